Source: an optimization exercise on an open RTL-to-GDS flow (aim: small area, a short achievable clock period and few clock cycles per item). Production flows keep margins and buffers that such runs may drop.
At most, simulation tests tie the RTL to the original design; equivalence was not proved.
Order is by start time. A run may have started before the one above it ended, and the first run may already hold edits.
Some runs may be left out. An edit can pass the tests and still lose a function that they never use.
No functional check of the RTL was part of runs 2 to 12, 14 to 22, 26, 28 to 31, 36 to 39, 41, 43 to 51, 58 and 59.

===== run.sh =====
#!/bin/bash
# synth_recipe.tcl (not shown) runs the flow's synth.tcl, then flattens the netlist and writes it again
# the make line also repeats each setting of config.mk as NAME=value (left out here)
make -C /OpenROAD-flow-scripts/flow DESIGN_CONFIG=/design/flow/config.mk WORK_HOME=/design/flow/orfs CLKGATE_MAP_FILE= SYNTH_SCRIPT=/design/flow/synth_recipe.tcl finish

===== config.mk =====
export PLATFORM = sky130hd
export DESIGN_NAME = expression_solver
export DESIGN_NICKNAME = expression_solver
export VERILOG_FILES = /design/flow/design.v
export SDC_FILE = /design/flow/constraint.sdc
export NUM_CORES = 4
export LEC_CHECK = 0
export CAP_MARGIN = 20
export CORE_MARGIN = 2
export CORE_UTILIZATION = 40
export SLEW_MARGIN = 20

===== constraint.sdc =====
create_clock -name core_clock -period 11.0 [get_ports {clk}]
set_input_delay 2.2000 -clock core_clock [delete_from_list [all_inputs] [get_ports {clk}]]
set_output_delay 2.2000 -clock core_clock [all_outputs]
set_load 0.01 [all_outputs]

===== design.v =====
module alu (
    input h,
    input [15:0] a,
    input [15:0] b,
    output overflow,
    output [15:0] result
);
    assign {overflow, result} = h ? a * b : a + b;
endmodule
module mux 
(
    input [1:0] select,
    input [15:0] a,
    input [15:0] b,
    input [15:0] c,
    input [15:0] d,
    output [15:0] out
);
    assign out = select == 2'b00 ? a : select == 2'b01 ? b : select == 2'b10 ? c : d;
endmodule
module register
(
    input clk,
    input rst,
    input l,
    input [15:0] in,
    output reg [15:0] out
);
    always @(posedge clk)
    begin
        if (l) out <= in;
    end
endmodule
module control (
    input clk,
    input rst,
    input start,
    output reg LX,
    output reg LS,
    output reg LH,
    output reg OP,
    output reg [1:0] M0,
    output reg [1:0] M1,
    output reg [1:0] M2,
    output reg completed
);
    parameter [3:0] A = 4'b0000, B = 4'b0001, C = 4'b0010, D = 4'b0011, E = 4'b0100, F = 4'b0101, G = 4'b0110, H = 4'b0111, I = 4'b1000;
    reg [3:0] state;
    always @(posedge clk or posedge rst) 
    begin
        if (rst) 
        begin
            state <= A;
            completed <= 1'b0;
        end
        else begin
            case (state)
                A : begin
                    LX <= 1'b0;
                    M0 <= 2'b00;
                    M1 <= 2'b00;
                    M2 <= 2'b00;
                    OP <= 1'b0;
                    LS <= 1'b0;
                    LH <= 1'b0;
                    completed <= 1'b0;
                    if (start == 1'b1) state <= B;
                end
                B : begin
                    LX <= 1'b1; 
                    M0 <= 2'b00; 
                    M1 <= 2'b01;
                    M2 <= 2'b00; 
                    OP <= 1'b1; 
                    LS <= 1'b0; 
                    LH <= 1'b0;
                    completed <= 1'b0;
                    state <= C;
                end
                C : begin
                    LX <= 1'b0;
                    M0 <= 2'b00; 
                    M1 <= 2'b01;
                    M2 <= 2'b00; 
                    OP <= 1'b1; 
                    LS <= 1'b1; 
                    LH <= 1'b0; 
                    completed <= 1'b0;
                    state <= D;
                end
                D : begin
                    LX <= 1'b0; 
                    M0 <= 2'b01; 
                    M1 <= 2'b00;
                    M2 <= 2'b10; 
                    OP <= 1'b1; 
                    LS <= 1'b0; 
                    LH <= 1'b1;
                    completed <= 1'b0;
                    state <= E;
                end
                E : begin
                    LX <= 1'b0;
                    M0 <= 2'b10;
                    M1 <= 2'b00;
                    M2 <= 2'b00; 
                    OP <= 1'b1;
                    LS <= 1'b1;
                    LH <= 1'b0;
                    completed <= 1'b0;
                    state <= F;
                end
                F : begin
                    LX <= 1'b0;
                    M0 <= 2'b10;
                    M1 <= 2'b11;
                    M2 <= 2'b10; 
                    OP <= 1'b0;
                    LS <= 1'b0;
                    LH <= 1'b1;
                    completed <= 1'b0;
                    state <= G;
                end
                G : begin
                    LX <= 1'b0;
                    M0 <= 2'b11;
                    M1 <= 2'b00;
                    M2 <= 2'b11; 
                    OP <= 1'b0;
                    LS <= 1'b1;
                    LH <= 1'b0;
                    completed <= 1'b0;
                    state <= H;
                end
                H : begin
                    LX <= 1'b0;
                    M0 <= 2'b00;
                    M1 <= 2'b00;
                    M2 <= 2'b00; 
                    OP <= 1'b0;
                    LS <= 1'b0;
                    LH <= 1'b0;
                    completed <= 1'b1;
                    state <= I;
                end
            endcase
        end
    end
endmodule
module operative 
(
    input clk,
    input [7:0] input_X,
    input [15:0] A,
    input [15:0] B,
    input [15:0] C,
    input LX,
    input LS,
    input LH,
    input H,
    input [1:0] M0,
    input [1:0] M1,
    input [1:0] M2,
    output zero,
    output overflow,
    output [15:0] result
);
    parameter z = 16'b0;
    wire [15:0] X, Reg_X, Reg_S, Reg_H, M0_out, M1_out, M2_out, ula_out;
    assign X = input_X;
    mux mux_0 (M0, z, A, B, C, M0_out);
    mux mux_1 (M1, M0_out, Reg_X, Reg_S, Reg_H, M1_out);
    mux mux_2 (M2, Reg_X, M0_out, Reg_S, Reg_H, M2_out);
    register reg_x (clk, rst, LX, X, Reg_X);
    register reg_s (clk, rst, LS, ula_out, Reg_S);
    register reg_h (clk, rst, LH, ula_out, Reg_H);
    alu alu_0 (H, M2_out, M1_out, overflow, ula_out);
    assign result = Reg_S;
    assign zero = result ? 1'b0 : 1'b1;
endmodule
module expression_solver
(
    input clk,
    input rst,
    input start,
    input [7:0] X,
    input [15:0] A,
    input [15:0] B,
    input [15:0] C,
    output [15:0] result,
    output zero,
    output overflow,
    output completed
);
    wire LX, LS, LH, H;
    wire [1:0] M0, M1, M2;
    control control_block (clk, rst, start, LX, LS, LH, H, M0, M1, M2, completed);
    operative operative_block (clk, X, A, B, C, LX, LS, LH, H, M0, M1, M2, zero, overflow, result);
endmodule

==> flow_metrics.tcl, run 1 <==
set metrics [dict create \
    outcome "complete, no violations" \
    grt_pass1_vias 6828 \
    core-area_mm2 0.0203 \
    setup-tns-final_ns 0 \
    drt_wl_total_um 22500 \
    grt_start_max_net_pins 37 \
    crit_path_frequent_cell "sky130_fd_sc_hd__xnor2_1" \
    cts_hold_repair.buffers 0 \
    floorplan.rows 52 \
    crit_arrival_ns 8.46 \
    numPortBuffers 77 \
    drt_pass1_iterations 7 \
    clk_pin_slew_worst_paths_ns 0.07 \
    tritoncts.num_buffers 5 \
    num_antenna_cells 0 \
    timing.final.setup_violations 0 \
    hold_viol_final 0 \
    max_cap_violations 0 \
    initial_core_utilization_pct 40.8 \
    routed_via_density 5.03 \
    detailroute.via_count 6488 \
    synth.yosys.seq_area_share_pct 19.7 \
    number_of_remaining_drc_errors 0 \
    mostFrequentLayoutCell "sky130_fd_sc_hd__inv_1" \
    asyncSetResetFlopFracSynth_pct 9.09 \
    tritoncts_num_sinks 55 \
    clkLatencyLatePin_ns 0.30 \
    topRoutingLayerUsed "met4" \
    worstSetupEndpointType "primary output" \
    layout-drive-gt1-share_pct 14.1 \
    fmax_mhz 93.8 \
    die_w_um 148 \
    yosys-top-cells-area "sky130_fd_sc_hd__fa_1 (23%), sky130_fd_sc_hd__edfxtp_1 (18%), sky130_fd_sc_hd__ha_1 (10%)" \
    post-route-min-period_ns 10.66 \
    overflow 0 \
    cts_buffer_depth 2 \
    finalWeightedCongestion 0.907 \
    global_route_wire_length_before_repair_um 36400 \
    synth.lib_cells_used.distinct 62 \
    synth.largest_area_cell "sky130_fd_sc_hd__fa_1" \
    synthDominantCellAreaShare_pct 23.0 \
    yosysWarningCount 3 \
    post_synth_instance_area_mm2 0.00827 \
    crit_path_kind "primary input to primary output" \
    cpPeakStageDelay_ns 0.54 \
    worst-slew-pin-transition_ns 0.900 \
    synth_seq_cells 55 \
    critical_path.cell_chain "clkdlybuf4s50_1, mux2_4, a22o_1, mux4_2, and2_1, fa_1, inv_1, fa_1, inv_1, fa_1, inv_1, fa_1, fa_1, fa_1, xnor2_1, xnor2_1, xnor2_1, xnor2_1, xnor2_1, xnor2_1, xnor3_1, xnor2_1, a211oi_2, clkbuf_2" \
    dieArea_mm2 0.0219 \
    detail_route.iter0.violations 388 \
    critPathBufInv 5 \
    worstSetupStartpointType "primary input" \
    finish.net_count 1238 \
    antenna_violating_nets_post_route 0 \
    synth_flop_cell "sky130_fd_sc_hd__edfxtp_1" \
    timing.reg2reg.setup_slack_ns 3.83 \
    detailed_place_hpwl_um 19000 \
    cpLargestDelayFamily "adder cells" \
    post_layout_utilization_of_the_core_pct 49.3 \
    fillerInstances 1984 \
    final-max-slew-violation-count 0 \
    h-tree-depth 2 \
    hold_path.class "register to register" \
    syn_avg_cell_area_um2 9.30 \
    globalRouteTotalUtil_pct 21.4 \
    tritoncts "done" \
    io_pins 78 \
    post-cts-setup-buffers 0 \
    critPathSlowestCell "sky130_fd_sc_hd__mux4_2" \
    path_max_fanout 4 \
    area.growth.synth_to_final_pct 21.0 \
    syn_inst 890 \
    floorplan.die.height_um 148 \
    routedWlPerCell_um 17.4 \
    final.period_utilization_pct 96.9 \
    initial_antenna_violation_count 0 \
    clock-skew-final_ns 0.00677 \
    met2_wirelength_um 10500 \
    clk_root_buffer_cell "sky130_fd_sc_hd__clkbuf_16" \
    final_cell_mix "sky130_fd_sc_hd__inv_1 (159), sky130_fd_sc_hd__nand2_1 (108), sky130_fd_sc_hd__fa_1 (95)" \
    met3_length_um 1060 \
    wl_met1_um 10500 \
    rsz0062_at_grt "no" \
    worst_endpoint_required_time_ns 8.80 \
    synth-edff-count 50 \
    slew_headroom_pct 40.0 \
]
tightest hold or removal path, delay by kind of cell, from the launching register on:
| family | cells | cell delay (ns) |
|---|---|---|
| AND/OR/NAND/NOR | 1 | 0.05 |
| flip-flops | 1 | 0.36 |
| AO/OA/AOI/OAI | 1 | 0.06 |
layer usage:
| metal | up-vias | global-route usage [%] |
|---|---|---|
| li1 | 3139 | - |
| met1 | 3171 | 30.1 |
| met2 | 154 | 35.3 |
| met3 | 24 | 3.27 |
| met4 | 0 | 4.24 |
| met5 | - | 0 |
cells in the mapped netlist (4+ instances only):
| master | instances |
|---|---|
| sky130_fd_sc_hd__mux2_2 | 21 |
| sky130_fd_sc_hd__nor4_1 | 6 |
| sky130_fd_sc_hd__a22oi_1 | 8 |
| sky130_fd_sc_hd__inv_1 | 159 |
| sky130_fd_sc_hd__edfxtp_1 | 50 |
| sky130_fd_sc_hd__nor2_1 | 72 |
| sky130_fd_sc_hd__and2_1 | 21 |
| sky130_fd_sc_hd__o2bb2ai_1 | 6 |
| sky130_fd_sc_hd__nor2b_1 | 16 |
| sky130_fd_sc_hd__a21o_1 | 13 |
| sky130_fd_sc_hd__a221oi_1 | 5 |
| sky130_fd_sc_hd__mux4_2 | 10 |
| sky130_fd_sc_hd__or3_1 | 4 |
| sky130_fd_sc_hd__nor3_1 | 7 |
| sky130_fd_sc_hd__dfrtp_1 | 5 |
| sky130_fd_sc_hd__buf_2 | 11 |
| sky130_fd_sc_hd__o21ai_0 | 27 |
| sky130_fd_sc_hd__a21oi_1 | 26 |
| sky130_fd_sc_hd__xnor2_1 | 31 |
| sky130_fd_sc_hd__o21a_1 | 5 |
| sky130_fd_sc_hd__nand2b_1 | 8 |
| sky130_fd_sc_hd__fa_1 | 95 |
| sky130_fd_sc_hd__clkbuf_1 | 19 |
| sky130_fd_sc_hd__xor2_1 | 16 |
| sky130_fd_sc_hd__mux2i_1 | 13 |
| sky130_fd_sc_hd__nand2_1 | 108 |
| sky130_fd_sc_hd__ha_1 | 66 |
metrics by stage:
| step | hold slack [ns] | area [um^2] | setup slack (ns) | instances |
|---|---|---|---|---|
| 6_report | 0.501 | 10000 | 0.342 | 1289 |
| 3_3_place_gp | 0.470 | 9830 | -0.135 | 1281 |
| 5_1_grt | 0.552 | 10000 | 0.00386 | 1289 |
| 4_1_cts | 0.510 | 10000 | 0.0889 | 1289 |
| 3_5_place_dp | 0.489 | 9830 | -0.171 | 1281 |
| 2_1_floorplan | 0.516 | 8270 | 0.836 | 890 |
what timing repair did:
item,CTS,global route
cloned,0,0
endpoints found under the setup margin,1,1
hold endpoints to repair,0,0
gates resized for setup,1,5
pin swaps,0,2
cells by family (layout without fill, tap and decap cells):
family                   Yosys count  in the layout  synth area share [%]
XOR/XNOR                          50             50                  5.79
adder cells (fa/ha/maj)          161            161                  33.0
AO/OA/AOI/OAI                    125            125                  10.8
flip-flops                        55             55                  19.7
AND/OR/NAND/NOR                  253            253                  13.7
multiplexers                      47             47                  7.61
buffers and inverters            199            328                  9.42
registers in the layout, indices dropped and copies added, names as in the netlist:
| name | flops |
|---|---|
| operative_block.reg_h.out | 16 |
| operative_block.reg_s.out | 16 |
| operative_block.reg_x.out | 8 |
| control_block.state | 4 |
| control_block.M0 | 2 |
| control_block.M1 | 2 |
| control_block.M2 | 2 |
| control_block.LH | 1 |
| control_block.LS | 1 |
| control_block.LX | 1 |
| control_block.OP | 1 |
| control_block.completed | 1 |
path summary, 6_finish.rpt:
check	start	endpoint	cells after the start
max in group asynchronous	rst	control_block.state[2]	2
hold reg to reg	control_block.completed	control_block.completed	2
hold / removal	control_block.completed	control_block.completed	2
setup / recovery	B[6]	overflow	24
setup reg to reg	control_block.M0[1]	operative_block.reg_s.out[15]	25
min in group asynchronous	rst	control_block.state[0]	2
cell type report:
type	instances	area [um^2]	area share (%)
Multi-Input combinational cell	636	5880	58.7
Sequential cell	55	1630	16.2
Timing Repair Buffer	158	1390	13.8
Inverter	162	608	6.07
Tap cell	270	338	3.37
Clock buffer	5	125	1.25
Clock inverter	3	50.0	0.500
Testbench counts, summed over its fixed seeds: cycles 10,800, items 1,200.
Power of run 1 is left out: the tool's default activity adds up to more than one toggle a clock period on the data nets, which glitch-free logic cannot reach.
==> inputs of run 2 (changes only) <==
==> design.v (replaced) <==
module alu (
    input [7:0] x,
    input [15:0] a,
    input [15:0] b,
    input [15:0] c,
    output [15:0] result
);
    wire [15:0] x16 = {8'd0, x};
    wire [15:0] t = a * x16 + b;
    assign result = t * x16 + c;
endmodule
module mux
(
    input select,
    input [15:0] a,
    input [15:0] b,
    output [15:0] out
);
    assign out = select ? b : a;
endmodule
module register
(
    input clk,
    input hold,
    input [15:0] in,
    output reg [15:0] out
);
    always @(posedge clk)
    begin
        if (!hold) out <= in;
    end
endmodule
module control (
    input clk,
    input rst,
    input start,
    output reg done
);
    always @(posedge clk or posedge rst)
    begin
        if (rst) done <= 1'b0;
        else if (start) done <= 1'b1;
    end
endmodule
module expression_solver
(
    input clk,
    input rst,
    input start,
    input [7:0] X,
    input [15:0] A,
    input [15:0] B,
    input [15:0] C,
    output [15:0] result,
    output zero,
    output overflow,
    output completed
);
    wire done;
    wire [15:0] value;
    wire [15:0] held;
    control control_block (clk, rst, start, done);
    alu alu_0 (X, A, B, C, value);
    register reg_s (clk, done, value, held);
    assign completed = done | (start & ~rst);
    mux mux_0 (done, value, held, result);
    assign zero = ~|result;
    assign overflow = 1'b0;
endmodule
==> flow_metrics.tcl, run 2 <==
set metrics [dict create \
    crit_path_kind "primary input to primary output" \
    mostFrequentLayoutCell "sky130_fd_sc_hd__inv_1" \
    synthTopCellsByCount "sky130_fd_sc_hd__inv_1 (192), sky130_fd_sc_hd__fa_1 (148), sky130_fd_sc_hd__nand2_1 (138)" \
    synth_seq_cells 17 \
    rsz0062_at_grt "yes" \
    post_synth_instance_area_mm2 0.00686 \
    numPortBuffers 76 \
    worst_endpoint_required_time_ns 8.80 \
    h-tree-depth 1 \
    topRoutingLayerUsed "met4" \
    final_cell_mix "sky130_fd_sc_hd__inv_1 (172), sky130_fd_sc_hd__buf_4 (149), sky130_fd_sc_hd__fa_1 (138)" \
    met2_wirelength_um 8660 \
    detail_route.iter0.violations 199 \
    largest_register_ffs 16 \
    synth.lib_cells_used.distinct 50 \
    wl_met1_um 7770 \
    syn_inst 788 \
    worstSetupStartpointType "primary input" \
    crit_path_frequent_cell "sky130_fd_sc_hd__fa_1" \
    fmax_mhz 79.8 \
    clkLatencyLatePin_ns 0.25 \
    io_pins 78 \
    timing.rr.start "control_block.done" \
    synth.yosys.seq_area_share_pct 5.03 \
    placed_cell_area_mm2 0.00887 \
    crit_arrival_ns 10.33 \
    drt_pass1_iterations 4 \
    check-failures "negative setup slack" \
    hold_viol_final 0 \
    detailed_place_hpwl_um 13900 \
    global_route_wire_length_before_repair_um 28900 \
    antenna_violating_nets_post_route 0 \
    layout-drive-gt1-share_pct 30.1 \
    yosysWarningCount 2 \
    tritoncts.num_buffers 3 \
    timing.final.setup_violations 11 \
    met3_length_um 579 \
    number_of_remaining_drc_errors 0 \
    asyncSetResetFlopFracSynth_pct 5.88 \
    synth.largest_area_cell "sky130_fd_sc_hd__fa_1" \
    finalWeightedCongestion 0.884 \
    core-area_mm2 0.0167 \
    synth-edff-count 0 \
    die_w_um 135 \
    synth_flop_cell "sky130_fd_sc_hd__dfxtp_1" \
    post-route-worst-setup-slack_ns -1.53 \
    register_with_the_highest_flop_count "reg_s.out" \
    outcome "complete, but fails checks" \
    drt_wl_total_um 17100 \
    fin_area_mm2 0.00978 \
    final-max-slew-violation-count 0 \
    hp-start "reg_s.out[2]" \
    initial_core_utilization_pct 41.1 \
    yosys-top-cells-area "sky130_fd_sc_hd__fa_1 (43%), sky130_fd_sc_hd__inv_1 (11%), sky130_fd_sc_hd__ha_1 (9.1%)" \
    cts_buffer_depth 2 \
    length_in_cells_of_the_worst_reg_to_reg_path 3 \
    yosys.cell_count.top_type "sky130_fd_sc_hd__inv_1" \
    clk_root_buffer_cell "sky130_fd_sc_hd__clkbuf_16" \
    grt_start_max_net_pins 24 \
    overflow 0 \
    clk_pin_slew_worst_paths_ns 0.05 \
    synthDominantCellAreaShare_pct 43.2 \
    routed_via_density 4.63 \
    hold-path-cell-count 1 \
    max_cap_violations 0 \
    globalRouteTotalUtil_pct 19.6 \
    critical_path.reg2reg.endpoint "reg_s.out[15]" \
    area.growth.synth_to_final_pct 42.5 \
    cpPeakStageDelay_ns 0.52 \
    hold_path.class "register to register" \
    dieArea_mm2 0.0182 \
    path_max_fanout 5 \
    grt_use_met1_pct 28.1 \
    met3_usage_pct 1.16 \
    worstSetupEndpointType "primary output" \
    grt-busiest-layer "met2" \
    finish.net_count 1270 \
    syn_avg_cell_area_um2 8.71 \
    reg.largest.list "reg_s.out (16), control_block.done (1)" \
    routedWlPerCell_um 13.9 \
    num_antenna_cells 0 \
    tritoncts "done" \
    clock-skew-final_ns 0.00737 \
    detailroute.via_count 5702 \
    critPathSlowestCell "sky130_fd_sc_hd__fa_1" \
    floorplan.die.height_um 135 \
    setup-tns-final_ns -8.16 \
    initial_antenna_violation_count 0 \
    timing.reg2reg.setup_slack_ns 9.57 \
    worst_hold_endpoint "reg_s.out[2]" \
    tritoncts_num_sinks 17 \
    final.period_utilization_pct 114 \
    cts_hold_repair.buffers 0 \
    gr-usage-met2_pct 34.2 \
    grt_pass1_vias 6067 \
    post-route-min-period_ns 12.53 \
    floorplan.rows 47 \
]
==> run 2: area by class of cell <==
type | count | area (um^2)
fillers | 1513 | 6920
multi-input cells | 553 | 6240
repair buffers | 246 | 2120
inverters | 192 | 721
flip-flops and latches | 17 | 345
well taps | 220 | 275
clock buffers | 4 | 78.8
==> run 2: metrics by stage <==
| stage | setup slack (ns) | utilization (%) | hold slack (ns) | std cells |
|---|---|---|---|---|
| after global placement | -2.32 | 53.1 | 0.475 | 1182 |
| after detailed placement | -2.40 | 53.1 | 0.479 | 1182 |
| final | -1.53 | 58.6 | 0.489 | 1232 |
| after global routing | -1.86 | 58.6 | 0.507 | 1232 |
| after floorplan | -1.12 | - | 0.467 | 788 |
| after CTS | -1.50 | 57.7 | 0.490 | 1222 |
==> run 2: repair_timing <==
item,4_1_cts,5_1_grt
cloned,1,0
buffers inserted,35,10
gates resized for setup,202,22
hold endpoints to repair,0,0
endpoints found under the setup margin,13,12
pin swaps,83,37
==> run 2: worst max path at each step <==
| stage | startpoint | end |
|---|---|---|
| 6_report | X[0] | zero |
| 5_1_grt | B[9] | zero |
| 4_1_cts | X[0] | zero |
| 3_5_place_dp | X[1] | zero |
| 3_3_place_gp | X[1] | zero |
| 2_1_floorplan | X[3] | zero |
==> run 2: cells by family (layout without fill, tap and decap cells) <==
| family | Yosys count | count (layout) | share of synthesized area [%] |
|---|---|---|---|
| AOI/OAI and AO/OA | 54 | 54 | 5.32 |
| xor gates and xnor gates | 43 | 43 | 6.31 |
| adders and majority gates | 198 | 198 | 52.3 |
| buffers and inverters | 218 | 442 | 12.1 |
| DFF | 17 | 17 | 5.03 |
| muxes | 8 | 8 | 1.35 |
| other | 1 | 1 | 0.0546 |
| and+or+nand+nor | 249 | 249 | 17.6 |
==> run 2: critical path, delay by kind of cell <==
family,cells,cell delay (ns)
compound gates,3,0.66
xor+xnor,3,0.57
fa+ha+maj,10,4.34
buf+inv,10,0.80
mux,1,0.30
simple gates,6,1.47
Power of run 2 is left out for the same reason.
==> inputs of run 3 (changes only) <==
==> design.v (replaced) <==
module alu (
    input [15:0] m,
    input [7:0] x,
    input [15:0] k,
    output [15:0] y
);
    assign y = m * {8'd0, x} + k;
endmodule
module mux
(
    input select,
    input [15:0] a,
    input [15:0] b,
    output [15:0] out
);
    assign out = select ? b : a;
endmodule
module register
(
    input clk,
    input hold,
    input [15:0] in,
    output reg [15:0] out
);
    always @(posedge clk)
    begin
        if (!hold) out <= in;
    end
endmodule
module control (
    input clk,
    input rst,
    input start,
    output reg busy,
    output reg done
);
    always @(posedge clk or posedge rst)
    begin
        if (rst) begin
            busy <= 1'b0;
            done <= 1'b0;
        end else begin
            if (start) busy <= 1'b1;
            done <= busy;
        end
    end
endmodule
module operative
(
    input clk,
    input busy,
    input done,
    input [7:0] X,
    input [15:0] A,
    input [15:0] B,
    input [15:0] C,
    output [15:0] T,
    output [15:0] mac_out
);
    wire [15:0] m, k;
    mux mux_m (busy, A, T, m);
    mux mux_k (busy, B, C, k);
    alu alu_0 (m, X, k, mac_out);
    register reg_t (clk, done, mac_out, T);
endmodule
module expression_solver
(
    input clk,
    input rst,
    input start,
    input [7:0] X,
    input [15:0] A,
    input [15:0] B,
    input [15:0] C,
    output [15:0] result,
    output zero,
    output overflow,
    output completed
);
    wire busy, done;
    wire [15:0] T, mac_out;
    control control_block (clk, rst, start, busy, done);
    operative operative_block (clk, busy, done, X, A, B, C, T, mac_out);
    assign completed = busy;
    mux mux_r (done, mac_out, T, result);
    assign zero = ~|result;
    assign overflow = 1'b0;
endmodule
==> flow_metrics.tcl, run 3 <==
set metrics [dict create \
    outcome "complete, no violations" \
    critPathSlowestCell "sky130_fd_sc_hd__clkdlybuf4s50_1" \
    crit_arrival_ns 8.17 \
    largest_register_ffs 16 \
    clock-skew-final_ns 0.00238 \
    core-area_mm2 0.0103 \
    detailed_place_hpwl_um 8810 \
    yosys-top-cells-area "sky130_fd_sc_hd__fa_1 (35%), sky130_fd_sc_hd__inv_1 (8.7%), sky130_fd_sc_hd__dfxtp_1 (7.5%)" \
    timing.reg2reg.setup_slack_ns 5.14 \
    synth_compound_area_share_pct 6.03 \
    final.period_utilization_pct 94.3 \
    path_max_fanout 8 \
    antenna_violating_nets_post_route 0 \
    syn_inst 466 \
    post-route-min-period_ns 10.37 \
    pre_cts_slack_ns 0.643 \
    die_w_um 107 \
    timing.final.setup_violations 0 \
    floorplan.die.height_um 107 \
    drt_pass1_iterations 4 \
    gr-usage-met2_pct 35.0 \
    endpoint "zero" \
    crit_path_kind "primary input to primary output" \
    synthDominantCellAreaShare_pct 34.8 \
    grt_use_met1_pct 24.2 \
    synth.largest_area_cell "sky130_fd_sc_hd__fa_1" \
    crit_path_frequent_cell "sky130_fd_sc_hd__fa_1" \
    numPortBuffers 76 \
    timing.rr.start "control_block.busy" \
    final_cell_mix "sky130_fd_sc_hd__inv_1 (99), sky130_fd_sc_hd__clkdlybuf4s50_1 (76), sky130_fd_sc_hd__fa_1 (74)" \
    floorplan.rows 37 \
    tritoncts "done" \
    reg.largest.list "operative_block.reg_t.out (16), control_block.busy (1), control_block.done (1)" \
    clk_root_buffer_cell "sky130_fd_sc_hd__clkbuf_8" \
    synth-simple-area-share_pct 18.2 \
    worstSetupPathDepth 20 \
    post_synth_instance_area_mm2 0.00425 \
    initial_core_utilization_pct 41.2 \
    register_with_the_highest_flop_count "operative_block.reg_t.out" \
    asyncSetResetFlopFracSynth_pct 11.1 \
    yosysWarningCount 2 \
    routed_via_density 4.86 \
    drt_wl_total_um 10100 \
    mostFrequentLayoutCell "sky130_fd_sc_hd__inv_1" \
    rsz0062_at_grt "no" \
    area.growth.synth_to_final_pct 22.0 \
    worst_endpoint_required_time_ns 8.80 \
    synth_adder_area_share_pct 42.2 \
    critPathBufInv 5 \
    initial_antenna_violation_count 0 \
    io_pins 78 \
    length_in_cells_of_the_worst_reg_to_reg_path 16 \
    finish.net_count 694 \
    number_of_remaining_drc_errors 0 \
    grt_pass1_vias 3508 \
    synthTopCellsByCount "sky130_fd_sc_hd__inv_1 (99), sky130_fd_sc_hd__fa_1 (74), sky130_fd_sc_hd__nand2_1 (46)" \
    post-route-worst-setup-slack_ns 0.631 \
    dieArea_mm2 0.0115 \
    clk_pin_slew_worst_paths_ns 0.07 \
    critical_path.reg2reg.endpoint "operative_block.reg_t.out[14]" \
    global_route_wire_length_before_repair_um 17200 \
    yosys.cell_count.top_type "sky130_fd_sc_hd__inv_1" \
    routedWlPerCell_um 15.0 \
    worstSetupStartpointType "primary input" \
    met3_usage_pct 2.07 \
    synth-edff-count 0 \
    syn_avg_cell_area_um2 9.12 \
    post_layout_utilization_of_the_core_pct 50.2 \
    globalRouteTotalUtil_pct 19.0 \
    fmax_mhz 96.4 \
    layout-drive-gt1-share_pct 6.92 \
]
## run 3: changes by cell type after synthesis, moves of 8 or more
cell,previous run,this run
sky130_fd_sc_hd__mux2i_1,1,17
sky130_fd_sc_hd__and2_1,75,40
sky130_fd_sc_hd__inv_1,192,99
sky130_fd_sc_hd__clkbuf_1,24,7
sky130_fd_sc_hd__ha_1,50,25
sky130_fd_sc_hd__fa_1,148,74
sky130_fd_sc_hd__nor2b_1,3,18
sky130_fd_sc_hd__o21ai_1,8,0
sky130_fd_sc_hd__mux2_2,5,19
sky130_fd_sc_hd__xnor2_1,30,11
sky130_fd_sc_hd__nand2_1,138,46
## run 3: worst min-delay path by stage
stage,slack (ns),endpoint,cells after the start,startpoint
after global placement,0.50,operative_block.reg_t.out[15],2,operative_block.reg_t.out[15]
final,0.51,operative_block.reg_t.out[15],2,operative_block.reg_t.out[15]
after global routing,0.55,operative_block.reg_t.out[15],2,operative_block.reg_t.out[15]
after detailed placement,0.51,operative_block.reg_t.out[15],2,operative_block.reg_t.out[15]
after floorplan,0.45,control_block.done,0,control_block.busy
after CTS,0.52,operative_block.reg_t.out[15],2,operative_block.reg_t.out[15]
## run 3: cells by family (layout without fill, tap and decap cells)
logic type	Yosys count	after routing
buffers and inverters	113	182
flip-flops	18	18
multiplexers	37	37
AO/OA/AOI/OAI	37	37
other	1	1
adder cells (fa/ha/maj)	99	99
AND/OR/NAND/NOR	139	139
XOR/XNOR	22	22
## run 3: area by class of cell
class / instances / area, um^2
Fill cell: 1005 / 5140
Multi-Input combinational cell: 335 / 3440
Timing Repair Buffer: 79 / 783
Sequential cell: 18 / 372
Inverter: 99 / 372
Tap cell: 136 / 170
Clock buffer: 4 / 55.1
## run 3: through the flow
step	instances	hold WS (ns)	area, um^2
finish	671	0.513	5190
global route	671	0.549	5190
CTS	671	0.518	5190
detailed placement	667	0.508	5130
global placement	667	0.503	5130
floorplan	466	0.454	4250
## run 3: layer usage
metal  part of all wire, %  routed length (um)
met1                    42                4250
met2                    52                5210
met3                   4.0                 407
met4                   2.1                 215
met5                     0                   0
Power of run 3 is left out for the same reason.
==> run 4: too many edits to list; what changed since run 3 <==
design.v: 88 -> 442 lines; modules unchanged: 5
  alu: edited, 8 -> 362 lines, not shown
==> flow_metrics.tcl, run 4 <==
set metrics [dict create \
    outcome "complete, no violations" \
    post-cts-setup-buffers 0 \
    synthTopCellsByCount "sky130_fd_sc_hd__inv_1 (77), sky130_fd_sc_hd__fa_1 (71), sky130_fd_sc_hd__nand2_1 (67)" \
    cpPeakStageDelay_ns 0.58 \
    worstSetupPathDepth 19 \
    routedWlPerCell_um 16.2 \
    worst-slew-pin-transition_ns 0.944 \
    length_in_cells_of_the_worst_reg_to_reg_path 17 \
    antenna_violating_nets_post_route 0 \
    number_of_remaining_drc_errors 0 \
    core-area_mm2 0.00982 \
    worstSetupEndpointType "primary output" \
    worstSetupStartpointType "primary input" \
    critical_path.cell_chain "clkdlybuf4s50_1, mux2_2, and2_1, fa_1, fa_1, fa_1, inv_1, fa_1, inv_1, ha_1, a21o_1, or3_1, o21a_1, xnor2_1, o21ai_1, nor4_1, or4b_1, nor4_2, clkdlybuf4s50_1" \
    global_route_wire_length_before_repair_um 18100 \
    pre_cts_slack_ns 0.465 \
    max_cap_violations 0 \
    mostFrequentLayoutCell "sky130_fd_sc_hd__inv_1" \
    reg.largest.list "operative_block.reg_t.out (16), control_block.busy (1), control_block.done (1)" \
    dieArea_mm2 0.0110 \
    floorplan.rows 36 \
    clock-skew-final_ns 0.00164 \
    grt_pass1_vias 3619 \
    hold-path-cell-count 2 \
    detailed_place_hpwl_um 9400 \
    tritoncts.num_buffers 3 \
    worst_endpoint_required_time_ns 8.80 \
    floorplan.die.height_um 105 \
    clkLatencyLatePin_ns 0.26 \
    yosysWarningCount 2 \
    routed_via_density 4.97 \
    synth.largest_area_cell "sky130_fd_sc_hd__fa_1" \
    path_max_fanout 8 \
    initial_core_utilization_pct 41.5 \
    critPathSlowestCell "sky130_fd_sc_hd__clkdlybuf4s50_1" \
    yosys.cell_count.top_type "sky130_fd_sc_hd__inv_1" \
    cpLargestDelayFamily "adder cells" \
    grt_start_max_net_pins 32 \
    largest_register_ffs 16 \
    globalRouteTotalUtil_pct 20.8 \
    clk_pin_slew_worst_paths_ns 0.07 \
    drt_wl_total_um 10800 \
    detail_route.iter0.violations 153 \
    final-max-slew-violation-count 0 \
    tritoncts "done" \
    die_w_um 105 \
    yosys-top-cells-area "sky130_fd_sc_hd__fa_1 (35%), sky130_fd_sc_hd__dfxtp_1 (7.9%), sky130_fd_sc_hd__inv_1 (7.1%)" \
    drt_pass1_iterations 4 \
    placed_cell_area_mm2 0.00499 \
    overflow 0 \
    stdcell_count 663 \
    num_antenna_cells 0 \
    crit_path_kind "primary input to primary output" \
    tritoncts_num_sinks 18 \
    crit_path_frequent_cell "sky130_fd_sc_hd__fa_1" \
    crit_arrival_ns 8.37 \
    cts_resized 0 \
    synth_seq_cells 18 \
    syn_inst 456 \
    clk_root_buffer_cell "sky130_fd_sc_hd__clkbuf_8" \
    final_cell_mix "sky130_fd_sc_hd__inv_1 (77), sky130_fd_sc_hd__clkdlybuf4s50_1 (76), sky130_fd_sc_hd__fa_1 (71)" \
    post-route-worst-setup-slack_ns 0.429 \
    cts_hold_repair.buffers 0 \
    hold_viol_final 0 \
    critPathBufInv 4 \
    cts_buffer_depth 2 \
    syn_avg_cell_area_um2 8.93 \
    io_pins 78 \
    timing.final.setup_violations 0 \
    synth.yosys.seq_area_share_pct 9.10 \
    register_with_the_highest_flop_count "operative_block.reg_t.out" \
    setup-tns-final_ns 0 \
    synth-edff-count 0 \
    post_synth_instance_area_mm2 0.00407 \
    initial_antenna_violation_count 0 \
    area.growth.synth_to_final_pct 24.1 \
    asyncSetResetFlopFracSynth_pct 11.1 \
    rsz0062_at_grt "no" \
    synthDominantCellAreaShare_pct 34.9 \
    detailroute.via_count 3296 \
    slew_headroom_pct 37.1 \
    final.period_utilization_pct 96.1 \
    fmax_mhz 94.6 \
    hold_path.class "register to register" \
    synth_flop_cell "sky130_fd_sc_hd__dfxtp_1" \
    finalWeightedCongestion 0.861 \
    h-tree-depth 1 \
    finish.net_count 683 \
    fin_area_mm2 0.00505 \
    layout-drive-gt1-share_pct 8.11 \
    synth.lib_cells_used.distinct 46 \
    numPortBuffers 76 \
    numPlacedInstances 659 \
    post-route-min-period_ns 10.57 \
]
run 4: cells by family after synthesis:
| group | Yosys count | share of synthesized area, % |
|---|---|---|
| buffers and inverters | 92 | 8.85 |
| XOR/XNOR | 26 | 5.93 |
| AND/OR/NAND/NOR | 141 | 17.3 |
| AO/OA/AOI/OAI | 51 | 7.90 |
| adder cells (fa/ha/maj) | 93 | 41.7 |
| other | 1 | 0.0921 |
| multiplexers | 34 | 9.16 |
| flip-flops | 18 | 9.10 |
run 4: worst paths after layout:
| kind | start | end | slack, ns |
|---|---|---|---|
| hold reg to reg | operative_block.reg_t.out[8] | operative_block.reg_t.out[8] | 0.49 |
| max in group asynchronous | rst | control_block.busy | 8.79 |
| hold / removal | operative_block.reg_t.out[8] | operative_block.reg_t.out[8] | 0.49 |
| setup / recovery | A[7] | zero | 0.43 |
| setup reg to reg | control_block.busy | operative_block.reg_t.out[15] | 5.04 |
| min in group asynchronous | rst | control_block.busy | 2.09 |
run 4: final cells by class:
class	count	area [um^2]
timing repair buffer	85	828
multi-input combinational	346	3340
inverter	77	289
fill	1002	4770
tap	133	166
clock buffer	4	55.1
sequential	18	372
run 4: through the flow:
| stage | util (%) | hold slack (ns) |
|---|---|---|
| floorplan | - | 0.430 |
| global placement | 50.9 | 0.478 |
| detailed placement | 50.9 | 0.489 |
| CTS | 51.4 | 0.499 |
| global route | 51.4 | 0.553 |
| finish | 51.4 | 0.493 |
run 4: per-layer routing:
| metal | global-route usage, % | part of all wire (%) | up-vias | wire length, um |
|---|---|---|---|---|
| met1 | 26.4 | 43 | 1635 | 4610 |
| met3 | 2.37 | 3.8 | 16 | 413 |
| met2 | 37.4 | 51 | 76 | 5550 |
| met5 | 0 | 0 | - | 0 |
| met4 | 5.33 | 1.9 | 0 | 207 |
| li1 | - | - | 1569 | - |
run 4: worst min-delay path, delay by kind of cell (launching register included):
kind               cells  cell delay [ns]
DFF                    1             0.31
AOI/OAI and AO/OA      1             0.08
and+or+nand+nor        1             0.05
Power of run 4 is left out for the same reason.
==> inputs of run 5 (changes only) <==
==> design.v (replaced) <==
module alu (
    input [15:0] m,
    input [7:0] x,
    input [15:0] k,
    output [15:0] y,
    output z
);
    wire pp_0_0 = x[0] & m[0];
    wire pp_0_1 = x[0] & m[1];
    wire pp_0_2 = x[0] & m[2];
    wire pp_0_3 = x[0] & m[3];
    wire pp_0_4 = x[0] & m[4];
    wire pp_0_5 = x[0] & m[5];
    wire pp_0_6 = x[0] & m[6];
    wire pp_0_7 = x[0] & m[7];
    wire pp_0_8 = x[0] & m[8];
    wire pp_0_9 = x[0] & m[9];
    wire pp_0_10 = x[0] & m[10];
    wire pp_0_11 = x[0] & m[11];
    wire pp_0_12 = x[0] & m[12];
    wire pp_0_13 = x[0] & m[13];
    wire pp_0_14 = x[0] & m[14];
    wire pp_0_15 = x[0] & m[15];
    wire pp_1_0 = x[1] & m[0];
    wire pp_1_1 = x[1] & m[1];
    wire pp_1_2 = x[1] & m[2];
    wire pp_1_3 = x[1] & m[3];
    wire pp_1_4 = x[1] & m[4];
    wire pp_1_5 = x[1] & m[5];
    wire pp_1_6 = x[1] & m[6];
    wire pp_1_7 = x[1] & m[7];
    wire pp_1_8 = x[1] & m[8];
    wire pp_1_9 = x[1] & m[9];
    wire pp_1_10 = x[1] & m[10];
    wire pp_1_11 = x[1] & m[11];
    wire pp_1_12 = x[1] & m[12];
    wire pp_1_13 = x[1] & m[13];
    wire pp_1_14 = x[1] & m[14];
    wire pp_2_0 = x[2] & m[0];
    wire pp_2_1 = x[2] & m[1];
    wire pp_2_2 = x[2] & m[2];
    wire pp_2_3 = x[2] & m[3];
    wire pp_2_4 = x[2] & m[4];
    wire pp_2_5 = x[2] & m[5];
    wire pp_2_6 = x[2] & m[6];
    wire pp_2_7 = x[2] & m[7];
    wire pp_2_8 = x[2] & m[8];
    wire pp_2_9 = x[2] & m[9];
    wire pp_2_10 = x[2] & m[10];
    wire pp_2_11 = x[2] & m[11];
    wire pp_2_12 = x[2] & m[12];
    wire pp_2_13 = x[2] & m[13];
    wire pp_3_0 = x[3] & m[0];
    wire pp_3_1 = x[3] & m[1];
    wire pp_3_2 = x[3] & m[2];
    wire pp_3_3 = x[3] & m[3];
    wire pp_3_4 = x[3] & m[4];
    wire pp_3_5 = x[3] & m[5];
    wire pp_3_6 = x[3] & m[6];
    wire pp_3_7 = x[3] & m[7];
    wire pp_3_8 = x[3] & m[8];
    wire pp_3_9 = x[3] & m[9];
    wire pp_3_10 = x[3] & m[10];
    wire pp_3_11 = x[3] & m[11];
    wire pp_3_12 = x[3] & m[12];
    wire pp_4_0 = x[4] & m[0];
    wire pp_4_1 = x[4] & m[1];
    wire pp_4_2 = x[4] & m[2];
    wire pp_4_3 = x[4] & m[3];
    wire pp_4_4 = x[4] & m[4];
    wire pp_4_5 = x[4] & m[5];
    wire pp_4_6 = x[4] & m[6];
    wire pp_4_7 = x[4] & m[7];
    wire pp_4_8 = x[4] & m[8];
    wire pp_4_9 = x[4] & m[9];
    wire pp_4_10 = x[4] & m[10];
    wire pp_4_11 = x[4] & m[11];
    wire pp_5_0 = x[5] & m[0];
    wire pp_5_1 = x[5] & m[1];
    wire pp_5_2 = x[5] & m[2];
    wire pp_5_3 = x[5] & m[3];
    wire pp_5_4 = x[5] & m[4];
    wire pp_5_5 = x[5] & m[5];
    wire pp_5_6 = x[5] & m[6];
    wire pp_5_7 = x[5] & m[7];
    wire pp_5_8 = x[5] & m[8];
    wire pp_5_9 = x[5] & m[9];
    wire pp_5_10 = x[5] & m[10];
    wire pp_6_0 = x[6] & m[0];
    wire pp_6_1 = x[6] & m[1];
    wire pp_6_2 = x[6] & m[2];
    wire pp_6_3 = x[6] & m[3];
    wire pp_6_4 = x[6] & m[4];
    wire pp_6_5 = x[6] & m[5];
    wire pp_6_6 = x[6] & m[6];
    wire pp_6_7 = x[6] & m[7];
    wire pp_6_8 = x[6] & m[8];
    wire pp_6_9 = x[6] & m[9];
    wire pp_7_0 = x[7] & m[0];
    wire pp_7_1 = x[7] & m[1];
    wire pp_7_2 = x[7] & m[2];
    wire pp_7_3 = x[7] & m[3];
    wire pp_7_4 = x[7] & m[4];
    wire pp_7_5 = x[7] & m[5];
    wire pp_7_6 = x[7] & m[6];
    wire pp_7_7 = x[7] & m[7];
    wire pp_7_8 = x[7] & m[8];
    wire s1, c2;
    ha ha_s1 (pp_0_5, pp_1_4, s1, c2);
    wire s3, c4;
    fa fa_s3 (pp_0_6, pp_1_5, pp_2_4, s3, c4);
    wire s5, c6;
    ha ha_s5 (pp_3_3, pp_4_2, s5, c6);
    wire s7, c8;
    fa fa_s7 (pp_0_7, pp_1_6, pp_2_5, s7, c8);
    wire s9, c10;
    fa fa_s9 (pp_3_4, pp_4_3, pp_5_2, s9, c10);
    wire s11, c12;
    ha ha_s11 (pp_6_1, pp_7_0, s11, c12);
    wire s13, c14;
    fa fa_s13 (pp_0_8, pp_1_7, pp_2_6, s13, c14);
    wire s15, c16;
    fa fa_s15 (pp_3_5, pp_4_4, pp_5_3, s15, c16);
    wire s17, c18;
    fa fa_s17 (pp_6_2, pp_7_1, k[8], s17, c18);
    wire s19, c20;
    fa fa_s19 (pp_0_9, pp_1_8, pp_2_7, s19, c20);
    wire s21, c22;
    fa fa_s21 (pp_3_6, pp_4_5, pp_5_4, s21, c22);
    wire s23, c24;
    fa fa_s23 (pp_6_3, pp_7_2, k[9], s23, c24);
    wire s25, c26;
    fa fa_s25 (pp_0_10, pp_1_9, pp_2_8, s25, c26);
    wire s27, c28;
    fa fa_s27 (pp_3_7, pp_4_6, pp_5_5, s27, c28);
    wire s29, c30;
    fa fa_s29 (pp_6_4, pp_7_3, k[10], s29, c30);
    wire s31, c32;
    fa fa_s31 (pp_0_11, pp_1_10, pp_2_9, s31, c32);
    wire s33, c34;
    fa fa_s33 (pp_3_8, pp_4_7, pp_5_6, s33, c34);
    wire s35, c36;
    fa fa_s35 (pp_6_5, pp_7_4, k[11], s35, c36);
    wire s37, c38;
    fa fa_s37 (pp_0_12, pp_1_11, pp_2_10, s37, c38);
    wire s39, c40;
    fa fa_s39 (pp_3_9, pp_4_8, pp_5_7, s39, c40);
    wire s41, c42;
    fa fa_s41 (pp_6_6, pp_7_5, k[12], s41, c42);
    wire s43, c44;
    fa fa_s43 (pp_0_13, pp_1_12, pp_2_11, s43, c44);
    wire s45, c46;
    fa fa_s45 (pp_3_10, pp_4_9, pp_5_8, s45, c46);
    wire s47, c48;
    fa fa_s47 (pp_6_7, pp_7_6, k[13], s47, c48);
    wire s49, c50;
    fa fa_s49 (pp_0_14, pp_1_13, pp_2_12, s49, c50);
    wire s51, c52;
    fa fa_s51 (pp_3_11, pp_4_10, pp_5_9, s51, c52);
    wire s53, c54;
    fa fa_s53 (pp_6_8, pp_7_7, k[14], s53, c54);
    wire s55, c56;
    fa fa_s55 (pp_0_15, pp_1_14, pp_2_13, s55, c56);
    wire s57, c58;
    fa fa_s57 (pp_3_12, pp_4_11, pp_5_10, s57, c58);
    wire s59, c60;
    fa fa_s59 (pp_6_9, pp_7_8, k[15], s59, c60);
    wire s61, c62;
    ha ha_s61 (pp_0_3, pp_1_2, s61, c62);
    wire s63, c64;
    fa fa_s63 (pp_0_4, pp_1_3, pp_2_2, s63, c64);
    wire s65, c66;
    ha ha_s65 (pp_3_1, pp_4_0, s65, c66);
    wire s67, c68;
    fa fa_s67 (pp_2_3, pp_3_2, pp_4_1, s67, c68);
    wire s69, c70;
    fa fa_s69 (pp_5_0, k[5], s1, s69, c70);
    wire s71, c72;
    fa fa_s71 (pp_5_1, pp_6_0, k[6], s71, c72);
    wire s73, c74;
    fa fa_s73 (s3, s5, c2, s73, c74);
    wire s75, c76;
    fa fa_s75 (k[7], s7, s9, s75, c76);
    wire s77, c78;
    fa fa_s77 (s11, c4, c6, s77, c78);
    wire s79, c80;
    fa fa_s79 (s13, s15, s17, s79, c80);
    wire s81, c82;
    fa fa_s81 (c8, c10, c12, s81, c82);
    wire s83, c84;
    fa fa_s83 (s19, s21, s23, s83, c84);
    wire s85, c86;
    fa fa_s85 (c14, c16, c18, s85, c86);
    wire s87, c88;
    fa fa_s87 (s25, s27, s29, s87, c88);
    wire s89, c90;
    fa fa_s89 (c20, c22, c24, s89, c90);
    wire s91, c92;
    fa fa_s91 (s31, s33, s35, s91, c92);
    wire s93, c94;
    fa fa_s93 (c26, c28, c30, s93, c94);
    wire s95, c96;
    fa fa_s95 (s37, s39, s41, s95, c96);
    wire s97, c98;
    fa fa_s97 (c32, c34, c36, s97, c98);
    wire s99, c100;
    fa fa_s99 (s43, s45, s47, s99, c100);
    wire s101, c102;
    fa fa_s101 (c38, c40, c42, s101, c102);
    wire s103, c104;
    fa fa_s103 (s49, s51, s53, s103, c104);
    wire s105, c106;
    fa fa_s105 (c44, c46, c48, s105, c106);
    wire s107, c108;
    fa fa_s107 (s55, s57, s59, s107, c108);
    wire s109, c110;
    fa fa_s109 (c50, c52, c54, s109, c110);
    wire s111, c112;
    ha ha_s111 (pp_0_2, pp_1_1, s111, c112);
    wire s113, c114;
    fa fa_s113 (pp_2_1, pp_3_0, k[3], s113, c114);
    wire s115, c116;
    fa fa_s115 (k[4], s63, s65, s115, c116);
    wire s117, c118;
    fa fa_s117 (s67, s69, c64, s117, c118);
    wire s119, c120;
    fa fa_s119 (s71, s73, c68, s119, c120);
    wire s121, c122;
    fa fa_s121 (s75, s77, c72, s121, c122);
    wire s123, c124;
    fa fa_s123 (s79, s81, c76, s123, c124);
    wire s125, c126;
    fa fa_s125 (s83, s85, c80, s125, c126);
    wire s127, c128;
    fa fa_s127 (s87, s89, c84, s127, c128);
    wire s129, c130;
    fa fa_s129 (s91, s93, c88, s129, c130);
    wire s131, c132;
    fa fa_s131 (s95, s97, c92, s131, c132);
    wire s133, c134;
    fa fa_s133 (s99, s101, c96, s133, c134);
    wire s135, c136;
    fa fa_s135 (s103, s105, c100, s135, c136);
    wire s137, c138;
    fa fa_s137 (s107, s109, c104, s137, c138);
    wire s139, c140;
    ha ha_s139 (pp_0_1, pp_1_0, s139, c140);
    wire s141, c142;
    fa fa_s141 (pp_2_0, k[2], s111, s141, c142);
    wire s143, c144;
    fa fa_s143 (s61, s113, c112, s143, c144);
    wire s145, c146;
    fa fa_s145 (c62, s115, c114, s145, c146);
    wire s147, c148;
    fa fa_s147 (c66, s117, c116, s147, c148);
    wire s149, c150;
    fa fa_s149 (c70, s119, c118, s149, c150);
    wire s151, c152;
    fa fa_s151 (c74, s121, c120, s151, c152);
    wire s153, c154;
    fa fa_s153 (c78, s123, c122, s153, c154);
    wire s155, c156;
    fa fa_s155 (c82, s125, c124, s155, c156);
    wire s157, c158;
    fa fa_s157 (c86, s127, c126, s157, c158);
    wire s159, c160;
    fa fa_s159 (c90, s129, c128, s159, c160);
    wire s161, c162;
    fa fa_s161 (c94, s131, c130, s161, c162);
    wire s163, c164;
    fa fa_s163 (c98, s133, c132, s163, c164);
    wire s165, c166;
    fa fa_s165 (c102, s135, c134, s165, c166);
    wire s167, c168;
    fa fa_s167 (c106, s137, c136, s167, c168);
    wire [15:0] r0 = {s167, s165, s163, s161, s159, s157, s155, s153, s151, s149, s147, s145, s143, s141, k[1], pp_0_0};
    wire [15:0] r1 = {c166, c164, c162, c160, c158, c156, c154, c152, c150, c148, c146, c144, c142, c140, s139, k[0]};
    assign y = r0 + r1;
    wire [15:0] p = r0 ^ r1;
    wire [15:0] o = r0 | r1;
    assign z = ~|(p ^ {o[14:0], 1'b0});
endmodule
module fa (input a, input b, input c, output s, output co);
    assign s = a ^ b ^ c;
    assign co = (a & b) | (a & c) | (b & c);
endmodule
module ha (input a, input b, output s, output co);
    assign s = a ^ b;
    assign co = a & b;
endmodule
module expression_solver
(
    input clk,
    input rst,
    input start,
    input [7:0] X,
    input [15:0] A,
    input [15:0] B,
    input [15:0] C,
    output [15:0] result,
    output zero,
    output overflow,
    output completed
);
    reg busy;        
    reg done;        
    reg [15:0] T;
    reg Z;           
    wire [15:0] mac_out;
    wire mac_zero;
    always @(posedge clk or posedge rst)
    begin
        if (rst) begin
            busy <= 1'b0;
            done <= 1'b0;
        end else begin
            if (start) busy <= 1'b1;
            done <= busy;
        end
    end
    alu alu_0 (busy ? T : A, X, busy ? C : B, mac_out, mac_zero);
    assign result = done ? T : mac_out;
    assign zero = done ? Z : mac_zero;
    always @(posedge clk)
    begin
        T <= result;
        Z <= zero;
    end
    assign completed = busy;
    assign overflow = 1'b0;
endmodule
--- a/config.mk
+++ b/config.mk
@@ -9,3 +9,5 @@
 export CORE_MARGIN = 2
 export CORE_UTILIZATION = 40
 export SLEW_MARGIN = 20
+export SYNTH_HIERARCHICAL = 1
+export SYNTH_MINIMUM_KEEP_SIZE = 0
==> flow_metrics.tcl, run 5 <==
set metrics [dict create \
    tritoncts_num_sinks 19 \
    area.growth.synth_to_final_pct 19.2 \
    clkLatencyLatePin_ns 0.25 \
    clk_root_buffer_cell "sky130_fd_sc_hd__clkbuf_16" \
    num_antenna_cells 0 \
    initial_antenna_violation_count 0 \
    placed_cell_area_mm2 0.00544 \
    dieArea_mm2 0.0125 \
    max_cap_violations 0 \
    post-cts-setup-buffers 0 \
    routedWlPerCell_um 17.1 \
    hold-path-cell-count 0 \
    synth-simple-area-share_pct 15.9 \
    routed_via_density 4.97 \
    pre_cts_slack_ns 1.15 \
    floorplan.rows 39 \
    n_all_inverters 34 \
    taps 143 \
    die_w_um 112 \
    detail_route.iter0.violations 123 \
    largest_family_of_logic_cells_by_synthesized_area "adder cells" \
    synthDominantCellAreaShare_pct 33.7 \
    bufAreaShareNonClock_pct 13.9 \
    finish.net_count 660 \
    hold_path.class "register to register" \
    number_of_remaining_drc_errors 0 \
    globalRouteTotalUtil_pct 18.3 \
    worst_endpoint_required_time_ns 8.80 \
    detailroute.via_count 3122 \
    detailed_place_hpwl_um 8750 \
    tritoncts "done" \
    post_synth_instance_area_mm2 0.00463 \
    met2_wirelength_um 5010 \
    non_clock_buffer_count_in_the_final_layout 77 \
    h-tree-depth 1 \
    worst-slew-pin-transition_ns 0.906 \
    crit_arrival_ns 7.67 \
    multi_input_gate_area_mm2 0.00397 \
    syn_avg_cell_area_um2 11.1 \
    length_in_cells_of_the_worst_reg_to_reg_path 16 \
    clk_pin_slew_worst_paths_ns 0.05 \
    seq_cells 19 \
    synth.largest_area_cell "sky130_fd_sc_hd__fa_1" \
    overflow 0 \
    register_with_the_highest_flop_count "T" \
    cts_resized 0 \
    clock-skew-final_ns 0.00173 \
    synth.yosys.seq_area_share_pct 8.43 \
    numPortBuffers 76 \
    synthTopCellsByCount "sky130_fd_sc_hd__and2_1 (101), sky130_fd_sc_hd__fa_1 (78), sky130_fd_sc_hd__mux2_4 (39)" \
    met3_length_um 410 \
    hold_ws_ns 0.422 \
    worstSetupEndpointType "primary output" \
    core-area_mm2 0.0114 \
    area_dominant_class "multi-input gates" \
    topRoutingLayerUsed "met4" \
    outcome "complete, no violations" \
    timing.final.setup_violations 0 \
    asyncSetResetFlopFracSynth_pct 10.5 \
    final.clkbuf_count 3 \
    grt_pass1_vias 3586 \
    seqAreaFraction_pct 7.09 \
    final.period_utilization_pct 89.8 \
    post-route-min-period_ns 9.87 \
    crit_path_kind "primary input to primary output" \
    final-clk-cell-share_pct 1.45 \
    drt_wl_total_um 10800 \
    synth-edff-count 0 \
    final_cell_mix "sky130_fd_sc_hd__and2_1 (101), sky130_fd_sc_hd__fa_1 (78), sky130_fd_sc_hd__clkdlybuf4s50_1 (76)" \
    synth.lib_cells_used.distinct 41 \
    largest_register_ffs 16 \
]
[run 5: cell types whose count changed in the layout (fill, tap and decap cells not counted), moves of 8 or more]
cell	before	now
sky130_fd_sc_hd__and2_1	33	101
sky130_fd_sc_hd__buf_4	9	1
sky130_fd_sc_hd__ha_1	22	37
sky130_fd_sc_hd__inv_1	77	34
sky130_fd_sc_hd__mux2_2	25	10
sky130_fd_sc_hd__mux2_4	0	39
sky130_fd_sc_hd__mux2i_1	8	0
sky130_fd_sc_hd__nand2_1	67	5
sky130_fd_sc_hd__nor2b_1	12	2
sky130_fd_sc_hd__o21ai_0	12	4
[run 5: critical path, cell delays in order]
cell                              delay (ns)
sky130_fd_sc_hd__clkdlybuf4s50_1        0.75
sky130_fd_sc_hd__and2_1                 0.31
sky130_fd_sc_hd__ha_1                   0.31
sky130_fd_sc_hd__fa_1                   0.46
sky130_fd_sc_hd__fa_1                   0.50
sky130_fd_sc_hd__fa_1                   0.55
sky130_fd_sc_hd__inv_1                  0.05
sky130_fd_sc_hd__ha_1                   0.37
sky130_fd_sc_hd__and3_1                 0.24
sky130_fd_sc_hd__a221oi_2               0.38
sky130_fd_sc_hd__o31ai_2                0.12
sky130_fd_sc_hd__a311o_1                0.38
sky130_fd_sc_hd__a21oi_2                0.15
sky130_fd_sc_hd__xnor2_1                0.16
sky130_fd_sc_hd__mux2_2                 0.20
sky130_fd_sc_hd__clkdlybuf4s50_1        0.54
[run 5: path summary, 6_finish.rpt]
kind | slack (ns) | startpoint | endpoint
worst max register to register | 5.49 | busy | T[14]
max in group asynchronous | 8.79 | rst | busy
worst max-delay path | 1.13 | X[0] | result[14]
worst min register to register | 0.42 | busy | done
worst min-delay path | 0.42 | busy | done
min in group asynchronous | 2.09 | rst | done
[run 5: logic make-up after synthesis]
kind of cell    count (synthesis)
xor+xnor                       30
mux                            49
simple gates                  121
flops                          19
compound gates                 35
fa+ha+maj                     115
other cells                     1
buf+inv                        49
[run 5: routing by layer]
metal  GRT usage (%)  up-vias
met2            30.7       73
met3            2.18       10
met4            2.22        0
li1                -     1469
met5               0        -
met1            26.4     1570
Power of run 5 is left out for the same reason.
==> inputs of run 6 (changes only) <==
--- a/config.mk
+++ b/config.mk
@@ -9,5 +9,3 @@
 export CORE_MARGIN = 2
 export CORE_UTILIZATION = 40
 export SLEW_MARGIN = 20
-export SYNTH_HIERARCHICAL = 1
-export SYNTH_MINIMUM_KEEP_SIZE = 0
==> flow_metrics.tcl, run 6 <==
set metrics [dict create \
    outcome "complete, no violations" \
    num_antenna_cells 0 \
    tritoncts "done" \
    register_with_the_highest_flop_count "T" \
    hold_path.class "register to register" \
    overflow 0 \
    placed_cell_area_mm2 0.00533 \
    worst-slew-pin-transition_ns 0.939 \
    fmax_mhz 99.7 \
    synth.yosys.seq_area_share_pct 8.73 \
    met2_wirelength_um 5820 \
    worst_setup_path_startpoint "X[0]" \
    timing.rr.start "busy" \
    gr-usage-met2_pct 37.1 \
    post_synth_instance_area_mm2 0.00447 \
    routedWlPerCell_um 16.0 \
    final.period_utilization_pct 91.2 \
    timing.final.setup_violations 0 \
    clk_root_buffer_cell "sky130_fd_sc_hd__clkbuf_8" \
    die_w_um 110 \
    critical_path.cell_chain "clkdlybuf4s50_1, nand2_1, fa_1, inv_1, fa_1, fa_1, fa_1, ha_1, nor3_1, o211ai_1, a41oi_1, nor2_1, a31o_2, xnor2_1, o21ai_0, clkdlybuf4s50_1" \
    topRoutingLayerUsed "met4" \
    dieArea_mm2 0.0120 \
    post-route-min-period_ns 10.03 \
    grt_use_met1_pct 26.3 \
    core-area_mm2 0.0109 \
    worst_endpoint_required_time_ns 8.80 \
    clock-skew-final_ns 0.00453 \
    clk_pin_slew_worst_paths_ns 0.07 \
    initial_antenna_violation_count 0 \
    crit_path_kind "primary input to primary output" \
    h-tree-depth 1 \
    crit_arrival_ns 7.83 \
    crit_path_frequent_cell "sky130_fd_sc_hd__fa_1" \
    post-cts-setup-buffers 0 \
    detailroute.via_count 3458 \
    max_cap_violations 0 \
    setup-tns-final_ns 0 \
    hold_viol_final 0 \
    yosysWarningCount 1 \
    asyncSetResetFlopFracSynth_pct 10.5 \
    numPortBuffers 76 \
    synth_flop_cell "sky130_fd_sc_hd__dfxtp_1" \
    synth.largest_area_cell "sky130_fd_sc_hd__fa_1" \
    final_cell_mix "sky130_fd_sc_hd__inv_1 (88), sky130_fd_sc_hd__clkdlybuf4s50_1 (76), sky130_fd_sc_hd__fa_1 (71)" \
    floorplan.rows 38 \
    routed_via_density 4.94 \
    hold_ws_ns 0.477 \
    cpPeakStageDelay_ns 0.90 \
    synthDominantCellAreaShare_pct 31.8 \
    finish.net_count 728 \
    grt_pass1_vias 3714 \
    synth.lib_cells_used.distinct 43 \
    detail_route.iter0.violations 120 \
    globalRouteTotalUtil_pct 19.9 \
    grt-busiest-layer "met2" \
    met3_usage_pct 0.889 \
    worstSetupEndpointType "primary output" \
    hp-start "Z" \
    largest_register_ffs 16 \
    area.growth.synth_to_final_pct 20.3 \
    synth-edff-count 0 \
    cts_resized 0 \
    cpLargestDelayFamily "adder cells" \
    timing.reg2reg.setup_slack_ns 5.32 \
    syn_avg_cell_area_um2 9.00 \
    critPathSlowestCell "sky130_fd_sc_hd__clkdlybuf4s50_1" \
    clkLatencyLatePin_ns 0.26 \
    drt_wl_total_um 11200 \
    detailed_place_hpwl_um 9300 \
    met3_length_um 357 \
]
## run 6: cell types whose count changed in the layout (fill, tap and decap cells not counted), moves of 7 or more
cell / previous run / this run
sky130_fd_sc_hd__nand2_1: 5 / 61
sky130_fd_sc_hd__fa_1: 78 / 71
sky130_fd_sc_hd__mux2_4: 39 / 5
sky130_fd_sc_hd__o21ai_0: 4 / 18
sky130_fd_sc_hd__mux2i_1: 0 / 12
sky130_fd_sc_hd__inv_1: 34 / 88
sky130_fd_sc_hd__mux2_2: 10 / 17
sky130_fd_sc_hd__nor2b_1: 2 / 15
sky130_fd_sc_hd__xnor2_1: 20 / 28
sky130_fd_sc_hd__and2_1: 101 / 35
## run 6: final cells by class
| class | count | area (um^2) | share of cell area, % |
|---|---|---|---|
| clock buffers | 4 | 45.0 | 0.838 |
| inverters | 88 | 330 | 6.14 |
| multi-input cells | 371 | 3660 | 68.1 |
| flip-flops and latches | 19 | 392 | 7.28 |
| well taps | 140 | 175 | 3.26 |
| repair buffers | 78 | 776 | 14.4 |
## run 6: metrics by stage
| step | worst slack, ns | utilization (%) |
|---|---|---|
| 3_5_place_dp | 1.01 | 49.0 |
| 5_1_grt | 0.668 | 49.4 |
| 3_3_place_gp | 1.14 | 49.0 |
| 6_report | 0.971 | 49.4 |
| 4_1_cts | 0.987 | 49.4 |
| 2_1_floorplan | 2.46 | - |
## run 6: worst paths after layout
path                              end  cells past startpoint
max                        result[13]                     16
max reg2reg                     T[13]                     15
min in group asynchronous        busy                      2
min reg2reg                         Z                      2
max in group asynchronous        busy                      2
min                                 Z                      2
## run 6: kinds of logic (layout without fill, tap and decap cells)
group                      Yosys count  count (layout)  synth area share [%]
AOI/OAI and AO/OA                   46              46                  6.35
xor gates and xnor gates            43              43                  9.09
adders and majority gates          108             108                  42.1
buffers and inverters              107             170                  9.43
DFF                                 19              19                  8.73
muxes                               34              34                  8.65
other                                1               1                0.0839
and+or+nand+nor                    139             139                  15.5
Power of run 6 is left out for the same reason.
==> inputs of run 7 (changes only) <==
--- a/config.mk
+++ b/config.mk
@@ -8,4 +8,5 @@
 export CAP_MARGIN = 20
 export CORE_MARGIN = 2
 export CORE_UTILIZATION = 40
+export SETUP_SLACK_MARGIN = 1
 export SLEW_MARGIN = 20
==> flow_metrics.tcl, run 7 <==
set metrics [dict create \
    cpLargestDelayFamily "adder cells" \
    drt_pass1_iterations 4 \
    yosys.cell_count.top_type "sky130_fd_sc_hd__inv_1" \
    antenna_violating_nets_post_route 0 \
    finish.net_count 728 \
    floorplan.rows 38 \
    clock-skew-final_ns 0.00407 \
    synth-simple-area-share_pct 15.5 \
    worstSetupPathDepth 16 \
    detailed_place_hpwl_um 9300 \
    numPlacedInstances 696 \
    crit_path_kind "primary input to primary output" \
    slew_headroom_pct 37.2 \
    largest_register_ffs 16 \
    hold-path-cell-count 2 \
    synth_seq_cells 19 \
    number_of_remaining_drc_errors 0 \
    overflow 0 \
    final_cell_mix "sky130_fd_sc_hd__inv_1 (88), sky130_fd_sc_hd__clkdlybuf4s50_1 (72), sky130_fd_sc_hd__fa_1 (71)" \
    grt_start_max_net_pins 37 \
    core-area_mm2 0.0109 \
    tritoncts_num_sinks 19 \
    synthDominantCellAreaShare_pct 31.8 \
    worstSetupEndpointType "primary output" \
    synth.largest_area_cell "sky130_fd_sc_hd__fa_1" \
    tritoncts.num_buffers 3 \
    num_antenna_cells 0 \
    routedWlPerCell_um 16.0 \
    crit_path_frequent_cell "sky130_fd_sc_hd__fa_1" \
    clk_root_buffer_cell "sky130_fd_sc_hd__clkbuf_8" \
    placed_cell_area_mm2 0.00533 \
    asyncSetResetFlopFracSynth_pct 10.5 \
    routed_via_density 4.92 \
    timing.rr.start "busy" \
    fmax_mhz 102 \
    dieArea_mm2 0.0120 \
    length_in_cells_of_the_worst_reg_to_reg_path 16 \
    critPathSlowestCell "sky130_fd_sc_hd__clkdlybuf4s50_1" \
    hold_viol_final 0 \
    area.growth.synth_to_final_pct 20.5 \
    max_cap_violations 0 \
    yosysWarningCount 1 \
    worstSetupStartpointType "primary input" \
    timing.final.setup_violations 0 \
    drt_wl_total_um 11200 \
    cts_buffer_depth 2 \
    rsz0062_at_grt "yes" \
    post-route-min-period_ns 9.77 \
    critical_path.cell_chain "clkdlybuf4s50_1, nand2_1, fa_1, inv_1, fa_1, fa_1, fa_1, ha_1, nor3_1, o211ai_1, a41oi_2, nor2_1, a31o_2, xnor2_1, o21ai_0, clkdlybuf4s50_1" \
    die_w_um 110 \
    grt_pass1_vias 3714 \
    largest_family_of_logic_cells_by_synthesized_area "adder cells" \
    critPathBufInv 3 \
    synth_compound_area_share_pct 6.35 \
    clk_pin_slew_worst_paths_ns 0.07 \
    synth_flop_cell "sky130_fd_sc_hd__dfxtp_1" \
    initial_core_utilization_pct 41.1 \
    path_max_fanout 14 \
    tritoncts "done" \
    hp-start "Z" \
    syn_inst 497 \
    floorplan.die.height_um 110 \
    worst_hold_endpoint "Z" \
    synth.lib_cells_used.distinct 43 \
    finalWeightedCongestion 0.908 \
    hold_ws_ns 0.479 \
    detailroute.via_count 3445 \
    synth.yosys.seq_area_share_pct 8.73 \
    detail_route.iter0.violations 124 \
    initial_antenna_violation_count 0 \
    post_synthesis_share_of_cell_area_spent_on_xor_and_xnor_gates_pct 9.09 \
    clkLatencyLatePin_ns 0.26 \
    fin_area_mm2 0.00539 \
    io_pins 78 \
    hold_path.class "register to register" \
    layout-drive-gt1-share_pct 6.61 \
    worst-slew-pin-transition_ns 0.942 \
    synth-edff-count 0 \
    outcome "complete, no violations" \
    register_with_the_highest_flop_count "T" \
    post-cts-setup-buffers 0 \
    worst_endpoint_required_time_ns 8.80 \
    yosys-top-cells-area "sky130_fd_sc_hd__fa_1 (32%), sky130_fd_sc_hd__ha_1 (10%), sky130_fd_sc_hd__dfxtp_1 (7.6%)" \
    stdcell_count 700 \
    h-tree-depth 1 \
    crit_arrival_ns 7.57 \
    post_synth_instance_area_mm2 0.00447 \
    setup-tns-final_ns 0 \
    synth_mux_area_share_pct 8.65 \
    timing.reg2reg.setup_slack_ns 5.38 \
    critical_path.reg2reg.endpoint "T[14]" \
    final-max-slew-violation-count 0 \
    globalRouteTotalUtil_pct 19.9 \
    numPortBuffers 76 \
    final.period_utilization_pct 88.8 \
    syn_avg_cell_area_um2 9.00 \
    mostFrequentLayoutCell "sky130_fd_sc_hd__inv_1" \
    global_route_wire_length_before_repair_um 18400 \
    cpPeakStageDelay_ns 0.85 \
    synthTopCellsByCount "sky130_fd_sc_hd__inv_1 (88), sky130_fd_sc_hd__fa_1 (71), sky130_fd_sc_hd__nand2_1 (61)" \
    synth_adder_area_share_pct 42.1 \
]
[run 7: cell counts after synthesis]
No cell type changed its count.
[run 7: kinds of logic (layout without fill, tap and decap cells)]
family | after synthesis | after routing
simple gates | 139 | 139
fa+ha+maj | 108 | 108
buf+inv | 107 | 170
compound gates | 46 | 46
xor+xnor | 43 | 43
mux | 34 | 34
flops | 19 | 19
other cells | 1 | 1
[run 7: per-layer routing]
metal	track usage, %	share of wire [%]
met5	0	0
met4	1.81	0.53
met3	0.889	2.1
met2	37.1	53
met1	26.3	45
[run 7: final cells by class]
| class | instances | area, um^2 |
|---|---|---|
| Sequential cell | 19 | 392 |
| Fill cell | 1057 | 5500 |
| Clock buffer | 4 | 45.0 |
| Timing Repair Buffer | 78 | 778 |
| Tap cell | 140 | 175 |
| Inverter | 88 | 330 |
| Multi-Input combinational cell | 371 | 3670 |
[run 7: through the flow]
step	setup WS, ns	utilization [%]
6_report	1.23	49.5
5_1_grt	0.993	49.5
3_3_place_gp	1.14	49.0
2_1_floorplan	2.46	-
4_1_cts	1.14	49.4
3_5_place_dp	1.01	49.0
[run 7: worst max path at each step]
stage	startpoint	end	slack, ns
global placement	X[1]	result[13]	1.14
global route	A[6]	result[13]	0.99
floorplan	A[8]	result[13]	2.46
finish	X[2]	result[13]	1.23
detailed placement	X[0]	result[13]	1.01
CTS	X[3]	result[13]	1.14
[run 7: what timing repair did]
item,in CTS,in global routing
setup endpoints to repair,1,2
resized for setup,2,3
hold buffers,0,0
[run 7: worst reg2reg max path: cells and delay by family, from the launching register on]
kind,cells,cell delay (ns)
fa+ha+maj,5,2.35
simple gates,1,0.22
flops,1,0.99
mux,1,0.54
xor+xnor,1,0.22
compound gates,5,0.97
buf+inv,3,0.19
Power of run 7 is left out for the same reason.
==> inputs of run 8 (changes only) <==
--- a/config.mk
+++ b/config.mk
@@ -8,5 +8,5 @@
 export CAP_MARGIN = 20
 export CORE_MARGIN = 2
 export CORE_UTILIZATION = 40
-export SETUP_SLACK_MARGIN = 1
+export SETUP_SLACK_MARGIN = 2
 export SLEW_MARGIN = 20
==> flow_metrics.tcl, run 8 <==
set metrics [dict create \
    outcome "complete, no violations" \
    syn_inst 497 \
    synth_flop_cell "sky130_fd_sc_hd__dfxtp_1" \
    layout-drive-gt1-share_pct 21.1 \
    hp-start "T[11]" \
    initial_antenna_violation_count 0 \
    final.period_utilization_pct 81.1 \
    worst_endpoint_required_time_ns 8.80 \
    dieArea_mm2 0.0120 \
    drt_wl_total_um 12100 \
    max_cap_violations 0 \
    io_pins 78 \
    clk_root_buffer_cell "sky130_fd_sc_hd__clkbuf_8" \
    rsz0062_at_grt "no" \
    placed_cell_area_mm2 0.00533 \
    overflow 0 \
    tritoncts.num_buffers 3 \
    synthDominantCellAreaShare_pct 31.8 \
    floorplan.die.height_um 110 \
    drt_pass1_iterations 4 \
    clkLatencyLatePin_ns 0.25 \
    crit_arrival_ns 6.72 \
    hold_path.class "register to register" \
    largest_family_of_logic_cells_by_synthesized_area "adder cells" \
    final_cell_mix "sky130_fd_sc_hd__inv_1 (85), sky130_fd_sc_hd__fa_1 (60), sky130_fd_sc_hd__nand2_1 (56)" \
    worstSetupEndpointType "primary output" \
    floorplan.rows 38 \
    worst_hold_endpoint "T[11]" \
    synth.lib_cells_used.distinct 43 \
    globalRouteTotalUtil_pct 20.5 \
    setup-tns-final_ns 0 \
    synthTopCellsByCount "sky130_fd_sc_hd__inv_1 (88), sky130_fd_sc_hd__fa_1 (71), sky130_fd_sc_hd__nand2_1 (61)" \
    detailroute.via_count 3635 \
    numPlacedInstances 696 \
    stdcell_count 728 \
    clock-skew-final_ns 0.00378 \
    detailed_place_hpwl_um 9300 \
    fmax_mhz 112 \
    numPortBuffers 76 \
    timing.reg2reg.setup_slack_ns 5.67 \
    hold_viol_final 0 \
    cts_buffer_depth 2 \
    number_of_remaining_drc_errors 0 \
    synth_seq_cells 19 \
    asyncSetResetFlopFracSynth_pct 10.5 \
    clk_pin_slew_worst_paths_ns 0.07 \
    routed_via_density 4.99 \
    area.growth.synth_to_final_pct 31.8 \
    pre_cts_slack_ns 1.01 \
    global_route_wire_length_before_repair_um 19000 \
    yosysWarningCount 1 \
    syn_avg_cell_area_um2 9.00 \
    yosys-top-cells-area "sky130_fd_sc_hd__fa_1 (32%), sky130_fd_sc_hd__ha_1 (10%), sky130_fd_sc_hd__dfxtp_1 (7.6%)" \
    synth_adder_area_share_pct 42.1 \
    register_with_the_highest_flop_count "T" \
    synth_compound_area_share_pct 6.35 \
    post_synth_instance_area_mm2 0.00447 \
    worstSetupStartpointType "primary input" \
    timing.final.setup_violations 0 \
    post-route-worst-setup-slack_ns 2.08 \
    synth.yosys.seq_area_share_pct 8.73 \
    antenna_violating_nets_post_route 0 \
    grt_start_max_net_pins 37 \
    tritoncts_num_sinks 19 \
    crit_path_kind "primary input to primary output" \
    fin_area_mm2 0.00589 \
    die_w_um 110 \
    synth-edff-count 0 \
    hold_ws_ns 0.484 \
    core-area_mm2 0.0109 \
    finalWeightedCongestion 0.908 \
    routedWlPerCell_um 16.6 \
    num_antenna_cells 0 \
    worst_setup_path_startpoint "A[7]" \
    final-max-slew-violation-count 0 \
    path_max_fanout 5 \
    synth.largest_area_cell "sky130_fd_sc_hd__fa_1" \
    post-route-min-period_ns 8.92 \
    hold-path-cell-count 2 \
    mostFrequentLayoutCell "sky130_fd_sc_hd__inv_1" \
    h-tree-depth 1 \
    worst-slew-pin-transition_ns 0.999 \
    post_synthesis_share_of_cell_area_spent_on_xor_and_xnor_gates_pct 9.09 \
    critical_path.reg2reg.endpoint "T[15]" \
    yosys.cell_count.top_type "sky130_fd_sc_hd__inv_1" \
    timing.rr.start "busy" \
    tritoncts "done" \
    finish.net_count 756 \
    post_layout_utilization_of_the_core_pct 54.1 \
    largest_register_ffs 16 \
    detail_route.iter0.violations 98 \
    length_in_cells_of_the_worst_reg_to_reg_path 17 \
    synth-simple-area-share_pct 15.5 \
    synth_mux_area_share_pct 8.65 \
    slew_headroom_pct 33.4 \
    grt_pass1_vias 3839 \
    initial_core_utilization_pct 41.1 \
]
[run 8: cell counts after synthesis]
No cell type changed its count.
[run 8: logic make-up (layout without fill, tap and decap cells)]
kind of cell,count (synthesis),in the layout
other,1,1
buffers and inverters,107,198
muxes,34,34
and+or+nand+nor,139,139
xor gates and xnor gates,43,43
adders and majority gates,108,108
AOI/OAI and AO/OA,46,46
DFF,19,19
[run 8: critical path: stages]
cell and delay, ns:
sky130_fd_sc_hd__clkdlybuf4s50_1 0.43, sky130_fd_sc_hd__mux2_4 0.32, sky130_fd_sc_hd__and2_1 0.19, sky130_fd_sc_hd__fa_1 0.54, sky130_fd_sc_hd__fa_1 0.43, sky130_fd_sc_hd__fa_1 0.48
sky130_fd_sc_hd__fa_2 0.60, sky130_fd_sc_hd__ha_4 0.23, sky130_fd_sc_hd__a21oi_4 0.13, sky130_fd_sc_hd__nand2_1 0.08, sky130_fd_sc_hd__a41oi_2 0.22, sky130_fd_sc_hd__nor2_1 0.11
sky130_fd_sc_hd__a31o_2 0.28, sky130_fd_sc_hd__xnor2_2 0.14, sky130_fd_sc_hd__o21ai_1 0.16, sky130_fd_sc_hd__clkbuf_2 0.17
[run 8: worst max-delay path by stage]
stage,to,slack [ns]
6_report,result[13],2.08
5_1_grt,result[15],1.94
4_1_cts,result[13],1.92
3_5_place_dp,result[13],1.01
3_3_place_gp,result[13],1.14
2_1_floorplan,result[13],2.46
[run 8: area by class of cell]
cell class	count	area (um^2)
clock buffer	4	45.0
sequential	19	392
multi-input combinational	371	3970
inverter	88	330
tap	140	175
timing repair buffer	106	980
fill	1014	5000
[run 8: timing repair]
action,in CTS,in global routing
setup buffers,10,18
hold buffers,0,0
pin swaps,16,53
setup endpoints to repair,11,10
gates resized for setup,61,55
gates cloned,0,0
[run 8: per-layer routing]
layer / part of all wire [%] / global-route usage (%)
met1: 42 / 26.6
met2: 53 / 38.0
met3: 4.0 / 1.60
met4: 0.72 / 3.07
met5: 0 / 0
Power of run 8 is left out for the same reason.
==> inputs of run 9 (changes only) <==
==> flow/run.sh (new file) <==
#!/bin/bash
# The standard layout, with the port buffers made from the smallest buffer
# (buf_1) instead of the delay buffer buffer_ports picks by default; the
# resizer still upsizes them where timing, slew or load ask for it.
set -euo pipefail
export BUFFER_PORTS_ARGS="-buffer_cell sky130_fd_sc_hd__buf_1"
bash standard.sh > standard_finish.log 2>&1
==> standard.sh (new file) <==
#!/bin/bash
# synth_recipe.tcl (not shown) runs the flow's synth.tcl, then flattens the netlist and writes it again
# the make line also repeats each setting of config.mk as NAME=value (left out here)
make -C /OpenROAD-flow-scripts/flow DESIGN_CONFIG=/design/flow/config.mk WORK_HOME=/design/flow/orfs CLKGATE_MAP_FILE= SYNTH_SCRIPT=/design/flow/synth_recipe.tcl "${@:-finish}"
--- a/config.mk
+++ b/config.mk
@@ -8,5 +8,4 @@
 export CAP_MARGIN = 20
 export CORE_MARGIN = 2
 export CORE_UTILIZATION = 40
-export SETUP_SLACK_MARGIN = 2
 export SLEW_MARGIN = 20
removed: run.sh
==> flow_metrics.tcl, run 9 <==
set metrics [dict create \
    outcome "complete, no violations" \
    largest_register_ffs 16 \
    die_w_um 110 \
    post-cts-setup-buffers 0 \
    finish.net_count 728 \
    synth_flop_cell "sky130_fd_sc_hd__dfxtp_1" \
    worst-slew-pin-transition_ns 0.876 \
    synth-edff-count 0 \
    syn_inst 497 \
    detailed_place_hpwl_um 9110 \
    pre_cts_slack_ns 1.74 \
    yosysWarningCount 1 \
    grt_start_max_net_pins 32 \
    overflow 0 \
    fmax_mhz 107 \
    area.growth.synth_to_final_pct 9.65 \
    worst_setup_path_startpoint "X[0]" \
    tritoncts_num_sinks 19 \
    global_route_wire_length_before_repair_um 17800 \
    max_cap_violations 0 \
    cts_buffer_depth 2 \
    crit_path_kind "primary input to primary output" \
    io_pins 78 \
    initial_core_utilization_pct 41.1 \
    synth_seq_cells 19 \
    register_with_the_highest_flop_count "T" \
    clk_root_buffer_cell "sky130_fd_sc_hd__clkbuf_8" \
    h-tree-depth 1 \
    numPortBuffers 76 \
    slew_headroom_pct 39.9 \
    drt_wl_total_um 10800 \
    rsz0062_at_grt "no" \
    asyncSetResetFlopFracSynth_pct 10.5 \
    yosys.cell_count.top_type "sky130_fd_sc_hd__inv_1" \
    post_layout_utilization_of_the_core_pct 45.0 \
    worst_endpoint_required_time_ns 8.80 \
    post-route-min-period_ns 9.32 \
    finalWeightedCongestion 0.952 \
    final_cell_mix "sky130_fd_sc_hd__inv_1 (88), sky130_fd_sc_hd__buf_1 (76), sky130_fd_sc_hd__fa_1 (71)" \
    drt_pass1_iterations 4 \
    globalRouteTotalUtil_pct 19.3 \
    placed_cell_area_mm2 0.00486 \
    layout-drive-gt1-share_pct 6.61 \
    routedWlPerCell_um 15.5 \
    tritoncts "done" \
    number_of_remaining_drc_errors 0 \
    length_in_cells_of_the_worst_reg_to_reg_path 15 \
    cts_hold_repair.buffers 0 \
    final-max-slew-violation-count 0 \
    endpoint "result[13]" \
    grt_pass1_vias 3621 \
    synthTopCellsByCount "sky130_fd_sc_hd__inv_1 (88), sky130_fd_sc_hd__fa_1 (71), sky130_fd_sc_hd__nand2_1 (61)" \
    fillerInstances 1092 \
    synthDominantCellAreaShare_pct 31.8 \
    hold_viol_final 0 \
    routed_via_density 4.94 \
    post_synth_instance_area_mm2 0.00447 \
    mostFrequentLayoutCell "sky130_fd_sc_hd__inv_1" \
    dieArea_mm2 0.0120 \
    initial_antenna_violation_count 0 \
    num_antenna_cells 0 \
    clk_pin_slew_worst_paths_ns 0.08 \
    clock-skew-final_ns 0.00554 \
    fin_area_mm2 0.00490 \
    floorplan.die.height_um 110 \
    hold_ws_ns 0.476 \
    antenna_violating_nets_post_route 0 \
    floorplan.rows 38 \
    hold_path.class "register to register" \
    critical_path.reg2reg.endpoint "T[13]" \
    numPlacedInstances 696 \
    syn_avg_cell_area_um2 9.00 \
    worstSetupEndpointType "primary output" \
    detail_route.iter0.violations 137 \
    synth.largest_area_cell "sky130_fd_sc_hd__fa_1" \
    worstSetupStartpointType "primary input" \
    timing.final.setup_violations 0 \
    core-area_mm2 0.0109 \
    crit_arrival_ns 7.12 \
    final.period_utilization_pct 84.7 \
    cts_resized 0 \
    clkLatencyLatePin_ns 0.26 \
    post-route-worst-setup-slack_ns 1.68 \
    timing.rr.start "busy" \
    timing.reg2reg.setup_slack_ns 5.12 \
    detailroute.via_count 3457 \
    synth.lib_cells_used.distinct 43 \
    stdcell_count 700 \
    yosys-top-cells-area "sky130_fd_sc_hd__fa_1 (32%), sky130_fd_sc_hd__ha_1 (10%), sky130_fd_sc_hd__dfxtp_1 (7.6%)" \
    path_max_fanout 16 \
    tritoncts.num_buffers 3 \
    synth.yosys.seq_area_share_pct 8.73 \
    setup-tns-final_ns 0 \
]
==> run 9: cell counts after synthesis <==
Identical to the previous run, type by type.
==> run 9: worst min-delay path by stage <==
stage / from / end / cells after the start
2_1_floorplan: busy / done / 0
3_3_place_gp: Z / Z / 2
3_5_place_dp: Z / Z / 2
4_1_cts: Z / Z / 2
5_1_grt: Z / Z / 2
6_report: Z / Z / 2
==> run 9: worst max-delay path, cell delays in order <==
cell	delay, ns
sky130_fd_sc_hd__buf_1	0.61
sky130_fd_sc_hd__nand2_1	0.18
sky130_fd_sc_hd__fa_1	0.57
sky130_fd_sc_hd__inv_1	0.05
sky130_fd_sc_hd__fa_1	0.56
sky130_fd_sc_hd__fa_1	0.44
sky130_fd_sc_hd__fa_1	0.49
sky130_fd_sc_hd__ha_1	0.26
sky130_fd_sc_hd__nor3_1	0.28
sky130_fd_sc_hd__o211ai_1	0.21
sky130_fd_sc_hd__a41oi_1	0.36
sky130_fd_sc_hd__nor2_1	0.11
sky130_fd_sc_hd__a31o_2	0.26
sky130_fd_sc_hd__xnor2_1	0.13
sky130_fd_sc_hd__o21ai_0	0.22
sky130_fd_sc_hd__buf_1	0.19
==> run 9: layout make-up <==
cell class                      count  area [um^2]  area share (%)
Inverter                           88          330            6.74
Timing Repair Buffer               78          300            6.12
Sequential cell                    19          392            7.99
Clock buffer                        3         41.3           0.842
Multi-Input combinational cell    371         3660            74.6
Tap cell                          140          175            3.57
Clock inverter                      1         5.00           0.102
==> run 9: cell families (layout without fill, tap and decap cells) <==
group,count (synthesis),in the layout,synth area share (%)
other cells,1,1,0.0839
fa+ha+maj,108,108,42.1
mux,34,34,8.65
xor+xnor,43,43,9.09
simple gates,139,139,15.5
flops,19,19,8.73
buf+inv,107,170,9.43
compound gates,46,46,6.35
==> run 9: metal layers <==
| layer | GRT usage, % | routed length (um) |
|---|---|---|
| met3 | 1.19 | 411 |
| met4 | 3.44 | 145 |
| met2 | 35.1 | 5510 |
| met1 | 25.5 | 4770 |
| met5 | 0 | 0 |
Power of run 9 is left out for the same reason.
## Run 10: large edit since run 9, in outline
design.v: 331 -> 318 lines; modules unchanged: 1
  expression_solver: edited, 41 -> 314 lines, shown in part
  removed: alu, ha
==> module expression_solver, changes in run 10, first 44 of 297 lines <==
@@ -16,8 +16,6 @@
     reg done;        
     reg [15:0] T;
     reg Z;           
-    wire [15:0] mac_out;
-    wire mac_zero;
     always @(posedge clk or posedge rst)
     begin
         if (rst) begin
@@ -28,9 +26,284 @@
             done <= busy;
         end
     end
-    alu alu_0 (busy ? T : A, X, busy ? C : B, mac_out, mac_zero);
-    assign result = done ? T : mac_out;
-    assign zero = done ? Z : mac_zero;
+    wire [15:0] m = busy ? T : A;
+    wire [15:0] kn = ~(busy ? C : B);
+    wire pp_0_0 = ~(X[0] & m[0]);
+    wire pp_0_1 = ~(X[0] & m[1]);
+    wire pp_0_2 = ~(X[0] & m[2]);
+    wire pp_0_3 = ~(X[0] & m[3]);
+    wire pp_0_4 = ~(X[0] & m[4]);
+    wire pp_0_5 = ~(X[0] & m[5]);
+    wire pp_0_6 = ~(X[0] & m[6]);
+    wire pp_0_7 = ~(X[0] & m[7]);
+    wire pp_0_8 = ~(X[0] & m[8]);
+    wire pp_0_9 = ~(X[0] & m[9]);
+    wire pp_0_10 = ~(X[0] & m[10]);
+    wire pp_0_11 = ~(X[0] & m[11]);
+    wire pp_0_12 = ~(X[0] & m[12]);
+    wire pp_0_13 = ~(X[0] & m[13]);
+    wire pp_0_14 = ~(X[0] & m[14]);
+    wire pp_0_15 = ~(X[0] & m[15]);
+    wire pp_1_0 = ~(X[1] & m[0]);
+    wire pp_1_1 = ~(X[1] & m[1]);
+    wire pp_1_2 = ~(X[1] & m[2]);
+    wire pp_1_3 = ~(X[1] & m[3]);
+    wire pp_1_4 = ~(X[1] & m[4]);
+    wire pp_1_5 = ~(X[1] & m[5]);
+    wire pp_1_6 = ~(X[1] & m[6]);
+    wire pp_1_7 = ~(X[1] & m[7]);
+    wire pp_1_8 = ~(X[1] & m[8]);
+    wire pp_1_9 = ~(X[1] & m[9]);
--- a/config.mk
+++ b/config.mk
@@ -9,3 +9,5 @@
 export CORE_MARGIN = 2
 export CORE_UTILIZATION = 40
 export SLEW_MARGIN = 20
+export SYNTH_HIERARCHICAL = 1
+export SYNTH_MINIMUM_KEEP_SIZE = 0
==> flow_metrics.tcl, run 10 <==
set metrics [dict create \
    routed_via_density 5.08 \
    tritoncts.num_buffers 3 \
    slew_headroom_pct 36.1 \
    initial_core_utilization_pct 41.2 \
    synth_seq_cells 19 \
    detailroute.via_count 3369 \
    drt_wl_total_um 10500 \
    critical_path.reg2reg.endpoint "T[12]" \
    global_route_wire_length_before_repair_um 17500 \
    detailed_place_hpwl_um 8840 \
    overflow 0 \
    mostFrequentLayoutCell "sky130_fd_sc_hd__nand2_1" \
    tritoncts_num_sinks 19 \
    post-cts-setup-buffers 0 \
    post_synth_instance_area_mm2 0.00423 \
    clk_root_buffer_cell "sky130_fd_sc_hd__clkbuf_8" \
    critPathBufInv 3 \
    post-route-min-period_ns 9.50 \
    synth_mux_area_share_pct 8.78 \
    worst_setup_path_startpoint "X[0]" \
    timing.final.setup_violations 0 \
    finish.net_count 695 \
    placed_cell_area_mm2 0.00463 \
    outcome "complete, no violations" \
    critical_path.cell_chain "buf_1, nand2_1, fa_1, fa_1, fa_1, fa_1, inv_1, ha_1, o21ai_0, nand2b_1, a31oi_1, o21ai_0, nor4_1, a211oi_1, buf_1" \
    synth-simple-area-share_pct 15.0 \
    hold_viol_final 0 \
    asyncSetResetFlopFracSynth_pct 10.5 \
    h-tree-depth 1 \
    length_in_cells_of_the_worst_reg_to_reg_path 15 \
    cts_buffer_depth 2 \
    detail_route.iter0.violations 126 \
    final-max-slew-violation-count 0 \
    final_cell_mix "sky130_fd_sc_hd__nand2_1 (102), sky130_fd_sc_hd__buf_1 (76), sky130_fd_sc_hd__fa_1 (71)" \
    worstSetupPathDepth 15 \
    finalWeightedCongestion 0.883 \
    hold_ws_ns 0.501 \
    clk_pin_slew_worst_paths_ns 0.09 \
    register_with_the_highest_flop_count "T" \
    post_layout_utilization_of_the_core_pct 45.5 \
    fin_area_mm2 0.00467 \
    met3_length_um 424 \
    grt_pass1_vias 3557 \
    syn_avg_cell_area_um2 9.16 \
    crit_path_kind "primary input to primary output" \
    crit_arrival_ns 7.30 \
    cts_hold_repair.buffers 0 \
    floorplan.rows 37 \
    wl_met1_um 4580 \
    drt_pass1_iterations 4 \
    synth.largest_area_cell "sky130_fd_sc_hd__fa_1" \
    antenna_violating_nets_post_route 0 \
    synth-edff-count 0 \
    fmax_mhz 105 \
    layout-drive-gt1-share_pct 6.07 \
    floorplan.die.height_um 107 \
    timing.reg2reg.setup_slack_ns 5.23 \
    post_synthesis_share_of_cell_area_spent_on_xor_and_xnor_gates_pct 8.60 \
    io_pins 78 \
    synthDominantCellAreaShare_pct 33.6 \
    cpPeakStageDelay_ns 0.69 \
    num_antenna_cells 0 \
    largest_family_of_logic_cells_by_synthesized_area "adder cells" \
    synth.yosys.seq_area_share_pct 9.22 \
    timing.rr.start "busy" \
    dieArea_mm2 0.0114 \
    globalRouteTotalUtil_pct 19.3 \
    rsz0062_at_grt "no" \
    worst-slew-pin-transition_ns 0.959 \
    clkLatencyLatePin_ns 0.26 \
    met2_wirelength_um 5400 \
    setup-tns-final_ns 0 \
    area.growth.synth_to_final_pct 10.4 \
    yosys.cell_count.top_type "sky130_fd_sc_hd__nand2_1" \
    worstSetupEndpointType "primary output" \
    endpoint "result[12]" \
    yosysWarningCount 7 \
    hp-start "T[0]" \
    cts_resized 0 \
    core-area_mm2 0.0103 \
    hold_path.class "register to register" \
    grt_start_max_net_pins 34 \
    die_w_um 107 \
    routedWlPerCell_um 15.9 \
    synth.lib_cells_used.distinct 44 \
    largest_register_ffs 16 \
    syn_inst 462 \
    synth_compound_area_share_pct 7.48 \
    number_of_remaining_drc_errors 0 \
    yosys-top-cells-area "sky130_fd_sc_hd__fa_1 (34%), sky130_fd_sc_hd__ha_1 (11%), sky130_fd_sc_hd__nand2_1 (9.0%)" \
    max_cap_violations 0 \
    final.period_utilization_pct 86.4 \
    critPathSlowestCell "sky130_fd_sc_hd__buf_1" \
    path_max_fanout 18 \
    initial_antenna_violation_count 0 \
    fillerInstances 1053 \
    synthTopCellsByCount "sky130_fd_sc_hd__nand2_1 (102), sky130_fd_sc_hd__fa_1 (71), sky130_fd_sc_hd__inv_1 (49)" \
    numPortBuffers 76 \
    synth_adder_area_share_pct 44.5 \
    cpLargestDelayFamily "adder cells" \
    synth_flop_cell "sky130_fd_sc_hd__dfxtp_1" \
    worst_endpoint_required_time_ns 8.80 \
    worstSetupStartpointType "primary input" \
    crit_path_frequent_cell "sky130_fd_sc_hd__fa_1" \
    tritoncts "done" \
    topRoutingLayerUsed "met4" \
    clock-skew-final_ns 0.0139 \
]
run 10: Yosys stat by module (local to each module, per instance):
module / times used / flip-flops and latches
fa: 70 / 0
expression_solver: 1 / 19
run 10: through the flow:
| step | instances | setup WS [ns] |
|---|---|---|
| after CTS | 663 | 1.55 |
| after floorplan | 462 | 2.37 |
| after detailed placement | 659 | 1.57 |
| after global placement | 659 | 1.66 |
| final | 663 | 1.50 |
| after global routing | 663 | 1.21 |
run 10: layout make-up:
cell class | instances | area (um^2) | area share [%]
multi-input cells | 376 | 3570 | 76.5
well taps | 136 | 170 | 3.64
flip-flops and latches | 19 | 392 | 8.38
clock buffers | 4 | 45.0 | 0.964
repair buffers | 79 | 308 | 6.59
inverters | 49 | 184 | 3.94
run 10: layer usage:
metal	vias up	GRT usage, %
met2	90	34.7
met1	1670	26.5
met4	0	2.60
met3	7	0.912
li1	1602	-
met5	-	0
run 10: worst min-delay path by stage:
stage / slack (ns) / depth (start not counted) / end
2_1_floorplan: 0.45 / 0 / done
3_3_place_gp: 0.48 / 1 / T[0]
3_5_place_dp: 0.48 / 1 / T[0]
4_1_cts: 0.50 / 1 / T[0]
5_1_grt: 0.53 / 1 / T[0]
6_report: 0.50 / 1 / T[0]
run 10: cells by family after synthesis:
family                   Yosys count
other                              1
adder cells (fa/ha/maj)          108
AO/OA/AOI/OAI                     52
flip-flops                        19
buffers and inverters             67
XOR/XNOR                          39
AND/OR/NAND/NOR                  143
multiplexers                      33
Power of run 10 is left out for the same reason.
==> inputs of run 11 (changes only) <==
==> design.v: back to that of run 4 <==
--- a/config.mk
+++ b/config.mk
@@ -9,5 +9,3 @@
 export CORE_MARGIN = 2
 export CORE_UTILIZATION = 40
 export SLEW_MARGIN = 20
-export SYNTH_HIERARCHICAL = 1
-export SYNTH_MINIMUM_KEEP_SIZE = 0
==> flow_metrics.tcl, run 11 <==
set metrics [dict create \
    largest_register_ffs 16 \
    yosys.cell_count.top_type "sky130_fd_sc_hd__inv_1" \
    globalRouteTotalUtil_pct 20.1 \
    floorplan.die.height_um 105 \
    critical_path.cell_chain "buf_1, mux2i_1, nor2b_1, fa_1, fa_1, fa_1, inv_1, fa_1, inv_1, ha_1, a21o_1, or3_1, o21a_1, a31oi_1, xor2_1, o21ai_1, or4b_1, nor4_2, buf_1" \
    outcome "complete, no violations" \
    h-tree-depth 1 \
    timing.final.setup_violations 0 \
    clock-skew-final_ns 0.00308 \
    layout.area.seq_um2 372 \
    synth-edff-count 0 \
    critical_path.reg2reg.endpoint "operative_block.reg_t.out[15]" \
    core-area_mm2 0.00982 \
    die_w_um 105 \
    finalWeightedCongestion 0.905 \
    critPathSlowestCell "sky130_fd_sc_hd__or4b_1" \
    asyncSetResetFlopFracSynth_pct 11.1 \
    layout-drive-gt1-share_pct 7.59 \
    synth.largest_area_cell "sky130_fd_sc_hd__fa_1" \
    cts_resized 0 \
    routed_via_density 5.04 \
    cpLargestDelayFamily "adder cells" \
    final_cell_mix "sky130_fd_sc_hd__inv_1 (77), sky130_fd_sc_hd__buf_1 (76), sky130_fd_sc_hd__fa_1 (71)" \
    synth.yosys.seq_area_share_pct 9.10 \
    grt_pass1_vias 3550 \
    timing.rr.start "control_block.busy" \
    syn_inst 456 \
    fin_area_mm2 0.00455 \
    critPathBufInv 4 \
    crit_path_frequent_cell "sky130_fd_sc_hd__fa_1" \
    synthTopCellsByCount "sky130_fd_sc_hd__inv_1 (77), sky130_fd_sc_hd__fa_1 (71), sky130_fd_sc_hd__nand2_1 (67)" \
    post-cts-setup-buffers 0 \
    length_in_cells_of_the_worst_reg_to_reg_path 16 \
    grt_start_max_net_pins 32 \
    cts_hold_repair.buffers 0 \
    io_pins 78 \
    finish.net_count 680 \
    detail_route.iter0.violations 122 \
    hold_viol_final 0 \
    clk_root_buffer_cell "sky130_fd_sc_hd__clkbuf_8" \
    multi_input_gate_area_mm2 0.00334 \
    path_max_fanout 8 \
    initial_antenna_violation_count 0 \
    hold_path.class "register to register" \
    cts_buffer_depth 2 \
    routedWlPerCell_um 16.0 \
    num_antenna_cells 0 \
    worstSetupPathDepth 19 \
    crit_arrival_ns 7.68 \
    setup-tns-final_ns 0 \
    synthDominantCellAreaShare_pct 34.9 \
    detailroute.via_count 3328 \
    clk_pin_slew_worst_paths_ns 0.07 \
    mostFrequentLayoutCell "sky130_fd_sc_hd__inv_1" \
    clkLatencyLatePin_ns 0.25 \
    final.period_utilization_pct 89.8 \
    dieArea_mm2 0.0110 \
    rsz0062_at_grt "no" \
    register_with_the_highest_flop_count "operative_block.reg_t.out" \
    yosysWarningCount 2 \
    worst_setup_path_startpoint "A[2]" \
    worstSetupStartpointType "primary input" \
    floorplan.rows 36 \
    hp-start "operative_block.reg_t.out[8]" \
    worstSetupEndpointType "primary output" \
    slew_headroom_pct 54.5 \
    post_synth_instance_area_mm2 0.00407 \
    worst_endpoint_required_time_ns 8.80 \
    fillerInstances 1016 \
    endpoint "zero" \
    initial_core_utilization_pct 41.5 \
]
==> run 11: cell types whose count changed after synthesis, moves of 15 or more <==
cell / previous run / this run
sky130_fd_sc_hd__nand2_1: 102 / 67
sky130_fd_sc_hd__inv_1: 49 / 77
sky130_fd_sc_hd__ha_1: 37 / 22
sky130_fd_sc_hd__and2_1: 14 / 33
==> run 11: kinds of logic (layout without fill, tap and decap cells) <==
group,count (synthesis),in the layout,share of synthesized area (%)
xor+xnor,26,26,5.93
other cells,1,1,0.0921
compound gates,51,51,7.90
mux,34,34,9.16
fa+ha+maj,93,93,41.7
buf+inv,92,163,8.85
flops,18,18,9.10
simple gates,141,141,17.3
==> run 11: cell type report <==
| cell class | count | area share (%) |
|---|---|---|
| clock buffer | 4 | 1.21 |
| inverter | 77 | 6.35 |
| multi-input combinational | 346 | 73.4 |
| timing repair buffer | 82 | 7.26 |
| sequential | 18 | 8.16 |
| tap | 133 | 3.66 |
==> run 11: through the flow <==
step / util [%] / std cells / hold WS, ns
after detailed placement: 45.8 / 656 / 0.482
after floorplan: - / 456 / 0.430
after global routing: 46.4 / 660 / 0.523
final: 46.4 / 660 / 0.492
after global placement: 45.8 / 656 / 0.482
after CTS: 46.4 / 660 / 0.492
==> run 11: metal layers <==
metal  GRT usage, %  up-vias  wire length (um)
met5              0        -                 0
met4           3.43        0               134
met3           1.50       10               567
met2           35.5      109              5300
met1           27.5     1640              4560
li1               -     1569                 -
==> run 11: worst min-delay path by stage <==
| stage | endpoint | slack (ns) | depth (start not counted) |
|---|---|---|---|
| finish | operative_block.reg_t.out[8] | 0.49 | 2 |
| CTS | operative_block.reg_t.out[8] | 0.49 | 2 |
| floorplan | control_block.done | 0.43 | 0 |
| global route | operative_block.reg_t.out[8] | 0.52 | 2 |
| detailed placement | operative_block.reg_t.out[8] | 0.48 | 2 |
| global placement | operative_block.reg_t.out[8] | 0.48 | 2 |
Power of run 11 is left out for the same reason.
==> run 12: too many edits to list; what changed since run 11 <==
design.v: 442 -> 307 lines; modules unchanged: 0
  fa: new, 4 lines
  expression_solver: edited, 23 -> 303 lines, shown in part
  removed: alu, mux, register, control, operative
==> module fa as of run 12 <==
module fa (input a, input b, input c, output s, output co);
    assign s = a ^ b ^ c;
    assign co = (a & b) | (a & c) | (b & c);
endmodule
==> module expression_solver, changes in run 12, first 41 of 299 lines <==
@@ -12,12 +12,292 @@
     output overflow,
     output completed
 );
-    wire busy, done;
-    wire [15:0] T, mac_out;
-    control control_block (clk, rst, start, busy, done);
-    operative operative_block (clk, busy, done, X, A, B, C, T, mac_out);
+    reg busy;          
+    reg done;          
+    reg [15:0] T;
+    always @(posedge clk or posedge rst)
+    begin
+        if (rst) begin
+            busy <= 1'b0;
+            done <= 1'b0;
+        end else begin
+            if (start) busy <= 1'b1;
+            done <= busy;
+        end
+    end
+    wire [15:0] m = busy ? T : A;
+    wire [7:0] x = X;
+    wire [15:0] kn = ~(busy ? C : B);
+    wire pp_0_0 = ~(x[0] & m[0]);
+    wire pp_0_1 = ~(x[0] & m[1]);
+    wire pp_0_2 = ~(x[0] & m[2]);
+    wire pp_0_3 = ~(x[0] & m[3]);
+    wire pp_0_4 = ~(x[0] & m[4]);
+    wire pp_0_5 = ~(x[0] & m[5]);
+    wire pp_0_6 = ~(x[0] & m[6]);
+    wire pp_0_7 = ~(x[0] & m[7]);
+    wire pp_0_8 = ~(x[0] & m[8]);
+    wire pp_0_9 = ~(x[0] & m[9]);
+    wire pp_0_10 = ~(x[0] & m[10]);
+    wire pp_0_11 = ~(x[0] & m[11]);
+    wire pp_0_12 = ~(x[0] & m[12]);
+    wire pp_0_13 = ~(x[0] & m[13]);
+    wire pp_0_14 = ~(x[0] & m[14]);
+    wire pp_0_15 = ~(x[0] & m[15]);
+    wire pp_1_0 = ~(x[1] & m[0]);
--- a/config.mk
+++ b/config.mk
@@ -9,3 +9,5 @@
 export CORE_MARGIN = 2
 export CORE_UTILIZATION = 40
 export SLEW_MARGIN = 20
+export SYNTH_HIERARCHICAL = 1
+export SYNTH_MINIMUM_KEEP_SIZE = 0
==> flow_metrics.tcl, run 12 <==
set metrics [dict create \
    synthDominantCellAreaShare_pct 36.9 \
    synthTopCellsByCount "sky130_fd_sc_hd__nand2_1 (115), sky130_fd_sc_hd__fa_1 (71), sky130_fd_sc_hd__inv_1 (46)" \
    globalRouteTotalUtil_pct 19.5 \
    synth_flop_cell "sky130_fd_sc_hd__dfxtp_1" \
    h-tree-depth 1 \
    synth.lib_cells_used.distinct 51 \
    grt_start_max_net_pins 31 \
    timing.rr.start "busy" \
    number_of_remaining_drc_errors 0 \
    detail_route.iter0.violations 106 \
    post_synthesis_share_of_cell_area_spent_on_xor_and_xnor_gates_pct 5.01 \
    overflow 0 \
    drt_pass1_iterations 4 \
    post-route-min-period_ns 9.61 \
    global_route_wire_length_before_repair_um 16200 \
    slew_headroom_pct 35.6 \
    yosysWarningCount 7 \
    tritoncts_num_sinks 18 \
    synth.yosys.seq_area_share_pct 9.63 \
    num_antenna_cells 0 \
    worstSetupStartpointType "primary input" \
    hold-path-cell-count 2 \
    hold_ws_ns 0.534 \
    routedWlPerCell_um 15.2 \
    syn_inst 425 \
    layout-drive-gt1-share_pct 7.36 \
    cts_resized 0 \
    synth_seq_cells 18 \
    cts_buffer_depth 2 \
    clk_pin_slew_worst_paths_ns 0.06 \
    worst_endpoint_required_time_ns 8.80 \
    synth_mux_area_share_pct 9.24 \
    reg.largest.list "T (16), busy (1), done (1)" \
    hp-start "T[4]" \
    finalWeightedCongestion 0.857 \
    largest_family_of_logic_cells_by_synthesized_area "adder cells" \
    max_cap_violations 0 \
    detailed_place_hpwl_um 7970 \
    hold_path.class "register to register" \
    length_in_cells_of_the_worst_reg_to_reg_path 16 \
    register_with_the_highest_flop_count "T" \
    dieArea_mm2 0.0104 \
    routed_via_density 5.13 \
    initial_core_utilization_pct 41.4 \
    final-max-slew-violation-count 0 \
    post-cts-setup-buffers 0 \
    detailroute.via_count 3170 \
    clk_root_buffer_cell "sky130_fd_sc_hd__clkbuf_8" \
    final_cell_mix "sky130_fd_sc_hd__nand2_1 (115), sky130_fd_sc_hd__buf_1 (76), sky130_fd_sc_hd__fa_1 (71)" \
    worst_setup_path_startpoint "X[0]" \
    outcome "complete, no violations" \
    synth-edff-count 0 \
    asyncSetResetFlopFracSynth_pct 11.1 \
    hold_viol_final 0 \
    yosys.cell_count.top_type "sky130_fd_sc_hd__nand2_1" \
    endpoint "zero" \
    yosys-top-cells-area "sky130_fd_sc_hd__fa_1 (37%), sky130_fd_sc_hd__nand2_1 (11%), sky130_fd_sc_hd__dfxtp_1 (8.3%)" \
    mostFrequentLayoutCell "sky130_fd_sc_hd__nand2_1" \
    worstSetupEndpointType "primary output" \
    die_w_um 102 \
    drt_wl_total_um 9410 \
    syn_avg_cell_area_um2 9.05 \
    path_max_fanout 18 \
    worst_hold_endpoint "T[4]" \
    cts_hold_repair.buffers 0 \
    clkLatencyLatePin_ns 0.25 \
    setup-tns-final_ns 0 \
    synth_compound_area_share_pct 9.85 \
    largest_register_ffs 16 \
    grt_pass1_vias 3382 \
    fmax_mhz 104 \
    final.period_utilization_pct 87.4 \
    floorplan.die.height_um 102 \
    area.growth.synth_to_final_pct 11.1 \
    clock-skew-final_ns 0.00178 \
    antenna_violating_nets_post_route 0 \
    synth.largest_area_cell "sky130_fd_sc_hd__fa_1" \
    rsz0062_at_grt "no" \
    crit_arrival_ns 7.41 \
    synth_adder_area_share_pct 43.8 \
    io_pins 78 \
    initial_antenna_violation_count 0 \
    finish.net_count 641 \
    floorplan.rows 35 \
    timing.final.setup_violations 0 \
    tritoncts.num_buffers 3 \
    worst-slew-pin-transition_ns 0.966 \
    crit_path_kind "primary input to primary output" \
    tritoncts "done" \
    critical_path.reg2reg.endpoint "T[15]" \
    core-area_mm2 0.00928 \
    numPortBuffers 76 \
    synth-simple-area-share_pct 15.8 \
    post_synth_instance_area_mm2 0.00385 \
    timing.reg2reg.setup_slack_ns 5.62 \
]
## run 12: cell count changes after synthesis, sizes merged, moves of 3 or more
cell and delta:
nand2 +48, inv -31, and2 -29, nor2b -12, xor2 -9, mux2 -6, xnor2 +6, mux2i +5
nor2 -4, nand2b -3
## run 12: worst max-delay path, stage by stage
cell	delay, ns
sky130_fd_sc_hd__buf_1	0.70
sky130_fd_sc_hd__nand2_1	0.20
sky130_fd_sc_hd__fa_1	0.48
sky130_fd_sc_hd__fa_1	0.41
sky130_fd_sc_hd__fa_1	0.50
sky130_fd_sc_hd__fa_1	0.49
sky130_fd_sc_hd__inv_1	0.04
sky130_fd_sc_hd__ha_1	0.35
sky130_fd_sc_hd__and3_1	0.21
sky130_fd_sc_hd__o221ai_2	0.06
sky130_fd_sc_hd__a41oi_1	0.14
sky130_fd_sc_hd__or3_1	0.32
sky130_fd_sc_hd__a31o_1	0.25
sky130_fd_sc_hd__or4_4	0.52
sky130_fd_sc_hd__nor4_2	0.15
sky130_fd_sc_hd__o2111a_1	0.22
sky130_fd_sc_hd__buf_1	0.16
## run 12: final cells by class
| cell class | instances | area (um^2) |
|---|---|---|
| clock buffer | 4 | 55.1 |
| sequential | 18 | 372 |
| multi-input combinational | 344 | 3220 |
| tap | 129 | 161 |
| fill | 949 | 5010 |
| inverter | 46 | 173 |
| timing repair buffer | 77 | 293 |
## run 12: routing by layer
metal / wire (um) / GRT usage (%) / vias to the layer above
li1: - / - / 1500
met1: 3970 / 25.5 / 1580
met2: 4970 / 35.9 / 82
met3: 349 / 1.64 / 8
met4: 123 / 3.08 / 0
met5: 0 / 0 / -
## run 12: per-module statistics from Yosys, one instance, submodules excluded
module,cell area (um^2),cells inside
expression_solver,2430,354
fa,20.0,1
## run 12: per-stage QoR
stage,std cells,utilization (%),instance area [um^2],setup slack [ns]
finish,618,46.1,4280,1.39
global route,618,46.1,4280,1.13
CTS,618,46.1,4280,1.40
detailed placement,614,45.5,4220,1.39
global placement,614,45.5,4220,1.49
floorplan,425,-,3850,1.97
Power of run 12 is left out for the same reason.
==> inputs of run 13 (changes only) <==
==> design.v (replaced) <==
module fa (input a, input b, input c, output s, output co);
    assign s = a ^ b ^ c;
    assign co = (a & b) | (a & c) | (b & c);
endmodule
module expression_solver
(
    input clk,
    input rst,
    input start,
    input [7:0] X,
    input [15:0] A,
    input [15:0] B,
    input [15:0] C,
    output [15:0] result,
    output zero,
    output overflow,
    output completed
);
    reg busy;        
    reg done;        
    reg [15:0] T;
    always @(posedge clk or posedge rst)
    begin
        if (rst) begin
            busy <= 1'b0;
            done <= 1'b0;
        end else begin
            if (start) busy <= 1'b1;
            done <= busy;
        end
    end
    wire [15:0] m = busy ? T : A;
    wire [15:0] kn = ~(busy ? C : B);
    wire pp_0_0 = ~(X[0] & m[0]);
    wire pp_0_1 = ~(X[0] & m[1]);
    wire pp_0_2 = ~(X[0] & m[2]);
    wire pp_0_3 = ~(X[0] & m[3]);
    wire pp_0_4 = ~(X[0] & m[4]);
    wire pp_0_5 = ~(X[0] & m[5]);
    wire pp_0_6 = ~(X[0] & m[6]);
    wire pp_0_7 = ~(X[0] & m[7]);
    wire pp_0_8 = ~(X[0] & m[8]);
    wire pp_0_9 = ~(X[0] & m[9]);
    wire pp_0_10 = ~(X[0] & m[10]);
    wire pp_0_11 = ~(X[0] & m[11]);
    wire pp_0_12 = ~(X[0] & m[12]);
    wire pp_0_13 = ~(X[0] & m[13]);
    wire pp_0_14 = ~(X[0] & m[14]);
    wire pp_0_15 = ~(X[0] & m[15]);
    wire pp_1_0 = ~(X[1] & m[0]);
    wire pp_1_1 = ~(X[1] & m[1]);
    wire pp_1_2 = ~(X[1] & m[2]);
    wire pp_1_3 = ~(X[1] & m[3]);
    wire pp_1_4 = ~(X[1] & m[4]);
    wire pp_1_5 = ~(X[1] & m[5]);
    wire pp_1_6 = ~(X[1] & m[6]);
    wire pp_1_7 = ~(X[1] & m[7]);
    wire pp_1_8 = ~(X[1] & m[8]);
    wire pp_1_9 = ~(X[1] & m[9]);
    wire pp_1_10 = ~(X[1] & m[10]);
    wire pp_1_11 = ~(X[1] & m[11]);
    wire pp_1_12 = ~(X[1] & m[12]);
    wire pp_1_13 = ~(X[1] & m[13]);
    wire pp_1_14 = ~(X[1] & m[14]);
    wire pp_2_0 = ~(X[2] & m[0]);
    wire pp_2_1 = ~(X[2] & m[1]);
    wire pp_2_2 = ~(X[2] & m[2]);
    wire pp_2_3 = ~(X[2] & m[3]);
    wire pp_2_4 = ~(X[2] & m[4]);
    wire pp_2_5 = ~(X[2] & m[5]);
    wire pp_2_6 = ~(X[2] & m[6]);
    wire pp_2_7 = ~(X[2] & m[7]);
    wire pp_2_8 = ~(X[2] & m[8]);
    wire pp_2_9 = ~(X[2] & m[9]);
    wire pp_2_10 = ~(X[2] & m[10]);
    wire pp_2_11 = ~(X[2] & m[11]);
    wire pp_2_12 = ~(X[2] & m[12]);
    wire pp_2_13 = ~(X[2] & m[13]);
    wire pp_3_0 = ~(X[3] & m[0]);
    wire pp_3_1 = ~(X[3] & m[1]);
    wire pp_3_2 = ~(X[3] & m[2]);
    wire pp_3_3 = ~(X[3] & m[3]);
    wire pp_3_4 = ~(X[3] & m[4]);
    wire pp_3_5 = ~(X[3] & m[5]);
    wire pp_3_6 = ~(X[3] & m[6]);
    wire pp_3_7 = ~(X[3] & m[7]);
    wire pp_3_8 = ~(X[3] & m[8]);
    wire pp_3_9 = ~(X[3] & m[9]);
    wire pp_3_10 = ~(X[3] & m[10]);
    wire pp_3_11 = ~(X[3] & m[11]);
    wire pp_3_12 = ~(X[3] & m[12]);
    wire pp_4_0 = ~(X[4] & m[0]);
    wire pp_4_1 = ~(X[4] & m[1]);
    wire pp_4_2 = ~(X[4] & m[2]);
    wire pp_4_3 = ~(X[4] & m[3]);
    wire pp_4_4 = ~(X[4] & m[4]);
    wire pp_4_5 = ~(X[4] & m[5]);
    wire pp_4_6 = ~(X[4] & m[6]);
    wire pp_4_7 = ~(X[4] & m[7]);
    wire pp_4_8 = ~(X[4] & m[8]);
    wire pp_4_9 = ~(X[4] & m[9]);
    wire pp_4_10 = ~(X[4] & m[10]);
    wire pp_4_11 = ~(X[4] & m[11]);
    wire pp_5_0 = ~(X[5] & m[0]);
    wire pp_5_1 = ~(X[5] & m[1]);
    wire pp_5_2 = ~(X[5] & m[2]);
    wire pp_5_3 = ~(X[5] & m[3]);
    wire pp_5_4 = ~(X[5] & m[4]);
    wire pp_5_5 = ~(X[5] & m[5]);
    wire pp_5_6 = ~(X[5] & m[6]);
    wire pp_5_7 = ~(X[5] & m[7]);
    wire pp_5_8 = ~(X[5] & m[8]);
    wire pp_5_9 = ~(X[5] & m[9]);
    wire pp_5_10 = ~(X[5] & m[10]);
    wire pp_6_0 = ~(X[6] & m[0]);
    wire pp_6_1 = ~(X[6] & m[1]);
    wire pp_6_2 = ~(X[6] & m[2]);
    wire pp_6_3 = ~(X[6] & m[3]);
    wire pp_6_4 = ~(X[6] & m[4]);
    wire pp_6_5 = ~(X[6] & m[5]);
    wire pp_6_6 = ~(X[6] & m[6]);
    wire pp_6_7 = ~(X[6] & m[7]);
    wire pp_6_8 = ~(X[6] & m[8]);
    wire pp_6_9 = ~(X[6] & m[9]);
    wire pp_7_0 = ~(X[7] & m[0]);
    wire pp_7_1 = ~(X[7] & m[1]);
    wire pp_7_2 = ~(X[7] & m[2]);
    wire pp_7_3 = ~(X[7] & m[3]);
    wire pp_7_4 = ~(X[7] & m[4]);
    wire pp_7_5 = ~(X[7] & m[5]);
    wire pp_7_6 = ~(X[7] & m[6]);
    wire pp_7_7 = ~(X[7] & m[7]);
    wire pp_7_8 = ~(X[7] & m[8]);
    wire s1, c2;
    assign s1 = ~(pp_0_5 ^ pp_1_4);
    assign c2 = pp_0_5 | pp_1_4;
    wire s3, c4;
    fa fa_s3 (pp_0_6, pp_1_5, pp_2_4, s3, c4);
    wire s5, c6;
    assign s5 = ~(pp_3_3 ^ pp_4_2);
    assign c6 = pp_3_3 | pp_4_2;
    wire s7, c8;
    fa fa_s7 (pp_0_7, pp_1_6, pp_2_5, s7, c8);
    wire s9, c10;
    fa fa_s9 (pp_3_4, pp_4_3, pp_5_2, s9, c10);
    wire s11, c12;
    assign s11 = ~(pp_6_1 ^ pp_7_0);
    assign c12 = pp_6_1 | pp_7_0;
    wire s13, c14;
    fa fa_s13 (pp_0_8, pp_1_7, pp_2_6, s13, c14);
    wire s15, c16;
    fa fa_s15 (pp_3_5, pp_4_4, pp_5_3, s15, c16);
    wire s17, c18;
    fa fa_s17 (pp_6_2, pp_7_1, kn[8], s17, c18);
    wire s19, c20;
    fa fa_s19 (pp_0_9, pp_1_8, pp_2_7, s19, c20);
    wire s21, c22;
    fa fa_s21 (pp_3_6, pp_4_5, pp_5_4, s21, c22);
    wire s23, c24;
    fa fa_s23 (pp_6_3, pp_7_2, kn[9], s23, c24);
    wire s25, c26;
    fa fa_s25 (pp_0_10, pp_1_9, pp_2_8, s25, c26);
    wire s27, c28;
    fa fa_s27 (pp_3_7, pp_4_6, pp_5_5, s27, c28);
    wire s29, c30;
    fa fa_s29 (pp_6_4, pp_7_3, kn[10], s29, c30);
    wire s31, c32;
    fa fa_s31 (pp_0_11, pp_1_10, pp_2_9, s31, c32);
    wire s33, c34;
    fa fa_s33 (pp_3_8, pp_4_7, pp_5_6, s33, c34);
    wire s35, c36;
    fa fa_s35 (pp_6_5, pp_7_4, kn[11], s35, c36);
    wire s37, c38;
    fa fa_s37 (pp_0_12, pp_1_11, pp_2_10, s37, c38);
    wire s39, c40;
    fa fa_s39 (pp_3_9, pp_4_8, pp_5_7, s39, c40);
    wire s41, c42;
    fa fa_s41 (pp_6_6, pp_7_5, kn[12], s41, c42);
    wire s43, c44;
    fa fa_s43 (pp_0_13, pp_1_12, pp_2_11, s43, c44);
    wire s45, c46;
    fa fa_s45 (pp_3_10, pp_4_9, pp_5_8, s45, c46);
    wire s47, c48;
    fa fa_s47 (pp_6_7, pp_7_6, kn[13], s47, c48);
    wire s49, c50;
    fa fa_s49 (pp_0_14, pp_1_13, pp_2_12, s49, c50);
    wire s51, c52;
    fa fa_s51 (pp_3_11, pp_4_10, pp_5_9, s51, c52);
    wire s53, c54;
    fa fa_s53 (pp_6_8, pp_7_7, kn[14], s53, c54);
    wire s55 = pp_0_15 ^ pp_1_14 ^ pp_2_13;
    wire s57 = pp_3_12 ^ pp_4_11 ^ pp_5_10;
    wire s59 = pp_6_9 ^ pp_7_8 ^ kn[15];
    wire s61, c62;
    assign s61 = ~(pp_0_3 ^ pp_1_2);
    assign c62 = pp_0_3 | pp_1_2;
    wire s63, c64;
    fa fa_s63 (pp_0_4, pp_1_3, pp_2_2, s63, c64);
    wire s65, c66;
    assign s65 = ~(pp_3_1 ^ pp_4_0);
    assign c66 = pp_3_1 | pp_4_0;
    wire s67, c68;
    fa fa_s67 (pp_2_3, pp_3_2, pp_4_1, s67, c68);
    wire s69, c70;
    fa fa_s69 (pp_5_0, kn[5], s1, s69, c70);
    wire s71, c72;
    fa fa_s71 (pp_5_1, pp_6_0, kn[6], s71, c72);
    wire s73, c74;
    fa fa_s73 (s3, s5, c2, s73, c74);
    wire s75, c76;
    fa fa_s75 (kn[7], s7, s9, s75, c76);
    wire s77, c78;
    fa fa_s77 (s11, c4, c6, s77, c78);
    wire s79, c80;
    fa fa_s79 (s13, s15, s17, s79, c80);
    wire s81, c82;
    fa fa_s81 (c8, c10, c12, s81, c82);
    wire s83, c84;
    fa fa_s83 (s19, s21, s23, s83, c84);
    wire s85, c86;
    fa fa_s85 (c14, c16, c18, s85, c86);
    wire s87, c88;
    fa fa_s87 (s25, s27, s29, s87, c88);
    wire s89, c90;
    fa fa_s89 (c20, c22, c24, s89, c90);
    wire s91, c92;
    fa fa_s91 (s31, s33, s35, s91, c92);
    wire s93, c94;
    fa fa_s93 (c26, c28, c30, s93, c94);
    wire s95, c96;
    fa fa_s95 (s37, s39, s41, s95, c96);
    wire s97, c98;
    fa fa_s97 (c32, c34, c36, s97, c98);
    wire s99, c100;
    fa fa_s99 (s43, s45, s47, s99, c100);
    wire s101, c102;
    fa fa_s101 (c38, c40, c42, s101, c102);
    wire s103, c104;
    fa fa_s103 (s49, s51, s53, s103, c104);
    wire s105, c106;
    fa fa_s105 (c44, c46, c48, s105, c106);
    wire s107 = s55 ^ s57 ^ s59;
    wire s109 = c50 ^ c52 ^ c54;
    wire s111, c112;
    assign s111 = ~(pp_0_2 ^ pp_1_1);
    assign c112 = pp_0_2 | pp_1_1;
    wire s113, c114;
    fa fa_s113 (pp_2_1, pp_3_0, kn[3], s113, c114);
    wire s115, c116;
    fa fa_s115 (kn[4], s63, s65, s115, c116);
    wire s117, c118;
    fa fa_s117 (s67, s69, c64, s117, c118);
    wire s119, c120;
    fa fa_s119 (s71, s73, c68, s119, c120);
    wire s121, c122;
    fa fa_s121 (s75, s77, c72, s121, c122);
    wire s123, c124;
    fa fa_s123 (s79, s81, c76, s123, c124);
    wire s125, c126;
    fa fa_s125 (s83, s85, c80, s125, c126);
    wire s127, c128;
    fa fa_s127 (s87, s89, c84, s127, c128);
    wire s129, c130;
    fa fa_s129 (s91, s93, c88, s129, c130);
    wire s131, c132;
    fa fa_s131 (s95, s97, c92, s131, c132);
    wire s133, c134;
    fa fa_s133 (s99, s101, c96, s133, c134);
    wire s135, c136;
    fa fa_s135 (s103, s105, c100, s135, c136);
    wire s137 = s107 ^ s109 ^ c104;
    wire s139, c140;
    assign s139 = ~(pp_0_1 ^ pp_1_0);
    assign c140 = pp_0_1 | pp_1_0;
    wire s141, c142;
    fa fa_s141 (pp_2_0, kn[2], s111, s141, c142);
    wire s143, c144;
    fa fa_s143 (s61, s113, c112, s143, c144);
    wire s145, c146;
    fa fa_s145 (c62, s115, c114, s145, c146);
    wire s147, c148;
    fa fa_s147 (c66, s117, c116, s147, c148);
    wire s149, c150;
    fa fa_s149 (c70, s119, c118, s149, c150);
    wire s151, c152;
    fa fa_s151 (c74, s121, c120, s151, c152);
    wire s153, c154;
    fa fa_s153 (c78, s123, c122, s153, c154);
    wire s155, c156;
    fa fa_s155 (c82, s125, c124, s155, c156);
    wire s157, c158;
    fa fa_s157 (c86, s127, c126, s157, c158);
    wire s159, c160;
    fa fa_s159 (c90, s129, c128, s159, c160);
    wire s161, c162;
    fa fa_s161 (c94, s131, c130, s161, c162);
    wire s163, c164;
    fa fa_s163 (c98, s133, c132, s163, c164);
    wire s165, c166;
    fa fa_s165 (c102, s135, c134, s165, c166);
    wire s167 = c106 ^ s137 ^ c136;
    wire [15:0] r0 = {~s167, ~s165, ~s163, ~s161, ~s159, ~s157, ~s155, ~s153, ~s151, ~s149, ~s147, ~s145, ~s143, ~s141, ~kn[1], ~pp_0_0};
    wire [15:0] r1 = {~c166, ~c164, ~c162, ~c160, ~c158, ~c156, ~c154, ~c152, ~c150, ~c148, ~c146, ~c144, ~c142, ~c140, ~s139, ~kn[0]};
    wire [15:0] y = r0 + r1;
    assign result = done ? T : y;
    assign zero = ~|result;
    always @(posedge clk)
    begin
        T <= result;
    end
    assign completed = busy;
    assign overflow = 1'b0;
endmodule
==> flow_metrics.tcl, run 13 <==
set metrics [dict create \
    drt_wl_total_um 10200 \
    yosysWarningCount 7 \
    detail_route.iter0.violations 142 \
    crit_arrival_ns 7.52 \
    antenna_violating_nets_post_route 0 \
    cts_resized 0 \
    cts_buffer_depth 2 \
    num_antenna_cells 0 \
    globalRouteTotalUtil_pct 20.2 \
    asyncSetResetFlopFracSynth_pct 11.1 \
    tritoncts "done" \
    final-max-slew-violation-count 0 \
    post-cts-setup-buffers 0 \
    grt_start_max_net_pins 39 \
    fmax_mhz 103 \
    h-tree-depth 1 \
    floorplan.rows 36 \
    overflow 0 \
    largest_register_ffs 16 \
    mostFrequentLayoutCell "sky130_fd_sc_hd__nand2_1" \
    core-area_mm2 0.00964 \
    syn_inst 423 \
    number_of_remaining_drc_errors 0 \
    synthDominantCellAreaShare_pct 36.4 \
    synth_flop_cell "sky130_fd_sc_hd__dfxtp_1" \
    initial_core_utilization_pct 40.6 \
    outcome "complete, no violations" \
    cts_hold_repair.buffers 0 \
    fillerInstances 977 \
    synth-edff-count 0 \
    clkLatencyLatePin_ns 0.25 \
    worst-slew-pin-transition_ns 0.982 \
    length_in_cells_of_the_worst_reg_to_reg_path 16 \
    yosys.cell_count.top_type "sky130_fd_sc_hd__nand2_1" \
    floorplan.die.height_um 103 \
    hold_viol_final 0 \
    worst_endpoint_required_time_ns 8.80 \
    io_pins 78 \
    timing.final.setup_violations 0 \
    detailed_place_hpwl_um 8100 \
    finalWeightedCongestion 0.888 \
    clk_pin_slew_worst_paths_ns 0.07 \
    routed_via_density 5.14 \
    area.growth.synth_to_final_pct 11.2 \
    synth.yosys.seq_area_share_pct 9.47 \
    synth.lib_cells_used.distinct 44 \
    synth.largest_area_cell "sky130_fd_sc_hd__fa_1" \
    grt_pass1_vias 3334 \
    detailroute.via_count 3190 \
    post-route-min-period_ns 9.72 \
    final.period_utilization_pct 88.4 \
    syn_avg_cell_area_um2 9.24 \
    setup-tns-final_ns 0 \
    crit_path_kind "primary input to primary output" \
    post_synth_instance_area_mm2 0.00391 \
    die_w_um 103 \
    max_cap_violations 0 \
    routedWlPerCell_um 16.4 \
    yosys-top-cells-area "sky130_fd_sc_hd__fa_1 (36%), sky130_fd_sc_hd__nand2_1 (9.3%), sky130_fd_sc_hd__dfxtp_1 (8.2%)" \
    post_layout_utilization_of_the_core_pct 45.1 \
    finish.net_count 641 \
    initial_antenna_violation_count 0 \
    rsz0062_at_grt "no" \
    slew_headroom_pct 34.5 \
    synth_seq_cells 18 \
    clock-skew-final_ns 0.00824 \
    dieArea_mm2 0.0106 \
    register_with_the_highest_flop_count "T" \
    synthTopCellsByCount "sky130_fd_sc_hd__nand2_1 (97), sky130_fd_sc_hd__fa_1 (71), sky130_fd_sc_hd__inv_1 (41)" \
    worstSetupEndpointType "primary output" \
    hold_path.class "register to register" \
    tritoncts.num_buffers 3 \
    tritoncts_num_sinks 18 \
    drt_pass1_iterations 4 \
    global_route_wire_length_before_repair_um 16500 \
    layout-drive-gt1-share_pct 6.76 \
    reg.largest.list "T (16), busy (1), done (1)" \
    clk_root_buffer_cell "sky130_fd_sc_hd__clkbuf_8" \
    worstSetupStartpointType "primary input" \
    hold-path-cell-count 2 \
    final_cell_mix "sky130_fd_sc_hd__nand2_1 (97), sky130_fd_sc_hd__buf_1 (76), sky130_fd_sc_hd__fa_1 (71)" \
    numPortBuffers 76 \
    path_max_fanout 16 \
]
[run 13: final timing paths]
path,startpoint,to,slack (ns)
min reg2reg,T[2],T[2],0.51
max,X[0],zero,1.28
min,T[2],T[2],0.51
min in group asynchronous,rst,done,1.77
max reg2reg,busy,T[14],5.18
max in group asynchronous,rst,busy,9.11
[run 13: metrics by stage]
step                      std cells  cell area (um^2)  hold WS [ns]  worst slack, ns
after floorplan                 423              3910         0.454             2.20
after global placement          617              4290         0.478             1.50
after detailed placement        617              4290         0.495             1.32
after CTS                       621              4350         0.510             1.31
after global routing            621              4350         0.525            0.899
final                           621              4350         0.506             1.28
[run 13: logic make-up after synthesis]
group / share of synthesized area (%)
simple gates: 15.0
fa+ha+maj: 43.4
compound gates: 9.89
buf+inv: 5.95
mux: 10.2
xor+xnor: 5.95
flops: 9.47
other cells: 0.0959
[run 13: layout make-up]
class                      instances  area [um^2]  area share (%)
tap                              133          166            3.83
timing repair buffer              77          293            6.74
inverter                          41          154            3.54
multi-input combinational        348         3310            76.1
clock buffer                       4         55.1            1.27
sequential                        18          372            8.55
[run 13: metal layers]
layer	up-vias	GRT usage [%]	wire length (um)
met5	-	0	0
met4	0	3.14	117
met3	10	2.10	484
met2	113	37.7	5290
met1	1566	25.7	4310
li1	1501	-	-
[run 13: worst max-delay path: stages]
cell	delay, ns
sky130_fd_sc_hd__buf_1	0.62
sky130_fd_sc_hd__nand2_1	0.19
sky130_fd_sc_hd__fa_1	0.55
sky130_fd_sc_hd__fa_1	0.52
sky130_fd_sc_hd__fa_1	0.53
sky130_fd_sc_hd__fa_1	0.52
sky130_fd_sc_hd__inv_1	0.04
sky130_fd_sc_hd__ha_1	0.35
sky130_fd_sc_hd__a211oi_1	0.37
sky130_fd_sc_hd__o31ai_1	0.12
sky130_fd_sc_hd__a211oi_1	0.36
sky130_fd_sc_hd__xnor2_1	0.17
sky130_fd_sc_hd__o21ai_0	0.18
sky130_fd_sc_hd__nor3_1	0.26
sky130_fd_sc_hd__nand3_1	0.14
sky130_fd_sc_hd__a2111oi_4	0.23
sky130_fd_sc_hd__buf_1	0.18
Testbench counts for the RTL of run 13, summed over its fixed seeds: cycles 2,400, items 1,200.
Power of run 13 is left out for the same reason.
==> inputs of run 14 (changes only) <==
==> design.v: back to that of run 12 <==
--- a/config.mk
+++ b/config.mk
@@ -8,6 +8,7 @@
 export CAP_MARGIN = 20
 export CORE_MARGIN = 2
 export CORE_UTILIZATION = 40
+export SETUP_SLACK_MARGIN = 1
 export SLEW_MARGIN = 20
 export SYNTH_HIERARCHICAL = 1
 export SYNTH_MINIMUM_KEEP_SIZE = 0
==> flow_metrics.tcl, run 14 <==
set metrics [dict create \
    multi_input_gate_area_mm2 0.00322 \
    final.period_utilization_pct 87.4 \
    routed_via_density 5.13 \
    rsz0062_at_grt "no" \
    initial_antenna_violation_count 0 \
    synth_seq_cells 18 \
    cts_hold_repair.buffers 0 \
    overflow 0 \
    layout.area.seq_um2 372 \
    antenna_violating_nets_post_route 0 \
    clock-skew-final_ns 0.00178 \
    initial_core_utilization_pct 41.4 \
    synth_flop_cell "sky130_fd_sc_hd__dfxtp_1" \
    drt_pass1_iterations 4 \
    num_antenna_cells 0 \
    drt_wl_total_um 9410 \
    routedWlPerCell_um 15.2 \
    synth.lib_cells_used.distinct 51 \
    placed_cell_area_mm2 0.00422 \
    worst-slew-pin-transition_ns 0.966 \
    crit_path_frequent_cell "sky130_fd_sc_hd__fa_1" \
    h-tree-depth 1 \
    critical_path.cell_chain "buf_1, nand2_1, fa_1, fa_1, fa_1, fa_1, inv_1, ha_1, and3_1, o221ai_2, a41oi_1, or3_1, a31o_1, or4_4, nor4_2, o2111a_1, buf_1" \
    worstSetupStartpointType "primary input" \
    final_cell_mix "sky130_fd_sc_hd__nand2_1 (115), sky130_fd_sc_hd__buf_1 (76), sky130_fd_sc_hd__fa_1 (71)" \
    yosysWarningCount 7 \
    slew_headroom_pct 35.6 \
    dieArea_mm2 0.0104 \
    worst_endpoint_required_time_ns 8.80 \
    detailroute.via_count 3170 \
    detailed_place_hpwl_um 7970 \
    path_max_fanout 18 \
    floorplan.die.height_um 102 \
    clk_pin_slew_worst_paths_ns 0.06 \
    die_w_um 102 \
    global_route_wire_length_before_repair_um 16200 \
    finish.net_count 641 \
    fin_area_mm2 0.00428 \
    timing.final.setup_violations 0 \
    crit_path_kind "primary input to primary output" \
    tritoncts.num_buffers 3 \
    post_synth_instance_area_mm2 0.00385 \
    asyncSetResetFlopFracSynth_pct 11.1 \
    numPortBuffers 76 \
    cts_resized 0 \
    post-route-min-period_ns 9.61 \
    fmax_mhz 104 \
    io_pins 78 \
    syn_inst 425 \
    hold_viol_final 0 \
    detail_route.iter0.violations 106 \
    syn_avg_cell_area_um2 9.05 \
    synthTopCellsByCount "sky130_fd_sc_hd__nand2_1 (115), sky130_fd_sc_hd__fa_1 (71), sky130_fd_sc_hd__inv_1 (46)" \
    layout-drive-gt1-share_pct 7.36 \
    post-cts-setup-buffers 0 \
    floorplan.rows 35 \
    yosys.cell_count.top_type "sky130_fd_sc_hd__nand2_1" \
    clk_root_buffer_cell "sky130_fd_sc_hd__clkbuf_8" \
    synth.yosys.seq_area_share_pct 9.63 \
    tritoncts_num_sinks 18 \
    cts_buffer_depth 2 \
    area.growth.synth_to_final_pct 11.1 \
    grt_pass1_vias 3382 \
    number_of_remaining_drc_errors 0 \
    post_layout_utilization_of_the_core_pct 46.1 \
    crit_arrival_ns 7.41 \
    final-max-slew-violation-count 0 \
    synthDominantCellAreaShare_pct 36.9 \
    fillerInstances 949 \
    globalRouteTotalUtil_pct 19.5 \
    worstSetupEndpointType "primary output" \
    cpLargestDelayFamily "adder cells" \
    synth.largest_area_cell "sky130_fd_sc_hd__fa_1" \
    largest_register_ffs 16 \
    critPathSlowestCell "sky130_fd_sc_hd__buf_1" \
    mostFrequentLayoutCell "sky130_fd_sc_hd__nand2_1" \
    setup-tns-final_ns 0 \
    clkLatencyLatePin_ns 0.25 \
    reg.largest.list "T (16), busy (1), done (1)" \
    grt_start_max_net_pins 31 \
    yosys-top-cells-area "sky130_fd_sc_hd__fa_1 (37%), sky130_fd_sc_hd__nand2_1 (11%), sky130_fd_sc_hd__dfxtp_1 (8.3%)" \
    cpPeakStageDelay_ns 0.70 \
    finalWeightedCongestion 0.857 \
    core-area_mm2 0.00928 \
    max_cap_violations 0 \
    critPathBufInv 3 \
    hold_path.class "register to register" \
    tritoncts "done" \
    register_with_the_highest_flop_count "T" \
    synth-edff-count 0 \
    outcome "complete, no violations" \
]
## run 14: changes by cell type after synthesis, sizes merged, moves of 5 or more
cell   change
a21oi      -8
and2      -11
xor2       -5
nand2     +16
inv        +5
## run 14: per-stage QoR
step                      hold slack, ns  setup WS (ns)  cells
final                              0.534           1.39    618
after global routing               0.569           1.13    618
after CTS                          0.534           1.40    618
after detailed placement           0.514           1.39    614
after global placement             0.496           1.49    614
after floorplan                    0.433           1.97    425
## run 14: path summary, 6_finish.rpt
kind | startpoint | to | slack (ns) | cells after the start
worst min-delay path | T[4] | T[4] | 0.53 | 2
worst max register to register | busy | T[15] | 5.62 | 16
worst min register to register | T[4] | T[4] | 0.53 | 2
min in group asynchronous | rst | done | 1.76 | 2
worst max-delay path | X[0] | zero | 1.39 | 17
max in group asynchronous | rst | busy | 9.12 | 2
## run 14: routing by layer
metal  routed length, um  vias up  track usage [%]
met2                4970       82             35.9
li1                    -     1500                -
met3                 349        8             1.64
met1                3970     1580             25.5
met5                   0        -                0
met4                 123        0             3.08
## run 14: area by class of cell
class | instances | area share (%)
Sequential cell | 18 | 8.69
Timing Repair Buffer | 77 | 6.85
Clock buffer | 4 | 1.29
Tap cell | 129 | 3.78
Multi-Input combinational cell | 344 | 75.4
Inverter | 46 | 4.04
## run 14: cell families (layout without fill, tap and decap cells)
| group | count (synthesis) | in the layout | share of synthesized area (%) |
|---|---|---|---|
| AO/OA/AOI/OAI | 54 | 54 | 9.85 |
| buffers and inverters | 63 | 127 | 6.63 |
| XOR/XNOR | 22 | 22 | 5.01 |
| multiplexers | 33 | 33 | 9.24 |
| other | 1 | 1 | 0.0975 |
| AND/OR/NAND/NOR | 142 | 142 | 15.8 |
| adder cells (fa/ha/maj) | 92 | 92 | 43.8 |
| flip-flops | 18 | 18 | 9.63 |
## run 14: per-module statistics from Yosys (local to each module, per instance)
module | cells inside | area (um^2) | flops+latches
expression_solver | 354 | 2430 | 18
fa | 1 | 20.0 | 0
Power of run 14 is left out for the same reason.
==> inputs of run 15 (changes only) <==
--- a/config.mk
+++ b/config.mk
@@ -8,7 +8,7 @@
 export CAP_MARGIN = 20
 export CORE_MARGIN = 2
 export CORE_UTILIZATION = 40
-export SETUP_SLACK_MARGIN = 1
+export SETUP_SLACK_MARGIN = 2
 export SLEW_MARGIN = 20
 export SYNTH_HIERARCHICAL = 1
 export SYNTH_MINIMUM_KEEP_SIZE = 0
==> flow_metrics.tcl, run 15 <==
set metrics [dict create \
    final.period_utilization_pct 81.7 \
    largest_family_of_logic_cells_by_synthesized_area "adder cells" \
    antenna_violating_nets_post_route 0 \
    outcome "complete, no violations" \
    cts_hold_repair.buffers 0 \
    synth_flop_cell "sky130_fd_sc_hd__dfxtp_1" \
    grt_pass1_vias 3258 \
    finish.net_count 648 \
    layout-drive-gt1-share_pct 12.3 \
    critical_path.reg2reg.endpoint "T[15]" \
    io_pins 78 \
    met3_usage_pct 1.50 \
    routed_via_density 5.11 \
    num_antenna_cells 0 \
    timing.reg2reg.setup_slack_ns 5.69 \
    hold_path.class "register to register" \
    synth.largest_area_cell "sky130_fd_sc_hd__fa_1" \
    routedWlPerCell_um 14.7 \
    hp-start "T[11]" \
    globalRouteTotalUtil_pct 18.8 \
    overflow 0 \
    dieArea_mm2 0.0104 \
    core-area_mm2 0.00928 \
    post_synth_instance_area_mm2 0.00385 \
    synth.yosys.seq_area_share_pct 9.63 \
    number_of_remaining_drc_errors 0 \
    met3_length_um 301 \
    max_cap_violations 0 \
    reg.largest.list "T (16), busy (1), done (1)" \
    timing.final.setup_violations 0 \
    tritoncts.num_buffers 3 \
    length_in_cells_of_the_worst_reg_to_reg_path 17 \
    worstSetupStartpointType "primary input" \
    topRoutingLayerUsed "met4" \
    met2_wirelength_um 4950 \
    crit_arrival_ns 6.79 \
    stdcell_count 625 \
    crit_path_kind "primary input to primary output" \
    wl_met1_um 3920 \
    yosysWarningCount 7 \
    synth_mux_area_share_pct 9.24 \
    numPortBuffers 76 \
    cts_resized 27 \
    setup-tns-final_ns 0 \
    clkLatencyLatePin_ns 0.25 \
    syn_inst 425 \
    slew_headroom_pct 42.9 \
    pre_cts_slack_ns 1.39 \
    synth_adder_area_share_pct 43.8 \
    synth_compound_area_share_pct 9.85 \
    synthTopCellsByCount "sky130_fd_sc_hd__nand2_1 (115), sky130_fd_sc_hd__fa_1 (71), sky130_fd_sc_hd__inv_1 (46)" \
    post_synthesis_share_of_cell_area_spent_on_xor_and_xnor_gates_pct 5.01 \
    die_w_um 102 \
    grt_use_met1_pct 25.4 \
    grt-busiest-layer "met2" \
    synth-edff-count 0 \
    global_route_wire_length_before_repair_um 15600 \
    worst-slew-pin-transition_ns 0.857 \
    register_with_the_highest_flop_count "T" \
    detail_route.iter0.violations 88 \
    grt_start_max_net_pins 31 \
    detailroute.via_count 3191 \
    fmax_mhz 111 \
    floorplan.rows 35 \
    timing.rr.start "busy" \
    syn_avg_cell_area_um2 9.05 \
    drt_wl_total_um 9210 \
    post-cts-setup-buffers 4 \
    floorplan.die.height_um 102 \
    post-route-worst-setup-slack_ns 2.01 \
    worstSetupEndpointType "primary output" \
    hold-path-cell-count 2 \
    clk_root_buffer_cell "sky130_fd_sc_hd__clkbuf_8" \
    rsz0062_at_grt "yes" \
    detailed_place_hpwl_um 7740 \
    yosys.cell_count.top_type "sky130_fd_sc_hd__nand2_1" \
    hold_viol_final 0 \
    numPlacedInstances 614 \
    gr-usage-met2_pct 33.9 \
    clk_pin_slew_worst_paths_ns 0.06 \
    yosys-top-cells-area "sky130_fd_sc_hd__fa_1 (37%), sky130_fd_sc_hd__nand2_1 (11%), sky130_fd_sc_hd__dfxtp_1 (8.3%)" \
    h-tree-depth 1 \
    asyncSetResetFlopFracSynth_pct 11.1 \
    cts_buffer_depth 2 \
    hold_ws_ns 0.531 \
    post-route-min-period_ns 8.99 \
    clock-skew-final_ns 0.00321 \
    initial_core_utilization_pct 41.4 \
    worst_endpoint_required_time_ns 8.80 \
    synthDominantCellAreaShare_pct 36.9 \
    initial_antenna_violation_count 0 \
    synth.lib_cells_used.distinct 51 \
    final_cell_mix "sky130_fd_sc_hd__nand2_1 (115), sky130_fd_sc_hd__fa_1 (70), sky130_fd_sc_hd__buf_1 (67)" \
    path_max_fanout 6 \
    worst_hold_endpoint "T[11]" \
    tritoncts "done" \
    final-max-slew-violation-count 0 \
    largest_register_ffs 16 \
    mostFrequentLayoutCell "sky130_fd_sc_hd__nand2_1" \
    area.growth.synth_to_final_pct 15.6 \
    drt_pass1_iterations 4 \
    synth-simple-area-share_pct 15.8 \
    synth_seq_cells 18 \
    tritoncts_num_sinks 18 \
    finalWeightedCongestion 0.851 \
]
run 15: cell counts after synthesis:
Identical to the previous run, type by type.
run 15: how the worst max path moves through the flow:
| stage | from | to | slack [ns] | depth (start not counted) |
|---|---|---|---|---|
| floorplan | X[0] | zero | 2.06 | 17 |
| global route | A[8] | zero | 1.83 | 19 |
| detailed placement | X[0] | zero | 1.39 | 19 |
| finish | A[8] | zero | 2.01 | 19 |
| global placement | X[0] | zero | 1.49 | 17 |
| CTS | A[8] | zero | 2.00 | 18 |
run 15: worst max-delay path: stages:
cell,delay (ns)
sky130_fd_sc_hd__buf_1,0.11
sky130_fd_sc_hd__mux2_4,0.29
sky130_fd_sc_hd__buf_4,0.17
sky130_fd_sc_hd__nand2_1,0.08
sky130_fd_sc_hd__fa_1,0.43
sky130_fd_sc_hd__fa_1,0.52
sky130_fd_sc_hd__fa_1,0.43
sky130_fd_sc_hd__fa_1,0.50
sky130_fd_sc_hd__inv_1,0.04
sky130_fd_sc_hd__ha_1,0.32
sky130_fd_sc_hd__a21oi_1,0.17
sky130_fd_sc_hd__o21ai_0,0.16
sky130_fd_sc_hd__a31oi_1,0.26
sky130_fd_sc_hd__o21bai_1,0.11
sky130_fd_sc_hd__xnor2_1,0.21
sky130_fd_sc_hd__o21ai_2,0.13
sky130_fd_sc_hd__nor4_4,0.29
sky130_fd_sc_hd__o2111a_1,0.22
sky130_fd_sc_hd__clkbuf_2,0.14
run 15: cell type report:
cell class,count,area [um^2]
fill,938,4840
multi-input combinational,344,3330
sequential,18,372
timing repair buffer,84,362
inverter,46,173
tap,129,161
clock buffer,4,55.1
run 15: metrics by stage:
step / instance area, um^2 / util [%]
after floorplan: 3850 / -
after global placement: 4220 / 45.5
after detailed placement: 4220 / 45.5
after CTS: 4380 / 47.2
after global routing: 4450 / 47.9
final: 4450 / 47.9
run 15: modules after synthesis (local to each module, per instance):
module | cells inside | cell area (um^2)
expression_solver | 354 | 2430
fa | 1 | 20.0
Power of run 15 is left out for the same reason.
==> inputs of run 16 (changes only) <==
--- a/config.mk
+++ b/config.mk
@@ -8,7 +8,7 @@
 export CAP_MARGIN = 20
 export CORE_MARGIN = 2
 export CORE_UTILIZATION = 40
-export SETUP_SLACK_MARGIN = 2
+export SETUP_SLACK_MARGIN = 3
 export SLEW_MARGIN = 20
 export SYNTH_HIERARCHICAL = 1
 export SYNTH_MINIMUM_KEEP_SIZE = 0
==> flow_metrics.tcl, run 16 <==
set metrics [dict create \
    floorplan.die.height_um 102 \
    core-area_mm2 0.00928 \
    setup-tns-final_ns 0 \
    syn_avg_cell_area_um2 9.05 \
    clock-skew-final_ns 0.00143 \
    dieArea_mm2 0.0104 \
    detailed_place_hpwl_um 7690 \
    timing.final.setup_violations 0 \
    grt_start_max_net_pins 38 \
    largest_register_ffs 16 \
    yosysWarningCount 7 \
    hold_path.class "register to register" \
    crit_path_kind "primary input to primary output" \
    drt_wl_total_um 9490 \
    numPortBuffers 76 \
    worst_endpoint_required_time_ns 8.80 \
    tritoncts_num_sinks 18 \
    tritoncts "done" \
    finalWeightedCongestion 0.803 \
    cts_hold_repair.buffers 0 \
    clk_root_buffer_cell "sky130_fd_sc_hd__clkbuf_8" \
    synthDominantCellAreaShare_pct 36.9 \
    antenna_violating_nets_post_route 0 \
    final_cell_mix "sky130_fd_sc_hd__nand2_1 (108), sky130_fd_sc_hd__fa_1 (68), sky130_fd_sc_hd__buf_1 (61)" \
    globalRouteTotalUtil_pct 19.0 \
    reg.largest.list "T (16), busy (1), done (1)" \
    clkLatencyLatePin_ns 0.25 \
    synth.yosys.seq_area_share_pct 9.63 \
    register_with_the_highest_flop_count "T" \
    grt_pass1_vias 3328 \
    post-route-min-period_ns 8.85 \
    overflow 0 \
    worst-slew-pin-transition_ns 0.994 \
    area.growth.synth_to_final_pct 21.7 \
    number_of_remaining_drc_errors 0 \
    slew_headroom_pct 33.7 \
    floorplan.rows 35 \
    detailroute.via_count 3261 \
    worstSetupStartpointType "primary input" \
    cpPeakStageDelay_ns 0.54 \
    fillerInstances 930 \
    layout-drive-gt1-share_pct 19.6 \
    critPathBufInv 5 \
    routedWlPerCell_um 15.0 \
    asyncSetResetFlopFracSynth_pct 11.1 \
    num_antenna_cells 0 \
    path_max_fanout 6 \
    cpLargestDelayFamily "adder cells" \
    initial_core_utilization_pct 41.4 \
    detail_route.iter0.violations 129 \
    critical_path.cell_chain "buf_1, mux2_4, nand2_1, fa_1, inv_1, ha_1, inv_1, fa_1, fa_1, inv_1, ha_4, and3_1, o221ai_2, a41oi_2, or3_1, a31o_1, or4_4, nor4_2, o2111a_1, buf_2" \
    multi_input_gate_area_mm2 0.00348 \
    drt_pass1_iterations 4 \
    critPathSlowestCell "sky130_fd_sc_hd__fa_1" \
    rsz0062_at_grt "yes" \
    yosys.cell_count.top_type "sky130_fd_sc_hd__nand2_1" \
    h-tree-depth 1 \
    mostFrequentLayoutCell "sky130_fd_sc_hd__nand2_1" \
    io_pins 78 \
    final-max-slew-violation-count 0 \
    yosys-top-cells-area "sky130_fd_sc_hd__fa_1 (37%), sky130_fd_sc_hd__nand2_1 (11%), sky130_fd_sc_hd__dfxtp_1 (8.3%)" \
    clk_pin_slew_worst_paths_ns 0.07 \
    syn_inst 425 \
    synth.largest_area_cell "sky130_fd_sc_hd__fa_1" \
    worstSetupEndpointType "primary output" \
    hold_viol_final 0 \
    synth.lib_cells_used.distinct 51 \
    synth_flop_cell "sky130_fd_sc_hd__dfxtp_1" \
    fmax_mhz 113 \
    cts_buffer_depth 2 \
    initial_antenna_violation_count 0 \
    tritoncts.num_buffers 3 \
    outcome "complete, no violations" \
    global_route_wire_length_before_repair_um 15700 \
    synthTopCellsByCount "sky130_fd_sc_hd__nand2_1 (115), sky130_fd_sc_hd__fa_1 (71), sky130_fd_sc_hd__inv_1 (46)" \
    max_cap_violations 0 \
    post_synth_instance_area_mm2 0.00385 \
    crit_arrival_ns 6.65 \
    synth_seq_cells 18 \
    finish.net_count 656 \
    final.period_utilization_pct 80.4 \
    layout.area.seq_um2 372 \
    synth-edff-count 0 \
    routed_via_density 5.15 \
    die_w_um 102 \
]
==> run 16: modules after synthesis (local to each module, per instance) <==
module             area, um^2  times used  cells
fa                       20.0          71      1
expression_solver        2430           1    354
==> run 16: layout make-up <==
cell class,count,share of cell area [%]
clock buffers,4,1.18
inverters,46,3.69
multi-input cells,344,74.4
flip-flops and latches,18,7.93
well taps,129,3.45
repair buffers,92,9.35
==> run 16: worst paths after layout <==
check                       from    end  slack (ns)  cells past startpoint
min reg2reg                T[11]  T[11]        0.51                      2
min in group asynchronous    rst   busy        1.76                      2
min                        T[11]  T[11]        0.51                      2
max reg2reg                 busy  T[12]        5.96                     16
max in group asynchronous    rst   busy        9.12                      2
max                         A[3]   zero        2.15                     20
==> run 16: what timing repair did <==
| action | CTS | global route |
|---|---|---|
| setup endpoints to repair | 12 | 11 |
| pin swaps | 12 | 7 |
| buffers inserted | 15 | 1 |
| gates resized for setup | 46 | 15 |
==> run 16: metal layers <==
metal | track usage [%] | routed length, um | vias to the layer above
li1 | - | - | 1537
met1 | 25.5 | 4110 | 1643
met2 | 34.5 | 4980 | 73
met3 | 1.16 | 279 | 8
met4 | 3.28 | 113 | 0
met5 | 0 | 0 | -
==> run 16: logic make-up (layout without fill, tap and decap cells) <==
family	count (synthesis)	in the layout	share of synthesized area [%]
simple gates	142	142	15.8
fa+ha+maj	92	92	43.8
buf+inv	63	142	6.63
compound gates	54	54	9.85
mux	33	33	9.24
xor+xnor	22	22	5.01
flops	18	18	9.63
other cells	1	1	0.0975
==> run 16: metrics by stage <==
step	instance area [um^2]	instances	setup slack, ns	hold WS [ns]	util [%]
floorplan	3960	425	2.41	0.433	-
global route	4680	633	2.00	0.559	50.4
finish	4680	633	2.15	0.515	50.4
detailed placement	4300	613	1.57	0.494	46.3
global placement	4300	613	1.62	0.500	46.3
CTS	4600	632	2.13	0.523	49.5
Power of run 16 is left out for the same reason.
==> inputs of run 17 (changes only) <==
--- a/config.mk
+++ b/config.mk
@@ -8,7 +8,7 @@
 export CAP_MARGIN = 20
 export CORE_MARGIN = 2
 export CORE_UTILIZATION = 40
-export SETUP_SLACK_MARGIN = 3
+export SETUP_SLACK_MARGIN = 4
 export SLEW_MARGIN = 20
 export SYNTH_HIERARCHICAL = 1
 export SYNTH_MINIMUM_KEEP_SIZE = 0
==> flow_metrics.tcl, run 17 <==
set metrics [dict create \
    numPortBuffers 76 \
    floorplan.rows 35 \
    crit_path_kind "primary input to primary output" \
    number_of_remaining_drc_errors 0 \
    critPathSlowestCell "sky130_fd_sc_hd__or4_4" \
    clk_pin_slew_worst_paths_ns 0.07 \
    globalRouteTotalUtil_pct 20.3 \
    floorplan.die.height_um 102 \
    cpPeakStageDelay_ns 0.56 \
    synth_flop_cell "sky130_fd_sc_hd__dfxtp_1" \
    worst_endpoint_required_time_ns 8.80 \
    synth-edff-count 0 \
    hold_viol_final 0 \
    detail_route.iter0.violations 93 \
    tritoncts.num_buffers 3 \
    synth.largest_area_cell "sky130_fd_sc_hd__fa_1" \
    synthDominantCellAreaShare_pct 36.9 \
    post-route-worst-setup-slack_ns 2.14 \
    core-area_mm2 0.00928 \
    cts_hold_repair.buffers 0 \
    crit_arrival_ns 6.66 \
    reg.largest.list "T (16), busy (1), done (1)" \
    post_synth_instance_area_mm2 0.00385 \
    detailed_place_hpwl_um 7960 \
    final-max-slew-violation-count 0 \
    finalWeightedCongestion 0.796 \
    clkLatencyLatePin_ns 0.25 \
    pre_cts_slack_ns 1.77 \
    grt_start_max_net_pins 35 \
    asyncSetResetFlopFracSynth_pct 11.1 \
    initial_antenna_violation_count 0 \
    slew_headroom_pct 38.7 \
    crit_path_frequent_cell "sky130_fd_sc_hd__fa_1" \
    path_max_fanout 6 \
    timing.final.setup_violations 0 \
    stdcell_count 653 \
    final.period_utilization_pct 80.6 \
    register_with_the_highest_flop_count "T" \
    initial_core_utilization_pct 41.4 \
    synthTopCellsByCount "sky130_fd_sc_hd__nand2_1 (115), sky130_fd_sc_hd__fa_1 (71), sky130_fd_sc_hd__inv_1 (46)" \
    detailroute.via_count 3300 \
    drt_wl_total_um 10200 \
    grt_use_met1_pct 26.2 \
    synth.lib_cells_used.distinct 51 \
    synth.yosys.seq_area_share_pct 9.63 \
    outcome "complete, no violations" \
    tritoncts_num_sinks 18 \
    routedWlPerCell_um 15.7 \
    fmax_mhz 113 \
    overflow 0 \
    critical_path.cell_chain "buf_1, mux2_4, nand2_4, fa_1, inv_1, ha_1, inv_1, fa_1, fa_1, inv_2, ha_4, and3_4, o221ai_2, a41oi_2, or3_1, a31o_1, or4_4, nor4_4, o2111a_1, buf_2" \
    dieArea_mm2 0.0104 \
    synth_seq_cells 18 \
    area.growth.synth_to_final_pct 32.3 \
    gr-usage-met2_pct 37.5 \
    syn_inst 425 \
    grt-busiest-layer "met2" \
    hold_path.class "register to register" \
    global_route_wire_length_before_repair_um 16500 \
    yosys.cell_count.top_type "sky130_fd_sc_hd__nand2_1" \
    fillerInstances 873 \
    clock-skew-final_ns 0.00233 \
    grt_pass1_vias 3397 \
    worst-slew-pin-transition_ns 0.919 \
    worstSetupEndpointType "primary output" \
    yosys-top-cells-area "sky130_fd_sc_hd__fa_1 (37%), sky130_fd_sc_hd__nand2_1 (11%), sky130_fd_sc_hd__dfxtp_1 (8.3%)" \
    finish.net_count 676 \
    clk_root_buffer_cell "sky130_fd_sc_hd__clkbuf_8" \
    post-route-min-period_ns 8.86 \
    h-tree-depth 1 \
    yosysWarningCount 7 \
    io_pins 78 \
    numPlacedInstances 615 \
    max_cap_violations 0 \
    num_antenna_cells 0 \
    setup-tns-final_ns 0 \
    routed_via_density 5.05 \
    drt_pass1_iterations 4 \
    syn_avg_cell_area_um2 9.05 \
    met3_usage_pct 1.09 \
    antenna_violating_nets_post_route 0 \
    final_cell_mix "sky130_fd_sc_hd__nand2_1 (96), sky130_fd_sc_hd__fa_1 (61), sky130_fd_sc_hd__buf_1 (57)" \
    worstSetupStartpointType "primary input" \
    largest_register_ffs 16 \
    tritoncts "done" \
    mostFrequentLayoutCell "sky130_fd_sc_hd__nand2_1" \
    die_w_um 102 \
    rsz0062_at_grt "yes" \
    cts_buffer_depth 2 \
    layout-drive-gt1-share_pct 31.5 \
]
==> run 17: cell counts after synthesis <==
No cell type changed its count.
==> run 17: Yosys stat by module (local to each module, per instance) <==
module,area [um^2],copies in the design
expression_solver,2430,1
fa,20.0,71
==> run 17: final cells by class <==
cell class	count	area [um^2]	area share [%]
timing repair buffer	112	632	12.4
tap	129	161	3.17
multi-input combinational	344	3700	72.6
clock buffer	4	55.1	1.08
inverter	46	175	3.44
sequential	18	372	7.30
==> run 17: logic make-up after synthesis <==
family,share of synthesized area [%]
AO/OA/AOI/OAI,9.85
buffers and inverters,6.63
flip-flops,9.63
multiplexers,9.24
other,0.0975
AND/OR/NAND/NOR,15.8
adder cells (fa/ha/maj),43.8
XOR/XNOR,5.01
==> run 17: repair_timing <==
item,4_1_cts,5_1_grt
setup buffers,23,11
pin swaps,25,32
resized for setup,62,42
setup endpoints to repair,15,14
==> run 17: path summary, 6_finish.rpt <==
| check | cells after the start | slack, ns | to | start |
|---|---|---|---|---|
| worst max register to register | 17 | 6.16 | T[15] | busy |
| worst min-delay path | 0 | 0.42 | done | busy |
| min in group asynchronous | 2 | 1.76 | busy | rst |
| max in group asynchronous | 2 | 9.12 | busy | rst |
| worst min register to register | 0 | 0.42 | done | busy |
| worst max-delay path | 20 | 2.14 | zero | A[4] |
==> run 17: metrics by stage <==
stage	cell area [um^2]	hold WS (ns)	utilization, %
after CTS	4860	0.418	52.3
after global placement	4390	0.394	47.3
after global routing	5090	0.426	54.8
after floorplan	4060	0.433	-
final	5090	0.417	54.8
after detailed placement	4390	0.403	47.3
==> run 17: worst max-delay path: cells and delay by family <==
family                   cells  cell delay (ns)
AO/OA/AOI/OAI                4             0.64
adder cells (fa/ha/maj)      5             1.97
buffers and inverters        5             0.37
multiplexers                 1             0.23
AND/OR/NAND/NOR              5             1.26
==> run 17: routing by layer <==
metal	up-vias	part of all wire (%)
met5	-	0
li1	1571	-
met3	23	3.4
met4	0	3.4
met2	94	53
met1	1612	40
Power of run 17 is left out for the same reason.
==> inputs of run 18 (changes only) <==
--- a/config.mk
+++ b/config.mk
@@ -7,8 +7,8 @@
 export LEC_CHECK = 0
 export CAP_MARGIN = 20
 export CORE_MARGIN = 2
-export CORE_UTILIZATION = 40
-export SETUP_SLACK_MARGIN = 4
+export CORE_UTILIZATION = 60
+export SETUP_SLACK_MARGIN = 2
 export SLEW_MARGIN = 20
 export SYNTH_HIERARCHICAL = 1
 export SYNTH_MINIMUM_KEEP_SIZE = 0
==> flow_metrics.tcl, run 18 <==
set metrics [dict create \
    outcome "complete, no violations" \
    seq_cells 18 \
    critPathSlowestCell "sky130_fd_sc_hd__or4_4" \
    worstSetupStartpointType "primary input" \
    hold_path.class "register to register" \
    syn_inst 425 \
    placed_cell_area_mm2 0.00415 \
    critPathBufInv 4 \
    fmax_mhz 110 \
    final_cell_mix "sky130_fd_sc_hd__nand2_1 (111), sky130_fd_sc_hd__fa_1 (69), sky130_fd_sc_hd__buf_1 (67)" \
    synth_flop_cell "sky130_fd_sc_hd__dfxtp_1" \
    timing.reg2reg.setup_slack_ns 5.29 \
    bufAreaShareNonClock_pct 8.48 \
    io_pins 78 \
    reg.largest.list "T (16), busy (1), done (1)" \
    synth.largest_area_cell "sky130_fd_sc_hd__fa_1" \
    post-route-min-period_ns 9.06 \
    number_of_remaining_drc_errors 0 \
    global_route_wire_length_before_repair_um 15700 \
    detailroute.via_count 3183 \
    area.growth.synth_to_final_pct 14.6 \
    timing.rr.start "busy" \
    final-max-slew-violation-count 0 \
    non_clock_buffer_count_in_the_final_layout 85 \
    post_synth_instance_area_mm2 0.00385 \
    crit_path_frequent_cell "sky130_fd_sc_hd__fa_1" \
    drt_pass1_iterations 5 \
    largest_register_ffs 16 \
    globalRouteTotalUtil_pct 27.5 \
    detailed_place_hpwl_um 7570 \
    hold_ws_ns 0.518 \
    area_dominant_class "multi-input gates" \
    final-clk-cell-share_pct 1.02 \
    syn_avg_cell_area_um2 9.05 \
    crit_arrival_ns 6.86 \
    synthTopCellsByCount "sky130_fd_sc_hd__nand2_1 (115), sky130_fd_sc_hd__fa_1 (71), sky130_fd_sc_hd__inv_1 (46)" \
    hp-start "T[11]" \
    topRoutingLayerUsed "met4" \
    register_with_the_highest_flop_count "T" \
    grt_pass1_vias 3332 \
    die_w_um 84.1 \
    final.clkbuf_count 4 \
    cpLargestDelayFamily "adder cells" \
    floorplan.die.height_um 84.1 \
    clk_pin_slew_worst_paths_ns 0.06 \
    seqAreaFraction_pct 8.40 \
    taps 77 \
    post_layout_utilization_of_the_core_pct 70.3 \
    yosys.cell_count.top_type "sky130_fd_sc_hd__nand2_1" \
    path_max_fanout 8 \
    worst-slew-pin-transition_ns 0.963 \
    setup-tns-final_ns 0 \
    crit_path_kind "primary input to primary output" \
    cts_buffer_depth 2 \
    wl_met1_um 3850 \
    layout.area.seq_um2 370 \
    antenna_violating_nets_post_route 0 \
    yosysWarningCount 7 \
    multi_input_gate_area_mm2 0.00335 \
    finalWeightedCongestion 0.842 \
    multiInputCombCellCount 344 \
    tritoncts "done" \
    worst_endpoint_required_time_ns 8.80 \
    detail_route.iter0.violations 151 \
    yosys-top-cells-area "sky130_fd_sc_hd__fa_1 (37%), sky130_fd_sc_hd__nand2_1 (11%), sky130_fd_sc_hd__dfxtp_1 (8.3%)" \
    length_in_cells_of_the_worst_reg_to_reg_path 17 \
    fillerInstances 525 \
    core-area_mm2 0.00628 \
    fin_area_mm2 0.00441 \
    synth-edff-count 0 \
    asyncSetResetFlopFracSynth_pct 11.1 \
]
[run 18: changes by cell type in the layout (fill, tap and decap cells not counted), moves of 10 or more]
cell and change:
sky130_fd_sc_hd__o21ai_0 +10, sky130_fd_sc_hd__nand2_2 -12, sky130_fd_sc_hd__buf_4 -21, sky130_fd_sc_hd__nand2_1 +15, sky130_fd_sc_hd__buf_1 +10, sky130_fd_sc_hd__o21ai_2 -10
[run 18: how the worst max path moves through the flow]
stage               startpoint  endpoint  slack (ns)  depth (start not counted)
global route              A[6]      zero        1.79                         17
detailed placement        X[0]      zero        1.46                         19
CTS                       A[4]      zero        2.00                         18
finish                    A[6]      zero        1.94                         17
global placement          X[0]      zero        1.55                         17
floorplan                 X[0]      zero        2.06                         17
[run 18: tightest hold or removal path, stage by stage, from the launching register on]
cell	delay, ns
sky130_fd_sc_hd__dfxtp_1	0.33
sky130_fd_sc_hd__mux2i_1	0.09
sky130_fd_sc_hd__inv_1	0.07
[run 18: stage by stage]
stage / worst slack (ns) / cells
after floorplan: 2.06 / 425
after global placement: 1.55 / 562
after detailed placement: 1.46 / 562
after CTS: 2.00 / 570
after global routing: 1.79 / 574
final: 1.94 / 574
[run 18: kinds of logic (layout without fill, tap and decap cells)]
kind of cell	count (synthesis)	count (layout)	synth area share, %
buffers and inverters	63	135	6.63
AO/OA/AOI/OAI	54	54	9.85
other	1	1	0.0975
flip-flops	18	18	9.63
AND/OR/NAND/NOR	142	142	15.8
XOR/XNOR	22	22	5.01
multiplexers	33	33	9.24
adder cells (fa/ha/maj)	92	92	43.8
[run 18: repair_timing]
| action | in CTS | in global routing |
|---|---|---|
| gates resized for setup | 24 | 19 |
| pin swaps | 0 | 12 |
| endpoints found under the hold margin | 0 | 0 |
| setup endpoints to repair | 3 | 2 |
| setup buffers | 4 | 4 |
[run 18: modules after synthesis (local to each module, per instance)]
module	cells inside	cell area, um^2
fa	1	20.0
expression_solver	354	2430
[run 18: routing by layer]
metal / vias up / global-route usage (%)
li1: 1521 / -
met1: 1555 / 37.6
met2: 97 / 47.3
met3: 10 / 2.27
met4: 0 / 7.04
met5: - / 0
Power of run 18 is left out for the same reason.
==> inputs of run 19 (changes only) <==
--- a/config.mk
+++ b/config.mk
@@ -7,8 +7,8 @@
 export LEC_CHECK = 0
 export CAP_MARGIN = 20
 export CORE_MARGIN = 2
-export CORE_UTILIZATION = 60
-export SETUP_SLACK_MARGIN = 2
+export CORE_UTILIZATION = 40
+export SETUP_SLACK_MARGIN = 2.5
 export SLEW_MARGIN = 20
 export SYNTH_HIERARCHICAL = 1
 export SYNTH_MINIMUM_KEEP_SIZE = 0
==> flow_metrics.tcl, run 19 <==
set metrics [dict create \
    yosys-top-cells-area "sky130_fd_sc_hd__fa_1 (37%), sky130_fd_sc_hd__nand2_1 (11%), sky130_fd_sc_hd__dfxtp_1 (8.3%)" \
    post_synthesis_share_of_cell_area_spent_on_xor_and_xnor_gates_pct 5.01 \
    critPathBufInv 5 \
    cpPeakStageDelay_ns 0.54 \
    max_cap_violations 0 \
    tritoncts.num_buffers 3 \
    synth.largest_area_cell "sky130_fd_sc_hd__fa_1" \
    io_pins 78 \
    synth_flop_cell "sky130_fd_sc_hd__dfxtp_1" \
    post_synth_instance_area_mm2 0.00385 \
    synthTopCellsByCount "sky130_fd_sc_hd__nand2_1 (115), sky130_fd_sc_hd__fa_1 (71), sky130_fd_sc_hd__inv_1 (46)" \
    syn_inst 425 \
    global_route_wire_length_before_repair_um 15600 \
    stdcell_count 628 \
    layout-drive-gt1-share_pct 15.0 \
    worstSetupStartpointType "primary input" \
    largest_family_of_logic_cells_by_synthesized_area "adder cells" \
    die_w_um 102 \
    crit_path_kind "primary input to primary output" \
    setup-tns-final_ns 0 \
    core-area_mm2 0.00928 \
    pre_cts_slack_ns 1.54 \
    post-route-worst-setup-slack_ns 2.08 \
    hold_ws_ns 0.518 \
    detailroute.via_count 3279 \
    final_cell_mix "sky130_fd_sc_hd__nand2_1 (112), sky130_fd_sc_hd__fa_1 (68), sky130_fd_sc_hd__buf_1 (63)" \
    yosys.cell_count.top_type "sky130_fd_sc_hd__nand2_1" \
    cpLargestDelayFamily "adder cells" \
    register_with_the_highest_flop_count "T" \
    globalRouteTotalUtil_pct 19.2 \
    cts_buffer_depth 2 \
    fmax_mhz 112 \
    reg.largest.list "T (16), busy (1), done (1)" \
    rsz0062_at_grt "yes" \
    antenna_violating_nets_post_route 0 \
    overflow 0 \
    hold_path.class "register to register" \
    final-max-slew-violation-count 0 \
    timing.reg2reg.setup_slack_ns 5.81 \
    drt_pass1_iterations 4 \
    clkLatencyLatePin_ns 0.26 \
    synth-edff-count 0 \
    synth-simple-area-share_pct 15.8 \
    detail_route.iter0.violations 119 \
    yosysWarningCount 7 \
    fin_area_mm2 0.00449 \
    detailed_place_hpwl_um 7790 \
    crit_arrival_ns 6.72 \
    synth_compound_area_share_pct 9.85 \
    critPathSlowestCell "sky130_fd_sc_hd__fa_1" \
    post_layout_utilization_of_the_core_pct 48.4 \
    floorplan.die.height_um 102 \
    tritoncts "done" \
    worst_endpoint_required_time_ns 8.80 \
    area.growth.synth_to_final_pct 16.7 \
    number_of_remaining_drc_errors 0 \
    clk_pin_slew_worst_paths_ns 0.07 \
    syn_avg_cell_area_um2 9.05 \
    placed_cell_area_mm2 0.00425 \
    post-route-min-period_ns 8.92 \
    largest_register_ffs 16 \
    grt_pass1_vias 3262 \
    synth_mux_area_share_pct 9.24 \
    numPlacedInstances 613 \
    finalWeightedCongestion 0.846 \
    worst-slew-pin-transition_ns 1.05 \
    outcome "complete, no violations" \
    num_antenna_cells 0 \
    path_max_fanout 6 \
    synth_adder_area_share_pct 43.8 \
    asyncSetResetFlopFracSynth_pct 11.1 \
]
[run 19: final timing paths]
kind | startpoint | endpoint | depth (start not counted)
setup / recovery | A[4] | zero | 20
hold / removal | T[11] | T[11] | 2
setup reg to reg | busy | T[15] | 15
hold reg to reg | T[11] | T[11] | 2
max in group asynchronous | rst | busy | 2
min in group asynchronous | rst | busy | 2
[run 19: cell type report]
cell class	instances	area (um^2)
fillers	938	4790
multi-input cells	344	3350
repair buffers	87	392
flip-flops and latches	18	372
inverters	46	173
well taps	129	161
clock buffers	4	45.0
[run 19: worst register-to-register path: stages, from the launching register on]
cell                      delay [ns]
sky130_fd_sc_hd__dfrtp_2        1.07
sky130_fd_sc_hd__mux2_4         0.39
sky130_fd_sc_hd__nand2_1        0.10
sky130_fd_sc_hd__fa_1           0.46
sky130_fd_sc_hd__fa_1           0.57
sky130_fd_sc_hd__fa_1           0.43
sky130_fd_sc_hd__fa_1           0.51
sky130_fd_sc_hd__inv_1          0.05
sky130_fd_sc_hd__ha_1           0.31
sky130_fd_sc_hd__and3_1         0.19
sky130_fd_sc_hd__and2_1         0.19
sky130_fd_sc_hd__a21oi_2        0.21
sky130_fd_sc_hd__o21ai_2        0.08
sky130_fd_sc_hd__a31oi_1        0.21
sky130_fd_sc_hd__xnor2_1        0.17
sky130_fd_sc_hd__o21ai_1        0.11
[run 19: modules after synthesis (local to each module, per instance)]
| module | times used | area (um^2) | cells | flip-flops and latches |
|---|---|---|---|---|
| fa | 71 | 20.0 | 1 | 0 |
| expression_solver | 1 | 2430 | 354 | 18 |
[run 19: timing repair]
item	4_1_cts	5_1_grt
hold endpoints to repair	0	0
setup buffers	4	7
pin swaps	0	8
endpoints found under the setup margin	9	5
resized for setup	28	21
[run 19: routing by layer]
metal / track usage [%] / vias up / wire (um)
met5: 0 / - / 0
met4: 2.87 / 0 / 100
met3: 2.05 / 12 / 459
met2: 34.6 / 99 / 5040
met1: 25.4 / 1644 / 3970
li1: - / 1524 / -
Power of run 19 is left out for the same reason.
==> inputs of run 20 (changes only) <==
--- a/design.v
+++ b/design.v
@@ -30,8 +30,8 @@
         end
     end
     wire [15:0] m = busy ? T : A;
-    wire [7:0] x = X;
-    wire [15:0] kn = ~(busy ? C : B);
+    wire [7:0] x = done ? 8'd1 : X;
+    wire [15:0] kn = ~(done ? 16'd0 : busy ? C : B);
     wire pp_0_0 = ~(x[0] & m[0]);
     wire pp_0_1 = ~(x[0] & m[1]);
     wire pp_0_2 = ~(x[0] & m[2]);
@@ -296,11 +296,11 @@
     wire [15:0] r0 = {~c160, ~c158, ~c156, ~c154, ~c152, ~c150, ~c148, ~c146, ~c144, ~c142, ~c140, ~c138, ~c136, ~c134, ~s133, ~pp_0_0};
     wire [15:0] r1 = {~s161, ~s159, ~s157, ~s155, ~s153, ~s151, ~s149, ~s147, ~s145, ~s143, ~s141, ~h139, ~h137, ~h135, 1'b0, ~kn[0]};
     wire [15:0] y = r0 + r1;
-    assign result = done ? T : y;
-    assign zero = ~|result;
+    assign result = y;
+    assign zero = ~|y;
     always @(posedge clk)
     begin
-        T <= result;
+        T <= y;
     end
     assign completed = busy;
     assign overflow = 1'b0;
--- a/config.mk
+++ b/config.mk
@@ -8,7 +8,7 @@
 export CAP_MARGIN = 20
 export CORE_MARGIN = 2
 export CORE_UTILIZATION = 40
-export SETUP_SLACK_MARGIN = 2.5
+export SETUP_SLACK_MARGIN = 2
 export SLEW_MARGIN = 20
 export SYNTH_HIERARCHICAL = 1
 export SYNTH_MINIMUM_KEEP_SIZE = 0
==> flow_metrics.tcl, run 20 <==
set metrics [dict create \
    initial_antenna_violation_count 0 \
    slew_headroom_pct 27.4 \
    io_pins 78 \
    synth_seq_cells 18 \
    asyncSetResetFlopFracSynth_pct 11.1 \
    floorplan.rows 35 \
    cts_buffer_depth 2 \
    post-route-worst-setup-slack_ns 2.12 \
    synth.lib_cells_used.distinct 50 \
    cpPeakStageDelay_ns 0.51 \
    core-area_mm2 0.00928 \
    final.period_utilization_pct 80.7 \
    drt_pass1_iterations 4 \
    grt_pass1_vias 3195 \
    worst-slew-pin-transition_ns 1.09 \
    clk_pin_slew_worst_paths_ns 0.07 \
    number_of_remaining_drc_errors 0 \
    tritoncts_num_sinks 18 \
    initial_core_utilization_pct 41.3 \
    multi_input_gate_area_mm2 0.00347 \
    path_max_fanout 8 \
    syn_avg_cell_area_um2 9.28 \
    register_with_the_highest_flop_count "T" \
    yosys.cell_count.top_type "sky130_fd_sc_hd__nand2_1" \
    synth.largest_area_cell "sky130_fd_sc_hd__fa_1" \
    clk_root_buffer_cell "sky130_fd_sc_hd__clkbuf_8" \
    reg.largest.list "T (16), busy (1), done (1)" \
    fillerInstances 917 \
    detailed_place_hpwl_um 7730 \
    critical_path.cell_chain "clkbuf_2, nor2b_4, nand2_2, fa_1, inv_1, ha_1, inv_2, fa_1, fa_1, inv_1, ha_2, or2_2, a21oi_2, a31oi_2, a221o_1, a311oi_2, xnor2_2, nor4_2, buf_2" \
    syn_inst 413 \
    cts_hold_repair.buffers 0 \
    post_layout_utilization_of_the_core_pct 51.1 \
    finalWeightedCongestion 0.863 \
    layout-drive-gt1-share_pct 20.7 \
    post-cts-setup-buffers 8 \
    numPortBuffers 76 \
    layout.area.seq_um2 372 \
    clock-skew-final_ns 0.00152 \
    crit_path_frequent_cell "sky130_fd_sc_hd__fa_1" \
    final_cell_mix "sky130_fd_sc_hd__nand2_1 (103), sky130_fd_sc_hd__buf_1 (73), sky130_fd_sc_hd__fa_1 (67)" \
    tritoncts.num_buffers 3 \
    tritoncts "done" \
    clkLatencyLatePin_ns 0.25 \
    dieArea_mm2 0.0104 \
    die_w_um 102 \
    fmax_mhz 113 \
    synthDominantCellAreaShare_pct 37.1 \
    timing.final.setup_violations 0 \
    area.growth.synth_to_final_pct 23.6 \
    cpLargestDelayFamily "adder cells" \
    cts_resized 20 \
    detail_route.iter0.violations 125 \
    synth_flop_cell "sky130_fd_sc_hd__dfxtp_1" \
    hold_path.class "register to register" \
    largest_register_ffs 16 \
    critPathSlowestCell "sky130_fd_sc_hd__fa_1" \
    post_synth_instance_area_mm2 0.00383 \
    post-route-min-period_ns 8.88 \
    worstSetupStartpointType "primary input" \
    mostFrequentLayoutCell "sky130_fd_sc_hd__nand2_1" \
    setup-tns-final_ns 0 \
    critPathBufInv 5 \
    detailroute.via_count 3176 \
    pre_cts_slack_ns 1.33 \
    routed_via_density 4.98 \
    yosysWarningCount 7 \
    drt_wl_total_um 10100 \
    crit_arrival_ns 6.68 \
    synthTopCellsByCount "sky130_fd_sc_hd__nand2_1 (106), sky130_fd_sc_hd__fa_1 (71), sky130_fd_sc_hd__inv_1 (41)" \
    grt_start_max_net_pins 36 \
    antenna_violating_nets_post_route 0 \
    final-max-slew-violation-count 0 \
    outcome "complete, no violations" \
    finish.net_count 660 \
    yosys-top-cells-area "sky130_fd_sc_hd__fa_1 (37%), sky130_fd_sc_hd__nand2_1 (10%), sky130_fd_sc_hd__dfxtp_1 (8.4%)" \
    worstSetupEndpointType "primary output" \
    overflow 0 \
    rsz0062_at_grt "no" \
    global_route_wire_length_before_repair_um 15500 \
    routedWlPerCell_um 15.9 \
    synth-edff-count 0 \
    h-tree-depth 1 \
    synth.yosys.seq_area_share_pct 9.66 \
    worst_endpoint_required_time_ns 8.80 \
    max_cap_violations 0 \
    crit_path_kind "primary input to primary output" \
    hold_viol_final 0 \
    floorplan.die.height_um 102 \
    globalRouteTotalUtil_pct 19.1 \
]
-- run 20: cell types whose count changed after synthesis, moves of 4 or more --
cell and change:
sky130_fd_sc_hd__inv_1 -5, sky130_fd_sc_hd__mux2_2 -7, sky130_fd_sc_hd__nand2_1 -9, sky130_fd_sc_hd__nor2_1 +6, sky130_fd_sc_hd__nor2b_1 +5, sky130_fd_sc_hd__o21ai_0 -12, sky130_fd_sc_hd__or2_2 +13, sky130_fd_sc_hd__xnor2_1 -4
-- run 20: path summary, 6_finish.rpt --
kind / slack (ns) / depth (start not counted) / start / end
hold / removal: 0.89 / 3 / T[0] / T[0]
setup / recovery: 2.12 / 19 / X[5] / zero
setup reg to reg: 5.55 / 17 / busy / T[14]
hold reg to reg: 0.89 / 3 / T[0] / T[0]
max in group asynchronous: 9.12 / 2 / rst / busy
min in group asynchronous: 1.76 / 2 / rst / done
-- run 20: final cells by class --
class                      instances  area share, %
multi-input combinational        338           73.2
timing repair buffer             107           11.3
sequential                        18           7.84
tap                              129           3.41
inverter                          41           3.25
clock buffer                       4          0.950
antenna                            1         0.0528
-- run 20: cells by family after synthesis --
| group | after synthesis | synth area share [%] |
|---|---|---|
| AO/OA/AOI/OAI | 27 | 5.45 |
| XOR/XNOR | 24 | 6.56 |
| adder cells (fa/ha/maj) | 92 | 43.9 |
| buffers and inverters | 58 | 6.14 |
| flip-flops | 18 | 9.66 |
| multiplexers | 32 | 9.07 |
| other | 1 | 0.0978 |
| AND/OR/NAND/NOR | 161 | 19.1 |
-- run 20: per-stage QoR --
| stage | instances | area (um^2) | hold slack (ns) |
|---|---|---|---|
| floorplan | 413 | 3830 | 0.454 |
| global placement | 602 | 4210 | 0.920 |
| detailed placement | 602 | 4210 | 0.927 |
| CTS | 614 | 4380 | 0.943 |
| global route | 637 | 4740 | 0.945 |
| finish | 638 | 4740 | 0.888 |
-- run 20: per-layer routing --
metal  track usage (%)  routed length, um
met5                 0                  0
met4              2.77                114
met3              2.74                471
met2              34.5               5300
met1              25.0               4250
Power of run 20 is not shown: the default activity estimate is doubtful for this run.
## Run 21: large edit since run 20, in outline
design.v: 307 -> 374 lines; modules unchanged: 0
  expression_solver: edited, 303 -> 374 lines, not shown
  removed: fa
--- a/config.mk
+++ b/config.mk
@@ -10,5 +10,3 @@
 export CORE_UTILIZATION = 40
 export SETUP_SLACK_MARGIN = 2
 export SLEW_MARGIN = 20
-export SYNTH_HIERARCHICAL = 1
-export SYNTH_MINIMUM_KEEP_SIZE = 0
==> flow_metrics.tcl, run 21 <==
set metrics [dict create \
    outcome "complete, no violations" \
    critPathSlowestCell "sky130_fd_sc_hd__fa_1" \
    clkLatencyLatePin_ns 0.25 \
    detailroute.via_count 3545 \
    area.growth.synth_to_final_pct 26.1 \
    cts_buffer_depth 2 \
    worstSetupStartpointType "primary input" \
    post_synth_instance_area_mm2 0.00419 \
    synth.yosys.seq_area_share_pct 8.84 \
    synthTopCellsByCount "sky130_fd_sc_hd__inv_1 (77), sky130_fd_sc_hd__fa_1 (71), sky130_fd_sc_hd__nand2_1 (52)" \
    worst-slew-pin-transition_ns 0.702 \
    synth-edff-count 0 \
    synth_flop_cell "sky130_fd_sc_hd__dfxtp_1" \
    worst_endpoint_required_time_ns 8.80 \
    syn_inst 467 \
    routedWlPerCell_um 16.1 \
    drt_pass1_iterations 4 \
    synth.largest_area_cell "sky130_fd_sc_hd__fa_1" \
    dieArea_mm2 0.0113 \
    initial_core_utilization_pct 41.0 \
    rsz0062_at_grt "yes" \
    fmax_mhz 111 \
    finish.net_count 713 \
    hold_viol_final 0 \
    worstSetupEndpointType "primary output" \
    yosys.cell_count.top_type "sky130_fd_sc_hd__inv_1" \
    core-area_mm2 0.0102 \
    timing.rr.start "busy" \
    clk_pin_slew_worst_paths_ns 0.07 \
    floorplan.rows 37 \
    max_cap_violations 0 \
    synthDominantCellAreaShare_pct 33.9 \
    synth.lib_cells_used.distinct 53 \
    synth_seq_cells 18 \
    numPortBuffers 76 \
    h-tree-depth 1 \
    hp-start "T[4]" \
    crit_arrival_ns 6.82 \
    antenna_violating_nets_post_route 0 \
    detailed_place_hpwl_um 8710 \
    crit_path_frequent_cell "sky130_fd_sc_hd__fa_1" \
    overflow 0 \
    tritoncts.num_buffers 3 \
    path_max_fanout 7 \
    tritoncts "done" \
    final.period_utilization_pct 82.0 \
    asyncSetResetFlopFracSynth_pct 11.1 \
    yosys-top-cells-area "sky130_fd_sc_hd__fa_1 (34%), sky130_fd_sc_hd__dfxtp_1 (7.6%), sky130_fd_sc_hd__inv_1 (6.9%)" \
    mostFrequentLayoutCell "sky130_fd_sc_hd__inv_1" \
    layout-drive-gt1-share_pct 22.1 \
    tritoncts_num_sinks 18 \
    clock-skew-final_ns 0.00500 \
    number_of_remaining_drc_errors 0 \
    detail_route.iter0.violations 113 \
    slew_headroom_pct 53.2 \
    cpLargestDelayFamily "adder cells" \
    grt_pass1_vias 3826 \
    reg.largest.list "T (16), busy (1), done (1)" \
    floorplan.die.height_um 106 \
    initial_antenna_violation_count 0 \
    grt_start_max_net_pins 38 \
    final-max-slew-violation-count 0 \
    hold_path.class "register to register" \
    register_with_the_highest_flop_count "T" \
    yosysWarningCount 1 \
    setup-tns-final_ns 0 \
    critPathBufInv 5 \
    critical_path.cell_chain "buf_2, mux2i_4, buf_12, nor2b_2, fa_1, fa_1, inv_1, fa_1, inv_1, fa_1, ha_4, o21ai_4, a21oi_4, nand2_2, a21boi_2, o31ai_2, a211o_2, or4_4, nor4_4, buf_2" \
    cpPeakStageDelay_ns 0.54 \
    routed_via_density 5.09 \
    global_route_wire_length_before_repair_um 18800 \
    syn_avg_cell_area_um2 8.97 \
    die_w_um 106 \
    clk_root_buffer_cell "sky130_fd_sc_hd__clkbuf_8" \
    timing.final.setup_violations 0 \
    worst_setup_path_startpoint "A[9]" \
    post-route-min-period_ns 9.02 \
    finalWeightedCongestion 0.838 \
    post_layout_utilization_of_the_core_pct 51.6 \
    largest_register_ffs 16 \
    io_pins 78 \
    drt_wl_total_um 11300 \
    num_antenna_cells 0 \
    globalRouteTotalUtil_pct 20.9 \
    crit_path_kind "primary input to primary output" \
    final_cell_mix "sky130_fd_sc_hd__inv_1 (75), sky130_fd_sc_hd__fa_1 (70), sky130_fd_sc_hd__buf_1 (68)" \
]
## run 21: final cells by class
class	count	area (um^2)
multi-input combinational	356	3830
sequential	18	374
clock buffer	4	55.1
timing repair buffer	106	566
fill	985	4950
inverter	77	289
tap	136	170
## run 21: metal layers
metal | track usage [%] | wire length, um | part of all wire [%] | vias to the layer above
li1 | - | - | - | 1677
met1 | 26.7 | 4730 | 42 | 1758
met2 | 39.1 | 5980 | 53 | 96
met3 | 1.53 | 419 | 3.7 | 14
met4 | 3.01 | 129 | 1.1 | 0
met5 | 0 | 0 | 0 | -
## run 21: cells by family (layout without fill, tap and decap cells)
group	count (synthesis)	in the layout	share of synthesized area, %
buffers and inverters	93	187	9.32
adder cells (fa/ha/maj)	92	92	40.2
AO/OA/AOI/OAI	59	59	9.17
XOR/XNOR	22	22	4.93
multiplexers	33	33	8.51
flip-flops	18	18	8.84
other	1	1	0.0895
AND/OR/NAND/NOR	149	149	19.0
## run 21: through the flow
step / std cells / worst slack (ns) / hold WS [ns] / area [um^2]
after floorplan: 467 / 2.01 / 0.430 / 4220
after global placement: 664 / 1.41 / 0.489 / 4580
after detailed placement: 664 / 1.29 / 0.492 / 4580
after CTS: 692 / 1.95 / 0.501 / 5200
after global routing: 697 / 1.83 / 0.553 / 5280
final: 697 / 1.98 / 0.511 / 5280
## run 21: final timing paths
kind / endpoint / slack (ns) / cells after the start
setup reg to reg: T[15] / 5.68 / 15
min in group asynchronous: done / 1.77 / 2
hold / removal: T[4] / 0.51 / 2
setup / recovery: zero / 1.98 / 20
max in group asynchronous: busy / 9.10 / 2
hold reg to reg: T[4] / 0.51 / 2
## run 21: timing repair
item,4_1_cts,5_1_grt
buffers inserted,24,5
setup endpoints to repair,4,2
hold buffers,0,0
pin swaps,29,16
gates resized for setup,77,11
Power of run 21 is left out: the tool's default activity adds up to more than one toggle a clock period on the data nets, which glitch-free logic cannot reach.
==> inputs of run 22 (changes only) <==
==> design.v: back to that of run 20 <==
--- a/config.mk
+++ b/config.mk
@@ -8,5 +8,7 @@
 export CAP_MARGIN = 20
 export CORE_MARGIN = 2
 export CORE_UTILIZATION = 40
-export SETUP_SLACK_MARGIN = 2
+export SETUP_SLACK_MARGIN = 2.5
 export SLEW_MARGIN = 20
+export SYNTH_HIERARCHICAL = 1
+export SYNTH_MINIMUM_KEEP_SIZE = 0
==> flow_metrics.tcl, run 22 <==
set metrics [dict create \
    cts_hold_repair.buffers 0 \
    number_of_remaining_drc_errors 0 \
    die_w_um 102 \
    syn_avg_cell_area_um2 9.28 \
    hold_viol_final 0 \
    endpoint "zero" \
    floorplan.die.height_um 102 \
    clk_pin_slew_worst_paths_ns 0.07 \
    core-area_mm2 0.00928 \
    globalRouteTotalUtil_pct 20.4 \
    yosys-top-cells-area "sky130_fd_sc_hd__fa_1 (37%), sky130_fd_sc_hd__nand2_1 (10%), sky130_fd_sc_hd__dfxtp_1 (8.4%)" \
    detail_route.iter0.violations 111 \
    cpLargestDelayFamily "adder cells" \
    synth_flop_cell "sky130_fd_sc_hd__dfxtp_1" \
    post_synth_instance_area_mm2 0.00383 \
    clock-skew-final_ns 0.00187 \
    drt_wl_total_um 10500 \
    drt_pass1_iterations 4 \
    tritoncts "done" \
    synthTopCellsByCount "sky130_fd_sc_hd__nand2_1 (106), sky130_fd_sc_hd__fa_1 (71), sky130_fd_sc_hd__inv_1 (41)" \
    clk_root_buffer_cell "sky130_fd_sc_hd__clkbuf_8" \
    path_max_fanout 11 \
    finalWeightedCongestion 0.815 \
    final.period_utilization_pct 80.7 \
    yosys.cell_count.top_type "sky130_fd_sc_hd__nand2_1" \
    hold_ws_ns 0.896 \
    tritoncts_num_sinks 18 \
    register_with_the_highest_flop_count "T" \
    initial_antenna_violation_count 0 \
    detailroute.via_count 3276 \
    fin_area_mm2 0.00499 \
    mostFrequentLayoutCell "sky130_fd_sc_hd__nand2_1" \
    floorplan.rows 35 \
    reg.largest.list "T (16), busy (1), done (1)" \
    placed_cell_area_mm2 0.00428 \
    final-max-slew-violation-count 0 \
    synthDominantCellAreaShare_pct 37.1 \
    area.growth.synth_to_final_pct 30.3 \
    critical_path.reg2reg.endpoint "T[15]" \
    worstSetupStartpointType "primary input" \
    worst-slew-pin-transition_ns 0.987 \
    grt_pass1_vias 3442 \
    io_pins 78 \
    finish.net_count 673 \
    setup-tns-final_ns 0 \
    timing.reg2reg.setup_slack_ns 5.59 \
    final_cell_mix "sky130_fd_sc_hd__nand2_1 (102), sky130_fd_sc_hd__buf_1 (70), sky130_fd_sc_hd__fa_1 (55)" \
    synth.lib_cells_used.distinct 50 \
    crit_arrival_ns 6.68 \
    hold_path.class "register to register" \
    critPathSlowestCell "sky130_fd_sc_hd__fa_1" \
    fmax_mhz 113 \
    layout-drive-gt1-share_pct 27.6 \
    tritoncts.num_buffers 3 \
    critical_path.cell_chain "buf_1, and2b_4, nand2_1, fa_1, inv_1, ha_1, inv_1, fa_1, fa_1, inv_1, ha_2, or3_1, a2111o_1, and3_4, nor3_2, xor2_1, o2111ai_2, nor4_2, buf_2" \
    max_cap_violations 0 \
    critPathBufInv 5 \
    synth-edff-count 0 \
    h-tree-depth 1 \
    synth.yosys.seq_area_share_pct 9.66 \
    cpPeakStageDelay_ns 0.51 \
    routed_via_density 5.04 \
    routedWlPerCell_um 16.1 \
    grt_start_max_net_pins 36 \
    crit_path_kind "primary input to primary output" \
    worstSetupEndpointType "primary output" \
    outcome "complete, no violations" \
    numPortBuffers 76 \
    num_antenna_cells 0 \
    yosysWarningCount 7 \
    post-route-min-period_ns 8.88 \
    asyncSetResetFlopFracSynth_pct 11.1 \
    largest_register_ffs 16 \
    worst_setup_path_startpoint "X[4]" \
    worstSetupPathDepth 19 \
    detailed_place_hpwl_um 7730 \
    initial_core_utilization_pct 41.3 \
    antenna_violating_nets_post_route 0 \
    dieArea_mm2 0.0104 \
    cts_buffer_depth 2 \
    worst_endpoint_required_time_ns 8.80 \
    timing.final.setup_violations 0 \
    syn_inst 413 \
    rsz0062_at_grt "yes" \
    slew_headroom_pct 34.2 \
    global_route_wire_length_before_repair_um 16300 \
    synth_seq_cells 18 \
    timing.rr.start "busy" \
    clkLatencyLatePin_ns 0.26 \
    length_in_cells_of_the_worst_reg_to_reg_path 18 \
    synth.largest_area_cell "sky130_fd_sc_hd__fa_1" \
    post_layout_utilization_of_the_core_pct 53.8 \
    overflow 0 \
]
## run 22: cell types whose count changed after synthesis, sizes merged, moves of 8 or more
cell	before	now
a21oi	16	8
and2	20	3
inv	77	41
nand2	52	106
nand2b	11	1
nor2b	39	5
o21ai	13	3
or2	2	16
## run 22: per-layer routing
metal | global-route usage (%) | share of wire, % | vias up
met1 | 25.9 | 39 | 1601
met2 | 37.6 | 52 | 129
met5 | 0 | 0 | -
li1 | - | - | 1530
met3 | 3.15 | 7.0 | 16
met4 | 3.18 | 1.3 | 0
## run 22: kinds of logic (layout without fill, tap and decap cells)
logic type / after synthesis / in the layout / share of synthesized area (%)
adders and majority gates: 92 / 92 / 43.9
DFF: 18 / 18 / 9.66
other: 1 / 1 / 0.0978
AOI/OAI and AO/OA: 27 / 27 / 5.45
and+or+nand+nor: 161 / 162 / 19.1
muxes: 32 / 32 / 9.07
xor gates and xnor gates: 24 / 24 / 6.56
buffers and inverters: 58 / 165 / 6.14
## run 22: metrics by stage
step                cells  worst slack [ns]
finish                650              2.12
global route          650              1.96
CTS                   633              2.20
detailed placement    601              1.69
global placement      601              1.77
floorplan             413              2.40
## run 22: area by class of cell
class | instances | area, um^2
clock buffer | 4 | 55.1
sequential | 18 | 373
inverter | 41 | 154
multi-input combinational | 338 | 3570
timing repair buffer | 120 | 678
fill | 886 | 4290
tap | 129 | 161
## run 22: worst min path at each step
stage,from,to,depth (start not counted)
after floorplan,busy,done,0
after global placement,T[0],T[0],3
after detailed placement,T[0],T[0],3
after CTS,T[0],T[0],3
after global routing,T[0],T[0],3
final,T[0],T[0],3
## run 22: timing repair
item	in CTS	in global routing
endpoints found under the setup margin	7	5
gates resized for setup	71	14
buffers inserted	27	17
pin swaps	17	4
cloned	1	0
## run 22: worst min-delay path: stages, from the launching register on
cell and delay [ns]:
sky130_fd_sc_hd__dfxtp_1 0.32, sky130_fd_sc_hd__mux2_4 0.20, sky130_fd_sc_hd__and2_1 0.14, sky130_fd_sc_hd__ha_1 0.19
Power of run 22 is not shown: the default activity estimate is doubtful for this run.
==> inputs of run 23 (changes only) <==
--- a/design.v
+++ b/design.v
@@ -30,8 +30,8 @@
         end
     end
     wire [15:0] m = busy ? T : A;
-    wire [7:0] x = done ? 8'd1 : X;
-    wire [15:0] kn = ~(done ? 16'd0 : busy ? C : B);
+    wire [7:0] x = X;
+    wire [15:0] kn = ~(busy ? C : B);
     wire pp_0_0 = ~(x[0] & m[0]);
     wire pp_0_1 = ~(x[0] & m[1]);
     wire pp_0_2 = ~(x[0] & m[2]);
@@ -293,14 +293,15 @@
     wire s159, c160;
     fa fa_s159 (s102, c129, s130, s159, c160);
     wire s161 = s105 ^ c131 ^ s132;
-    wire [15:0] r0 = {~c160, ~c158, ~c156, ~c154, ~c152, ~c150, ~c148, ~c146, ~c144, ~c142, ~c140, ~c138, ~c136, ~c134, ~s133, ~pp_0_0};
-    wire [15:0] r1 = {~s161, ~s159, ~s157, ~s155, ~s153, ~s151, ~s149, ~s147, ~s145, ~s143, ~s141, ~h139, ~h137, ~h135, 1'b0, ~kn[0]};
-    wire [15:0] y = r0 + r1;
-    assign result = y;
-    assign zero = ~|y;
+    wire [15:0] n0 = {c160, c158, c156, c154, c152, c150, c148, c146, c144, c142, c140, c138, c136, c134, s133, pp_0_0};
+    wire [15:0] n1 = {s161, s159, s157, s155, s153, s151, s149, s147, s145, s143, s141, h139, h137, h135, 1'b1, kn[0]};
+    wire [15:0] yn = n0 + n1 + 16'd1;
+    wire [15:0] y = ~yn;
+    assign result = done ? T : y;
+    assign zero = ~|result;
     always @(posedge clk)
     begin
-        T <= y;
+        T <= result;
     end
     assign completed = busy;
     assign overflow = 1'b0;
==> flow_metrics.tcl, run 23 <==
set metrics [dict create \
    timing.final.setup_violations 0 \
    max_cap_violations 0 \
    slew_headroom_pct 41.9 \
    tritoncts_num_sinks 18 \
    mostFrequentLayoutCell "sky130_fd_sc_hd__nand2_1" \
    routedWlPerCell_um 15.6 \
    core-area_mm2 0.00928 \
    tritoncts "done" \
    floorplan.die.height_um 102 \
    finalWeightedCongestion 0.852 \
    outcome "complete, no violations" \
    area.growth.synth_to_final_pct 18.2 \
    placed_cell_area_mm2 0.00424 \
    crit_path_frequent_cell "sky130_fd_sc_hd__fa_1" \
    drt_wl_total_um 9590 \
    globalRouteTotalUtil_pct 19.3 \
    fmax_mhz 114 \
    finish.net_count 638 \
    reg.largest.list "T (16), busy (1), done (1)" \
    yosys.cell_count.top_type "sky130_fd_sc_hd__nand2_1" \
    cts_buffer_depth 2 \
    detail_route.iter0.violations 147 \
    crit_path_kind "primary input to primary output" \
    synth-edff-count 0 \
    post_synth_instance_area_mm2 0.00384 \
    worstSetupEndpointType "primary output" \
    hold_viol_final 0 \
    worstSetupStartpointType "primary input" \
    detailroute.via_count 3157 \
    tritoncts.num_buffers 3 \
    post-route-worst-setup-slack_ns 2.20 \
    detailed_place_hpwl_um 7950 \
    synth.largest_area_cell "sky130_fd_sc_hd__fa_1" \
    asyncSetResetFlopFracSynth_pct 11.1 \
    number_of_remaining_drc_errors 0 \
    initial_antenna_violation_count 0 \
    synth.lib_cells_used.distinct 55 \
    dieArea_mm2 0.0104 \
    clk_root_buffer_cell "sky130_fd_sc_hd__clkbuf_8" \
    synth_seq_cells 18 \
    setup-tns-final_ns 0 \
    pre_cts_slack_ns 1.66 \
    endpoint "zero" \
    critical_path.reg2reg.endpoint "T[14]" \
    critPathBufInv 4 \
    post-route-min-period_ns 8.80 \
    synth.yosys.seq_area_share_pct 9.64 \
    numPortBuffers 76 \
    floorplan.rows 35 \
    worst-slew-pin-transition_ns 0.872 \
    syn_avg_cell_area_um2 9.30 \
    critPathSlowestCell "sky130_fd_sc_hd__fa_1" \
    global_route_wire_length_before_repair_um 15800 \
    initial_core_utilization_pct 41.4 \
    largest_register_ffs 16 \
    h-tree-depth 1 \
    synthDominantCellAreaShare_pct 37.0 \
    clk_pin_slew_worst_paths_ns 0.07 \
    register_with_the_highest_flop_count "T" \
    syn_inst 413 \
    clock-skew-final_ns 0.00281 \
    timing.rr.start "busy" \
    io_pins 78 \
    num_antenna_cells 0 \
    crit_arrival_ns 6.60 \
    rsz0062_at_grt "yes" \
    worst_setup_path_startpoint "X[1]" \
    overflow 0 \
    cpLargestDelayFamily "adder cells" \
    synth_flop_cell "sky130_fd_sc_hd__dfxtp_1" \
    length_in_cells_of_the_worst_reg_to_reg_path 15 \
    antenna_violating_nets_post_route 0 \
    clkLatencyLatePin_ns 0.26 \
    timing.reg2reg.setup_slack_ns 6.03 \
    worst_endpoint_required_time_ns 8.80 \
    grt_pass1_vias 3268 \
    final_cell_mix "sky130_fd_sc_hd__nand2_1 (109), sky130_fd_sc_hd__fa_1 (67), sky130_fd_sc_hd__buf_1 (65)" \
    final-max-slew-violation-count 0 \
    path_max_fanout 15 \
    layout-drive-gt1-share_pct 15.8 \
    routed_via_density 5.13 \
    yosysWarningCount 7 \
    die_w_um 102 \
    hold_ws_ns 0.524 \
    yosys-top-cells-area "sky130_fd_sc_hd__fa_1 (37%), sky130_fd_sc_hd__nand2_1 (11%), sky130_fd_sc_hd__dfxtp_1 (8.3%)" \
    fin_area_mm2 0.00454 \
    drt_pass1_iterations 4 \
    cpPeakStageDelay_ns 0.51 \
    final.period_utilization_pct 80.0 \
    critical_path.cell_chain "buf_2, nand2_1, fa_1, inv_1, ha_1, inv_1, fa_1, fa_1, ha_4, or2_2, o31a_1, o2111ai_4, a211oi_2, nor2_2, a221o_1, nand4bb_1, a2111oi_4, buf_2" \
    grt_start_max_net_pins 28 \
    worstSetupPathDepth 18 \
    hold_path.class "register to register" \
    synthTopCellsByCount "sky130_fd_sc_hd__nand2_1 (111), sky130_fd_sc_hd__fa_1 (71), sky130_fd_sc_hd__inv_1 (32)" \
]
[run 23: cell count changes after synthesis, sizes merged, moves of 4 or more]
cell | previous run | this run
inv | 41 | 32
mux2i | 16 | 12
or3 | 4 | 0
mux2 | 16 | 22
o21ai | 3 | 8
nand2 | 106 | 112
or2 | 16 | 3
[run 23: through the flow]
| stage | instances | util (%) |
|---|---|---|
| after floorplan | 413 | - |
| after global placement | 601 | 45.7 |
| after detailed placement | 601 | 45.7 |
| after CTS | 610 | 47.6 |
| after global routing | 615 | 48.9 |
| final | 615 | 48.9 |
[run 23: area by class of cell]
cell class                 instances  area [um^2]
clock buffer                       4         55.1
fill                             941         4740
inverter                          32          120
multi-input combinational        345         3440
sequential                        18          372
tap                              129          161
timing repair buffer              87          387
[run 23: what timing repair did]
| action | in CTS | in global routing |
|---|---|---|
| hold endpoints to repair | 0 | 0 |
| setup endpoints to repair | 9 | 5 |
| gates resized for setup | 28 | 21 |
| buffers inserted | 5 | 5 |
| hold buffers | 0 | 0 |
| pin swaps | 8 | 13 |
[run 23: logic make-up after synthesis]
kind of cell,after synthesis,synth area share (%)
and+or+nand+nor,149,16.8
adders and majority gates,92,43.9
buffers and inverters,50,5.25
AOI/OAI and AO/OA,48,9.97
muxes,34,9.58
xor gates and xnor gates,21,4.79
DFF,18,9.64
other,1,0.0977
[run 23: per-module statistics from Yosys (local to each module, per instance)]
module	cell area (um^2)	flip-flops and latches	copies in the design
expression_solver	2420	18	1
fa	20.0	0	71
[run 23: worst min-delay path by stage]
stage,startpoint,endpoint,slack (ns),depth (start not counted)
2_1_floorplan,busy,done,0.45,0
3_3_place_gp,T[0],T[0],0.49,1
3_5_place_dp,T[8],T[8],0.51,1
4_1_cts,T[0],T[0],0.53,1
5_1_grt,T[1],T[1],0.55,1
6_report,T[8],T[8],0.52,1
[run 23: per-layer routing]
layer | track usage [%] | routed length (um) | part of all wire, %
met1 | 24.9 | 4130 | 43
met4 | 4.00 | 144 | 1.5
met3 | 1.85 | 278 | 2.9
met5 | 0 | 0 | 0
met2 | 35.2 | 5040 | 53
Testbench counts for the RTL of run 23, summed over its fixed seeds: cycles 2,400, items 1,200.
Power of run 23 is left out: the tool's default activity adds up to more than one toggle a clock period on the data nets, which glitch-free logic cannot reach.
==> inputs of run 24 (changes only) <==
--- a/config.mk
+++ b/config.mk
@@ -7,8 +7,8 @@
 export LEC_CHECK = 0
 export CAP_MARGIN = 20
 export CORE_MARGIN = 2
-export CORE_UTILIZATION = 40
-export SETUP_SLACK_MARGIN = 2.5
+export CORE_UTILIZATION = 55
+export SETUP_SLACK_MARGIN = 2
 export SLEW_MARGIN = 20
 export SYNTH_HIERARCHICAL = 1
 export SYNTH_MINIMUM_KEEP_SIZE = 0
==> flow_metrics.tcl, run 24 <==
set metrics [dict create \
    outcome "complete, no violations" \
    cts_resized 11 \
    length_in_cells_of_the_worst_reg_to_reg_path 15 \
    crit_path_frequent_cell "sky130_fd_sc_hd__fa_1" \
    clkLatencyLatePin_ns 0.25 \
    synth_flop_cell "sky130_fd_sc_hd__dfxtp_1" \
    worstSetupPathDepth 18 \
    initial_core_utilization_pct 56.8 \
    register_with_the_highest_flop_count "T" \
    global_route_wire_length_before_repair_um 15100 \
    path_max_fanout 5 \
    worstSetupEndpointType "primary output" \
    globalRouteTotalUtil_pct 25.5 \
    final-max-slew-violation-count 0 \
    cts_hold_repair.buffers 0 \
    tritoncts "done" \
    syn_avg_cell_area_um2 9.30 \
    tritoncts_num_sinks 18 \
    mostFrequentLayoutCell "sky130_fd_sc_hd__nand2_1" \
    detailed_place_hpwl_um 7790 \
    slew_headroom_pct 34.0 \
    clk_root_buffer_cell "sky130_fd_sc_hd__clkbuf_8" \
    overflow 0 \
    multi_input_gate_area_mm2 0.00345 \
    layout.area.seq_um2 372 \
    hold_path.class "register to register" \
    synth.yosys.seq_area_share_pct 9.64 \
    crit_arrival_ns 6.70 \
    worst-slew-pin-transition_ns 0.990 \
    h-tree-depth 1 \
    post-cts-setup-buffers 0 \
    num_antenna_cells 0 \
    synthDominantCellAreaShare_pct 37.0 \
    yosysWarningCount 7 \
    hold-path-cell-count 1 \
    largest_register_ffs 16 \
    antenna_violating_nets_post_route 0 \
    post-route-min-period_ns 8.90 \
    finish.net_count 633 \
    floorplan.rows 30 \
    hold_viol_final 0 \
    detail_route.iter0.violations 193 \
    cts_buffer_depth 2 \
    synth.largest_area_cell "sky130_fd_sc_hd__fa_1" \
    layout-drive-gt1-share_pct 14.8 \
    rsz0062_at_grt "yes" \
    critPathBufInv 3 \
    reg.largest.list "T (16), busy (1), done (1)" \
    critPathSlowestCell "sky130_fd_sc_hd__fa_1" \
    syn_inst 413 \
    critical_path.cell_chain "buf_1, mux2_4, buf_12, nand2_1, fa_1, fa_2, fa_1, fa_1, ha_4, o21a_1, o21ai_2, o21bai_1, a31oi_2, o21ai_1, xnor2_1, mux2_4, a2111oi_4, buf_2" \
    tritoncts.num_buffers 3 \
    yosys.cell_count.top_type "sky130_fd_sc_hd__nand2_1" \
    cpPeakStageDelay_ns 0.57 \
    synth-edff-count 0 \
    asyncSetResetFlopFracSynth_pct 11.1 \
    number_of_remaining_drc_errors 0 \
    clock-skew-final_ns 0.00240 \
    dieArea_mm2 0.00767 \
    final.period_utilization_pct 80.9 \
    fillerInstances 586 \
    met3_usage_pct 2.54 \
    post_synth_instance_area_mm2 0.00384 \
    fmax_mhz 112 \
    detailroute.via_count 3218 \
    yosys-top-cells-area "sky130_fd_sc_hd__fa_1 (37%), sky130_fd_sc_hd__nand2_1 (11%), sky130_fd_sc_hd__dfxtp_1 (8.3%)" \
    finalWeightedCongestion 0.857 \
    die_w_um 87.6 \
    grt_use_met1_pct 35.3 \
    numPortBuffers 76 \
    max_cap_violations 0 \
    clk_pin_slew_worst_paths_ns 0.07 \
    area.growth.synth_to_final_pct 15.6 \
    final_cell_mix "sky130_fd_sc_hd__nand2_1 (108), sky130_fd_sc_hd__buf_1 (69), sky130_fd_sc_hd__fa_1 (66)" \
    setup-tns-final_ns 0 \
    cpLargestDelayFamily "adder cells" \
    grt_pass1_vias 3144 \
    routed_via_density 5.74 \
    initial_antenna_violation_count 0 \
    crit_path_kind "primary input to primary output" \
    timing.final.setup_violations 0 \
    routedWlPerCell_um 17.2 \
    drt_pass1_iterations 4 \
    floorplan.die.height_um 87.6 \
    worstSetupStartpointType "primary input" \
    drt_wl_total_um 9630 \
    synthTopCellsByCount "sky130_fd_sc_hd__nand2_1 (111), sky130_fd_sc_hd__fa_1 (71), sky130_fd_sc_hd__inv_1 (32)" \
    io_pins 78 \
    synth_seq_cells 18 \
    grt-busiest-layer "met2" \
    grt_start_max_net_pins 38 \
    worst_endpoint_required_time_ns 8.80 \
    core-area_mm2 0.00676 \
    gr-usage-met2_pct 43.9 \
    synth.lib_cells_used.distinct 55 \
]
-- run 24: cell types whose count changed in the layout (fill, tap and decap cells not counted), moves of 2 or more --
cell / delta
sky130_fd_sc_hd__buf_1: +4
sky130_fd_sc_hd__clkbuf_2: -2
sky130_fd_sc_hd__buf_4: -8
sky130_fd_sc_hd__ha_4: -2
sky130_fd_sc_hd__nand2_2: +2
-- run 24: cells by family after synthesis --
group           share of synthesized area (%)
mux                                      9.58
xor+xnor                                 4.79
compound gates                           9.97
buf+inv                                  5.25
simple gates                             16.8
fa+ha+maj                                43.9
other cells                            0.0977
flops                                    9.64
-- run 24: per-stage QoR --
| stage | setup WS, ns | instance area [um^2] | std cells | hold slack (ns) | util, % |
|---|---|---|---|---|---|
| 6_report | 2.10 | 4440 | 561 | 0.522 | 65.7 |
| 5_1_grt | 1.96 | 4440 | 561 | 0.552 | 65.7 |
| 4_1_cts | 2.00 | 4220 | 556 | 0.520 | 62.4 |
| 3_5_place_dp | 1.72 | 4150 | 552 | 0.501 | 61.5 |
| 3_3_place_gp | 1.81 | 4150 | 552 | 0.495 | 61.5 |
| 2_1_floorplan | 2.06 | 3840 | 413 | 0.454 | - |
-- run 24: per-layer routing --
layer / vias up / wire [um]
met5: - / 0
met4: 0 / 155
met3: 16 / 491
met2: 119 / 4980
met1: 1589 / 4010
li1: 1494 / -
-- run 24: area by class of cell --
type,instances,area share [%]
repair buffers,82,8.00
flip-flops and latches,18,8.37
clock buffers,4,1.01
inverters,32,2.71
multi-input cells,345,77.6
well taps,80,2.25
-- run 24: final timing paths --
check	slack (ns)	start	to
hold / removal	0.52	T[1]	T[1]
min in group asynchronous	1.75	rst	busy
hold reg to reg	0.52	T[1]	T[1]
setup reg to reg	5.75	busy	T[14]
setup / recovery	2.10	A[3]	zero
max in group asynchronous	9.13	rst	busy
-- run 24: per-module statistics from Yosys (local to each module, per instance) --
| module | times used | flip-flops and latches |
|---|---|---|
| expression_solver | 1 | 18 |
| fa | 71 | 0 |
Power of run 24 is left out for the same reason.
==> inputs of run 25 (changes only) <==
--- a/config.mk
+++ b/config.mk
@@ -7,7 +7,10 @@
 export LEC_CHECK = 0
 export CAP_MARGIN = 20
 export CORE_MARGIN = 2
-export CORE_UTILIZATION = 55
+export CORE_UTILIZATION = 40
+export CTS_BUF_LIST = sky130_fd_sc_hd__clkbuf_8
+export CTS_CLUSTER_DIAMETER = 200
+export CTS_CLUSTER_SIZE = 50
 export SETUP_SLACK_MARGIN = 2
 export SLEW_MARGIN = 20
 export SYNTH_HIERARCHICAL = 1
==> flow_metrics.tcl, run 25 <==
set metrics [dict create \
    timing.final.setup_violations 0 \
    grt_use_met1_pct 25.4 \
    largest_register_ffs 16 \
    max_cap_violations 0 \
    layout-drive-gt1-share_pct 11.5 \
    worst_endpoint_required_time_ns 8.80 \
    yosysWarningCount 7 \
    setup-tns-final_ns 0 \
    synthTopCellsByCount "sky130_fd_sc_hd__nand2_1 (111), sky130_fd_sc_hd__fa_1 (71), sky130_fd_sc_hd__inv_1 (32)" \
    post-route-min-period_ns 8.79 \
    worstSetupEndpointType "primary output" \
    crit_path_frequent_cell "sky130_fd_sc_hd__fa_1" \
    clk_pin_slew_worst_paths_ns 0.07 \
    crit_arrival_ns 6.59 \
    initial_antenna_violation_count 0 \
    met2_wirelength_um 4980 \
    number_of_remaining_drc_errors 0 \
    synth.largest_area_cell "sky130_fd_sc_hd__fa_1" \
    drt_pass1_iterations 4 \
    final_cell_mix "sky130_fd_sc_hd__nand2_1 (111), sky130_fd_sc_hd__fa_1 (71), sky130_fd_sc_hd__buf_1 (68)" \
    slew_headroom_pct 35.1 \
    numPortBuffers 76 \
    critical_path.cell_chain "buf_1, mux2_4, nand2_1, fa_1, inv_1, ha_1, inv_1, fa_1, fa_1, ha_4, or2_2, o31a_1, o2111ai_4, a211oi_2, nor2_1, a221o_1, nand4bb_1, a2111oi_2, buf_2" \
    final.period_utilization_pct 79.9 \
    area.growth.synth_to_final_pct 14.3 \
    post_synth_instance_area_mm2 0.00384 \
    dieArea_mm2 0.0104 \
    h-tree-depth 1 \
    num_antenna_cells 0 \
    synth_mux_area_share_pct 9.58 \
    cts_buffer_depth 2 \
    largest_family_of_logic_cells_by_synthesized_area "adder cells" \
    grt_pass1_vias 3204 \
    clk_root_buffer_cell "sky130_fd_sc_hd__clkbuf_8" \
    path_max_fanout 8 \
    met3_usage_pct 1.30 \
    detail_route.iter0.violations 136 \
    mostFrequentLayoutCell "sky130_fd_sc_hd__nand2_1" \
    fmax_mhz 114 \
    tritoncts.num_buffers 3 \
    grt_start_max_net_pins 38 \
    crit_path_kind "primary input to primary output" \
    overflow 0 \
    worstSetupStartpointType "primary input" \
    register_with_the_highest_flop_count "T" \
    synth_flop_cell "sky130_fd_sc_hd__dfxtp_1" \
    synth_adder_area_share_pct 43.9 \
    critPathSlowestCell "sky130_fd_sc_hd__fa_1" \
    syn_avg_cell_area_um2 9.30 \
    routed_via_density 5.21 \
    detailed_place_hpwl_um 7900 \
    tritoncts_num_sinks 18 \
    clkLatencyLatePin_ns 0.26 \
    synth.lib_cells_used.distinct 55 \
    asyncSetResetFlopFracSynth_pct 11.1 \
    synth-edff-count 0 \
    finish.net_count 630 \
    global_route_wire_length_before_repair_um 15500 \
    cpLargestDelayFamily "adder cells" \
    gr-usage-met2_pct 34.1 \
    clock-skew-final_ns 0.00182 \
    finalWeightedCongestion 0.882 \
    yosys.cell_count.top_type "sky130_fd_sc_hd__nand2_1" \
    fillerInstances 984 \
    grt-busiest-layer "met2" \
    synthDominantCellAreaShare_pct 37.0 \
    synth_compound_area_share_pct 9.97 \
    post_synthesis_share_of_cell_area_spent_on_xor_and_xnor_gates_pct 4.79 \
    critPathBufInv 4 \
    tritoncts "done" \
    wl_met1_um 4030 \
    floorplan.rows 35 \
    initial_core_utilization_pct 41.4 \
    hold_path.class "register to register" \
    routedWlPerCell_um 15.5 \
    cpPeakStageDelay_ns 0.54 \
    final-max-slew-violation-count 0 \
    met3_length_um 361 \
    detailroute.via_count 3161 \
    antenna_violating_nets_post_route 0 \
    multi_input_gate_area_mm2 0.00335 \
    layout.area.seq_um2 372 \
    drt_wl_total_um 9430 \
    globalRouteTotalUtil_pct 18.8 \
    worst-slew-pin-transition_ns 0.973 \
    core-area_mm2 0.00928 \
    rsz0062_at_grt "yes" \
    reg.largest.list "T (16), busy (1), done (1)" \
    io_pins 78 \
    synth-simple-area-share_pct 16.8 \
    syn_inst 413 \
    hold_viol_final 0 \
    topRoutingLayerUsed "met4" \
    floorplan.die.height_um 102 \
    outcome "complete, no violations" \
    synth_seq_cells 18 \
    yosys-top-cells-area "sky130_fd_sc_hd__fa_1 (37%), sky130_fd_sc_hd__nand2_1 (11%), sky130_fd_sc_hd__dfxtp_1 (8.3%)" \
    synth.yosys.seq_area_share_pct 9.64 \
    die_w_um 102 \
]
[run 25: changes by cell type in the layout (fill, tap and decap cells not counted), sizes merged]
cell,previous run,this run
clkbuf,4,6
buf,82,77
[run 25: what timing repair did]
action	in CTS	in global routing
setup endpoints to repair	5	1
buffers inserted	0	3
hold buffers	0	0
resized for setup	17	18
pin swaps	0	3
[run 25: worst paths after layout]
| kind | startpoint | end | slack, ns | cells past startpoint |
|---|---|---|---|---|
| setup / recovery | A[3] | zero | 2.21 | 19 |
| hold / removal | T[1] | T[1] | 0.53 | 1 |
| setup reg to reg | busy | T[15] | 5.77 | 17 |
| hold reg to reg | T[1] | T[1] | 0.53 | 1 |
| max in group asynchronous | rst | busy | 9.12 | 2 |
| min in group asynchronous | rst | done | 1.76 | 2 |
[run 25: layout make-up]
class	instances	share of cell area (%)
clock buffer	4	1.25
inverter	32	2.74
multi-input combinational	345	76.4
sequential	18	8.47
tap	129	3.68
timing repair buffer	79	7.41
[run 25: logic make-up after synthesis]
kind of cell / after synthesis
AND/OR/NAND/NOR: 149
adder cells (fa/ha/maj): 92
buffers and inverters: 50
AO/OA/AOI/OAI: 48
multiplexers: 34
XOR/XNOR: 21
flip-flops: 18
other: 1
[run 25: stage by stage]
step / util [%] / hold slack (ns) / setup slack [ns] / instance area, um^2 / instances
5_1_grt: 47.3 / 0.561 / 1.99 / 4390 / 607
3_3_place_gp: 45.3 / 0.494 / 1.63 / 4210 / 600
3_5_place_dp: 45.3 / 0.506 / 1.42 / 4210 / 600
6_report: 47.3 / 0.531 / 2.21 / 4390 / 607
2_1_floorplan: - / 0.454 / 2.06 / 3840 / 413
4_1_cts: 46.2 / 0.527 / 2.01 / 4290 / 604
[run 25: per-module statistics from Yosys, one instance, submodules excluded]
module	area, um^2	flip-flops and latches
fa	20.0	0
expression_solver	2420	18
Power of run 25 is left out for the same reason.
==> inputs of run 26 (changes only) <==
--- a/design.v
+++ b/design.v
@@ -197,16 +197,16 @@
     fa fa_s62 (pp_3_1, pp_4_0, kn[4], s62, c63);
     wire s64, c65;
     fa fa_s64 (pp_3_2, pp_4_1, pp_5_0, s64, c65);
-    wire h66 = ~(kn[5] ^ s1);
-    wire c67 = kn[5] | s1;
+    wire h66, c67;
+    fa fa_h66 (kn[5], s1, 1'b1, h66, c67);
     wire s68, c69;
     fa fa_s68 (pp_6_0, kn[6], c2, s68, c69);
-    wire h70 = ~(s3 ^ s5);
-    wire c71 = s3 | s5;
+    wire h70, c71;
+    fa fa_h70 (s3, s5, 1'b1, h70, c71);
     wire s72, c73;
     fa fa_s72 (c4, c6, s7, s72, c73);
-    wire h74 = ~(s9 ^ s11);
-    wire c75 = s9 | s11;
+    wire h74, c75;
+    fa fa_h74 (s9, s11, 1'b1, h74, c75);
     wire s76, c77;
     fa fa_s76 (c10, c8, s13, s76, c77);
     wire s78, c79;
@@ -246,11 +246,11 @@
     wire s112, c113;
     fa fa_s112 (c61, s64, c63, s112, c113);
     wire s114, c115;
-    fa fa_s114 (c65, c67, h70, s114, c115);
+    fa fa_s114 (c65, c67, s68, s114, c115);
     wire s116, c117;
-    fa fa_s116 (c69, c71, h74, s116, c117);
+    fa fa_s116 (c69, c71, s72, s116, c117);
     wire s118, c119;
-    fa fa_s118 (c73, c75, s76, s118, c119);
+    fa fa_s118 (c73, s76, c75, s118, c119);
     wire s120, c121;
     fa fa_s120 (c77, s80, c79, s120, c121);
     wire s122, c123;
@@ -266,18 +266,18 @@
     wire s132 = c101 ^ s104 ^ c103;
     wire s133, c134;
     fa fa_s133 (pp_0_1, pp_1_0, kn[1], s133, c134);
-    wire h135 = ~(kn[2] ^ s106);
-    wire c136 = kn[2] | s106;
-    wire h137 = ~(c107 ^ s108);
-    wire c138 = c107 | s108;
-    wire h139 = ~(c109 ^ s110);
-    wire c140 = c109 | s110;
+    wire h135, c136;
+    fa fa_h135 (kn[2], s106, 1'b1, h135, c136);
+    wire h137, c138;
+    fa fa_h137 (c107, s108, 1'b1, h137, c138);
+    wire h139, c140;
+    fa fa_h139 (c109, s110, 1'b1, h139, c140);
     wire s141, c142;
     fa fa_s141 (h66, c111, s112, s141, c142);
     wire s143, c144;
-    fa fa_s143 (s68, c113, s114, s143, c144);
+    fa fa_s143 (c113, h70, s114, s143, c144);
     wire s145, c146;
-    fa fa_s145 (s72, c115, s116, s145, c146);
+    fa fa_s145 (h74, c115, s116, s145, c146);
     wire s147, c148;
     fa fa_s147 (s78, c117, s118, s147, c148);
     wire s149, c150;
--- a/config.mk
+++ b/config.mk
@@ -8,9 +8,6 @@
 export CAP_MARGIN = 20
 export CORE_MARGIN = 2
 export CORE_UTILIZATION = 40
-export CTS_BUF_LIST = sky130_fd_sc_hd__clkbuf_8
-export CTS_CLUSTER_DIAMETER = 200
-export CTS_CLUSTER_SIZE = 50
 export SETUP_SLACK_MARGIN = 2
 export SLEW_MARGIN = 20
 export SYNTH_HIERARCHICAL = 1
==> flow_metrics.tcl, run 26 <==
set metrics [dict create \
    floorplan.die.height_um 101 \
    synth-edff-count 0 \
    drt_pass1_iterations 4 \
    hold-path-cell-count 1 \
    length_in_cells_of_the_worst_reg_to_reg_path 14 \
    worst_setup_path_startpoint "A[3]" \
    io_pins 78 \
    final_cell_mix "sky130_fd_sc_hd__nand2_1 (108), sky130_fd_sc_hd__fa_1 (72), sky130_fd_sc_hd__buf_1 (68)" \
    critical_path.cell_chain "buf_1, mux2_4, buf_6, buf_6, nand2_4, fa_2, fa_2, fa_1, fa_1, ha_4, o21a_1, o21ai_2, o21bai_1, a31oi_2, buf_4, xnor2_4, a211oi_2, nand4bb_4, a2111oi_4, buf_2" \
    asyncSetResetFlopFracSynth_pct 11.1 \
    path_max_fanout 4 \
    cts_resized 33 \
    timing.reg2reg.setup_slack_ns 5.95 \
    antenna_violating_nets_post_route 0 \
    core-area_mm2 0.00920 \
    grt_start_max_net_pins 23 \
    cpPeakStageDelay_ns 0.57 \
    synth.yosys.seq_area_share_pct 9.82 \
    num_antenna_cells 0 \
    synth-simple-area-share_pct 16.3 \
    endpoint "zero" \
    finalWeightedCongestion 0.845 \
    fmax_mhz 112 \
    synth_adder_area_share_pct 45.9 \
    synth_seq_cells 18 \
    detailed_place_hpwl_um 7890 \
    largest_register_ffs 16 \
    crit_arrival_ns 6.72 \
    floorplan.rows 35 \
    crit_path_kind "primary input to primary output" \
    area.growth.synth_to_final_pct 19.6 \
    initial_core_utilization_pct 41.0 \
    setup-tns-final_ns 0 \
    synthTopCellsByCount "sky130_fd_sc_hd__nand2_1 (111), sky130_fd_sc_hd__fa_1 (77), sky130_fd_sc_hd__mux2_2 (20)" \
    globalRouteTotalUtil_pct 19.3 \
    number_of_remaining_drc_errors 0 \
    yosys.cell_count.top_type "sky130_fd_sc_hd__nand2_1" \
    finish.net_count 618 \
    post-cts-setup-buffers 9 \
    worst-slew-pin-transition_ns 0.670 \
    numPortBuffers 76 \
    register_with_the_highest_flop_count "T" \
    h-tree-depth 1 \
    grt_pass1_vias 3306 \
    mostFrequentLayoutCell "sky130_fd_sc_hd__nand2_1" \
    largest_family_of_logic_cells_by_synthesized_area "adder cells" \
    cts_buffer_depth 2 \
    global_route_wire_length_before_repair_um 15600 \
    rsz0062_at_grt "yes" \
    post_synthesis_share_of_cell_area_spent_on_xor_and_xnor_gates_pct 5.11 \
    reg.largest.list "T (16), busy (1), done (1)" \
    overflow 0 \
    detailroute.via_count 3087 \
    hold_viol_final 0 \
    detail_route.iter0.violations 94 \
    worstSetupEndpointType "primary output" \
    final.period_utilization_pct 81.1 \
    critPathSlowestCell "sky130_fd_sc_hd__fa_1" \
    hp-start "T[0]" \
    synth_mux_area_share_pct 10.1 \
    post_synth_instance_area_mm2 0.00377 \
    clk_pin_slew_worst_paths_ns 0.06 \
    drt_wl_total_um 9410 \
    worst_endpoint_required_time_ns 8.80 \
    outcome "complete, no violations" \
    yosysWarningCount 7 \
    dieArea_mm2 0.0102 \
    worstSetupStartpointType "primary input" \
    syn_inst 386 \
    synth_compound_area_share_pct 9.19 \
    routedWlPerCell_um 16.3 \
]
==> run 26: changes by cell type in the layout (fill, tap and decap cells not counted), moves of 4 or more <==
cell	previous run	this run
sky130_fd_sc_hd__buf_4	4	12
sky130_fd_sc_hd__conb_1	1	7
sky130_fd_sc_hd__fa_2	0	5
sky130_fd_sc_hd__ha_1	18	10
sky130_fd_sc_hd__inv_1	32	9
sky130_fd_sc_hd__mux2_2	13	17
sky130_fd_sc_hd__mux2_4	9	4
==> run 26: stage by stage <==
step / utilization [%] / std cells / setup slack, ns / hold slack (ns) / area, um^2
after global routing: 49.0 / 577 / 1.86 / 0.559 / 4510
after CTS: 47.4 / 575 / 2.01 / 0.528 / 4360
after floorplan: - / 391 / 2.02 / 0.430 / 3800
after global placement: 45.0 / 562 / 1.52 / 0.493 / 4140
after detailed placement: 45.0 / 562 / 1.39 / 0.508 / 4140
final: 49.0 / 577 / 2.08 / 0.529 / 4510
==> run 26: cell families after synthesis <==
family	count (synthesis)
buffers and inverters	26
DFF	18
other	2
muxes	35
xor gates and xnor gates	22
AOI/OAI and AO/OA	48
adders and majority gates	92
and+or+nand+nor	143
==> run 26: modules after synthesis, one instance, submodules excluded <==
module,area [um^2],times used,cells
fa,20.0,77,1
expression_solver,2230,1,309
==> run 26: cell type report <==
class / count / area [um^2] / share of cell area [%]
inverter: 9 / 33.8 / 0.749
timing repair buffer: 88 / 404 / 8.96
sequential: 18 / 372 / 8.24
multi-input combinational: 347 / 3510 / 77.8
tap: 111 / 139 / 3.08
clock buffer: 4 / 55.1 / 1.22
==> run 26: layer usage <==
layer / part of all wire (%) / up-vias / global-route usage, %
met2: 55 / 75 / 36.7
met3: 3.6 / 4 / 1.66
met4: 0.74 / 0 / 2.39
met5: 0 / - / 0
li1: - / 1437 / -
met1: 41 / 1571 / 24.4
==> run 26: critical path, delay by kind of cell <==
family	cells	cell delay (ns)
buffers and inverters	5	0.67
AO/OA/AOI/OAI	6	1.17
XOR/XNOR	1	0.08
AND/OR/NAND/NOR	2	0.20
multiplexers	1	0.30
adder cells (fa/ha/maj)	5	2.08
Power of run 26 is left out for the same reason.
==> inputs of run 27 (changes only) <==
--- a/design.v
+++ b/design.v
@@ -197,16 +197,16 @@
     fa fa_s62 (pp_3_1, pp_4_0, kn[4], s62, c63);
     wire s64, c65;
     fa fa_s64 (pp_3_2, pp_4_1, pp_5_0, s64, c65);
-    wire h66, c67;
-    fa fa_h66 (kn[5], s1, 1'b1, h66, c67);
+    wire h66 = ~(kn[5] ^ s1);
+    wire c67 = kn[5] | s1;
     wire s68, c69;
     fa fa_s68 (pp_6_0, kn[6], c2, s68, c69);
-    wire h70, c71;
-    fa fa_h70 (s3, s5, 1'b1, h70, c71);
+    wire h70 = ~(s3 ^ s5);
+    wire c71 = s3 | s5;
     wire s72, c73;
     fa fa_s72 (c4, c6, s7, s72, c73);
-    wire h74, c75;
-    fa fa_h74 (s9, s11, 1'b1, h74, c75);
+    wire h74 = ~(s9 ^ s11);
+    wire c75 = s9 | s11;
     wire s76, c77;
     fa fa_s76 (c10, c8, s13, s76, c77);
     wire s78, c79;
@@ -246,11 +246,11 @@
     wire s112, c113;
     fa fa_s112 (c61, s64, c63, s112, c113);
     wire s114, c115;
-    fa fa_s114 (c65, c67, s68, s114, c115);
+    fa fa_s114 (c65, c67, h70, s114, c115);
     wire s116, c117;
-    fa fa_s116 (c69, c71, s72, s116, c117);
+    fa fa_s116 (c69, c71, h74, s116, c117);
     wire s118, c119;
-    fa fa_s118 (c73, s76, c75, s118, c119);
+    fa fa_s118 (c73, c75, s76, s118, c119);
     wire s120, c121;
     fa fa_s120 (c77, s80, c79, s120, c121);
     wire s122, c123;
@@ -266,18 +266,18 @@
     wire s132 = c101 ^ s104 ^ c103;
     wire s133, c134;
     fa fa_s133 (pp_0_1, pp_1_0, kn[1], s133, c134);
-    wire h135, c136;
-    fa fa_h135 (kn[2], s106, 1'b1, h135, c136);
-    wire h137, c138;
-    fa fa_h137 (c107, s108, 1'b1, h137, c138);
-    wire h139, c140;
-    fa fa_h139 (c109, s110, 1'b1, h139, c140);
+    wire h135 = ~(kn[2] ^ s106);
+    wire c136 = kn[2] | s106;
+    wire h137 = ~(c107 ^ s108);
+    wire c138 = c107 | s108;
+    wire h139 = ~(c109 ^ s110);
+    wire c140 = c109 | s110;
     wire s141, c142;
     fa fa_s141 (h66, c111, s112, s141, c142);
     wire s143, c144;
-    fa fa_s143 (c113, h70, s114, s143, c144);
+    fa fa_s143 (s68, c113, s114, s143, c144);
     wire s145, c146;
-    fa fa_s145 (h74, c115, s116, s145, c146);
+    fa fa_s145 (s72, c115, s116, s145, c146);
     wire s147, c148;
     fa fa_s147 (s78, c117, s118, s147, c148);
     wire s149, c150;
==> flow_metrics.tcl, run 27 <==
set metrics [dict create \
    post-route-min-period_ns 8.79 \
    number_of_remaining_drc_errors 0 \
    worstSetupEndpointType "primary output" \
    critPathBufInv 4 \
    clkLatencyLatePin_ns 0.26 \
    cpPeakStageDelay_ns 0.54 \
    setup-tns-final_ns 0 \
    initial_core_utilization_pct 41.4 \
    largest_register_ffs 16 \
    rsz0062_at_grt "yes" \
    asyncSetResetFlopFracSynth_pct 11.1 \
    post_layout_utilization_of_the_core_pct 47.3 \
    global_route_wire_length_before_repair_um 15500 \
    synth.lib_cells_used.distinct 55 \
    slew_headroom_pct 35.1 \
    outcome "complete, no violations" \
    hold_ws_ns 0.531 \
    timing.reg2reg.setup_slack_ns 5.77 \
    io_pins 78 \
    fmax_mhz 114 \
    routedWlPerCell_um 15.5 \
    numPlacedInstances 600 \
    cpLargestDelayFamily "adder cells" \
    core-area_mm2 0.00928 \
    die_w_um 102 \
    crit_arrival_ns 6.59 \
    max_cap_violations 0 \
    placed_cell_area_mm2 0.00421 \
    worst-slew-pin-transition_ns 0.973 \
    num_antenna_cells 0 \
    floorplan.rows 35 \
    numPortBuffers 76 \
    timing.final.setup_violations 0 \
    crit_path_kind "primary input to primary output" \
    layout-drive-gt1-share_pct 11.5 \
    yosys.cell_count.top_type "sky130_fd_sc_hd__nand2_1" \
    synth.yosys.seq_area_share_pct 9.64 \
    final-max-slew-violation-count 0 \
    pre_cts_slack_ns 1.42 \
    antenna_violating_nets_post_route 0 \
    overflow 0 \
    finish.net_count 630 \
    register_with_the_highest_flop_count "T" \
    synth_seq_cells 18 \
    crit_path_frequent_cell "sky130_fd_sc_hd__fa_1" \
    critical_path.cell_chain "buf_1, mux2_4, nand2_1, fa_1, inv_1, ha_1, inv_1, fa_1, fa_1, ha_4, or2_2, o31a_1, o2111ai_4, a211oi_2, nor2_1, a221o_1, nand4bb_1, a2111oi_2, buf_2" \
    finalWeightedCongestion 0.882 \
    clock-skew-final_ns 0.00182 \
    hold_viol_final 0 \
    syn_avg_cell_area_um2 9.30 \
    tritoncts "done" \
    cts_buffer_depth 2 \
    clk_pin_slew_worst_paths_ns 0.07 \
    post-route-worst-setup-slack_ns 2.21 \
    synthTopCellsByCount "sky130_fd_sc_hd__nand2_1 (111), sky130_fd_sc_hd__fa_1 (71), sky130_fd_sc_hd__inv_1 (32)" \
    synth.largest_area_cell "sky130_fd_sc_hd__fa_1" \
    drt_wl_total_um 9430 \
    globalRouteTotalUtil_pct 18.8 \
    mostFrequentLayoutCell "sky130_fd_sc_hd__nand2_1" \
    reg.largest.list "T (16), busy (1), done (1)" \
    clk_root_buffer_cell "sky130_fd_sc_hd__clkbuf_8" \
    synth-edff-count 0 \
    worst_endpoint_required_time_ns 8.80 \
    yosysWarningCount 7 \
    area.growth.synth_to_final_pct 14.3 \
    worstSetupStartpointType "primary input" \
    detail_route.iter0.violations 136 \
    yosys-top-cells-area "sky130_fd_sc_hd__fa_1 (37%), sky130_fd_sc_hd__nand2_1 (11%), sky130_fd_sc_hd__dfxtp_1 (8.3%)" \
    post_synth_instance_area_mm2 0.00384 \
    detailroute.via_count 3161 \
    routed_via_density 5.21 \
    initial_antenna_violation_count 0 \
    floorplan.die.height_um 102 \
    detailed_place_hpwl_um 7900 \
    final_cell_mix "sky130_fd_sc_hd__nand2_1 (111), sky130_fd_sc_hd__fa_1 (71), sky130_fd_sc_hd__buf_1 (68)" \
    hold_path.class "register to register" \
    path_max_fanout 8 \
    grt_start_max_net_pins 38 \
    tritoncts.num_buffers 3 \
    syn_inst 413 \
    fin_area_mm2 0.00439 \
    drt_pass1_iterations 4 \
    critPathSlowestCell "sky130_fd_sc_hd__fa_1" \
    synthDominantCellAreaShare_pct 37.0 \
    tritoncts_num_sinks 18 \
    dieArea_mm2 0.0104 \
    stdcell_count 607 \
    h-tree-depth 1 \
    synth_flop_cell "sky130_fd_sc_hd__dfxtp_1" \
    grt_pass1_vias 3204 \
    final.period_utilization_pct 79.9 \
]
run 27: cell types whose count changed in the layout (fill, tap and decap cells not counted), sizes merged, moves of 6 or more:
cell | previous run | this run
ha | 15 | 21
fa | 77 | 71
conb | 7 | 1
buf | 88 | 77
inv | 9 | 32
run 27: modules after synthesis (local to each module, per instance):
module / times used / cell area [um^2]
expression_solver: 1 / 2420
fa: 71 / 20.0
run 27: what timing repair did:
action / 4_1_cts / 5_1_grt
setup endpoints to repair: 5 / 1
buffers inserted: 0 / 3
pin swaps: 0 / 3
gates resized for setup: 17 / 18
hold buffers: 0 / 0
run 27: path summary, 6_finish.rpt:
| path | start | end | depth (start not counted) |
|---|---|---|---|
| worst max-delay path | A[3] | zero | 19 |
| worst min-delay path | T[1] | T[1] | 1 |
| worst max register to register | busy | T[15] | 17 |
| worst min register to register | T[1] | T[1] | 1 |
| max in group asynchronous | rst | busy | 2 |
| min in group asynchronous | rst | done | 2 |
run 27: per-layer routing:
| layer | global-route usage [%] | up-vias | wire length (um) |
|---|---|---|---|
| li1 | - | 1488 | - |
| met1 | 25.4 | 1589 | 4030 |
| met2 | 34.1 | 79 | 4980 |
| met3 | 1.30 | 5 | 361 |
| met4 | 2.36 | 0 | 54 |
| met5 | 0 | - | 0 |
run 27: area by class of cell:
type                            instances  area (um^2)
Fill cell                             984         4900
Sequential cell                        18          372
Multi-Input combinational cell        345         3350
Tap cell                              129          161
Clock buffer                            4         55.1
Timing Repair Buffer                   79          325
Inverter                               32          120
run 27: cell families (layout without fill, tap and decap cells):
| group | after synthesis | in the layout | share of synthesized area [%] |
|---|---|---|---|
| mux | 34 | 34 | 9.58 |
| buf+inv | 50 | 115 | 5.25 |
| compound gates | 48 | 48 | 9.97 |
| simple gates | 149 | 149 | 16.8 |
| xor+xnor | 21 | 21 | 4.79 |
| fa+ha+maj | 92 | 92 | 43.9 |
| other cells | 1 | 1 | 0.0977 |
| flops | 18 | 18 | 9.64 |
Testbench counts for the RTL of run 27, summed over its fixed seeds: cycles 2,400, items 1,200.
Power of run 27 is left out for the same reason.
==> inputs of run 28 (changes only) <==
--- a/design.v
+++ b/design.v
@@ -19,6 +19,7 @@
     reg busy;          
     reg done;          
     reg [15:0] T;
+    reg Z;             
     always @(posedge clk or posedge rst)
     begin
         if (rst) begin
@@ -297,11 +298,15 @@
     wire [15:0] n1 = {s161, s159, s157, s155, s153, s151, s149, s147, s145, s143, s141, h139, h137, h135, 1'b1, kn[0]};
     wire [15:0] yn = n0 + n1 + 16'd1;
     wire [15:0] y = ~yn;
+    wire [15:0] p = n0 ^ n1;
+    wire [15:0] o = ~(n0 & n1);
+    wire yz = ~|(p ^ {o[14:0], 1'b0});
     assign result = done ? T : y;
-    assign zero = ~|result;
+    assign zero = done ? Z : yz;
     always @(posedge clk)
     begin
         T <= result;
+        Z <= zero;
     end
     assign completed = busy;
     assign overflow = 1'b0;
==> flow_metrics.tcl, run 28 <==
set metrics [dict create \
    syn_avg_cell_area_um2 9.76 \
    clkLatencyLatePin_ns 0.27 \
    fmax_mhz 114 \
    hold_ws_ns 0.500 \
    numPortBuffers 76 \
    core-area_mm2 0.00968 \
    outcome "complete, no violations" \
    synth_adder_area_share_pct 49.7 \
    worstSetupEndpointType "primary output" \
    slew_headroom_pct 44.9 \
    synth.largest_area_cell "sky130_fd_sc_hd__fa_1" \
    clock-skew-final_ns 0.00477 \
    h-tree-depth 1 \
    fillerInstances 971 \
    antenna_violating_nets_post_route 0 \
    grt_start_max_net_pins 30 \
    tritoncts_num_sinks 19 \
    synth_seq_cells 19 \
    routed_via_density 5.08 \
    crit_path_kind "primary input to primary output" \
    post-route-min-period_ns 8.75 \
    path_max_fanout 12 \
    pre_cts_slack_ns 2.00 \
    fin_area_mm2 0.00440 \
    syn_inst 406 \
    max_cap_violations 0 \
    synthTopCellsByCount "sky130_fd_sc_hd__nand2_1 (115), sky130_fd_sc_hd__fa_1 (84), sky130_fd_sc_hd__inv_1 (32)" \
    synth.yosys.seq_area_share_pct 9.85 \
    cts_hold_repair.buffers 0 \
    placed_cell_area_mm2 0.00434 \
    synthDominantCellAreaShare_pct 42.4 \
    crit_arrival_ns 6.55 \
    floorplan.die.height_um 104 \
    synth_compound_area_share_pct 4.99 \
    asyncSetResetFlopFracSynth_pct 10.5 \
    post_synthesis_share_of_cell_area_spent_on_xor_and_xnor_gates_pct 6.54 \
    largest_register_ffs 16 \
    drt_pass1_iterations 4 \
    initial_core_utilization_pct 40.9 \
    worstSetupStartpointType "primary input" \
    layout-drive-gt1-share_pct 7.87 \
    post-route-worst-setup-slack_ns 2.25 \
    synth_mux_area_share_pct 9.63 \
    synth-edff-count 0 \
    number_of_remaining_drc_errors 0 \
    final.period_utilization_pct 79.5 \
    yosys.cell_count.top_type "sky130_fd_sc_hd__nand2_1" \
    synth-simple-area-share_pct 14.2 \
    die_w_um 104 \
    setup-tns-final_ns 0 \
    synth.lib_cells_used.distinct 41 \
    hold_path.class "register to register" \
    clk_pin_slew_worst_paths_ns 0.08 \
    mostFrequentLayoutCell "sky130_fd_sc_hd__nand2_1" \
    routedWlPerCell_um 15.3 \
    largest_family_of_logic_cells_by_synthesized_area "adder cells" \
    stdcell_count 603 \
    hold_viol_final 0 \
    grt_pass1_vias 3333 \
    cts_buffer_depth 2 \
    io_pins 78 \
    floorplan.rows 36 \
    overflow 0 \
    final_cell_mix "sky130_fd_sc_hd__nand2_1 (115), sky130_fd_sc_hd__fa_1 (84), sky130_fd_sc_hd__buf_1 (72)" \
    num_antenna_cells 0 \
    post-cts-setup-buffers 0 \
    detailroute.via_count 3065 \
    cts_resized 1 \
    finish.net_count 637 \
    final-max-slew-violation-count 0 \
    finalWeightedCongestion 0.815 \
    globalRouteTotalUtil_pct 18.1 \
    register_with_the_highest_flop_count "T" \
    post_synth_instance_area_mm2 0.00396 \
    drt_wl_total_um 9230 \
    detail_route.iter0.violations 96 \
    numPlacedInstances 599 \
    detailed_place_hpwl_um 8040 \
    yosysWarningCount 7 \
    tritoncts.num_buffers 3 \
    tritoncts "done" \
    timing.final.setup_violations 0 \
    synth_flop_cell "sky130_fd_sc_hd__dfxtp_1" \
    area.growth.synth_to_final_pct 11.0 \
    post_layout_utilization_of_the_core_pct 45.4 \
    dieArea_mm2 0.0107 \
    initial_antenna_violation_count 0 \
    rsz0062_at_grt "no" \
    worst_endpoint_required_time_ns 8.80 \
    yosys-top-cells-area "sky130_fd_sc_hd__fa_1 (42%), sky130_fd_sc_hd__nand2_1 (11%), sky130_fd_sc_hd__dfxtp_1 (8.6%)" \
    clk_root_buffer_cell "sky130_fd_sc_hd__clkbuf_8" \
    worst-slew-pin-transition_ns 0.826 \
    global_route_wire_length_before_repair_um 15900 \
]
## run 28: cell types whose count changed after synthesis, sizes merged, moves of 5 or more
cell and change:
a21o -6, fa +13, xor2 +6, nor2 -5, o21ai +6, nand2 +5
## run 28: critical path, stage by stage
cell	delay [ns]
sky130_fd_sc_hd__buf_1	0.49
sky130_fd_sc_hd__nand2_1	0.16
sky130_fd_sc_hd__fa_1	0.52
sky130_fd_sc_hd__fa_1	0.47
sky130_fd_sc_hd__fa_1	0.51
sky130_fd_sc_hd__fa_1	0.46
sky130_fd_sc_hd__ha_1	0.22
sky130_fd_sc_hd__fa_1	0.35
sky130_fd_sc_hd__a31o_2	0.22
sky130_fd_sc_hd__a31o_2	0.24
sky130_fd_sc_hd__a31oi_1	0.21
sky130_fd_sc_hd__xor2_1	0.09
sky130_fd_sc_hd__mux2_2	0.28
sky130_fd_sc_hd__buf_1	0.13
## run 28: layout make-up
cell class	instances	area, um^2	area share [%]
Sequential cell	19	392	8.90
Clock buffer	3	41.3	0.939
Inverter	32	120	2.73
Clock inverter	1	7.51	0.171
Timing Repair Buffer	77	298	6.77
Multi-Input combinational cell	338	3370	76.7
Tap cell	133	166	3.78
## run 28: layer usage
metal,global-route usage [%],wire (um),vias up,part of all wire [%]
met5,0,0,-,0
met4,4.63,181,0,2.0
met3,1.70,361,14,3.9
met2,32.1,4730,93,51
met1,24.0,3960,1531,43
li1,-,-,1427,-
## run 28: path summary, 6_finish.rpt
| check | from | to | slack [ns] | depth (start not counted) |
|---|---|---|---|---|
| max reg2reg | busy | T[13] | 5.78 | 14 |
| max | X[4] | result[13] | 2.25 | 14 |
| max in group asynchronous | rst | busy | 9.14 | 2 |
| min in group asynchronous | rst | busy | 1.74 | 2 |
| min | T[3] | T[3] | 0.50 | 2 |
| min reg2reg | T[3] | T[3] | 0.50 | 2 |
## run 28: per-module statistics from Yosys (local to each module, per instance)
module	copies in the design	area (um^2)	flops+latches
expression_solver	1	2540	19
fa	71	20.0	0
Power of run 28 is left out for the same reason.
==> inputs of run 29 (changes only) <==
--- a/design.v
+++ b/design.v
@@ -19,7 +19,6 @@
     reg busy;          
     reg done;          
     reg [15:0] T;
-    reg Z;             
     always @(posedge clk or posedge rst)
     begin
         if (rst) begin
@@ -31,8 +30,8 @@
         end
     end
     wire [15:0] m = busy ? T : A;
-    wire [7:0] x = X;
-    wire [15:0] kn = ~(busy ? C : B);
+    wire [7:0] x = done ? 8'd1 : X;
+    wire [15:0] kn = ~(done ? 16'd0 : busy ? C : B);
     wire pp_0_0 = ~(x[0] & m[0]);
     wire pp_0_1 = ~(x[0] & m[1]);
     wire pp_0_2 = ~(x[0] & m[2]);
@@ -298,15 +297,11 @@
     wire [15:0] n1 = {s161, s159, s157, s155, s153, s151, s149, s147, s145, s143, s141, h139, h137, h135, 1'b1, kn[0]};
     wire [15:0] yn = n0 + n1 + 16'd1;
     wire [15:0] y = ~yn;
-    wire [15:0] p = n0 ^ n1;
-    wire [15:0] o = ~(n0 & n1);
-    wire yz = ~|(p ^ {o[14:0], 1'b0});
-    assign result = done ? T : y;
-    assign zero = done ? Z : yz;
+    assign result = y;
+    assign zero = ~|y;
     always @(posedge clk)
     begin
-        T <= result;
-        Z <= zero;
+        T <= y;
     end
     assign completed = busy;
     assign overflow = 1'b0;
==> flow_metrics.tcl, run 29 <==
set metrics [dict create \
    outcome "complete, no violations" \
    asyncSetResetFlopFracSynth_pct 11.1 \
    detail_route.iter0.violations 193 \
    finish.net_count 641 \
    yosysWarningCount 7 \
    post-route-min-period_ns 9.18 \
    routedWlPerCell_um 17.3 \
    yosys.cell_count.top_type "sky130_fd_sc_hd__nand2_1" \
    mostFrequentLayoutCell "sky130_fd_sc_hd__nand2_1" \
    layout-drive-gt1-share_pct 19.0 \
    area.growth.synth_to_final_pct 22.2 \
    worst-slew-pin-transition_ns 0.949 \
    final.period_utilization_pct 83.4 \
    clkLatencyLatePin_ns 0.26 \
    clock-skew-final_ns 0.000990 \
    post-route-worst-setup-slack_ns 1.82 \
    post_synth_instance_area_mm2 0.00370 \
    max_cap_violations 0 \
    cpPeakStageDelay_ns 0.58 \
    syn_inst 396 \
    crit_path_kind "primary input to primary output" \
    register_with_the_highest_flop_count "T" \
    hold_path.class "register to register" \
    core-area_mm2 0.00911 \
    drt_pass1_iterations 5 \
    rsz0062_at_grt "yes" \
    worstSetupEndpointType "primary output" \
    io_pins 78 \
    initial_core_utilization_pct 40.6 \
    h-tree-depth 1 \
    timing.reg2reg.setup_slack_ns 5.62 \
    global_route_wire_length_before_repair_um 16700 \
    floorplan.die.height_um 100 \
    yosys-top-cells-area "sky130_fd_sc_hd__fa_1 (38%), sky130_fd_sc_hd__nand2_1 (11%), sky130_fd_sc_hd__dfxtp_1 (8.7%)" \
    synthTopCellsByCount "sky130_fd_sc_hd__nand2_1 (106), sky130_fd_sc_hd__fa_1 (71), sky130_fd_sc_hd__inv_1 (25)" \
    cpLargestDelayFamily "simple AND/OR/NAND/NOR gates" \
    initial_antenna_violation_count 0 \
    grt_start_max_net_pins 25 \
    tritoncts_num_sinks 18 \
    cts_hold_repair.buffers 0 \
    routed_via_density 5.43 \
    tritoncts.num_buffers 3 \
    detailroute.via_count 3255 \
    hold_viol_final 0 \
    syn_avg_cell_area_um2 9.35 \
    grt_pass1_vias 3295 \
    pre_cts_slack_ns 1.35 \
    clk_root_buffer_cell "sky130_fd_sc_hd__clkbuf_8" \
    synth.largest_area_cell "sky130_fd_sc_hd__fa_1" \
    finalWeightedCongestion 0.883 \
    num_antenna_cells 0 \
    crit_path_frequent_cell "sky130_fd_sc_hd__fa_1" \
    cts_buffer_depth 2 \
    synth.yosys.seq_area_share_pct 10.0 \
    clk_pin_slew_worst_paths_ns 0.07 \
    worstSetupStartpointType "primary input" \
    synthDominantCellAreaShare_pct 38.4 \
    detailed_place_hpwl_um 7920 \
    synth_seq_cells 18 \
    numPlacedInstances 573 \
    critical_path.cell_chain "buf_1, nor2b_2, buf_6, buf_6, nand2_1, fa_1, fa_1, fa_1, ha_2, a21boi_2, o21a_1, or4_1, or4_4, or4_4, nor4_4, buf_2" \
    fillerInstances 874 \
    number_of_remaining_drc_errors 0 \
    final_cell_mix "sky130_fd_sc_hd__nand2_1 (105), sky130_fd_sc_hd__buf_1 (75), sky130_fd_sc_hd__fa_1 (71)" \
    synth.lib_cells_used.distinct 43 \
    path_max_fanout 9 \
    fmax_mhz 109 \
    timing.final.setup_violations 0 \
    synth_flop_cell "sky130_fd_sc_hd__dfxtp_1" \
    globalRouteTotalUtil_pct 21.4 \
    crit_arrival_ns 6.98 \
    reg.largest.list "T (16), busy (1), done (1)" \
    worst_endpoint_required_time_ns 8.80 \
    synth-edff-count 0 \
    critPathSlowestCell "sky130_fd_sc_hd__fa_1" \
    dieArea_mm2 0.0100 \
    tritoncts "done" \
    overflow 0 \
    critPathBufInv 4 \
    largest_register_ffs 16 \
    numPortBuffers 76 \
    drt_wl_total_um 10400 \
    die_w_um 100 \
    slew_headroom_pct 36.7 \
    floorplan.rows 35 \
    final-max-slew-violation-count 0 \
    stdcell_count 600 \
    antenna_violating_nets_post_route 0 \
    setup-tns-final_ns 0 \
]
[run 29: cell count changes after synthesis, sizes merged, moves of 4 or more]
cell and change:
fa -13, inv -7, mux2 -5, a31oi -5, nor3 +4, nor2b +6
o21ai -11, nor2 +9, a21oi +6, o21a +4, nand2 -11, or2 +14
[run 29: cell type report]
type                    count  area [um^2]  share of cell area (%)
multi-input cells         337         3330                    73.5
repair buffers            105          539                    11.9
flip-flops and latches     18          372                    8.21
well taps                 111          139                    3.07
inverters                  25         93.8                    2.07
clock buffers               4         55.1                    1.22
[run 29: per-stage QoR]
step                      utilization (%)  hold WS (ns)  cell area, um^2
after CTS                            48.3         0.947             4400
after global routing                 49.7         0.975             4530
after detailed placement             45.2         0.921             4120
after floorplan                         -         0.433             3720
after global placement               45.2         0.892             4120
final                                49.7         0.944             4530
[run 29: Yosys stat by module, one instance, submodules excluded]
module | cells inside | flops+latches
expression_solver | 325 | 18
fa | 1 | 0
[run 29: path summary, 6_finish.rpt]
kind,start,end,cells after the start
setup / recovery,X[3],zero,16
hold / removal,T[0],T[0],3
setup reg to reg,busy,T[15],14
hold reg to reg,T[0],T[0],3
max in group asynchronous,rst,busy,2
min in group asynchronous,rst,busy,2
[run 29: per-layer routing]
metal / global-route usage, % / routed length [um] / vias up
met1: 29.1 / 4300 / 1626
li1: - / - / 1454
met4: 3.48 / 187 / 0
met5: 0 / 0 / -
met2: 36.4 / 5080 / 148
met3: 3.69 / 798 / 27
[run 29: cells by family (layout without fill, tap and decap cells)]
kind of cell,after synthesis,after routing,share of synthesized area [%]
simple gates,158,158,19.1
fa+ha+maj,92,92,45.5
buf+inv,41,134,4.29
mux,32,32,9.19
compound gates,27,27,5.41
xor+xnor,27,27,6.39
flops,18,18,10.0
other cells,1,1,0.101
[run 29: repair_timing]
action,in CTS,in global routing
gates resized for setup,17,20
pin swaps,0,9
buffers inserted,19,4
endpoints found under the setup margin,4,3
Power of run 29 is not shown: the default activity estimate is doubtful for this run.
==> inputs of run 30 (changes only) <==
--- a/design.v
+++ b/design.v
@@ -19,6 +19,7 @@
     reg busy;          
     reg done;          
     reg [15:0] T;
+    reg Z;             
     always @(posedge clk or posedge rst)
     begin
         if (rst) begin
@@ -30,8 +31,8 @@
         end
     end
     wire [15:0] m = busy ? T : A;
-    wire [7:0] x = done ? 8'd1 : X;
-    wire [15:0] kn = ~(done ? 16'd0 : busy ? C : B);
+    wire [7:0] x = X;
+    wire [15:0] kn = ~(busy ? C : B);
     wire pp_0_0 = ~(x[0] & m[0]);
     wire pp_0_1 = ~(x[0] & m[1]);
     wire pp_0_2 = ~(x[0] & m[2]);
@@ -297,11 +298,15 @@
     wire [15:0] n1 = {s161, s159, s157, s155, s153, s151, s149, s147, s145, s143, s141, h139, h137, h135, 1'b1, kn[0]};
     wire [15:0] yn = n0 + n1 + 16'd1;
     wire [15:0] y = ~yn;
-    assign result = y;
-    assign zero = ~|y;
+    wire [15:0] p = n0 ^ n1;
+    wire [15:0] o = ~(n0 & n1);
+    wire yz = ~|(p ^ {o[14:0], 1'b0});
+    assign result = done ? T : y;
+    assign zero = done ? Z : yz;
     always @(posedge clk)
     begin
-        T <= y;
+        T <= result;
+        Z <= zero;
     end
     assign completed = busy;
     assign overflow = 1'b0;
--- a/config.mk
+++ b/config.mk
@@ -8,7 +8,7 @@
 export CAP_MARGIN = 20
 export CORE_MARGIN = 2
 export CORE_UTILIZATION = 40
-export SETUP_SLACK_MARGIN = 2
+export SETUP_SLACK_MARGIN = 2.5
 export SLEW_MARGIN = 20
 export SYNTH_HIERARCHICAL = 1
 export SYNTH_MINIMUM_KEEP_SIZE = 0
==> flow_metrics.tcl, run 30 <==
set metrics [dict create \
    register_with_the_highest_flop_count "T" \
    multi_input_gate_area_mm2 0.00356 \
    hold_path.class "register to register" \
    timing.reg2reg.setup_slack_ns 5.93 \
    crit_arrival_ns 6.24 \
    detailed_place_hpwl_um 8150 \
    hp-start "T[12]" \
    io_pins 78 \
    mostFrequentLayoutCell "sky130_fd_sc_hd__nand2_1" \
    global_route_wire_length_before_repair_um 16100 \
    area_dominant_class "multi-input gates" \
    detailroute.via_count 3084 \
    final.period_utilization_pct 76.7 \
    drt_wl_total_um 9600 \
    met3_usage_pct 1.45 \
    bufAreaShareNonClock_pct 8.32 \
    num_antenna_cells 0 \
    slew_headroom_pct 39.7 \
    synth.largest_area_cell "sky130_fd_sc_hd__fa_1" \
    h-tree-depth 1 \
    numPortBuffers 76 \
    globalRouteTotalUtil_pct 18.3 \
    layout.area.seq_um2 392 \
    grt_use_met1_pct 24.0 \
    synth_seq_cells 19 \
    clock-skew-final_ns 0.00203 \
    crit_path_kind "primary input to primary output" \
    routedWlPerCell_um 15.7 \
    drt_pass1_iterations 4 \
    gr-usage-met2_pct 33.7 \
    setup-tns-final_ns 0 \
    grt_start_max_net_pins 30 \
    layout-drive-gt1-share_pct 18.3 \
    yosysWarningCount 7 \
    floorplan.die.height_um 104 \
    wl_met1_um 4110 \
    grt-busiest-layer "met2" \
    cts_hold_repair.buffers 0 \
    final-clk-cell-share_pct 1.04 \
    clk_pin_slew_worst_paths_ns 0.08 \
    floorplan.rows 36 \
    critical_path.reg2reg.endpoint "Z" \
    yosys.cell_count.top_type "sky130_fd_sc_hd__nand2_1" \
    tritoncts_num_sinks 19 \
    share_of_cell_area_taken_by_multi_input_logic_gates_pct 76.1 \
    met3_length_um 271 \
    timing.final.setup_violations 0 \
    rsz0062_at_grt "yes" \
    final-max-slew-violation-count 0 \
    synth.yosys.seq_area_share_pct 9.85 \
    overflow 0 \
    clkLatencyLatePin_ns 0.27 \
    initial_antenna_violation_count 0 \
    worst_endpoint_required_time_ns 8.80 \
    length_in_cells_of_the_worst_reg_to_reg_path 13 \
    synth_flop_cell "sky130_fd_sc_hd__dfxtp_1" \
    synth-edff-count 0 \
    multiInputCombCellCount 338 \
    fillerInstances 949 \
    taps 133 \
    fmax_mhz 119 \
    finish.net_count 647 \
    n_all_inverters 32 \
    final_cell_mix "sky130_fd_sc_hd__nand2_1 (108), sky130_fd_sc_hd__fa_1 (72), sky130_fd_sc_hd__buf_1 (63)" \
    detail_route.iter0.violations 123 \
    post-route-min-period_ns 8.44 \
    topRoutingLayerUsed "met4" \
    timing.rr.start "busy" \
    non_clock_buffer_count_in_the_final_layout 87 \
    post-cts-setup-buffers 3 \
    path_max_fanout 6 \
    routed_via_density 5.03 \
    synthTopCellsByCount "sky130_fd_sc_hd__nand2_1 (115), sky130_fd_sc_hd__fa_1 (84), sky130_fd_sc_hd__inv_1 (32)" \
    syn_avg_cell_area_um2 9.76 \
    grt_pass1_vias 3381 \
    cts_resized 20 \
    final.clkbuf_count 3 \
    die_w_um 104 \
    worst_hold_endpoint "T[12]" \
    post_synth_instance_area_mm2 0.00396 \
    worst-slew-pin-transition_ns 0.905 \
    max_cap_violations 0 \
    tritoncts "done" \
    core-area_mm2 0.00968 \
    worstSetupEndpointType "primary output" \
    initial_core_utilization_pct 40.9 \
    outcome "complete, no violations" \
    cts_buffer_depth 2 \
    finalWeightedCongestion 0.836 \
    worstSetupStartpointType "primary input" \
    syn_inst 406 \
    antenna_violating_nets_post_route 0 \
    seq_cells 19 \
    met2_wirelength_um 5120 \
    largest_register_ffs 16 \
    seqAreaFraction_pct 8.38 \
    asyncSetResetFlopFracSynth_pct 10.5 \
    tritoncts.num_buffers 3 \
    yosys-top-cells-area "sky130_fd_sc_hd__fa_1 (42%), sky130_fd_sc_hd__nand2_1 (11%), sky130_fd_sc_hd__dfxtp_1 (8.6%)" \
    synth.lib_cells_used.distinct 41 \
    number_of_remaining_drc_errors 0 \
    hold-path-cell-count 2 \
]
[run 30: cell types whose count changed after synthesis, sizes merged, moves of 5 or more]
cell and delta:
or2 -14, fa +13, nand2 +11, o21ai +11
nor2 -9, inv +7, a21oi -6, nor2b -6
a31oi +5, mux2 +5
[run 30: Yosys stat by module, one instance, submodules excluded]
module	copies in the design	cells
fa	71	1
expression_solver	1	335
[run 30: critical path, cell delays in order]
cell and delay [ns]:
sky130_fd_sc_hd__buf_1 0.07, sky130_fd_sc_hd__mux2_4 0.32, sky130_fd_sc_hd__nand2_2 0.08, sky130_fd_sc_hd__fa_1 0.44, sky130_fd_sc_hd__fa_2 0.60, sky130_fd_sc_hd__fa_1 0.45, sky130_fd_sc_hd__fa_2 0.41, sky130_fd_sc_hd__ha_2 0.19
sky130_fd_sc_hd__fa_1 0.37, sky130_fd_sc_hd__a31o_2 0.23, sky130_fd_sc_hd__a31o_4 0.23, sky130_fd_sc_hd__a31oi_4 0.14, sky130_fd_sc_hd__xor2_1 0.09, sky130_fd_sc_hd__mux2_2 0.28, sky130_fd_sc_hd__buf_2 0.14
[run 30: stage by stage]
step	area (um^2)	cells	hold WS (ns)	util, %	setup WS (ns)
floorplan	3960	406	0.454	-	2.57
global placement	4340	599	0.471	44.9	2.08
detailed placement	4340	599	0.480	44.9	2.00
CTS	4450	606	0.502	46.0	2.49
global route	4670	613	0.503	48.3	2.42
finish	4670	613	0.481	48.3	2.56
[run 30: how the worst max path moves through the flow]
| stage | from | endpoint | slack, ns | cells past startpoint |
|---|---|---|---|---|
| after detailed placement | X[0] | result[13] | 2.00 | 14 |
| after global placement | X[0] | result[13] | 2.08 | 14 |
| after global routing | A[6] | result[13] | 2.42 | 15 |
| final | A[7] | result[13] | 2.56 | 15 |
| after floorplan | X[0] | result[13] | 2.57 | 14 |
| after CTS | A[8] | result[13] | 2.49 | 15 |
[run 30: cell families after synthesis]
kind of cell	synth area share, %
simple gates	14.2
mux	9.63
fa+ha+maj	49.7
compound gates	4.99
buf+inv	5.02
xor+xnor	6.54
other cells	0.0946
flops	9.85
Power of run 30 is left out: the tool's default activity adds up to more than one toggle a clock period on the data nets, which glitch-free logic cannot reach.
==> inputs of run 31 (changes only) <==
--- a/config.mk
+++ b/config.mk
@@ -8,7 +8,7 @@
 export CAP_MARGIN = 20
 export CORE_MARGIN = 2
 export CORE_UTILIZATION = 40
-export SETUP_SLACK_MARGIN = 2.5
+export SETUP_SLACK_MARGIN = 1.5
 export SLEW_MARGIN = 20
 export SYNTH_HIERARCHICAL = 1
 export SYNTH_MINIMUM_KEEP_SIZE = 0
==> flow_metrics.tcl, run 31 <==
set metrics [dict create \
    setup-tns-final_ns 0 \
    pre_cts_slack_ns 2.00 \
    grt_use_met1_pct 24.0 \
    yosysWarningCount 7 \
    routed_via_density 5.08 \
    fmax_mhz 111 \
    bufAreaShareNonClock_pct 6.66 \
    slew_headroom_pct 39.1 \
    yosys-top-cells-area "sky130_fd_sc_hd__fa_1 (42%), sky130_fd_sc_hd__nand2_1 (11%), sky130_fd_sc_hd__dfxtp_1 (8.6%)" \
    timing.reg2reg.setup_slack_ns 5.77 \
    hold-path-cell-count 2 \
    initial_antenna_violation_count 0 \
    cpLargestDelayFamily "adder cells" \
    final_cell_mix "sky130_fd_sc_hd__nand2_1 (115), sky130_fd_sc_hd__fa_1 (84), sky130_fd_sc_hd__buf_1 (76)" \
    detailed_place_hpwl_um 8040 \
    layout.area.seq_um2 392 \
    largest_register_ffs 16 \
    synth.lib_cells_used.distinct 41 \
    final-max-slew-violation-count 0 \
    critical_path.reg2reg.endpoint "T[13]" \
    hp-start "T[3]" \
    crit_arrival_ns 6.82 \
    path_max_fanout 18 \
    layout-drive-gt1-share_pct 7.02 \
    syn_inst 406 \
    globalRouteTotalUtil_pct 18.1 \
    multi_input_gate_area_mm2 0.00337 \
    clock-skew-final_ns 0.00427 \
    finalWeightedCongestion 0.815 \
    die_w_um 104 \
    floorplan.die.height_um 104 \
    numPortBuffers 76 \
    global_route_wire_length_before_repair_um 15900 \
    detailroute.via_count 3065 \
    n_all_inverters 32 \
    timing.rr.start "busy" \
    numPlacedInstances 599 \
    num_antenna_cells 0 \
    drt_pass1_iterations 4 \
    initial_core_utilization_pct 40.9 \
    number_of_remaining_drc_errors 0 \
    max_cap_violations 0 \
    core-area_mm2 0.00968 \
    synth.largest_area_cell "sky130_fd_sc_hd__fa_1" \
    cts_hold_repair.buffers 0 \
    timing.final.setup_violations 0 \
    post-cts-setup-buffers 0 \
    clk_pin_slew_worst_paths_ns 0.08 \
    tritoncts.num_buffers 3 \
    non_clock_buffer_count_in_the_final_layout 77 \
    hold_viol_final 0 \
    finish.net_count 637 \
    length_in_cells_of_the_worst_reg_to_reg_path 14 \
    cts_buffer_depth 2 \
    area_dominant_class "multi-input gates" \
    crit_path_kind "primary input to primary output" \
    critical_path.cell_chain "buf_1, nand2_1, fa_1, fa_1, fa_1, fa_1, ha_1, fa_1, a31o_2, a31o_2, a31oi_1, xor2_1, mux2_2, buf_1" \
    cts_resized 0 \
    grt_pass1_vias 3335 \
    worst_endpoint_required_time_ns 8.80 \
    worstSetupEndpointType "primary output" \
    post-route-worst-setup-slack_ns 1.98 \
    antenna_violating_nets_post_route 0 \
    worst_hold_endpoint "T[3]" \
    synth_seq_cells 19 \
    worstSetupStartpointType "primary input" \
    synth_flop_cell "sky130_fd_sc_hd__dfxtp_1" \
    tritoncts "done" \
    worst-slew-pin-transition_ns 0.914 \
    post-route-min-period_ns 9.02 \
    synth-edff-count 0 \
    register_with_the_highest_flop_count "T" \
    hold_ws_ns 0.500 \
    syn_avg_cell_area_um2 9.76 \
    critPathBufInv 2 \
    multiInputCombCellCount 338 \
    cpPeakStageDelay_ns 0.66 \
    h-tree-depth 1 \
    seq_cells 19 \
    fillerInstances 973 \
    overflow 0 \
    tritoncts_num_sinks 19 \
    final.clkbuf_count 3 \
    io_pins 78 \
    clkLatencyLatePin_ns 0.27 \
    seqAreaFraction_pct 8.91 \
    yosys.cell_count.top_type "sky130_fd_sc_hd__nand2_1" \
    critPathSlowestCell "sky130_fd_sc_hd__buf_1" \
    final.period_utilization_pct 82.0 \
    gr-usage-met2_pct 32.1 \
    crit_path_frequent_cell "sky130_fd_sc_hd__fa_1" \
    drt_wl_total_um 9230 \
    met3_length_um 343 \
    stdcell_count 603 \
    grt_start_max_net_pins 30 \
    synthTopCellsByCount "sky130_fd_sc_hd__nand2_1 (115), sky130_fd_sc_hd__fa_1 (84), sky130_fd_sc_hd__inv_1 (32)" \
    outcome "complete, no violations" \
    grt-busiest-layer "met2" \
    routedWlPerCell_um 15.3 \
    floorplan.rows 36 \
    wl_met1_um 3960 \
    asyncSetResetFlopFracSynth_pct 10.5 \
]
-- run 31: cell counts after synthesis --
Identical to the previous run, type by type.
-- run 31: cells by family (layout without fill, tap and decap cells) --
family | Yosys count | after routing | share of synthesized area (%)
mux | 34 | 34 | 9.63
flops | 19 | 19 | 9.85
compound gates | 32 | 32 | 4.99
xor+xnor | 28 | 28 | 6.54
other cells | 1 | 1 | 0.0946
buf+inv | 49 | 113 | 5.02
simple gates | 136 | 136 | 14.2
fa+ha+maj | 107 | 107 | 49.7
-- run 31: Yosys stat by module, one instance, submodules excluded --
module,copies in the design,cells inside,flops+latches
fa,71,1,0
expression_solver,1,335,19
-- run 31: worst max path at each step --
stage               startpoint          to  slack (ns)  depth (start not counted)
floorplan                 X[0]  result[13]        2.47                         14
global placement          X[0]  result[13]        2.08                         14
detailed placement        X[0]  result[13]        2.00                         14
CTS                       X[0]  result[13]        1.98                         14
global route              X[0]  result[13]        1.68                         18
finish                    X[0]  result[13]        1.98                         14
-- run 31: stage by stage --
stage	area [um^2]	utilization (%)
after global routing	4390	45.4
after detailed placement	4340	44.9
after floorplan	3960	-
after global placement	4340	44.9
final	4390	45.4
after CTS	4390	45.4
-- run 31: worst register-to-register path, cell delays in order (launching register included) --
cell                      delay (ns)
sky130_fd_sc_hd__dfrtp_2        0.63
sky130_fd_sc_hd__buf_4          0.40
sky130_fd_sc_hd__mux2_2         0.47
sky130_fd_sc_hd__nand2_1        0.13
sky130_fd_sc_hd__fa_1           0.42
sky130_fd_sc_hd__fa_1           0.47
sky130_fd_sc_hd__fa_1           0.53
sky130_fd_sc_hd__fa_1           0.46
sky130_fd_sc_hd__ha_1           0.22
sky130_fd_sc_hd__fa_1           0.35
sky130_fd_sc_hd__a31o_2         0.22
sky130_fd_sc_hd__a31o_2         0.24
sky130_fd_sc_hd__a31oi_1        0.21
sky130_fd_sc_hd__xor2_1         0.09
sky130_fd_sc_hd__mux2_2         0.28
Power of run 31 is left out for the same reason.
==> inputs of run 32 (changes only) <==
--- a/design.v
+++ b/design.v
@@ -198,16 +198,16 @@
     fa fa_s62 (pp_3_1, pp_4_0, kn[4], s62, c63);
     wire s64, c65;
     fa fa_s64 (pp_3_2, pp_4_1, pp_5_0, s64, c65);
-    wire h66 = ~(kn[5] ^ s1);
-    wire c67 = kn[5] | s1;
+    wire h66, c67;
+    fa fa_h66 (kn[5], s1, 1'b1, h66, c67);
     wire s68, c69;
     fa fa_s68 (pp_6_0, kn[6], c2, s68, c69);
-    wire h70 = ~(s3 ^ s5);
-    wire c71 = s3 | s5;
+    wire h70, c71;
+    fa fa_h70 (s3, s5, 1'b1, h70, c71);
     wire s72, c73;
     fa fa_s72 (c4, c6, s7, s72, c73);
-    wire h74 = ~(s9 ^ s11);
-    wire c75 = s9 | s11;
+    wire h74, c75;
+    fa fa_h74 (s9, s11, 1'b1, h74, c75);
     wire s76, c77;
     fa fa_s76 (c10, c8, s13, s76, c77);
     wire s78, c79;
@@ -247,11 +247,11 @@
     wire s112, c113;
     fa fa_s112 (c61, s64, c63, s112, c113);
     wire s114, c115;
-    fa fa_s114 (c65, c67, h70, s114, c115);
+    fa fa_s114 (c65, c67, s68, s114, c115);
     wire s116, c117;
-    fa fa_s116 (c69, c71, h74, s116, c117);
+    fa fa_s116 (c69, c71, s72, s116, c117);
     wire s118, c119;
-    fa fa_s118 (c73, c75, s76, s118, c119);
+    fa fa_s118 (c73, s76, c75, s118, c119);
     wire s120, c121;
     fa fa_s120 (c77, s80, c79, s120, c121);
     wire s122, c123;
@@ -267,18 +267,18 @@
     wire s132 = c101 ^ s104 ^ c103;
     wire s133, c134;
     fa fa_s133 (pp_0_1, pp_1_0, kn[1], s133, c134);
-    wire h135 = ~(kn[2] ^ s106);
-    wire c136 = kn[2] | s106;
-    wire h137 = ~(c107 ^ s108);
-    wire c138 = c107 | s108;
-    wire h139 = ~(c109 ^ s110);
-    wire c140 = c109 | s110;
+    wire h135, c136;
+    fa fa_h135 (kn[2], s106, 1'b1, h135, c136);
+    wire h137, c138;
+    fa fa_h137 (c107, s108, 1'b1, h137, c138);
+    wire h139, c140;
+    fa fa_h139 (c109, s110, 1'b1, h139, c140);
     wire s141, c142;
     fa fa_s141 (h66, c111, s112, s141, c142);
     wire s143, c144;
-    fa fa_s143 (s68, c113, s114, s143, c144);
+    fa fa_s143 (c113, h70, s114, s143, c144);
     wire s145, c146;
-    fa fa_s145 (s72, c115, s116, s145, c146);
+    fa fa_s145 (h74, c115, s116, s145, c146);
     wire s147, c148;
     fa fa_s147 (s78, c117, s118, s147, c148);
     wire s149, c150;
==> flow/run.sh (replaced) <==
#!/bin/bash
# The standard layout, with two changes:
# - the port buffers are made from the smallest buffer (buf_1) instead of the
#   delay buffer buffer_ports picks by default; the resizer still upsizes
#   them where timing, slew or load ask for it;
# - clock tree synthesis does not add dummy loads.
set -euo pipefail
export BUFFER_PORTS_ARGS="-buffer_cell sky130_fd_sc_hd__buf_1"
export CTS_ARGS="-sink_clustering_enable -repair_clock_nets -dont_use_dummy_load"
bash standard.sh > standard_finish.log 2>&1
--- a/config.mk
+++ b/config.mk
@@ -8,7 +8,7 @@
 export CAP_MARGIN = 20
 export CORE_MARGIN = 2
 export CORE_UTILIZATION = 40
-export SETUP_SLACK_MARGIN = 1.5
+export SETUP_SLACK_MARGIN = 2
 export SLEW_MARGIN = 20
 export SYNTH_HIERARCHICAL = 1
 export SYNTH_MINIMUM_KEEP_SIZE = 0
==> flow_metrics.tcl, run 32 <==
set metrics [dict create \
    cts_buffer_depth 2 \
    number_of_remaining_drc_errors 0 \
    synth-edff-count 0 \
    finalWeightedCongestion 0.835 \
    yosys.cell_count.top_type "sky130_fd_sc_hd__nand2_1" \
    detailroute.via_count 2940 \
    dieArea_mm2 0.0106 \
    cts_hold_repair.buffers 0 \
    antenna_violating_nets_post_route 0 \
    post-route-worst-setup-slack_ns 2.21 \
    timing.rr.start "busy" \
    yosysWarningCount 7 \
    slew_headroom_pct 44.3 \
    initial_core_utilization_pct 40.7 \
    cpPeakStageDelay_ns 0.63 \
    synthTopCellsByCount "sky130_fd_sc_hd__nand2_1 (113), sky130_fd_sc_hd__fa_1 (90), sky130_fd_sc_hd__dfxtp_1 (17), sky130_fd_sc_hd__ha_1 (17), sky130_fd_sc_hd__mux2_2 (16)" \
    global_route_wire_length_before_repair_um 15300 \
    final_cell_mix "sky130_fd_sc_hd__nand2_1 (113), sky130_fd_sc_hd__fa_1 (90), sky130_fd_sc_hd__buf_1 (69)" \
    synth_flop_cell "sky130_fd_sc_hd__dfxtp_1" \
    worstSetupEndpointType "primary output" \
    drt_pass1_iterations 4 \
    post_synth_instance_area_mm2 0.00392 \
    finish.net_count 615 \
    globalRouteTotalUtil_pct 18.7 \
    final-max-slew-violation-count 0 \
    yosys-top-cells-area "sky130_fd_sc_hd__fa_1 (46%), sky130_fd_sc_hd__nand2_1 (11%), sky130_fd_sc_hd__dfxtp_1 (8.7%)" \
    worst_endpoint_required_time_ns 8.80 \
    worstSetupStartpointType "primary input" \
    h-tree-depth 1 \
    worst-slew-pin-transition_ns 0.836 \
    synth.largest_area_cell "sky130_fd_sc_hd__fa_1" \
    io_pins 78 \
    synthDominantCellAreaShare_pct 46.0 \
    num_antenna_cells 0 \
    outcome "complete, no violations" \
    fillerInstances 958 \
    core-area_mm2 0.00964 \
    path_max_fanout 8 \
    hp-start "T[5]" \
    routedWlPerCell_um 15.6 \
    grt_pass1_vias 3154 \
    tritoncts_num_sinks 19 \
    layout-drive-gt1-share_pct 8.72 \
    routed_via_density 5.07 \
    critPathSlowestCell "sky130_fd_sc_hd__or4b_2" \
    clk_pin_slew_worst_paths_ns 0.07 \
    detailed_place_hpwl_um 7910 \
    worst_setup_path_startpoint "A[6]" \
    asyncSetResetFlopFracSynth_pct 10.5 \
    syn_inst 379 \
    post-route-min-period_ns 8.79 \
    post_layout_utilization_of_the_core_pct 45.4 \
    pre_cts_slack_ns 1.90 \
    synth_seq_cells 19 \
    clock-skew-final_ns 0.00924 \
    drt_wl_total_um 9030 \
    clkLatencyLatePin_ns 0.26 \
    numPortBuffers 76 \
    floorplan.rows 36 \
    hold_path.class "register to register" \
    setup-tns-final_ns 0 \
    crit_arrival_ns 6.59 \
    critical_path.cell_chain "buf_1, mux2_2, nand2_1, fa_1, fa_1, fa_1, fa_1, ha_1, fa_1, nand4_1, or4b_2, nor4_1, a22o_1, buf_1" \
    grt_start_max_net_pins 38 \
    tritoncts.num_buffers 3 \
    clk_root_buffer_cell "sky130_fd_sc_hd__clkbuf_8" \
    floorplan.die.height_um 103 \
    hold_viol_final 0 \
    timing.final.setup_violations 0 \
    initial_antenna_violation_count 0 \
    rsz0062_at_grt "no" \
    synth.yosys.seq_area_share_pct 9.96 \
    overflow 0 \
    largest_register_ffs 16 \
    syn_avg_cell_area_um2 10.3 \
    detail_route.iter0.violations 147 \
    die_w_um 103 \
    mostFrequentLayoutCell "sky130_fd_sc_hd__nand2_1" \
    fmax_mhz 114 \
    crit_path_frequent_cell "sky130_fd_sc_hd__fa_1" \
    final.period_utilization_pct 79.9 \
    max_cap_violations 0 \
    synth.lib_cells_used.distinct 40 \
    placed_cell_area_mm2 0.00432 \
    register_with_the_highest_flop_count "T" \
    crit_path_kind "primary input to primary output" \
    tritoncts "done" \
    area.growth.synth_to_final_pct 11.6 \
    fin_area_mm2 0.00437 \
]
## run 32: area by class of cell
type / instances / area (um^2) / share of cell area [%]
clock buffers: 3 / 41.3 / 0.944
inverters: 7 / 26.3 / 0.601
multi-input cells: 341 / 3440 / 78.7
flip-flops and latches: 19 / 392 / 8.96
well taps: 133 / 166 / 3.81
repair buffers: 77 / 304 / 6.95
## run 32: kinds of logic after synthesis
group | after synthesis | share of synthesized area, %
buffers and inverters | 24 | 2.65
XOR/XNOR | 27 | 6.93
adder cells (fa/ha/maj) | 107 | 51.4
AO/OA/AOI/OAI | 34 | 5.17
flip-flops | 19 | 9.96
AND/OR/NAND/NOR | 131 | 13.7
other | 2 | 0.192
multiplexers | 35 | 9.96
## run 32: path summary, 6_finish.rpt
path	end	depth (start not counted)	slack [ns]
worst max-delay path	zero	14	2.21
worst min-delay path	T[5]	2	0.50
worst max register to register	Z	13	5.79
worst min register to register	T[5]	2	0.50
max in group asynchronous	busy	2	9.14
min in group asynchronous	done	2	1.74
## run 32: worst max-delay path: cells and delay by family
kind / cells / cell delay, ns
buf+inv: 2 / 0.23
fa+ha+maj: 6 / 2.56
mux: 1 / 0.35
compound gates: 1 / 0.20
simple gates: 4 / 1.03
## run 32: per-layer routing
metal	global-route usage, %	share of wire (%)	up-vias
li1	-	-	1364
met1	24.9	42	1484
met2	34.4	53	81
met3	1.42	3.8	11
met4	2.43	0.87	0
met5	0	0	-
## run 32: timing repair
action | CTS | global route
setup endpoints to repair | 2 | 5
buffers inserted | 0 | 0
gates resized for setup | 3 | 5
## run 32: Yosys stat by module (local to each module, per instance)
module	cells	flops+latches	times used	area [um^2]
expression_solver	302	19	1	2380
fa	1	0	77	20.0
## run 32: metrics by stage
stage                     hold slack (ns)  instances
after floorplan                     0.454        384
after global placement              0.475        577
after detailed placement            0.488        577
after CTS                           0.507        580
after global routing                0.523        580
final                               0.498        580
Testbench counts for the RTL of run 32, summed over its fixed seeds: cycles 2,400, items 1,200.
Power of run 32 is left out for the same reason.
==> inputs of run 33 (changes only) <==
==> flow/run.sh (replaced) <==
#!/bin/bash
# The standard layout, with the port buffers made from the smallest buffer
# (buf_1) instead of the delay buffer buffer_ports picks by default; the
# resizer still upsizes them where timing, slew or load ask for it.
set -euo pipefail
export BUFFER_PORTS_ARGS="-buffer_cell sky130_fd_sc_hd__buf_1"
bash standard.sh > standard_finish.log 2>&1
==> flow_metrics.tcl, run 33 <==
set metrics [dict create \
    outcome "complete, no violations" \
    grt_use_met1_pct 24.9 \
    multi_input_gate_area_mm2 0.00344 \
    synth_flop_cell "sky130_fd_sc_hd__dfxtp_1" \
    routedWlPerCell_um 15.5 \
    yosys.cell_count.top_type "sky130_fd_sc_hd__nand2_1" \
    worstSetupEndpointType "primary output" \
    mostFrequentLayoutCell "sky130_fd_sc_hd__nand2_1" \
    critPathSlowestCell "sky130_fd_sc_hd__or4b_2" \
    clock-skew-final_ns 0.00256 \
    initial_antenna_violation_count 0 \
    finalWeightedCongestion 0.835 \
    yosysWarningCount 7 \
    critical_path.cell_chain "buf_1, mux2_2, nand2_1, fa_1, fa_1, fa_1, fa_1, ha_1, fa_1, nand4_1, or4b_2, nor4_1, a22o_1, buf_1" \
    topRoutingLayerUsed "met4" \
    max_cap_violations 0 \
    grt-busiest-layer "met2" \
    crit_arrival_ns 6.58 \
    post-cts-setup-buffers 0 \
    tritoncts.num_buffers 3 \
    routed_via_density 5.08 \
    synthDominantCellAreaShare_pct 46.0 \
    worst_endpoint_required_time_ns 8.80 \
    crit_path_frequent_cell "sky130_fd_sc_hd__fa_1" \
    clkLatencyLatePin_ns 0.26 \
    final-max-slew-violation-count 0 \
    met3_usage_pct 1.42 \
    clk_root_buffer_cell "sky130_fd_sc_hd__clkbuf_8" \
    area.growth.synth_to_final_pct 11.7 \
    global_route_wire_length_before_repair_um 15300 \
    synth.lib_cells_used.distinct 40 \
    cts_hold_repair.buffers 0 \
    hold-path-cell-count 2 \
    io_pins 78 \
    path_max_fanout 8 \
    register_with_the_highest_flop_count "T" \
    initial_core_utilization_pct 40.7 \
    syn_inst 379 \
    gr-usage-met2_pct 34.4 \
    largest_register_ffs 16 \
    crit_path_kind "primary input to primary output" \
    tritoncts "done" \
    drt_wl_total_um 9030 \
    setup-tns-final_ns 0 \
    wl_met1_um 3760 \
    length_in_cells_of_the_worst_reg_to_reg_path 13 \
    syn_avg_cell_area_um2 10.3 \
    numPortBuffers 76 \
    overflow 0 \
    cts_resized 3 \
    finish.net_count 615 \
    worst-slew-pin-transition_ns 0.832 \
    final_cell_mix "sky130_fd_sc_hd__nand2_1 (113), sky130_fd_sc_hd__fa_1 (90), sky130_fd_sc_hd__buf_1 (69)" \
    slew_headroom_pct 44.6 \
    antenna_violating_nets_post_route 0 \
    synthTopCellsByCount "sky130_fd_sc_hd__nand2_1 (113), sky130_fd_sc_hd__fa_1 (90), sky130_fd_sc_hd__dfxtp_1 (17), sky130_fd_sc_hd__ha_1 (17), sky130_fd_sc_hd__mux2_2 (16)" \
    synth-edff-count 0 \
    globalRouteTotalUtil_pct 18.7 \
    grt_pass1_vias 3154 \
    met3_length_um 387 \
    synth.largest_area_cell "sky130_fd_sc_hd__fa_1" \
    hold_path.class "register to register" \
    fmax_mhz 114 \
    number_of_remaining_drc_errors 0 \
    layout.area.seq_um2 392 \
    hold_viol_final 0 \
    cpPeakStageDelay_ns 0.63 \
    floorplan.die.height_um 103 \
    detailroute.via_count 2954 \
    fillerInstances 958 \
    detail_route.iter0.violations 119 \
    asyncSetResetFlopFracSynth_pct 10.5 \
    clk_pin_slew_worst_paths_ns 0.08 \
    post-route-min-period_ns 8.78 \
    tritoncts_num_sinks 19 \
    synth.yosys.seq_area_share_pct 9.96 \
    layout-drive-gt1-share_pct 8.93 \
    timing.final.setup_violations 0 \
    core-area_mm2 0.00964 \
    final.period_utilization_pct 79.9 \
    grt_start_max_net_pins 38 \
    h-tree-depth 1 \
    worstSetupStartpointType "primary input" \
    met2_wirelength_um 4810 \
    yosys-top-cells-area "sky130_fd_sc_hd__fa_1 (46%), sky130_fd_sc_hd__nand2_1 (11%), sky130_fd_sc_hd__dfxtp_1 (8.7%)" \
    num_antenna_cells 0 \
    floorplan.rows 36 \
    synth_seq_cells 19 \
    rsz0062_at_grt "no" \
    die_w_um 103 \
    detailed_place_hpwl_um 7910 \
    post_synth_instance_area_mm2 0.00392 \
    dieArea_mm2 0.0106 \
    drt_pass1_iterations 4 \
    cts_buffer_depth 2 \
]
==> run 33: cell counts after synthesis <==
No cell type changed its count.
==> run 33: cells by family (layout without fill, tap and decap cells) <==
| kind of cell | Yosys count | count (layout) | share of synthesized area, % |
|---|---|---|---|
| compound gates | 34 | 34 | 5.17 |
| xor+xnor | 27 | 27 | 6.93 |
| fa+ha+maj | 107 | 107 | 51.4 |
| buf+inv | 24 | 88 | 2.65 |
| flops | 19 | 19 | 9.96 |
| mux | 35 | 35 | 9.96 |
| other cells | 2 | 7 | 0.192 |
| simple gates | 131 | 131 | 13.7 |
==> run 33: per-stage QoR <==
step	setup slack, ns	utilization (%)	std cells	hold slack, ns	area, um^2
2_1_floorplan	2.34	-	384	0.454	3940
3_3_place_gp	1.97	44.8	577	0.475	4320
3_5_place_dp	1.90	44.8	577	0.488	4320
4_1_cts	2.02	45.3	581	0.509	4370
5_1_grt	2.02	45.4	581	0.525	4380
6_report	2.22	45.4	581	0.500	4380
==> run 33: cell type report <==
cell class | count | area share (%)
clock inverter | 1 | 0.114
inverter | 7 | 0.600
clock buffer | 3 | 0.943
tap | 133 | 3.80
multi-input combinational | 341 | 78.7
timing repair buffer | 77 | 6.94
sequential | 19 | 8.95
==> run 33: modules after synthesis, one instance, submodules excluded <==
module / area, um^2 / cells / copies in the design / flip-flops and latches
fa: 20.0 / 1 / 77 / 0
expression_solver: 2380 / 302 / 1 / 19
==> run 33: critical path: cells and delay by family <==
family	cells	cell delay, ns
and+or+nand+nor	4	1.03
buffers and inverters	2	0.23
adders and majority gates	6	2.56
muxes	1	0.35
AOI/OAI and AO/OA	1	0.19
==> run 33: path summary, 6_finish.rpt <==
path | startpoint | endpoint | slack (ns)
worst max register to register | busy | Z | 5.79
max in group asynchronous | rst | busy | 9.14
worst min register to register | T[5] | T[5] | 0.50
worst min-delay path | T[5] | T[5] | 0.50
min in group asynchronous | rst | done | 1.74
worst max-delay path | A[6] | zero | 2.22
Power of run 33 is left out for the same reason.
==> inputs of run 34 (changes only) <==
--- a/config.mk
+++ b/config.mk
@@ -8,6 +8,7 @@
 export CAP_MARGIN = 20
 export CORE_MARGIN = 2
 export CORE_UTILIZATION = 40
+export PLACE_DENSITY = 0.8
 export SETUP_SLACK_MARGIN = 2
 export SLEW_MARGIN = 20
 export SYNTH_HIERARCHICAL = 1
==> flow_metrics.tcl, run 34 <==
set metrics [dict create \
    routedWlPerCell_um 16.3 \
    final-max-slew-violation-count 0 \
    hold_viol_final 0 \
    max_cap_violations 0 \
    drt_pass1_iterations 5 \
    largest_register_ffs 16 \
    worst-slew-pin-transition_ns 0.966 \
    final_cell_mix "sky130_fd_sc_hd__nand2_1 (113), sky130_fd_sc_hd__fa_1 (90), sky130_fd_sc_hd__buf_1 (69)" \
    worst_endpoint_required_time_ns 8.80 \
    outcome "complete, no violations" \
    detail_route.iter0.violations 110 \
    final.period_utilization_pct 80.6 \
    synth-edff-count 0 \
    detailed_place_hpwl_um 8140 \
    h-tree-depth 1 \
    synth.lib_cells_used.distinct 40 \
    clk_root_buffer_cell "sky130_fd_sc_hd__clkbuf_8" \
    detailroute.via_count 3016 \
    dieArea_mm2 0.0106 \
    grt_start_max_net_pins 39 \
    length_in_cells_of_the_worst_reg_to_reg_path 12 \
    endpoint "zero" \
    worst_setup_path_startpoint "A[6]" \
    synth_flop_cell "sky130_fd_sc_hd__dfxtp_1" \
    crit_arrival_ns 6.67 \
    setup-tns-final_ns 0 \
    cts_buffer_depth 2 \
    hold_path.class "register to register" \
    cpLargestDelayFamily "adder cells" \
    register_with_the_highest_flop_count "T" \
    timing.rr.start "busy" \
    floorplan.rows 36 \
    yosys-top-cells-area "sky130_fd_sc_hd__fa_1 (46%), sky130_fd_sc_hd__nand2_1 (11%), sky130_fd_sc_hd__dfxtp_1 (8.7%)" \
    hold-path-cell-count 2 \
    post-route-min-period_ns 8.87 \
    clkLatencyLatePin_ns 0.26 \
    grt-busiest-layer "met2" \
    rsz0062_at_grt "no" \
    globalRouteTotalUtil_pct 19.1 \
    synth.yosys.seq_area_share_pct 9.96 \
    worst_hold_endpoint "T[6]" \
    synthTopCellsByCount "sky130_fd_sc_hd__nand2_1 (113), sky130_fd_sc_hd__fa_1 (90), sky130_fd_sc_hd__dfxtp_1 (17), sky130_fd_sc_hd__ha_1 (17), sky130_fd_sc_hd__mux2_2 (16)" \
    tritoncts_num_sinks 19 \
    mostFrequentLayoutCell "sky130_fd_sc_hd__nand2_1" \
    finish.net_count 614 \
    num_antenna_cells 0 \
    slew_headroom_pct 35.6 \
    critPathBufInv 2 \
    critical_path.reg2reg.endpoint "Z" \
    met3_usage_pct 1.49 \
    syn_avg_cell_area_um2 10.3 \
    syn_inst 379 \
    io_pins 78 \
    yosysWarningCount 7 \
    tritoncts "done" \
    worstSetupStartpointType "primary input" \
    fmax_mhz 113 \
    initial_core_utilization_pct 40.7 \
    worstSetupEndpointType "primary output" \
    grt_pass1_vias 3319 \
    cpPeakStageDelay_ns 0.66 \
    core-area_mm2 0.00964 \
    finalWeightedCongestion 0.879 \
    number_of_remaining_drc_errors 0 \
    drt_wl_total_um 9460 \
    hp-start "T[6]" \
    path_max_fanout 8 \
    yosys.cell_count.top_type "sky130_fd_sc_hd__nand2_1" \
    post_synth_instance_area_mm2 0.00392 \
    layout-drive-gt1-share_pct 8.72 \
    grt_use_met1_pct 23.8 \
]
run 34: metrics by stage:
stage | setup slack (ns) | util [%] | cell area (um^2) | std cells
floorplan | 2.34 | - | 3940 | 384
CTS | 2.08 | 45.3 | 4360 | 580
detailed placement | 1.83 | 44.7 | 4310 | 576
global route | 2.03 | 45.4 | 4380 | 580
finish | 2.13 | 45.4 | 4380 | 580
global placement | 1.97 | 44.7 | 4310 | 576
run 34: cell families (layout without fill, tap and decap cells):
group,count (synthesis),after routing,share of synthesized area (%)
compound gates,34,34,5.17
xor+xnor,27,27,6.93
fa+ha+maj,107,107,51.4
buf+inv,24,87,2.65
flops,19,19,9.96
mux,35,35,9.96
other cells,2,7,0.192
simple gates,131,131,13.7
run 34: per-layer routing:
layer	vias to the layer above	part of all wire (%)
met3	16	4.5
li1	1365	-
met5	-	0
met4	0	2.0
met1	1525	40
met2	110	53
run 34: layout make-up:
cell class                 instances  area [um^2]
clock buffer                       4         45.0
fill                             940         5260
inverter                           7         26.3
multi-input combinational        341         3450
sequential                        19          392
tap                              133          166
timing repair buffer              76          297
run 34: worst reg2reg max path, stage by stage, from the launching register on:
cell and delay [ns]:
sky130_fd_sc_hd__dfrtp_2 1.00, sky130_fd_sc_hd__mux2_2 0.54, sky130_fd_sc_hd__nand2_1 0.13, sky130_fd_sc_hd__fa_1 0.45, sky130_fd_sc_hd__fa_1 0.48, sky130_fd_sc_hd__fa_1 0.53, sky130_fd_sc_hd__fa_1 0.48, sky130_fd_sc_hd__ha_1 0.22
sky130_fd_sc_hd__fa_1 0.48, sky130_fd_sc_hd__nand4_1 0.09, sky130_fd_sc_hd__or4b_2 0.66, sky130_fd_sc_hd__nor4_2 0.18, sky130_fd_sc_hd__a22o_1 0.19
run 34: timing repair:
action,4_1_cts,5_1_grt
resized for setup,5,4
buffers inserted,0,0
pin swaps,0,0
endpoints found under the setup margin,3,1
hold endpoints to repair,0,0
run 34: modules after synthesis (local to each module, per instance):
module | flip-flops and latches | times used | cells inside | cell area [um^2]
expression_solver | 19 | 1 | 302 | 2380
fa | 0 | 77 | 1 | 20.0
Power of run 34 is left out for the same reason.
==> inputs of run 35 (changes only) <==
--- a/config.mk
+++ b/config.mk
@@ -7,7 +7,7 @@
 export LEC_CHECK = 0
 export CAP_MARGIN = 20
 export CORE_MARGIN = 2
-export CORE_UTILIZATION = 40
+export CORE_UTILIZATION = 60
 export PLACE_DENSITY = 0.8
 export SETUP_SLACK_MARGIN = 2
 export SLEW_MARGIN = 20
==> flow_metrics.tcl, run 35 <==
set metrics [dict create \
    outcome "complete, no violations" \
    io_pins 78 \
    syn_avg_cell_area_um2 10.3 \
    worst-slew-pin-transition_ns 0.942 \
    die_w_um 84.8 \
    yosys.cell_count.top_type "sky130_fd_sc_hd__nand2_1" \
    core-area_mm2 0.00635 \
    met2_wirelength_um 4800 \
    drt_pass1_iterations 4 \
    grt-busiest-layer "met2" \
    number_of_remaining_drc_errors 0 \
    grt_pass1_vias 3262 \
    path_max_fanout 8 \
    area.growth.synth_to_final_pct 9.80 \
    final_cell_mix "sky130_fd_sc_hd__nand2_1 (113), sky130_fd_sc_hd__fa_1 (90), sky130_fd_sc_hd__buf_1 (69)" \
    h-tree-depth 1 \
    detailed_place_hpwl_um 7730 \
    fillerInstances 528 \
    final.clkbuf_count 3 \
    worstSetupStartpointType "primary input" \
    register_with_the_highest_flop_count "T" \
    setup-tns-final_ns 0 \
    yosysWarningCount 7 \
    initial_core_utilization_pct 61.7 \
    seq_cells 19 \
    tritoncts_num_sinks 19 \
    clk_pin_slew_worst_paths_ns 0.08 \
    clk_root_buffer_cell "sky130_fd_sc_hd__clkbuf_8" \
    synth.lib_cells_used.distinct 40 \
    rsz0062_at_grt "no" \
    worstSetupEndpointType "primary output" \
    final-clk-cell-share_pct 1.13 \
    clock-skew-final_ns 0.00576 \
    n_all_inverters 7 \
    share_of_cell_area_taken_by_multi_input_logic_gates_pct 80.0 \
    gr-usage-met2_pct 48.2 \
    largest_register_ffs 16 \
    mostFrequentLayoutCell "sky130_fd_sc_hd__nand2_1" \
    synth.yosys.seq_area_share_pct 9.96 \
    area_dominant_class "multi-input gates" \
    bufAreaShareNonClock_pct 6.89 \
    numPortBuffers 76 \
    stdcell_count 524 \
    pre_cts_slack_ns 1.86 \
    final.period_utilization_pct 80.3 \
    yosys-top-cells-area "sky130_fd_sc_hd__fa_1 (46%), sky130_fd_sc_hd__nand2_1 (11%), sky130_fd_sc_hd__dfxtp_1 (8.7%)" \
    synth.largest_area_cell "sky130_fd_sc_hd__fa_1" \
    post-route-min-period_ns 8.84 \
    drt_wl_total_um 8940 \
    cts_buffer_depth 2 \
    seqAreaFraction_pct 9.10 \
    numPlacedInstances 520 \
    routed_via_density 5.69 \
    num_antenna_cells 0 \
    hold_viol_final 0 \
    syn_inst 379 \
    post_synth_instance_area_mm2 0.00392 \
    clkLatencyLatePin_ns 0.27 \
    fin_area_mm2 0.00430 \
    floorplan.die.height_um 84.8 \
    global_route_wire_length_before_repair_um 15300 \
    crit_path_kind "primary input to primary output" \
    overflow 0 \
    hold_ws_ns 0.502 \
    synthTopCellsByCount "sky130_fd_sc_hd__nand2_1 (113), sky130_fd_sc_hd__fa_1 (90), sky130_fd_sc_hd__dfxtp_1 (17), sky130_fd_sc_hd__ha_1 (17), sky130_fd_sc_hd__mux2_2 (16)" \
    slew_headroom_pct 37.2 \
    met3_usage_pct 2.72 \
    placed_cell_area_mm2 0.00424 \
    taps 77 \
    post-route-worst-setup-slack_ns 2.16 \
    multi_input_gate_area_mm2 0.00344 \
    hold_path.class "register to register" \
    wl_met1_um 3530 \
    initial_antenna_violation_count 0 \
    tritoncts "done" \
    synth_flop_cell "sky130_fd_sc_hd__dfxtp_1" \
    antenna_violating_nets_post_route 0 \
    dieArea_mm2 0.00719 \
    routedWlPerCell_um 17.1 \
    floorplan.rows 29 \
    layout.area.seq_um2 392 \
    crit_arrival_ns 6.64 \
    finalWeightedCongestion 0.856 \
    post_layout_utilization_of_the_core_pct 67.8 \
    grt_use_met1_pct 34.4 \
    globalRouteTotalUtil_pct 26.9 \
    worst_endpoint_required_time_ns 8.80 \
    met3_length_um 333 \
    max_cap_violations 0 \
    detail_route.iter0.violations 127 \
    synth-edff-count 0 \
    grt_start_max_net_pins 39 \
    fmax_mhz 113 \
    topRoutingLayerUsed "met4" \
    finish.net_count 614 \
    final-max-slew-violation-count 0 \
    detailroute.via_count 2983 \
    layout-drive-gt1-share_pct 8.72 \
    multiInputCombCellCount 341 \
    non_clock_buffer_count_in_the_final_layout 76 \
    cts_hold_repair.buffers 0 \
    synth_seq_cells 19 \
]
[run 35: cell types whose count changed in the layout (fill, tap and decap cells not counted)]
cell                         delta
sky130_fd_sc_hd__buf_2          -1
sky130_fd_sc_hd__clkbuf_1       -1
sky130_fd_sc_hd__clkbuf_2       +1
sky130_fd_sc_hd__clkinvlp_4     +1
sky130_fd_sc_hd__nor4_1         +1
sky130_fd_sc_hd__nor4_2         -1
[run 35: modules after synthesis (local to each module, per instance)]
module | copies in the design | flops+latches
expression_solver | 1 | 19
fa | 77 | 0
[run 35: kinds of logic after synthesis]
family	Yosys count	synth area share, %
AND/OR/NAND/NOR	131	13.7
adder cells (fa/ha/maj)	107	51.4
multiplexers	35	9.96
AO/OA/AOI/OAI	34	5.17
XOR/XNOR	27	6.93
buffers and inverters	24	2.65
flip-flops	19	9.96
other	2	0.192
[run 35: timing repair]
action                                 in CTS  in global routing
buffers inserted                            0                  0
setup endpoints to repair                   2                  1
resized for setup                           4                  4
endpoints found under the hold margin       0                  0
[run 35: worst paths after layout]
path                       cells past startpoint  endpoint  slack (ns)  startpoint
max                                           14      zero        2.16        A[7]
min                                            2      T[2]        0.50        T[2]
max reg2reg                                   12         Z        5.55        busy
min reg2reg                                    2      T[2]        0.50        T[2]
max in group asynchronous                      2      busy        9.15         rst
min in group asynchronous                      2      busy        1.73         rst
[run 35: critical path, stage by stage]
cell and delay [ns]:
sky130_fd_sc_hd__buf_1 0.07, sky130_fd_sc_hd__mux2_2 0.34, sky130_fd_sc_hd__nand2_1 0.12, sky130_fd_sc_hd__fa_1 0.45, sky130_fd_sc_hd__fa_1 0.45, sky130_fd_sc_hd__fa_1 0.52, sky130_fd_sc_hd__fa_1 0.49, sky130_fd_sc_hd__ha_1 0.23
sky130_fd_sc_hd__fa_1 0.48, sky130_fd_sc_hd__nand4_1 0.09, sky130_fd_sc_hd__or4b_2 0.63, sky130_fd_sc_hd__nor4_1 0.21, sky130_fd_sc_hd__a22o_1 0.19, sky130_fd_sc_hd__buf_1 0.15
Power of run 35 is left out for the same reason.
==> inputs of run 36 (changes only) <==
--- a/design.v
+++ b/design.v
@@ -2,6 +2,10 @@
     assign s = a ^ b ^ c;
     assign co = (a & b) | (a & c) | (b & c);
 endmodule
+module ha (input a, input b, output s, output c);
+    assign s = a ^ b;
+    assign c = a & b;
+endmodule
 module expression_solver
 (
     input clk,
@@ -296,11 +300,35 @@
     wire s161 = s105 ^ c131 ^ s132;
     wire [15:0] n0 = {c160, c158, c156, c154, c152, c150, c148, c146, c144, c142, c140, c138, c136, c134, s133, pp_0_0};
     wire [15:0] n1 = {s161, s159, s157, s155, s153, s151, s149, s147, s145, s143, s141, h139, h137, h135, 1'b1, kn[0]};
-    wire [15:0] yn = n0 + n1 + 16'd1;
-    wire [15:0] y = ~yn;
-    wire [15:0] p = n0 ^ n1;
-    wire [15:0] o = ~(n0 & n1);
-    wire yz = ~|(p ^ {o[14:0], 1'b0});
+    wire [15:0] p, g;
+    ha ha_0 (n0[0], n1[0], p[0], g[0]);
+    ha ha_1 (n0[1], n1[1], p[1], g[1]);
+    ha ha_2 (n0[2], n1[2], p[2], g[2]);
+    ha ha_3 (n0[3], n1[3], p[3], g[3]);
+    ha ha_4 (n0[4], n1[4], p[4], g[4]);
+    ha ha_5 (n0[5], n1[5], p[5], g[5]);
+    ha ha_6 (n0[6], n1[6], p[6], g[6]);
+    ha ha_7 (n0[7], n1[7], p[7], g[7]);
+    ha ha_8 (n0[8], n1[8], p[8], g[8]);
+    ha ha_9 (n0[9], n1[9], p[9], g[9]);
+    ha ha_10 (n0[10], n1[10], p[10], g[10]);
+    ha ha_11 (n0[11], n1[11], p[11], g[11]);
+    ha ha_12 (n0[12], n1[12], p[12], g[12]);
+    ha ha_13 (n0[13], n1[13], p[13], g[13]);
+    ha ha_14 (n0[14], n1[14], p[14], g[14]);
+    ha ha_15 (n0[15], n1[15], p[15], g[15]);
+    wire [15:0] G0 = {g[15:1], g[0] | p[0]};
+    wire [15:0] P0 = {p[15:1], 1'b0};
+    wire [15:0] G1 = {G0[15:1] | (P0[15:1] & G0[14:0]), G0[0:0]};
+    wire [15:0] P1 = {P0[15:1] & P0[14:0], P0[0:0]};
+    wire [15:0] G2 = {G1[15:2] | (P1[15:2] & G1[13:0]), G1[1:0]};
+    wire [15:0] P2 = {P1[15:2] & P1[13:0], P1[1:0]};
+    wire [15:0] G3 = {G2[15:4] | (P2[15:4] & G2[11:0]), G2[3:0]};
+    wire [15:0] P3 = {P2[15:4] & P2[11:0], P2[3:0]};
+    wire [15:0] G4 = {G3[15:8] | (P3[15:8] & G3[7:0]), G3[7:0]};
+    wire [15:0] P4 = {P3[15:8] & P3[7:0], P3[7:0]};
+    wire [15:0] y = p ^ ~{G4[14:0], 1'b1};
+    wire yz = ~p[0] & (&(p[15:1] ^ g[14:0]));
     assign result = done ? T : y;
     assign zero = done ? Z : yz;
     always @(posedge clk)
--- a/config.mk
+++ b/config.mk
@@ -7,8 +7,7 @@
 export LEC_CHECK = 0
 export CAP_MARGIN = 20
 export CORE_MARGIN = 2
-export CORE_UTILIZATION = 60
-export PLACE_DENSITY = 0.8
+export CORE_UTILIZATION = 40
 export SETUP_SLACK_MARGIN = 2
 export SLEW_MARGIN = 20
 export SYNTH_HIERARCHICAL = 1
==> flow_metrics.tcl, run 36 <==
set metrics [dict create \
    clk_root_buffer_cell "sky130_fd_sc_hd__clkbuf_8" \
    overflow 0 \
    synth_flop_cell "sky130_fd_sc_hd__dfxtp_1" \
    gr-usage-met2_pct 33.3 \
    synth_seq_cells 19 \
    io_pins 78 \
    floorplan.die.height_um 103 \
    tritoncts_num_sinks 19 \
    met3_usage_pct 1.76 \
    num_antenna_cells 0 \
    fmax_mhz 114 \
    finish.net_count 641 \
    fillerInstances 994 \
    synth-edff-count 0 \
    routedWlPerCell_um 15.6 \
    core-area_mm2 0.00964 \
    path_max_fanout 8 \
    hold_path.class "register to register" \
    area.growth.synth_to_final_pct 11.5 \
    crit_path_kind "primary input to primary output" \
    clk_pin_slew_worst_paths_ns 0.08 \
    final_cell_mix "sky130_fd_sc_hd__nand2_1 (126), sky130_fd_sc_hd__fa_1 (77), sky130_fd_sc_hd__buf_1 (69)" \
    globalRouteTotalUtil_pct 19.3 \
    timing.rr.start "busy" \
    h-tree-depth 1 \
    synth.lib_cells_used.distinct 44 \
    die_w_um 103 \
    worst-slew-pin-transition_ns 0.956 \
    layout.area.seq_um2 392 \
    cpLargestDelayFamily "adder cells" \
    crit_arrival_ns 6.57 \
    finalWeightedCongestion 0.851 \
    numPlacedInstances 603 \
    post-route-min-period_ns 8.77 \
    length_in_cells_of_the_worst_reg_to_reg_path 13 \
    timing.reg2reg.setup_slack_ns 5.85 \
    tritoncts.num_buffers 3 \
    drt_pass1_iterations 4 \
    slew_headroom_pct 36.3 \
    dieArea_mm2 0.0106 \
    syn_inst 405 \
    critical_path.reg2reg.endpoint "T[15]" \
    yosys-top-cells-area "sky130_fd_sc_hd__fa_1 (39%), sky130_fd_sc_hd__nand2_1 (12%), sky130_fd_sc_hd__ha_1 (9.6%)" \
    floorplan.rows 36 \
    syn_avg_cell_area_um2 9.70 \
    tritoncts "done" \
    yosysWarningCount 7 \
    register_with_the_highest_flop_count "T" \
    post-cts-setup-buffers 0 \
    drt_wl_total_um 9460 \
    yosys.cell_count.top_type "sky130_fd_sc_hd__nand2_1" \
    largest_register_ffs 16 \
    final.period_utilization_pct 79.7 \
    cts_hold_repair.buffers 0 \
    clock-skew-final_ns 0.00575 \
    outcome "complete, no violations" \
    routed_via_density 5.20 \
    antenna_violating_nets_post_route 0 \
    grt-busiest-layer "met2" \
    worstSetupEndpointType "primary output" \
    rsz0062_at_grt "no" \
    clkLatencyLatePin_ns 0.27 \
    stdcell_count 607 \
    hold-path-cell-count 2 \
    hp-start "T[10]" \
    worst_hold_endpoint "T[10]" \
    grt_start_max_net_pins 36 \
    worst_endpoint_required_time_ns 8.80 \
    critPathBufInv 2 \
    grt_use_met1_pct 25.5 \
    crit_path_frequent_cell "sky130_fd_sc_hd__fa_1" \
    synthDominantCellAreaShare_pct 39.2 \
    layout-drive-gt1-share_pct 8.23 \
    max_cap_violations 0 \
    setup-tns-final_ns 0 \
    asyncSetResetFlopFracSynth_pct 10.5 \
    numPortBuffers 76 \
    global_route_wire_length_before_repair_um 15800 \
    initial_core_utilization_pct 40.8 \
    detail_route.iter0.violations 102 \
    cts_buffer_depth 2 \
    detailed_place_hpwl_um 8270 \
    synthTopCellsByCount "sky130_fd_sc_hd__nand2_1 (126), sky130_fd_sc_hd__fa_1 (77), sky130_fd_sc_hd__ha_1 (30)" \
    hold_viol_final 0 \
    number_of_remaining_drc_errors 0 \
    mostFrequentLayoutCell "sky130_fd_sc_hd__nand2_1" \
    synth.yosys.seq_area_share_pct 9.94 \
    critPathSlowestCell "sky130_fd_sc_hd__fa_1" \
    cpPeakStageDelay_ns 0.49 \
    timing.final.setup_violations 0 \
    post_synth_instance_area_mm2 0.00393 \
    detailroute.via_count 3154 \
    cts_resized 4 \
    initial_antenna_violation_count 0 \
    multi_input_gate_area_mm2 0.00346 \
    synth.largest_area_cell "sky130_fd_sc_hd__fa_1" \
    critical_path.cell_chain "buf_1, mux2_2, nand2_1, fa_1, fa_1, fa_1, fa_1, ha_2, ha_1, nor2_1, o21ai_1, a311oi_2, a21oi_2, or4_1, nand3_1, buf_1" \
    worstSetupStartpointType "primary input" \
    grt_pass1_vias 3276 \
    final-max-slew-violation-count 0 \
]
==> run 36: kinds of logic after synthesis <==
family / Yosys count / synth area share (%)
AND/OR/NAND/NOR: 160 / 16.8
AO/OA/AOI/OAI: 37 / 6.69
adder cells (fa/ha/maj): 107 / 48.8
flip-flops: 19 / 9.94
other: 2 / 0.191
buffers and inverters: 21 / 2.77
XOR/XNOR: 25 / 5.57
multiplexers: 34 / 9.30
==> run 36: through the flow <==
step / area [um^2] / utilization (%) / hold slack [ns] / setup slack (ns)
final: 4380 / 45.4 / 0.499 / 2.23
after floorplan: 3950 / - / 0.430 / 2.33
after global routing: 4380 / 45.4 / 0.528 / 2.02
after detailed placement: 4310 / 44.8 / 0.478 / 1.82
after CTS: 4370 / 45.3 / 0.500 / 2.04
after global placement: 4310 / 44.8 / 0.475 / 1.90
==> run 36: worst max path at each step <==
stage	startpoint	to	slack, ns	cells after the start
floorplan	X[0]	result[15]	2.33	15
global placement	X[0]	result[15]	1.90	15
detailed placement	X[0]	result[15]	1.82	15
CTS	X[4]	result[15]	2.04	15
global route	A[4]	result[15]	2.02	16
finish	A[4]	result[15]	2.23	16
==> run 36: Yosys stat by module, one instance, submodules excluded <==
| module | flops+latches | copies in the design | cells inside | area [um^2] |
|---|---|---|---|---|
| expression_solver | 19 | 1 | 312 | 2190 |
| fa | 0 | 77 | 1 | 20.0 |
| ha | 0 | 16 | 1 | 12.5 |
==> run 36: metal layers <==
| layer | vias up | wire length (um) |
|---|---|---|
| met1 | 1576 | 4110 |
| met2 | 81 | 4720 |
| met3 | 20 | 340 |
| met4 | 0 | 284 |
| li1 | 1477 | - |
| met5 | - | 0 |
==> run 36: layout make-up <==
| cell class | count | share of cell area, % |
|---|---|---|
| multi-input combinational | 371 | 79.0 |
| sequential | 19 | 8.94 |
| timing repair buffer | 77 | 6.88 |
| tap | 133 | 3.80 |
| clock buffer | 3 | 0.943 |
| inverter | 3 | 0.257 |
| clock inverter | 1 | 0.171 |
Power of run 36 is left out for the same reason.
==> inputs of run 37 (changes only) <==
--- a/design.v
+++ b/design.v
@@ -23,7 +23,6 @@
     reg busy;          
     reg done;          
     reg [15:0] T;
-    reg Z;             
     always @(posedge clk or posedge rst)
     begin
         if (rst) begin
@@ -328,13 +327,11 @@
     wire [15:0] G4 = {G3[15:8] | (P3[15:8] & G3[7:0]), G3[7:0]};
     wire [15:0] P4 = {P3[15:8] & P3[7:0], P3[7:0]};
     wire [15:0] y = p ^ ~{G4[14:0], 1'b1};
-    wire yz = ~p[0] & (&(p[15:1] ^ g[14:0]));
     assign result = done ? T : y;
-    assign zero = done ? Z : yz;
+    assign zero = ~|result;
     always @(posedge clk)
     begin
         T <= result;
-        Z <= zero;
     end
     assign completed = busy;
     assign overflow = 1'b0;
==> flow_metrics.tcl, run 37 <==
set metrics [dict create \
    cpPeakStageDelay_ns 0.54 \
    clk_pin_slew_worst_paths_ns 0.08 \
    yosysWarningCount 7 \
    tritoncts "done" \
    hold_viol_final 0 \
    final.period_utilization_pct 81.4 \
    reg.largest.list "T (16), busy (1), done (1)" \
    path_max_fanout 4 \
    core-area_mm2 0.00928 \
    drt_wl_total_um 9940 \
    h-tree-depth 1 \
    floorplan.die.height_um 102 \
    worst-slew-pin-transition_ns 0.894 \
    detailroute.via_count 3242 \
    stdcell_count 606 \
    final-max-slew-violation-count 0 \
    synth.lib_cells_used.distinct 53 \
    routedWlPerCell_um 16.4 \
    max_cap_violations 0 \
    grt_start_max_net_pins 30 \
    critPathSlowestCell "sky130_fd_sc_hd__fa_1" \
    io_pins 78 \
    number_of_remaining_drc_errors 0 \
    detailed_place_hpwl_um 8130 \
    overflow 0 \
    finish.net_count 631 \
    crit_arrival_ns 6.75 \
    cts_hold_repair.buffers 0 \
    post_layout_utilization_of_the_core_pct 48.5 \
    placed_cell_area_mm2 0.00423 \
    outcome "complete, no violations" \
    initial_core_utilization_pct 41.6 \
    worst_setup_path_startpoint "A[4]" \
    num_antenna_cells 0 \
    globalRouteTotalUtil_pct 19.7 \
    synth.largest_area_cell "sky130_fd_sc_hd__fa_1" \
    crit_path_frequent_cell "sky130_fd_sc_hd__fa_1" \
    final_cell_mix "sky130_fd_sc_hd__nand2_1 (103), sky130_fd_sc_hd__fa_1 (74), sky130_fd_sc_hd__buf_1 (68)" \
    critical_path.cell_chain "buf_1, mux2_4, nand2_4, fa_1, fa_2, fa_1, fa_1, ha_4, and2_4, a221o_1, o21a_1, o31ai_2, o2111ai_2, a2111oi_2, o2111ai_1, nor4_2, buf_2" \
    initial_antenna_violation_count 0 \
    asyncSetResetFlopFracSynth_pct 11.1 \
    numPortBuffers 76 \
    tritoncts_num_sinks 18 \
    fin_area_mm2 0.00451 \
    timing.rr.start "busy" \
    setup-tns-final_ns 0 \
    global_route_wire_length_before_repair_um 16100 \
    hold_ws_ns 0.533 \
    worstSetupStartpointType "primary input" \
    grt_pass1_vias 3293 \
    post-route-worst-setup-slack_ns 2.05 \
    fmax_mhz 112 \
    synth_seq_cells 18 \
    detail_route.iter0.violations 151 \
    area.growth.synth_to_final_pct 16.7 \
    routed_via_density 5.35 \
    clock-skew-final_ns 0.00733 \
    post-route-min-period_ns 8.95 \
    synth.yosys.seq_area_share_pct 9.59 \
    cts_buffer_depth 2 \
    yosys-top-cells-area "sky130_fd_sc_hd__fa_1 (40%), sky130_fd_sc_hd__nand2_1 (10%), sky130_fd_sc_hd__dfxtp_1 (8.3%)" \
    mostFrequentLayoutCell "sky130_fd_sc_hd__nand2_1" \
    drt_pass1_iterations 6 \
    post_synth_instance_area_mm2 0.00386 \
    floorplan.rows 35 \
    crit_path_kind "primary input to primary output" \
    synthDominantCellAreaShare_pct 39.9 \
    syn_avg_cell_area_um2 9.63 \
    die_w_um 102 \
    finalWeightedCongestion 0.896 \
    tritoncts.num_buffers 3 \
    largest_register_ffs 16 \
    timing.final.setup_violations 0 \
    syn_inst 401 \
    worstSetupEndpointType "primary output" \
    clk_root_buffer_cell "sky130_fd_sc_hd__clkbuf_8" \
    synth_flop_cell "sky130_fd_sc_hd__dfxtp_1" \
    register_with_the_highest_flop_count "T" \
    rsz0062_at_grt "yes" \
    hold_path.class "register to register" \
    dieArea_mm2 0.0105 \
    hp-start "T[2]" \
    yosys.cell_count.top_type "sky130_fd_sc_hd__nand2_1" \
    pre_cts_slack_ns 1.43 \
    antenna_violating_nets_post_route 0 \
    synthTopCellsByCount "sky130_fd_sc_hd__nand2_1 (106), sky130_fd_sc_hd__fa_1 (77), sky130_fd_sc_hd__mux2_2 (18)" \
    layout-drive-gt1-share_pct 15.1 \
    numPlacedInstances 594 \
    fillerInstances 923 \
    worst_endpoint_required_time_ns 8.80 \
    clkLatencyLatePin_ns 0.26 \
    synth-edff-count 0 \
    slew_headroom_pct 40.4 \
]
run 37: cell count changes after synthesis, moves of 5 or more:
cell,change
sky130_fd_sc_hd__nor3b_1,+5
sky130_fd_sc_hd__a21oi_1,+9
sky130_fd_sc_hd__o21ai_0,-8
sky130_fd_sc_hd__nand2_1,-20
sky130_fd_sc_hd__a21o_1,+6
sky130_fd_sc_hd__ha_1,-13
run 37: worst paths after layout:
check	cells past startpoint	endpoint	slack [ns]
max reg2reg	14	T[14]	5.57
max in group asynchronous	2	busy	9.13
max	17	zero	2.05
min reg2reg	2	T[2]	0.53
min in group asynchronous	2	done	1.75
min	2	T[2]	0.53
run 37: worst max-delay path: cells and delay by family:
kind	cells	cell delay [ns]
AOI/OAI and AO/OA	6	1.52
buffers and inverters	2	0.25
adders and majority gates	5	2.11
muxes	1	0.29
and+or+nand+nor	3	0.39
run 37: per-layer routing:
metal	global-route usage, %	routed length (um)
met4	1.33	14
met5	0	0
met1	25.9	4120
met2	36.9	5440
met3	1.92	366
run 37: modules after synthesis (local to each module, per instance):
module             cell area [um^2]  times used  cells  flops+latches
ha                             12.5          16      1              0
expression_solver              2120           1    308             18
fa                             20.0          77      1              0
run 37: cell families after synthesis:
| group | count (synthesis) | synth area share [%] |
|---|---|---|
| buffers and inverters | 26 | 3.43 |
| adders and majority gates | 94 | 45.4 |
| DFF | 18 | 9.59 |
| AOI/OAI and AO/OA | 54 | 9.88 |
| xor gates and xnor gates | 19 | 4.31 |
| muxes | 35 | 9.66 |
| other | 2 | 0.194 |
| and+or+nand+nor | 153 | 17.5 |
run 37: timing repair:
action                     4_1_cts  5_1_grt
setup buffers                    5        3
pin swaps                       11       13
resized for setup               18       25
setup endpoints to repair        5        3
run 37: cell type report:
type	count	area [um^2]	share of cell area [%]
Multi-Input combinational cell	363	3510	78.0
Tap cell	129	161	3.58
Inverter	7	26.3	0.583
Timing Repair Buffer	85	378	8.39
Sequential cell	18	372	8.25
Clock buffer	4	55.1	1.22
Power of run 37 is left out for the same reason.
==> inputs of run 38 (changes only) <==
--- a/design.v
+++ b/design.v
@@ -23,6 +23,7 @@
     reg busy;          
     reg done;          
     reg [15:0] T;
+    reg Z;             
     always @(posedge clk or posedge rst)
     begin
         if (rst) begin
@@ -327,11 +328,13 @@
     wire [15:0] G4 = {G3[15:8] | (P3[15:8] & G3[7:0]), G3[7:0]};
     wire [15:0] P4 = {P3[15:8] & P3[7:0], P3[7:0]};
     wire [15:0] y = p ^ ~{G4[14:0], 1'b1};
+    wire yz = ~p[0] & (&(p[15:1] ^ g[14:0]));
     assign result = done ? T : y;
-    assign zero = ~|result;
+    assign zero = done ? Z : yz;
     always @(posedge clk)
     begin
         T <= result;
+        Z <= zero;
     end
     assign completed = busy;
     assign overflow = 1'b0;
--- a/config.mk
+++ b/config.mk
@@ -8,7 +8,7 @@
 export CAP_MARGIN = 20
 export CORE_MARGIN = 2
 export CORE_UTILIZATION = 40
-export SETUP_SLACK_MARGIN = 2
+export SETUP_SLACK_MARGIN = 2.5
 export SLEW_MARGIN = 20
 export SYNTH_HIERARCHICAL = 1
 export SYNTH_MINIMUM_KEEP_SIZE = 0
==> flow_metrics.tcl, run 38 <==
set metrics [dict create \
    crit_arrival_ns 6.25 \
    n_all_inverters 3 \
    cpPeakStageDelay_ns 0.54 \
    synth.lib_cells_used.distinct 44 \
    layout.area.seq_um2 392 \
    initial_antenna_violation_count 0 \
    die_w_um 103 \
    layout-drive-gt1-share_pct 20.0 \
    gr-usage-met2_pct 34.5 \
    crit_path_kind "primary input to primary output" \
    taps 133 \
    syn_inst 405 \
    met3_length_um 383 \
    seq_cells 19 \
    grt_use_met1_pct 25.2 \
    syn_avg_cell_area_um2 9.70 \
    outcome "complete, no violations" \
    rsz0062_at_grt "yes" \
    floorplan.die.height_um 103 \
    wl_met1_um 4230 \
    grt_start_max_net_pins 36 \
    worst-slew-pin-transition_ns 1.02 \
    num_antenna_cells 0 \
    critical_path.cell_chain "buf_1, mux2_4, nand2_2, fa_1, fa_1, fa_1, fa_1, ha_4, ha_4, nor2_4, o21ai_2, a311oi_2, a21oi_2, or4_4, nand3_2, buf_6" \
    slew_headroom_pct 31.9 \
    initial_core_utilization_pct 40.8 \
    multiInputCombCellCount 371 \
    routedWlPerCell_um 16.1 \
    topRoutingLayerUsed "met4" \
    global_route_wire_length_before_repair_um 15500 \
    h-tree-depth 1 \
    largest_register_ffs 16 \
    overflow 0 \
    max_cap_violations 0 \
    core-area_mm2 0.00964 \
    asyncSetResetFlopFracSynth_pct 10.5 \
    final.period_utilization_pct 76.9 \
    yosysWarningCount 7 \
    cts_hold_repair.buffers 0 \
    fillerInstances 939 \
    yosys-top-cells-area "sky130_fd_sc_hd__fa_1 (39%), sky130_fd_sc_hd__nand2_1 (12%), sky130_fd_sc_hd__ha_1 (9.6%)" \
    synthTopCellsByCount "sky130_fd_sc_hd__nand2_1 (126), sky130_fd_sc_hd__fa_1 (77), sky130_fd_sc_hd__ha_1 (30)" \
    clock-skew-final_ns 0.00653 \
    floorplan.rows 36 \
    final-max-slew-violation-count 0 \
    post-route-min-period_ns 8.45 \
    area_dominant_class "multi-input gates" \
    dieArea_mm2 0.0106 \
    detailed_place_hpwl_um 8240 \
    tritoncts.num_buffers 3 \
    clkLatencyLatePin_ns 0.26 \
    setup-tns-final_ns 0 \
    grt_pass1_vias 3193 \
    final_cell_mix "sky130_fd_sc_hd__nand2_1 (118), sky130_fd_sc_hd__fa_1 (68), sky130_fd_sc_hd__buf_1 (64)" \
    non_clock_buffer_count_in_the_final_layout 88 \
    final.clkbuf_count 4 \
    path_max_fanout 7 \
    post_synth_instance_area_mm2 0.00393 \
    detail_route.iter0.violations 145 \
    hold_path.class "register to register" \
    worstSetupEndpointType "primary output" \
    clk_root_buffer_cell "sky130_fd_sc_hd__clkbuf_8" \
    crit_path_frequent_cell "sky130_fd_sc_hd__fa_1" \
    fmax_mhz 118 \
    synth.yosys.seq_area_share_pct 9.94 \
    mostFrequentLayoutCell "sky130_fd_sc_hd__nand2_1" \
    tritoncts "done" \
    worst_endpoint_required_time_ns 8.80 \
    final-clk-cell-share_pct 0.944 \
    detailroute.via_count 3211 \
    hold_viol_final 0 \
]
[run 38: cell count changes after synthesis, moves of 4 or more]
cell	change
sky130_fd_sc_hd__nand2_1	+20
sky130_fd_sc_hd__a21oi_1	-9
sky130_fd_sc_hd__a21o_1	-6
sky130_fd_sc_hd__inv_1	-4
sky130_fd_sc_hd__ha_1	+13
sky130_fd_sc_hd__a31oi_1	-4
sky130_fd_sc_hd__xor2_1	+4
sky130_fd_sc_hd__o21ai_0	+8
sky130_fd_sc_hd__nor3b_1	-5
sky130_fd_sc_hd__mux2_2	-4
[run 38: cells by family after synthesis]
family          after synthesis  synth area share [%]
mux                          34                  9.30
other cells                   2                 0.191
flops                        19                  9.94
buf+inv                      21                  2.77
compound gates               37                  6.69
simple gates                160                  16.8
fa+ha+maj                   107                  48.8
xor+xnor                     25                  5.57
[run 38: worst min-delay path: cells and delay by family, from the launching register on]
family          cells  cell delay (ns)
compound gates      1             0.06
simple gates        1             0.06
flops               1             0.31
[run 38: what timing repair did]
| action | 4_1_cts | 5_1_grt |
|---|---|---|
| resized for setup | 32 | 51 |
| pin swaps | 12 | 32 |
| endpoints found under the hold margin | 0 | 0 |
| endpoints found under the setup margin | 9 | 7 |
| buffers inserted | 6 | 5 |
[run 38: final timing paths]
| kind | start | cells past startpoint | endpoint | slack, ns |
|---|---|---|---|---|
| min reg2reg | Z | 2 | Z | 0.46 |
| min in group asynchronous | rst | 2 | done | 1.75 |
| max reg2reg | busy | 16 | T[12] | 5.84 |
| max in group asynchronous | rst | 2 | busy | 9.13 |
| min | Z | 2 | Z | 0.46 |
| max | A[8] | 16 | result[15] | 2.55 |
[run 38: metrics by stage]
step / cell area, um^2 / instances / hold slack (ns) / util, % / worst slack (ns)
global placement: 4320 / 603 / 0.475 / 44.8 / 1.99
detailed placement: 4320 / 603 / 0.481 / 44.8 / 1.91
finish: 4770 / 618 / 0.461 / 49.5 / 2.55
CTS: 4530 / 613 / 0.490 / 47.0 / 2.45
global route: 4770 / 618 / 0.504 / 49.5 / 2.43
floorplan: 3970 / 411 / 0.430 / - / 2.51
Power of run 38 is left out for the same reason.
==> inputs of run 39 (changes only) <==
--- a/config.mk
+++ b/config.mk
@@ -8,7 +8,7 @@
 export CAP_MARGIN = 20
 export CORE_MARGIN = 2
 export CORE_UTILIZATION = 40
-export SETUP_SLACK_MARGIN = 2.5
+export SETUP_SLACK_MARGIN = 3
 export SLEW_MARGIN = 20
 export SYNTH_HIERARCHICAL = 1
 export SYNTH_MINIMUM_KEEP_SIZE = 0
==> flow_metrics.tcl, run 39 <==
set metrics [dict create \
    tritoncts.num_buffers 3 \
    synthTopCellsByCount "sky130_fd_sc_hd__nand2_1 (126), sky130_fd_sc_hd__fa_1 (77), sky130_fd_sc_hd__ha_1 (30)" \
    layout-drive-gt1-share_pct 24.5 \
    synthDominantCellAreaShare_pct 39.2 \
    core-area_mm2 0.00964 \
    finish.net_count 661 \
    detailed_place_hpwl_um 8250 \
    overflow 0 \
    endpoint "result[15]" \
    critical_path.reg2reg.endpoint "T[15]" \
    pre_cts_slack_ns 1.98 \
    mostFrequentLayoutCell "sky130_fd_sc_hd__nand2_1" \
    met3_length_um 418 \
    synth.lib_cells_used.distinct 44 \
    grt_pass1_vias 3404 \
    timing.rr.start "busy" \
    hold-path-cell-count 2 \
    path_max_fanout 6 \
    io_pins 78 \
    slew_headroom_pct 63.5 \
    synth.largest_area_cell "sky130_fd_sc_hd__fa_1" \
    fmax_mhz 119 \
    syn_avg_cell_area_um2 9.70 \
    max_cap_violations 0 \
    post_layout_utilization_of_the_core_pct 50.9 \
    final-max-slew-violation-count 0 \
    crit_arrival_ns 6.19 \
    dieArea_mm2 0.0106 \
    global_route_wire_length_before_repair_um 16400 \
    floorplan.rows 36 \
    asyncSetResetFlopFracSynth_pct 10.5 \
    register_with_the_highest_flop_count "T" \
    crit_path_kind "primary input to primary output" \
    numPortBuffers 76 \
    cts_buffer_depth 2 \
    initial_core_utilization_pct 40.8 \
    timing.final.setup_violations 0 \
    num_antenna_cells 0 \
    final.period_utilization_pct 76.3 \
    final_cell_mix "sky130_fd_sc_hd__nand2_1 (118), sky130_fd_sc_hd__fa_1 (67), sky130_fd_sc_hd__buf_1 (59)" \
    worstSetupStartpointType "primary input" \
    drt_wl_total_um 10100 \
    die_w_um 103 \
    rsz0062_at_grt "yes" \
    hold_viol_final 0 \
    worst-slew-pin-transition_ns 0.548 \
    area.growth.synth_to_final_pct 25.0 \
    yosys-top-cells-area "sky130_fd_sc_hd__fa_1 (39%), sky130_fd_sc_hd__nand2_1 (12%), sky130_fd_sc_hd__ha_1 (9.6%)" \
    fin_area_mm2 0.00491 \
    tritoncts_num_sinks 19 \
    clkLatencyLatePin_ns 0.26 \
    placed_cell_area_mm2 0.00440 \
    h-tree-depth 1 \
    syn_inst 405 \
    synth-edff-count 0 \
    wl_met1_um 4170 \
    timing.reg2reg.setup_slack_ns 5.95 \
    worstSetupEndpointType "primary output" \
    synth_flop_cell "sky130_fd_sc_hd__dfxtp_1" \
    detailroute.via_count 3286 \
    globalRouteTotalUtil_pct 19.9 \
    finalWeightedCongestion 0.832 \
    initial_antenna_violation_count 0 \
    hold_path.class "register to register" \
    post_synth_instance_area_mm2 0.00393 \
    grt_start_max_net_pins 36 \
    worst_hold_endpoint "Z" \
    largest_register_ffs 16 \
    floorplan.die.height_um 103 \
    clock-skew-final_ns 0.00904 \
    yosys.cell_count.top_type "sky130_fd_sc_hd__nand2_1" \
    outcome "complete, no violations" \
    worst_endpoint_required_time_ns 8.80 \
    post-route-min-period_ns 8.39 \
    routedWlPerCell_um 16.1 \
    topRoutingLayerUsed "met4" \
    routed_via_density 5.24 \
    tritoncts "done" \
    setup-tns-final_ns 0 \
    clk_pin_slew_worst_paths_ns 0.08 \
    yosysWarningCount 7 \
    clk_root_buffer_cell "sky130_fd_sc_hd__clkbuf_8" \
    cts_hold_repair.buffers 0 \
    synth_seq_cells 19 \
    number_of_remaining_drc_errors 0 \
    antenna_violating_nets_post_route 0 \
    post-route-worst-setup-slack_ns 2.61 \
    synth.yosys.seq_area_share_pct 9.94 \
    met2_wirelength_um 5350 \
    length_in_cells_of_the_worst_reg_to_reg_path 13 \
    drt_pass1_iterations 4 \
    detail_route.iter0.violations 119 \
    worst_setup_path_startpoint "A[5]" \
    hp-start "Z" \
]
run 39: per-layer routing:
| metal | GRT usage [%] | up-vias |
|---|---|---|
| met5 | 0 | - |
| met4 | 3.04 | 0 |
| met3 | 1.97 | 10 |
| met2 | 36.7 | 97 |
| met1 | 25.7 | 1656 |
| li1 | - | 1523 |
run 39: layout make-up:
class,count,area [um^2]
clock buffer,4,45.0
fill,948,4730
inverter,3,11.3
multi-input combinational,371,3810
sequential,19,392
tap,133,166
timing repair buffer,97,489
run 39: cells by family (layout without fill, tap and decap cells):
| logic type | Yosys count | in the layout | synth area share (%) |
|---|---|---|---|
| AOI/OAI and AO/OA | 37 | 37 | 6.69 |
| xor gates and xnor gates | 25 | 25 | 5.57 |
| adders and majority gates | 107 | 107 | 48.8 |
| buffers and inverters | 21 | 104 | 2.77 |
| DFF | 19 | 19 | 9.94 |
| muxes | 34 | 34 | 9.30 |
| other | 2 | 8 | 0.191 |
| and+or+nand+nor | 160 | 160 | 16.8 |
run 39: repair_timing:
action,CTS,global route
setup endpoints to repair,13,11
pin swaps,20,24
resized for setup,50,40
buffers inserted,14,5
run 39: critical path: stages:
cell and delay (ns):
sky130_fd_sc_hd__buf_1 0.07, sky130_fd_sc_hd__mux2_4 0.32, sky130_fd_sc_hd__nand2_1 0.11, sky130_fd_sc_hd__fa_1 0.44, sky130_fd_sc_hd__fa_1 0.47, sky130_fd_sc_hd__fa_2 0.56
sky130_fd_sc_hd__fa_1 0.44, sky130_fd_sc_hd__ha_4 0.20, sky130_fd_sc_hd__ha_4 0.16, sky130_fd_sc_hd__nor2_4 0.10, sky130_fd_sc_hd__o21ai_2 0.07, sky130_fd_sc_hd__a311oi_2 0.32
sky130_fd_sc_hd__a21oi_2 0.11, sky130_fd_sc_hd__or4_4 0.42, sky130_fd_sc_hd__nand3_2 0.10, sky130_fd_sc_hd__buf_6 0.10
run 39: metrics by stage:
stage | instances | hold WS, ns
final | 627 | 0.484
after CTS | 621 | 0.502
after global placement | 603 | 0.468
after detailed placement | 603 | 0.483
after floorplan | 411 | 0.430
after global routing | 627 | 0.490
Power of run 39 is left out for the same reason.
==> inputs of run 40 (changes only) <==
==> design.v: back to that of run 23 <==
--- a/config.mk
+++ b/config.mk
@@ -5,10 +5,11 @@
 export SDC_FILE = /design/flow/constraint.sdc
 export NUM_CORES = 4
 export LEC_CHECK = 0
+export ABC_AREA = 1
 export CAP_MARGIN = 20
 export CORE_MARGIN = 2
 export CORE_UTILIZATION = 40
-export SETUP_SLACK_MARGIN = 3
+export SETUP_SLACK_MARGIN = 2
 export SLEW_MARGIN = 20
 export SYNTH_HIERARCHICAL = 1
 export SYNTH_MINIMUM_KEEP_SIZE = 0
==> flow_metrics.tcl, run 40 <==
set metrics [dict create \
    hold_path.class "register to register" \
    finish.net_count 798 \
    synth_mux_area_share_pct 2.86 \
    crit_path_frequent_cell "sky130_fd_sc_hd__fa_1" \
    multi_input_gate_area_mm2 0.00349 \
    detailed_place_hpwl_um 9330 \
    reg.largest.list "T (16), busy (1), done (1)" \
    die_w_um 107 \
    post_synth_instance_area_mm2 0.00421 \
    tritoncts.num_buffers 3 \
    yosysWarningCount 7 \
    register_with_the_highest_flop_count "T" \
    post_synthesis_share_of_cell_area_spent_on_xor_and_xnor_gates_pct 2.47 \
    clkLatencyLatePin_ns 0.26 \
    timing.final.setup_violations 0 \
    numPortBuffers 76 \
    initial_core_utilization_pct 40.9 \
    num_antenna_cells 0 \
    largest_family_of_logic_cells_by_synthesized_area "adder cells" \
    synthDominantCellAreaShare_pct 33.8 \
    floorplan.rows 37 \
    drt_wl_total_um 10900 \
    worstSetupStartpointType "primary input" \
    rsz0062_at_grt "no" \
    final.period_utilization_pct 79.4 \
    setup-tns-final_ns 0 \
    clk_root_buffer_cell "sky130_fd_sc_hd__clkbuf_8" \
    routed_via_density 4.91 \
    synth_flop_cell "sky130_fd_sc_hd__dfxtp_1" \
    grt_start_max_net_pins 38 \
    critical_path.cell_chain "buf_1, or2_0, nand2_2, clkinvlp_4, nand2_2, fa_1, fa_1, fa_1, fa_1, ha_4, nand2_1, nor2_2, nand4_1, nand3_1, nand2_1, nand3_1, nand2_2, inv_1, nand4_1, nor2_1, nand4_1, nor2_2, buf_1" \
    largest_register_ffs 16 \
    overflow 0 \
    synth.yosys.seq_area_share_pct 8.80 \
    antenna_violating_nets_post_route 0 \
    io_pins 78 \
    cpPeakStageDelay_ns 0.51 \
    synth.largest_area_cell "sky130_fd_sc_hd__fa_1" \
    synth-edff-count 0 \
    drt_pass1_iterations 4 \
    layout.area.seq_um2 372 \
    synth_compound_area_share_pct 5.56 \
    worstSetupEndpointType "primary output" \
    final_cell_mix "sky130_fd_sc_hd__nand2_1 (202), sky130_fd_sc_hd__inv_1 (94), sky130_fd_sc_hd__fa_1 (71)" \
    syn_inst 582 \
    hold-path-cell-count 2 \
    worst_endpoint_required_time_ns 8.80 \
    fmax_mhz 115 \
    synth_adder_area_share_pct 40.0 \
    asyncSetResetFlopFracSynth_pct 11.1 \
    clk_pin_slew_worst_paths_ns 0.07 \
    critPathSlowestCell "sky130_fd_sc_hd__fa_1" \
    clock-skew-final_ns 0.00307 \
    layout-drive-gt1-share_pct 8.05 \
    core-area_mm2 0.0103 \
    cts_buffer_depth 2 \
    number_of_remaining_drc_errors 0 \
    globalRouteTotalUtil_pct 20.2 \
    tritoncts_num_sinks 18 \
    mostFrequentLayoutCell "sky130_fd_sc_hd__nand2_1" \
    crit_path_kind "primary input to primary output" \
    synth-simple-area-share_pct 29.5 \
    synth_seq_cells 18 \
    path_max_fanout 7 \
    global_route_wire_length_before_repair_um 18300 \
    slew_headroom_pct 63.4 \
    final-max-slew-violation-count 0 \
    area.growth.synth_to_final_pct 13.0 \
    length_in_cells_of_the_worst_reg_to_reg_path 19 \
    routedWlPerCell_um 14.0 \
    floorplan.die.height_um 107 \
    synth.lib_cells_used.distinct 43 \
    initial_antenna_violation_count 0 \
    detailroute.via_count 3841 \
    yosys.cell_count.top_type "sky130_fd_sc_hd__nand2_1" \
    h-tree-depth 1 \
    hold_viol_final 0 \
    detail_route.iter0.violations 221 \
    tritoncts "done" \
    yosys-top-cells-area "sky130_fd_sc_hd__fa_1 (34%), sky130_fd_sc_hd__nand2_1 (19%), sky130_fd_sc_hd__inv_1 (8.5%)" \
    synthTopCellsByCount "sky130_fd_sc_hd__nand2_1 (209), sky130_fd_sc_hd__inv_1 (95), sky130_fd_sc_hd__fa_1 (71)" \
    max_cap_violations 0 \
    grt_pass1_vias 3838 \
    fillerInstances 1058 \
    syn_avg_cell_area_um2 7.23 \
    post-route-min-period_ns 8.73 \
    cts_hold_repair.buffers 0 \
    finalWeightedCongestion 0.925 \
    worst-slew-pin-transition_ns 0.545 \
    dieArea_mm2 0.0114 \
    outcome "complete, no violations" \
    crit_arrival_ns 6.53 \
]
run 40: repair_timing:
item,CTS,global route
gates cloned,0,0
setup buffers,0,0
setup endpoints to repair,2,3
pin swaps,0,1
gates resized for setup,5,30
run 40: worst max-delay path: cells and delay by family:
family | cells | cell delay [ns]
adders and majority gates | 5 | 2.17
and+or+nand+nor | 14 | 1.70
buffers and inverters | 4 | 0.46
run 40: worst paths after layout:
kind                         end  slack [ns]  start
hold reg to reg             T[6]        0.50   T[6]
max in group asynchronous   busy        9.13    rst
setup reg to reg           T[14]        6.10   busy
hold / removal              T[6]        0.50   T[6]
setup / recovery            zero        2.27   A[8]
min in group asynchronous   done        1.75    rst
run 40: final cells by class:
class | count | area share [%]
Multi-Input combinational cell | 450 | 73.4
Sequential cell | 18 | 7.82
Inverter | 97 | 7.74
Timing Repair Buffer | 77 | 6.34
Tap cell | 136 | 3.58
Clock buffer | 4 | 1.16
run 40: layer usage:
layer	wire length, um	GRT usage [%]	up-vias
met5	0	0	-
met4	115	3.71	0
met3	641	2.58	11
li1	-	-	1910
met2	5240	34.4	115
met1	4910	27.8	1805
run 40: kinds of logic after synthesis:
| family | Yosys count |
|---|---|
| AND/OR/NAND/NOR | 294 |
| other | 1 |
| AO/OA/AOI/OAI | 40 |
| flip-flops | 18 |
| XOR/XNOR | 11 |
| adder cells (fa/ha/maj) | 92 |
| buffers and inverters | 114 |
| multiplexers | 12 |
run 40: per-stage QoR:
stage                     utilization (%)  worst slack (ns)  instances  hold slack (ns)  instance area (um^2)
final                                46.3              2.27        782            0.504                  4750
after detailed placement             44.6              1.81        778            0.493                  4590
after global placement               44.6              1.76        778            0.486                  4590
after floorplan                         -              2.56        582            0.454                  4210
after CTS                            45.3              2.04        782            0.503                  4660
after global routing                 46.3              1.98        782            0.534                  4750
run 40: Yosys stat by module (local to each module, per instance):
module / flops+latches / area, um^2 / cells / copies in the design
fa: 0 / 20.0 / 1 / 71
expression_solver: 18 / 2790 / 511 / 1
Testbench counts for the RTL of run 40, summed over its fixed seeds: cycles 2,400, items 1,200.
Power of run 40 is left out for the same reason.
==> inputs of run 41 (changes only) <==
==> design.v: back to that of run 36 <==
==> flow_metrics.tcl, run 41 <==
set metrics [dict create \
    seq_cells 19 \
    bufAreaShareNonClock_pct 6.33 \
    crit_path_frequent_cell "sky130_fd_sc_hd__fa_1" \
    initial_core_utilization_pct 41.3 \
    worst_endpoint_required_time_ns 8.80 \
    fin_area_mm2 0.00472 \
    layout.area.seq_um2 390 \
    tritoncts_num_sinks 19 \
    global_route_wire_length_before_repair_um 19000 \
    crit_path_kind "primary input to primary output" \
    drt_pass1_iterations 7 \
    largest_family_of_logic_cells_by_synthesized_area "adder cells" \
    h-tree-depth 1 \
    largest_register_ffs 16 \
    post_synthesis_share_of_cell_area_spent_on_xor_and_xnor_gates_pct 1.44 \
    path_max_fanout 8 \
    seqAreaFraction_pct 8.26 \
    synthTopCellsByCount "sky130_fd_sc_hd__nand2_1 (208), sky130_fd_sc_hd__fa_1 (77), sky130_fd_sc_hd__inv_1 (46)" \
    synthDominantCellAreaShare_pct 36.1 \
    final.clkbuf_count 3 \
    yosys.cell_count.top_type "sky130_fd_sc_hd__nand2_1" \
    critPathSlowestCell "sky130_fd_sc_hd__fa_1" \
    synth_adder_area_share_pct 44.9 \
    hold_viol_final 0 \
    cts_buffer_depth 2 \
    synth.lib_cells_used.distinct 35 \
    grt_start_max_net_pins 35 \
    final-clk-cell-share_pct 1.03 \
    overflow 0 \
    critPathBufInv 2 \
    fillerInstances 1044 \
    detailroute.via_count 3785 \
    mostFrequentLayoutCell "sky130_fd_sc_hd__nand2_1" \
    tritoncts "done" \
    synth_seq_cells 19 \
    stdcell_count 758 \
    detail_route.iter0.violations 212 \
    final_cell_mix "sky130_fd_sc_hd__nand2_1 (207), sky130_fd_sc_hd__fa_1 (77), sky130_fd_sc_hd__buf_1 (71)" \
    area.growth.synth_to_final_pct 10.7 \
    post-cts-setup-buffers 0 \
    post-route-min-period_ns 8.69 \
    core-area_mm2 0.0103 \
    synth_compound_area_share_pct 4.17 \
    max_cap_violations 0 \
    clkLatencyLatePin_ns 0.26 \
    fmax_mhz 115 \
    clk_root_buffer_cell "sky130_fd_sc_hd__clkbuf_8" \
    final-max-slew-violation-count 0 \
    area_dominant_class "multi-input gates" \
    non_clock_buffer_count_in_the_final_layout 77 \
    asyncSetResetFlopFracSynth_pct 10.5 \
    yosysWarningCount 7 \
    clock-skew-final_ns 0.00931 \
    outcome "complete, no violations" \
    multiInputCombCellCount 471 \
    numPortBuffers 76 \
    io_pins 78 \
    hold_path.class "register to register" \
    die_w_um 107 \
    floorplan.rows 37 \
    post-route-worst-setup-slack_ns 2.31 \
    floorplan.die.height_um 107 \
    hold_ws_ns 0.467 \
    worstSetupEndpointType "primary output" \
    post_synth_instance_area_mm2 0.00427 \
    synth-simple-area-share_pct 29.9 \
    setup-tns-final_ns 0 \
    placed_cell_area_mm2 0.00465 \
    worst-slew-pin-transition_ns 0.694 \
    detailed_place_hpwl_um 9850 \
    timing.final.setup_violations 0 \
]
-- run 41: changes by cell type after synthesis, moves of 4 or more --
cell and change:
sky130_fd_sc_hd__nor2_1 +6, sky130_fd_sc_hd__o21ai_0 +7, sky130_fd_sc_hd__ha_1 +9, sky130_fd_sc_hd__a21oi_1 -7
sky130_fd_sc_hd__inv_1 -49, sky130_fd_sc_hd__nand3_1 +4, sky130_fd_sc_hd__fa_1 +6
-- run 41: what timing repair did --
action | 4_1_cts | 5_1_grt
setup endpoints to repair | 0 | 6
resized for setup | 0 | 9
hold buffers | 0 | 0
-- run 41: cell families (layout without fill, tap and decap cells) --
| kind of cell | after synthesis | in the layout |
|---|---|---|
| compound gates | 33 | 33 |
| xor+xnor | 7 | 7 |
| fa+ha+maj | 107 | 107 |
| buf+inv | 69 | 132 |
| flops | 19 | 19 |
| mux | 15 | 15 |
| other cells | 2 | 8 |
| simple gates | 301 | 301 |
-- run 41: metal layers --
layer	part of all wire, %	GRT usage [%]	routed length, um	up-vias
met5	0	0	0	-
met4	0.94	2.88	107	0
met3	4.6	2.00	525	10
met2	48	35.8	5470	98
met1	46	29.5	5230	1817
li1	-	-	-	1860
-- run 41: worst paths after layout --
kind / start / to / slack, ns / cells after the start
max: A[6] / result[14] / 2.31 / 17
min: Z / Z / 0.47 / 2
max reg2reg: busy / T[14] / 5.96 / 16
min reg2reg: Z / Z / 0.47 / 2
max in group asynchronous: rst / busy / 9.15 / 2
min in group asynchronous: rst / done / 1.74 / 2
-- run 41: modules after synthesis, one instance, submodules excluded --
module	times used	area (um^2)	flops+latches	cells
fa	77	20.0	0	1
expression_solver	1	2520	19	460
ha	16	12.5	0	1
-- run 41: worst min-delay path, cell delays in order, from the launching register on --
cell and delay, ns:
sky130_fd_sc_hd__dfxtp_1 0.32, sky130_fd_sc_hd__nand2_1 0.05, sky130_fd_sc_hd__nand2_1 0.07
Power of run 41 is left out for the same reason.
==> inputs of run 42 (changes only) <==
--- a/design.v
+++ b/design.v
@@ -23,7 +23,6 @@
     reg busy;          
     reg done;          
     reg [15:0] T;
-    reg Z;             
     always @(posedge clk or posedge rst)
     begin
         if (rst) begin
@@ -328,14 +327,12 @@
     wire [15:0] G4 = {G3[15:8] | (P3[15:8] & G3[7:0]), G3[7:0]};
     wire [15:0] P4 = {P3[15:8] & P3[7:0], P3[7:0]};
     wire [15:0] y = p ^ ~{G4[14:0], 1'b1};
-    wire yz = ~p[0] & (&(p[15:1] ^ g[14:0]));
-    assign result = done ? T : y;
-    assign zero = done ? Z : yz;
     always @(posedge clk)
     begin
-        T <= result;
-        Z <= zero;
+        if (!done) T <= y;
     end
-    assign completed = busy;
+    assign result = T;
+    assign zero = ~|T;
+    assign completed = done;
     assign overflow = 1'b0;
 endmodule
--- a/config.mk
+++ b/config.mk
@@ -5,11 +5,10 @@
 export SDC_FILE = /design/flow/constraint.sdc
 export NUM_CORES = 4
 export LEC_CHECK = 0
-export ABC_AREA = 1
 export CAP_MARGIN = 20
 export CORE_MARGIN = 2
 export CORE_UTILIZATION = 40
-export SETUP_SLACK_MARGIN = 2
+export SETUP_SLACK_MARGIN = 4.5
 export SLEW_MARGIN = 20
 export SYNTH_HIERARCHICAL = 1
 export SYNTH_MINIMUM_KEEP_SIZE = 0
==> flow_metrics.tcl, run 42 <==
set metrics [dict create \
    path_max_fanout 14 \
    drt_pass1_iterations 4 \
    worstSetupStartpointType "primary input" \
    drt_wl_total_um 8970 \
    numPlacedInstances 566 \
    synth-simple-area-share_pct 15.6 \
    mostFrequentLayoutCell "sky130_fd_sc_hd__nand2_1" \
    layout-drive-gt1-share_pct 7.03 \
    overflow 0 \
    num_antenna_cells 0 \
    slew_headroom_pct 55.1 \
    global_route_wire_length_before_repair_um 14900 \
    tritoncts.num_buffers 3 \
    grt_start_max_net_pins 35 \
    crit_arrival_ns 6.24 \
    cts_hold_repair.buffers 0 \
    yosysWarningCount 7 \
    antenna_violating_nets_post_route 0 \
    length_in_cells_of_the_worst_reg_to_reg_path 14 \
    final_cell_mix "sky130_fd_sc_hd__nand2_1 (109), sky130_fd_sc_hd__fa_1 (77), sky130_fd_sc_hd__buf_1 (74)" \
    detail_route.iter0.violations 102 \
    die_w_um 102 \
    met2_wirelength_um 4950 \
    synth.lib_cells_used.distinct 50 \
    clock-skew-final_ns 0.00607 \
    hp-start "busy" \
    pre_cts_slack_ns 4.38 \
    floorplan.die.height_um 102 \
    worst_endpoint_required_time_ns 11.00 \
    post_synthesis_share_of_cell_area_spent_on_xor_and_xnor_gates_pct 5.52 \
    max_cap_violations 0 \
    clk_root_buffer_cell "sky130_fd_sc_hd__clkbuf_8" \
    globalRouteTotalUtil_pct 18.5 \
    h-tree-depth 1 \
    detailroute.via_count 2967 \
    synth.yosys.seq_area_share_pct 13.9 \
    post-route-worst-setup-slack_ns 4.76 \
    io_pins 78 \
    synthDominantCellAreaShare_pct 40.5 \
    syn_inst 370 \
    synth_mux_area_share_pct 9.14 \
    setup-tns-final_ns 0 \
    number_of_remaining_drc_errors 0 \
    yosys.cell_count.top_type "sky130_fd_sc_hd__nand2_1" \
    core-area_mm2 0.00924 \
    tritoncts_num_sinks 18 \
    cts_resized 0 \
    tritoncts "done" \
    synth_compound_area_share_pct 6.48 \
    worstSetupEndpointType "register" \
    post-route-min-period_ns 6.24 \
    area.growth.synth_to_final_pct 11.7 \
    topRoutingLayerUsed "met4" \
    hold_path.class "register to register" \
    wl_met1_um 3550 \
    reg.largest.list "T (16), busy (1), done (1)" \
    floorplan.rows 35 \
    crit_path_kind "primary input to register" \
    hold_ws_ns 0.791 \
    clkLatencyLatePin_ns 0.26 \
    clk_pin_slew_worst_paths_ns 0.07 \
    timing.reg2reg.setup_slack_ns 5.98 \
    final.period_utilization_pct 56.7 \
    synth_adder_area_share_pct 46.1 \
    initial_antenna_violation_count 0 \
    synth.largest_area_cell "sky130_fd_sc_hd__fa_1" \
    rsz0062_at_grt "no" \
    hold-path-cell-count 1 \
    numPortBuffers 76 \
    critical_path.reg2reg.endpoint "T[15]" \
    initial_core_utilization_pct 41.2 \
    fmax_mhz 160 \
    yosys-top-cells-area "sky130_fd_sc_hd__fa_1 (41%), sky130_fd_sc_hd__edfxtp_1 (13%), sky130_fd_sc_hd__nand2_1 (11%)" \
    timing.rr.start "busy" \
    finalWeightedCongestion 0.834 \
    synth-edff-count 16 \
    timing.final.setup_violations 0 \
    detailed_place_hpwl_um 7780 \
    post-cts-setup-buffers 0 \
    met3_length_um 313 \
    grt_pass1_vias 3162 \
    synth_flop_cell "sky130_fd_sc_hd__edfxtp_1" \
    largest_family_of_logic_cells_by_synthesized_area "adder cells" \
    outcome "complete, no violations" \
    worst_hold_endpoint "done" \
    finish.net_count 595 \
    worst-slew-pin-transition_ns 0.674 \
    syn_avg_cell_area_um2 10.3 \
    synthTopCellsByCount "sky130_fd_sc_hd__nand2_1 (109), sky130_fd_sc_hd__fa_1 (77), sky130_fd_sc_hd__xnor2_1 (18)" \
    hold_viol_final 0 \
    synth_seq_cells 18 \
    final-max-slew-violation-count 0 \
    dieArea_mm2 0.0103 \
    register_with_the_highest_flop_count "T" \
    stdcell_count 570 \
    routedWlPerCell_um 15.7 \
    routed_via_density 5.21 \
    largest_register_ffs 16 \
    cts_buffer_depth 2 \
    asyncSetResetFlopFracSynth_pct 11.1 \
    post_synth_instance_area_mm2 0.00380 \
]
## run 42: modules after synthesis, one instance, submodules excluded
module             cells inside  copies in the design  cell area (um^2)
ha                            1                    16              12.5
fa                            1                    77              20.0
expression_solver           277                     1              2060
## run 42: critical path, cell delays in order
cell	delay, ns
sky130_fd_sc_hd__buf_1	0.50
sky130_fd_sc_hd__nand2_1	0.14
sky130_fd_sc_hd__fa_1	0.49
sky130_fd_sc_hd__fa_1	0.43
sky130_fd_sc_hd__fa_1	0.54
sky130_fd_sc_hd__fa_1	0.42
sky130_fd_sc_hd__ha_1	0.39
sky130_fd_sc_hd__a21oi_1	0.19
sky130_fd_sc_hd__a2bb2oi_1	0.22
sky130_fd_sc_hd__a21oi_1	0.09
sky130_fd_sc_hd__a211o_1	0.33
sky130_fd_sc_hd__a41oi_2	0.21
sky130_fd_sc_hd__xor2_1	0.09
## run 42: worst max path at each step
stage	from	endpoint	slack (ns)	cells after the start
2_1_floorplan	X[0]	T[15]	4.72	15
3_3_place_gp	X[0]	T[15]	4.51	13
3_5_place_dp	X[0]	T[15]	4.38	13
4_1_cts	X[0]	T[15]	4.65	13
5_1_grt	X[2]	T[15]	4.58	13
6_report	X[2]	T[15]	4.76	13
## run 42: logic make-up after synthesis
| kind of cell | count (synthesis) |
|---|---|
| other cells | 2 |
| compound gates | 33 |
| mux | 32 |
| xor+xnor | 24 |
| fa+ha+maj | 94 |
| simple gates | 142 |
| flops | 18 |
| buf+inv | 25 |
## run 42: layout make-up
cell class	count	area (um^2)
clock buffers	4	45.0
fillers	918	4990
inverters	9	33.8
multi-input cells	333	3180
flip-flops and latches	18	532
well taps	129	161
repair buffers	77	295
## run 42: through the flow
stage | instance area [um^2] | utilization [%]
3_5_place_dp | 4200 | 45.5
2_1_floorplan | 3830 | -
3_3_place_gp | 4200 | 45.5
6_report | 4250 | 46.0
5_1_grt | 4250 | 46.0
4_1_cts | 4250 | 46.0
## run 42: per-layer routing
metal	global-route usage, %	up-vias
met1	22.7	1512
li1	-	1361
met5	0	-
met3	1.86	12
met2	35.3	82
met4	3.64	0
Testbench counts for the RTL of run 42, summed over its fixed seeds: cycles 3,600, items 1,200.
Power of run 42 is not shown: the default activity estimate is doubtful for this run.
==> inputs of run 43 (changes only) <==
--- a/design.v
+++ b/design.v
@@ -34,8 +34,8 @@
         end
     end
     wire [15:0] m = busy ? T : A;
-    wire [7:0] x = X;
-    wire [15:0] kn = ~(busy ? C : B);
+    wire [7:0] x = done ? 8'd1 : X;
+    wire [15:0] kn = ~(done ? 16'd0 : busy ? C : B);
     wire pp_0_0 = ~(x[0] & m[0]);
     wire pp_0_1 = ~(x[0] & m[1]);
     wire pp_0_2 = ~(x[0] & m[2]);
@@ -329,7 +329,7 @@
     wire [15:0] y = p ^ ~{G4[14:0], 1'b1};
     always @(posedge clk)
     begin
-        if (!done) T <= y;
+        T <= y;
     end
     assign result = T;
     assign zero = ~|T;
--- a/config.mk
+++ b/config.mk
@@ -8,7 +8,7 @@
 export CAP_MARGIN = 20
 export CORE_MARGIN = 2
 export CORE_UTILIZATION = 40
-export SETUP_SLACK_MARGIN = 4.5
+export SETUP_SLACK_MARGIN = 5
 export SLEW_MARGIN = 20
 export SYNTH_HIERARCHICAL = 1
 export SYNTH_MINIMUM_KEEP_SIZE = 0
==> flow_metrics.tcl, run 43 <==
set metrics [dict create \
    fmax_mhz 170 \
    reg.largest.list "T (16), busy (1), done (1)" \
    cts_buffer_depth 2 \
    overflow 0 \
    hold_path.class "register to register" \
    io_pins 78 \
    floorplan.rows 35 \
    initial_core_utilization_pct 41.3 \
    numPortBuffers 76 \
    drt_pass1_iterations 4 \
    syn_inst 398 \
    cts_resized 8 \
    outcome "complete, no violations" \
    yosys.cell_count.top_type "sky130_fd_sc_hd__nand2_1" \
    cts_hold_repair.buffers 0 \
    pre_cts_slack_ns 4.27 \
    worstSetupEndpointType "register" \
    grt-busiest-layer "met2" \
    final.period_utilization_pct 53.5 \
    gr-usage-met2_pct 34.8 \
    timing.final.setup_violations 0 \
    stdcell_count 628 \
    wl_met1_um 4000 \
    detail_route.iter0.violations 106 \
    grt_use_met1_pct 23.1 \
    initial_antenna_violation_count 0 \
    synth.lib_cells_used.distinct 47 \
    yosys-top-cells-area "sky130_fd_sc_hd__fa_1 (40%), sky130_fd_sc_hd__nand2_1 (10%), sky130_fd_sc_hd__dfxtp_1 (8.4%)" \
    tritoncts.num_buffers 3 \
    synth-edff-count 0 \
    post-cts-setup-buffers 0 \
    clk_root_buffer_cell "sky130_fd_sc_hd__clkbuf_8" \
    grt_start_max_net_pins 36 \
    die_w_um 102 \
    final-max-slew-violation-count 0 \
    post_layout_utilization_of_the_core_pct 49.9 \
    largest_register_ffs 16 \
    met3_usage_pct 2.19 \
    placed_cell_area_mm2 0.00425 \
    crit_path_kind "primary input to register" \
    max_cap_violations 0 \
    worstSetupStartpointType "primary input" \
    antenna_violating_nets_post_route 0 \
    floorplan.die.height_um 102 \
    yosysWarningCount 7 \
    finalWeightedCongestion 0.878 \
    hold_viol_final 0 \
    number_of_remaining_drc_errors 0 \
    clk_pin_slew_worst_paths_ns 0.07 \
    synthTopCellsByCount "sky130_fd_sc_hd__nand2_1 (107), sky130_fd_sc_hd__fa_1 (77), sky130_fd_sc_hd__or2_2 (20)" \
    synth.yosys.seq_area_share_pct 9.66 \
    post_synth_instance_area_mm2 0.00383 \
    clock-skew-final_ns 0.00191 \
    setup-tns-final_ns 0 \
    synth_seq_cells 18 \
    post-route-worst-setup-slack_ns 5.12 \
    routedWlPerCell_um 15.4 \
    tritoncts "done" \
    synth.largest_area_cell "sky130_fd_sc_hd__fa_1" \
    tritoncts_num_sinks 18 \
    crit_arrival_ns 6.07 \
    num_antenna_cells 0 \
    layout-drive-gt1-share_pct 19.8 \
    dieArea_mm2 0.0104 \
    slew_headroom_pct 13.5 \
    register_with_the_highest_flop_count "T" \
    drt_wl_total_um 9670 \
    mostFrequentLayoutCell "sky130_fd_sc_hd__nand2_1" \
    final_cell_mix "sky130_fd_sc_hd__nand2_1 (105), sky130_fd_sc_hd__buf_1 (75), sky130_fd_sc_hd__fa_1 (73)" \
    clkLatencyLatePin_ns 0.26 \
    asyncSetResetFlopFracSynth_pct 11.1 \
    h-tree-depth 1 \
    detailroute.via_count 3186 \
    met2_wirelength_um 5050 \
    hold_ws_ns 0.857 \
    worst_endpoint_required_time_ns 11.18 \
    finish.net_count 653 \
    post-route-min-period_ns 5.88 \
    core-area_mm2 0.00928 \
    synthDominantCellAreaShare_pct 40.2 \
    path_max_fanout 6 \
    synth_flop_cell "sky130_fd_sc_hd__dfxtp_1" \
    worst-slew-pin-transition_ns 1.30 \
    detailed_place_hpwl_um 7700 \
    met3_length_um 525 \
    routed_via_density 5.07 \
    rsz0062_at_grt "yes" \
    numPlacedInstances 595 \
    area.growth.synth_to_final_pct 20.8 \
    topRoutingLayerUsed "met4" \
    grt_pass1_vias 3132 \
    globalRouteTotalUtil_pct 18.4 \
    global_route_wire_length_before_repair_um 14900 \
    syn_avg_cell_area_um2 9.64 \
    fin_area_mm2 0.00463 \
]
## run 43: changes by cell type in the layout (fill, tap and decap cells not counted), moves of 5 or more
cell	change
sky130_fd_sc_hd__or2_2	+16
sky130_fd_sc_hd__dfxtp_1	+16
sky130_fd_sc_hd__mux2_2	-5
sky130_fd_sc_hd__buf_4	+26
sky130_fd_sc_hd__mux2_4	+5
sky130_fd_sc_hd__nor2b_4	+6
sky130_fd_sc_hd__edfxtp_1	-16
## run 43: cell families (layout without fill, tap and decap cells)
family                     Yosys count  in the layout  share of synthesized area, %
and+or+nand+nor                    167            171                          19.8
adders and majority gates           94             94                          45.7
AOI/OAI and AO/OA                   39             39                          7.05
muxes                               34             34                          9.89
buffers and inverters               24            115                          2.90
xor gates and xnor gates            20             20                          4.76
DFF                                 18             18                          9.66
other                                2              8                         0.196
## run 43: final cells by class
class	instances	area, um^2
Clock buffer	4	55.1
Timing Repair Buffer	103	489
Inverter	8	30.0
Fill cell	918	4650
Tap cell	129	161
Sequential cell	18	372
Multi-Input combinational cell	366	3530
## run 43: final timing paths
path	slack (ns)	to	cells after the start	from
worst max-delay path	5.12	T[13]	14	X[1]
worst min-delay path	0.86	done	1	busy
worst max register to register	5.89	T[13]	13	done
worst min register to register	0.86	done	1	busy
max in group asynchronous	9.13	busy	2	rst
min in group asynchronous	1.75	busy	2	rst
## run 43: worst max-delay path, cell delays in order
cell,delay (ns)
sky130_fd_sc_hd__buf_1,0.15
sky130_fd_sc_hd__nor2b_4,0.27
sky130_fd_sc_hd__nand2_1,0.12
sky130_fd_sc_hd__fa_1,0.49
sky130_fd_sc_hd__fa_1,0.52
sky130_fd_sc_hd__fa_1,0.43
sky130_fd_sc_hd__fa_1,0.50
sky130_fd_sc_hd__ha_2,0.30
sky130_fd_sc_hd__nand2_1,0.06
sky130_fd_sc_hd__o21ai_0,0.11
sky130_fd_sc_hd__o31ai_1,0.31
sky130_fd_sc_hd__o311ai_2,0.20
sky130_fd_sc_hd__a31oi_1,0.24
sky130_fd_sc_hd__xor2_1,0.18
Power of run 43 is not shown: the default activity estimate is doubtful for this run.
==> inputs of run 44 (changes only) <==
--- a/design.v
+++ b/design.v
@@ -22,7 +22,7 @@
 );
     reg busy;          
     reg done;          
-    reg [15:0] T;
+    reg [15:0] S0, S1;
     always @(posedge clk or posedge rst)
     begin
         if (rst) begin
@@ -33,9 +33,37 @@
             done <= busy;
         end
     end
+    wire [15:0] p, g;
+    ha ha_0 (S0[0], S1[0], p[0], g[0]);
+    ha ha_1 (S0[1], S1[1], p[1], g[1]);
+    ha ha_2 (S0[2], S1[2], p[2], g[2]);
+    ha ha_3 (S0[3], S1[3], p[3], g[3]);
+    ha ha_4 (S0[4], S1[4], p[4], g[4]);
+    ha ha_5 (S0[5], S1[5], p[5], g[5]);
+    ha ha_6 (S0[6], S1[6], p[6], g[6]);
+    ha ha_7 (S0[7], S1[7], p[7], g[7]);
+    ha ha_8 (S0[8], S1[8], p[8], g[8]);
+    ha ha_9 (S0[9], S1[9], p[9], g[9]);
+    ha ha_10 (S0[10], S1[10], p[10], g[10]);
+    ha ha_11 (S0[11], S1[11], p[11], g[11]);
+    ha ha_12 (S0[12], S1[12], p[12], g[12]);
+    ha ha_13 (S0[13], S1[13], p[13], g[13]);
+    ha ha_14 (S0[14], S1[14], p[14], g[14]);
+    ha ha_15 (S0[15], S1[15], p[15], g[15]);
+    wire [15:0] G0 = {g[15:1], g[0] | p[0]};
+    wire [15:0] P0 = {p[15:1], 1'b0};
+    wire [15:0] G1 = {G0[15:1] | (P0[15:1] & G0[14:0]), G0[0:0]};
+    wire [15:0] P1 = {P0[15:1] & P0[14:0], P0[0:0]};
+    wire [15:0] G2 = {G1[15:2] | (P1[15:2] & G1[13:0]), G1[1:0]};
+    wire [15:0] P2 = {P1[15:2] & P1[13:0], P1[1:0]};
+    wire [15:0] G3 = {G2[15:4] | (P2[15:4] & G2[11:0]), G2[3:0]};
+    wire [15:0] P3 = {P2[15:4] & P2[11:0], P2[3:0]};
+    wire [15:0] G4 = {G3[15:8] | (P3[15:8] & G3[7:0]), G3[7:0]};
+    wire [15:0] P4 = {P3[15:8] & P3[7:0], P3[7:0]};
+    wire [15:0] T = p ^ ~{G4[14:0], 1'b1};
     wire [15:0] m = busy ? T : A;
-    wire [7:0] x = done ? 8'd1 : X;
-    wire [15:0] kn = ~(done ? 16'd0 : busy ? C : B);
+    wire [7:0] x = X;
+    wire [15:0] kn = ~(busy ? C : B);
     wire pp_0_0 = ~(x[0] & m[0]);
     wire pp_0_1 = ~(x[0] & m[1]);
     wire pp_0_2 = ~(x[0] & m[2]);
@@ -299,37 +327,12 @@
     wire s161 = s105 ^ c131 ^ s132;
     wire [15:0] n0 = {c160, c158, c156, c154, c152, c150, c148, c146, c144, c142, c140, c138, c136, c134, s133, pp_0_0};
     wire [15:0] n1 = {s161, s159, s157, s155, s153, s151, s149, s147, s145, s143, s141, h139, h137, h135, 1'b1, kn[0]};
-    wire [15:0] p, g;
-    ha ha_0 (n0[0], n1[0], p[0], g[0]);
-    ha ha_1 (n0[1], n1[1], p[1], g[1]);
-    ha ha_2 (n0[2], n1[2], p[2], g[2]);
-    ha ha_3 (n0[3], n1[3], p[3], g[3]);
-    ha ha_4 (n0[4], n1[4], p[4], g[4]);
-    ha ha_5 (n0[5], n1[5], p[5], g[5]);
-    ha ha_6 (n0[6], n1[6], p[6], g[6]);
-    ha ha_7 (n0[7], n1[7], p[7], g[7]);
-    ha ha_8 (n0[8], n1[8], p[8], g[8]);
-    ha ha_9 (n0[9], n1[9], p[9], g[9]);
-    ha ha_10 (n0[10], n1[10], p[10], g[10]);
-    ha ha_11 (n0[11], n1[11], p[11], g[11]);
-    ha ha_12 (n0[12], n1[12], p[12], g[12]);
-    ha ha_13 (n0[13], n1[13], p[13], g[13]);
-    ha ha_14 (n0[14], n1[14], p[14], g[14]);
-    ha ha_15 (n0[15], n1[15], p[15], g[15]);
-    wire [15:0] G0 = {g[15:1], g[0] | p[0]};
-    wire [15:0] P0 = {p[15:1], 1'b0};
-    wire [15:0] G1 = {G0[15:1] | (P0[15:1] & G0[14:0]), G0[0:0]};
-    wire [15:0] P1 = {P0[15:1] & P0[14:0], P0[0:0]};
-    wire [15:0] G2 = {G1[15:2] | (P1[15:2] & G1[13:0]), G1[1:0]};
-    wire [15:0] P2 = {P1[15:2] & P1[13:0], P1[1:0]};
-    wire [15:0] G3 = {G2[15:4] | (P2[15:4] & G2[11:0]), G2[3:0]};
-    wire [15:0] P3 = {P2[15:4] & P2[11:0], P2[3:0]};
-    wire [15:0] G4 = {G3[15:8] | (P3[15:8] & G3[7:0]), G3[7:0]};
-    wire [15:0] P4 = {P3[15:8] & P3[7:0], P3[7:0]};
-    wire [15:0] y = p ^ ~{G4[14:0], 1'b1};
     always @(posedge clk)
     begin
-        T <= y;
+        if (!done) begin
+            S0 <= n0;
+            S1 <= n1;
+        end
     end
     assign result = T;
     assign zero = ~|T;
==> flow_metrics.tcl, run 44 <==
set metrics [dict create \
    outcome "complete, no violations" \
    num_antenna_cells 0 \
    critPathBufInv 1 \
    syn_avg_cell_area_um2 10.4 \
    number_of_remaining_drc_errors 0 \
    gr-usage-met2_pct 31.4 \
    fmax_mhz 172 \
    dieArea_mm2 0.0119 \
    mostFrequentLayoutCell "sky130_fd_sc_hd__nand2_1" \
    drt_pass1_iterations 5 \
    crit_arrival_ns 5.85 \
    yosysWarningCount 7 \
    cpPeakStageDelay_ns 0.66 \
    wl_met1_um 4880 \
    finalWeightedCongestion 0.895 \
    grt_start_max_net_pins 51 \
    clk_pin_slew_worst_paths_ns 0.07 \
    initial_core_utilization_pct 41.0 \
    largest_register_ffs 16 \
    critical_path.reg2reg.endpoint "S1[15]" \
    worst-slew-pin-transition_ns 0.762 \
    cpLargestDelayFamily "adder cells" \
    met3_length_um 670 \
    globalRouteTotalUtil_pct 19.8 \
    numPortBuffers 76 \
    drt_wl_total_um 10800 \
    detailroute.via_count 3403 \
    routedWlPerCell_um 16.9 \
    die_w_um 109 \
    initial_antenna_violation_count 0 \
    post_layout_utilization_of_the_core_pct 46.1 \
    length_in_cells_of_the_worst_reg_to_reg_path 21 \
    synth-edff-count 31 \
    clkLatencyLatePin_ns 0.29 \
    routed_via_density 5.31 \
    antenna_violating_nets_post_route 0 \
    tritoncts.num_buffers 5 \
    clk_root_buffer_cell "sky130_fd_sc_hd__clkbuf_8" \
    post-route-min-period_ns 5.80 \
    cts_buffer_depth 2 \
    post_synth_instance_area_mm2 0.00442 \
    max_cap_violations 0 \
    worstSetupPathDepth 13 \
    worstSetupStartpointType "primary input" \
    syn_inst 427 \
    area.growth.synth_to_final_pct 12.5 \
    critical_path.cell_chain "clkdlybuf4s15_1, nand2_1, fa_1, fa_1, fa_1, xnor2_1, xnor2_1, xnor2_1, xnor2_1, xnor2_1, xnor2_1, xnor3_1, xor2_1" \
    grt_use_met1_pct 29.1 \
    h-tree-depth 2 \
    final_cell_mix "sky130_fd_sc_hd__nand2_1 (104), sky130_fd_sc_hd__fa_1 (77), sky130_fd_sc_hd__buf_1 (74)" \
    synth_seq_cells 33 \
    final.period_utilization_pct 52.8 \
    clock-skew-final_ns 0.00783 \
    layout-drive-gt1-share_pct 6.99 \
    worst_hold_endpoint "S0[15]" \
    timing.final.setup_violations 0 \
    floorplan.die.height_um 109 \
    grt-busiest-layer "met2" \
    met2_wirelength_um 5210 \
    hold_ws_ns 0.840 \
    cts_hold_repair.buffers 0 \
    yosys.cell_count.top_type "sky130_fd_sc_hd__nand2_1" \
    crit_path_frequent_cell "sky130_fd_sc_hd__xnor2_1" \
    endpoint "S1[15]" \
    slew_headroom_pct 49.2 \
    global_route_wire_length_before_repair_um 17800 \
    worst_setup_path_startpoint "X[1]" \
    hold_path.class "register to register" \
    critPathSlowestCell "sky130_fd_sc_hd__clkdlybuf4s15_1" \
    met3_usage_pct 2.75 \
    detail_route.iter0.violations 267 \
]
-- run 44: cell types whose count changed after synthesis, moves of 4 or more --
cell / delta
sky130_fd_sc_hd__nand4_1: +4
sky130_fd_sc_hd__clkbuf_1: +4
sky130_fd_sc_hd__nor2b_1: -8
sky130_fd_sc_hd__edfxtp_1: +31
sky130_fd_sc_hd__dfxtp_1: -16
sky130_fd_sc_hd__inv_1: +14
sky130_fd_sc_hd__buf_1: +4
sky130_fd_sc_hd__mux2_4: -5
sky130_fd_sc_hd__nor2_1: +16
sky130_fd_sc_hd__or2_2: -17
sky130_fd_sc_hd__mux2_2: -8
-- run 44: area by class of cell --
type | instances | area (um^2)
Clock inverter | 2 | 33.8
Inverter | 22 | 82.6
Timing Repair Buffer | 81 | 330
Clock buffer | 6 | 72.6
Multi-Input combinational cell | 357 | 3300
Fill cell | 1044 | 5810
Tap cell | 140 | 175
Sequential cell | 33 | 982
-- run 44: logic make-up after synthesis --
group                      after synthesis  share of synthesized area, %
muxes                                   20                          4.61
AOI/OAI and AO/OA                       49                          8.23
DFF                                     33                          22.2
and+or+nand+nor                        162                          15.8
buffers and inverters                   43                          3.99
adders and majority gates               94                          39.6
xor gates and xnor gates                24                          5.40
other                                    2                         0.170
-- run 44: per-module statistics from Yosys, one instance, submodules excluded --
module | cells inside | copies in the design | flip-flops and latches | area [um^2]
expression_solver | 334 | 1 | 33 | 2680
fa | 1 | 77 | 0 | 20.0
ha | 1 | 16 | 0 | 12.5
-- run 44: through the flow --
| stage | instances | instance area, um^2 | worst slack, ns |
|---|---|---|---|
| after floorplan | 433 | 4450 | 5.25 |
| after detailed placement | 632 | 4840 | 4.77 |
| final | 641 | 4980 | 5.20 |
| after global placement | 632 | 4840 | 4.89 |
| after CTS | 640 | 4950 | 5.08 |
| after global routing | 641 | 4980 | 5.00 |
-- run 44: what timing repair did --
item / in CTS / in global routing
gates resized for setup: 0 / 6
buffers inserted: 0 / 1
setup endpoints to repair: 0 / 1
Power of run 44 is not shown: the default activity estimate is doubtful for this run.
==> inputs of run 45 (changes only) <==
--- a/design.v
+++ b/design.v
@@ -62,8 +62,8 @@
     wire [15:0] P4 = {P3[15:8] & P3[7:0], P3[7:0]};
     wire [15:0] T = p ^ ~{G4[14:0], 1'b1};
     wire [15:0] m = busy ? T : A;
-    wire [7:0] x = X;
-    wire [15:0] kn = ~(busy ? C : B);
+    wire [7:0] x = done ? 8'd1 : X;
+    wire [15:0] kn = ~(done ? 16'd0 : busy ? C : B);
     wire pp_0_0 = ~(x[0] & m[0]);
     wire pp_0_1 = ~(x[0] & m[1]);
     wire pp_0_2 = ~(x[0] & m[2]);
@@ -329,10 +329,8 @@
     wire [15:0] n1 = {s161, s159, s157, s155, s153, s151, s149, s147, s145, s143, s141, h139, h137, h135, 1'b1, kn[0]};
     always @(posedge clk)
     begin
-        if (!done) begin
-            S0 <= n0;
-            S1 <= n1;
-        end
+        S0 <= n0;
+        S1 <= n1;
     end
     assign result = T;
     assign zero = ~|T;
==> flow_metrics.tcl, run 45 <==
set metrics [dict create \
    synth_flop_cell "sky130_fd_sc_hd__dfxtp_1" \
    die_w_um 105 \
    fmax_mhz 173 \
    crit_arrival_ns 5.93 \
    core-area_mm2 0.0101 \
    yosysWarningCount 7 \
    cts_hold_repair.buffers 0 \
    io_pins 78 \
    cpLargestDelayFamily "XOR/XNOR gates" \
    clk_pin_slew_worst_paths_ns 0.07 \
    clock-skew-final_ns 0.00564 \
    grt_start_max_net_pins 52 \
    final.period_utilization_pct 52.4 \
    post_synth_instance_area_mm2 0.00412 \
    layout-drive-gt1-share_pct 11.0 \
    synthDominantCellAreaShare_pct 37.4 \
    met2_wirelength_um 4840 \
    floorplan.rows 37 \
    finalWeightedCongestion 0.916 \
    fillerInstances 986 \
    met3_usage_pct 2.72 \
    h-tree-depth 2 \
    synth.largest_area_cell "sky130_fd_sc_hd__fa_1" \
    outcome "complete, no violations" \
    timing.final.setup_violations 0 \
    syn_inst 433 \
    grt_pass1_vias 3386 \
    yosys.cell_count.top_type "sky130_fd_sc_hd__nand2_1" \
    final-max-slew-violation-count 0 \
    finish.net_count 663 \
    cpPeakStageDelay_ns 0.55 \
    worstSetupEndpointType "register" \
    worst-slew-pin-transition_ns 0.860 \
    dieArea_mm2 0.0111 \
    grt_use_met1_pct 28.7 \
    crit_path_kind "primary input to register" \
    register_with_the_highest_flop_count "S0" \
    largest_register_ffs 16 \
    synthTopCellsByCount "sky130_fd_sc_hd__nand2_1 (99), sky130_fd_sc_hd__fa_1 (77), sky130_fd_sc_hd__dfxtp_1 (31)" \
    clkLatencyLatePin_ns 0.28 \
    number_of_remaining_drc_errors 0 \
    topRoutingLayerUsed "met4" \
    grt-busiest-layer "met2" \
    post_layout_utilization_of_the_core_pct 47.0 \
    asyncSetResetFlopFracSynth_pct 6.06 \
    met3_length_um 528 \
    clk_root_buffer_cell "sky130_fd_sc_hd__clkbuf_8" \
    critPathSlowestCell "sky130_fd_sc_hd__nor2b_2" \
    post-route-min-period_ns 5.76 \
    synth.lib_cells_used.distinct 43 \
    detailroute.via_count 3341 \
    gr-usage-met2_pct 31.1 \
    critical_path.cell_chain "buf_1, nor2b_2, nand2_1, fa_1, fa_1, fa_1, xnor2_1, xnor2_1, xnor2_1, xnor2_1, xnor3_1, xnor2_1, xnor3_1, xnor2_1" \
    hold_viol_final 0 \
    tritoncts.num_buffers 5 \
    synth.yosys.seq_area_share_pct 16.3 \
    tritoncts_num_sinks 33 \
    global_route_wire_length_before_repair_um 17400 \
    path_max_fanout 11 \
    routed_via_density 5.16 \
    detailed_place_hpwl_um 8430 \
    overflow 0 \
    mostFrequentLayoutCell "sky130_fd_sc_hd__nand2_1" \
    wl_met1_um 4870 \
    tritoncts "done" \
    yosys-top-cells-area "sky130_fd_sc_hd__fa_1 (37%), sky130_fd_sc_hd__dfxtp_1 (15%), sky130_fd_sc_hd__nand2_1 (9.0%)" \
    reg.largest.list "S0 (16), S1 (15)" \
    layout.area.seq_um2 672 \
    initial_antenna_violation_count 0 \
    drt_wl_total_um 10500 \
    numPortBuffers 76 \
    crit_path_frequent_cell "sky130_fd_sc_hd__xnor2_1" \
    cts_buffer_depth 2 \
    final_cell_mix "sky130_fd_sc_hd__nand2_1 (99), sky130_fd_sc_hd__fa_1 (76), sky130_fd_sc_hd__buf_1 (76)" \
    syn_avg_cell_area_um2 9.51 \
    initial_core_utilization_pct 40.6 \
    synth_seq_cells 33 \
    synth-edff-count 0 \
    max_cap_violations 0 \
    area.growth.synth_to_final_pct 15.6 \
    worstSetupStartpointType "primary input" \
    setup-tns-final_ns 0 \
    num_antenna_cells 0 \
    worst_endpoint_required_time_ns 11.16 \
    globalRouteTotalUtil_pct 19.9 \
    slew_headroom_pct 42.6 \
    routedWlPerCell_um 16.2 \
    drt_pass1_iterations 5 \
    floorplan.die.height_um 105 \
    multi_input_gate_area_mm2 0.00342 \
    antenna_violating_nets_post_route 0 \
    rsz0062_at_grt "no" \
    critPathBufInv 1 \
    hold_path.class "register to register" \
    detail_route.iter0.violations 245 \
]
## run 45: stage by stage
step / hold slack (ns) / area, um^2 / setup slack [ns] / cells
finish: 0.831 / 4760 / 5.24 / 647
global route: 0.857 / 4760 / 5.03 / 647
detailed placement: 0.757 / 4550 / 4.18 / 636
floorplan: 0.444 / 4140 / 5.08 / 439
CTS: 0.818 / 4710 / 5.00 / 644
global placement: 0.749 / 4550 / 4.32 / 636
## run 45: modules after synthesis, one instance, submodules excluded
module	cells	cell area [um^2]
expression_solver	340	2380
ha	1	12.5
fa	1	20.0
## run 45: path summary, 6_finish.rpt
kind	from	cells past startpoint	endpoint	slack, ns
worst max-delay path	X[5]	14	S1[15]	5.24
worst min-delay path	done	2	S1[0]	0.83
worst max register to register	S0[0]	21	S1[15]	5.27
worst min register to register	done	2	S1[0]	0.83
max in group asynchronous	rst	2	busy	9.13
min in group asynchronous	rst	2	done	1.74
## run 45: repair_timing
item / 4_1_cts / 5_1_grt
endpoints found under the hold margin: 0 / 0
pin swaps: 1 / 8
buffers inserted: 0 / 3
gates resized for setup: 14 / 6
endpoints found under the setup margin: 1 / 1
## run 45: kinds of logic after synthesis
group / count (synthesis) / share of synthesized area, %
AND/OR/NAND/NOR: 171 / 18.1
adder cells (fa/ha/maj): 94 / 42.6
AO/OA/AOI/OAI: 58 / 9.51
flip-flops: 33 / 16.3
buffers and inverters: 33 / 3.10
XOR/XNOR: 24 / 5.77
multiplexers: 18 / 4.43
other: 2 / 0.182
## run 45: layout make-up
cell class                 count  area share [%]
multi-input combinational    373            71.8
sequential                    33            14.1
timing repair buffer          82            6.94
clock inverter                 1           0.631
inverter                      15            1.18
tap                          136            3.57
clock buffer                   7            1.81
## run 45: worst min-delay path, cell delays in order (launching register included)
cell                      delay [ns]
sky130_fd_sc_hd__dfrtp_1        0.32
sky130_fd_sc_hd__buf_4          0.31
sky130_fd_sc_hd__or2_2          0.17
Power of run 45 is not shown: the default activity estimate is doubtful for this run.
==> inputs of run 46 (changes only) <==
--- a/design.v
+++ b/design.v
@@ -62,8 +62,8 @@
     wire [15:0] P4 = {P3[15:8] & P3[7:0], P3[7:0]};
     wire [15:0] T = p ^ ~{G4[14:0], 1'b1};
     wire [15:0] m = busy ? T : A;
-    wire [7:0] x = done ? 8'd1 : X;
-    wire [15:0] kn = ~(done ? 16'd0 : busy ? C : B);
+    wire [7:0] x = X;
+    wire [15:0] kn = ~(busy ? C : B);
     wire pp_0_0 = ~(x[0] & m[0]);
     wire pp_0_1 = ~(x[0] & m[1]);
     wire pp_0_2 = ~(x[0] & m[2]);
@@ -218,119 +218,128 @@
     fa fa_s51 (pp_3_11, pp_4_10, pp_5_9, s51, c52);
     wire s53, c54;
     fa fa_s53 (pp_6_8, pp_7_7, kn[14], s53, c54);
-    wire s55 = pp_0_15 ^ pp_1_14 ^ pp_2_13;
-    wire s56 = pp_3_12 ^ pp_4_11 ^ pp_5_10;
-    wire s57 = pp_6_9 ^ pp_7_8 ^ kn[15];
-    wire s58, c59;
-    fa fa_s58 (pp_0_3, pp_1_2, pp_2_1, s58, c59);
-    wire s60, c61;
-    fa fa_s60 (pp_0_4, pp_1_3, pp_2_2, s60, c61);
-    wire s62, c63;
-    fa fa_s62 (pp_3_1, pp_4_0, kn[4], s62, c63);
-    wire s64, c65;
-    fa fa_s64 (pp_3_2, pp_4_1, pp_5_0, s64, c65);
-    wire h66, c67;
-    fa fa_h66 (kn[5], s1, 1'b1, h66, c67);
-    wire s68, c69;
-    fa fa_s68 (pp_6_0, kn[6], c2, s68, c69);
-    wire h70, c71;
-    fa fa_h70 (s3, s5, 1'b1, h70, c71);
-    wire s72, c73;
-    fa fa_s72 (c4, c6, s7, s72, c73);
-    wire h74, c75;
-    fa fa_h74 (s9, s11, 1'b1, h74, c75);
-    wire s76, c77;
-    fa fa_s76 (c10, c8, s13, s76, c77);
-    wire s78, c79;
-    fa fa_s78 (s15, c12, s17, s78, c79);
-    wire s80, c81;
-    fa fa_s80 (c14, c16, s19, s80, c81);
-    wire s82, c83;
-    fa fa_s82 (s21, c18, s23, s82, c83);
-    wire s84, c85;
-    fa fa_s84 (c20, c22, s25, s84, c85);
-    wire s86, c87;
-    fa fa_s86 (s27, c24, s29, s86, c87);
-    wire s88, c89;
-    fa fa_s88 (c26, c28, s31, s88, c89);
-    wire s90, c91;
-    fa fa_s90 (s33, c30, s35, s90, c91);
-    wire s92, c93;
-    fa fa_s92 (c32, c34, s37, s92, c93);
-    wire s94, c95;
-    fa fa_s94 (s39, c36, s41, s94, c95);
-    wire s96, c97;
-    fa fa_s96 (c38, c40, s43, s96, c97);
-    wire s98, c99;
-    fa fa_s98 (s45, c42, s47, s98, c99);
-    wire s100, c101;
-    fa fa_s100 (c44, c46, s49, s100, c101);
-    wire s102, c103;
-    fa fa_s102 (s51, c48, s53, s102, c103);
-    wire s104 = c50 ^ c52 ^ s55;
-    wire s105 = s56 ^ c54 ^ s57;
-    wire s106, c107;
-    fa fa_s106 (pp_0_2, pp_1_1, pp_2_0, s106, c107);
-    wire s108, c109;
-    fa fa_s108 (pp_3_0, kn[3], s58, s108, c109);
-    wire s110, c111;
-    fa fa_s110 (c59, s60, s62, s110, c111);
-    wire s112, c113;
-    fa fa_s112 (c61, s64, c63, s112, c113);
-    wire s114, c115;
-    fa fa_s114 (c65, c67, s68, s114, c115);
-    wire s116, c117;
-    fa fa_s116 (c69, c71, s72, s116, c117);
-    wire s118, c119;
-    fa fa_s118 (c73, s76, c75, s118, c119);
-    wire s120, c121;
-    fa fa_s120 (c77, s80, c79, s120, c121);
-    wire s122, c123;
-    fa fa_s122 (c81, s84, c83, s122, c123);
-    wire s124, c125;
-    fa fa_s124 (c85, s88, c87, s124, c125);
-    wire s126, c127;
-    fa fa_s126 (c89, s92, c91, s126, c127);
-    wire s128, c129;
-    fa fa_s128 (c93, s96, c95, s128, c129);
-    wire s130, c131;
-    fa fa_s130 (c97, s100, c99, s130, c131);
-    wire s132 = c101 ^ s104 ^ c103;
+    wire s55, c56;
+    fa fa_s55 (pp_0_15, pp_1_14, pp_2_13, s55, c56);
+    wire s57, c58;
+    fa fa_s57 (pp_3_12, pp_4_11, pp_5_10, s57, c58);
+    wire s59, c60;
+    fa fa_s59 (pp_6_9, pp_7_8, kn[15], s59, c60);
+    wire s61, c62;
+    fa fa_s61 (pp_0_3, pp_1_2, pp_2_1, s61, c62);
+    wire s63, c64;
+    fa fa_s63 (pp_0_4, pp_1_3, pp_2_2, s63, c64);
+    wire s65, c66;
+    fa fa_s65 (pp_3_1, pp_4_0, kn[4], s65, c66);
+    wire s67, c68;
+    fa fa_s67 (pp_3_2, pp_4_1, pp_5_0, s67, c68);
+    wire h69, c70;
+    fa fa_h69 (kn[5], s1, 1'b1, h69, c70);
+    wire s71, c72;
+    fa fa_s71 (pp_6_0, kn[6], c2, s71, c72);
+    wire h73, c74;
+    fa fa_h73 (s3, s5, 1'b1, h73, c74);
+    wire s75, c76;
+    fa fa_s75 (c4, c6, s7, s75, c76);
+    wire h77, c78;
+    fa fa_h77 (s9, s11, 1'b1, h77, c78);
+    wire s79, c80;
+    fa fa_s79 (c10, c8, s13, s79, c80);
+    wire s81, c82;
+    fa fa_s81 (s15, c12, s17, s81, c82);
+    wire s83, c84;
+    fa fa_s83 (c14, c16, s19, s83, c84);
+    wire s85, c86;
+    fa fa_s85 (s21, c18, s23, s85, c86);
+    wire s87, c88;
+    fa fa_s87 (c20, c22, s25, s87, c88);
+    wire s89, c90;
+    fa fa_s89 (s27, c24, s29, s89, c90);
+    wire s91, c92;
+    fa fa_s91 (c26, c28, s31, s91, c92);
+    wire s93, c94;
+    fa fa_s93 (s33, c30, s35, s93, c94);
+    wire s95, c96;
+    fa fa_s95 (c32, c34, s37, s95, c96);
+    wire s97, c98;
+    fa fa_s97 (s39, c36, s41, s97, c98);
+    wire s99, c100;
+    fa fa_s99 (c38, c40, s43, s99, c100);
+    wire s101, c102;
+    fa fa_s101 (s45, c42, s47, s101, c102);
+    wire s103, c104;
+    fa fa_s103 (c44, c46, s49, s103, c104);
+    wire s105, c106;
+    fa fa_s105 (s51, c48, s53, s105, c106);
+    wire s107, c108;
+    fa fa_s107 (c50, c52, s55, s107, c108);
+    wire s109, c110;
+    fa fa_s109 (s57, c54, s59, s109, c110);
+    wire s111, c112;
+    fa fa_s111 (pp_0_2, pp_1_1, pp_2_0, s111, c112);
+    wire s113, c114;
+    fa fa_s113 (pp_3_0, kn[3], s61, s113, c114);
+    wire s115, c116;
+    fa fa_s115 (c62, s63, s65, s115, c116);
+    wire s117, c118;
+    fa fa_s117 (c64, s67, c66, s117, c118);
+    wire s119, c120;
+    fa fa_s119 (c68, c70, s71, s119, c120);
+    wire s121, c122;
+    fa fa_s121 (c72, c74, s75, s121, c122);
+    wire s123, c124;
+    fa fa_s123 (c76, s79, c78, s123, c124);
+    wire s125, c126;
+    fa fa_s125 (c80, s83, c82, s125, c126);
+    wire s127, c128;
+    fa fa_s127 (c84, s87, c86, s127, c128);
+    wire s129, c130;
+    fa fa_s129 (c88, s91, c90, s129, c130);
+    wire s131, c132;
+    fa fa_s131 (c92, s95, c94, s131, c132);
     wire s133, c134;
-    fa fa_s133 (pp_0_1, pp_1_0, kn[1], s133, c134);
-    wire h135, c136;
-    fa fa_h135 (kn[2], s106, 1'b1, h135, c136);
-    wire h137, c138;
-    fa fa_h137 (c107, s108, 1'b1, h137, c138);
-    wire h139, c140;
-    fa fa_h139 (c109, s110, 1'b1, h139, c140);
-    wire s141, c142;
-    fa fa_s141 (h66, c111, s112, s141, c142);
-    wire s143, c144;
-    fa fa_s143 (c113, h70, s114, s143, c144);
-    wire s145, c146;
-    fa fa_s145 (h74, c115, s116, s145, c146);
+    fa fa_s133 (c96, s99, c98, s133, c134);
+    wire s135, c136;
+    fa fa_s135 (c100, s103, c102, s135, c136);
+    wire s137, c138;
+    fa fa_s137 (c104, s107, c106, s137, c138);
+    wire s139, c140;
+    fa fa_s139 (pp_0_1, pp_1_0, kn[1], s139, c140);
+    wire h141, c142;
+    fa fa_h141 (kn[2], s111, 1'b1, h141, c142);
+    wire h143, c144;
+    fa fa_h143 (c112, s113, 1'b1, h143, c144);
+    wire h145, c146;
+    fa fa_h145 (c114, s115, 1'b1, h145, c146);
     wire s147, c148;
-    fa fa_s147 (s78, c117, s118, s147, c148);
+    fa fa_s147 (h69, c116, s117, s147, c148);
     wire s149, c150;
-    fa fa_s149 (s82, c119, s120, s149, c150);
+    fa fa_s149 (c118, h73, s119, s149, c150);
     wire s151, c152;
-    fa fa_s151 (s86, c121, s122, s151, c152);
+    fa fa_s151 (h77, c120, s121, s151, c152);
     wire s153, c154;
-    fa fa_s153 (s90, c123, s124, s153, c154);
+    fa fa_s153 (s81, c122, s123, s153, c154);
     wire s155, c156;
-    fa fa_s155 (s94, c125, s126, s155, c156);
+    fa fa_s155 (s85, c124, s125, s155, c156);
     wire s157, c158;
-    fa fa_s157 (s98, c127, s128, s157, c158);
+    fa fa_s157 (s89, c126, s127, s157, c158);
     wire s159, c160;
-    fa fa_s159 (s102, c129, s130, s159, c160);
-    wire s161 = s105 ^ c131 ^ s132;
-    wire [15:0] n0 = {c160, c158, c156, c154, c152, c150, c148, c146, c144, c142, c140, c138, c136, c134, s133, pp_0_0};
-    wire [15:0] n1 = {s161, s159, s157, s155, s153, s151, s149, s147, s145, s143, s141, h139, h137, h135, 1'b1, kn[0]};
+    fa fa_s159 (s93, c128, s129, s159, c160);
+    wire s161, c162;
+    fa fa_s161 (s97, c130, s131, s161, c162);
+    wire s163, c164;
+    fa fa_s163 (s101, c132, s133, s163, c164);
+    wire s165, c166;
+    fa fa_s165 (s105, c134, s135, s165, c166);
+    wire s167, c168;
+    fa fa_s167 (s109, c136, s137, s167, c168);
+    wire [15:0] n0 = {c166, c164, c162, c160, c158, c156, c154, c152, c150, c148, c146, c144, c142, c140, s139, pp_0_0};
+    wire [15:0] n1 = {s167, s165, s163, s161, s159, s157, s155, s153, s151, s149, s147, h145, h143, h141, 1'b1, kn[0]};
     always @(posedge clk)
     begin
-        S0 <= n0;
-        S1 <= n1;
+        if (!done) begin
+            S0 <= n0;
+            S1 <= n1;
+        end
     end
     assign result = T;
     assign zero = ~|T;
==> flow_metrics.tcl, run 46 <==
set metrics [dict create \
    initial_core_utilization_pct 41.1 \
    yosys.cell_count.top_type "sky130_fd_sc_hd__nand2_1" \
    clock-skew-final_ns 0.00841 \
    die_w_um 107 \
    tritoncts.num_buffers 5 \
    register_with_the_highest_flop_count "S0" \
    synth-edff-count 31 \
    drt_wl_total_um 10600 \
    max_cap_violations 0 \
    stdcell_count 606 \
    worstSetupEndpointType "primary output" \
    clkLatencyLatePin_ns 0.30 \
    reg.largest.list "S0 (16), S1 (15)" \
    yosysWarningCount 7 \
    final.period_utilization_pct 50.0 \
    crit_path_kind "register to primary output" \
    clk_pin_slew_worst_paths_ns 0.06 \
    post_synthesis_share_of_cell_area_spent_on_xor_and_xnor_gates_pct 2.48 \
    synth_compound_area_share_pct 6.78 \
    asyncSetResetFlopFracSynth_pct 6.06 \
    worst-slew-pin-transition_ns 0.952 \
    antenna_violating_nets_post_route 0 \
    finalWeightedCongestion 0.840 \
    routed_via_density 5.19 \
    floorplan.rows 37 \
    fmax_mhz 182 \
    synth_seq_cells 33 \
    setup-tns-final_ns 0 \
    initial_antenna_violation_count 0 \
    final-max-slew-violation-count 0 \
    numPortBuffers 76 \
    synth_adder_area_share_pct 44.6 \
    timing.reg2reg.setup_slack_ns 5.83 \
    floorplan.die.height_um 107 \
    routedWlPerCell_um 17.5 \
    slew_headroom_pct 36.6 \
    rsz0062_at_grt "no" \
    num_antenna_cells 0 \
    core-area_mm2 0.0103 \
    post-route-min-period_ns 5.50 \
    post-cts-setup-buffers 0 \
    global_route_wire_length_before_repair_um 17400 \
    final_cell_mix "sky130_fd_sc_hd__nand2_1 (106), sky130_fd_sc_hd__fa_1 (84), sky130_fd_sc_hd__buf_1 (76)" \
    finish.net_count 630 \
    synth.lib_cells_used.distinct 43 \
    timing.final.setup_violations 0 \
    cts_hold_repair.buffers 0 \
    yosys-top-cells-area "sky130_fd_sc_hd__fa_1 (40%), sky130_fd_sc_hd__edfxtp_1 (22%), sky130_fd_sc_hd__nand2_1 (9.4%)" \
    cts_buffer_depth 2 \
    synthTopCellsByCount "sky130_fd_sc_hd__nand2_1 (106), sky130_fd_sc_hd__fa_1 (84), sky130_fd_sc_hd__edfxtp_1 (31)" \
    syn_inst 396 \
    crit_arrival_ns 3.30 \
    post-route-worst-setup-slack_ns 5.50 \
    io_pins 78 \
    largest_register_ffs 16 \
    largest_family_of_logic_cells_by_synthesized_area "adder cells" \
    detailed_place_hpwl_um 8540 \
    numPlacedInstances 599 \
    outcome "complete, no violations" \
    synth_mux_area_share_pct 5.10 \
    synth.yosys.seq_area_share_pct 23.1 \
    cts_resized 0 \
    grt_pass1_vias 3382 \
    layout-drive-gt1-share_pct 4.89 \
    post_synth_instance_area_mm2 0.00425 \
    tritoncts "done" \
    synth.largest_area_cell "sky130_fd_sc_hd__fa_1" \
    worst_endpoint_required_time_ns 8.80 \
    clk_root_buffer_cell "sky130_fd_sc_hd__clkbuf_8" \
    worstSetupStartpointType "register" \
    hold_path.class "register to register" \
    drt_pass1_iterations 5 \
    grt_start_max_net_pins 42 \
    globalRouteTotalUtil_pct 20.0 \
    detail_route.iter0.violations 222 \
    tritoncts_num_sinks 33 \
    path_max_fanout 5 \
    syn_avg_cell_area_um2 10.7 \
    synth-simple-area-share_pct 14.9 \
    overflow 0 \
    synthDominantCellAreaShare_pct 39.6 \
    number_of_remaining_drc_errors 0 \
    detailroute.via_count 3145 \
    hold_viol_final 0 \
    synth_flop_cell "sky130_fd_sc_hd__edfxtp_1" \
    area.growth.synth_to_final_pct 11.7 \
    mostFrequentLayoutCell "sky130_fd_sc_hd__nand2_1" \
    pre_cts_slack_ns 5.55 \
    dieArea_mm2 0.0115 \
    h-tree-depth 2 \
]
## run 46: cell type report
cell class	instances	area (um^2)
fill	1008	5580
clock inverter	1	3.75
inverter	15	56.3
multi-input combinational	338	3160
sequential	33	982
clock buffer	6	72.6
tap	136	170
timing repair buffer	77	293
## run 46: logic make-up after synthesis
group | after synthesis
other cells | 2
flops | 33
buf+inv | 31
fa+ha+maj | 101
compound gates | 43
mux | 21
xor+xnor | 12
simple gates | 153
## run 46: worst paths after layout
check | start | to | cells past startpoint
setup / recovery | S0[0] | zero | 12
hold / removal | busy | done | 1
setup reg to reg | S0[0] | S1[14] | 15
hold reg to reg | busy | done | 1
max in group asynchronous | rst | busy | 2
min in group asynchronous | rst | done | 2
## run 46: Yosys stat by module (local to each module, per instance)
module / flops+latches / area (um^2) / cells inside
fa: 0 / 20.0 / 1
expression_solver: 33 / 2360 / 296
ha: 0 / 12.5 / 1
## run 46: per-layer routing
layer	wire, um	global-route usage [%]	up-vias
met2	5020	31.8	99
met4	149	5.94	0
met1	4870	28.9	1591
li1	-	-	1443
met5	0	0	-
met3	569	2.25	12
## run 46: stage by stage
step | hold slack [ns] | util [%] | cell area [um^2]
6_report | 0.799 | 45.9 | 4740
3_3_place_gp | 0.794 | 45.2 | 4670
4_1_cts | 0.811 | 45.9 | 4740
5_1_grt | 0.841 | 45.9 | 4740
2_1_floorplan | 0.417 | - | 4270
3_5_place_dp | 0.803 | 45.2 | 4670
## run 46: worst max-delay path: stages (launching register included)
cell                       delay (ns)
sky130_fd_sc_hd__edfxtp_1        0.39
sky130_fd_sc_hd__ha_1            0.36
sky130_fd_sc_hd__or2_2           0.29
sky130_fd_sc_hd__ha_1            0.19
sky130_fd_sc_hd__o211ai_1        0.24
sky130_fd_sc_hd__a21oi_1         0.12
sky130_fd_sc_hd__o31a_1          0.28
sky130_fd_sc_hd__a21oi_2         0.17
sky130_fd_sc_hd__nand4_1         0.12
sky130_fd_sc_hd__nor4_1          0.34
sky130_fd_sc_hd__nand4_1         0.13
sky130_fd_sc_hd__nor4_1          0.19
sky130_fd_sc_hd__buf_1           0.18
Power of run 46 is not shown: the default activity estimate is doubtful for this run.
==> inputs of run 47 (changes only) <==
--- a/design.v
+++ b/design.v
@@ -62,8 +62,8 @@
     wire [15:0] P4 = {P3[15:8] & P3[7:0], P3[7:0]};
     wire [15:0] T = p ^ ~{G4[14:0], 1'b1};
     wire [15:0] m = busy ? T : A;
-    wire [7:0] x = X;
-    wire [15:0] kn = ~(busy ? C : B);
+    wire [7:0] x = done ? 8'd1 : X;
+    wire [15:0] kn = ~(done ? 16'd0 : busy ? C : B);
     wire pp_0_0 = ~(x[0] & m[0]);
     wire pp_0_1 = ~(x[0] & m[1]);
     wire pp_0_2 = ~(x[0] & m[2]);
@@ -336,10 +336,8 @@
     wire [15:0] n1 = {s167, s165, s163, s161, s159, s157, s155, s153, s151, s149, s147, h145, h143, h141, 1'b1, kn[0]};
     always @(posedge clk)
     begin
-        if (!done) begin
-            S0 <= n0;
-            S1 <= n1;
-        end
+        S0 <= n0;
+        S1 <= n1;
     end
     assign result = T;
     assign zero = ~|T;
==> flow_metrics.tcl, run 47 <==
set metrics [dict create \
    final.clkbuf_count 6 \
    mostFrequentLayoutCell "sky130_fd_sc_hd__nand2_1" \
    cts_hold_repair.buffers 0 \
    tritoncts_num_sinks 33 \
    clk_pin_slew_worst_paths_ns 0.07 \
    gr-usage-met2_pct 31.5 \
    clk_root_buffer_cell "sky130_fd_sc_hd__clkbuf_8" \
    final-clk-cell-share_pct 1.70 \
    endpoint "zero" \
    antenna_violating_nets_post_route 0 \
    initial_core_utilization_pct 40.8 \
    outcome "complete, no violations" \
    crit_arrival_ns 3.48 \
    grt-busiest-layer "met2" \
    core-area_mm2 0.0108 \
    floorplan.die.height_um 109 \
    numPlacedInstances 651 \
    final_cell_mix "sky130_fd_sc_hd__nand2_1 (99), sky130_fd_sc_hd__fa_1 (84), sky130_fd_sc_hd__buf_1 (76)" \
    grt_use_met1_pct 28.7 \
    stdcell_count 659 \
    synthDominantCellAreaShare_pct 38.2 \
    numPortBuffers 76 \
    worst-slew-pin-transition_ns 1.07 \
    yosys.cell_count.top_type "sky130_fd_sc_hd__nand2_1" \
    globalRouteTotalUtil_pct 19.6 \
    synth_seq_cells 33 \
    post-route-worst-setup-slack_ns 5.32 \
    routedWlPerCell_um 16.4 \
    largest_register_ffs 16 \
    hold_ws_ns 0.894 \
    drt_pass1_iterations 4 \
    worst_endpoint_required_time_ns 8.80 \
    hp-start "S1[0]" \
    routed_via_density 5.28 \
    worstSetupStartpointType "register" \
    detail_route.iter0.violations 229 \
    layout.area.seq_um2 672 \
    area_dominant_class "multi-input gates" \
    crit_path_kind "register to primary output" \
    finish.net_count 678 \
    floorplan.rows 38 \
    synth-edff-count 0 \
    synth_flop_cell "sky130_fd_sc_hd__dfxtp_1" \
    rsz0062_at_grt "no" \
    cts_resized 0 \
    worstSetupEndpointType "primary output" \
    final.period_utilization_pct 51.6 \
    hold-path-cell-count 3 \
    overflow 0 \
    h-tree-depth 2 \
    worst_hold_endpoint "S0[0]" \
    max_cap_violations 0 \
    fin_area_mm2 0.00486 \
    cts_buffer_depth 2 \
    critical_path.reg2reg.endpoint "S1[10]" \
    asyncSetResetFlopFracSynth_pct 6.06 \
    register_with_the_highest_flop_count "S0" \
    seq_cells 33 \
    clock-skew-final_ns 0.00774 \
    n_all_inverters 13 \
    synth.lib_cells_used.distinct 66 \
    hold_path.class "register to register" \
    global_route_wire_length_before_repair_um 18000 \
    taps 140 \
    post-cts-setup-buffers 0 \
    dieArea_mm2 0.0119 \
    post_synth_instance_area_mm2 0.00440 \
    reg.largest.list "S0 (16), S1 (15)" \
    syn_avg_cell_area_um2 9.74 \
    number_of_remaining_drc_errors 0 \
    slew_headroom_pct 28.5 \
    placed_cell_area_mm2 0.00478 \
    syn_inst 452 \
    synthTopCellsByCount "sky130_fd_sc_hd__nand2_1 (99), sky130_fd_sc_hd__fa_1 (84), sky130_fd_sc_hd__dfxtp_1 (31)" \
    worst_setup_path_startpoint "S0[0]" \
    post_layout_utilization_of_the_core_pct 45.0 \
    clkLatencyLatePin_ns 0.27 \
    timing.rr.start "S0[0]" \
    grt_pass1_vias 3622 \
    multiInputCombCellCount 389 \
    detailroute.via_count 3478 \
    timing.reg2reg.setup_slack_ns 5.98 \
    share_of_cell_area_taken_by_multi_input_logic_gates_pct 74.0 \
    path_max_fanout 5 \
    num_antenna_cells 0 \
    met3_length_um 712 \
    topRoutingLayerUsed "met4" \
    finalWeightedCongestion 0.895 \
    yosys-top-cells-area "sky130_fd_sc_hd__fa_1 (38%), sky130_fd_sc_hd__dfxtp_1 (14%), sky130_fd_sc_hd__nand2_1 (8.4%)" \
    final-max-slew-violation-count 0 \
    met3_usage_pct 2.63 \
    pre_cts_slack_ns 5.54 \
    multi_input_gate_area_mm2 0.00360 \
    synth.largest_area_cell "sky130_fd_sc_hd__fa_1" \
    fmax_mhz 176 \
    grt_start_max_net_pins 43 \
    layout-drive-gt1-share_pct 10.8 \
    area.growth.synth_to_final_pct 10.4 \
    tritoncts "done" \
    yosysWarningCount 7 \
    post-route-min-period_ns 5.68 \
    met2_wirelength_um 5050 \
]
run 47: changes by cell type in the layout (fill, tap and decap cells not counted), moves of 5 or more:
| cell | before | now |
|---|---|---|
| sky130_fd_sc_hd__a21oi_1 | 17 | 9 |
| sky130_fd_sc_hd__dfxtp_1 | 0 | 31 |
| sky130_fd_sc_hd__edfxtp_1 | 31 | 0 |
| sky130_fd_sc_hd__nand2_1 | 106 | 99 |
| sky130_fd_sc_hd__nand3_1 | 8 | 18 |
| sky130_fd_sc_hd__nor2b_1 | 0 | 7 |
| sky130_fd_sc_hd__or2_2 | 3 | 23 |
| sky130_fd_sc_hd__or3_1 | 1 | 6 |
| sky130_fd_sc_hd__xor2_1 | 6 | 0 |
run 47: Yosys stat by module, one instance, submodules excluded:
module | times used | flip-flops and latches | cell area [um^2] | cells inside
expression_solver | 1 | 33 | 2520 | 352
fa | 84 | 0 | 20.0 | 1
ha | 16 | 0 | 12.5 | 1
run 47: cell families (layout without fill, tap and decap cells):
kind of cell             Yosys count  after routing  share of synthesized area [%]
multiplexers                      22             22                           5.14
flip-flops                        33             33                           15.2
buffers and inverters             36             97                           3.61
XOR/XNOR                           4              4                          0.967
AND/OR/NAND/NOR                  206            206                           22.6
other                              2              8                          0.171
AO/OA/AOI/OAI                     48             48                           9.24
adder cells (fa/ha/maj)          101            101                           43.0
run 47: worst max-delay path: stages (launching register included):
cell and delay (ns):
sky130_fd_sc_hd__dfxtp_1 0.31, sky130_fd_sc_hd__ha_1 0.33, sky130_fd_sc_hd__or2_2 0.29, sky130_fd_sc_hd__ha_1 0.20, sky130_fd_sc_hd__o211a_1 0.26, sky130_fd_sc_hd__o211a_1 0.26
sky130_fd_sc_hd__o31a_2 0.36, sky130_fd_sc_hd__nor4_1 0.29, sky130_fd_sc_hd__nand4_1 0.19, sky130_fd_sc_hd__a2111oi_1 0.33, sky130_fd_sc_hd__and4_1 0.24, sky130_fd_sc_hd__buf_1 0.15
Power of run 47 is not shown: the default activity estimate is doubtful for this run.
==> inputs of run 48 (changes only) <==
--- a/design.v
+++ b/design.v
@@ -62,8 +62,8 @@
     wire [15:0] P4 = {P3[15:8] & P3[7:0], P3[7:0]};
     wire [15:0] T = p ^ ~{G4[14:0], 1'b1};
     wire [15:0] m = busy ? T : A;
-    wire [7:0] x = done ? 8'd1 : X;
-    wire [15:0] kn = ~(done ? 16'd0 : busy ? C : B);
+    wire [7:0] x = X;
+    wire [15:0] kn = ~(busy ? C : B);
     wire pp_0_0 = ~(x[0] & m[0]);
     wire pp_0_1 = ~(x[0] & m[1]);
     wire pp_0_2 = ~(x[0] & m[2]);
@@ -336,11 +336,13 @@
     wire [15:0] n1 = {s167, s165, s163, s161, s159, s157, s155, s153, s151, s149, s147, h145, h143, h141, 1'b1, kn[0]};
     always @(posedge clk)
     begin
-        S0 <= n0;
-        S1 <= n1;
+        if (!done) begin
+            S0 <= n0;
+            S1 <= n1;
+        end
     end
     assign result = T;
-    assign zero = ~|T;
+    assign zero = ~p[0] & (&(p[15:1] ^ g[14:0]));
     assign completed = done;
     assign overflow = 1'b0;
 endmodule
==> flow_metrics.tcl, run 48 <==
set metrics [dict create \
    fmax_mhz 194 \
    synthDominantCellAreaShare_pct 36.0 \
    cts_resized 0 \
    io_pins 78 \
    reg.largest.list "S0 (16), S1 (15)" \
    length_in_cells_of_the_worst_reg_to_reg_path 9 \
    slew_headroom_pct 31.0 \
    clk_pin_slew_worst_paths_ns 0.06 \
    grt_pass1_vias 3740 \
    final.period_utilization_pct 46.9 \
    synth_seq_cells 33 \
    mostFrequentLayoutCell "sky130_fd_sc_hd__nand2_1" \
    finish.net_count 671 \
    detailroute.via_count 3485 \
    synth.lib_cells_used.distinct 50 \
    grt_use_met1_pct 27.1 \
    cts_hold_repair.buffers 0 \
    core-area_mm2 0.0114 \
    setup-tns-final_ns 0 \
    h-tree-depth 2 \
    cpLargestDelayFamily "adder cells" \
    floorplan.rows 39 \
    critical_path.cell_chain "inv_1, or4_1, a21o_1, mux2i_1, o21ai_0, fa_1, fa_1, fa_1, fa_1" \
    overflow 0 \
    timing.reg2reg.setup_slack_ns 5.84 \
    numPortBuffers 76 \
    max_cap_violations 0 \
    post-cts-setup-buffers 0 \
    rsz0062_at_grt "no" \
    hold_path.class "register to register" \
    synth.largest_area_cell "sky130_fd_sc_hd__fa_1" \
    post-route-min-period_ns 5.16 \
    post_synth_instance_area_mm2 0.00467 \
    cpPeakStageDelay_ns 1.02 \
    outcome "complete, no violations" \
    worstSetupEndpointType "register" \
    num_antenna_cells 0 \
    antenna_violating_nets_post_route 0 \
    critical_path.reg2reg.endpoint "S1[15]" \
    syn_avg_cell_area_um2 11.0 \
    final_cell_mix "sky130_fd_sc_hd__nand2_1 (115), sky130_fd_sc_hd__fa_1 (84), sky130_fd_sc_hd__buf_1 (76)" \
    worst-slew-pin-transition_ns 1.04 \
    asyncSetResetFlopFracSynth_pct 6.06 \
    synth_flop_cell "sky130_fd_sc_hd__edfxtp_1" \
    syn_inst 426 \
    grt_start_max_net_pins 40 \
    area.growth.synth_to_final_pct 11.8 \
    clock-skew-final_ns 0.00887 \
    gr-usage-met2_pct 33.2 \
    drt_pass1_iterations 5 \
    final-max-slew-violation-count 0 \
    worstSetupPathDepth 9 \
    grt-busiest-layer "met2" \
    synth-edff-count 31 \
    path_max_fanout 39 \
    finalWeightedCongestion 0.884 \
    clk_root_buffer_cell "sky130_fd_sc_hd__clkbuf_16" \
    clkLatencyLatePin_ns 0.28 \
    worst_setup_path_startpoint "busy" \
    global_route_wire_length_before_repair_um 19400 \
    detail_route.iter0.violations 246 \
    layout-drive-gt1-share_pct 6.41 \
    routedWlPerCell_um 18.3 \
    tritoncts_num_sinks 33 \
    largest_register_ffs 16 \
    timing.rr.start "busy" \
    worst_endpoint_required_time_ns 11.02 \
    detailed_place_hpwl_um 9700 \
    crit_arrival_ns 5.18 \
    worstSetupStartpointType "register" \
    die_w_um 112 \
    critPathSlowestCell "sky130_fd_sc_hd__dfrtp_2" \
    hold_viol_final 0 \
    yosys.cell_count.top_type "sky130_fd_sc_hd__nand2_1" \
    critPathBufInv 1 \
    synthTopCellsByCount "sky130_fd_sc_hd__nand2_1 (115), sky130_fd_sc_hd__fa_1 (84), sky130_fd_sc_hd__edfxtp_1 (31)" \
    initial_core_utilization_pct 40.9 \
    floorplan.die.height_um 112 \
    routed_via_density 5.43 \
    endpoint "S1[15]" \
    register_with_the_highest_flop_count "S0" \
    crit_path_kind "register to register" \
    cts_buffer_depth 2 \
    globalRouteTotalUtil_pct 19.6 \
    initial_antenna_violation_count 0 \
    drt_wl_total_um 11700 \
    timing.final.setup_violations 0 \
    number_of_remaining_drc_errors 0 \
    tritoncts "done" \
    crit_path_frequent_cell "sky130_fd_sc_hd__fa_1" \
    tritoncts.num_buffers 5 \
    yosys-top-cells-area "sky130_fd_sc_hd__fa_1 (36%), sky130_fd_sc_hd__edfxtp_1 (20%), sky130_fd_sc_hd__nand2_1 (9.2%)" \
    met3_usage_pct 2.86 \
    dieArea_mm2 0.0126 \
    yosysWarningCount 7 \
    synth.yosys.seq_area_share_pct 21.0 \
]
run 48: through the flow:
step | util (%) | worst slack (ns) | std cells | cell area, um^2 | hold WS [ns]
final | 45.8 | 5.84 | 642 | 5230 | 0.873
after global routing | 45.8 | 5.51 | 642 | 5230 | 0.931
after CTS | 45.8 | 5.75 | 642 | 5230 | 0.901
after detailed placement | 44.5 | 5.66 | 634 | 5080 | 0.887
after global placement | 44.5 | 5.81 | 634 | 5080 | 1.02
after floorplan | - | 6.15 | 432 | 4700 | 0.369
run 48: worst min path at each step:
stage | start | end | slack, ns | depth (start not counted)
after global placement | busy | done | 1.02 | 0
after floorplan | busy | done | 0.37 | 0
final | done | S1[14] | 0.87 | 1
after global routing | done | S1[14] | 0.93 | 1
after CTS | done | S1[13] | 0.90 | 1
after detailed placement | done | S1[13] | 0.89 | 1
run 48: cells by family after synthesis:
group                    Yosys count  share of synthesized area, %
buffers and inverters             23                          2.14
multiplexers                      25                          5.54
XOR/XNOR                          13                          2.44
adder cells (fa/ha/maj)          114                          44.0
AO/OA/AOI/OAI                     53                          9.37
other                              2                         0.161
AND/OR/NAND/NOR                  163                          15.3
flip-flops                        33                          21.0
run 48: metal layers:
metal / share of wire (%) / wire, um
met5: 0 / 0
met4: 1.2 / 138
met3: 5.7 / 671
met2: 49 / 5750
met1: 44 / 5190
run 48: Yosys stat by module (local to each module, per instance):
module | flip-flops and latches | area [um^2] | cells
ha | 0 | 12.5 | 1
fa | 0 | 20.0 | 1
expression_solver | 33 | 2790 | 326
run 48: layout make-up:
cell class,count,area (um^2)
sequential,33,982
timing repair buffer,76,285
inverter,6,22.5
fill,1116,6190
clock inverter,3,17.5
clock buffer,5,125
tap,143,179
multi-input combinational,376,3610
Power of run 48 is not shown: the default activity estimate is doubtful for this run.
==> inputs of run 49 (changes only) <==
--- a/design.v
+++ b/design.v
@@ -62,8 +62,8 @@
     wire [15:0] P4 = {P3[15:8] & P3[7:0], P3[7:0]};
     wire [15:0] T = p ^ ~{G4[14:0], 1'b1};
     wire [15:0] m = busy ? T : A;
-    wire [7:0] x = X;
-    wire [15:0] kn = ~(busy ? C : B);
+    wire [7:0] x = done ? 8'd1 : X;
+    wire [15:0] kn = ~(done ? 16'd0 : busy ? C : B);
     wire pp_0_0 = ~(x[0] & m[0]);
     wire pp_0_1 = ~(x[0] & m[1]);
     wire pp_0_2 = ~(x[0] & m[2]);
@@ -336,10 +336,8 @@
     wire [15:0] n1 = {s167, s165, s163, s161, s159, s157, s155, s153, s151, s149, s147, h145, h143, h141, 1'b1, kn[0]};
     always @(posedge clk)
     begin
-        if (!done) begin
-            S0 <= n0;
-            S1 <= n1;
-        end
+        S0 <= n0;
+        S1 <= n1;
     end
     assign result = T;
     assign zero = ~p[0] & (&(p[15:1] ^ g[14:0]));
==> flow_metrics.tcl, run 49 <==
set metrics [dict create \
    timing.reg2reg.setup_slack_ns 6.37 \
    post-route-worst-setup-slack_ns 5.68 \
    grt_start_max_net_pins 44 \
    initial_core_utilization_pct 40.7 \
    drt_pass1_iterations 5 \
    io_pins 78 \
    crit_path_kind "primary input to register" \
    yosysWarningCount 7 \
    synth_flop_cell "sky130_fd_sc_hd__dfxtp_1" \
    yosys.cell_count.top_type "sky130_fd_sc_hd__nand2_1" \
    area.growth.synth_to_final_pct 12.0 \
    detailroute.via_count 3627 \
    setup-tns-final_ns 0 \
    cts_hold_repair.buffers 0 \
    numPlacedInstances 668 \
    final_cell_mix "sky130_fd_sc_hd__nand2_1 (113), sky130_fd_sc_hd__fa_1 (84), sky130_fd_sc_hd__buf_1 (76)" \
    synth.lib_cells_used.distinct 59 \
    numPortBuffers 76 \
    antenna_violating_nets_post_route 0 \
    fin_area_mm2 0.00516 \
    routedWlPerCell_um 17.1 \
    reg.largest.list "S0 (16), S1 (15)" \
    hold_viol_final 0 \
    post_layout_utilization_of_the_core_pct 45.6 \
    initial_antenna_violation_count 0 \
    tritoncts "done" \
    num_antenna_cells 0 \
    clkLatencyLatePin_ns 0.27 \
    hold_path.class "register to register" \
    worstSetupEndpointType "register" \
    critPathBufInv 1 \
    hold_ws_ns 0.835 \
    floorplan.die.height_um 111 \
    core-area_mm2 0.0113 \
    hold-path-cell-count 1 \
    post_synth_instance_area_mm2 0.00461 \
    synthDominantCellAreaShare_pct 36.5 \
    synth_seq_cells 33 \
    layout-drive-gt1-share_pct 10.7 \
    cpPeakStageDelay_ns 0.86 \
    detail_route.iter0.violations 291 \
    final-max-slew-violation-count 0 \
    critPathSlowestCell "sky130_fd_sc_hd__nor2b_1" \
    routed_via_density 5.37 \
    slew_headroom_pct 25.6 \
    timing.rr.start "S0[0]" \
    synth.largest_area_cell "sky130_fd_sc_hd__fa_1" \
    worst_hold_endpoint "done" \
    detailed_place_hpwl_um 9730 \
    grt_pass1_vias 3943 \
    outcome "complete, no violations" \
    clock-skew-final_ns 0.00558 \
    globalRouteTotalUtil_pct 19.2 \
    syn_inst 461 \
    worstSetupStartpointType "primary input" \
    critical_path.cell_chain "buf_1, nor2b_1, o21ai_0, fa_1, fa_1, fa_1, fa_1" \
    synth-edff-count 0 \
    stdcell_count 676 \
    largest_register_ffs 16 \
    post-cts-setup-buffers 0 \
    finish.net_count 705 \
    placed_cell_area_mm2 0.00502 \
    clk_pin_slew_worst_paths_ns 0.05 \
    number_of_remaining_drc_errors 0 \
    dieArea_mm2 0.0124 \
    yosys-top-cells-area "sky130_fd_sc_hd__fa_1 (36%), sky130_fd_sc_hd__dfxtp_1 (13%), sky130_fd_sc_hd__nand2_1 (9.2%)" \
    floorplan.rows 39 \
    die_w_um 111 \
    overflow 0 \
    rsz0062_at_grt "no" \
    global_route_wire_length_before_repair_um 19200 \
    worst_endpoint_required_time_ns 11.15 \
    pre_cts_slack_ns 5.47 \
    tritoncts_num_sinks 33 \
    hp-start "busy" \
    cpLargestDelayFamily "adder cells" \
    max_cap_violations 0 \
    post-route-min-period_ns 5.32 \
    synthTopCellsByCount "sky130_fd_sc_hd__nand2_1 (113), sky130_fd_sc_hd__fa_1 (84), sky130_fd_sc_hd__dfxtp_1 (31)" \
    clk_root_buffer_cell "sky130_fd_sc_hd__clkbuf_16" \
    tritoncts.num_buffers 5 \
    critical_path.reg2reg.endpoint "S1[10]" \
    h-tree-depth 2 \
    crit_arrival_ns 5.47 \
    drt_wl_total_um 11600 \
    worst-slew-pin-transition_ns 1.11 \
    syn_avg_cell_area_um2 10.0 \
    crit_path_frequent_cell "sky130_fd_sc_hd__fa_1" \
    cts_resized 0 \
    path_max_fanout 15 \
    mostFrequentLayoutCell "sky130_fd_sc_hd__nand2_1" \
    asyncSetResetFlopFracSynth_pct 6.06 \
    synth.yosys.seq_area_share_pct 14.5 \
    fmax_mhz 188 \
    final.period_utilization_pct 48.3 \
    timing.final.setup_violations 0 \
    finalWeightedCongestion 0.820 \
    register_with_the_highest_flop_count "S0" \
    length_in_cells_of_the_worst_reg_to_reg_path 12 \
    cts_buffer_depth 2 \
]
## run 49: changes by cell type in the layout (fill, tap and decap cells not counted), moves of 4 or more
cell / before / now
sky130_fd_sc_hd__o211ai_1: 9 / 3
sky130_fd_sc_hd__or2_2: 3 / 22
sky130_fd_sc_hd__o21ai_0: 11 / 7
sky130_fd_sc_hd__dfxtp_1: 0 / 31
sky130_fd_sc_hd__nor2_1: 14 / 21
sky130_fd_sc_hd__edfxtp_1: 31 / 0
sky130_fd_sc_hd__a211oi_1: 6 / 1
sky130_fd_sc_hd__nor2b_1: 1 / 8
sky130_fd_sc_hd__nand3_1: 3 / 8
sky130_fd_sc_hd__o21ai_1: 0 / 7
## run 49: cell type report
type	count	area [um^2]
clock buffer	5	125
clock inverter	3	17.5
fill	1131	6160
inverter	3	11.3
multi-input combinational	412	3870
sequential	33	672
tap	143	179
timing repair buffer	77	293
## run 49: cells by family after synthesis
kind of cell / after synthesis / synth area share [%]
simple gates: 201 / 20.5
fa+ha+maj: 114 / 44.6
compound gates: 54 / 10.5
flops: 33 / 14.5
mux: 24 / 5.45
buf+inv: 22 / 2.14
xor+xnor: 11 / 2.09
other cells: 2 / 0.163
## run 49: how the worst max path moves through the flow
stage	start	to	cells after the start
4_1_cts	X[1]	S1[14]	7
6_report	X[1]	S1[15]	7
3_3_place_gp	X[1]	S1[14]	7
5_1_grt	X[1]	S1[14]	7
2_1_floorplan	X[0]	S1[8]	8
3_5_place_dp	X[1]	S1[14]	7
## run 49: per-module statistics from Yosys (local to each module, per instance)
module             area (um^2)  flip-flops and latches
expression_solver         2730                      33
fa                        20.0                       0
ha                        12.5                       0
## run 49: routing by layer
layer	vias to the layer above	share of wire, %	GRT usage (%)
li1	1687	-	-
met1	1789	46	26.7
met2	139	47	31.6
met3	12	5.6	2.72
met4	0	1.3	5.43
met5	-	0	0
Power of run 49 is not shown: the default activity estimate is doubtful for this run.
==> inputs of run 50 (changes only) <==
--- a/design.v
+++ b/design.v
@@ -22,7 +22,8 @@
 );
     reg busy;          
     reg done;          
-    reg [15:0] S0, S1;
+    reg [15:0] T;
+    reg Z;             
     always @(posedge clk or posedge rst)
     begin
         if (rst) begin
@@ -33,37 +34,9 @@
             done <= busy;
         end
     end
-    wire [15:0] p, g;
-    ha ha_0 (S0[0], S1[0], p[0], g[0]);
-    ha ha_1 (S0[1], S1[1], p[1], g[1]);
-    ha ha_2 (S0[2], S1[2], p[2], g[2]);
-    ha ha_3 (S0[3], S1[3], p[3], g[3]);
-    ha ha_4 (S0[4], S1[4], p[4], g[4]);
-    ha ha_5 (S0[5], S1[5], p[5], g[5]);
-    ha ha_6 (S0[6], S1[6], p[6], g[6]);
-    ha ha_7 (S0[7], S1[7], p[7], g[7]);
-    ha ha_8 (S0[8], S1[8], p[8], g[8]);
-    ha ha_9 (S0[9], S1[9], p[9], g[9]);
-    ha ha_10 (S0[10], S1[10], p[10], g[10]);
-    ha ha_11 (S0[11], S1[11], p[11], g[11]);
-    ha ha_12 (S0[12], S1[12], p[12], g[12]);
-    ha ha_13 (S0[13], S1[13], p[13], g[13]);
-    ha ha_14 (S0[14], S1[14], p[14], g[14]);
-    ha ha_15 (S0[15], S1[15], p[15], g[15]);
-    wire [15:0] G0 = {g[15:1], g[0] | p[0]};
-    wire [15:0] P0 = {p[15:1], 1'b0};
-    wire [15:0] G1 = {G0[15:1] | (P0[15:1] & G0[14:0]), G0[0:0]};
-    wire [15:0] P1 = {P0[15:1] & P0[14:0], P0[0:0]};
-    wire [15:0] G2 = {G1[15:2] | (P1[15:2] & G1[13:0]), G1[1:0]};
-    wire [15:0] P2 = {P1[15:2] & P1[13:0], P1[1:0]};
-    wire [15:0] G3 = {G2[15:4] | (P2[15:4] & G2[11:0]), G2[3:0]};
-    wire [15:0] P3 = {P2[15:4] & P2[11:0], P2[3:0]};
-    wire [15:0] G4 = {G3[15:8] | (P3[15:8] & G3[7:0]), G3[7:0]};
-    wire [15:0] P4 = {P3[15:8] & P3[7:0], P3[7:0]};
-    wire [15:0] T = p ^ ~{G4[14:0], 1'b1};
     wire [15:0] m = busy ? T : A;
-    wire [7:0] x = done ? 8'd1 : X;
-    wire [15:0] kn = ~(done ? 16'd0 : busy ? C : B);
+    wire [7:0] x = X;
+    wire [15:0] kn = ~(busy ? C : B);
     wire pp_0_0 = ~(x[0] & m[0]);
     wire pp_0_1 = ~(x[0] & m[1]);
     wire pp_0_2 = ~(x[0] & m[2]);
@@ -334,13 +307,42 @@
     fa fa_s167 (s109, c136, s137, s167, c168);
     wire [15:0] n0 = {c166, c164, c162, c160, c158, c156, c154, c152, c150, c148, c146, c144, c142, c140, s139, pp_0_0};
     wire [15:0] n1 = {s167, s165, s163, s161, s159, s157, s155, s153, s151, s149, s147, h145, h143, h141, 1'b1, kn[0]};
+    wire [15:0] p, g;
+    ha ha_0 (n0[0], n1[0], p[0], g[0]);
+    ha ha_1 (n0[1], n1[1], p[1], g[1]);
+    ha ha_2 (n0[2], n1[2], p[2], g[2]);
+    ha ha_3 (n0[3], n1[3], p[3], g[3]);
+    ha ha_4 (n0[4], n1[4], p[4], g[4]);
+    ha ha_5 (n0[5], n1[5], p[5], g[5]);
+    ha ha_6 (n0[6], n1[6], p[6], g[6]);
+    ha ha_7 (n0[7], n1[7], p[7], g[7]);
+    ha ha_8 (n0[8], n1[8], p[8], g[8]);
+    ha ha_9 (n0[9], n1[9], p[9], g[9]);
+    ha ha_10 (n0[10], n1[10], p[10], g[10]);
+    ha ha_11 (n0[11], n1[11], p[11], g[11]);
+    ha ha_12 (n0[12], n1[12], p[12], g[12]);
+    ha ha_13 (n0[13], n1[13], p[13], g[13]);
+    ha ha_14 (n0[14], n1[14], p[14], g[14]);
+    ha ha_15 (n0[15], n1[15], p[15], g[15]);
+    wire [15:0] G0 = {g[15:1], g[0] | p[0]};
+    wire [15:0] P0 = {p[15:1], 1'b0};
+    wire [15:0] G1 = {G0[15:1] | (P0[15:1] & G0[14:0]), G0[0:0]};
+    wire [15:0] P1 = {P0[15:1] & P0[14:0], P0[0:0]};
+    wire [15:0] G2 = {G1[15:2] | (P1[15:2] & G1[13:0]), G1[1:0]};
+    wire [15:0] P2 = {P1[15:2] & P1[13:0], P1[1:0]};
+    wire [15:0] G3 = {G2[15:4] | (P2[15:4] & G2[11:0]), G2[3:0]};
+    wire [15:0] P3 = {P2[15:4] & P2[11:0], P2[3:0]};
+    wire [15:0] G4 = {G3[15:8] | (P3[15:8] & G3[7:0]), G3[7:0]};
+    wire [15:0] P4 = {P3[15:8] & P3[7:0], P3[7:0]};
+    wire [15:0] y = p ^ ~{G4[14:0], 1'b1};
+    wire yz = ~p[0] & (&(p[15:1] ^ g[14:0]));
+    assign result = done ? T : y;
+    assign zero = done ? Z : yz;
     always @(posedge clk)
     begin
-        S0 <= n0;
-        S1 <= n1;
+        T <= result;
+        Z <= zero;
     end
-    assign result = T;
-    assign zero = ~p[0] & (&(p[15:1] ^ g[14:0]));
-    assign completed = done;
+    assign completed = busy;
     assign overflow = 1'b0;
 endmodule
--- a/config.mk
+++ b/config.mk
@@ -8,7 +8,7 @@
 export CAP_MARGIN = 20
 export CORE_MARGIN = 2
 export CORE_UTILIZATION = 40
-export SETUP_SLACK_MARGIN = 5
+export SETUP_SLACK_MARGIN = 2
 export SLEW_MARGIN = 20
 export SYNTH_HIERARCHICAL = 1
 export SYNTH_MINIMUM_KEEP_SIZE = 0
==> flow_metrics.tcl, run 50 <==
set metrics [dict create \
    outcome "complete, no violations" \
    worstSetupStartpointType "primary input" \
    h-tree-depth 1 \
    synthTopCellsByCount "sky130_fd_sc_hd__nand2_1 (126), sky130_fd_sc_hd__fa_1 (84), sky130_fd_sc_hd__ha_1 (30)" \
    core-area_mm2 0.00973 \
    wl_met1_um 3930 \
    global_route_wire_length_before_repair_um 16700 \
    synth_flop_cell "sky130_fd_sc_hd__dfxtp_1" \
    length_in_cells_of_the_worst_reg_to_reg_path 13 \
    crit_arrival_ns 6.48 \
    worst-slew-pin-transition_ns 0.917 \
    yosysWarningCount 7 \
    timing.reg2reg.setup_slack_ns 5.65 \
    globalRouteTotalUtil_pct 18.9 \
    topRoutingLayerUsed "met4" \
    final.period_utilization_pct 78.9 \
    clkLatencyLatePin_ns 0.26 \
    final_cell_mix "sky130_fd_sc_hd__nand2_1 (126), sky130_fd_sc_hd__fa_1 (84), sky130_fd_sc_hd__buf_1 (71)" \
    routedWlPerCell_um 15.8 \
    cts_hold_repair.buffers 0 \
    timing.final.setup_violations 0 \
    largest_family_of_logic_cells_by_synthesized_area "adder cells" \
    finish.net_count 655 \
    post-cts-setup-buffers 0 \
    max_cap_violations 0 \
    grt_start_max_net_pins 39 \
    yosys-top-cells-area "sky130_fd_sc_hd__fa_1 (42%), sky130_fd_sc_hd__nand2_1 (12%), sky130_fd_sc_hd__ha_1 (9.4%)" \
    post_synthesis_share_of_cell_area_spent_on_xor_and_xnor_gates_pct 2.42 \
    met3_usage_pct 2.45 \
    overflow 0 \
    tritoncts_num_sinks 19 \
    hold-path-cell-count 2 \
    crit_path_kind "primary input to primary output" \
    worst_endpoint_required_time_ns 8.80 \
    synth-simple-area-share_pct 18.3 \
    met2_wirelength_um 4960 \
    synth.largest_area_cell "sky130_fd_sc_hd__fa_1" \
    setup-tns-final_ns 0 \
    numPortBuffers 76 \
    clk_pin_slew_worst_paths_ns 0.08 \
    asyncSetResetFlopFracSynth_pct 10.5 \
    detailroute.via_count 3218 \
    floorplan.die.height_um 104 \
    area.growth.synth_to_final_pct 11.4 \
    fillerInstances 1017 \
    dieArea_mm2 0.0108 \
    die_w_um 104 \
    critical_path.reg2reg.endpoint "T[15]" \
    initial_antenna_violation_count 0 \
    synth_adder_area_share_pct 51.7 \
    syn_avg_cell_area_um2 9.62 \
    timing.rr.start "busy" \
    tritoncts "done" \
    floorplan.rows 36 \
    antenna_violating_nets_post_route 0 \
    gr-usage-met2_pct 33.7 \
    synth.lib_cells_used.distinct 44 \
    largest_register_ffs 16 \
    clock-skew-final_ns 0.00329 \
    detailed_place_hpwl_um 8380 \
    grt-busiest-layer "met2" \
    clk_root_buffer_cell "sky130_fd_sc_hd__clkbuf_8" \
    drt_wl_total_um 9690 \
    num_antenna_cells 0 \
    syn_inst 413 \
    cts_buffer_depth 2 \
    final-max-slew-violation-count 0 \
    layout-drive-gt1-share_pct 6.44 \
    detail_route.iter0.violations 137 \
    hold_path.class "register to register" \
    mostFrequentLayoutCell "sky130_fd_sc_hd__nand2_1" \
    worstSetupEndpointType "primary output" \
    synth_mux_area_share_pct 8.84 \
    register_with_the_highest_flop_count "T" \
    hold_viol_final 0 \
    slew_headroom_pct 38.9 \
    post_synth_instance_area_mm2 0.00398 \
    io_pins 78 \
    path_max_fanout 11 \
    yosys.cell_count.top_type "sky130_fd_sc_hd__nand2_1" \
    routed_via_density 5.24 \
    synth.yosys.seq_area_share_pct 9.82 \
    rsz0062_at_grt "no" \
    hp-start "Z" \
    synth-edff-count 0 \
    post-route-min-period_ns 8.68 \
    grt_use_met1_pct 24.5 \
    synth_compound_area_share_pct 6.58 \
    synthDominantCellAreaShare_pct 42.3 \
    synth_seq_cells 19 \
    initial_core_utilization_pct 40.9 \
    grt_pass1_vias 3493 \
    drt_pass1_iterations 4 \
    worst_hold_endpoint "Z" \
    finalWeightedCongestion 0.896 \
    met3_length_um 577 \
    number_of_remaining_drc_errors 0 \
    tritoncts.num_buffers 3 \
    fmax_mhz 115 \
]
run 50: worst max-delay path by stage:
stage	from	endpoint
finish	X[5]	result[15]
global route	X[5]	result[15]
CTS	X[1]	result[15]
detailed placement	X[0]	result[15]
global placement	X[0]	result[15]
floorplan	X[0]	result[15]
run 50: cell families after synthesis:
family                     count (synthesis)
adders and majority gates                114
muxes                                     33
AOI/OAI and AO/OA                         39
DFF                                       19
and+or+nand+nor                          174
buffers and inverters                     21
other                                      2
xor gates and xnor gates                  11
run 50: timing repair:
action | in CTS | in global routing
endpoints found under the setup margin | 1 | 6
pin swaps | 0 | 0
resized for setup | 1 | 4
run 50: metrics by stage:
stage                     std cells  util (%)  hold slack (ns)  instance area (um^2)  worst slack, ns
after floorplan                 419         -            0.433                  4000             2.56
after global placement          610      45.0            0.453                  4380             2.15
after detailed placement        610      45.0            0.466                  4380             1.97
after CTS                       614      45.5            0.486                  4420             2.01
after global routing            614      45.5            0.522                  4430             2.03
final                           614      45.5            0.479                  4430             2.32
run 50: critical path: stages:
cell and delay, ns:
sky130_fd_sc_hd__buf_1 0.39, sky130_fd_sc_hd__nand2_1 0.13, sky130_fd_sc_hd__fa_1 0.43, sky130_fd_sc_hd__fa_1 0.52, sky130_fd_sc_hd__fa_1 0.55, sky130_fd_sc_hd__fa_1 0.42
sky130_fd_sc_hd__ha_1 0.42, sky130_fd_sc_hd__ha_1 0.19, sky130_fd_sc_hd__nor2_1 0.06, sky130_fd_sc_hd__o21ai_0 0.31, sky130_fd_sc_hd__a41oi_1 0.19, sky130_fd_sc_hd__o211a_1 0.15
sky130_fd_sc_hd__or3_1 0.38, sky130_fd_sc_hd__buf_1 0.14
run 50: final cells by class:
type                    count  area, um^2  area share (%)
multi-input cells         379        3520            79.5
clock buffers               4        45.0            1.02
well taps                 133         166            3.76
flip-flops and latches     19         393            8.87
inverters                   3        11.3           0.254
repair buffers             76         292            6.58
run 50: per-module statistics from Yosys (local to each module, per instance):
module,times used,cells
expression_solver,1,313
ha,16,1
fa,84,1
Power of run 50 is left out: the tool's default activity adds up to more than one toggle a clock period on the data nets, which glitch-free logic cannot reach.
==> inputs of run 51 (changes only) <==
--- a/design.v
+++ b/design.v
@@ -23,7 +23,6 @@
     reg busy;          
     reg done;          
     reg [15:0] T;
-    reg Z;             
     always @(posedge clk or posedge rst)
     begin
         if (rst) begin
@@ -335,14 +334,12 @@
     wire [15:0] G4 = {G3[15:8] | (P3[15:8] & G3[7:0]), G3[7:0]};
     wire [15:0] P4 = {P3[15:8] & P3[7:0], P3[7:0]};
     wire [15:0] y = p ^ ~{G4[14:0], 1'b1};
-    wire yz = ~p[0] & (&(p[15:1] ^ g[14:0]));
-    assign result = done ? T : y;
-    assign zero = done ? Z : yz;
     always @(posedge clk)
     begin
-        T <= result;
-        Z <= zero;
+        if (!done) T <= y;
     end
-    assign completed = busy;
+    assign result = T;
+    assign zero = ~|T;
+    assign completed = done;
     assign overflow = 1'b0;
 endmodule
--- a/config.mk
+++ b/config.mk
@@ -8,7 +8,7 @@
 export CAP_MARGIN = 20
 export CORE_MARGIN = 2
 export CORE_UTILIZATION = 40
-export SETUP_SLACK_MARGIN = 2
+export SETUP_SLACK_MARGIN = 5
 export SLEW_MARGIN = 20
 export SYNTH_HIERARCHICAL = 1
 export SYNTH_MINIMUM_KEEP_SIZE = 0
==> flow_metrics.tcl, run 51 <==
set metrics [dict create \
    outcome "complete, no violations" \
    syn_avg_cell_area_um2 10.4 \
    hold_path.class "register to register" \
    worst_setup_path_startpoint "A[4]" \
    final_cell_mix "sky130_fd_sc_hd__nand2_1 (113), sky130_fd_sc_hd__fa_1 (84), sky130_fd_sc_hd__buf_1 (69)" \
    asyncSetResetFlopFracSynth_pct 11.1 \
    timing.rr.start "busy" \
    clk_root_buffer_cell "sky130_fd_sc_hd__clkbuf_8" \
    dieArea_mm2 0.0103 \
    hp-start "done" \
    clk_pin_slew_worst_paths_ns 0.07 \
    slew_headroom_pct 41.4 \
    area.growth.synth_to_final_pct 13.2 \
    grt_pass1_vias 3007 \
    yosysWarningCount 7 \
    floorplan.die.height_um 102 \
    multi_input_gate_area_mm2 0.00326 \
    clock-skew-final_ns 0.00348 \
    tritoncts_num_sinks 18 \
    tritoncts "done" \
    routed_via_density 5.20 \
    overflow 0 \
    post-route-worst-setup-slack_ns 5.10 \
    routedWlPerCell_um 16.1 \
    detailroute.via_count 2925 \
    stdcell_count 563 \
    layout-drive-gt1-share_pct 9.22 \
    worstSetupEndpointType "register" \
    drt_pass1_iterations 5 \
    clkLatencyLatePin_ns 0.25 \
    initial_core_utilization_pct 41.3 \
    global_route_wire_length_before_repair_um 15100 \
    hold_viol_final 0 \
    worstSetupStartpointType "primary input" \
    synth-simple-area-share_pct 15.1 \
    post-route-min-period_ns 5.90 \
    path_max_fanout 8 \
    setup-tns-final_ns 0 \
    critPathSlowestCell "sky130_fd_sc_hd__fa_1" \
    synthDominantCellAreaShare_pct 44.1 \
    cts_buffer_depth 2 \
    layout.area.seq_um2 532 \
    finalWeightedCongestion 0.858 \
    die_w_um 102 \
    synth_seq_cells 18 \
    io_pins 78 \
    timing.final.setup_violations 0 \
    detail_route.iter0.violations 180 \
    critPathBufInv 1 \
    rsz0062_at_grt "yes" \
    synth-edff-count 16 \
    worst_endpoint_required_time_ns 11.00 \
    mostFrequentLayoutCell "sky130_fd_sc_hd__nand2_1" \
    largest_family_of_logic_cells_by_synthesized_area "adder cells" \
    post_synthesis_share_of_cell_area_spent_on_xor_and_xnor_gates_pct 2.52 \
    worst-slew-pin-transition_ns 0.879 \
    synthTopCellsByCount "sky130_fd_sc_hd__nand2_1 (113), sky130_fd_sc_hd__fa_1 (84), sky130_fd_sc_hd__ha_1 (17)" \
    final-max-slew-violation-count 0 \
    synth_flop_cell "sky130_fd_sc_hd__edfxtp_1" \
    numPlacedInstances 559 \
    cpLargestDelayFamily "adder cells" \
    syn_inst 366 \
    number_of_remaining_drc_errors 0 \
    finish.net_count 595 \
    yosys-top-cells-area "sky130_fd_sc_hd__fa_1 (44%), sky130_fd_sc_hd__edfxtp_1 (13%), sky130_fd_sc_hd__nand2_1 (11%)" \
    initial_antenna_violation_count 0 \
    numPortBuffers 76 \
    pre_cts_slack_ns 4.33 \
    final.period_utilization_pct 53.6 \
    cts_hold_repair.buffers 0 \
    register_with_the_highest_flop_count "T" \
    reg.largest.list "T (16), busy (1), done (1)" \
    hold_ws_ns 0.870 \
    floorplan.rows 35 \
    fillerInstances 908 \
    crit_path_frequent_cell "sky130_fd_sc_hd__fa_1" \
    critical_path.cell_chain "buf_1, mux2_2, nand2_1, fa_1, fa_1, fa_1, fa_1, ha_1, a21oi_1, o21ai_1, nor2_1, o221ai_1, xnor2_1" \
    fmax_mhz 170 \
    grt_start_max_net_pins 35 \
    synth.lib_cells_used.distinct 47 \
    h-tree-depth 1 \
    post_synth_instance_area_mm2 0.00382 \
    synth_mux_area_share_pct 8.92 \
    synth.largest_area_cell "sky130_fd_sc_hd__fa_1" \
    tritoncts.num_buffers 3 \
    crit_path_kind "primary input to register" \
    synth_adder_area_share_pct 49.6 \
    crit_arrival_ns 5.90 \
    num_antenna_cells 0 \
    drt_wl_total_um 9060 \
    max_cap_violations 0 \
    antenna_violating_nets_post_route 0 \
    globalRouteTotalUtil_pct 18.8 \
    cpPeakStageDelay_ns 0.56 \
    synth_compound_area_share_pct 6.92 \
    yosys.cell_count.top_type "sky130_fd_sc_hd__nand2_1" \
    detailed_place_hpwl_um 7840 \
    largest_register_ffs 16 \
    core-area_mm2 0.00924 \
    synth.yosys.seq_area_share_pct 13.9 \
]
-- run 51: cell count changes after synthesis, sizes merged, moves of 4 or more --
| cell | delta |
|---|---|
| a41oi | -4 |
| ha | -13 |
| o21ai | -11 |
| a21oi | +14 |
| dfxtp | -17 |
| nor2 | -10 |
| nand2 | -13 |
| edfxtp | +16 |
| nand3 | -6 |
-- run 51: cell families after synthesis --
family / count (synthesis)
AND/OR/NAND/NOR: 140
multiplexers: 32
AO/OA/AOI/OAI: 39
other: 2
buffers and inverters: 23
XOR/XNOR: 11
adder cells (fa/ha/maj): 101
flip-flops: 18
-- run 51: repair_timing --
item	4_1_cts	5_1_grt
pin swaps	0	1
setup endpoints to repair	8	5
gates resized for setup	7	13
setup buffers	0	0
-- run 51: path summary, 6_finish.rpt --
path                       endpoint  slack (ns)  depth (start not counted)
hold reg to reg                T[0]        0.87                          1
min in group asynchronous      done        1.76                          2
max in group asynchronous      busy        9.12                          2
setup / recovery              T[15]        5.10                         13
hold / removal                 T[0]        0.87                          1
setup reg to reg              T[15]        6.00                         12
-- run 51: per-module statistics from Yosys, one instance, submodules excluded --
module / times used / flops+latches / cells
ha: 16 / 0 / 1
fa: 84 / 0 / 1
expression_solver: 1 / 18 / 266
-- run 51: routing by layer --
layer / global-route usage, % / vias up / routed length (um)
met5: 0 / - / 0
met4: 1.04 / 0 / 31
met3: 2.00 / 6 / 398
met2: 33.9 / 90 / 4840
met1: 25.7 / 1487 / 3790
li1: - / 1342 / -
-- run 51: cell type report --
type,instances,share of cell area [%]
clock buffers,4,1.27
inverters,5,0.434
multi-input cells,331,75.4
flip-flops and latches,18,12.3
well taps,129,3.74
repair buffers,76,6.86
-- run 51: stage by stage --
stage	util, %	instance area (um^2)
finish	46.8	4320
global route	46.8	4320
CTS	46.2	4270
detailed placement	45.4	4200
global placement	45.4	4200
floorplan	-	3840
Power of run 51 is not shown: the default activity estimate is doubtful for this run.
==> inputs of run 52 (changes only) <==
==> design.v: back to that of run 42 <==
==> flow_metrics.tcl, run 52 <==
set metrics [dict create \
    yosysWarningCount 7 \
    post-route-worst-setup-slack_ns 5.14 \
    fmax_mhz 171 \
    cpPeakStageDelay_ns 0.51 \
    synth-edff-count 16 \
    register_with_the_highest_flop_count "T" \
    synth_seq_cells 18 \
    drt_wl_total_um 8960 \
    critPathSlowestCell "sky130_fd_sc_hd__fa_1" \
    layout-drive-gt1-share_pct 10.2 \
    tritoncts.num_buffers 3 \
    drt_pass1_iterations 4 \
    synth_mux_area_share_pct 9.14 \
    die_w_um 102 \
    crit_path_kind "primary input to register" \
    post_synthesis_share_of_cell_area_spent_on_xor_and_xnor_gates_pct 5.52 \
    overflow 0 \
    synthDominantCellAreaShare_pct 40.5 \
    cpLargestDelayFamily "adder cells" \
    timing.rr.start "busy" \
    rsz0062_at_grt "no" \
    fillerInstances 895 \
    critical_path.cell_chain "buf_1, mux2_2, nand2_1, fa_1, fa_2, fa_1, fa_1, ha_2, a21oi_2, a2bb2oi_2, a21oi_1, a211o_1, a41oi_2, xor2_1" \
    syn_inst 370 \
    synthTopCellsByCount "sky130_fd_sc_hd__nand2_1 (109), sky130_fd_sc_hd__fa_1 (77), sky130_fd_sc_hd__xnor2_1 (18)" \
    grt_pass1_vias 2956 \
    detail_route.iter0.violations 110 \
    syn_avg_cell_area_um2 10.3 \
    final_cell_mix "sky130_fd_sc_hd__nand2_1 (109), sky130_fd_sc_hd__fa_1 (76), sky130_fd_sc_hd__buf_1 (68)" \
    max_cap_violations 0 \
    num_antenna_cells 0 \
    yosys-top-cells-area "sky130_fd_sc_hd__fa_1 (41%), sky130_fd_sc_hd__edfxtp_1 (13%), sky130_fd_sc_hd__nand2_1 (11%)" \
    detailed_place_hpwl_um 7670 \
    global_route_wire_length_before_repair_um 14600 \
    timing.reg2reg.setup_slack_ns 6.20 \
    synth_flop_cell "sky130_fd_sc_hd__edfxtp_1" \
    worst_setup_path_startpoint "A[3]" \
    post-route-min-period_ns 5.86 \
    path_max_fanout 8 \
    mostFrequentLayoutCell "sky130_fd_sc_hd__nand2_1" \
    final.period_utilization_pct 53.2 \
    floorplan.die.height_um 102 \
    routedWlPerCell_um 15.7 \
    crit_path_frequent_cell "sky130_fd_sc_hd__fa_1" \
    synth-simple-area-share_pct 15.6 \
    largest_register_ffs 16 \
    largest_family_of_logic_cells_by_synthesized_area "adder cells" \
    hp-start "busy" \
    clkLatencyLatePin_ns 0.25 \
    synth_adder_area_share_pct 46.1 \
    grt_start_max_net_pins 35 \
    cts_buffer_depth 2 \
    reg.largest.list "T (16), busy (1), done (1)" \
    slew_headroom_pct 59.5 \
    crit_arrival_ns 5.85 \
    antenna_violating_nets_post_route 0 \
    post_layout_utilization_of_the_core_pct 46.7 \
    worst_endpoint_required_time_ns 11.00 \
    critPathBufInv 1 \
    worst-slew-pin-transition_ns 0.607 \
    routed_via_density 5.20 \
    h-tree-depth 1 \
    outcome "complete, no violations" \
    initial_core_utilization_pct 41.2 \
    finalWeightedCongestion 0.872 \
    number_of_remaining_drc_errors 0 \
    cts_hold_repair.buffers 0 \
    dieArea_mm2 0.0103 \
    initial_antenna_violation_count 0 \
    post_synth_instance_area_mm2 0.00380 \
    synth.yosys.seq_area_share_pct 13.9 \
]
[run 52: cell types whose count changed after synthesis, moves of 3 or more]
cell / before / now
sky130_fd_sc_hd__a21oi_1: 12 / 9
sky130_fd_sc_hd__a21oi_2: 4 / 1
sky130_fd_sc_hd__xnor2_1: 6 / 18
sky130_fd_sc_hd__fa_1: 84 / 77
sky130_fd_sc_hd__o21ai_1: 5 / 0
sky130_fd_sc_hd__inv_1: 5 / 9
sky130_fd_sc_hd__nand2_1: 113 / 109
[run 52: per-stage QoR]
stage / cell area [um^2] / cells
finish: 4320 / 570
global route: 4320 / 570
CTS: 4260 / 570
detailed placement: 4210 / 566
global placement: 4210 / 566
floorplan: 3840 / 376
[run 52: Yosys stat by module (local to each module, per instance)]
module / cell area (um^2) / flops+latches
fa: 20.0 / 0
expression_solver: 2060 / 18
ha: 12.5 / 0
[run 52: final cells by class]
class                      instances  share of cell area, %
inverter                           9                  0.783
multi-input combinational        333                   75.0
sequential                        18                   12.3
tap                              129                   3.74
clock buffer                       4                   1.04
timing repair buffer              77                   7.07
[run 52: timing repair]
action                     4_1_cts  5_1_grt
setup endpoints to repair        6        3
gates cloned                     0        0
gates resized for setup          8       13
[run 52: final timing paths]
path | endpoint | cells after the start
min in group asynchronous | done | 2
hold / removal | done | 1
setup / recovery | T[15] | 14
hold reg to reg | done | 1
setup reg to reg | T[15] | 14
max in group asynchronous | busy | 2
[run 52: logic make-up (layout without fill, tap and decap cells)]
group           after synthesis  in the layout
compound gates               33             33
xor+xnor                     24             24
fa+ha+maj                    94             94
buf+inv                      25             90
flops                        18             18
mux                          32             32
other cells                   2              8
simple gates                142            142
[run 52: per-layer routing]
| metal | GRT usage (%) | vias up | wire, um | share of wire, % |
|---|---|---|---|---|
| met5 | 0 | - | 0 | 0 |
| li1 | - | 1365 | - | - |
| met4 | 2.29 | 0 | 80 | 0.89 |
| met2 | 34.3 | 78 | 4900 | 55 |
| met1 | 23.2 | 1517 | 3690 | 41 |
| met3 | 1.66 | 6 | 287 | 3.2 |
Testbench counts for the RTL of run 52, summed over its fixed seeds: cycles 3,600, items 1,200.
Power of run 52 is not shown: the default activity estimate is doubtful for this run.
==> inputs of run 53 (changes only) <==
--- a/config.mk
+++ b/config.mk
@@ -7,7 +7,7 @@
 export LEC_CHECK = 0
 export CAP_MARGIN = 20
 export CORE_MARGIN = 2
-export CORE_UTILIZATION = 40
+export CORE_UTILIZATION = 70
 export SETUP_SLACK_MARGIN = 5
 export SLEW_MARGIN = 20
 export SYNTH_HIERARCHICAL = 1
==> flow_metrics.tcl, run 53 <==
set metrics [dict create \
    outcome "complete, no violations" \
    wl_met1_um 3300 \
    finalWeightedCongestion 0.919 \
    path_max_fanout 8 \
    mostFrequentLayoutCell "sky130_fd_sc_hd__nand2_1" \
    overflow 0 \
    largest_register_ffs 16 \
    clkLatencyLatePin_ns 0.26 \
    layout-drive-gt1-share_pct 10.4 \
    met3_usage_pct 3.26 \
    synthTopCellsByCount "sky130_fd_sc_hd__nand2_1 (109), sky130_fd_sc_hd__fa_1 (77), sky130_fd_sc_hd__xnor2_1 (18)" \
    placed_cell_area_mm2 0.00412 \
    yosysWarningCount 7 \
    topRoutingLayerUsed "met4" \
    floorplan.die.height_um 77.7 \
    grt_pass1_vias 3237 \
    dieArea_mm2 0.00604 \
    asyncSetResetFlopFracSynth_pct 11.1 \
    critPathSlowestCell "sky130_fd_sc_hd__fa_1" \
    max_cap_violations 0 \
    grt_use_met1_pct 38.1 \
    global_route_wire_length_before_repair_um 14700 \
    drt_pass1_iterations 4 \
    antenna_violating_nets_post_route 0 \
    cts_resized 8 \
    worst_endpoint_required_time_ns 11.01 \
    num_antenna_cells 0 \
    crit_path_kind "primary input to register" \
    cpLargestDelayFamily "adder cells" \
    worst-slew-pin-transition_ns 0.905 \
    synth.yosys.seq_area_share_pct 13.9 \
    post_synth_instance_area_mm2 0.00380 \
    final.period_utilization_pct 54.0 \
    h-tree-depth 1 \
    slew_headroom_pct 39.7 \
    hp-start "done" \
    met3_length_um 527 \
    synthDominantCellAreaShare_pct 40.5 \
    detailed_place_hpwl_um 7530 \
    post_synthesis_share_of_cell_area_spent_on_xor_and_xnor_gates_pct 5.52 \
    fmax_mhz 168 \
    routed_via_density 5.97 \
    crit_arrival_ns 5.95 \
    grt-busiest-layer "met2" \
    largest_family_of_logic_cells_by_synthesized_area "adder cells" \
    initial_core_utilization_pct 73.6 \
    reg.largest.list "T (16), busy (1), done (1)" \
    worst_setup_path_startpoint "A[6]" \
    initial_antenna_violation_count 0 \
    tritoncts.num_buffers 3 \
    fillerInstances 328 \
    drt_wl_total_um 9060 \
    critical_path.cell_chain "buf_1, mux2_4, nand2_2, fa_1, fa_1, fa_1, fa_1, ha_2, nand2_2, a2bb2oi_2, a21oi_1, a211o_1, a41oi_2, xor2_1" \
    crit_path_frequent_cell "sky130_fd_sc_hd__fa_1" \
    die_w_um 77.7 \
    cts_hold_repair.buffers 0 \
    post-route-min-period_ns 5.94 \
    critPathBufInv 1 \
    final_cell_mix "sky130_fd_sc_hd__nand2_1 (107), sky130_fd_sc_hd__fa_1 (76), sky130_fd_sc_hd__buf_1 (69)" \
    syn_inst 370 \
    synth_flop_cell "sky130_fd_sc_hd__edfxtp_1" \
    rsz0062_at_grt "no" \
    synth-edff-count 16 \
    synth_compound_area_share_pct 6.48 \
    synth_mux_area_share_pct 9.14 \
    register_with_the_highest_flop_count "T" \
    gr-usage-met2_pct 57.6 \
    fin_area_mm2 0.00425 \
    routedWlPerCell_um 17.7 \
    met2_wirelength_um 4810 \
    cpPeakStageDelay_ns 0.56 \
]
==> run 53: area by class of cell <==
cell class | count | area (um^2) | area share, %
multi-input combinational | 333 | 3240 | 76.2
tap | 70 | 87.6 | 2.06
clock inverter | 1 | 3.75 | 0.0884
sequential | 18 | 532 | 12.5
timing repair buffer | 78 | 312 | 7.34
inverter | 9 | 33.8 | 0.796
clock buffer | 3 | 41.3 | 0.972
==> run 53: path summary, 6_finish.rpt <==
check,endpoint,slack (ns),cells past startpoint
worst max-delay path,T[15],5.06,14
worst min-delay path,T[1],0.90,1
worst max register to register,T[15],5.93,13
worst min register to register,T[1],0.90,1
max in group asynchronous,busy,9.13,2
min in group asynchronous,done,1.75,2
==> run 53: stage by stage <==
step | instances | hold WS, ns | worst slack (ns) | utilization, %
final | 512 | 0.903 | 5.06 | 82.1
after global routing | 512 | 0.968 | 4.97 | 82.1
after CTS | 510 | 0.899 | 5.00 | 80.9
after detailed placement | 506 | 0.881 | 4.39 | 79.7
after global placement | 506 | 0.851 | 4.60 | 79.7
after floorplan | 376 | 0.355 | 5.03 | -
==> run 53: worst reg2reg max path, cell delays in order, from the launching register on <==
cell                        delay (ns)
sky130_fd_sc_hd__dfrtp_2          0.97
sky130_fd_sc_hd__mux2_2           0.45
sky130_fd_sc_hd__nand2_1          0.12
sky130_fd_sc_hd__fa_1             0.52
sky130_fd_sc_hd__fa_2             0.39
sky130_fd_sc_hd__fa_1             0.47
sky130_fd_sc_hd__fa_1             0.50
sky130_fd_sc_hd__ha_2             0.32
sky130_fd_sc_hd__a21oi_2          0.18
sky130_fd_sc_hd__a2bb2oi_2        0.19
sky130_fd_sc_hd__a21oi_1          0.08
sky130_fd_sc_hd__a211o_1          0.33
sky130_fd_sc_hd__a41oi_2          0.21
sky130_fd_sc_hd__xor2_1           0.08
==> run 53: cell families (layout without fill, tap and decap cells) <==
kind of cell               count (synthesis)  count (layout)
DFF                                       18              18
muxes                                     32              32
buffers and inverters                     25              91
xor gates and xnor gates                  24              24
other                                      2               8
and+or+nand+nor                          142             142
adders and majority gates                 94              94
AOI/OAI and AO/OA                         33              33
Power of run 53 is not shown: the default activity estimate is doubtful for this run.
==> inputs of run 54 (changes only) <==
--- a/config.mk
+++ b/config.mk
@@ -7,7 +7,7 @@
 export LEC_CHECK = 0
 export CAP_MARGIN = 20
 export CORE_MARGIN = 2
-export CORE_UTILIZATION = 70
+export CORE_UTILIZATION = 80
 export SETUP_SLACK_MARGIN = 5
 export SLEW_MARGIN = 20
 export SYNTH_HIERARCHICAL = 1
==> flow_metrics.tcl, run 54 <==
set metrics [dict create \
    outcome "complete, no violations" \
    numPlacedInstances 491 \
    synth_flop_cell "sky130_fd_sc_hd__edfxtp_1" \
    routed_via_density 6.69 \
    h-tree-depth 1 \
    global_route_wire_length_before_repair_um 15800 \
    cts_hold_repair.buffers 0 \
    crit_path_frequent_cell "sky130_fd_sc_hd__fa_1" \
    drt_wl_total_um 10400 \
    clkLatencyLatePin_ns 0.26 \
    tritoncts.num_buffers 3 \
    post_synth_instance_area_mm2 0.00380 \
    dieArea_mm2 0.00532 \
    layout.area.seq_um2 531 \
    slew_headroom_pct 54.6 \
    path_max_fanout 8 \
    post-route-min-period_ns 5.99 \
    synth.yosys.seq_area_share_pct 13.9 \
    register_with_the_highest_flop_count "T" \
    cpLargestDelayFamily "adder cells" \
    critical_path.cell_chain "buf_1, mux2_4, nand2_1, fa_1, fa_1, fa_1, fa_1, ha_2, nand2_1, a2bb2oi_2, a21oi_1, a211o_1, buf_4, xnor2_1" \
    io_pins 78 \
    die_w_um 73.0 \
    critPathSlowestCell "sky130_fd_sc_hd__fa_1" \
    cts_buffer_depth 2 \
    setup-tns-final_ns 0 \
    crit_arrival_ns 5.98 \
    syn_avg_cell_area_um2 10.3 \
    synthTopCellsByCount "sky130_fd_sc_hd__nand2_1 (109), sky130_fd_sc_hd__fa_1 (77), sky130_fd_sc_hd__xnor2_1 (18)" \
    hold_path.class "register to register" \
    max_cap_violations 0 \
    final.period_utilization_pct 54.4 \
    yosys-top-cells-area "sky130_fd_sc_hd__fa_1 (41%), sky130_fd_sc_hd__edfxtp_1 (13%), sky130_fd_sc_hd__nand2_1 (11%)" \
    overflow 0 \
    timing.final.setup_violations 0 \
    detail_route.iter0.violations 305 \
    numPortBuffers 76 \
    fillerInstances 191 \
    detailroute.via_count 3323 \
    tritoncts_num_sinks 18 \
    finalWeightedCongestion 0.894 \
    cpPeakStageDelay_ns 0.52 \
    yosys.cell_count.top_type "sky130_fd_sc_hd__nand2_1" \
    yosysWarningCount 7 \
    floorplan.rows 25 \
    floorplan.die.height_um 73.0 \
    core-area_mm2 0.00466 \
    synth.largest_area_cell "sky130_fd_sc_hd__fa_1" \
    initial_antenna_violation_count 0 \
    synth-edff-count 16 \
    fmax_mhz 167 \
    final-max-slew-violation-count 0 \
    critPathBufInv 2 \
    tritoncts "done" \
    crit_path_kind "primary input to register" \
    globalRouteTotalUtil_pct 39.6 \
    worst-slew-pin-transition_ns 0.680 \
    grt_pass1_vias 3412 \
    rsz0062_at_grt "no" \
    detailed_place_hpwl_um 8090 \
    synthDominantCellAreaShare_pct 40.5 \
    synth.lib_cells_used.distinct 50 \
    finish.net_count 597 \
    worst_endpoint_required_time_ns 11.00 \
    hold_ws_ns 0.802 \
    hold_viol_final 0 \
    asyncSetResetFlopFracSynth_pct 11.1 \
    stdcell_count 497 \
    final_cell_mix "sky130_fd_sc_hd__nand2_1 (109), sky130_fd_sc_hd__fa_1 (74), sky130_fd_sc_hd__buf_1 (69)" \
    layout-drive-gt1-share_pct 10.8 \
    worstSetupStartpointType "primary input" \
    antenna_violating_nets_post_route 0 \
    drt_pass1_iterations 5 \
    initial_core_utilization_pct 81.6 \
    clk_root_buffer_cell "sky130_fd_sc_hd__clkbuf_8" \
    multi_input_gate_area_mm2 0.00326 \
    area.growth.synth_to_final_pct 11.8 \
    reg.largest.list "T (16), busy (1), done (1)" \
    clk_pin_slew_worst_paths_ns 0.07 \
    number_of_remaining_drc_errors 0 \
    mostFrequentLayoutCell "sky130_fd_sc_hd__nand2_1" \
    largest_register_ffs 16 \
    worstSetupEndpointType "register" \
    routedWlPerCell_um 20.9 \
    synth_seq_cells 18 \
    clock-skew-final_ns 0.00671 \
    syn_inst 370 \
    num_antenna_cells 0 \
    grt_start_max_net_pins 22 \
]
## run 54: cell counts after synthesis
No cell type changed its count.
## run 54: Yosys stat by module (local to each module, per instance)
| module | cells | flip-flops and latches | area, um^2 |
|---|---|---|---|
| ha | 1 | 0 | 12.5 |
| expression_solver | 277 | 18 | 2060 |
| fa | 1 | 0 | 20.0 |
## run 54: metrics by stage
step                instance area [um^2]  worst slack [ns]  utilization, %
floorplan                           3840              5.03               -
global placement                    4110              4.60            88.2
detailed placement                  4110              4.37            88.2
CTS                                 4170              5.02            89.5
global route                        4250              4.94            91.3
finish                              4250              5.01            91.3
## run 54: routing by layer
layer,track usage (%),part of all wire [%]
met3,3.73,8.2
met1,48.9,33
met5,0,0
met4,16.3,5.9
met2,71.3,53
## run 54: kinds of logic (layout without fill, tap and decap cells)
family / count (synthesis) / count (layout) / synth area share, %
compound gates: 33 / 33 / 6.48
xor+xnor: 24 / 24 / 5.52
fa+ha+maj: 94 / 94 / 46.1
buf+inv: 25 / 92 / 2.99
flops: 18 / 18 / 13.9
mux: 32 / 32 / 9.14
other cells: 2 / 8 / 0.197
simple gates: 142 / 142 / 15.6
## run 54: layout make-up
cell class / count / area share [%]
Multi-Input combinational cell: 333 / 76.6
Inverter: 9 / 0.794
Tap cell: 54 / 1.59
Timing Repair Buffer: 79 / 7.50
Clock buffer: 3 / 0.971
Clock inverter: 1 / 0.0882
Sequential cell: 18 / 12.5
## run 54: what timing repair did
action | 4_1_cts | 5_1_grt
endpoints found under the setup margin | 7 | 7
pin swaps | 0 | 5
buffers inserted | 0 | 2
hold endpoints to repair | 0 | 0
gates resized for setup | 8 | 19
## run 54: worst paths after layout
path / start / slack [ns] / endpoint / cells after the start
min: busy / 0.80 / done / 0
max reg2reg: busy / 5.70 / T[11] / 14
max in group asynchronous: rst / 9.13 / done / 2
min reg2reg: busy / 0.80 / done / 0
max: A[7] / 5.01 / T[11] / 14
min in group asynchronous: rst / 1.76 / busy / 2
Power of run 54 is not shown: the default activity estimate is doubtful for this run.
==> inputs of run 55 (changes only) <==
==> flow/run.sh (replaced) <==
#!/bin/bash
set -euo pipefail
export BUFFER_PORTS_ARGS="-buffer_cell sky130_fd_sc_hd__buf_1"
export SETUP_SLACK_MARGIN=5.5
bash standard.sh > standard_finish.log 2>&1
--- a/config.mk
+++ b/config.mk
@@ -7,8 +7,7 @@
 export LEC_CHECK = 0
 export CAP_MARGIN = 20
 export CORE_MARGIN = 2
-export CORE_UTILIZATION = 80
-export SETUP_SLACK_MARGIN = 5
+export CORE_UTILIZATION = 60
 export SLEW_MARGIN = 20
 export SYNTH_HIERARCHICAL = 1
 export SYNTH_MINIMUM_KEEP_SIZE = 0
==> flow_metrics.tcl, run 55 <==
set metrics [dict create \
    worstSetupStartpointType "primary input" \
    synthTopCellsByCount "sky130_fd_sc_hd__nand2_1 (109), sky130_fd_sc_hd__fa_1 (77), sky130_fd_sc_hd__xnor2_1 (18)" \
    layout-drive-gt1-share_pct 20.8 \
    non_clock_buffer_count_in_the_final_layout 93 \
    num_antenna_cells 0 \
    fillerInstances 486 \
    seqAreaFraction_pct 11.6 \
    hold_path.class "register to register" \
    multiInputCombCellCount 333 \
    multi_input_gate_area_mm2 0.00346 \
    final.clkbuf_count 3 \
    clkLatencyLatePin_ns 0.25 \
    placed_cell_area_mm2 0.00422 \
    core-area_mm2 0.00624 \
    pre_cts_slack_ns 4.48 \
    bufAreaShareNonClock_pct 9.46 \
    stdcell_count 534 \
    detailed_place_hpwl_um 7620 \
    register_with_the_highest_flop_count "T" \
    initial_core_utilization_pct 61.0 \
    cts_hold_repair.buffers 0 \
    synth_seq_cells 18 \
    tritoncts_num_sinks 18 \
    synth.lib_cells_used.distinct 50 \
    timing.final.setup_violations 0 \
    worst-slew-pin-transition_ns 1.02 \
    tritoncts "done" \
    clk_root_buffer_cell "sky130_fd_sc_hd__clkbuf_8" \
    largest_register_ffs 16 \
    final-clk-cell-share_pct 0.979 \
    drt_wl_total_um 9680 \
    yosysWarningCount 7 \
    worst_hold_endpoint "T[10]" \
    die_w_um 83.6 \
    hp-start "done" \
    numPlacedInstances 513 \
    syn_inst 370 \
    tritoncts.num_buffers 3 \
    n_all_inverters 9 \
    grt_start_max_net_pins 35 \
    critical_path.reg2reg.endpoint "T[15]" \
    seq_cells 18 \
    layout.area.seq_um2 532 \
    final_cell_mix "sky130_fd_sc_hd__nand2_1 (97), sky130_fd_sc_hd__fa_1 (69), sky130_fd_sc_hd__buf_1 (68)" \
    dieArea_mm2 0.00699 \
    initial_antenna_violation_count 0 \
    clock-skew-final_ns 0.00863 \
    fmax_mhz 174 \
    reg.largest.list "T (16), busy (1), done (1)" \
    synth_flop_cell "sky130_fd_sc_hd__edfxtp_1" \
    post_synth_instance_area_mm2 0.00380 \
    share_of_cell_area_taken_by_multi_input_logic_gates_pct 75.2 \
    global_route_wire_length_before_repair_um 15000 \
    length_in_cells_of_the_worst_reg_to_reg_path 14 \
    globalRouteTotalUtil_pct 27.1 \
    synth.largest_area_cell "sky130_fd_sc_hd__fa_1" \
    post_layout_utilization_of_the_core_pct 73.8 \
    finish.net_count 611 \
    worst_endpoint_required_time_ns 11.01 \
    numPortBuffers 76 \
    setup-tns-final_ns 0 \
    path_max_fanout 7 \
    post-route-worst-setup-slack_ns 5.24 \
    yosys-top-cells-area "sky130_fd_sc_hd__fa_1 (41%), sky130_fd_sc_hd__edfxtp_1 (13%), sky130_fd_sc_hd__nand2_1 (11%)" \
    cts_buffer_depth 2 \
    fin_area_mm2 0.00460 \
    synth-edff-count 16 \
    clk_pin_slew_worst_paths_ns 0.07 \
    hold-path-cell-count 1 \
    floorplan.rows 29 \
    antenna_violating_nets_post_route 0 \
    hold_viol_final 0 \
    h-tree-depth 1 \
    asyncSetResetFlopFracSynth_pct 11.1 \
    synthDominantCellAreaShare_pct 40.5 \
    slew_headroom_pct 32.0 \
    overflow 0 \
    crit_path_kind "primary input to register" \
    io_pins 78 \
    final-max-slew-violation-count 0 \
    routedWlPerCell_um 18.1 \
    area.growth.synth_to_final_pct 21.0 \
    routed_via_density 5.80 \
    syn_avg_cell_area_um2 10.3 \
    area_dominant_class "multi-input gates" \
    max_cap_violations 0 \
    number_of_remaining_drc_errors 0 \
    detailroute.via_count 3098 \
    timing.rr.start "busy" \
    synth.yosys.seq_area_share_pct 13.9 \
    drt_pass1_iterations 4 \
    timing.reg2reg.setup_slack_ns 6.05 \
    crit_arrival_ns 5.77 \
    worstSetupEndpointType "register" \
    outcome "complete, no violations" \
    grt_pass1_vias 3165 \
    floorplan.die.height_um 83.6 \
    detail_route.iter0.violations 109 \
    finalWeightedCongestion 0.829 \
    taps 77 \
    mostFrequentLayoutCell "sky130_fd_sc_hd__nand2_1" \
    post-route-min-period_ns 5.76 \
    final.period_utilization_pct 52.3 \
    yosys.cell_count.top_type "sky130_fd_sc_hd__nand2_1" \
    rsz0062_at_grt "yes" \
    hold_ws_ns 0.882 \
]
[run 55: Yosys stat by module, one instance, submodules excluded]
module,cells,copies in the design,cell area [um^2],flops+latches
expression_solver,277,1,2060,18
fa,1,77,20.0,0
ha,1,16,12.5,0
[run 55: repair_timing]
action | CTS | global route
pin swaps | 6 | 10
cloned | 0 | 0
setup buffers | 4 | 13
setup endpoints to repair | 10 | 8
resized for setup | 29 | 26
[run 55: critical path, cell delays in order]
cell and delay, ns:
sky130_fd_sc_hd__buf_1 0.07, sky130_fd_sc_hd__mux2_4 0.32, sky130_fd_sc_hd__nand2_1 0.09, sky130_fd_sc_hd__fa_1 0.43, sky130_fd_sc_hd__fa_1 0.51, sky130_fd_sc_hd__fa_1 0.43
sky130_fd_sc_hd__fa_1 0.56, sky130_fd_sc_hd__ha_4 0.24, sky130_fd_sc_hd__nand2_2 0.07, sky130_fd_sc_hd__a2bb2oi_2 0.17, sky130_fd_sc_hd__a21oi_2 0.07, sky130_fd_sc_hd__a211o_1 0.31
sky130_fd_sc_hd__buf_6 0.16, sky130_fd_sc_hd__xnor2_4 0.12
[run 55: worst max path at each step]
stage / start / end / slack [ns]
after floorplan: X[0] / T[15] / 5.27
after global placement: X[0] / T[14] / 4.55
after detailed placement: X[0] / T[14] / 4.48
after CTS: A[6] / T[14] / 5.29
after global routing: A[7] / T[15] / 5.13
final: A[6] / T[11] / 5.24
[run 55: per-layer routing]
metal / track usage [%] / up-vias / wire length (um)
li1: - / 1397 / -
met1: 32.9 / 1583 / 3640
met2: 51.3 / 101 / 5510
met3: 3.17 / 17 / 386
met4: 6.30 / 0 / 153
met5: 0 / - / 0
[run 55: cell families after synthesis]
family	after synthesis	synth area share [%]
fa+ha+maj	94	46.1
buf+inv	25	2.99
other cells	2	0.197
compound gates	33	6.48
simple gates	142	15.6
xor+xnor	24	5.52
flops	18	13.9
mux	32	9.14
Power of run 55 is not shown: the default activity estimate is doubtful for this run.
==> inputs of run 56 (changes only) <==
==> flow/run.sh (replaced) <==
#!/bin/bash
set -euo pipefail
export BUFFER_PORTS_ARGS="-buffer_cell sky130_fd_sc_hd__buf_1"
export SETUP_SLACK_MARGIN=6
bash standard.sh > standard_finish.log 2>&1
==> flow_metrics.tcl, run 56 <==
set metrics [dict create \
    yosysWarningCount 7 \
    cts_buffer_depth 2 \
    syn_avg_cell_area_um2 10.3 \
    synthDominantCellAreaShare_pct 40.5 \
    post_layout_utilization_of_the_core_pct 73.3 \
    area.growth.synth_to_final_pct 20.3 \
    post_synthesis_share_of_cell_area_spent_on_xor_and_xnor_gates_pct 5.52 \
    register_with_the_highest_flop_count "T" \
    routedWlPerCell_um 17.6 \
    post_synth_instance_area_mm2 0.00380 \
    yosys.cell_count.top_type "sky130_fd_sc_hd__nand2_1" \
    floorplan.rows 29 \
    multi_input_gate_area_mm2 0.00345 \
    largest_register_ffs 16 \
    final-max-slew-violation-count 0 \
    length_in_cells_of_the_worst_reg_to_reg_path 13 \
    drt_pass1_iterations 4 \
    clkLatencyLatePin_ns 0.26 \
    hold_viol_final 0 \
    asyncSetResetFlopFracSynth_pct 11.1 \
    largest_family_of_logic_cells_by_synthesized_area "adder cells" \
    detail_route.iter0.violations 91 \
    post-route-min-period_ns 5.71 \
    finalWeightedCongestion 0.833 \
    initial_antenna_violation_count 0 \
    max_cap_violations 0 \
    path_max_fanout 8 \
    synth-simple-area-share_pct 15.6 \
    slew_headroom_pct 33.6 \
    layout.area.seq_um2 532 \
    synth_compound_area_share_pct 6.48 \
    fmax_mhz 175 \
    io_pins 78 \
    fillerInstances 471 \
    synth.largest_area_cell "sky130_fd_sc_hd__fa_1" \
    tritoncts_num_sinks 18 \
    crit_arrival_ns 5.71 \
    rsz0062_at_grt "yes" \
    synth_mux_area_share_pct 9.14 \
    reg.largest.list "T (16), busy (1), done (1)" \
    setup-tns-final_ns 0 \
    critical_path.cell_chain "buf_1, mux2_4, nand2_2, fa_2, fa_2, fa_1, fa_1, ha_4, a21oi_2, a2bb2oi_2, a21oi_1, a211o_1, a41oi_2, xor2_1" \
    grt_pass1_vias 3232 \
    cpPeakStageDelay_ns 0.53 \
    floorplan.die.height_um 83.6 \
    grt_start_max_net_pins 35 \
    synth-edff-count 16 \
    synth_adder_area_share_pct 46.1 \
    stdcell_count 530 \
    final_cell_mix "sky130_fd_sc_hd__nand2_1 (96), sky130_fd_sc_hd__fa_1 (67), sky130_fd_sc_hd__buf_1 (67)" \
    outcome "complete, no violations" \
    clk_pin_slew_worst_paths_ns 0.07 \
    num_antenna_cells 0 \
    clock-skew-final_ns 0.00726 \
    initial_core_utilization_pct 61.0 \
    yosys-top-cells-area "sky130_fd_sc_hd__fa_1 (41%), sky130_fd_sc_hd__edfxtp_1 (13%), sky130_fd_sc_hd__nand2_1 (11%)" \
    finish.net_count 607 \
    synth_seq_cells 18 \
    globalRouteTotalUtil_pct 28.2 \
    synthTopCellsByCount "sky130_fd_sc_hd__nand2_1 (109), sky130_fd_sc_hd__fa_1 (77), sky130_fd_sc_hd__xnor2_1 (18)" \
    tritoncts.num_buffers 3 \
    worst-slew-pin-transition_ns 0.997 \
    synth_flop_cell "sky130_fd_sc_hd__edfxtp_1" \
    dieArea_mm2 0.00699 \
    overflow 0 \
    pre_cts_slack_ns 4.62 \
    cts_hold_repair.buffers 0 \
    number_of_remaining_drc_errors 0 \
    clk_root_buffer_cell "sky130_fd_sc_hd__clkbuf_8" \
    critPathSlowestCell "sky130_fd_sc_hd__fa_1" \
    antenna_violating_nets_post_route 0 \
    worstSetupEndpointType "register" \
    worstSetupStartpointType "primary input" \
    mostFrequentLayoutCell "sky130_fd_sc_hd__nand2_1" \
    detailroute.via_count 3034 \
    synth.yosys.seq_area_share_pct 13.9 \
    tritoncts "done" \
    final.period_utilization_pct 51.9 \
    crit_path_kind "primary input to register" \
    numPlacedInstances 513 \
    post-route-worst-setup-slack_ns 5.29 \
    core-area_mm2 0.00624 \
    global_route_wire_length_before_repair_um 15500 \
    hold_path.class "register to register" \
    timing.final.setup_violations 0 \
    die_w_um 83.6 \
    h-tree-depth 1 \
    syn_inst 370 \
    numPortBuffers 76 \
    hold-path-cell-count 1 \
    worst_endpoint_required_time_ns 11.00 \
    drt_wl_total_um 9330 \
    detailed_place_hpwl_um 7560 \
    layout-drive-gt1-share_pct 21.2 \
    synth.lib_cells_used.distinct 50 \
    routed_via_density 5.72 \
]
[run 56: cell counts after synthesis]
Identical to the previous run, type by type.
[run 56: metal layers]
layer  wire [um]  part of all wire (%)  up-vias  track usage, %
li1            -                     -     1388               -
met2        5140                    55       96            52.9
met4         117                   1.3        0            4.40
met5           0                     0        -               0
met3         441                   4.7       12            2.87
met1        3630                    39     1538            36.0
[run 56: logic make-up after synthesis]
family / after synthesis
other cells: 2
fa+ha+maj: 94
simple gates: 142
xor+xnor: 24
compound gates: 33
buf+inv: 25
flops: 18
mux: 32
[run 56: through the flow]
step	area (um^2)	hold WS [ns]
6_report	4580	0.885
5_1_grt	4580	0.920
4_1_cts	4550	0.888
3_5_place_dp	4290	0.885
3_3_place_gp	4290	0.858
2_1_floorplan	4020	0.355
[run 56: layout make-up]
type	count	share of cell area (%)
multi-input combinational	333	75.4
tap	77	2.10
inverter	9	0.738
sequential	18	11.6
timing repair buffer	89	9.19
clock buffer	4	0.984
[run 56: critical path: cells and delay by family]
family          cells  cell delay [ns]
mux                 1             0.32
fa+ha+maj           5             2.04
xor+xnor            1             0.09
simple gates        1             0.10
compound gates      5             0.86
buf+inv             1             0.08
[run 56: final timing paths]
kind | startpoint | to | slack, ns
worst min-delay path | done | T[9] | 0.88
worst min register to register | done | T[9] | 0.88
worst max register to register | busy | T[15] | 6.13
max in group asynchronous | rst | busy | 9.13
worst max-delay path | A[3] | T[15] | 5.29
min in group asynchronous | rst | done | 1.75
[run 56: timing repair]
action	in CTS	in global routing
endpoints found under the setup margin	12	10
gates resized for setup	31	9
buffers inserted	13	0
pin swaps	18	13
[run 56: modules after synthesis (local to each module, per instance)]
| module | flops+latches | cells inside | times used | cell area [um^2] |
|---|---|---|---|---|
| fa | 0 | 1 | 77 | 20.0 |
| expression_solver | 18 | 277 | 1 | 2060 |
| ha | 0 | 1 | 16 | 12.5 |
Power of run 56 is not shown: the default activity estimate is doubtful for this run.
==> inputs of run 57 (changes only) <==
==> flow/run.sh (replaced) <==
#!/bin/bash
# The standard layout, with the port buffers made from the smallest buffer
# (buf_1) instead of the delay buffer buffer_ports picks by default; the
# resizer still upsizes them where timing, slew or load ask for it.
set -euo pipefail
export BUFFER_PORTS_ARGS="-buffer_cell sky130_fd_sc_hd__buf_1"
bash standard.sh > standard_finish.log 2>&1
--- a/config.mk
+++ b/config.mk
@@ -8,6 +8,7 @@
 export CAP_MARGIN = 20
 export CORE_MARGIN = 2
 export CORE_UTILIZATION = 60
+export SETUP_SLACK_MARGIN = 5
 export SLEW_MARGIN = 20
 export SYNTH_HIERARCHICAL = 1
 export SYNTH_MINIMUM_KEEP_SIZE = 0
==> flow_metrics.tcl, run 57 <==
set metrics [dict create \
    outcome "complete, no violations" \
    yosysWarningCount 7 \
    initial_core_utilization_pct 61.0 \
    post-route-worst-setup-slack_ns 5.17 \
    layout-drive-gt1-share_pct 9.32 \
    cts_buffer_depth 2 \
    critical_path.cell_chain "buf_1, mux2_2, nand2_1, fa_1, fa_1, fa_1, fa_1, ha_2, nand2_1, a2bb2oi_2, a21oi_1, a211o_1, a41oi_2, xor2_1" \
    grt_start_max_net_pins 35 \
    path_max_fanout 8 \
    detail_route.iter0.violations 162 \
    tritoncts.num_buffers 3 \
    synthTopCellsByCount "sky130_fd_sc_hd__nand2_1 (109), sky130_fd_sc_hd__fa_1 (77), sky130_fd_sc_hd__xnor2_1 (18)" \
    finish.net_count 594 \
    routedWlPerCell_um 16.8 \
    clk_root_buffer_cell "sky130_fd_sc_hd__clkbuf_8" \
    rsz0062_at_grt "no" \
    asyncSetResetFlopFracSynth_pct 11.1 \
    post_synth_instance_area_mm2 0.00380 \
    drt_pass1_iterations 4 \
    crit_path_kind "primary input to register" \
    timing.final.setup_violations 0 \
    synth_seq_cells 18 \
    timing.rr.start "busy" \
    worst-slew-pin-transition_ns 0.935 \
    globalRouteTotalUtil_pct 25.9 \
    routed_via_density 5.68 \
    area.growth.synth_to_final_pct 11.0 \
    core-area_mm2 0.00624 \
    hp-start "done" \
    syn_inst 370 \
    antenna_violating_nets_post_route 0 \
    synth.largest_area_cell "sky130_fd_sc_hd__fa_1" \
    clock-skew-final_ns 0.00483 \
    largest_register_ffs 16 \
    critPathSlowestCell "sky130_fd_sc_hd__fa_1" \
    tritoncts_num_sinks 18 \
    fmax_mhz 171 \
    max_cap_violations 0 \
    hold_path.class "register to register" \
    initial_antenna_violation_count 0 \
    worst_setup_path_startpoint "A[3]" \
    tritoncts "done" \
    final.period_utilization_pct 53.0 \
    h-tree-depth 1 \
    numPortBuffers 76 \
    io_pins 78 \
    cts_resized 5 \
    drt_wl_total_um 8700 \
    post-route-min-period_ns 5.83 \
    mostFrequentLayoutCell "sky130_fd_sc_hd__nand2_1" \
    hold_ws_ns 0.897 \
    crit_arrival_ns 5.84 \
    syn_avg_cell_area_um2 10.3 \
    reg.largest.list "T (16), busy (1), done (1)" \
    final_cell_mix "sky130_fd_sc_hd__nand2_1 (109), sky130_fd_sc_hd__fa_1 (76), sky130_fd_sc_hd__buf_1 (69)" \
    detailed_place_hpwl_um 7400 \
    post_layout_utilization_of_the_core_pct 67.6 \
    register_with_the_highest_flop_count "T" \
    cts_hold_repair.buffers 0 \
    crit_path_frequent_cell "sky130_fd_sc_hd__fa_1" \
    synth.yosys.seq_area_share_pct 13.9 \
    worstSetupEndpointType "register" \
    synth-edff-count 16 \
    clkLatencyLatePin_ns 0.26 \
    floorplan.rows 29 \
    post-cts-setup-buffers 0 \
    floorplan.die.height_um 83.6 \
    synth.lib_cells_used.distinct 50 \
    yosys-top-cells-area "sky130_fd_sc_hd__fa_1 (41%), sky130_fd_sc_hd__edfxtp_1 (13%), sky130_fd_sc_hd__nand2_1 (11%)" \
    yosys.cell_count.top_type "sky130_fd_sc_hd__nand2_1" \
    synth_flop_cell "sky130_fd_sc_hd__edfxtp_1" \
    worst_endpoint_required_time_ns 11.01 \
    die_w_um 83.6 \
    pre_cts_slack_ns 4.44 \
    cpPeakStageDelay_ns 0.51 \
    global_route_wire_length_before_repair_um 14200 \
    detailroute.via_count 2938 \
    worstSetupStartpointType "primary input" \
    hold_viol_final 0 \
    overflow 0 \
    grt_pass1_vias 2960 \
    synthDominantCellAreaShare_pct 40.5 \
    slew_headroom_pct 37.7 \
    num_antenna_cells 0 \
    clk_pin_slew_worst_paths_ns 0.07 \
    number_of_remaining_drc_errors 0 \
    finalWeightedCongestion 0.867 \
    final-max-slew-violation-count 0 \
    setup-tns-final_ns 0 \
    dieArea_mm2 0.00699 \
]
==> run 57: cell counts after synthesis <==
No cell type changed its count.
==> run 57: per-module statistics from Yosys, one instance, submodules excluded <==
module | area, um^2 | cells | copies in the design
expression_solver | 2060 | 277 | 1
fa | 20.0 | 1 | 77
ha | 12.5 | 1 | 16
==> run 57: stage by stage <==
step | cells | cell area (um^2)
after floorplan | 376 | 3840
after global placement | 513 | 4130
after detailed placement | 513 | 4130
after CTS | 517 | 4180
after global routing | 517 | 4220
final | 517 | 4220
==> run 57: logic make-up after synthesis <==
kind of cell / Yosys count / synth area share [%]
flip-flops: 18 / 13.9
adder cells (fa/ha/maj): 94 / 46.1
AO/OA/AOI/OAI: 33 / 6.48
AND/OR/NAND/NOR: 142 / 15.6
XOR/XNOR: 24 / 5.52
buffers and inverters: 25 / 2.99
other: 2 / 0.197
multiplexers: 32 / 9.14
==> run 57: routing by layer <==
layer	track usage (%)	wire, um	part of all wire (%)
met1	33.7	3330	38
met5	0	0	0
met3	2.57	405	4.7
met4	5.72	88	1.0
met2	47.1	4880	56
==> run 57: worst paths after layout <==
check                      endpoint  slack, ns  cells after the start
max reg2reg                   T[15]       6.02                     13
max in group asynchronous      busy       9.13                      2
min reg2reg                    T[1]       0.90                      1
min in group asynchronous      done       1.75                      2
max                           T[15]       5.17                     14
min                            T[1]       0.90                      1
==> run 57: cell type report <==
type | count | area (um^2)
inverters | 9 | 33.8
multi-input cells | 333 | 3220
well taps | 77 | 96.3
flip-flops and latches | 18 | 532
fillers | 524 | 2020
clock buffers | 3 | 41.3
clock inverters | 1 | 3.75
repair buffers | 76 | 297
==> run 57: worst max-delay path: cells and delay by family <==
| kind | cells | cell delay, ns |
|---|---|---|
| simple gates | 2 | 0.21 |
| buf+inv | 1 | 0.07 |
| mux | 1 | 0.34 |
| fa+ha+maj | 5 | 2.25 |
| compound gates | 4 | 0.62 |
| xor+xnor | 1 | 0.15 |
Power of run 57 is not shown: the default activity estimate is doubtful for this run.
==> inputs of run 58 (changes only) <==
==> design.v: back to that of run 51 <==
==> flow_metrics.tcl, run 58 <==
set metrics [dict create \
    outcome "complete, no violations" \
    synthTopCellsByCount "sky130_fd_sc_hd__nand2_1 (113), sky130_fd_sc_hd__fa_1 (84), sky130_fd_sc_hd__ha_1 (17)" \
    num_antenna_cells 0 \
    yosysWarningCount 7 \
    drt_pass1_iterations 4 \
    hold_viol_final 0 \
    critPathBufInv 1 \
    floorplan.rows 29 \
    detailed_place_hpwl_um 7470 \
    multi_input_gate_area_mm2 0.00328 \
    clk_pin_slew_worst_paths_ns 0.07 \
    cts_buffer_depth 2 \
    rsz0062_at_grt "no" \
    synthDominantCellAreaShare_pct 44.1 \
    routed_via_density 5.69 \
    max_cap_violations 0 \
    cpLargestDelayFamily "adder cells" \
    worstSetupStartpointType "primary input" \
    area.growth.synth_to_final_pct 12.2 \
    overflow 0 \
    antenna_violating_nets_post_route 0 \
    reg.largest.list "T (16), busy (1), done (1)" \
    setup-tns-final_ns 0 \
    fmax_mhz 171 \
    syn_inst 366 \
    clk_root_buffer_cell "sky130_fd_sc_hd__clkbuf_8" \
    yosys-top-cells-area "sky130_fd_sc_hd__fa_1 (44%), sky130_fd_sc_hd__edfxtp_1 (13%), sky130_fd_sc_hd__nand2_1 (11%)" \
    synth-edff-count 16 \
    cpPeakStageDelay_ns 0.53 \
    fillerInstances 508 \
    final.period_utilization_pct 53.1 \
    timing.final.setup_violations 0 \
    mostFrequentLayoutCell "sky130_fd_sc_hd__nand2_1" \
    global_route_wire_length_before_repair_um 14400 \
    routedWlPerCell_um 17.0 \
    layout-drive-gt1-share_pct 9.66 \
    layout.area.seq_um2 531 \
    tritoncts_num_sinks 18 \
    number_of_remaining_drc_errors 0 \
    largest_register_ffs 16 \
    worstSetupEndpointType "register" \
    grt_pass1_vias 3003 \
    slew_headroom_pct 59.7 \
    tritoncts "done" \
    clkLatencyLatePin_ns 0.26 \
    finalWeightedCongestion 0.889 \
    grt_start_max_net_pins 35 \
    synth_flop_cell "sky130_fd_sc_hd__edfxtp_1" \
    path_max_fanout 8 \
    crit_path_frequent_cell "sky130_fd_sc_hd__fa_1" \
    syn_avg_cell_area_um2 10.4 \
    hold_path.class "register to register" \
    cts_hold_repair.buffers 0 \
    io_pins 78 \
    tritoncts.num_buffers 3 \
    floorplan.die.height_um 83.8 \
    synth.largest_area_cell "sky130_fd_sc_hd__fa_1" \
    initial_antenna_violation_count 0 \
    post-route-min-period_ns 5.84 \
    yosys.cell_count.top_type "sky130_fd_sc_hd__nand2_1" \
    worst-slew-pin-transition_ns 0.604 \
    clock-skew-final_ns 0.00571 \
    critPathSlowestCell "sky130_fd_sc_hd__fa_1" \
    h-tree-depth 1 \
    numPortBuffers 76 \
    synth.lib_cells_used.distinct 47 \
    register_with_the_highest_flop_count "T" \
    core-area_mm2 0.00624 \
    post_synth_instance_area_mm2 0.00382 \
    synth_seq_cells 18 \
    critical_path.cell_chain "buf_1, mux2_2, nand2_1, fa_1, fa_1, fa_1, fa_1, ha_1, a21oi_2, o21ai_1, a31oi_1, o221ai_1, xnor2_1" \
    detailroute.via_count 2915 \
    final-max-slew-violation-count 0 \
    crit_arrival_ns 5.86 \
    initial_core_utilization_pct 61.1 \
    dieArea_mm2 0.00701 \
    die_w_um 83.8 \
    globalRouteTotalUtil_pct 25.7 \
    crit_path_kind "primary input to register" \
    detail_route.iter0.violations 99 \
    asyncSetResetFlopFracSynth_pct 11.1 \
    synth.yosys.seq_area_share_pct 13.9 \
    drt_wl_total_um 8720 \
    worst_endpoint_required_time_ns 11.01 \
    finish.net_count 596 \
    final_cell_mix "sky130_fd_sc_hd__nand2_1 (113), sky130_fd_sc_hd__fa_1 (84), sky130_fd_sc_hd__buf_1 (70)" \
]
-- run 58: final timing paths --
check / slack (ns) / end / cells after the start / start
setup / recovery: 5.16 / T[15] / 13 / A[7]
hold / removal: 0.75 / done / 1 / busy
setup reg to reg: 6.28 / T[15] / 13 / busy
hold reg to reg: 0.75 / done / 1 / busy
max in group asynchronous: 9.15 / done / 2 / rst
min in group asynchronous: 1.75 / busy / 2 / rst
-- run 58: what timing repair did --
action | in CTS | in global routing
resized for setup | 6 | 17
buffers inserted | 0 | 0
endpoints found under the setup margin | 7 | 5
cloned | 0 | 0
-- run 58: Yosys stat by module, one instance, submodules excluded --
module,flip-flops and latches,times used,cells inside
fa,0,84,1
expression_solver,18,1,266
ha,0,16,1
-- run 58: final cells by class --
type / instances / share of cell area [%]
Multi-Input combinational cell: 331 / 76.6
Inverter: 5 / 0.438
Tap cell: 77 / 2.25
Clock buffer: 4 / 1.29
Sequential cell: 18 / 12.4
Timing Repair Buffer: 77 / 7.07
-- run 58: cells by family after synthesis --
kind of cell	after synthesis	share of synthesized area, %
fa+ha+maj	101	49.6
flops	18	13.9
xor+xnor	11	2.52
buf+inv	23	2.79
mux	32	8.92
other cells	2	0.197
compound gates	39	6.92
simple gates	140	15.1
-- run 58: per-stage QoR --
stage	util [%]	area, um^2	setup WS [ns]	hold slack, ns	std cells
final	68.6	4280	5.16	0.752	512
after global routing	68.6	4280	5.00	0.793	512
after CTS	67.3	4200	5.00	0.755	512
after detailed placement	66.3	4140	4.45	0.750	508
after global placement	66.3	4140	4.45	0.745	508
after floorplan	-	3840	5.01	0.352	372
-- run 58: routing by layer --
layer / GRT usage (%) / share of wire (%) / vias up / routed length, um
met2: 46.5 / 54 / 90 / 4720
met1: 34.9 / 41 / 1467 / 3540
met3: 2.67 / 4.4 / 11 / 382
met4: 2.79 / 0.89 / 0 / 78
li1: - / - / 1347 / -
met5: 0 / 0 / - / 0
Power of run 58 is not shown: the default activity estimate is doubtful for this run.
==> inputs of run 59 (changes only) <==
--- a/design.v
+++ b/design.v
@@ -2,10 +2,6 @@
     assign s = a ^ b ^ c;
     assign co = (a & b) | (a & c) | (b & c);
 endmodule
-module ha (input a, input b, output s, output c);
-    assign s = a ^ b;
-    assign c = a & b;
-endmodule
 module expression_solver
 (
     input clk,
@@ -190,150 +186,117 @@
     fa fa_s51 (pp_3_11, pp_4_10, pp_5_9, s51, c52);
     wire s53, c54;
     fa fa_s53 (pp_6_8, pp_7_7, kn[14], s53, c54);
-    wire s55, c56;
-    fa fa_s55 (pp_0_15, pp_1_14, pp_2_13, s55, c56);
-    wire s57, c58;
-    fa fa_s57 (pp_3_12, pp_4_11, pp_5_10, s57, c58);
-    wire s59, c60;
-    fa fa_s59 (pp_6_9, pp_7_8, kn[15], s59, c60);
-    wire s61, c62;
-    fa fa_s61 (pp_0_3, pp_1_2, pp_2_1, s61, c62);
-    wire s63, c64;
-    fa fa_s63 (pp_0_4, pp_1_3, pp_2_2, s63, c64);
-    wire s65, c66;
-    fa fa_s65 (pp_3_1, pp_4_0, kn[4], s65, c66);
-    wire s67, c68;
-    fa fa_s67 (pp_3_2, pp_4_1, pp_5_0, s67, c68);
-    wire h69, c70;
-    fa fa_h69 (kn[5], s1, 1'b1, h69, c70);
-    wire s71, c72;
-    fa fa_s71 (pp_6_0, kn[6], c2, s71, c72);
-    wire h73, c74;
-    fa fa_h73 (s3, s5, 1'b1, h73, c74);
-    wire s75, c76;
-    fa fa_s75 (c4, c6, s7, s75, c76);
-    wire h77, c78;
-    fa fa_h77 (s9, s11, 1'b1, h77, c78);
-    wire s79, c80;
-    fa fa_s79 (c10, c8, s13, s79, c80);
-    wire s81, c82;
-    fa fa_s81 (s15, c12, s17, s81, c82);
-    wire s83, c84;
-    fa fa_s83 (c14, c16, s19, s83, c84);
-    wire s85, c86;
-    fa fa_s85 (s21, c18, s23, s85, c86);
-    wire s87, c88;
-    fa fa_s87 (c20, c22, s25, s87, c88);
-    wire s89, c90;
-    fa fa_s89 (s27, c24, s29, s89, c90);
-    wire s91, c92;
-    fa fa_s91 (c26, c28, s31, s91, c92);
-    wire s93, c94;
-    fa fa_s93 (s33, c30, s35, s93, c94);
-    wire s95, c96;
-    fa fa_s95 (c32, c34, s37, s95, c96);
-    wire s97, c98;
-    fa fa_s97 (s39, c36, s41, s97, c98);
-    wire s99, c100;
-    fa fa_s99 (c38, c40, s43, s99, c100);
-    wire s101, c102;
-    fa fa_s101 (s45, c42, s47, s101, c102);
-    wire s103, c104;
-    fa fa_s103 (c44, c46, s49, s103, c104);
-    wire s105, c106;
-    fa fa_s105 (s51, c48, s53, s105, c106);
-    wire s107, c108;
-    fa fa_s107 (c50, c52, s55, s107, c108);
-    wire s109, c110;
-    fa fa_s109 (s57, c54, s59, s109, c110);
-    wire s111, c112;
-    fa fa_s111 (pp_0_2, pp_1_1, pp_2_0, s111, c112);
-    wire s113, c114;
-    fa fa_s113 (pp_3_0, kn[3], s61, s113, c114);
-    wire s115, c116;
-    fa fa_s115 (c62, s63, s65, s115, c116);
-    wire s117, c118;
-    fa fa_s117 (c64, s67, c66, s117, c118);
-    wire s119, c120;
-    fa fa_s119 (c68, c70, s71, s119, c120);
-    wire s121, c122;
-    fa fa_s121 (c72, c74, s75, s121, c122);
-    wire s123, c124;
-    fa fa_s123 (c76, s79, c78, s123, c124);
-    wire s125, c126;
-    fa fa_s125 (c80, s83, c82, s125, c126);
-    wire s127, c128;
-    fa fa_s127 (c84, s87, c86, s127, c128);
-    wire s129, c130;
-    fa fa_s129 (c88, s91, c90, s129, c130);
-    wire s131, c132;
-    fa fa_s131 (c92, s95, c94, s131, c132);
+    wire s55 = pp_0_15 ^ pp_1_14 ^ pp_2_13;
+    wire s56 = pp_3_12 ^ pp_4_11 ^ pp_5_10;
+    wire s57 = pp_6_9 ^ pp_7_8 ^ kn[15];
+    wire s58, c59;
+    fa fa_s58 (pp_0_3, pp_1_2, pp_2_1, s58, c59);
+    wire s60, c61;
+    fa fa_s60 (pp_0_4, pp_1_3, pp_2_2, s60, c61);
+    wire s62, c63;
+    fa fa_s62 (pp_3_1, pp_4_0, kn[4], s62, c63);
+    wire s64, c65;
+    fa fa_s64 (pp_3_2, pp_4_1, pp_5_0, s64, c65);
+    wire h66, c67;
+    fa fa_h66 (kn[5], s1, 1'b1, h66, c67);
+    wire s68, c69;
+    fa fa_s68 (pp_6_0, kn[6], c2, s68, c69);
+    wire h70, c71;
+    fa fa_h70 (s3, s5, 1'b1, h70, c71);
+    wire s72, c73;
+    fa fa_s72 (c4, c6, s7, s72, c73);
+    wire h74, c75;
+    fa fa_h74 (s9, s11, 1'b1, h74, c75);
+    wire s76, c77;
+    fa fa_s76 (c10, c8, s13, s76, c77);
+    wire s78, c79;
+    fa fa_s78 (s15, c12, s17, s78, c79);
+    wire s80, c81;
+    fa fa_s80 (c14, c16, s19, s80, c81);
+    wire s82, c83;
+    fa fa_s82 (s21, c18, s23, s82, c83);
+    wire s84, c85;
+    fa fa_s84 (c20, c22, s25, s84, c85);
+    wire s86, c87;
+    fa fa_s86 (s27, c24, s29, s86, c87);
+    wire s88, c89;
+    fa fa_s88 (c26, c28, s31, s88, c89);
+    wire s90, c91;
+    fa fa_s90 (s33, c30, s35, s90, c91);
+    wire s92, c93;
+    fa fa_s92 (c32, c34, s37, s92, c93);
+    wire s94, c95;
+    fa fa_s94 (s39, c36, s41, s94, c95);
+    wire s96, c97;
+    fa fa_s96 (c38, c40, s43, s96, c97);
+    wire s98, c99;
+    fa fa_s98 (s45, c42, s47, s98, c99);
+    wire s100, c101;
+    fa fa_s100 (c44, c46, s49, s100, c101);
+    wire s102, c103;
+    fa fa_s102 (s51, c48, s53, s102, c103);
+    wire s104 = c50 ^ c52 ^ s55;
+    wire s105 = s56 ^ c54 ^ s57;
+    wire s106, c107;
+    fa fa_s106 (pp_0_2, pp_1_1, pp_2_0, s106, c107);
+    wire s108, c109;
+    fa fa_s108 (pp_3_0, kn[3], s58, s108, c109);
+    wire s110, c111;
+    fa fa_s110 (c59, s60, s62, s110, c111);
+    wire s112, c113;
+    fa fa_s112 (c61, s64, c63, s112, c113);
+    wire s114, c115;
+    fa fa_s114 (c65, c67, s68, s114, c115);
+    wire s116, c117;
+    fa fa_s116 (c69, c71, s72, s116, c117);
+    wire s118, c119;
+    fa fa_s118 (c73, s76, c75, s118, c119);
+    wire s120, c121;
+    fa fa_s120 (c77, s80, c79, s120, c121);
+    wire s122, c123;
+    fa fa_s122 (c81, s84, c83, s122, c123);
+    wire s124, c125;
+    fa fa_s124 (c85, s88, c87, s124, c125);
+    wire s126, c127;
+    fa fa_s126 (c89, s92, c91, s126, c127);
+    wire s128, c129;
+    fa fa_s128 (c93, s96, c95, s128, c129);
+    wire s130, c131;
+    fa fa_s130 (c97, s100, c99, s130, c131);
+    wire s132 = c101 ^ s104 ^ c103;
     wire s133, c134;
-    fa fa_s133 (c96, s99, c98, s133, c134);
-    wire s135, c136;
-    fa fa_s135 (c100, s103, c102, s135, c136);
-    wire s137, c138;
-    fa fa_s137 (c104, s107, c106, s137, c138);
-    wire s139, c140;
-    fa fa_s139 (pp_0_1, pp_1_0, kn[1], s139, c140);
-    wire h141, c142;
-    fa fa_h141 (kn[2], s111, 1'b1, h141, c142);
-    wire h143, c144;
-    fa fa_h143 (c112, s113, 1'b1, h143, c144);
-    wire h145, c146;
-    fa fa_h145 (c114, s115, 1'b1, h145, c146);
+    fa fa_s133 (pp_0_1, pp_1_0, kn[1], s133, c134);
+    wire h135, c136;
+    fa fa_h135 (kn[2], s106, 1'b1, h135, c136);
+    wire h137, c138;
+    fa fa_h137 (c107, s108, 1'b1, h137, c138);
+    wire h139, c140;
+    fa fa_h139 (c109, s110, 1'b1, h139, c140);
+    wire s141, c142;
+    fa fa_s141 (h66, c111, s112, s141, c142);
+    wire s143, c144;
+    fa fa_s143 (c113, h70, s114, s143, c144);
+    wire s145, c146;
+    fa fa_s145 (h74, c115, s116, s145, c146);
     wire s147, c148;
-    fa fa_s147 (h69, c116, s117, s147, c148);
+    fa fa_s147 (s78, c117, s118, s147, c148);
     wire s149, c150;
-    fa fa_s149 (c118, h73, s119, s149, c150);
+    fa fa_s149 (s82, c119, s120, s149, c150);
     wire s151, c152;
-    fa fa_s151 (h77, c120, s121, s151, c152);
+    fa fa_s151 (s86, c121, s122, s151, c152);
     wire s153, c154;
-    fa fa_s153 (s81, c122, s123, s153, c154);
+    fa fa_s153 (s90, c123, s124, s153, c154);
     wire s155, c156;
-    fa fa_s155 (s85, c124, s125, s155, c156);
+    fa fa_s155 (s94, c125, s126, s155, c156);
     wire s157, c158;
-    fa fa_s157 (s89, c126, s127, s157, c158);
+    fa fa_s157 (s98, c127, s128, s157, c158);
     wire s159, c160;
-    fa fa_s159 (s93, c128, s129, s159, c160);
-    wire s161, c162;
-    fa fa_s161 (s97, c130, s131, s161, c162);
-    wire s163, c164;
-    fa fa_s163 (s101, c132, s133, s163, c164);
-    wire s165, c166;
-    fa fa_s165 (s105, c134, s135, s165, c166);
-    wire s167, c168;
-    fa fa_s167 (s109, c136, s137, s167, c168);
-    wire [15:0] n0 = {c166, c164, c162, c160, c158, c156, c154, c152, c150, c148, c146, c144, c142, c140, s139, pp_0_0};
-    wire [15:0] n1 = {s167, s165, s163, s161, s159, s157, s155, s153, s151, s149, s147, h145, h143, h141, 1'b1, kn[0]};
-    wire [15:0] p, g;
-    ha ha_0 (n0[0], n1[0], p[0], g[0]);
-    ha ha_1 (n0[1], n1[1], p[1], g[1]);
-    ha ha_2 (n0[2], n1[2], p[2], g[2]);
-    ha ha_3 (n0[3], n1[3], p[3], g[3]);
-    ha ha_4 (n0[4], n1[4], p[4], g[4]);
-    ha ha_5 (n0[5], n1[5], p[5], g[5]);
-    ha ha_6 (n0[6], n1[6], p[6], g[6]);
-    ha ha_7 (n0[7], n1[7], p[7], g[7]);
-    ha ha_8 (n0[8], n1[8], p[8], g[8]);
-    ha ha_9 (n0[9], n1[9], p[9], g[9]);
-    ha ha_10 (n0[10], n1[10], p[10], g[10]);
-    ha ha_11 (n0[11], n1[11], p[11], g[11]);
-    ha ha_12 (n0[12], n1[12], p[12], g[12]);
-    ha ha_13 (n0[13], n1[13], p[13], g[13]);
-    ha ha_14 (n0[14], n1[14], p[14], g[14]);
-    ha ha_15 (n0[15], n1[15], p[15], g[15]);
-    wire [15:0] G0 = {g[15:1], g[0] | p[0]};
-    wire [15:0] P0 = {p[15:1], 1'b0};
-    wire [15:0] G1 = {G0[15:1] | (P0[15:1] & G0[14:0]), G0[0:0]};
-    wire [15:0] P1 = {P0[15:1] & P0[14:0], P0[0:0]};
-    wire [15:0] G2 = {G1[15:2] | (P1[15:2] & G1[13:0]), G1[1:0]};
-    wire [15:0] P2 = {P1[15:2] & P1[13:0], P1[1:0]};
-    wire [15:0] G3 = {G2[15:4] | (P2[15:4] & G2[11:0]), G2[3:0]};
-    wire [15:0] P3 = {P2[15:4] & P2[11:0], P2[3:0]};
-    wire [15:0] G4 = {G3[15:8] | (P3[15:8] & G3[7:0]), G3[7:0]};
-    wire [15:0] P4 = {P3[15:8] & P3[7:0], P3[7:0]};
-    wire [15:0] y = p ^ ~{G4[14:0], 1'b1};
+    fa fa_s159 (s102, c129, s130, s159, c160);
+    wire s161 = s105 ^ c131 ^ s132;
+    wire [15:0] n0 = {c160, c158, c156, c154, c152, c150, c148, c146, c144, c142, c140, c138, c136, c134, s133, pp_0_0};
+    wire [15:0] n1 = {s161, s159, s157, s155, s153, s151, s149, s147, s145, s143, s141, h139, h137, h135, 1'b1, kn[0]};
+    wire [15:0] yn = n0 + n1 + 16'd1;
+    wire [15:0] y = ~yn;
     always @(posedge clk)
     begin
         if (!done) T <= y;
==> flow_metrics.tcl, run 59 <==
set metrics [dict create \
    crit_arrival_ns 5.90 \
    synth.lib_cells_used.distinct 40 \
    crit_path_kind "primary input to register" \
    dieArea_mm2 0.00685 \
    post-route-min-period_ns 5.90 \
    synth.yosys.seq_area_share_pct 14.3 \
    floorplan.die.height_um 82.7 \
    synth_flop_cell "sky130_fd_sc_hd__edfxtp_1" \
    initial_antenna_violation_count 0 \
    clock-skew-final_ns 0.00370 \
    setup-tns-final_ns 0 \
    synthDominantCellAreaShare_pct 41.4 \
    critPathBufInv 1 \
    length_in_cells_of_the_worst_reg_to_reg_path 14 \
    asyncSetResetFlopFracSynth_pct 11.1 \
    hold_path.class "register to register" \
    synth-edff-count 16 \
    crit_path_frequent_cell "sky130_fd_sc_hd__fa_1" \
    hold-path-cell-count 1 \
    core-area_mm2 0.00596 \
    timing.reg2reg.setup_slack_ns 6.02 \
    grt_pass1_vias 2762 \
    die_w_um 82.7 \
    mostFrequentLayoutCell "sky130_fd_sc_hd__nand2_1" \
    clk_root_buffer_cell "sky130_fd_sc_hd__clkbuf_8" \
    cts_buffer_depth 2 \
    synthTopCellsByCount "sky130_fd_sc_hd__nand2_1 (103), sky130_fd_sc_hd__fa_1 (77), sky130_fd_sc_hd__xnor2_1 (17)" \
    hold_ws_ns 0.858 \
    largest_register_ffs 16 \
    clkLatencyLatePin_ns 0.25 \
    worstSetupPathDepth 15 \
    slew_headroom_pct 36.5 \
    tritoncts "done" \
    syn_inst 356 \
    global_route_wire_length_before_repair_um 13500 \
    drt_pass1_iterations 4 \
    initial_core_utilization_pct 62.5 \
    grt_use_met1_pct 35.5 \
    max_cap_violations 0 \
    number_of_remaining_drc_errors 0 \
    area.growth.synth_to_final_pct 14.6 \
    cpLargestDelayFamily "adder cells" \
    critical_path.reg2reg.endpoint "T[13]" \
    met3_usage_pct 2.39 \
    fmax_mhz 169 \
    globalRouteTotalUtil_pct 26.4 \
    overflow 0 \
    gr-usage-met2_pct 48.1 \
    hp-start "done" \
    reg.largest.list "T (16), busy (1), done (1)" \
    yosys-top-cells-area "sky130_fd_sc_hd__fa_1 (41%), sky130_fd_sc_hd__edfxtp_1 (13%), sky130_fd_sc_hd__nand2_1 (10%)" \
    topRoutingLayerUsed "met4" \
    outcome "complete, no violations" \
    register_with_the_highest_flop_count "T" \
    routedWlPerCell_um 16.6 \
    critical_path.cell_chain "buf_1, mux2_4, nand2_2, fa_1, fa_1, fa_1, fa_1, ha_4, a22oi_2, nand2_1, a211oi_2, nor2_2, a31o_2, a21oi_2, xor2_1" \
    post_synth_instance_area_mm2 0.00372 \
    tritoncts.num_buffers 3 \
    finalWeightedCongestion 0.901 \
    met3_length_um 273 \
    synth_seq_cells 18 \
    worstSetupStartpointType "primary input" \
    worst_endpoint_required_time_ns 11.00 \
    wl_met1_um 3480 \
    routed_via_density 5.60 \
    detail_route.iter0.violations 139 \
    h-tree-depth 1 \
    hold_viol_final 0 \
    final-max-slew-violation-count 0 \
    final_cell_mix "sky130_fd_sc_hd__nand2_1 (98), sky130_fd_sc_hd__fa_1 (74), sky130_fd_sc_hd__buf_1 (68)" \
    detailroute.via_count 2835 \
]
==> run 59: cell count changes in the layout (fill, tap and decap cells not counted), sizes merged, moves of 4 or more <==
| cell | delta |
|---|---|
| fa | -7 |
| nand2 | -8 |
| nand2b | +5 |
| o211ai | -4 |
| xnor2 | +11 |
| xor2 | +7 |
==> run 59: what timing repair did <==
item,4_1_cts,5_1_grt
hold buffers,0,0
resized for setup,20,20
endpoints found under the setup margin,7,4
setup buffers,0,4
pin swaps,0,11
gates cloned,0,0
==> run 59: per-stage QoR <==
stage	setup slack, ns	cell area (um^2)	instances
final	5.10	4260	506
after global routing	4.96	4260	506
after CTS	5.04	4160	502
after detailed placement	4.25	4060	498
after global placement	4.44	4060	498
after floorplan	5.02	3760	361
==> run 59: cell families after synthesis <==
| kind of cell | Yosys count | share of synthesized area [%] |
|---|---|---|
| AND/OR/NAND/NOR | 133 | 14.9 |
| adder cells (fa/ha/maj) | 92 | 46.5 |
| AO/OA/AOI/OAI | 31 | 5.18 |
| multiplexers | 31 | 9.42 |
| XOR/XNOR | 29 | 7.03 |
| buffers and inverters | 20 | 2.52 |
| flip-flops | 18 | 14.3 |
| other | 2 | 0.202 |
==> run 59: layout make-up <==
class	count	area, um^2	share of cell area, %
clock buffer	3	41.3	0.969
clock inverter	1	3.75	0.0881
inverter	6	22.5	0.528
multi-input combinational	323	3240	75.9
sequential	18	532	12.5
tap	75	93.8	2.20
timing repair buffer	80	333	7.81
==> run 59: how the worst max path moves through the flow <==
stage / from / endpoint
after global placement: X[1] / T[13]
final: A[6] / T[13]
after detailed placement: X[1] / T[13]
after CTS: A[5] / T[13]
after floorplan: X[1] / T[13]
after global routing: A[6] / T[13]
==> run 59: worst reg2reg max path, delay by kind of cell, from the launching register on <==
| family | cells | cell delay, ns |
|---|---|---|
| compound gates | 4 | 0.70 |
| xor+xnor | 1 | 0.09 |
| fa+ha+maj | 5 | 2.10 |
| flops | 1 | 0.99 |
| mux | 1 | 0.53 |
| simple gates | 3 | 0.32 |
Power of run 59 is not shown: the default activity estimate is doubtful for this run.
==> inputs of run 60 (changes only) <==
--- a/design.v
+++ b/design.v
@@ -2,6 +2,10 @@
     assign s = a ^ b ^ c;
     assign co = (a & b) | (a & c) | (b & c);
 endmodule
+module ha (input a, input b, output s, output c);
+    assign s = a ^ b;
+    assign c = a & b;
+endmodule
 module expression_solver
 (
     input clk,
@@ -295,8 +299,34 @@
     wire s161 = s105 ^ c131 ^ s132;
     wire [15:0] n0 = {c160, c158, c156, c154, c152, c150, c148, c146, c144, c142, c140, c138, c136, c134, s133, pp_0_0};
     wire [15:0] n1 = {s161, s159, s157, s155, s153, s151, s149, s147, s145, s143, s141, h139, h137, h135, 1'b1, kn[0]};
-    wire [15:0] yn = n0 + n1 + 16'd1;
-    wire [15:0] y = ~yn;
+    wire [15:0] p, g;
+    ha ha_0 (n0[0], n1[0], p[0], g[0]);
+    ha ha_1 (n0[1], n1[1], p[1], g[1]);
+    ha ha_2 (n0[2], n1[2], p[2], g[2]);
+    ha ha_3 (n0[3], n1[3], p[3], g[3]);
+    ha ha_4 (n0[4], n1[4], p[4], g[4]);
+    ha ha_5 (n0[5], n1[5], p[5], g[5]);
+    ha ha_6 (n0[6], n1[6], p[6], g[6]);
+    ha ha_7 (n0[7], n1[7], p[7], g[7]);
+    ha ha_8 (n0[8], n1[8], p[8], g[8]);
+    ha ha_9 (n0[9], n1[9], p[9], g[9]);
+    ha ha_10 (n0[10], n1[10], p[10], g[10]);
+    ha ha_11 (n0[11], n1[11], p[11], g[11]);
+    ha ha_12 (n0[12], n1[12], p[12], g[12]);
+    ha ha_13 (n0[13], n1[13], p[13], g[13]);
+    ha ha_14 (n0[14], n1[14], p[14], g[14]);
+    ha ha_15 (n0[15], n1[15], p[15], g[15]);
+    wire [15:0] G0 = {g[15:1], g[0] | p[0]};
+    wire [15:0] P0 = {p[15:1], 1'b0};
+    wire [15:0] G1 = {G0[15:1] | (P0[15:1] & G0[14:0]), G0[0:0]};
+    wire [15:0] P1 = {P0[15:1] & P0[14:0], P0[0:0]};
+    wire [15:0] G2 = {G1[15:2] | (P1[15:2] & G1[13:0]), G1[1:0]};
+    wire [15:0] P2 = {P1[15:2] & P1[13:0], P1[1:0]};
+    wire [15:0] G3 = {G2[15:4] | (P2[15:4] & G2[11:0]), G2[3:0]};
+    wire [15:0] P3 = {P2[15:4] & P2[11:0], P2[3:0]};
+    wire [15:0] G4 = {G3[15:8] | (P3[15:8] & G3[7:0]), G3[7:0]};
+    wire [15:0] P4 = {P3[15:8] & P3[7:0], P3[7:0]};
+    wire [15:0] y = p ^ ~{G4[14:0], 1'b1};
     always @(posedge clk)
     begin
         if (!done) T <= y;
--- a/config.mk
+++ b/config.mk
@@ -8,6 +8,7 @@
 export CAP_MARGIN = 20
 export CORE_MARGIN = 2
 export CORE_UTILIZATION = 60
+export CTS_BUF_LIST = sky130_fd_sc_hd__clkbuf_4
 export SETUP_SLACK_MARGIN = 5
 export SLEW_MARGIN = 20
 export SYNTH_HIERARCHICAL = 1
==> flow_metrics.tcl, run 60 <==
set metrics [dict create \
    outcome "complete, no violations" \
    cts_buffer_depth 2 \
    largest_register_ffs 16 \
    synth.yosys.seq_area_share_pct 13.9 \
    synth.largest_area_cell "sky130_fd_sc_hd__fa_1" \
    final-max-slew-violation-count 0 \
    synth_flop_cell "sky130_fd_sc_hd__edfxtp_1" \
    stdcell_count 517 \
    mostFrequentLayoutCell "sky130_fd_sc_hd__nand2_1" \
    yosys-top-cells-area "sky130_fd_sc_hd__fa_1 (41%), sky130_fd_sc_hd__edfxtp_1 (13%), sky130_fd_sc_hd__nand2_1 (11%)" \
    crit_path_kind "primary input to register" \
    post_layout_utilization_of_the_core_pct 67.0 \
    antenna_violating_nets_post_route 0 \
    post-route-worst-setup-slack_ns 5.12 \
    tritoncts_num_sinks 18 \
    hold_ws_ns 0.911 \
    crit_arrival_ns 5.95 \
    number_of_remaining_drc_errors 0 \
    post_synth_instance_area_mm2 0.00380 \
    cts_hold_repair.buffers 0 \
    floorplan.rows 29 \
    synthTopCellsByCount "sky130_fd_sc_hd__nand2_1 (109), sky130_fd_sc_hd__fa_1 (77), sky130_fd_sc_hd__xnor2_1 (18)" \
    synth.lib_cells_used.distinct 50 \
    placed_cell_area_mm2 0.00413 \
    dieArea_mm2 0.00699 \
    syn_inst 370 \
    post-route-min-period_ns 5.88 \
    numPortBuffers 76 \
    routed_via_density 5.65 \
    finalWeightedCongestion 0.867 \
    final.period_utilization_pct 53.5 \
    routedWlPerCell_um 16.8 \
    initial_antenna_violation_count 0 \
    worst-slew-pin-transition_ns 0.899 \
    syn_avg_cell_area_um2 10.3 \
    clkLatencyLatePin_ns 0.31 \
    synth_seq_cells 18 \
    clk_pin_slew_worst_paths_ns 0.11 \
    overflow 0 \
    core-area_mm2 0.00624 \
    tritoncts "done" \
    setup-tns-final_ns 0 \
    critical_path.cell_chain "buf_1, nand2_1, fa_1, fa_1, fa_1, fa_1, ha_1, nand2_1, a2bb2oi_2, a21oi_1, a211o_1, a41oi_2, xor2_1" \
    cpLargestDelayFamily "adder cells" \
    globalRouteTotalUtil_pct 25.8 \
    pre_cts_slack_ns 4.44 \
    fillerInstances 530 \
    initial_core_utilization_pct 61.0 \
    hold_viol_final 0 \
    drt_wl_total_um 8680 \
    hold_path.class "register to register" \
    layout-drive-gt1-share_pct 8.41 \
    yosysWarningCount 7 \
    tritoncts.num_buffers 3 \
    critPathSlowestCell "sky130_fd_sc_hd__fa_1" \
    num_antenna_cells 0 \
    drt_pass1_iterations 4 \
    global_route_wire_length_before_repair_um 14100 \
    io_pins 78 \
    synthDominantCellAreaShare_pct 40.5 \
    clk_root_buffer_cell "sky130_fd_sc_hd__clkbuf_4" \
    crit_path_frequent_cell "sky130_fd_sc_hd__fa_1" \
    die_w_um 83.6 \
    clock-skew-final_ns 0.00184 \
    final_cell_mix "sky130_fd_sc_hd__nand2_1 (109), sky130_fd_sc_hd__fa_1 (76), sky130_fd_sc_hd__buf_1 (70)" \
    grt_pass1_vias 2959 \
    finish.net_count 594 \
    grt_start_max_net_pins 35 \
    h-tree-depth 1 \
    critPathBufInv 1 \
    asyncSetResetFlopFracSynth_pct 11.1 \
    slew_headroom_pct 40.1 \
    path_max_fanout 10 \
    floorplan.die.height_um 83.6 \
    area.growth.synth_to_final_pct 9.87 \
    worstSetupEndpointType "register" \
    fmax_mhz 170 \
    reg.largest.list "T (16), busy (1), done (1)" \
    detailed_place_hpwl_um 7400 \
    max_cap_violations 0 \
    cpPeakStageDelay_ns 0.53 \
    fin_area_mm2 0.00418 \
    timing.final.setup_violations 0 \
    detailroute.via_count 2922 \
    register_with_the_highest_flop_count "T" \
    synth-edff-count 16 \
    numPlacedInstances 513 \
    detail_route.iter0.violations 123 \
    yosys.cell_count.top_type "sky130_fd_sc_hd__nand2_1" \
    rsz0062_at_grt "yes" \
    worst_endpoint_required_time_ns 11.07 \
    worstSetupStartpointType "primary input" \
]
[run 60: cell count changes after synthesis, moves of 3 or more]
cell                       previous run  this run
sky130_fd_sc_hd__xor2_1              11         6
sky130_fd_sc_hd__inv_1                6         9
sky130_fd_sc_hd__nand2b_1             5         2
sky130_fd_sc_hd__mux2_4               5         2
sky130_fd_sc_hd__a21oi_1             13         9
sky130_fd_sc_hd__nand2_1            103       109
sky130_fd_sc_hd__nand3_1              2         5
sky130_fd_sc_hd__nor3_1               0         5
[run 60: worst paths after layout]
path / from / end / slack (ns) / depth (start not counted)
max: X[6] / T[15] / 5.12 / 13
min: done / T[1] / 0.91 / 1
max reg2reg: busy / T[15] / 5.93 / 13
min reg2reg: done / T[1] / 0.91 / 1
max in group asynchronous: rst / busy / 9.20 / 2
min in group asynchronous: rst / done / 1.68 / 2
[run 60: timing repair]
| item | in CTS | in global routing |
|---|---|---|
| gates resized for setup | 5 | 4 |
| endpoints found under the setup margin | 7 | 5 |
| setup buffers | 0 | 0 |
[run 60: per-module statistics from Yosys, one instance, submodules excluded]
module             cells  flops+latches  area (um^2)
ha                     1              0         12.5
fa                     1              0         20.0
expression_solver    277             18         2060
[run 60: layout make-up]
type                            count  area [um^2]  area share [%]
Clock buffer                        3         22.5           0.539
Clock inverter                      1         3.75          0.0898
Inverter                            9         33.8           0.808
Multi-Input combinational cell    333         3200            76.5
Sequential cell                    18          532            12.7
Tap cell                           77         96.3            2.30
Timing Repair Buffer               76          293            7.00
[run 60: per-layer routing]
layer,global-route usage [%],share of wire [%],vias to the layer above
met5,0,0,-
met1,33.6,40,1482
met3,2.57,3.3,8
li1,-,-,1359
met2,47.1,56,73
met4,5.28,1.1,0
[run 60: logic make-up (layout without fill, tap and decap cells)]
kind of cell	Yosys count	after routing	share of synthesized area [%]
compound gates	33	33	6.48
xor+xnor	24	24	5.52
fa+ha+maj	94	94	46.1
simple gates	142	142	15.6
mux	32	32	9.14
flops	18	18	13.9
other cells	2	8	0.197
buf+inv	25	89	2.99
Testbench counts for the RTL of run 60, summed over its fixed seeds: cycles 3,600, items 1,200.
Power of run 60 is not shown: the default activity estimate is doubtful for this run.

==> port drivers added, routing unchanged <==
Ports are ideal in the flow. The routed layouts listed here were re-timed in OpenROAD. Step 1 sets driving cells, clkbuf_16 on the clock port and buf_2 on the other inputs (assumed; they add their load-dependent delay and slew). Step 2 also shifts input and output timing later by t, the mid clock arrival at the registers, as if the neighbouring blocks saw the same clock. a / b / c = no drivers / after step 1 / after step 2; a / b = the first two.
run	t, ns	slack for setup (ns)	worst register clock-pin slew, ns
run 1	0.334	0.342 / 0.319 / 0.319	0.08 / 0.08
run 2	0.276	-1.533 / -1.571 / -1.571	0.05 / 0.05
run 3	0.277	0.631 / 0.604 / 0.604	0.07 / 0.07
run 4	0.284	0.429 / 0.401 / 0.401	0.07 / 0.07
run 5	0.277	1.125 / 1.102 / 1.102	0.06 / 0.06
run 6	0.276	0.971 / 0.947 / 0.947	0.07 / 0.07
run 7	0.275	1.232 / 1.204 / 1.204	0.07 / 0.07
run 8	0.275	2.084 / 2.059 / 2.059	0.07 / 0.07
run 9	0.281	1.679 / 1.654 / 1.654	0.08 / 0.08
run 10	0.280	1.499 / 1.473 / 1.473	0.09 / 0.09
run 11	0.274	1.119 / 1.099 / 1.099	0.07 / 0.07
run 12	0.270	1.391 / 1.365 / 1.365	0.07 / 0.07
run 13	0.268	1.278 / 1.250 / 1.250	0.07 / 0.07
run 14	0.270	1.391 / 1.365 / 1.365	0.07 / 0.07
run 15	0.269	2.012 / 1.991 / 1.991	0.07 / 0.07
run 16	0.270	2.151 / 2.129 / 2.129	0.07 / 0.07
run 17	0.271	2.139 / 2.112 / 2.112	0.07 / 0.07
run 18	0.268	1.935 / 1.909 / 1.909	0.06 / 0.06
run 19	0.278	2.082 / 2.058 / 2.058	0.07 / 0.07
run 20	0.279	2.124 / 2.097 / 2.097	0.07 / 0.07
run 21	0.273	1.976 / 1.955 / 1.955	0.07 / 0.07
run 22	0.280	2.123 / 2.078 / 2.078	0.07 / 0.07
run 23	0.279	2.200 / 2.177 / 2.177	0.07 / 0.07
run 24	0.274	2.096 / 2.075 / 2.075	0.07 / 0.07
run 25	0.277	2.215 / 2.186 / 2.186	0.07 / 0.07
run 26	0.268	2.082 / 2.058 / 2.058	0.07 / 0.07
run 27	0.277	2.215 / 2.186 / 2.186	0.07 / 0.07
run 28	0.289	2.253 / 2.229 / 2.229	0.08 / 0.08
run 29	0.286	1.822 / 1.799 / 1.799	0.07 / 0.07
run 30	0.291	2.564 / 2.544 / 2.544	0.08 / 0.08
run 31	0.289	1.979 / 1.951 / 1.951	0.08 / 0.08
run 32	0.280	2.210 / 2.188 / 2.188	0.08 / 0.08
run 33	0.284	2.216 / 2.194 / 2.194	0.08 / 0.08
run 34	0.288	2.129 / 2.102 / 2.102	0.08 / 0.08
run 35	0.289	2.163 / 2.140 / 2.140	0.08 / 0.08
run 36	0.294	2.229 / 2.209 / 2.209	0.08 / 0.08
run 37	0.283	2.046 / 2.022 / 2.022	0.08 / 0.08
run 38	0.283	2.546 / 2.527 / 2.527	0.08 / 0.08
run 39	0.281	2.608 / 2.584 / 2.584	0.08 / 0.08
run 40	0.276	2.267 / 2.245 / 2.245	0.07 / 0.07
run 41	0.285	2.313 / 2.290 / 2.290	0.08 / 0.08
run 42	0.277	4.761 / 4.759 / 4.482	0.07 / 0.07
run 43	0.282	5.119 / 5.123 / 4.841	0.07 / 0.07
run 44	0.320	5.197 / 5.199 / 4.879	0.07 / 0.07
run 45	0.308	5.235 / 5.245 / 4.937	0.07 / 0.07
run 46	0.322	5.504 / 5.475 / 5.509	0.07 / 0.07
run 47	0.301	5.321 / 5.289 / 5.473	0.07 / 0.07
run 48	0.314	5.843 / 5.842 / 5.631	0.06 / 0.06
run 49	0.301	5.682 / 5.686 / 5.384	0.05 / 0.05
run 50	0.287	2.316 / 2.292 / 2.292	0.08 / 0.08
run 51	0.272	5.104 / 5.102 / 4.831	0.07 / 0.07
run 52	0.274	5.145 / 5.143 / 4.870	0.07 / 0.07
run 53	0.280	5.060 / 5.062 / 4.782	0.07 / 0.07
run 54	0.278	5.015 / 5.003 / 4.725	0.07 / 0.07
run 55	0.273	5.242 / 5.233 / 4.960	0.07 / 0.07
run 56	0.278	5.289 / 5.288 / 5.009	0.07 / 0.07
run 57	0.279	5.168 / 5.166 / 4.886	0.07 / 0.07
run 58	0.283	5.155 / 5.156 / 4.873	0.07 / 0.07
run 59	0.269	5.099 / 5.098 / 4.829	0.07 / 0.07
run 60	0.328	5.120 / 5.115 / 4.787	0.11 / 0.11
The setup slack of run 60, which loses most, moves by -0.005 ns with the drivers and by -0.333 ns with both steps.
